Context: an optimization exercise on an open-source flow, tuned for small area, a short achievable clock period and few clock cycles. The choices shown serve that exercise and are no tape-out recipe.
Where RTL was checked, it was by simulation tests only, not by an equivalence proof against the original.
Order is by start time. A run may have started before the one above it ended, and the first run may already hold edits.
Not every run is shown, and edits may drop behaviour that the tests do not exercise.
The RTL of runs 2 to 5, 9 to 14, 16 to 25, 30, 31 and 41 was laid out without a check of its function.
Power is estimated from default activity; no workload was simulated.

==> flow/design.v <==
module C2(d00, d01, d10, d11, a1, b1, a0, b0, out);
	input d00, d01, d10, d11, a1, b1, a0, b0;
	output out;
	wire s1, s0;
	assign s1 = a1 || b1;
	assign s0 = a0 && b0;
	assign out = {s1, s0} == 2'b00 ? d00:
	     	{s1, s0} == 2'b01 ? d01:
	     	{s1, s0} == 2'b10 ? d10: d11;
endmodule
module Not(x, nx);
input x;
output nx;
C2 myc2(1'b1, 1'b1, 1'b1, 1'b0, x, x, x, x, nx);
endmodule
module Xor(a, b, c, out);
input a, b, c;
output out;
wire nc;
Not mynot(c, nc);
C2 myc2(c, nc, nc, c, a, b, a, b, out);
endmodule
module Co(a, b, c, out);
input a, b, c;
output out;
C2 myc2(1'b0, c, c, 1'b1, a, b, a, b, out);
endmodule
module FA(a, b, ci, co, res);
input a, b, ci;
output co, res;
Xor myxor(a, b, ci, res);
Co myco(a, b, ci, co);
endmodule
module And1bit(a, b, res);
input a, b;
output res;
C2 myc2(1'b0, 1'b0, 1'b0, 1'b1, a, b, a, b, res);
endmodule
module And5bit(a, b, res);
input [4:0] a, b;
output [4:0] res;
C2 myc21(1'b0, 1'b0, 1'b0, 1'b1, a[4], b[4], a[4], b[4], res[4]);
C2 myc22(1'b0, 1'b0, 1'b0, 1'b1, a[3], b[3], a[3], b[3], res[3]);
C2 myc23(1'b0, 1'b0, 1'b0, 1'b1, a[2], b[2], a[2], b[2], res[2]);
C2 myc24(1'b0, 1'b0, 1'b0, 1'b1, a[1], b[1], a[1], b[1], res[1]);
C2 myc25(1'b0, 1'b0, 1'b0, 1'b1, a[0], b[0], a[0], b[0], res[0]);
endmodule
module Or1bit(a0, a1, a2, a3, a4, a5, out);
input a0, a1, a2, a3, a4, a5;
output out;
wire w1, w2, w3, w4;
C2 myc21(1'b0, 1'b1, 1'b1, 1'b1, a0, a1, a0, a1, w1);
C2 myc22(1'b0, 1'b1, 1'b1, 1'b1, a2, a3, a2, a3, w2);
C2 myc23(1'b0, 1'b1, 1'b1, 1'b1, a4, a5, a4, a5, w3);
C2 myc24(1'b0, 1'b1, 1'b1, 1'b1, w1, w2, w1, w2, w4);
C2 myc25(1'b0, 1'b1, 1'b1, 1'b1, w4, w3, w4, w3, out);
endmodule
module Adder11(a, b, out);
	input [9:0] a, b;
	output [10:0] out;
	wire [10:0] c;
	FA FA1(a[0], b[0], 1'b0, c[0], out[0]);
	FA FA2(a[1], b[1], c[0], c[1], out[1]);
	FA FA3(a[2], b[2], c[1], c[2], out[2]);
	FA FA4(a[3], b[3], c[2], c[3], out[3]);
	FA FA5(a[4], b[4], c[3], c[4], out[4]);
	FA FA6(a[5], b[5], c[4], c[5], out[5]);
	FA FA7(a[6], b[6], c[5], c[6], out[6]);
	FA FA8(a[7], b[7], c[6], c[7], out[7]);
	FA FA9(a[8], b[8], c[7], c[8], out[8]);
	FA FA10(a[9], b[9], c[8], c[9], out[9]);
	FA FA11(a[9], b[9], c[9], c[10], out[10]);
endmodule	 
module Adder12(a, b, out);
	input [10:0] a, b;
	output [11:0] out;
	wire [11:0] c;
	FA FA1(a[0], b[0], 1'b0, c[0], out[0]);
	FA FA2(a[1], b[1], c[0], c[1], out[1]);
	FA FA3(a[2], b[2], c[1], c[2], out[2]);
	FA FA4(a[3], b[3], c[2], c[3], out[3]);
	FA FA5(a[4], b[4], c[3], c[4], out[4]);
	FA FA6(a[5], b[5], c[4], c[5], out[5]);
	FA FA7(a[6], b[6], c[5], c[6], out[6]);
	FA FA8(a[7], b[7], c[6], c[7], out[7]);
	FA FA9(a[8], b[8], c[7], c[8], out[8]);
	FA FA10(a[9], b[9], c[8], c[9], out[9]);
	FA FA11(a[10], b[10], c[9], c[10], out[10]); 
	FA FA12(a[10], b[10], c[10], c[11], out[11]);
endmodule	 
module Abs #(parameter N = 5) (a, signbit, out);
    input[N-1:0] a;
    input signbit;
    output[N-1:0] out;
    wire [10:0] tmpout;
    wire[N-1:0] not_a;
    wire co;
    genvar i;
    generate
        for (i = 0; i < N; i = i + 1) begin
            Xor xor_ins(a[i], signbit, 1'b0, not_a[i]);
        end
    endgenerate
   Adder11 adder1 ({{(10-N){1'b0}}, not_a}, {{9{1'b0}}, signbit}, tmpout);
   assign out = tmpout[N-1:0];
endmodule
module Cell(input xn, am, Sin, Cin, output Cout, Sout);
  wire t;
  And1bit myand1(xn, am, t);
  wire xortmp;
  Xor myxor(t, Sin, Cin, Sout);
  Xor myxor3(Sin, Cin, 1'b0, t1);
  And1bit myand2(t, t1, t2);
  And1bit myand3(Cin, Sin, t3);
  Or1bit myor1(t2, t3, 1'b0, 1'b0, 1'b0, 1'b0, Cout);
endmodule
module Multiplier(a_2, x_2, out);
  parameter m = 5;
  parameter n = 5;
  output [m+n-1:0] out;
  wire [m+n-1:0] product;
  input [m-1:0] a_2;
  input [n-1:0] x_2;
  wire [m-1:0] a;
  wire [n-1:0] x;
  Abs #(m) a1(a_2, a_2[m - 1], a);
  Abs #(m) a2(x_2, x_2[m - 1], x);
  wire c_partial[m*n:0] ;
  wire s_partial[m*n:0] ;
  genvar i;
  generate
    for(i=0; i<m; i=i+1)
    begin
      Cell mycell(x[0], a[i], 1'b0, 1'b0, c_partial[i], s_partial[i]);
    end
  endgenerate
  genvar j, k;
  generate
    for(k=0; k<n-1; k=k+1)
    begin
      for(j=0; j<m-1; j=j+1)
      begin
  	 Cell mycell2(x[k + 1], a[j], s_partial[m*(k + 1) + j - m + 1], c_partial[m*(k+1)+j-m], c_partial[m*(k+1)+j], s_partial[m*(k+1)+j]);
      end
    end
  endgenerate
  genvar z;
  generate
    for(z=0; z<n-1; z=z+1)
    begin
      Cell c_middle_last_col(x[z+1], a[+(m-1)], 1'b0, c_partial[m*(z+1)+(m-1)-m], c_partial[m*(z+1)+(m-1)], s_partial[m*(z+1)+(m-1)]);
    end
  endgenerate
  wire c_last_partial[m-1:0] ;
  wire s_last_partial[m-2:0] ;
  assign c_last_partial[0] = 1'b0;
  genvar l;
  generate
    for(l=0; l<m-1; l=l+1)
    begin
      FA c_last(c_partial[(n-1)*m+l], s_partial[(n-1)*m+l+1], c_last_partial[l], c_last_partial[l+1], s_last_partial[l]);
    end
  endgenerate
  generate
    for(i=0; i<n; i=i+1)
    begin
      assign product[i] = s_partial[m*i];
    end
  endgenerate
  generate
    for(i=n; i<n+m-1; i=i+1)
    begin
      assign product[i] = s_last_partial[i-n];
    end
  endgenerate
  assign product[m+n-1] = c_last_partial[m-2];
  wire signbit_res;
  Xor xor1(a_2[m-1], x_2[n-1], 1'b0, signbit_res);
  Abs #(m+n) newAbs(product, signbit_res, out);
endmodule
module Mux2to1(a, b, sel, c);
	input [4:0] a, b;
	input sel;
	output [4:0] c;
	C2 myc2(a[0], a[0], b[0], b[0], sel, sel, sel, sel, c[0]); 
	C2 myc21(a[1], a[1], b[1], b[1], sel, sel, sel, sel, c[1]);
	C2 myc22(a[2], a[2], b[2], b[2], sel, sel, sel, sel, c[2]);
	C2 myc23(a[3], a[3], b[3], b[3], sel, sel, sel, sel, c[3]);
	C2 myc24(a[4], a[4], b[4], b[4], sel, sel, sel, sel, c[4]);
endmodule    
module iszer(A, out);
input [4:0] A;
output out;
Or1bit myOr1(A[4], A[3], A[2], A[1], A[0], 1'b0, out);
endmodule
module reg5bit(a, en, clk, rst, out);
input clk, rst, en;
input [4:0] a;
output [4:0] out;
wire b4, b3, b2, b1, b0;
S2 reg4(out[4], a[4], 1'b0, 1'b0, 1'b0, 1'b0, en, en, rst, clk, b4);
S2 reg3(out[3], a[3], 1'b0, 1'b0, 1'b0, 1'b0, en, en, rst, clk, b3);
S2 reg2(out[2], a[2], 1'b0, 1'b0, 1'b0, 1'b0, en, en, rst, clk, b2);
S2 reg1(out[1], a[1], 1'b0, 1'b0, 1'b0, 1'b0, en, en, rst, clk, b1);
S2 reg0(out[0], a[0], 1'b0, 1'b0, 1'b0, 1'b0, en, en, rst, clk, b0);
assign out = {b4, b3, b2, b1, b0};
endmodule
module reg10bit(A, clk, rst, out);
input clk, rst;
input [9:0] A;
output [9:0] out;
wire b9, b8, b7, b6, b5, b4, b3, b2, b1, b0;
S2 reg9(A[9], 1'b0, 1'b0, 1'b0, 1'b0, 1'b0, 1'b0, 1'b0, rst, clk, b9);
S2 reg8(A[8], 1'b0, 1'b0, 1'b0, 1'b0, 1'b0, 1'b0, 1'b0,  rst, clk, b8);
S2 reg7(A[7], 1'b0, 1'b0, 1'b0, 1'b0, 1'b0, 1'b0, 1'b0,  rst, clk, b7);
S2 reg6(A[6], 1'b0, 1'b0, 1'b0, 1'b0, 1'b0, 1'b0, 1'b0,  rst, clk, b6);
S2 reg5(A[5], 1'b0, 1'b0, 1'b0, 1'b0, 1'b0, 1'b0, 1'b0, rst, clk, b5);
S2 reg4(A[4], 1'b0, 1'b0, 1'b0, 1'b0, 1'b0, 1'b0, 1'b0,  rst, clk, b4);
S2 reg3(A[3], 01'b0, 1'b0, 1'b0, 1'b0, 1'b0, 1'b0, 1'b0,  rst, clk, b3);
S2 reg2(A[2], 1'b0, 1'b0, 1'b0, 1'b0, 1'b0, 1'b0, 1'b0,  rst, clk, b2);
S2 reg1(A[1], 01'b0, 1'b0, 1'b0, 1'b0, 1'b0, 1'b0, 1'b0,  rst, clk, b1);
S2 reg0(A[0], 01'b0, 1'b0, 1'b0, 1'b0, 1'b0, 1'b0, 1'b0,  rst, clk, b0);
assign out = {b9, b8, b7, b6, b5, b4, b3, b2, b1, b0};
endmodule
module S2(d00, d01, d10, d11, a1, b1, a0, b0, clr, clk, out);
input d00, d01, d10, d11, a1, b1, a0, b0, clr, clk;
output reg out;
wire s1, s0, d;
assign s1 = a1 || b1;
assign s0 = a0 && b0;
assign d = {s1, s0} == 2'b00 ? d00 :
	   {s1, s0} == 2'b01 ? d01 :
	   {s1, s0} == 2'b10 ? d10 : d11;
always@(posedge clk) begin
	if (clr) out <= 1'b0;
	else out <= d;
end
endmodule
module Actfun(A, out);
input [11:0] A;
output [4:0] out;
wire lb;
wire[11:0] B;
assign lb = A[11];
C2 c0(A[11], 1'b0, 1'b0, 1'b0, lb, lb, lb, lb, B[11]);
C2 c1(A[10], 1'b0, 1'b0, 1'b0, lb, lb, lb, lb, B[10]);
C2 c2(A[9], 1'b0, 1'b0, 1'b0, lb, lb, lb, lb, B[9]);
C2 c3(A[8], 1'b0, 1'b0, 1'b0, lb, lb, lb, lb, B[8]);
C2 c4(A[7], 1'b0, 1'b0, 1'b0, lb, lb, lb, lb, B[7]);
C2 c5(A[6], 1'b0, 1'b0, 1'b0, lb, lb, lb, lb, B[6]);
C2 c6(A[5], 1'b0, 1'b0, 1'b0, lb, lb, lb, lb, B[5]);
C2 c7(A[4], 1'b0, 1'b0, 1'b0, lb, lb, lb, lb, B[4]);
C2 c8(A[3], 1'b0, 1'b0, 1'b0, lb, lb, lb, lb, B[3]);
C2 c9(A[2], 1'b0, 1'b0, 1'b0, lb, lb, lb, lb, B[2]);
C2 c10(A[1], 1'b0, 1'b0, 1'b0, lb, lb, lb, lb, B[1]);
C2 c11(A[0], 1'b0, 1'b0, 1'b0, lb, lb, lb, lb, B[0]);
assign out = {B[11], B[6:3]};
endmodule
module PU(x1, w1, x2, w2, x3, w3, x4, w4, clk, rst, out);
input [4:0] x1, x2, x3, x4, w1, w2, w3, w4;
input clk, rst;
output [4:0] out;
wire [9:0] mres1, mres2, mres3, mres4, mreg1, mreg2, mreg3, mreg4;
wire [10:0] addres1, addres2;
wire [11:0] addres3;
Multiplier mul1(x1, w1, mres1);
Multiplier mul2(x2, w2, mres2);
Multiplier mul3(x3, w3, mres3);
Multiplier mul4(x4, w4, mres4);
reg10bit reg1(mres1, clk, rst, mreg1);
reg10bit reg2(mres2, clk, rst, mreg2);
reg10bit reg3(mres3, clk, rst, mreg3);
reg10bit reg4(mres4, clk, rst, mreg4);
Adder11 add1(mreg1, mreg2, addres1);
Adder11 add2(mreg3, mreg4, addres2);
Adder12 add3(addres1, addres2, addres3);
Actfun myfun(addres3, out);
endmodule
module DataPath(clk, rst, ix1, ix2, ix3, ix4, ieps, wen, wene, sel, zer, out);
input clk, rst, wen, wene, sel;
input [4:0] ix1, ix2, ix3, ix4, ieps;
output zer;
output [4:0] out;
wire [4:0] xp1, xp2, xp3, xp4, w1, w2, w3, w4, x1, x2, x3, x4, eps, initx1, initx2, initx3, initx4;
wire zx1, zx2, zx3, zx4, nsel;
Mux2to1 mux1(ix1, xp1, sel, w1);
Mux2to1 mux2(ix2, xp2, sel, w2);
Mux2to1 mux3(ix3, xp3, sel, w3);
Mux2to1 mux4(ix4, xp4, sel, w4);
Not Not1(sel, nsel);
reg5bit my_x1(w1, wen, clk, rst, x1);
reg5bit my_x2(w2, wen, clk, rst, x2);
reg5bit my_x3(w3, wen, clk, rst, x3);
reg5bit my_x4(w4, wen, clk, rst, x4);
reg5bit my_ix1(ix1, nsel, clk, rst, initx1);
reg5bit my_ix2(ix2, nsel, clk, rst, initx2);
reg5bit my_ix3(ix3, nsel, clk, rst, initx3);
reg5bit my_ix4(ix4, nsel, clk, rst, initx4);
reg5bit my_eps(ieps, wene, clk, rst, eps);
wire [4:0] one2c = 4'b01000;
PU PU1(x1, one2c, x2, eps, x3, eps, x4, eps, clk, rst, xp1);
PU PU2(x1, eps, x2, one2c, x3, eps, x4, eps, clk, rst, xp2);
PU PU3(x1, eps, x2, eps, x3, one2c, x4, eps, clk, rst, xp3);
PU PU4(x1, eps, x2, eps, x3, eps, x4, one2c, clk, rst, xp4);
iszer zerx1(x1, zx1);
iszer zerx2(x2, zx2);
iszer zerx3(x3, zx3);
iszer zerx4(x4, zx4);
wire [4:0] resx1, resx2, resx3, resx4;
And5bit myand1({5{zx1}}, initx1, resx1);
And5bit myand2({5{zx2}}, initx2, resx2);
And5bit myand3({5{zx3}}, initx3, resx3);
And5bit myand4({5{zx4}}, initx4, resx4);
Or1bit myor1(resx1[0], resx2[0], resx3[0], resx4[0], 1'b0, 1'b0, out[0]);
Or1bit myor2(resx1[1], resx2[1], resx3[1], resx4[1], 1'b0, 1'b0, out[1]);
Or1bit myor3(resx1[2], resx2[2], resx3[2], resx4[2], 1'b0, 1'b0, out[2]);
Or1bit myor4(resx1[3], resx2[3], resx3[3], resx4[3], 1'b0, 1'b0, out[3]);
Or1bit myor5(resx1[4], resx2[4], resx3[4], resx4[4], 1'b0, 1'b0, out[4]);
wire rega1, rega2, rega3, rega4, rega5, rega6;
And1bit myand5(zx1, zx2, rega1);
And1bit myand6(zx1, zx3, rega2);
And1bit myand7(zx1, zx4, rega3);
And1bit myand8(zx2, zx3, rega4);
And1bit myand9(zx2, zx4, rega5);
And1bit myand10(zx3, zx4, rega6);
Or1bit mynewor(rega1, rega2, rega3, rega4, rega5, rega6, zer);
endmodule
module controller(clk, rst, start, zer, wen, wenep, sel, done);
	input clk, rst, start, zer;
	output wen, wenep, sel, done;
	wire Q1, Q2, Q3, Q21, Q22, Q23, Q31, Q32, wen2;
	S2 newQ1(1'b0, 1'b1, 1'b0, 1'b0, Q1, zer, Q2, Q3, rst, clk, Q1);
	C2 newQ21(1'b0, 1'b0, 1'b1, 1'b0, Q2, Q2, Q3, Q3, Q21);
	C2 newQ22(1'b0, 1'b0, 1'b0, 1'b1, Q2, Q2, zer, zer, Q22);
	C2 newQ23(1'b0, 1'b1, 1'b0, 1'b0, Q2, start, Q3, Q3, Q23);
	S2 newQ2(Q23, Q23, 1'b1, 1'b1, Q21, Q22, 1'b1, 1'b1, rst, clk, Q2);
	C2 newQ31(1'b0, 1'b0, 1'b1, 1'b0, Q2, Q2, Q3, Q3, Q31);
	C2 newQ32(1'b0, 1'b1, 1'b0, 1'b0, Q1, Q2, start, start, Q32);
	S2 newQ3(1'b0, 1'b0, 1'b1, 1'b1, Q31, Q32, 1'b1, 1'b1, rst, clk, Q3);
	C2 newwen1(1'b0, 1'b1, 1'b0, 1'b0, Q1, Q2, Q3, Q3, wenep);
	C2 newwen2(1'b0, 1'b1, 1'b0, 1'b0, Q1, Q1, Q2, Q3, sel);
	C2 newwen(1'b0, 1'b0, 1'b1, 1'b1, wenep, sel, 1'b1, 1'b1, wen);
	C2 newdone(1'b0, 1'b1, 1'b0, 1'b0, Q2, Q3, Q1, Q1, done);
endmodule
module maxfinder(clk, rst, start, x1, x2, x3, x4, eps, done, result);
input clk, start, rst;
input [4:0] x1, x2, x3, x4, eps;
output done;
output [4:0] result;
wire wen, wenep, sel, zer;
DataPath datapath(clk, rst, x1, x2, x3, x4, eps, wen, wenep, sel, zer, result);
controller con(clk, rst, start, zer, wen, wenep, sel, done);
endmodule
==> flow/run.sh <==
#!/bin/bash
# synth_recipe.tcl (not shown) runs the flow's synth.tcl, then flattens the netlist and writes it again
# the make line also repeats each setting of config.mk as NAME=value (left out here)
make -C /OpenROAD-flow-scripts/flow DESIGN_CONFIG=/design/flow/config.mk WORK_HOME=/design/flow/orfs CLKGATE_MAP_FILE= SYNTH_SCRIPT=/design/flow/synth_recipe.tcl finish
==> flow/config.mk <==
export PLATFORM = sky130hd
export DESIGN_NAME = maxfinder
export DESIGN_NICKNAME = maxfinder
export VERILOG_FILES = /design/flow/design.v
export SDC_FILE = /design/flow/constraint.sdc
export NUM_CORES = 4
export LEC_CHECK = 0
export CAP_MARGIN = 20
export CORE_MARGIN = 2
export CORE_UTILIZATION = 40
export SLEW_MARGIN = 20
==> flow/constraint.sdc <==
create_clock -name core_clock -period 9.0 [get_ports {clk}]
set_input_delay 1.8000 -clock core_clock [delete_from_list [all_inputs] [get_ports {clk}]]
set_output_delay 1.8000 -clock core_clock [all_outputs]
set_load 0.01 [all_outputs]
==> summary.txt, run 1 <==
Detailed routing
  – Via count: between 8000 and 9000
  – Antenna Nets Post-Route: 0
  – First-pass detailed-route iteration total: 5
  – DRT met1 WL: around 14000 µm
  – DRC: 0
  – Post-Route WL: a little under 30000 µm
  – Via density: between 4 and 5
  – Met2 routed WL: 13950 µm
  – DR iter-0 viols: 453
  – Uppermost layer routed: met4
  – Post-detailed-route wirelength per cell: 15.91 µm
  – Met3 wire length: around 990 µm

Min path
  – Hold Crit Depth: 2
  – Worst hold path type: reg -> reg

Global routing
  – Largest net degree at the start of global routing: 62
  – First-pass GRT wire length: around 47000 µm
  – Initial antenna violation count: 1
  – Vias in the first global route: between 9000 and 10000
  – Total global-route track usage: 0.1836
  – Total gr overflow: 0

Finish
  – FF/Latch Area: between 2000 and 2500 µm²
  – Non-filler cells, final: around 1800
  – # fillers: 3003
  – Area of the multi-input gates: 9150 µm²
  – Area grow syn2layout: 10.01%
  – Most frequent cells in the layout: 234 x ha_1, 228 x inv_1, 116 x dfxtp_1
  – Commonest non-fill, non-tap cell in the layout: ha_1
  – Share of cells above drive strength 1: 0.04176
  – Final #Nets: ~1800

Setup path
  – Critical path's slowest cell: fa_1
  – Worst setup SP type: flip-flop
  – Critical path depth: 26
  – CP max stage delay: 0.46 ns
  – CP max FO: 5
  – Worst path top cell family by delay: adder cells
  – Worst R2R Path Depth: 26
  – CP arrival: roughly 6.8 ns
  – Critical path class: reg -> reg
  – Setup crit end kind: flip-flop
  – Buffer and inverter count on the worst path: 5
  – Req. time, crit path: a little over 9 ns
  – Most used cell, CP: fa_1

CTS
  – Post_cts resized: 0
  – TritonCTS clock tree: done
  – Clk Latency, worst-skew pair: around 0.44 ns
  – Hold_buf cts: 0
  – CTS H-Tree Depth: 4
  – CTS buffer count: 17
  – Clock-pin slew of the registers on the worst-case setup and hold paths: ~0.07 ns
  – CTS max path bufs: 2
  – Post-CTS setup buffer count: 0
  – CTS sink cnt: between 100 and 150
  – Root buffer cell: clkbuf_16

Timing
  – Endpoints failing hold: 0
  – Unrepaired setup endpoints after global routing: no
  – Final Critical Period: about 6.5 ns
  – Setup tns final: 0 ns
  – Final Skew: between 0.01 and 0.015 ns
  – Final Max Tran Viols: 0
  – Setup violators final: 0
  – Worst-Margin Slew: 0.9503 ns
  – Max Clk Rate: between 0.15 and 0.2 GHz
  – Crit share post-route: 0.7169
  – Max transition margin: 0.3619

Yosys
  – Top_reg_cell synth: dfxtp_1
  – Seq cells post-synth: approximately 120
  – Ys async rst share: 0
  – Yosys warns: 5
  – Mapped Avg Cell Area: 9.055 µm²
  – Number of synthesized flops with an enable pin: 0
  – Post-synthesis cell count: 1384
  – Yosys cell types: 69
  – Seq/Total Area, Yosys: 0.1853
  – Synthesized area: 12530 µm²

Die
  – FP Rows: 64
  – Die ar.: 32760 µm²
  – Area of the core: ~30000 µm²
  – Die outline height: about 180 µm
  – Die W: about 180 µm
  – Ports: 34
  – Initial Util: 0.4076

Place
  – DP HPWL: 23820 µm
  – Placed insts: 1777
  – Placer's final routability congestion estimate: around 0.84
  – Port buffer count: 33

Power and ir drop
  – Worst vdd ir: about 0.094 mV
  – Cell Pwr Density: 184.8 nW/µm²
  – Static Leak: 6.930 nW

Status
  – Status: timing/DRC/antenna clean

Run
  – Max Cap Viol: 0
## layout make-up
| cell class | instances | share of cell area |
|---|---|---|
| Multi-Input combinational cell | 991 | 0.6637 |
| Sequential cell | 116 | 0.1684 |
| Inverter | 232 | 0.06316 |
| Tap cell | 396 | 0.03594 |
| Clock buffer | 17 | 0.03086 |
| Timing Repair Buffer | 42 | 0.02868 |
| Clock inverter | 15 | 0.009075 |
| Antenna cell | 1 | 0.0001815 |
## through the flow
step                utilization  instance area (µm²)  power [mW]  hold slack, ns  worst slack [ns]
global placement         0.4304                13230       1.888          0.4386             2.661
finish                   0.4484                13790       2.547          0.4509             2.548
detailed placement       0.4304                13230       1.927          0.4426             2.602
CTS                      0.4483                13780       2.572          0.4522             2.528
global route             0.4483                13780       2.765          0.4735             2.006
floorplan                     -                12540       1.541          0.4315             3.088
## worst paths after layout
| path | start | end | slack (ns) |
|---|---|---|---|
| worst max register to register | datapath.PU4.reg3.reg1.out | datapath.my_x1.reg1.out | 2.55 |
| worst min-delay path | datapath.my_ix1.reg0.out | datapath.my_ix1.reg0.out | 0.45 |
| worst min register to register | datapath.my_ix1.reg0.out | datapath.my_ix1.reg0.out | 0.45 |
| worst max-delay path | datapath.PU4.reg3.reg1.out | datapath.my_x1.reg1.out | 2.55 |
## worst register-to-register path, delay by kind of cell, from the launching register on
family / cells / cell delay (ns)
flops: 1 / 0.38
buf+inv: 5 / 0.39
compound gates: 9 / 2.08
fa+ha+maj: 11 / 3.43
simple gates: 1 / 0.07
## power by group
part	internal (mW)	switching, mW	leakage (nW)
logic	0.529	0.755	5.71
clock network	0.358	0.283	0.264
registers	0.569	0.0530	0.952
total	1.46	1.09	6.93
## metal layers
metal	GRT usage	vias to the layer above
li1	-	4438
met5	0	-
met4	0.04033	0
met3	0.02560	32
met1	0.2437	4357
met2	0.3178	125
## cell families (layout without fill, tap and decap cells)
kind of cell    after synthesis  in the layout  share of synthesized area
mux                           8              8                   0.006889
other cells                   2              5                  0.0005993
xor+xnor                     75             75                    0.05242
compound gates              193            193                     0.1043
simple gates                359            359                     0.1464
flops                       116            116                     0.1853
fa+ha+maj                   352            352                     0.4189
buf+inv                     279            306                    0.08516
## Yosys cell counts (3+ instances only)
library cell  count  area, µm²
inv_1           228      855.8
o31ai_1           3      22.52
clkbuf_1         37      138.9
and3_1            4      25.02
a211o_1           5      43.79
a21oi_1          76      380.4
o21bai_1          4      30.03
nand3_1          11      55.05
buf_4             5      37.54
xnor2_1          41      359.1
mux2i_1           6      60.06
nor2_1           55      206.5
a21o_1            9      67.56
ha_1            234       2928
a222oi_1          8      80.08
maj3_1            4      40.04
dfxtp_1         116       2322
xor2_1           34      297.8
o211a_1           3      30.03
inv_2             4      15.01
nor3b_1           4      30.03
or3_1             6      37.54
fa_1            114       2282
a22oi_1          11      82.58
buf_1             4      15.01
o211ai_1          4      30.03
o21ai_0          23      115.1
a21boi_0          4      30.03
a31oi_1           9      56.30
nor3_1           15      75.07
and2_1           71      444.2
nand2b_1          7      43.79
nor2b_1          57      356.6
a211oi_1         12      90.09
nand2_1         114      427.9
Testbench counts, summed over its fixed seeds: cycles 21,968.
==> run 2: changes to the inputs <==
==> flow/design.v (replaced) <==
module maxfinder(clk, rst, start, x1, x2, x3, x4, eps, done, result);
input clk, start, rst;
input [4:0] x1, x2, x3, x4, eps;
output reg done;
output [4:0] result;
reg busy;
reg [3:0] v1, v2, v3, v4;
wire signed [4:0] a1 = start ? x1 : {1'b0, v1};
wire signed [4:0] a2 = start ? x2 : {1'b0, v2};
wire signed [4:0] a3 = start ? x3 : {1'b0, v3};
wire signed [4:0] a4 = start ? x4 : {1'b0, v4};
wire signed [4:0] e = eps;
function [3:0] act(input signed [10:0] s);
    act = s[10] ? 4'd0 : s[6:3];
endfunction
wire signed [10:0] s1 = 8 * a1 + e * (a2 + a3 + a4);
wire signed [10:0] s2 = 8 * a2 + e * (a1 + a3 + a4);
wire signed [10:0] s3 = 8 * a3 + e * (a1 + a2 + a4);
wire signed [10:0] s4 = 8 * a4 + e * (a1 + a2 + a3);
wire [3:0] n1 = act(s1), n2 = act(s2), n3 = act(s3), n4 = act(s4);
function lt2(input f1, f2, f3, f4);
    lt2 = !((f1 & (f2 | f3 | f4)) | (f2 & (f3 | f4)) | (f3 & f4));
endfunction
wire last = lt2(|a1, |a2, |a3, |a4) | lt2(|n1, |n2, |n3, |n4);
wire run = start | busy;
always @(posedge clk) begin
    v1 <= n1; v2 <= n2; v3 <= n3; v4 <= n4;
    if (rst) begin
        busy <= 1'b0;
        done <= 1'b0;
    end else begin
        busy <= run & !last;
        done <= run & last;
    end
end
assign result = ({5{|v1}} & x1) | ({5{|v2}} & x2) | ({5{|v3}} & x3) | ({5{|v4}} & x4);
endmodule
==> summary.txt, run 2 <==
CTS
  – CTS H-Tree Depth: 1 (-3)
  – Clock-pin slew of the registers on the worst-case setup and hold paths: 0.05 ns (-0.02 ns)
  – CTS max path bufs: 2 (unchanged)
  – Hold_buf cts: 0 (unchanged)
  – Clk Latency, worst-skew pair: 0.25 ns (-0.19 ns)
  – CTS sink cnt: 18 (-84%)
  – CTS buffer count: 3 (-14)
  – Root buffer cell: clkbuf_16
  – TritonCTS clock tree: done

Finish
  – Share of cells above drive strength 1: 0.1200 (+0.07820)
  – Most frequent cells in the layout: 149 x inv_1, 114 x fa_1, 91 x ha_1
  – # fillers: 1603 (-47%)
  – Final #Nets: 1079 (-39%)
  – Area grow syn2layout: 18.84%
  – FF/Latch Area: 360.3 µm² (-84%)
  – Area of the multi-input gates: 5742 µm² (-37%)
  – Commonest non-fill, non-tap cell in the layout: inv_1
  – N_diodes: 0 (-1)
  – Final instance area: 7941 µm² (-42%)

Die
  – FP Rows: 47 (-27%)
  – Initial Util: 0.4059 (-0.001701)
  – Die outline height: 133.3 µm (-26%)
  – Ports: 34 (unchanged)
  – Die W: 133.3 µm (-26%)
  – Die ar.: 17760 µm² (-46%)
  – Area of the core: 16470 µm² (-46%)

Timing
  – Worst-Margin Slew: 0.8812 ns (-0.06909 ns)
  – Final Critical Period: 8.660 ns (+2.208 ns)
  – Final Max Tran Viols: 0 (unchanged)
  – Unrepaired setup endpoints after global routing: no
  – Max transition margin: 0.4107 (+0.04877)
  – Setup violators final: 0 (unchanged)
  – Crit share post-route: 0.9622 (+0.2453)
  – Final Skew: 0.004776 ns (-0.009312 ns)
  – Endpoints failing hold: 0 (unchanged)
  – Max Clk Rate: 0.1155 GHz (-25%)
  – Setup WS post-layout: 0.3399 ns (-2.208 ns)
  – Setup tns final: 0 ns (unchanged)

Place
  – Dpl ws: -0.3218 ns (-2.924 ns)
  – Port buffer count: 33 (unchanged)
  – DP HPWL: 13890 µm (-42%)
  – Placer's final routability congestion estimate: 0.9201 (+10%)
  – DP Area: 7825 µm² (-41%)

Status
  – Status: timing/DRC/antenna clean

Yosys
  – Leading area contributor after synthesis: fa_1
  – Mapped Avg Cell Area: 9.018 µm² (-0.40%)
  – Seq/Total Area, Yosys: 0.05392 (-0.1314)
  – Number of synthesized flops with an enable pin: 0 (unchanged)
  – Top post-synthesis cells by area: fa_1 34%, ha_1 17%, inv_1 8.4%
  – Area share of the largest cell type after synthesis: 0.3445 (+0.1109)
  – Yosys warns: 1 (-4)
  – Synthesized area: 6683 µm² (-47%)
  – Commonest cells post-synth: 149 x inv_1, 115 x fa_1, 92 x ha_1, 69 x and2_1, 43 x nand2_1
  – Yosys cell types: 44 (-36%)
  – Top_reg_cell synth: dfxtp_1
  – Seq cells post-synth: 18 (-84%)
  – Top-count cell post-synth: inv_1
  – Ys async rst share: 0 (unchanged)
  – Post-synthesis cell count: 741 (-46%)

Setup path
  – Critical path's slowest cell: fa_1
  – CP max stage delay: 0.49 ns (+0.03 ns)
  – Worst setup SP type: primary input
  – Setup crit end kind: flip-flop
  – CP arrival: 8.81 ns (+2.03 ns)
  – Critical path class: in -> reg
  – Buffer and inverter count on the worst path: 5 (unchanged)
  – Req. time, crit path: 9.15 ns (-0.18 ns)
  – Most used cell, CP: fa_1
  – CP max FO: 2 (-3)
  – Worst path top cell family by delay: adder cells

Detailed routing
  – First-pass detailed-route iteration total: 4 (-1)
  – Antenna Nets Post-Route: 0 (unchanged)
  – Via density: 4.859 (-1.8%)
  – DR iter-0 viols: 261 (-42%)
  – Via count: 5160 (-42%)
  – DRC: 0 (unchanged)
  – Post-detailed-route wirelength per cell: 15.08 µm (-5.2%)
  – Post-Route WL: 16020 µm (-44%)

Run
  – Max Cap Viol: 0 (unchanged)

Global routing
  – Total global-route track usage: 0.1897 (+0.006153)
  – Initial antenna violation count: 0 (-1)
  – Largest net degree at the start of global routing: 30 (-52%)
  – First-pass GRT wire length: 27020 µm (-43%)
  – Total gr overflow: 0 (unchanged)
  – Vias in the first global route: 5443 (-41%)

Min path
  – Worst hold path type: reg -> reg
[run 2: per-stage QoR]
stage / utilization / std cells / hold WS (ns)
after floorplan: - / 741 / 0.4667
after global placement: 0.4752 / 1058 / 0.5426
after detailed placement: 0.4752 / 1058 / 0.5452
after CTS: 0.4799 / 1061 / 0.5643
after global routing: 0.4823 / 1062 / 0.5856
final: 0.4823 / 1062 / 0.5673
[run 2: layer usage]
metal | global-route usage | part of all wire
met1 | 0.2762 | 0.48
met2 | 0.3210 | 0.47
met3 | 0.01674 | 0.046
met4 | 0.01655 | 0.0054
met5 | 0 | 0
[run 2: worst min-delay path: stages, from the launching register on]
cell and delay [ns]:
dfxtp_1 0.32, o21bai_1 0.10, nor2_1 0.10
[run 2: path summary, 6_finish.rpt]
| kind | start | endpoint | slack, ns | cells after the start |
|---|---|---|---|---|
| worst max-delay path | x1[0] | busy | 0.34 | 29 |
| worst min-delay path | busy | done | 0.57 | 2 |
| worst max register to register | v1[0] | busy | 2.04 | 28 |
| worst min register to register | busy | done | 0.57 | 2 |
[run 2: cell families (layout without fill, tap and decap cells)]
family / Yosys count / in the layout / share of synthesized area
xor gates and xnor gates: 49 / 49 / 0.06834
muxes: 21 / 21 / 0.03276
and+or+nand+nor: 212 / 212 / 0.1672
adders and majority gates: 209 / 209 / 0.5199
AOI/OAI and AO/OA: 68 / 68 / 0.06572
buffers and inverters: 164 / 265 / 0.09212
DFF: 18 / 18 / 0.05392
[run 2: area by class of cell]
cell class                      count  share of cell area
Clock buffer                        3            0.009453
Tap cell                          220             0.03466
Sequential cell                    18             0.04538
Multi-Input combinational cell    559              0.7230
Inverter                          149             0.07043
Timing Repair Buffer              113              0.1171
[run 2: repair_timing]
item,in CTS,in global routing
gates resized for setup,2,10
pin swaps,0,8
setup buffers,0,1
endpoints found under the setup margin,2,2
Power of run 2 is not shown: default switching activity piles up to over one toggle a cycle in this logic, so the estimate is an artifact.
==> run 3: changes to the inputs <==
--- a/flow/config.mk
+++ b/flow/config.mk
@@ -5,7 +5,9 @@
 export SDC_FILE = /design/flow/constraint.sdc
 export NUM_CORES = 4
 export LEC_CHECK = 0
+export ABC_CLOCK_PERIOD_IN_PS = 4000
 export CAP_MARGIN = 20
 export CORE_MARGIN = 2
 export CORE_UTILIZATION = 40
+export SETUP_SLACK_MARGIN = 3
 export SLEW_MARGIN = 20
==> summary.txt, run 3 <==
Yosys
  – Top_reg_cell synth: dfxtp_1
  – Mapped Avg Cell Area: 9.018 µm² (unchanged)
  – Area share of the largest cell type after synthesis: 0.3445 (unchanged)
  – Leading area contributor after synthesis: fa_1
  – Number of synthesized flops with an enable pin: 0 (unchanged)
  – Post-synthesis cell count: 741 (unchanged)
  – Ys async rst share: 0 (unchanged)
  – Synthesized area: 6683 µm² (unchanged)
  – Commonest cells post-synth: 149 x inv_1, 115 x fa_1, 92 x ha_1, 69 x and2_1, 43 x nand2_1
  – Seq cells post-synth: 18 (unchanged)
  – Seq/Total Area, Yosys: 0.05392 (unchanged)
  – Yosys cell types: 44 (unchanged)
  – Top-count cell post-synth: inv_1
  – Yosys warns: 1 (unchanged)
  – Top post-synthesis cells by area: fa_1 34%, ha_1 17%, inv_1 8.4%

CTS
  – CTS H-Tree Depth: 1 (unchanged)
  – TritonCTS clock tree: done
  – CTS sink cnt: 18 (unchanged)
  – Clk Latency, worst-skew pair: 0.25 ns (about the same)
  – Root buffer cell: clkbuf_16
  – CTS buffer count: 3 (unchanged)
  – CTS max path bufs: 2 (unchanged)
  – Hold_buf cts: 0 (unchanged)
  – Clock-pin slew of the registers on the worst-case setup and hold paths: 0.05 ns (about the same)

Setup path
  – Req. time, crit path: 9.13 ns (-0.02 ns)
  – CP max FO: 5 (+3)
  – CP arrival: 8.27 ns (-0.54 ns)
  – CP max stage delay: 0.51 ns (+0.02 ns)
  – Most used cell, CP: fa_1
  – Critical path class: in -> reg
  – Worst setup SP type: primary input
  – Critical path's slowest cell: fa_1
  – Setup crit end kind: flip-flop

Die
  – Initial Util: 0.4059 (unchanged)
  – Die ar.: 17760 µm² (unchanged)
  – Die outline height: 133.3 µm (unchanged)
  – Die W: 133.3 µm (unchanged)
  – FP Rows: 47 (unchanged)
  – Ports: 34 (unchanged)
  – Area of the core: 16470 µm² (unchanged)

Detailed routing
  – First-pass detailed-route iteration total: 5 (+1)
  – DRC: 0 (unchanged)
  – Antenna Nets Post-Route: 0 (unchanged)
  – Post-Route WL: 17330 µm (+8.2%)
  – Via density: 4.890 (+0.63%)
  – Via count: 5315 (+3.0%)
  – Post-detailed-route wirelength per cell: 15.94 µm (+5.7%)
  – DR iter-0 viols: 276 (+5.7%)

Place
  – Placed insts: 1015 (-4.1%)
  – Placer's final routability congestion estimate: 0.9292 (+0.99%)
  – DP HPWL: 13760 µm (-0.99%)
  – Port buffer count: 33 (unchanged)

Global routing
  – Initial antenna violation count: 0 (unchanged)
  – Vias in the first global route: 5655 (+3.9%)
  – Largest net degree at the start of global routing: 30 (unchanged)
  – Total gr overflow: 0 (unchanged)
  – Total global-route track usage: 0.1990 (+0.009311)
  – First-pass GRT wire length: 28320 µm (+4.8%)

Finish
  – Non-filler cells, final: 1087 (+2.4%)
  – N_diodes: 0 (unchanged)
  – Most frequent cells in the layout: 120 x inv_1, 106 x fa_1, 90 x buf_4
  – Area grow syn2layout: 34.43%
  – Commonest non-fill, non-tap cell in the layout: inv_1
  – Final #Nets: 1103 (+2.2%)
  – Share of cells above drive strength 1: 0.3068 (+0.1869)

Min path
  – Worst hold path type: reg -> reg

Run
  – Max Cap Viol: 0 (unchanged)

Timing
  – Final Critical Period: 8.137 ns (-0.5235 ns)
  – Final Max Tran Viols: 0 (unchanged)
  – Setup violators final: 0 (unchanged)
  – Final Skew: 0.001986 ns (-0.002790 ns)
  – Max transition margin: 0.4584 (+0.04770)
  – Setup tns final: 0 ns (unchanged)
  – Worst-Margin Slew: 0.8098 ns (-0.07132 ns)
  – Crit share post-route: 0.9041 (-0.05817)
  – Unrepaired setup endpoints after global routing: yes
  – Endpoints failing hold: 0 (unchanged)
  – Max Clk Rate: 0.1229 GHz (+6.4%)

Status
  – Status: timing/DRC/antenna clean
[run 3: cell types whose count changed in the layout (fill, tap and decap cells not counted), sizes merged]
cell           before  now
clkdlybuf4s15       0    1
clkbuf              3    4
dlygate4sd2         1    9
clkdlybuf4s50      32   20
dlymetal6s2s        0    2
buf                80  105
[run 3: final cells by class]
class / count / area [µm²]
clock buffers: 4 / 88.84
fillers: 1492 / 7482
inverters: 149 / 559.3
multi-input cells: 559 / 6479
flip-flops and latches: 18 / 360.3
well taps: 220 / 275.3
repair buffers: 137 / 1221
[run 3: worst max-delay path: cells and delay by family]
family	cells	cell delay, ns
buf+inv	6	0.47
mux	1	0.32
fa+ha+maj	10	3.56
compound gates	7	1.15
xor+xnor	2	0.43
simple gates	5	0.53
[run 3: cell families after synthesis]
family,after synthesis,synth area share
buffers and inverters,164,0.09212
AND/OR/NAND/NOR,212,0.1672
AO/OA/AOI/OAI,68,0.06572
flip-flops,18,0.05392
multiplexers,21,0.03276
XOR/XNOR,49,0.06834
adder cells (fa/ha/maj),209,0.5199
[run 3: what timing repair did]
item                                    in CTS  in global routing
resized for setup                          101                 72
endpoints found under the hold margin        0                  0
cloned                                       2                  0
setup buffers                               40                 26
endpoints found under the setup margin      18                 18
pin swaps                                   66                 75
[run 3: per-stage QoR]
| step | area (µm²) | hold slack (ns) | util | setup slack, ns |
|---|---|---|---|---|
| 3_5_place_dp | 7642 | 0.5212 | 0.4641 | -0.05278 |
| 2_1_floorplan | 6837 | 0.4823 | - | 0.9536 |
| 6_report | 8984 | 0.5528 | 0.5456 | 0.8634 |
| 4_1_cts | 8439 | 0.5512 | 0.5125 | 0.8942 |
| 5_1_grt | 8984 | 0.5870 | 0.5456 | 0.6156 |
| 3_3_place_gp | 7642 | 0.5134 | 0.4641 | 0.05202 |
[run 3: metal layers]
metal | global-route usage | wire, µm | up-vias | share of wire
met5 | 0 | 0 | - | 0
met4 | 0.02600 | 255 | 0 | 0.015
met3 | 0.01979 | 778 | 22 | 0.045
met2 | 0.3465 | 8302 | 130 | 0.48
met1 | 0.2767 | 7990 | 2596 | 0.46
li1 | - | - | 2567 | -
[run 3: final timing paths]
kind | startpoint | end | slack, ns | cells past startpoint
setup / recovery | start | done | 0.86 | 31
hold / removal | busy | done | 0.55 | 2
setup reg to reg | v1[0] | done | 2.35 | 29
hold reg to reg | busy | done | 0.55 | 2
Power of run 3 is left out for the same reason.
==> run 4: changes to the inputs <==
==> flow/config.mk (replaced) <==
export PLATFORM = sky130hd
export DESIGN_NAME = maxfinder
export DESIGN_NICKNAME = maxfinder
export VERILOG_FILES = /design/flow/design.v
export SDC_FILE = /design/flow/constraint.sdc
export NUM_CORES = 4
export LEC_CHECK = 0
export CAP_MARGIN = 20
export CORE_MARGIN = 2
export CORE_UTILIZATION = 60
export SETUP_SLACK_MARGIN = 4
export SLEW_MARGIN = 20
==> summary.txt, run 4 <==
Yosys
  – Seq cells post-synth: 18 (unchanged)
  – Yosys cell types: 44 (unchanged)
  – Leading area contributor after synthesis: fa_1
  – Top_reg_cell synth: dfxtp_1
  – Seq/Total Area, Yosys: 0.05392 (unchanged)
  – Top-count cell post-synth: inv_1
  – Area share of the largest cell type after synthesis: 0.3445 (unchanged)
  – Ys async rst share: 0 (unchanged)
  – Top post-synthesis cells by area: fa_1 34%, ha_1 17%, inv_1 8.4%
  – Post-synthesis cell count: 741 (unchanged)
  – Yosys warns: 1 (unchanged)
  – Synthesized area: 6683 µm² (unchanged)
  – Number of synthesized flops with an enable pin: 0 (unchanged)
  – Mapped Avg Cell Area: 9.018 µm² (unchanged)
  – Commonest cells post-synth: 149 x inv_1, 115 x fa_1, 92 x ha_1, 69 x and2_1, 43 x nand2_1

Setup path
  – Critical path's slowest cell: fa_1
  – CP arrival: 8.32 ns (+0.05 ns)
  – CP max FO: 5 (unchanged)
  – RR Startpoint: v1[0]
  – Worst path top cell family by delay: adder cells
  – CP startpoint: start
  – Worst setup SP type: primary input
  – Most used cell, CP: fa_1
  – Setup crit end kind: flip-flop
  – Buffer and inverter count on the worst path: 7 (+1)
  – Req. time, crit path: 9.16 ns (+0.03 ns)
  – Critical path class: in -> reg
  – CP max stage delay: 0.51 ns (about the same)

Global routing
  – Vias in the first global route: 5764 (+1.9%)
  – GR Layer Usage met1: 0.4252 (+0.1484)
  – Total gr overflow: 0 (unchanged)
  – Total global-route track usage: 0.3130 (+0.1140)
  – First-pass GRT wire length: 28480 µm (+0.56%)
  – GRT Max-Usage Layer: met2
  – Initial antenna violation count: 0 (unchanged)
  – Largest net degree at the start of global routing: 18 (-40%)
  – GR Util met3: 0.04209 (+0.02230)
  – M2 GR Usage: 0.5331 (+0.1866)

Timing
  – Final Critical Period: 8.159 ns (+0.02200 ns)
  – Final Max Tran Viols: 0 (unchanged)
  – Max Clk Rate: 0.1226 GHz (-0.27%)
  – Worst-Margin Slew: 0.8407 ns (+0.03082 ns)
  – Max transition margin: 0.4378 (-0.02061)
  – Setup violators final: 0 (unchanged)
  – Setup tns final: 0 ns (unchanged)
  – Crit share post-route: 0.9065 (+0.002444)
  – Endpoints failing hold: 0 (unchanged)
  – Unrepaired setup endpoints after global routing: yes
  – Final Skew: 0.004852 ns (+0.002866 ns)

Status
  – Status: timing/DRC/antenna clean

CTS
  – CTS max path bufs: 2 (unchanged)
  – TritonCTS clock tree: done
  – CTS H-Tree Depth: 1 (unchanged)
  – Hold_buf cts: 0 (unchanged)
  – CTS sink cnt: 18 (unchanged)
  – Clk Latency, worst-skew pair: 0.26 ns (about the same)
  – CTS buffer count: 3 (unchanged)
  – Root buffer cell: clkbuf_8
  – Clock-pin slew of the registers on the worst-case setup and hold paths: 0.07 ns (+0.02 ns)

Detailed routing
  – Post-Route WL: 18210 µm (+5.1%)
  – Via count: 5568 (+4.8%)
  – Antenna Nets Post-Route: 0 (unchanged)
  – First-pass detailed-route iteration total: 5 (unchanged)
  – Post-detailed-route wirelength per cell: 18.24 µm (+14%)
  – DRC: 0 (unchanged)
  – Via density: 5.579 (+14%)
  – DR iter-0 viols: 306 (+11%)

Die
  – Area of the core: 10840 µm² (-34%)
  – Die W: 109.5 µm (-18%)
  – FP Rows: 38 (-19%)
  – Ports: 34 (unchanged)
  – Die outline height: 109.5 µm (-18%)
  – Die ar.: 12000 µm² (-32%)
  – Initial Util: 0.6165 (+0.2106)

Min path
  – Worst hold path type: reg -> reg
  – Worst Hold Launch: busy

Finish
  – Most frequent cells in the layout: 130 x inv_1, 103 x fa_1, 85 x buf_4
  – FF/Latch Area: 360.3 µm² (unchanged)
  – Area grow syn2layout: 28.40%
  – Final #Nets: 1094 (-0.82%)
  – Commonest non-fill, non-tap cell in the layout: inv_1
  – Share of cells above drive strength 1: 0.2716 (-0.03524)
  – Area of the multi-input gates: 6311 µm² (-2.6%)
  – # fillers: 720 (-52%)
  – N_diodes: 0 (unchanged)

Place
  – Placer's final routability congestion estimate: 1.021 (+9.8%)
  – Port buffer count: 33 (unchanged)
  – DP HPWL: 13920 µm (+1.2%)

Run
  – Max Cap Viol: 0 (unchanged)
run 4: cell counts after synthesis:
No cell type changed its count.
run 4: kinds of logic (layout without fill, tap and decap cells):
kind of cell	count (synthesis)	after routing	synth area share
flops	18	18	0.05392
mux	21	21	0.03276
simple gates	212	212	0.1672
xor+xnor	49	49	0.06834
fa+ha+maj	209	209	0.5199
compound gates	68	68	0.06572
buf+inv	164	281	0.09212
run 4: layout make-up:
| type | instances | area share |
|---|---|---|
| flip-flops and latches | 18 | 0.04199 |
| multi-input cells | 559 | 0.7355 |
| clock buffers | 4 | 0.006416 |
| repair buffers | 128 | 0.1305 |
| inverters | 149 | 0.06518 |
| well taps | 140 | 0.02041 |
run 4: repair_timing:
action / CTS / global route
gates resized for setup: 97 / 41
endpoints found under the setup margin: 18 / 18
pin swaps: 65 / 47
hold endpoints to repair: 0 / 0
gates cloned: 2 / 0
setup buffers: 45 / 12
run 4: tightest hold or removal path, stage by stage (launching register included):
cell and delay, ns:
dfxtp_1 0.31, o21bai_1 0.11, nor2_1 0.12
run 4: path summary, 6_finish.rpt:
check | to | slack [ns] | depth (start not counted)
max | busy | 0.84 | 28
min | done | 0.58 | 2
max reg2reg | busy | 2.32 | 26
min reg2reg | done | 0.58 | 2
run 4: routing by layer:
layer  wire, µm  vias up
li1           -     2557
met1       7697     2760
met2       8842      219
met3       1318       32
met4        350        0
met5          0        -
run 4: stage by stage:
stage	hold slack (ns)	setup WS (ns)	cell area, µm²	utilization	std cells
after global placement	0.5071	0.1387	7542	0.6958	935
after CTS	0.5335	0.9109	8337	0.7690	986
after global routing	0.5996	0.6804	8581	0.7916	998
final	0.5782	0.8414	8581	0.7916	998
after floorplan	0.4823	0.9536	6837	-	741
after detailed placement	0.5326	0.01139	7542	0.6958	935
Power of run 4 is left out for the same reason.
==> run 5: changes to the inputs <==
==> flow/design.v (replaced) <==
module maxfinder(clk, rst, start, x1, x2, x3, x4, eps, done, result);
input clk, start, rst;
input [4:0] x1, x2, x3, x4, eps;
output reg done;
output [4:0] result;
reg busy;
reg [3:0] v1, v2, v3, v4;
wire signed [4:0] a1 = start ? x1 : {1'b0, v1};
wire signed [4:0] a2 = start ? x2 : {1'b0, v2};
wire signed [4:0] a3 = start ? x3 : {1'b0, v3};
wire signed [4:0] a4 = start ? x4 : {1'b0, v4};
wire [3:0] n1, n2, n3, n4;
wire signed [6:0] t1 = a2 + a3 + a4;
wire p1_1;
assign p1_1 = eps[0] & t1[0];
wire p1_2;
assign p1_2 = eps[0] & t1[1];
wire p1_3;
assign p1_3 = eps[0] & t1[2];
wire p1_4;
assign p1_4 = eps[0] & t1[3];
wire p1_5;
assign p1_5 = eps[0] & t1[4];
wire p1_6;
assign p1_6 = eps[0] & t1[5];
wire p1_7;
assign p1_7 = eps[0] & t1[6];
wire p1_8;
assign p1_8 = eps[1] & t1[0];
wire p1_9;
assign p1_9 = eps[1] & t1[1];
wire p1_10;
assign p1_10 = eps[1] & t1[2];
wire p1_11;
assign p1_11 = eps[1] & t1[3];
wire p1_12;
assign p1_12 = eps[1] & t1[4];
wire p1_13;
assign p1_13 = eps[1] & t1[5];
wire p1_14;
assign p1_14 = eps[1] & t1[6];
wire p1_15;
assign p1_15 = eps[2] & t1[0];
wire p1_16;
assign p1_16 = eps[2] & t1[1];
wire p1_17;
assign p1_17 = eps[2] & t1[2];
wire p1_18;
assign p1_18 = eps[2] & t1[3];
wire p1_19;
assign p1_19 = eps[2] & t1[4];
wire p1_20;
assign p1_20 = eps[2] & t1[5];
wire p1_21;
assign p1_21 = eps[2] & t1[6];
wire p1_22;
assign p1_22 = eps[3] & t1[0];
wire p1_23;
assign p1_23 = eps[3] & t1[1];
wire p1_24;
assign p1_24 = eps[3] & t1[2];
wire p1_25;
assign p1_25 = eps[3] & t1[3];
wire p1_26;
assign p1_26 = eps[3] & t1[4];
wire p1_27;
assign p1_27 = eps[3] & t1[5];
wire p1_28;
assign p1_28 = eps[3] & t1[6];
wire s1_s29;
wire s1_c30;
assign s1_s29 = a1[1] ^ ~t1[0];
assign s1_c30 = a1[1] & ~t1[0];
wire s1_s31;
wire s1_c32;
assign s1_s31 = a1[2] ^ ~t1[1];
assign s1_c32 = a1[2] & ~t1[1];
wire s1_s33;
wire s1_c34;
assign s1_s33 = a1[3] ^ ~t1[2] ^ ~p1_7;
assign s1_c34 = (a1[3] & ~t1[2]) | (a1[3] & ~p1_7) | (~t1[2] & ~p1_7);
wire s1_s35;
wire s1_c36;
assign s1_s35 = ~a1[4] ^ ~t1[3];
assign s1_c36 = ~a1[4] & ~t1[3];
wire s1_s37;
wire s1_c38;
assign s1_s37 = a1[0] ^ p1_4;
assign s1_c38 = a1[0] & p1_4;
wire s1_s39;
wire s1_c40;
assign s1_s39 = p1_5 ^ p1_11 ^ p1_17;
assign s1_c40 = (p1_5 & p1_11) | (p1_5 & p1_17) | (p1_11 & p1_17);
wire s1_s41;
wire s1_c42;
assign s1_s41 = p1_23 ^ 1'b1;
assign s1_c42 = p1_23 & 1'b1;
wire s1_s43;
wire s1_c44;
assign s1_s43 = p1_6 ^ p1_12 ^ p1_18;
assign s1_c44 = (p1_6 & p1_12) | (p1_6 & p1_18) | (p1_12 & p1_18);
wire s1_s45;
wire s1_c46;
assign s1_s45 = p1_24 ^ s1_c30 ^ s1_s31;
assign s1_c46 = (p1_24 & s1_c30) | (p1_24 & s1_s31) | (s1_c30 & s1_s31);
wire s1_s47;
wire s1_c48;
assign s1_s47 = p1_13 ^ p1_19 ^ p1_25;
assign s1_c48 = (p1_13 & p1_19) | (p1_13 & p1_25) | (p1_19 & p1_25);
wire s1_s49;
wire s1_c50;
assign s1_s49 = 1'b1 ^ s1_c32 ^ s1_s33;
assign s1_c50 = (1'b1 & s1_c32) | (1'b1 & s1_s33) | (s1_c32 & s1_s33);
wire s1_s51;
wire s1_c52;
assign s1_s51 = ~p1_14 ^ p1_20 ^ p1_26;
assign s1_c52 = (~p1_14 & p1_20) | (~p1_14 & p1_26) | (p1_20 & p1_26);
wire s1_s53;
wire s1_c54;
assign s1_s53 = 1'b1 ^ s1_c34 ^ s1_s35;
assign s1_c54 = (1'b1 & s1_c34) | (1'b1 & s1_s35) | (s1_c34 & s1_s35);
wire s1_s55;
wire s1_c56;
assign s1_s55 = ~t1[4] ^ ~p1_21 ^ p1_27;
assign s1_c56 = (~t1[4] & ~p1_21) | (~t1[4] & p1_27) | (~p1_21 & p1_27);
wire s1_s57;
wire s1_c58;
assign s1_s57 = 1'b1 ^ s1_c36;
assign s1_c58 = 1'b1 & s1_c36;
wire s1_s59;
wire s1_c60;
assign s1_s59 = ~t1[5] ^ ~p1_28;
assign s1_c60 = ~t1[5] & ~p1_28;
wire s1_s61;
wire s1_c62;
assign s1_s61 = p1_10 ^ p1_16;
assign s1_c62 = p1_10 & p1_16;
wire s1_s63;
wire s1_c64;
assign s1_s63 = s1_s29 ^ s1_c38 ^ s1_s39;
assign s1_c64 = (s1_s29 & s1_c38) | (s1_s29 & s1_s39) | (s1_c38 & s1_s39);
wire s1_s65;
wire s1_c66;
assign s1_s65 = s1_c40 ^ s1_c42 ^ s1_s43;
assign s1_c66 = (s1_c40 & s1_c42) | (s1_c40 & s1_s43) | (s1_c42 & s1_s43);
wire s1_s67;
wire s1_c68;
assign s1_s67 = s1_c44 ^ s1_c46 ^ s1_s47;
assign s1_c68 = (s1_c44 & s1_c46) | (s1_c44 & s1_s47) | (s1_c46 & s1_s47);
wire s1_s69;
wire s1_c70;
assign s1_s69 = s1_c48 ^ s1_c50 ^ s1_s51;
assign s1_c70 = (s1_c48 & s1_c50) | (s1_c48 & s1_s51) | (s1_c50 & s1_s51);
wire s1_s71;
wire s1_c72;
assign s1_s71 = s1_c52 ^ s1_c54 ^ s1_s55;
assign s1_c72 = (s1_c52 & s1_c54) | (s1_c52 & s1_s55) | (s1_c54 & s1_s55);
wire s1_s73;
wire s1_c74;
assign s1_s73 = 1'b1 ^ s1_c56 ^ s1_c58;
assign s1_c74 = (1'b1 & s1_c56) | (1'b1 & s1_c58) | (s1_c56 & s1_c58);
wire s1_s75;
wire s1_c76;
assign s1_s75 = t1[6] ^ 1'b1;
assign s1_c76 = t1[6] & 1'b1;
wire s1_s77;
wire s1_c78;
assign s1_s77 = p1_3 ^ p1_9;
assign s1_c78 = p1_3 & p1_9;
wire s1_s79;
wire s1_c80;
assign s1_s79 = p1_22 ^ s1_s37 ^ s1_s61;
assign s1_c80 = (p1_22 & s1_s37) | (p1_22 & s1_s61) | (s1_s37 & s1_s61);
wire s1_s81;
wire s1_c82;
assign s1_s81 = s1_s41 ^ s1_c62 ^ s1_s63;
assign s1_c82 = (s1_s41 & s1_c62) | (s1_s41 & s1_s63) | (s1_c62 & s1_s63);
wire s1_s83;
wire s1_c84;
assign s1_s83 = s1_s45 ^ s1_c64 ^ s1_s65;
assign s1_c84 = (s1_s45 & s1_c64) | (s1_s45 & s1_s65) | (s1_c64 & s1_s65);
wire s1_s85;
wire s1_c86;
assign s1_s85 = s1_s49 ^ s1_c66 ^ s1_s67;
assign s1_c86 = (s1_s49 & s1_c66) | (s1_s49 & s1_s67) | (s1_c66 & s1_s67);
wire s1_s87;
wire s1_c88;
assign s1_s87 = s1_s53 ^ s1_c68 ^ s1_s69;
assign s1_c88 = (s1_s53 & s1_c68) | (s1_s53 & s1_s69) | (s1_c68 & s1_s69);
wire s1_s89;
wire s1_c90;
assign s1_s89 = s1_s57 ^ s1_c70 ^ s1_s71;
assign s1_c90 = (s1_s57 & s1_c70) | (s1_s57 & s1_s71) | (s1_c70 & s1_s71);
wire s1_s91;
wire s1_c92;
assign s1_s91 = s1_s59 ^ s1_c72 ^ s1_s73;
assign s1_c92 = (s1_s59 & s1_c72) | (s1_s59 & s1_s73) | (s1_c72 & s1_s73);
wire s1_s93;
wire s1_c94;
assign s1_s93 = s1_c60 ^ s1_c74 ^ s1_s75;
assign s1_c94 = (s1_c60 & s1_c74) | (s1_c60 & s1_s75) | (s1_c74 & s1_s75);
wire [10:0] s1__r0 = {s1_c92, s1_c90, s1_c88, s1_c86, s1_c84, s1_c82, s1_c80, s1_c78, p1_15, p1_2, p1_1};
wire [10:0] s1__r1 = {s1_s93, s1_s91, s1_s89, s1_s87, s1_s85, s1_s83, s1_s81, s1_s79, s1_s77, p1_8, 1'b0};
wire [10:0] s1_ = s1__r0 + s1__r1;
assign n1 = s1_[10] ? 4'd0 : s1_[6:3];
wire signed [6:0] t2 = a1 + a3 + a4;
wire p2_95;
assign p2_95 = eps[0] & t2[0];
wire p2_96;
assign p2_96 = eps[0] & t2[1];
wire p2_97;
assign p2_97 = eps[0] & t2[2];
wire p2_98;
assign p2_98 = eps[0] & t2[3];
wire p2_99;
assign p2_99 = eps[0] & t2[4];
wire p2_100;
assign p2_100 = eps[0] & t2[5];
wire p2_101;
assign p2_101 = eps[0] & t2[6];
wire p2_102;
assign p2_102 = eps[1] & t2[0];
wire p2_103;
assign p2_103 = eps[1] & t2[1];
wire p2_104;
assign p2_104 = eps[1] & t2[2];
wire p2_105;
assign p2_105 = eps[1] & t2[3];
wire p2_106;
assign p2_106 = eps[1] & t2[4];
wire p2_107;
assign p2_107 = eps[1] & t2[5];
wire p2_108;
assign p2_108 = eps[1] & t2[6];
wire p2_109;
assign p2_109 = eps[2] & t2[0];
wire p2_110;
assign p2_110 = eps[2] & t2[1];
wire p2_111;
assign p2_111 = eps[2] & t2[2];
wire p2_112;
assign p2_112 = eps[2] & t2[3];
wire p2_113;
assign p2_113 = eps[2] & t2[4];
wire p2_114;
assign p2_114 = eps[2] & t2[5];
wire p2_115;
assign p2_115 = eps[2] & t2[6];
wire p2_116;
assign p2_116 = eps[3] & t2[0];
wire p2_117;
assign p2_117 = eps[3] & t2[1];
wire p2_118;
assign p2_118 = eps[3] & t2[2];
wire p2_119;
assign p2_119 = eps[3] & t2[3];
wire p2_120;
assign p2_120 = eps[3] & t2[4];
wire p2_121;
assign p2_121 = eps[3] & t2[5];
wire p2_122;
assign p2_122 = eps[3] & t2[6];
wire s2_s123;
wire s2_c124;
assign s2_s123 = a2[1] ^ ~t2[0];
assign s2_c124 = a2[1] & ~t2[0];
wire s2_s125;
wire s2_c126;
assign s2_s125 = a2[2] ^ ~t2[1];
assign s2_c126 = a2[2] & ~t2[1];
wire s2_s127;
wire s2_c128;
assign s2_s127 = a2[3] ^ ~t2[2] ^ ~p2_101;
assign s2_c128 = (a2[3] & ~t2[2]) | (a2[3] & ~p2_101) | (~t2[2] & ~p2_101);
wire s2_s129;
wire s2_c130;
assign s2_s129 = ~a2[4] ^ ~t2[3];
assign s2_c130 = ~a2[4] & ~t2[3];
wire s2_s131;
wire s2_c132;
assign s2_s131 = a2[0] ^ p2_98;
assign s2_c132 = a2[0] & p2_98;
wire s2_s133;
wire s2_c134;
assign s2_s133 = p2_99 ^ p2_105 ^ p2_111;
assign s2_c134 = (p2_99 & p2_105) | (p2_99 & p2_111) | (p2_105 & p2_111);
wire s2_s135;
wire s2_c136;
assign s2_s135 = p2_117 ^ 1'b1;
assign s2_c136 = p2_117 & 1'b1;
wire s2_s137;
wire s2_c138;
assign s2_s137 = p2_100 ^ p2_106 ^ p2_112;
assign s2_c138 = (p2_100 & p2_106) | (p2_100 & p2_112) | (p2_106 & p2_112);
wire s2_s139;
wire s2_c140;
assign s2_s139 = p2_118 ^ s2_c124 ^ s2_s125;
assign s2_c140 = (p2_118 & s2_c124) | (p2_118 & s2_s125) | (s2_c124 & s2_s125);
wire s2_s141;
wire s2_c142;
assign s2_s141 = p2_107 ^ p2_113 ^ p2_119;
assign s2_c142 = (p2_107 & p2_113) | (p2_107 & p2_119) | (p2_113 & p2_119);
wire s2_s143;
wire s2_c144;
assign s2_s143 = 1'b1 ^ s2_c126 ^ s2_s127;
assign s2_c144 = (1'b1 & s2_c126) | (1'b1 & s2_s127) | (s2_c126 & s2_s127);
wire s2_s145;
wire s2_c146;
assign s2_s145 = ~p2_108 ^ p2_114 ^ p2_120;
assign s2_c146 = (~p2_108 & p2_114) | (~p2_108 & p2_120) | (p2_114 & p2_120);
wire s2_s147;
wire s2_c148;
assign s2_s147 = 1'b1 ^ s2_c128 ^ s2_s129;
assign s2_c148 = (1'b1 & s2_c128) | (1'b1 & s2_s129) | (s2_c128 & s2_s129);
wire s2_s149;
wire s2_c150;
assign s2_s149 = ~t2[4] ^ ~p2_115 ^ p2_121;
assign s2_c150 = (~t2[4] & ~p2_115) | (~t2[4] & p2_121) | (~p2_115 & p2_121);
wire s2_s151;
wire s2_c152;
assign s2_s151 = 1'b1 ^ s2_c130;
assign s2_c152 = 1'b1 & s2_c130;
wire s2_s153;
wire s2_c154;
assign s2_s153 = ~t2[5] ^ ~p2_122;
assign s2_c154 = ~t2[5] & ~p2_122;
wire s2_s155;
wire s2_c156;
assign s2_s155 = p2_104 ^ p2_110;
assign s2_c156 = p2_104 & p2_110;
wire s2_s157;
wire s2_c158;
assign s2_s157 = s2_s123 ^ s2_c132 ^ s2_s133;
assign s2_c158 = (s2_s123 & s2_c132) | (s2_s123 & s2_s133) | (s2_c132 & s2_s133);
wire s2_s159;
wire s2_c160;
assign s2_s159 = s2_c134 ^ s2_c136 ^ s2_s137;
assign s2_c160 = (s2_c134 & s2_c136) | (s2_c134 & s2_s137) | (s2_c136 & s2_s137);
wire s2_s161;
wire s2_c162;
assign s2_s161 = s2_c138 ^ s2_c140 ^ s2_s141;
assign s2_c162 = (s2_c138 & s2_c140) | (s2_c138 & s2_s141) | (s2_c140 & s2_s141);
wire s2_s163;
wire s2_c164;
assign s2_s163 = s2_c142 ^ s2_c144 ^ s2_s145;
assign s2_c164 = (s2_c142 & s2_c144) | (s2_c142 & s2_s145) | (s2_c144 & s2_s145);
wire s2_s165;
wire s2_c166;
assign s2_s165 = s2_c146 ^ s2_c148 ^ s2_s149;
assign s2_c166 = (s2_c146 & s2_c148) | (s2_c146 & s2_s149) | (s2_c148 & s2_s149);
wire s2_s167;
wire s2_c168;
assign s2_s167 = 1'b1 ^ s2_c150 ^ s2_c152;
assign s2_c168 = (1'b1 & s2_c150) | (1'b1 & s2_c152) | (s2_c150 & s2_c152);
wire s2_s169;
wire s2_c170;
assign s2_s169 = t2[6] ^ 1'b1;
assign s2_c170 = t2[6] & 1'b1;
wire s2_s171;
wire s2_c172;
assign s2_s171 = p2_97 ^ p2_103;
assign s2_c172 = p2_97 & p2_103;
wire s2_s173;
wire s2_c174;
assign s2_s173 = p2_116 ^ s2_s131 ^ s2_s155;
assign s2_c174 = (p2_116 & s2_s131) | (p2_116 & s2_s155) | (s2_s131 & s2_s155);
wire s2_s175;
wire s2_c176;
assign s2_s175 = s2_s135 ^ s2_c156 ^ s2_s157;
assign s2_c176 = (s2_s135 & s2_c156) | (s2_s135 & s2_s157) | (s2_c156 & s2_s157);
wire s2_s177;
wire s2_c178;
assign s2_s177 = s2_s139 ^ s2_c158 ^ s2_s159;
assign s2_c178 = (s2_s139 & s2_c158) | (s2_s139 & s2_s159) | (s2_c158 & s2_s159);
wire s2_s179;
wire s2_c180;
assign s2_s179 = s2_s143 ^ s2_c160 ^ s2_s161;
assign s2_c180 = (s2_s143 & s2_c160) | (s2_s143 & s2_s161) | (s2_c160 & s2_s161);
wire s2_s181;
wire s2_c182;
assign s2_s181 = s2_s147 ^ s2_c162 ^ s2_s163;
assign s2_c182 = (s2_s147 & s2_c162) | (s2_s147 & s2_s163) | (s2_c162 & s2_s163);
wire s2_s183;
wire s2_c184;
assign s2_s183 = s2_s151 ^ s2_c164 ^ s2_s165;
assign s2_c184 = (s2_s151 & s2_c164) | (s2_s151 & s2_s165) | (s2_c164 & s2_s165);
wire s2_s185;
wire s2_c186;
assign s2_s185 = s2_s153 ^ s2_c166 ^ s2_s167;
assign s2_c186 = (s2_s153 & s2_c166) | (s2_s153 & s2_s167) | (s2_c166 & s2_s167);
wire s2_s187;
wire s2_c188;
assign s2_s187 = s2_c154 ^ s2_c168 ^ s2_s169;
assign s2_c188 = (s2_c154 & s2_c168) | (s2_c154 & s2_s169) | (s2_c168 & s2_s169);
wire [10:0] s2__r0 = {s2_c186, s2_c184, s2_c182, s2_c180, s2_c178, s2_c176, s2_c174, s2_c172, p2_109, p2_96, p2_95};
wire [10:0] s2__r1 = {s2_s187, s2_s185, s2_s183, s2_s181, s2_s179, s2_s177, s2_s175, s2_s173, s2_s171, p2_102, 1'b0};
wire [10:0] s2_ = s2__r0 + s2__r1;
assign n2 = s2_[10] ? 4'd0 : s2_[6:3];
wire signed [6:0] t3 = a1 + a2 + a4;
wire p3_189;
assign p3_189 = eps[0] & t3[0];
wire p3_190;
assign p3_190 = eps[0] & t3[1];
wire p3_191;
assign p3_191 = eps[0] & t3[2];
wire p3_192;
assign p3_192 = eps[0] & t3[3];
wire p3_193;
assign p3_193 = eps[0] & t3[4];
wire p3_194;
assign p3_194 = eps[0] & t3[5];
wire p3_195;
assign p3_195 = eps[0] & t3[6];
wire p3_196;
assign p3_196 = eps[1] & t3[0];
wire p3_197;
assign p3_197 = eps[1] & t3[1];
wire p3_198;
assign p3_198 = eps[1] & t3[2];
wire p3_199;
assign p3_199 = eps[1] & t3[3];
wire p3_200;
assign p3_200 = eps[1] & t3[4];
wire p3_201;
assign p3_201 = eps[1] & t3[5];
wire p3_202;
assign p3_202 = eps[1] & t3[6];
wire p3_203;
assign p3_203 = eps[2] & t3[0];
wire p3_204;
assign p3_204 = eps[2] & t3[1];
wire p3_205;
assign p3_205 = eps[2] & t3[2];
wire p3_206;
assign p3_206 = eps[2] & t3[3];
wire p3_207;
assign p3_207 = eps[2] & t3[4];
wire p3_208;
assign p3_208 = eps[2] & t3[5];
wire p3_209;
assign p3_209 = eps[2] & t3[6];
wire p3_210;
assign p3_210 = eps[3] & t3[0];
wire p3_211;
assign p3_211 = eps[3] & t3[1];
wire p3_212;
assign p3_212 = eps[3] & t3[2];
wire p3_213;
assign p3_213 = eps[3] & t3[3];
wire p3_214;
assign p3_214 = eps[3] & t3[4];
wire p3_215;
assign p3_215 = eps[3] & t3[5];
wire p3_216;
assign p3_216 = eps[3] & t3[6];
wire s3_s217;
wire s3_c218;
assign s3_s217 = a3[1] ^ ~t3[0];
assign s3_c218 = a3[1] & ~t3[0];
wire s3_s219;
wire s3_c220;
assign s3_s219 = a3[2] ^ ~t3[1];
assign s3_c220 = a3[2] & ~t3[1];
wire s3_s221;
wire s3_c222;
assign s3_s221 = a3[3] ^ ~t3[2] ^ ~p3_195;
assign s3_c222 = (a3[3] & ~t3[2]) | (a3[3] & ~p3_195) | (~t3[2] & ~p3_195);
wire s3_s223;
wire s3_c224;
assign s3_s223 = ~a3[4] ^ ~t3[3];
assign s3_c224 = ~a3[4] & ~t3[3];
wire s3_s225;
wire s3_c226;
assign s3_s225 = a3[0] ^ p3_192;
assign s3_c226 = a3[0] & p3_192;
wire s3_s227;
wire s3_c228;
assign s3_s227 = p3_193 ^ p3_199 ^ p3_205;
assign s3_c228 = (p3_193 & p3_199) | (p3_193 & p3_205) | (p3_199 & p3_205);
wire s3_s229;
wire s3_c230;
assign s3_s229 = p3_211 ^ 1'b1;
assign s3_c230 = p3_211 & 1'b1;
wire s3_s231;
wire s3_c232;
assign s3_s231 = p3_194 ^ p3_200 ^ p3_206;
assign s3_c232 = (p3_194 & p3_200) | (p3_194 & p3_206) | (p3_200 & p3_206);
wire s3_s233;
wire s3_c234;
assign s3_s233 = p3_212 ^ s3_c218 ^ s3_s219;
assign s3_c234 = (p3_212 & s3_c218) | (p3_212 & s3_s219) | (s3_c218 & s3_s219);
wire s3_s235;
wire s3_c236;
assign s3_s235 = p3_201 ^ p3_207 ^ p3_213;
assign s3_c236 = (p3_201 & p3_207) | (p3_201 & p3_213) | (p3_207 & p3_213);
wire s3_s237;
wire s3_c238;
assign s3_s237 = 1'b1 ^ s3_c220 ^ s3_s221;
assign s3_c238 = (1'b1 & s3_c220) | (1'b1 & s3_s221) | (s3_c220 & s3_s221);
wire s3_s239;
wire s3_c240;
assign s3_s239 = ~p3_202 ^ p3_208 ^ p3_214;
assign s3_c240 = (~p3_202 & p3_208) | (~p3_202 & p3_214) | (p3_208 & p3_214);
wire s3_s241;
wire s3_c242;
assign s3_s241 = 1'b1 ^ s3_c222 ^ s3_s223;
assign s3_c242 = (1'b1 & s3_c222) | (1'b1 & s3_s223) | (s3_c222 & s3_s223);
wire s3_s243;
wire s3_c244;
assign s3_s243 = ~t3[4] ^ ~p3_209 ^ p3_215;
assign s3_c244 = (~t3[4] & ~p3_209) | (~t3[4] & p3_215) | (~p3_209 & p3_215);
wire s3_s245;
wire s3_c246;
assign s3_s245 = 1'b1 ^ s3_c224;
assign s3_c246 = 1'b1 & s3_c224;
wire s3_s247;
wire s3_c248;
assign s3_s247 = ~t3[5] ^ ~p3_216;
assign s3_c248 = ~t3[5] & ~p3_216;
wire s3_s249;
wire s3_c250;
assign s3_s249 = p3_198 ^ p3_204;
assign s3_c250 = p3_198 & p3_204;
wire s3_s251;
wire s3_c252;
assign s3_s251 = s3_s217 ^ s3_c226 ^ s3_s227;
assign s3_c252 = (s3_s217 & s3_c226) | (s3_s217 & s3_s227) | (s3_c226 & s3_s227);
wire s3_s253;
wire s3_c254;
assign s3_s253 = s3_c228 ^ s3_c230 ^ s3_s231;
assign s3_c254 = (s3_c228 & s3_c230) | (s3_c228 & s3_s231) | (s3_c230 & s3_s231);
wire s3_s255;
wire s3_c256;
assign s3_s255 = s3_c232 ^ s3_c234 ^ s3_s235;
assign s3_c256 = (s3_c232 & s3_c234) | (s3_c232 & s3_s235) | (s3_c234 & s3_s235);
wire s3_s257;
wire s3_c258;
assign s3_s257 = s3_c236 ^ s3_c238 ^ s3_s239;
assign s3_c258 = (s3_c236 & s3_c238) | (s3_c236 & s3_s239) | (s3_c238 & s3_s239);
wire s3_s259;
wire s3_c260;
assign s3_s259 = s3_c240 ^ s3_c242 ^ s3_s243;
assign s3_c260 = (s3_c240 & s3_c242) | (s3_c240 & s3_s243) | (s3_c242 & s3_s243);
wire s3_s261;
wire s3_c262;
assign s3_s261 = 1'b1 ^ s3_c244 ^ s3_c246;
assign s3_c262 = (1'b1 & s3_c244) | (1'b1 & s3_c246) | (s3_c244 & s3_c246);
wire s3_s263;
wire s3_c264;
assign s3_s263 = t3[6] ^ 1'b1;
assign s3_c264 = t3[6] & 1'b1;
wire s3_s265;
wire s3_c266;
assign s3_s265 = p3_191 ^ p3_197;
assign s3_c266 = p3_191 & p3_197;
wire s3_s267;
wire s3_c268;
assign s3_s267 = p3_210 ^ s3_s225 ^ s3_s249;
assign s3_c268 = (p3_210 & s3_s225) | (p3_210 & s3_s249) | (s3_s225 & s3_s249);
wire s3_s269;
wire s3_c270;
assign s3_s269 = s3_s229 ^ s3_c250 ^ s3_s251;
assign s3_c270 = (s3_s229 & s3_c250) | (s3_s229 & s3_s251) | (s3_c250 & s3_s251);
wire s3_s271;
wire s3_c272;
assign s3_s271 = s3_s233 ^ s3_c252 ^ s3_s253;
assign s3_c272 = (s3_s233 & s3_c252) | (s3_s233 & s3_s253) | (s3_c252 & s3_s253);
wire s3_s273;
wire s3_c274;
assign s3_s273 = s3_s237 ^ s3_c254 ^ s3_s255;
assign s3_c274 = (s3_s237 & s3_c254) | (s3_s237 & s3_s255) | (s3_c254 & s3_s255);
wire s3_s275;
wire s3_c276;
assign s3_s275 = s3_s241 ^ s3_c256 ^ s3_s257;
assign s3_c276 = (s3_s241 & s3_c256) | (s3_s241 & s3_s257) | (s3_c256 & s3_s257);
wire s3_s277;
wire s3_c278;
assign s3_s277 = s3_s245 ^ s3_c258 ^ s3_s259;
assign s3_c278 = (s3_s245 & s3_c258) | (s3_s245 & s3_s259) | (s3_c258 & s3_s259);
wire s3_s279;
wire s3_c280;
assign s3_s279 = s3_s247 ^ s3_c260 ^ s3_s261;
assign s3_c280 = (s3_s247 & s3_c260) | (s3_s247 & s3_s261) | (s3_c260 & s3_s261);
wire s3_s281;
wire s3_c282;
assign s3_s281 = s3_c248 ^ s3_c262 ^ s3_s263;
assign s3_c282 = (s3_c248 & s3_c262) | (s3_c248 & s3_s263) | (s3_c262 & s3_s263);
wire [10:0] s3__r0 = {s3_c280, s3_c278, s3_c276, s3_c274, s3_c272, s3_c270, s3_c268, s3_c266, p3_203, p3_190, p3_189};
wire [10:0] s3__r1 = {s3_s281, s3_s279, s3_s277, s3_s275, s3_s273, s3_s271, s3_s269, s3_s267, s3_s265, p3_196, 1'b0};
wire [10:0] s3_ = s3__r0 + s3__r1;
assign n3 = s3_[10] ? 4'd0 : s3_[6:3];
wire signed [6:0] t4 = a1 + a2 + a3;
wire p4_283;
assign p4_283 = eps[0] & t4[0];
wire p4_284;
assign p4_284 = eps[0] & t4[1];
wire p4_285;
assign p4_285 = eps[0] & t4[2];
wire p4_286;
assign p4_286 = eps[0] & t4[3];
wire p4_287;
assign p4_287 = eps[0] & t4[4];
wire p4_288;
assign p4_288 = eps[0] & t4[5];
wire p4_289;
assign p4_289 = eps[0] & t4[6];
wire p4_290;
assign p4_290 = eps[1] & t4[0];
wire p4_291;
assign p4_291 = eps[1] & t4[1];
wire p4_292;
assign p4_292 = eps[1] & t4[2];
wire p4_293;
assign p4_293 = eps[1] & t4[3];
wire p4_294;
assign p4_294 = eps[1] & t4[4];
wire p4_295;
assign p4_295 = eps[1] & t4[5];
wire p4_296;
assign p4_296 = eps[1] & t4[6];
wire p4_297;
assign p4_297 = eps[2] & t4[0];
wire p4_298;
assign p4_298 = eps[2] & t4[1];
wire p4_299;
assign p4_299 = eps[2] & t4[2];
wire p4_300;
assign p4_300 = eps[2] & t4[3];
wire p4_301;
assign p4_301 = eps[2] & t4[4];
wire p4_302;
assign p4_302 = eps[2] & t4[5];
wire p4_303;
assign p4_303 = eps[2] & t4[6];
wire p4_304;
assign p4_304 = eps[3] & t4[0];
wire p4_305;
assign p4_305 = eps[3] & t4[1];
wire p4_306;
assign p4_306 = eps[3] & t4[2];
wire p4_307;
assign p4_307 = eps[3] & t4[3];
wire p4_308;
assign p4_308 = eps[3] & t4[4];
wire p4_309;
assign p4_309 = eps[3] & t4[5];
wire p4_310;
assign p4_310 = eps[3] & t4[6];
wire s4_s311;
wire s4_c312;
assign s4_s311 = a4[1] ^ ~t4[0];
assign s4_c312 = a4[1] & ~t4[0];
wire s4_s313;
wire s4_c314;
assign s4_s313 = a4[2] ^ ~t4[1];
assign s4_c314 = a4[2] & ~t4[1];
wire s4_s315;
wire s4_c316;
assign s4_s315 = a4[3] ^ ~t4[2] ^ ~p4_289;
assign s4_c316 = (a4[3] & ~t4[2]) | (a4[3] & ~p4_289) | (~t4[2] & ~p4_289);
wire s4_s317;
wire s4_c318;
assign s4_s317 = ~a4[4] ^ ~t4[3];
assign s4_c318 = ~a4[4] & ~t4[3];
wire s4_s319;
wire s4_c320;
assign s4_s319 = a4[0] ^ p4_286;
assign s4_c320 = a4[0] & p4_286;
wire s4_s321;
wire s4_c322;
assign s4_s321 = p4_287 ^ p4_293 ^ p4_299;
assign s4_c322 = (p4_287 & p4_293) | (p4_287 & p4_299) | (p4_293 & p4_299);
wire s4_s323;
wire s4_c324;
assign s4_s323 = p4_305 ^ 1'b1;
assign s4_c324 = p4_305 & 1'b1;
wire s4_s325;
wire s4_c326;
assign s4_s325 = p4_288 ^ p4_294 ^ p4_300;
assign s4_c326 = (p4_288 & p4_294) | (p4_288 & p4_300) | (p4_294 & p4_300);
wire s4_s327;
wire s4_c328;
assign s4_s327 = p4_306 ^ s4_c312 ^ s4_s313;
assign s4_c328 = (p4_306 & s4_c312) | (p4_306 & s4_s313) | (s4_c312 & s4_s313);
wire s4_s329;
wire s4_c330;
assign s4_s329 = p4_295 ^ p4_301 ^ p4_307;
assign s4_c330 = (p4_295 & p4_301) | (p4_295 & p4_307) | (p4_301 & p4_307);
wire s4_s331;
wire s4_c332;
assign s4_s331 = 1'b1 ^ s4_c314 ^ s4_s315;
assign s4_c332 = (1'b1 & s4_c314) | (1'b1 & s4_s315) | (s4_c314 & s4_s315);
wire s4_s333;
wire s4_c334;
assign s4_s333 = ~p4_296 ^ p4_302 ^ p4_308;
assign s4_c334 = (~p4_296 & p4_302) | (~p4_296 & p4_308) | (p4_302 & p4_308);
wire s4_s335;
wire s4_c336;
assign s4_s335 = 1'b1 ^ s4_c316 ^ s4_s317;
assign s4_c336 = (1'b1 & s4_c316) | (1'b1 & s4_s317) | (s4_c316 & s4_s317);
wire s4_s337;
wire s4_c338;
assign s4_s337 = ~t4[4] ^ ~p4_303 ^ p4_309;
assign s4_c338 = (~t4[4] & ~p4_303) | (~t4[4] & p4_309) | (~p4_303 & p4_309);
wire s4_s339;
wire s4_c340;
assign s4_s339 = 1'b1 ^ s4_c318;
assign s4_c340 = 1'b1 & s4_c318;
wire s4_s341;
wire s4_c342;
assign s4_s341 = ~t4[5] ^ ~p4_310;
assign s4_c342 = ~t4[5] & ~p4_310;
wire s4_s343;
wire s4_c344;
assign s4_s343 = p4_292 ^ p4_298;
assign s4_c344 = p4_292 & p4_298;
wire s4_s345;
wire s4_c346;
assign s4_s345 = s4_s311 ^ s4_c320 ^ s4_s321;
assign s4_c346 = (s4_s311 & s4_c320) | (s4_s311 & s4_s321) | (s4_c320 & s4_s321);
wire s4_s347;
wire s4_c348;
assign s4_s347 = s4_c322 ^ s4_c324 ^ s4_s325;
assign s4_c348 = (s4_c322 & s4_c324) | (s4_c322 & s4_s325) | (s4_c324 & s4_s325);
wire s4_s349;
wire s4_c350;
assign s4_s349 = s4_c326 ^ s4_c328 ^ s4_s329;
assign s4_c350 = (s4_c326 & s4_c328) | (s4_c326 & s4_s329) | (s4_c328 & s4_s329);
wire s4_s351;
wire s4_c352;
assign s4_s351 = s4_c330 ^ s4_c332 ^ s4_s333;
assign s4_c352 = (s4_c330 & s4_c332) | (s4_c330 & s4_s333) | (s4_c332 & s4_s333);
wire s4_s353;
wire s4_c354;
assign s4_s353 = s4_c334 ^ s4_c336 ^ s4_s337;
assign s4_c354 = (s4_c334 & s4_c336) | (s4_c334 & s4_s337) | (s4_c336 & s4_s337);
wire s4_s355;
wire s4_c356;
assign s4_s355 = 1'b1 ^ s4_c338 ^ s4_c340;
assign s4_c356 = (1'b1 & s4_c338) | (1'b1 & s4_c340) | (s4_c338 & s4_c340);
wire s4_s357;
wire s4_c358;
assign s4_s357 = t4[6] ^ 1'b1;
assign s4_c358 = t4[6] & 1'b1;
wire s4_s359;
wire s4_c360;
assign s4_s359 = p4_285 ^ p4_291;
assign s4_c360 = p4_285 & p4_291;
wire s4_s361;
wire s4_c362;
assign s4_s361 = p4_304 ^ s4_s319 ^ s4_s343;
assign s4_c362 = (p4_304 & s4_s319) | (p4_304 & s4_s343) | (s4_s319 & s4_s343);
wire s4_s363;
wire s4_c364;
assign s4_s363 = s4_s323 ^ s4_c344 ^ s4_s345;
assign s4_c364 = (s4_s323 & s4_c344) | (s4_s323 & s4_s345) | (s4_c344 & s4_s345);
wire s4_s365;
wire s4_c366;
assign s4_s365 = s4_s327 ^ s4_c346 ^ s4_s347;
assign s4_c366 = (s4_s327 & s4_c346) | (s4_s327 & s4_s347) | (s4_c346 & s4_s347);
wire s4_s367;
wire s4_c368;
assign s4_s367 = s4_s331 ^ s4_c348 ^ s4_s349;
assign s4_c368 = (s4_s331 & s4_c348) | (s4_s331 & s4_s349) | (s4_c348 & s4_s349);
wire s4_s369;
wire s4_c370;
assign s4_s369 = s4_s335 ^ s4_c350 ^ s4_s351;
assign s4_c370 = (s4_s335 & s4_c350) | (s4_s335 & s4_s351) | (s4_c350 & s4_s351);
wire s4_s371;
wire s4_c372;
assign s4_s371 = s4_s339 ^ s4_c352 ^ s4_s353;
assign s4_c372 = (s4_s339 & s4_c352) | (s4_s339 & s4_s353) | (s4_c352 & s4_s353);
wire s4_s373;
wire s4_c374;
assign s4_s373 = s4_s341 ^ s4_c354 ^ s4_s355;
assign s4_c374 = (s4_s341 & s4_c354) | (s4_s341 & s4_s355) | (s4_c354 & s4_s355);
wire s4_s375;
wire s4_c376;
assign s4_s375 = s4_c342 ^ s4_c356 ^ s4_s357;
assign s4_c376 = (s4_c342 & s4_c356) | (s4_c342 & s4_s357) | (s4_c356 & s4_s357);
wire [10:0] s4__r0 = {s4_c374, s4_c372, s4_c370, s4_c368, s4_c366, s4_c364, s4_c362, s4_c360, p4_297, p4_284, p4_283};
wire [10:0] s4__r1 = {s4_s375, s4_s373, s4_s371, s4_s369, s4_s367, s4_s365, s4_s363, s4_s361, s4_s359, p4_290, 1'b0};
wire [10:0] s4_ = s4__r0 + s4__r1;
assign n4 = s4_[10] ? 4'd0 : s4_[6:3];
function lt2(input f1, f2, f3, f4);
    lt2 = !((f1 & (f2 | f3 | f4)) | (f2 & (f3 | f4)) | (f3 & f4));
endfunction
wire last = lt2(|a1, |a2, |a3, |a4) | lt2(|n1, |n2, |n3, |n4);
wire run = start | busy;
always @(posedge clk) begin
    v1 <= n1; v2 <= n2; v3 <= n3; v4 <= n4;
    if (rst) begin
        busy <= 1'b0;
        done <= 1'b0;
    end else begin
        busy <= run & !last;
        done <= run & last;
    end
end
assign result = ({5{|v1}} & x1) | ({5{|v2}} & x2) | ({5{|v3}} & x3) | ({5{|v4}} & x4);
endmodule
--- a/flow/config.mk
+++ b/flow/config.mk
@@ -7,6 +7,5 @@
 export LEC_CHECK = 0
 export CAP_MARGIN = 20
 export CORE_MARGIN = 2
-export CORE_UTILIZATION = 60
-export SETUP_SLACK_MARGIN = 4
+export CORE_UTILIZATION = 40
 export SLEW_MARGIN = 20
==> summary.txt, run 5 <==
Finish
  – Most frequent cells in the layout: 162 x inv_1, 100 x ha_1, 90 x fa_1
  – Commonest non-fill, non-tap cell in the layout: inv_1
  – Area grow syn2layout: 10.25%
  – Share of cells above drive strength 1: 0.04266 (-0.2289)
  – N_diodes: 0 (unchanged)
  – Final #Nets: 1016 (-7.1%)

Global routing
  – Total global-route track usage: 0.1763 (-0.1367)
  – First-pass GRT wire length: 25470 µm (-11%)
  – Initial antenna violation count: 0 (unchanged)
  – Vias in the first global route: 5219 (-9.5%)
  – Largest net degree at the start of global routing: 29 (+11)
  – Total gr overflow: 0 (unchanged)

Yosys
  – Ys async rst share: 0 (unchanged)
  – Top-count cell post-synth: inv_1
  – Top_reg_cell synth: dfxtp_1
  – Number of synthesized flops with an enable pin: 0 (unchanged)
  – Leading area contributor after synthesis: fa_1
  – Synthesized area: 6530 µm² (-2.3%)
  – Mapped Avg Cell Area: 8.514 µm² (-5.6%)
  – Top post-synthesis cells by area: fa_1 28%, ha_1 19%, inv_1 9.3%
  – Post-synthesis cell count: 767 (+3.5%)
  – Yosys warns: 1 (unchanged)
  – Area share of the largest cell type after synthesis: 0.2759 (-0.06859)
  – Seq cells post-synth: 18 (unchanged)
  – Yosys cell types: 53 (+20%)
  – Commonest cells post-synth: 162 x inv_1, 100 x ha_1, 90 x fa_1, 70 x nand2_1, 54 x and2_1
  – Seq/Total Area, Yosys: 0.05518 (+0.001260)

CTS
  – CTS buffer count: 3 (unchanged)
  – TritonCTS clock tree: done
  – Clock-pin slew of the registers on the worst-case setup and hold paths: 0.06 ns (about the same)
  – Hold_buf cts: 0 (unchanged)
  – CTS H-Tree Depth: 1 (unchanged)
  – Clk Latency, worst-skew pair: 0.25 ns (about the same)
  – CTS max path bufs: 2 (unchanged)
  – Root buffer cell: clkbuf_16
  – Post-CTS setup buffer count: 0 (-100%)
  – CTS sink cnt: 18 (unchanged)
  – Post_cts resized: 0 (-100%)

Setup path
  – Worst setup SP type: primary input
  – CP arrival: 8.65 ns (+0.33 ns)
  – Reg-to-reg slack, setup: 2.57 ns (+0.25 ns)
  – Critical path class: in -> reg
  – Setup crit end kind: flip-flop
  – CP max FO: 18 (+13)
  – Req. time, crit path: 9.15 ns (about the same)

Detailed routing
  – Antenna Nets Post-Route: 0 (unchanged)
  – First-pass detailed-route iteration total: 4 (-1)
  – DRC: 0 (unchanged)
  – DR iter-0 viols: 210 (-31%)
  – Post-detailed-route wirelength per cell: 14.45 µm (-21%)
  – Via density: 4.965 (-11%)
  – Post-Route WL: 14630 µm (-20%)
  – Via count: 5030 (-9.7%)

Die
  – Die outline height: 131.8 µm (+20%)
  – FP Rows: 46 (+21%)
  – Ports: 34 (unchanged)
  – Die ar.: 17360 µm² (+45%)
  – Die W: 131.8 µm (+20%)
  – Area of the core: 15940 µm² (+47%)
  – Initial Util: 0.4096 (-0.2069)

Timing
  – Setup tns final: 0 ns (unchanged)
  – Final Critical Period: 8.498 ns (+0.3395 ns)
  – Worst-Margin Slew: 0.5729 ns (-0.2678 ns)
  – Final Skew: 0.001781 ns (-0.003071 ns)
  – Crit share post-route: 0.9442 (+0.03773)
  – Endpoints failing hold: 0 (unchanged)
  – Hold_ws: 0.5486 ns (-0.02959 ns)
  – Setup WS post-layout: 0.5019 ns (-0.3395 ns)
  – Setup violators final: 0 (unchanged)
  – Final Max Tran Viols: 0 (unchanged)
  – Unrepaired setup endpoints after global routing: no
  – Max Clk Rate: 0.1177 GHz (-4.0%)
  – Max transition margin: 0.6181 (+0.1803)

Place
  – Placer's final routability congestion estimate: 0.8562 (-16%)
  – DP HPWL: 12640 µm (-9.2%)
  – Port buffer count: 32 (-3.0%)
  – Dpl ws: 0.2956 ns (+0.2843 ns)

Min path
  – Worst hold path type: reg -> reg

Run
  – Max Cap Viol: 0 (unchanged)

Status
  – Status: timing/DRC/antenna clean
run 5: logic make-up after synthesis:
logic type / share of synthesized area
AND/OR/NAND/NOR: 0.1663
adder cells (fa/ha/maj): 0.4691
buffers and inverters: 0.1017
AO/OA/AOI/OAI: 0.1121
XOR/XNOR: 0.06745
flip-flops: 0.05518
multiplexers: 0.02817
run 5: final timing paths:
check              from  endpoint  depth (start not counted)
setup / recovery  start      busy                         23
hold / removal     busy      done                          2
setup reg to reg  v2[0]      busy                         27
hold reg to reg    busy      done                          2
run 5: layer usage:
layer  global-route usage  vias to the layer above  wire length [µm]
met5                    0                        -                 0
met4              0.03200                        0               168
met3              0.01269                       11               415
met2               0.2923                       70              6599
met1               0.2558                     2422              7449
li1                     -                     2527                 -
run 5: stage by stage:
stage | utilization | cell area (µm²) | cells
floorplan | - | 6530 | 767
global placement | 0.4466 | 7121 | 1009
detailed placement | 0.4466 | 7121 | 1009
CTS | 0.4522 | 7209 | 1013
global route | 0.4516 | 7199 | 1013
finish | 0.4516 | 7199 | 1013
run 5: area by class of cell:
cell class	instances	area (µm²)
inverter	163	611.8
sequential	18	360.3
tap	216	270.3
fill	1621	8743
clock buffer	4	88.84
timing repair buffer	39	362.8
multi-input combinational	573	5505
run 5: critical path, cell delays in order:
cell and delay (ns):
clkdlybuf4s50_1 0.59, buf_4 0.30, mux2i_1 0.28, inv_1 0.22, fa_1 0.59, ha_1 0.20
inv_1 0.06, fa_1 0.40, inv_1 0.07, a21o_1 0.10, a21oi_1 0.07, xnor2_1 0.38
nand2_1 0.14, fa_1 0.60, fa_1 0.43, fa_1 0.49, inv_1 0.04, ha_1 0.36
or2_2 0.29, a2111oi_0 0.52, o31a_1 0.33, o211ai_2 0.14, and4b_1 0.23
Power of run 5 is left out for the same reason.
==> run 6: changes to the inputs <==
--- a/flow/design.v
+++ b/flow/design.v
@@ -5,10 +5,10 @@
 output [4:0] result;
 reg busy;
 reg [3:0] v1, v2, v3, v4;
-wire signed [4:0] a1 = start ? x1 : {1'b0, v1};
-wire signed [4:0] a2 = start ? x2 : {1'b0, v2};
-wire signed [4:0] a3 = start ? x3 : {1'b0, v3};
-wire signed [4:0] a4 = start ? x4 : {1'b0, v4};
+wire signed [4:0] a1 = busy ? {1'b0, v1} : x1;
+wire signed [4:0] a2 = busy ? {1'b0, v2} : x2;
+wire signed [4:0] a3 = busy ? {1'b0, v3} : x3;
+wire signed [4:0] a4 = busy ? {1'b0, v4} : x4;
 wire [3:0] n1, n2, n3, n4;
 wire signed [6:0] t1 = a2 + a3 + a4;
 wire p1_1;
==> summary.txt, run 6 <==
Die
  – FP Rows: 46 (unchanged)
  – Die ar.: 17380 µm² (about the same)
  – Die outline height: 131.8 µm (about the same)
  – Ports: 34 (unchanged)
  – Die W: 131.8 µm (about the same)
  – Area of the core: 15940 µm² (unchanged)
  – Initial Util: 0.4100 (about the same)

Setup path
  – Worst setup SP type: primary input
  – Req. time, crit path: 9.15 ns (about the same)
  – Buffer and inverter count on the worst path: 4 (-2)
  – Critical path class: in -> reg
  – CP max stage delay: 0.55 ns (-0.05 ns)
  – CP max FO: 5 (-13)
  – Most used cell, CP: fa_1
  – CP arrival: 8.28 ns (-0.37 ns)
  – Setup crit end kind: flip-flop
  – Critical path's slowest cell: fa_1
  – Worst path top cell family by delay: adder cells

Yosys
  – Yosys warns: 1 (unchanged)
  – Post-synthesis xor/xnor area fraction: 0.06738 (about the same)
  – Post-synthesis mux area share: 0.02776 (-0.0004098)
  – Post-synthesis cell count: 768 (+0.13%)
  – Main combinational cell family by area after synthesis: adder cells
  – Area share of the largest cell type after synthesis: 0.2757 (about the same)
  – Leading area contributor after synthesis: fa_1
  – Yosys cell types: 52 (-1.9%)
  – Number of synthesized flops with an enable pin: 0 (unchanged)
  – Post-synthesis compound-gate area fraction: 0.1120 (about the same)
  – Commonest cells post-synth: 163 x inv_1, 100 x ha_1, 90 x fa_1, 65 x nand2_1, 52 x and2_1
  – Mapped Avg Cell Area: 8.511 µm² (about the same)
  – Seq/Total Area, Yosys: 0.05513 (about the same)
  – Seq cells post-synth: 18 (unchanged)
  – Post-Synth Simple-Gate Area: 0.1669 (+0.0006065)
  – Synth Area in Adders: 0.4686 (about the same)
  – Top post-synthesis cells by area: fa_1 28%, ha_1 19%, inv_1 9.4%
  – Ys async rst share: 0 (unchanged)
  – Synthesized area: 6536 µm² (about the same)
  – Top-count cell post-synth: inv_1
  – Top_reg_cell synth: dfxtp_1

CTS
  – Root buffer cell: clkbuf_16
  – Post_cts resized: 0 (unchanged)
  – Post-CTS setup buffer count: 0 (unchanged)
  – Clock-pin slew of the registers on the worst-case setup and hold paths: 0.06 ns (about the same)
  – CTS buffer count: 3 (unchanged)
  – Clk Latency, worst-skew pair: 0.25 ns (about the same)
  – Hold_buf cts: 0 (unchanged)
  – CTS max path bufs: 2 (unchanged)
  – CTS sink cnt: 18 (unchanged)
  – TritonCTS clock tree: done
  – CTS H-Tree Depth: 1 (unchanged)

Finish
  – N_diodes: 0 (unchanged)
  – Share of cells above drive strength 1: 0.03522 (-0.007440)
  – Commonest non-fill, non-tap cell in the layout: inv_1
  – Area grow syn2layout: 9.897%
  – Final #Nets: 1014 (-0.20%)
  – Most frequent cells in the layout: 163 x inv_1, 100 x ha_1, 90 x fa_1
  – # fillers: 1573 (-3.0%)

Timing
  – Final Critical Period: 8.133 ns (-0.3652 ns)
  – Unrepaired setup endpoints after global routing: no
  – Endpoints failing hold: 0 (unchanged)
  – Max transition margin: 0.6011 (-0.01700)
  – Crit share post-route: 0.9037 (-0.04057)
  – Max Clk Rate: 0.1230 GHz (+4.5%)
  – Setup violators final: 0 (unchanged)
  – Final Skew: 0.001716 ns (-0.00006545 ns)
  – Worst-Margin Slew: 0.5944 ns (+0.02151 ns)
  – Setup tns final: 0 ns (unchanged)
  – Final Max Tran Viols: 0 (unchanged)

Detailed routing
  – Post-detailed-route wirelength per cell: 14.52 µm (+0.53%)
  – DRC: 0 (unchanged)
  – First-pass detailed-route iteration total: 5 (+1)
  – DR iter-0 viols: 185 (-12%)
  – Via count: 5046 (+0.32%)
  – Post-Route WL: 14680 µm (+0.33%)
  – Via density: 4.991 (+0.52%)
  – Antenna Nets Post-Route: 0 (unchanged)

Global routing
  – Largest net degree at the start of global routing: 29 (unchanged)
  – Total global-route track usage: 0.1768 (+0.0005058)
  – Vias in the first global route: 5123 (-1.8%)
  – First-pass GRT wire length: 25420 µm (-0.22%)
  – Total gr overflow: 0 (unchanged)
  – Initial antenna violation count: 0 (unchanged)

Run
  – Max Cap Viol: 0 (unchanged)

Place
  – Placer's final routability congestion estimate: 0.8878 (+3.7%)
  – Port buffer count: 32 (unchanged)
  – DP HPWL: 12400 µm (-1.9%)

Status
  – Status: timing/DRC/antenna clean

Min path
  – Worst hold path type: reg -> reg
## run 6: cell types whose count changed after synthesis
cell     previous run  this run
and2_1             54        52
inv_1             162       163
mux2_1              1         2
mux2_2             10         7
mux2i_1             6         8
nand2_1            70        65
nand3_1             1         3
nor2_1             32        33
nor2b_1            12        16
nor3_1              7         9
nor4_1              2         0
xnor2_1            27        28
xor2_1             16        15
## run 6: cell type report
| class | count | area (µm²) | area share |
|---|---|---|---|
| Clock buffer | 4 | 88.84 | 0.01237 |
| Sequential cell | 18 | 360.3 | 0.05017 |
| Timing Repair Buffer | 36 | 340.3 | 0.04738 |
| Multi-Input combinational cell | 573 | 5508 | 0.7668 |
| Tap cell | 216 | 270.3 | 0.03762 |
| Inverter | 164 | 615.6 | 0.08570 |
## run 6: metrics by stage
stage                     worst slack [ns]  cell area [µm²]  hold slack (ns)  utilization  cells
after detailed placement            0.6013             7104           0.6910       0.4456   1007
final                               0.8670             7183           0.7080       0.4506   1011
after global placement              0.6180             7104           0.6995       0.4456   1007
after global routing                0.3613             7183           0.7322       0.4506   1011
after CTS                           0.8537             7193           0.7004       0.4512   1011
after floorplan                      1.571             6536           0.8112            -    768
## run 6: metal layers
metal | part of all wire | global-route usage
met1 | 0.51 | 0.2575
met2 | 0.45 | 0.2932
met3 | 0.025 | 0.01153
met4 | 0.014 | 0.03080
met5 | 0 | 0
## run 6: cell families (layout without fill, tap and decap cells)
kind of cell             count (synthesis)  count (layout)
multiplexers                            17              17
XOR/XNOR                                46              46
flip-flops                              18              18
adder cells (fa/ha/maj)                191             191
AND/OR/NAND/NOR                        211             211
AO/OA/AOI/OAI                          108             108
buffers and inverters                  177             204
## run 6: worst paths after layout
path	start	cells after the start	slack, ns	end
worst max register to register	busy	26	1.95	busy
worst min-delay path	busy	2	0.71	done
worst min register to register	busy	2	0.71	done
worst max-delay path	x2[0]	27	0.87	busy
## run 6: tightest hold or removal path, cell delays in order (launching register included)
cell,delay (ns)
dfxtp_1,0.39
o21bai_1,0.23
a31oi_1,0.05
Testbench counts for the RTL of run 6, summed over its fixed seeds: cycles 4,587.
Power of run 6 is left out for the same reason.
==> run 7: changes to the inputs <==
==> flow/flow/run.sh (new file) <==
#!/bin/bash
export BUFFER_PORTS_ARGS="-buffer_cell sky130_fd_sc_hd__buf_2"
cp standard.sh standard_copy.sh.txt
bash standard.sh > standard.log 2>&1
==> flow/standard.sh (new file) <==
#!/bin/bash
# synth_recipe.tcl (not shown) runs the flow's synth.tcl, then flattens the netlist and writes it again
# the make line also repeats each setting of config.mk as NAME=value (left out here)
make -C /OpenROAD-flow-scripts/flow DESIGN_CONFIG=/design/flow/config.mk WORK_HOME=/design/flow/orfs CLKGATE_MAP_FILE= SYNTH_SCRIPT=/design/flow/synth_recipe.tcl "${@:-finish}"
removed: flow/run.sh
==> summary.txt, run 7 <==
Finish
  – Final #Nets: 1011 (-0.30%)
  – Commonest non-fill, non-tap cell in the layout: inv_1
  – Share of cells above drive strength 1: 0.06944 (+0.03422)
  – # fillers: 1627 (+3.4%)
  – N_diodes: 0 (unchanged)
  – Area grow syn2layout: 7.255%
  – Most frequent cells in the layout: 163 x inv_1, 100 x ha_1, 90 x fa_1

Yosys
  – Number of synthesized flops with an enable pin: 0 (unchanged)
  – Leading area contributor after synthesis: fa_1
  – Commonest cells post-synth: 163 x inv_1, 100 x ha_1, 90 x fa_1, 65 x nand2_1, 52 x and2_1
  – Post-synthesis cell count: 768 (unchanged)
  – Top-count cell post-synth: inv_1
  – Seq/Total Area, Yosys: 0.05513 (unchanged)
  – Ys async rst share: 0 (unchanged)
  – Top_reg_cell synth: dfxtp_1
  – Seq cells post-synth: 18 (unchanged)
  – Top post-synthesis cells by area: fa_1 28%, ha_1 19%, inv_1 9.4%
  – Synthesized area: 6536 µm² (unchanged)
  – Mapped Avg Cell Area: 8.511 µm² (unchanged)
  – Yosys cell types: 52 (unchanged)
  – Yosys warns: 1 (unchanged)
  – Area share of the largest cell type after synthesis: 0.2757 (unchanged)

Timing
  – Final Skew: 0.001881 ns (+0.0001648 ns)
  – Endpoints failing hold: 0 (unchanged)
  – Crit share post-route: 0.8664 (-0.03729)
  – Setup WS post-layout: 1.203 ns (+0.3356 ns)
  – Worst-Margin Slew: 1.015 ns (+0.4206 ns)
  – Setup violators final: 0 (unchanged)
  – Setup tns final: 0 ns (unchanged)
  – Final Max Tran Viols: 0 (unchanged)
  – Max transition margin: 0.3224 (-0.2787)
  – Unrepaired setup endpoints after global routing: no
  – Final Critical Period: 7.797 ns (-0.3356 ns)
  – Max Clk Rate: 0.1282 GHz (+4.3%)

Setup path
  – Setup crit end kind: flip-flop
  – Worst R2R Path Depth: 26 (unchanged)
  – Critical path class: in -> reg
  – CP max FO: 5 (unchanged)
  – CP arrival: 7.94 ns (-0.34 ns)
  – FF-to-FF End: busy
  – Worst setup SP type: primary input
  – CP startpoint: x2[0]
  – Reg-to-reg slack, setup: 1.72 ns (-0.23 ns)
  – Req. time, crit path: 9.14 ns (about the same)
  – Crit path to: busy
  – RR Startpoint: busy

CTS
  – CTS buffer count: 3 (unchanged)
  – CTS sink cnt: 18 (unchanged)
  – Clk Latency, worst-skew pair: 0.25 ns (about the same)
  – Hold_buf cts: 0 (unchanged)
  – CTS H-Tree Depth: 1 (unchanged)
  – Post_cts resized: 0 (unchanged)
  – TritonCTS clock tree: done
  – CTS max path bufs: 2 (unchanged)
  – Clock-pin slew of the registers on the worst-case setup and hold paths: 0.06 ns (about the same)
  – Post-CTS setup buffer count: 0 (unchanged)
  – Root buffer cell: clkbuf_16

Detailed routing
  – Antenna Nets Post-Route: 0 (unchanged)
  – Via count: 5007 (-0.77%)
  – Post-detailed-route wirelength per cell: 14.43 µm (-0.65%)
  – DRC: 0 (unchanged)
  – First-pass detailed-route iteration total: 5 (unchanged)
  – DR iter-0 viols: 238 (+29%)
  – Post-Route WL: 14540 µm (-0.94%)
  – Via density: 4.967 (-0.48%)

Die
  – Die W: 131.8 µm (unchanged)
  – Ports: 34 (unchanged)
  – FP Rows: 46 (unchanged)
  – Initial Util: 0.4100 (unchanged)
  – Area of the core: 15940 µm² (unchanged)
  – Die outline height: 131.8 µm (unchanged)
  – Die ar.: 17380 µm² (unchanged)

Place
  – DP HPWL: 12380 µm (-0.14%)
  – Placer's final routability congestion estimate: 0.8919 (+0.46%)
  – Dpl ws: 0.9682 ns (+0.3669 ns)
  – Port buffer count: 32 (unchanged)

Status
  – Status: timing/DRC/antenna clean

Global routing
  – Total gr overflow: 0 (unchanged)
  – Initial antenna violation count: 0 (unchanged)
  – First-pass GRT wire length: 25410 µm (about the same)
  – Vias in the first global route: 5109 (-0.27%)
  – Total global-route track usage: 0.1769 (about the same)
  – Largest net degree at the start of global routing: 29 (unchanged)

Min path
  – Worst hold path type: reg -> reg

Run
  – Max Cap Viol: 0 (unchanged)
run 7: critical path, stage by stage:
cell	delay, ns
buf_2	0.11
mux2i_1	0.17
inv_1	0.16
ha_1	0.27
fa_1	0.45
a21o_1	0.19
a21oi_1	0.18
xnor2_1	0.21
ha_1	0.32
o21a_1	0.12
o31a_1	0.13
a21oi_1	0.34
and2_1	0.21
fa_1	0.45
fa_1	0.54
inv_1	0.05
fa_1	0.52
inv_1	0.04
ha_1	0.33
nand2_1	0.09
nand2b_1	0.09
nor2b_1	0.16
a211oi_2	0.05
xnor2_1	0.32
o31a_1	0.29
o211ai_1	0.14
and4b_1	0.21
run 7: kinds of logic (layout without fill, tap and decap cells):
logic type	Yosys count	count (layout)	share of synthesized area
fa+ha+maj	191	191	0.4686
xor+xnor	46	46	0.06738
mux	17	17	0.02776
compound gates	108	108	0.1120
simple gates	211	211	0.1669
buf+inv	177	201	0.1022
flops	18	18	0.05513
run 7: area by class of cell:
cell class | instances | area, µm² | share of cell area
Clock buffer | 4 | 88.84 | 0.01267
Inverter | 164 | 615.6 | 0.08781
Multi-Input combinational cell | 573 | 5508 | 0.7857
Sequential cell | 18 | 360.3 | 0.05140
Tap cell | 216 | 270.3 | 0.03855
Timing Repair Buffer | 33 | 167.7 | 0.02392
run 7: worst min path at each step:
stage,slack (ns),depth (start not counted),startpoint,endpoint
after floorplan,0.81,5,v2[3],done
after global placement,0.95,5,v2[1],done
after detailed placement,0.95,5,v2[1],done
after CTS,0.97,5,v2[1],done
after global routing,1.05,5,v2[1],done
final,0.99,5,v2[3],done
run 7: through the flow:
stage               hold WS, ns  instance area, µm²  std cells    util
finish                   0.9882                7010       1008  0.4397
global route              1.055                7010       1008  0.4397
floorplan                0.8112                6536        768       -
global placement         0.9542                6922       1004  0.4342
CTS                      0.9735                7010       1008  0.4397
detailed placement       0.9528                6922       1004  0.4342
run 7: per-layer routing:
metal | up-vias | wire length (µm) | GRT usage
met4 | 0 | 82 | 0.02053
met2 | 66 | 6609 | 0.2906
met5 | - | 0 | 0
met1 | 2422 | 7438 | 0.2637
li1 | 2515 | - | -
met3 | 4 | 414 | 0.01153
Power of run 7 is left out for the same reason.
==> run 8: changes to the inputs <==
--- a/flow/design.v
+++ b/flow/design.v
@@ -1,14 +1,15 @@
 module maxfinder(clk, rst, start, x1, x2, x3, x4, eps, done, result);
 input clk, start, rst;
 input [4:0] x1, x2, x3, x4, eps;
-output reg done;
+output done;
 output [4:0] result;
-reg busy;
+reg active;    
+reg lx;        
 reg [3:0] v1, v2, v3, v4;
-wire signed [4:0] a1 = busy ? {1'b0, v1} : x1;
-wire signed [4:0] a2 = busy ? {1'b0, v2} : x2;
-wire signed [4:0] a3 = busy ? {1'b0, v3} : x3;
-wire signed [4:0] a4 = busy ? {1'b0, v4} : x4;
+wire signed [4:0] a1 = active ? {1'b0, v1} : x1;
+wire signed [4:0] a2 = active ? {1'b0, v2} : x2;
+wire signed [4:0] a3 = active ? {1'b0, v3} : x3;
+wire signed [4:0] a4 = active ? {1'b0, v4} : x4;
 wire [3:0] n1, n2, n3, n4;
 wire signed [6:0] t1 = a2 + a3 + a4;
 wire p1_1;
@@ -785,17 +786,30 @@
 function lt2(input f1, f2, f3, f4);
     lt2 = !((f1 & (f2 | f3 | f4)) | (f2 & (f3 | f4)) | (f3 & f4));
 endfunction
-wire last = lt2(|a1, |a2, |a3, |a4) | lt2(|n1, |n2, |n3, |n4);
-wire run = start | busy;
+function eq2(input f1, f2, f3, f4);
+    eq2 = (f1 + f2 + f3 + f4) == 3'd2;
+endfunction
+wire z1 = |v1, z2 = |v2, z3 = |v3, z4 = |v4;
+wire g1 = (t1[6:4] == 3'd0) & (t1[3:0] < v1);
+wire g2 = (t2[6:4] == 3'd0) & (t2[3:0] < v2);
+wire g3 = (t3[6:4] == 3'd0) & (t3[3:0] < v3);
+wire g4 = (t4[6:4] == 3'd0) & (t4[3:0] < v4);
+wire q1 = (t1[6:4] == 3'd0) & (t1[3:0] == v1);
+wire q2 = (t2[6:4] == 3'd0) & (t2[3:0] == v2);
+wire q3 = (t3[6:4] == 3'd0) & (t3[3:0] == v3);
+wire q4 = (t4[6:4] == 3'd0) & (t4[3:0] == v4);
+wire tie = eq2(z1, z2, z3, z4) & ((z1 & q1) | (z2 & q2) | (z3 & q3) | (z4 & q4));
+wire short = eps[3] & (g1 | g2 | g3 | g4 | tie);
+wire k1 = lx ? z1 : g1;
+wire k2 = lx ? z2 : g2;
+wire k3 = lx ? z3 : g3;
+wire k4 = lx ? z4 : g4;
+assign done = active & (lx | short | lt2(z1, z2, z3, z4));
+assign result = ({5{k1}} & x1) | ({5{k2}} & x2) | ({5{k3}} & x3) | ({5{k4}} & x4);
 always @(posedge clk) begin
     v1 <= n1; v2 <= n2; v3 <= n3; v4 <= n4;
-    if (rst) begin
-        busy <= 1'b0;
-        done <= 1'b0;
-    end else begin
-        busy <= run & !last;
-        done <= run & last;
-    end
+    lx <= !active & lt2(|a1, |a2, |a3, |a4);
+    if (rst) active <= 1'b0;
+    else active <= active ? !done : start;
 end
-assign result = ({5{|v1}} & x1) | ({5{|v2}} & x2) | ({5{|v3}} & x3) | ({5{|v4}} & x4);
 endmodule
==> summary.txt, run 8 <==
Yosys
  – Post-synthesis cell count: 806 (+4.9%)
  – Commonest cells post-synth: 183 x inv_1, 117 x ha_1, 92 x fa_1, 58 x and2_1, 53 x nand2_1
  – Number of synthesized flops with an enable pin: 0 (unchanged)
  – Top-count cell post-synth: inv_1
  – Leading area contributor after synthesis: fa_1
  – Synthesized area: 6920 µm² (+5.9%)
  – Seq cells post-synth: 18 (unchanged)
  – Ys async rst share: 0 (unchanged)
  – Yosys warns: 1 (unchanged)
  – Area share of the largest cell type after synthesis: 0.2661 (-0.009515)
  – Top post-synthesis cells by area: fa_1 27%, ha_1 21%, inv_1 9.9%
  – Yosys cell types: 56 (+7.7%)
  – Seq/Total Area, Yosys: 0.05207 (-0.003060)
  – Mapped Avg Cell Area: 8.586 µm² (+0.89%)
  – Top_reg_cell synth: dfxtp_1

Setup path
  – CP arrival: 5.88 ns (-2.06 ns)
  – Critical path's slowest cell: a2111oi_0
  – Req. time, crit path: 7.20 ns (-1.94 ns)
  – CP max stage delay: 0.75 ns (+0.21 ns)
  – RR Startpoint: active
  – Worst path top cell family by delay: adder cells
  – Setup crit end kind: primary output
  – Critical path class: in -> out
  – Reg-to-reg slack, setup: 1.91 ns (+0.19 ns)
  – CP Cell Sequence: buf_2 -> mux2i_1 -> inv_1 -> fa_1 -> ha_1 -> fa_1 -> xor2_1 -> ha_1 -> a2111oi_0 -> mux2_2 -> a222oi_1 -> o21ai_0 -> buf_2
  – Worst setup SP type: primary input
  – CP max FO: 6 (+1)
  – CP startpoint: x3[1]
  – Buffer and inverter count on the worst path: 3 (-1)

Global routing
  – Total gr overflow: 0 (unchanged)
  – Initial antenna violation count: 0 (unchanged)
  – Total global-route track usage: 0.1834 (+0.006495)
  – Largest net degree at the start of global routing: 30 (+3.4%)
  – First-pass GRT wire length: 26700 µm (+5.1%)
  – Vias in the first global route: 5344 (+4.6%)

CTS
  – Hold_buf cts: 0 (unchanged)
  – Clk Latency, worst-skew pair: 0.26 ns (about the same)
  – TritonCTS clock tree: done
  – CTS sink cnt: 18 (unchanged)
  – Post-CTS setup buffer count: 0 (unchanged)
  – Clock-pin slew of the registers on the worst-case setup and hold paths: 0.06 ns (about the same)
  – Post_cts resized: 0 (unchanged)
  – CTS max path bufs: 2 (unchanged)
  – Root buffer cell: clkbuf_16
  – CTS buffer count: 3 (unchanged)
  – CTS H-Tree Depth: 1 (unchanged)

Place
  – DP HPWL: 13370 µm (+8.0%)
  – Port buffer count: 32 (unchanged)
  – DP Area: 7320 µm² (+5.7%)
  – Placer's final routability congestion estimate: 0.8762 (-1.8%)

Die
  – Die outline height: 135.5 µm (+2.8%)
  – Initial Util: 0.4043 (-0.005670)
  – Die W: 135.5 µm (+2.8%)
  – Area of the core: 17120 µm² (+7.4%)
  – Ports: 34 (unchanged)
  – Die ar.: 18370 µm² (+5.7%)
  – FP Rows: 48 (+4.3%)

Finish
  – Area grow syn2layout: 7.051%
  – Final #Nets: 1067 (+5.5%)
  – Most frequent cells in the layout: 183 x inv_1, 117 x ha_1, 92 x fa_1
  – # fillers: 1740 (+6.9%)
  – Share of cells above drive strength 1: 0.07238 (+0.002932)
  – Final instance area: 7408 µm² (+5.7%)
  – N_diodes: 0 (unchanged)
  – Commonest non-fill, non-tap cell in the layout: inv_1

Detailed routing
  – Post-Route WL: 16040 µm (+10%)
  – Via count: 5359 (+7.0%)
  – Post-detailed-route wirelength per cell: 15.21 µm (+5.4%)
  – Via density: 5.084 (+2.4%)
  – DR iter-0 viols: 286 (+20%)
  – First-pass detailed-route iteration total: 5 (unchanged)
  – Antenna Nets Post-Route: 0 (unchanged)
  – DRC: 0 (unchanged)

Timing
  – Max Clk Rate: 0.1302 GHz (+1.5%)
  – Endpoints failing hold: 0 (unchanged)
  – Crit share post-route: 0.8534 (-0.01296)
  – Unrepaired setup endpoints after global routing: no
  – Final Max Tran Viols: 0 (unchanged)
  – Hold_ws: 0.8137 ns (-0.1745 ns)
  – Max transition margin: 0.2833 (-0.03913)
  – Setup tns final: 0 ns (unchanged)
  – Worst-Margin Slew: 1.074 ns (+0.05862 ns)
  – Setup violators final: 0 (unchanged)
  – Final Skew: 0.002643 ns (+0.0007625 ns)
  – Final Critical Period: 7.681 ns (-0.1166 ns)

Status
  – Status: timing/DRC/antenna clean

Min path
  – Worst hold path type: reg -> reg
  – Worst Hold Launch: v4[2]

Run
  – Max Cap Viol: 0 (unchanged)
==> run 8: changes by cell type after synthesis, moves of 6 or more <==
cell	delta
ha_1	+17
nand2_1	-12
nor2_1	-11
inv_1	+20
o21ai_1	-10
nand3_1	+6
nor4_1	+10
a22oi_1	-10
o21ai_0	+9
and2_1	+6
==> run 8: logic make-up (layout without fill, tap and decap cells) <==
| group | after synthesis | in the layout | share of synthesized area |
|---|---|---|---|
| simple gates | 214 | 214 | 0.1681 |
| fa+ha+maj | 211 | 211 | 0.4807 |
| buf+inv | 198 | 221 | 0.1076 |
| compound gates | 100 | 100 | 0.1032 |
| xor+xnor | 44 | 44 | 0.05569 |
| mux | 21 | 21 | 0.03254 |
| flops | 18 | 18 | 0.05207 |
==> run 8: layout make-up <==
type                            instances  area (µm²)  share of cell area
Clock buffer                            4       88.84             0.01199
Inverter                              183       686.9             0.09272
Sequential cell                        18       360.3             0.04864
Timing Repair Buffer                   34       175.2             0.02364
Tap cell                              225       281.5             0.03800
Multi-Input combinational cell        590        5816              0.7850
==> run 8: worst register-to-register path, delay by kind of cell (launching register included) <==
| family | cells | cell delay [ns] |
|---|---|---|
| simple gates | 5 | 0.85 |
| flops | 1 | 1.03 |
| compound gates | 7 | 1.40 |
| xor+xnor | 1 | 0.26 |
| mux | 2 | 0.64 |
| fa+ha+maj | 7 | 2.31 |
| buf+inv | 6 | 0.52 |
==> run 8: worst paths after layout <==
check                            endpoint  cells after the start
worst min-delay path                   lx                      5
worst max-delay path            result[4]                     13
worst min register to register         lx                      5
worst max register to register      v4[0]                     28
==> run 8: metrics by stage <==
step / setup slack [ns] / utilization / cells
floorplan: 1.942 / - / 806
detailed placement: 1.199 / 0.4276 / 1050
global placement: 1.255 / 0.4276 / 1050
finish: 1.319 / 0.4328 / 1054
global route: 1.033 / 0.4328 / 1054
CTS: 1.349 / 0.4328 / 1054
==> run 8: routing by layer <==
metal / vias to the layer above / wire, µm / GRT usage / share of wire
met1: 2597 / 7572 / 0.2567 / 0.47
met3: 7 / 715 / 0.01272 / 0.045
met2: 109 / 7628 / 0.3184 / 0.48
met5: - / 0 / 0 / 0
met4: 0 / 119 / 0.02720 / 0.0074
li1: 2646 / - / - / -
Testbench counts for the RTL of run 8, summed over its fixed seeds: cycles 3,431.
Power of run 8 is left out for the same reason.
==> run 9: changes to the inputs <==
--- a/flow/design.v
+++ b/flow/design.v
@@ -790,14 +790,15 @@
     eq2 = (f1 + f2 + f3 + f4) == 3'd2;
 endfunction
 wire z1 = |v1, z2 = |v2, z3 = |v3, z4 = |v4;
-wire g1 = (t1[6:4] == 3'd0) & (t1[3:0] < v1);
-wire g2 = (t2[6:4] == 3'd0) & (t2[3:0] < v2);
-wire g3 = (t3[6:4] == 3'd0) & (t3[3:0] < v3);
-wire g4 = (t4[6:4] == 3'd0) & (t4[3:0] < v4);
-wire q1 = (t1[6:4] == 3'd0) & (t1[3:0] == v1);
-wire q2 = (t2[6:4] == 3'd0) & (t2[3:0] == v2);
-wire q3 = (t3[6:4] == 3'd0) & (t3[3:0] == v3);
-wire q4 = (t4[6:4] == 3'd0) & (t4[3:0] == v4);
+wire [5:0] sv = v1 + v2 + v3 + v4;
+wire g1 = {v1, 1'b0} > sv;
+wire g2 = {v2, 1'b0} > sv;
+wire g3 = {v3, 1'b0} > sv;
+wire g4 = {v4, 1'b0} > sv;
+wire q1 = {v1, 1'b0} == sv;
+wire q2 = {v2, 1'b0} == sv;
+wire q3 = {v3, 1'b0} == sv;
+wire q4 = {v4, 1'b0} == sv;
 wire tie = eq2(z1, z2, z3, z4) & ((z1 & q1) | (z2 & q2) | (z3 & q3) | (z4 & q4));
 wire short = eps[3] & (g1 | g2 | g3 | g4 | tie);
 wire k1 = lx ? z1 : g1;
==> summary.txt, run 9 <==
Die
  – Ports: 34 (unchanged)
  – Initial Util: 0.4087 (+0.004369)
  – Area of the core: 17240 µm² (+0.70%)
  – Die W: 136.7 µm (+0.86%)
  – FP Rows: 48 (unchanged)
  – Die outline height: 136.7 µm (+0.86%)
  – Die ar.: 18690 µm² (+1.7%)

Yosys
  – Yosys warns: 1 (unchanged)
  – Top_reg_cell synth: dfxtp_1
  – Top post-synthesis cells by area: fa_1 28%, ha_1 21%, inv_1 8.9%
  – Seq/Total Area, Yosys: 0.05115 (-0.0009156)
  – Leading area contributor after synthesis: fa_1
  – Seq cells post-synth: 18 (unchanged)
  – Number of synthesized flops with an enable pin: 0 (unchanged)
  – Yosys cell types: 53 (-5.4%)
  – Post-synthesis cell count: 804 (-0.25%)
  – Top-count cell post-synth: inv_1
  – Ys async rst share: 0 (unchanged)
  – Area share of the largest cell type after synthesis: 0.2842 (+0.01806)
  – Commonest cells post-synth: 167 x inv_1, 121 x ha_1, 100 x fa_1, 59 x and2_1, 59 x nand2_1
  – Synthesized area: 7044 µm² (+1.8%)
  – Mapped Avg Cell Area: 8.762 µm² (+2.0%)

Timing
  – Crit share post-route: 0.8061 (-0.04735)
  – Unrepaired setup endpoints after global routing: no
  – Setup WS post-layout: 1.745 ns (+0.4262 ns)
  – Final Max Tran Viols: 0 (unchanged)
  – Final Skew: 0.002884 ns (+0.0002406 ns)
  – Worst-Margin Slew: 0.9940 ns (-0.07962 ns)
  – Setup tns final: 0 ns (unchanged)
  – Max transition margin: 0.3364 (+0.05316)
  – Final Critical Period: 7.255 ns (-0.4261 ns)
  – Endpoints failing hold: 0 (unchanged)
  – Max Clk Rate: 0.1378 GHz (+5.9%)
  – Setup violators final: 0 (unchanged)

Setup path
  – Critical path's slowest cell: fa_1
  – Worst R2R Path Depth: 25 (-11%)
  – Worst path top cell family by delay: adder cells
  – CP max stage delay: 0.50 ns (-0.25 ns)
  – Buffer and inverter count on the worst path: 5 (+2)
  – CP max FO: 5 (-1)
  – FF-to-FF End: v4[1]
  – CP arrival: 7.46 ns (+1.58 ns)
  – Critical path class: in -> reg
  – Setup crit end kind: flip-flop
  – Req. time, crit path: 9.20 ns (+2.00 ns)
  – Reg-to-reg slack, setup: 2.26 ns (+0.35 ns)
  – RR Startpoint: active
  – Worst setup SP type: primary input

Status
  – Status: timing/DRC/antenna clean

Detailed routing
  – Via density: 5.009 (-1.5%)
  – DRC: 0 (unchanged)
  – Via count: 5254 (-2.0%)
  – First-pass detailed-route iteration total: 4 (-1)
  – Post-Route WL: 15450 µm (-3.6%)
  – DR iter-0 viols: 256 (-10%)
  – Post-detailed-route wirelength per cell: 14.73 µm (-3.2%)
  – Antenna Nets Post-Route: 0 (unchanged)

Global routing
  – Total gr overflow: 0 (unchanged)
  – First-pass GRT wire length: 26520 µm (-0.65%)
  – Vias in the first global route: 5376 (+0.60%)
  – Largest net degree at the start of global routing: 30 (unchanged)
  – Total global-route track usage: 0.1774 (-0.005987)
  – Initial antenna violation count: 0 (unchanged)

CTS
  – Hold_buf cts: 0 (unchanged)
  – Root buffer cell: clkbuf_16
  – TritonCTS clock tree: done
  – Clk Latency, worst-skew pair: 0.26 ns (about the same)
  – Post-CTS setup buffer count: 0 (unchanged)
  – Clock-pin slew of the registers on the worst-case setup and hold paths: 0.06 ns (about the same)
  – CTS H-Tree Depth: 1 (unchanged)
  – CTS sink cnt: 18 (unchanged)
  – Post_cts resized: 0 (unchanged)
  – CTS buffer count: 3 (unchanged)
  – CTS max path bufs: 2 (unchanged)

Min path
  – Worst Hold Launch: lx
  – Hold Crit Depth: 3 (-2)
  – Worst hold path type: reg -> reg
  – Hold EP: active

Finish
  – Final core utilization: 0.4348 (+0.001992)
  – Area grow syn2layout: 6.394%
  – Commonest non-fill, non-tap cell in the layout: inv_1
  – # fillers: 1750 (+0.57%)
  – Most frequent cells in the layout: 167 x inv_1, 121 x ha_1, 100 x fa_1
  – Final #Nets: 1075 (+0.75%)
  – Non-filler cells, final: 1049 (-0.47%)
  – Share of cells above drive strength 1: 0.07646 (+0.004080)
  – N_diodes: 0 (unchanged)

Run
  – Max Cap Viol: 0 (unchanged)

Place
  – Placer's final routability congestion estimate: 0.8790 (+0.32%)
  – Port buffer count: 32 (unchanged)
  – DP HPWL: 13160 µm (-1.6%)
  – Dpl ws: 1.504 ns (+0.3055 ns)
  – Placed insts: 1046 (-0.38%)
## run 9: layout make-up
cell class / count / area [µm²] / area share
Multi-Input combinational cell: 604 / 5991 / 0.7993
Inverter: 167 / 626.9 / 0.08364
Sequential cell: 18 / 360.3 / 0.04808
Tap cell: 225 / 281.5 / 0.03756
Timing Repair Buffer: 32 / 160.2 / 0.02137
Clock buffer: 3 / 75.07 / 0.01002
## run 9: logic make-up (layout without fill, tap and decap cells)
family,after synthesis,in the layout,synth area share
fa+ha+maj,222,222,0.5005
compound gates,112,112,0.1115
mux,20,20,0.03055
xor+xnor,46,46,0.05719
buf+inv,182,202,0.09840
simple gates,204,204,0.1506
flops,18,18,0.05116
## run 9: stage by stage
step	instance area (µm²)	hold WS [ns]
global placement	7420	0.7539
detailed placement	7420	0.7474
floorplan	7044	0.6975
finish	7495	0.7543
global route	7495	0.8197
CTS	7495	0.7462
## run 9: worst max-delay path by stage
stage,endpoint,cells past startpoint,slack [ns],start
4_1_cts,v3[1],26,1.77,x1[0]
2_1_floorplan,v4[1],25,2.19,x1[0]
5_1_grt,v4[1],25,1.32,x1[1]
3_5_place_dp,v4[1],26,1.50,x1[1]
6_report,v4[1],26,1.75,x2[0]
3_3_place_gp,v3[1],21,1.54,x1[0]
## run 9: worst reg2reg max path, cell delays in order (launching register included)
cell and delay, ns:
dfxtp_1 0.97, mux2_2 0.51, ha_1 0.24, fa_1 0.41
a21o_1 0.20, a21oi_1 0.18, xnor2_1 0.21, ha_1 0.32
o21a_1 0.11, o31a_1 0.12, o22ai_2 0.26, nand2_1 0.11
fa_1 0.44, inv_1 0.06, ha_1 0.14, inv_1 0.06
fa_1 0.50, inv_1 0.05, fa_1 0.47, inv_1 0.04
ha_1 0.29, a21oi_1 0.15, o21ai_0 0.09, a211oi_1 0.29
xnor2_1 0.25, o211a_1 0.22
## run 9: metal layers
metal	wire (µm)	global-route usage
met1	7719	0.2534
met2	7129	0.3025
met3	494	0.01074
met4	109	0.02373
met5	0	0
Power of run 9 is left out for the same reason.
==> run 10: changes to the inputs <==
--- a/flow/config.mk
+++ b/flow/config.mk
@@ -7,5 +7,5 @@
 export LEC_CHECK = 0
 export CAP_MARGIN = 20
 export CORE_MARGIN = 2
-export CORE_UTILIZATION = 40
+export CORE_UTILIZATION = 60
 export SLEW_MARGIN = 20
==> summary.txt, run 10 <==
Min path
  – Hold EP: active
  – Worst hold path type: reg -> reg
  – Hold Crit Depth: 3 (unchanged)
  – Worst Hold Launch: lx

CTS
  – TritonCTS clock tree: done
  – Hold_buf cts: 0 (unchanged)
  – Clk Latency, worst-skew pair: 0.26 ns (about the same)
  – Root buffer cell: clkbuf_16
  – Clock-pin slew of the registers on the worst-case setup and hold paths: 0.05 ns (about the same)
  – CTS max path bufs: 2 (unchanged)
  – Post-CTS setup buffer count: 0 (unchanged)
  – CTS sink cnt: 18 (unchanged)
  – CTS buffer count: 3 (unchanged)
  – CTS H-Tree Depth: 1 (unchanged)
  – Post_cts resized: 0 (unchanged)

Finish
  – Final #Nets: 1076 (+0.093%)
  – Area of the multi-input gates: 5991 µm² (unchanged)
  – Most frequent cells in the layout: 167 x inv_1, 121 x ha_1, 100 x fa_1
  – FF/Latch Area: 360.3 µm² (unchanged)
  – N_diodes: 0 (unchanged)
  – Final core utilization: 0.6480 (+0.2132)
  – Final instance area: 7400 µm² (-1.3%)
  – # fillers: 1000 (-43%)
  – Area grow syn2layout: 5.044%
  – Commonest non-fill, non-tap cell in the layout: inv_1
  – Share of cells above drive strength 1: 0.07758 (+0.001119)

Die
  – Initial Util: 0.6169 (+0.2082)
  – Die outline height: 112.4 µm (-18%)
  – FP Rows: 39 (-19%)
  – Area of the core: 11420 µm² (-34%)
  – Die W: 112.4 µm (-18%)
  – Die ar.: 12620 µm² (-32%)
  – Ports: 34 (unchanged)

Setup path
  – Reg-to-reg slack, setup: 2.29 ns (+0.03 ns)
  – FF-to-FF End: v4[0]
  – CP arrival: 7.38 ns (-0.08 ns)
  – Critical path class: in -> reg
  – CP max FO: 5 (unchanged)
  – RR Startpoint: active
  – Setup crit end kind: flip-flop
  – Worst setup SP type: primary input
  – Worst R2R Path Depth: 25 (unchanged)
  – Req. time, crit path: 9.19 ns (about the same)

Timing
  – Max transition margin: 0.3087 (-0.02769)
  – Hold_ws: 0.7638 ns (+0.009458 ns)
  – Crit share post-route: 0.7989 (-0.007151)
  – Setup violators final: 0 (unchanged)
  – Max Clk Rate: 0.1391 GHz (+0.90%)
  – Setup tns final: 0 ns (unchanged)
  – Final Skew: 0.002619 ns (-0.0002645 ns)
  – Worst-Margin Slew: 1.035 ns (+0.04147 ns)
  – Final Critical Period: 7.190 ns (-0.06436 ns)
  – Unrepaired setup endpoints after global routing: no
  – Final Max Tran Viols: 0 (unchanged)
  – Endpoints failing hold: 0 (unchanged)

Yosys
  – Top_reg_cell synth: dfxtp_1
  – Seq cells post-synth: 18 (unchanged)
  – Post-synthesis cell count: 804 (unchanged)
  – Area share of the largest cell type after synthesis: 0.2842 (unchanged)
  – Synthesized area: 7044 µm² (unchanged)
  – Number of synthesized flops with an enable pin: 0 (unchanged)
  – Ys async rst share: 0 (unchanged)
  – Yosys cell types: 53 (unchanged)
  – Leading area contributor after synthesis: fa_1
  – Seq/Total Area, Yosys: 0.05115 (unchanged)
  – Top-count cell post-synth: inv_1
  – Commonest cells post-synth: 167 x inv_1, 121 x ha_1, 100 x fa_1, 59 x and2_1, 59 x nand2_1
  – Yosys warns: 1 (unchanged)
  – Mapped Avg Cell Area: 8.762 µm² (unchanged)
  – Top post-synthesis cells by area: fa_1 28%, ha_1 21%, inv_1 8.9%

Place
  – DP HPWL: 13540 µm (+2.8%)
  – DP Area: 7325 µm² (-1.3%)
  – Port buffer count: 32 (unchanged)
  – Placer's final routability congestion estimate: 0.8893 (+1.2%)

Status
  – Status: timing/DRC/antenna clean

Global routing
  – Largest net degree at the start of global routing: 30 (unchanged)
  – Total global-route track usage: 0.2731 (+0.09578)
  – Initial antenna violation count: 0 (unchanged)
  – Vias in the first global route: 5862 (+9.0%)
  – Total gr overflow: 0 (unchanged)
  – First-pass GRT wire length: 27830 µm (+4.9%)

Detailed routing
  – DR iter-0 viols: 402 (+57%)
  – First-pass detailed-route iteration total: 5 (+1)
  – Via density: 5.677 (+13%)
  – Post-Route WL: 16000 µm (+3.5%)
  – Antenna Nets Post-Route: 0 (unchanged)
  – DRC: 0 (unchanged)
  – Via count: 5495 (+4.6%)
  – Post-detailed-route wirelength per cell: 16.53 µm (+12%)

Run
  – Max Cap Viol: 0 (unchanged)
run 10: how the worst max path moves through the flow:
stage | slack (ns) | to | depth (start not counted) | from
floorplan | 2.19 | v4[1] | 25 | x1[0]
global placement | 1.62 | v4[3] | 26 | x1[0]
detailed placement | 1.53 | v4[3] | 26 | x1[0]
CTS | 1.81 | v4[3] | 26 | x1[0]
global route | 1.40 | v4[0] | 24 | x1[1]
finish | 1.81 | v4[0] | 26 | x1[0]
run 10: worst max-delay path, stage by stage:
cell and delay [ns]:
buf_2 0.11, mux2_2 0.33, ha_1 0.25, fa_1 0.41
a21o_1 0.19, a21oi_1 0.18, xnor2_1 0.22, ha_1 0.32
o21a_1 0.11, o31a_1 0.11, o22ai_2 0.26, nand2_1 0.11
fa_1 0.44, inv_1 0.08, ha_1 0.14, inv_1 0.05
fa_1 0.50, inv_1 0.05, fa_1 0.47, inv_1 0.04
ha_1 0.30, a21oi_1 0.14, o21ai_0 0.08, a211oi_1 0.25
xnor2_1 0.21, and2_1 0.21
run 10: kinds of logic (layout without fill, tap and decap cells):
group / after synthesis / in the layout / synth area share
flip-flops: 18 / 18 / 0.05116
XOR/XNOR: 46 / 46 / 0.05719
adder cells (fa/ha/maj): 222 / 222 / 0.5005
AND/OR/NAND/NOR: 204 / 204 / 0.1506
multiplexers: 20 / 20 / 0.03055
buffers and inverters: 182 / 203 / 0.09840
AO/OA/AOI/OAI: 112 / 112 / 0.1115
run 10: layer usage:
| metal | routed length (µm) | track usage | up-vias |
|---|---|---|---|
| li1 | - | - | 2642 |
| met1 | 7260 | 0.3640 | 2681 |
| met2 | 7653 | 0.4719 | 148 |
| met3 | 730 | 0.03132 | 24 |
| met4 | 355 | 0.07967 | 0 |
| met5 | 0 | 0 | - |
run 10: through the flow:
stage | std cells | setup WS (ns)
after floorplan | 804 | 2.194
after global placement | 965 | 1.621
after detailed placement | 965 | 1.530
after CTS | 968 | 1.811
after global routing | 968 | 1.401
final | 968 | 1.810
run 10: area by class of cell:
type                            count  area share
Clock buffer                        3     0.01015
Inverter                          167     0.08471
Multi-Input combinational cell    604      0.8096
Sequential cell                    18     0.04870
Tap cell                          143     0.02418
Timing Repair Buffer               33     0.02266
Power of run 10 is left out for the same reason.
==> run 11: changes to the inputs <==
--- a/flow/config.mk
+++ b/flow/config.mk
@@ -7,5 +7,6 @@
 export LEC_CHECK = 0
 export CAP_MARGIN = 20
 export CORE_MARGIN = 2
-export CORE_UTILIZATION = 60
+export CORE_UTILIZATION = 40
+export SETUP_SLACK_MARGIN = 1
 export SLEW_MARGIN = 20
==> summary.txt, run 11 <==
Status
  – Status: timing/DRC/antenna clean

CTS
  – CTS buffer count: 3 (unchanged)
  – TritonCTS clock tree: done
  – CTS H-Tree Depth: 1 (unchanged)
  – Clock-pin slew of the registers on the worst-case setup and hold paths: 0.06 ns (about the same)
  – Post_cts resized: 0 (unchanged)
  – Clk Latency, worst-skew pair: 0.26 ns (about the same)
  – Hold_buf cts: 0 (unchanged)
  – Post-CTS setup buffer count: 0 (unchanged)
  – CTS max path bufs: 2 (unchanged)
  – CTS sink cnt: 18 (unchanged)
  – Root buffer cell: clkbuf_16

Setup path
  – CP max FO: 5 (unchanged)
  – Buffer and inverter count on the worst path: 5 (unchanged)
  – FF-to-FF End: v4[1]
  – Critical path class: in -> reg
  – CP arrival: 7.46 ns (+0.08 ns)
  – Critical path's slowest cell: fa_1
  – Setup crit end kind: flip-flop
  – Req. time, crit path: 9.20 ns (about the same)
  – Worst R2R Path Depth: 25 (unchanged)
  – Reg-to-reg slack, setup: 2.26 ns (-0.03 ns)
  – Worst path top cell family by delay: adder cells
  – CP max stage delay: 0.50 ns (about the same)
  – RR Startpoint: active
  – Worst setup SP type: primary input

Min path
  – Worst Hold Launch: lx
  – Hold Crit Depth: 3 (unchanged)
  – Worst hold path type: reg -> reg
  – Hold EP: active

Detailed routing
  – Via density: 5.009 (-12%)
  – DR iter-0 viols: 256 (-36%)
  – Via count: 5254 (-4.4%)
  – Antenna Nets Post-Route: 0 (unchanged)
  – Post-detailed-route wirelength per cell: 14.73 µm (-11%)
  – Post-Route WL: 15450 µm (-3.4%)
  – First-pass detailed-route iteration total: 4 (-1)
  – DRC: 0 (unchanged)

Place
  – Placer's final routability congestion estimate: 0.8790 (-1.2%)
  – DP HPWL: 13160 µm (-2.8%)
  – Port buffer count: 32 (unchanged)
  – Placed insts: 1046 (+8.4%)
  – Dpl ws: 1.504 ns (-0.02546 ns)

Global routing
  – Total gr overflow: 0 (unchanged)
  – First-pass GRT wire length: 26520 µm (-4.7%)
  – Total global-route track usage: 0.1774 (-0.09578)
  – Largest net degree at the start of global routing: 30 (unchanged)
  – Initial antenna violation count: 0 (unchanged)
  – Vias in the first global route: 5376 (-8.3%)

Yosys
  – Number of synthesized flops with an enable pin: 0 (unchanged)
  – Yosys cell types: 53 (unchanged)
  – Top-count cell post-synth: inv_1
  – Ys async rst share: 0 (unchanged)
  – Commonest cells post-synth: 167 x inv_1, 121 x ha_1, 100 x fa_1, 59 x and2_1, 59 x nand2_1
  – Top post-synthesis cells by area: fa_1 28%, ha_1 21%, inv_1 8.9%
  – Seq cells post-synth: 18 (unchanged)
  – Yosys warns: 1 (unchanged)
  – Seq/Total Area, Yosys: 0.05115 (unchanged)
  – Post-synthesis cell count: 804 (unchanged)
  – Top_reg_cell synth: dfxtp_1
  – Synthesized area: 7044 µm² (unchanged)
  – Area share of the largest cell type after synthesis: 0.2842 (unchanged)
  – Mapped Avg Cell Area: 8.762 µm² (unchanged)
  – Leading area contributor after synthesis: fa_1

Finish
  – Share of cells above drive strength 1: 0.07646 (-0.001119)
  – Non-filler cells, final: 1049 (+8.4%)
  – Commonest non-fill, non-tap cell in the layout: inv_1
  – Most frequent cells in the layout: 167 x inv_1, 121 x ha_1, 100 x fa_1
  – # fillers: 1750 (+75%)
  – Area grow syn2layout: 6.394%
  – Final #Nets: 1075 (-0.093%)
  – N_diodes: 0 (unchanged)

Die
  – Initial Util: 0.4087 (-0.2082)
  – Die ar.: 18690 µm² (+48%)
  – Die W: 136.7 µm (+22%)
  – Area of the core: 17240 µm² (+51%)
  – Die outline height: 136.7 µm (+22%)
  – FP Rows: 48 (+23%)
  – Ports: 34 (unchanged)

Timing
  – Unrepaired setup endpoints after global routing: no
  – Crit share post-route: 0.8061 (+0.007151)
  – Final Skew: 0.002884 ns (+0.0002645 ns)
  – Worst-Margin Slew: 0.9940 ns (-0.04147 ns)
  – Setup violators final: 0 (unchanged)
  – Max transition margin: 0.3364 (+0.02769)
  – Setup WS post-layout: 1.745 ns (-0.06436 ns)
  – Setup tns final: 0 ns (unchanged)
  – Endpoints failing hold: 0 (unchanged)
  – Final Critical Period: 7.255 ns (+0.06436 ns)
  – Max Clk Rate: 0.1378 GHz (-0.89%)
  – Final Max Tran Viols: 0 (unchanged)

Run
  – Max Cap Viol: 0 (unchanged)
-- run 11: changes by cell type in the layout (fill, tap and decap cells not counted) --
cell   previous run  this run
buf_4             1         0
-- run 11: stage by stage --
| stage | hold WS [ns] | cell area [µm²] | util |
|---|---|---|---|
| 2_1_floorplan | 0.6975 | 7044 | - |
| 3_3_place_gp | 0.7539 | 7420 | 0.4305 |
| 3_5_place_dp | 0.7474 | 7420 | 0.4305 |
| 4_1_cts | 0.7462 | 7495 | 0.4348 |
| 5_1_grt | 0.8197 | 7495 | 0.4348 |
| 6_report | 0.7543 | 7495 | 0.4348 |
-- run 11: cells by family after synthesis --
kind of cell,after synthesis,synth area share
XOR/XNOR,46,0.05719
adder cells (fa/ha/maj),222,0.5005
AO/OA/AOI/OAI,112,0.1115
flip-flops,18,0.05116
multiplexers,20,0.03055
AND/OR/NAND/NOR,204,0.1506
buffers and inverters,182,0.09840
-- run 11: final cells by class --
class | instances | area [µm²] | area share
inverters | 167 | 626.9 | 0.08364
well taps | 225 | 281.5 | 0.03756
repair buffers | 32 | 160.2 | 0.02137
clock buffers | 3 | 75.07 | 0.01002
flip-flops and latches | 18 | 360.3 | 0.04808
multi-input cells | 604 | 5991 | 0.7993
-- run 11: worst max path at each step --
stage,from,end,slack [ns],cells past startpoint
after global routing,x1[1],v4[1],1.32,25
after CTS,x1[0],v3[1],1.77,26
after global placement,x1[0],v3[1],1.54,21
final,x2[0],v4[1],1.75,26
after floorplan,x1[0],v4[1],2.19,25
after detailed placement,x1[1],v4[1],1.50,26
-- run 11: metal layers --
layer / global-route usage / vias up / routed length (µm)
met1: 0.2534 / 2539 / 7719
li1: - / 2632 / -
met2: 0.3025 / 74 / 7129
met3: 0.01074 / 9 / 494
met4: 0.02373 / 0 / 109
met5: 0 / - / 0
-- run 11: worst min-delay path, delay by kind of cell (launching register included) --
kind               cells  cell delay (ns)
DFF                    1             0.45
and+or+nand+nor        1             0.05
AOI/OAI and AO/OA      2             0.22
Power of run 11 is left out for the same reason.
==> run 12: changes to the inputs <==
--- a/flow/design.v
+++ b/flow/design.v
@@ -4,6 +4,7 @@
 output done;
 output [4:0] result;
 reg active;    
+reg ph2;       
 reg lx;        
 reg [3:0] v1, v2, v3, v4;
 wire signed [4:0] a1 = active ? {1'b0, v1} : x1;
@@ -786,31 +787,35 @@
 function lt2(input f1, f2, f3, f4);
     lt2 = !((f1 & (f2 | f3 | f4)) | (f2 & (f3 | f4)) | (f3 & f4));
 endfunction
-function eq2(input f1, f2, f3, f4);
-    eq2 = (f1 + f2 + f3 + f4) == 3'd2;
-endfunction
 wire z1 = |v1, z2 = |v2, z3 = |v3, z4 = |v4;
+wire g12 = v1 > v2, e12 = v1 == v2;
+wire g34 = v3 > v4, e34 = v3 == v4;
+wire [3:0] w12 = g12 ? v1 : v2;
+wire [3:0] w34 = g34 ? v3 : v4;
+wire gf = w12 > w34, ef = w12 == w34;
+wire [3:0] vmax = gf ? w12 : w34;
+wire u1 = gf & g12;
+wire u2 = gf & !g12 & !e12;
+wire u3 = !gf & !ef & g34;
+wire u4 = !gf & !ef & !g34 & !e34;
+wire uniq = u1 | u2 | u3 | u4;
 wire [5:0] sv = v1 + v2 + v3 + v4;
-wire g1 = {v1, 1'b0} > sv;
-wire g2 = {v2, 1'b0} > sv;
-wire g3 = {v3, 1'b0} > sv;
-wire g4 = {v4, 1'b0} > sv;
-wire q1 = {v1, 1'b0} == sv;
-wire q2 = {v2, 1'b0} == sv;
-wire q3 = {v3, 1'b0} == sv;
-wire q4 = {v4, 1'b0} == sv;
-wire tie = eq2(z1, z2, z3, z4) & ((z1 & q1) | (z2 & q2) | (z3 & q3) | (z4 & q4));
-wire short = eps[3] & (g1 | g2 | g3 | g4 | tie);
-wire k1 = lx ? z1 : g1;
-wire k2 = lx ? z2 : g2;
-wire k3 = lx ? z3 : g3;
-wire k4 = lx ? z4 : g4;
-assign done = active & (lx | short | lt2(z1, z2, z3, z4));
+wire known = eps[3] & (!uniq | ({vmax, 1'b0} > sv));
+wire k1 = lx ? z1 : u1;
+wire k2 = lx ? z2 : u2;
+wire k3 = lx ? z3 : u3;
+wire k4 = lx ? z4 : u4;
+assign done = active & (ph2 | lx | known | lt2(z1, z2, z3, z4));
 assign result = ({5{k1}} & x1) | ({5{k2}} & x2) | ({5{k3}} & x3) | ({5{k4}} & x4);
 always @(posedge clk) begin
     v1 <= n1; v2 <= n2; v3 <= n3; v4 <= n4;
     lx <= !active & lt2(|a1, |a2, |a3, |a4);
-    if (rst) active <= 1'b0;
-    else active <= active ? !done : start;
+    if (rst) begin
+        active <= 1'b0;
+        ph2 <= 1'b0;
+    end else begin
+        active <= active ? !done : start;
+        ph2 <= active & !done;
+    end
 end
 endmodule
--- a/flow/config.mk
+++ b/flow/config.mk
@@ -8,5 +8,4 @@
 export CAP_MARGIN = 20
 export CORE_MARGIN = 2
 export CORE_UTILIZATION = 40
-export SETUP_SLACK_MARGIN = 1
 export SLEW_MARGIN = 20
==> summary.txt, run 12 <==
Die
  – Initial Util: 0.4049 (-0.003815)
  – Area of the core: 17840 µm² (+3.5%)
  – Ports: 34 (unchanged)
  – Die outline height: 138.4 µm (+1.2%)
  – Die ar.: 19150 µm² (+2.5%)
  – Die W: 138.4 µm (+1.2%)
  – FP Rows: 49 (+2.1%)

Timing
  – Setup tns final: 0 ns (unchanged)
  – Setup violators final: 0 (unchanged)
  – Max Clk Rate: 0.1317 GHz (-4.5%)
  – Final Critical Period: 7.593 ns (+0.3385 ns)
  – Max transition margin: 0.3177 (-0.01872)
  – Worst-Margin Slew: 1.022 ns (+0.02804 ns)
  – Endpoints failing hold: 0 (unchanged)
  – Final Max Tran Viols: 0 (unchanged)
  – Final Skew: 0.004839 ns (+0.001955 ns)
  – Crit share post-route: 0.8437 (+0.03761)
  – Unrepaired setup endpoints after global routing: no

Detailed routing
  – DR iter-0 viols: 190 (-26%)
  – Via count: 5492 (+4.5%)
  – Via density: 5.052 (+0.88%)
  – First-pass detailed-route iteration total: 5 (+1)
  – Post-detailed-route wirelength per cell: 15.00 µm (+1.8%)
  – Post-Route WL: 16300 µm (+5.5%)
  – Antenna Nets Post-Route: 0 (unchanged)
  – DRC: 0 (unchanged)

Finish
  – N_diodes: 0 (unchanged)
  – Share of cells above drive strength 1: 0.06876 (-0.007692)
  – Area grow syn2layout: 6.357% (about the same)
  – Final core utilization: 0.4306 (-0.004209)
  – # fillers: 1773 (+1.3%)
  – Commonest non-fill, non-tap cell in the layout: inv_1
  – Final #Nets: 1106 (+2.9%)
  – Most frequent cells in the layout: 179 x inv_1, 120 x ha_1, 99 x fa_1

Place
  – DP HPWL: 13820 µm (+5.0%)
  – Port buffer count: 32 (unchanged)
  – Placer's final routability congestion estimate: 0.8546 (-2.8%)

Setup path
  – Buffer and inverter count on the worst path: 6 (+1)
  – Most used cell, CP: inv_1
  – CP max FO: 5 (unchanged)
  – CP max stage delay: 0.50 ns (about the same)
  – Critical path class: in -> reg
  – FF-to-FF End: v3[1]
  – Worst setup SP type: primary input
  – Worst path top cell family by delay: adder cells
  – Req. time, crit path: 9.21 ns (about the same)
  – CP arrival: 7.81 ns (+0.35 ns)
  – RR Startpoint: active
  – Setup crit end kind: flip-flop
  – Reg-to-reg slack, setup: 1.90 ns (-0.36 ns)
  – Worst R2R Path Depth: 26 (+4.0%)
  – Critical path's slowest cell: fa_1

Global routing
  – First-pass GRT wire length: 27590 µm (+4.0%)
  – Initial antenna violation count: 0 (unchanged)
  – Total global-route track usage: 0.1758 (-0.001578)
  – Vias in the first global route: 5537 (+3.0%)
  – Largest net degree at the start of global routing: 30 (unchanged)
  – Total gr overflow: 0 (unchanged)

Yosys
  – Top-count cell post-synth: inv_1
  – Top_reg_cell synth: dfxtp_1
  – Number of synthesized flops with an enable pin: 0 (unchanged)
  – Mapped Avg Cell Area: 8.651 µm² (-1.3%)
  – Yosys warns: 1 (unchanged)
  – Top post-synthesis cells by area: fa_1 27%, ha_1 21%, inv_1 9.3%
  – Seq/Total Area, Yosys: 0.05266 (+0.001504)
  – Ys async rst share: 0 (unchanged)
  – Yosys cell types: 58 (+9.4%)
  – Seq cells post-synth: 19 (+1)
  – Area share of the largest cell type after synthesis: 0.2744 (-0.009811)
  – Post-synthesis cell count: 835 (+3.9%)
  – Commonest cells post-synth: 179 x inv_1, 120 x ha_1, 99 x fa_1, 60 x nand2_1, 53 x and2_1
  – Leading area contributor after synthesis: fa_1
  – Synthesized area: 7223 µm² (+2.5%)

CTS
  – CTS sink cnt: 19 (+1)
  – Clock-pin slew of the registers on the worst-case setup and hold paths: 0.06 ns (about the same)
  – Hold_buf cts: 0 (unchanged)
  – Post-CTS setup buffer count: 0 (unchanged)
  – CTS H-Tree Depth: 1 (unchanged)
  – CTS max path bufs: 2 (unchanged)
  – TritonCTS clock tree: done
  – Clk Latency, worst-skew pair: 0.26 ns (about the same)
  – Post_cts resized: 0 (unchanged)
  – CTS buffer count: 3 (unchanged)
  – Root buffer cell: clkbuf_16

Min path
  – Worst hold path type: reg -> reg
  – Hold Crit Depth: 3 (unchanged)
  – Worst Hold Launch: ph2
  – Hold EP: ph2

Run
  – Max Cap Viol: 0 (unchanged)

Status
  – Status: timing/DRC/antenna clean
==> run 12: cell types whose count changed in the layout (fill, tap and decap cells not counted), sizes merged, moves of 6 or more <==
cell    previous run  this run
a21oi             25        35
inv              167       179
mux2i              8        17
a221o              0         6
nor2b              9        17
nor2              35        42
a22oi             10         0
a211oi            14         6
and2              61        54
==> run 12: per-layer routing <==
layer | part of all wire | vias to the layer above | track usage | wire length [µm]
met5 | 0 | - | 0 | 0
met3 | 0.030 | 15 | 0.01420 | 484
met1 | 0.48 | 2639 | 0.2443 | 7784
met2 | 0.48 | 97 | 0.3059 | 7865
met4 | 0.010 | 0 | 0.02739 | 170
li1 | - | 2741 | - | -
==> run 12: cell families (layout without fill, tap and decap cells) <==
family          after synthesis  count (layout)  share of synthesized area
buf+inv                     193             216                     0.1034
simple gates                216             216                     0.1538
compound gates              119             119                     0.1173
flops                        19              19                    0.05266
fa+ha+maj                   221             221                     0.4852
xor+xnor                     43              43                    0.05318
mux                          24              24                    0.03447
==> run 12: worst max path at each step <==
stage	startpoint	to	slack, ns	cells after the start
5_1_grt	x1[0]	v3[1]	1.05	27
3_5_place_dp	x1[0]	v3[1]	1.08	27
3_3_place_gp	x1[0]	v3[1]	1.17	27
2_1_floorplan	x2[0]	v3[1]	1.94	25
6_report	x1[0]	v3[1]	1.41	27
4_1_cts	x1[0]	v3[1]	1.36	27
==> run 12: layout make-up <==
type                            instances  area (µm²)  area share
Clock buffer                            3       75.07    0.009772
Clock inverter                          1       5.005   0.0006515
Inverter                              179       671.9     0.08746
Multi-Input combinational cell        623        6096      0.7935
Sequential cell                        19       380.4     0.04951
Tap cell                              229       286.5     0.03730
Timing Repair Buffer                   33       167.7     0.02182
==> run 12: per-stage QoR <==
step	setup slack, ns	cell area [µm²]	instances	hold slack (ns)
finish	1.407	7682	1087	0.5343
floorplan	1.943	7223	835	0.4837
global placement	1.170	7602	1083	0.5224
detailed placement	1.080	7602	1083	0.5228
CTS	1.357	7682	1087	0.5318
global route	1.052	7682	1087	0.5773
==> run 12: tightest hold or removal path: cells and delay by family, from the launching register on <==
family	cells	cell delay [ns]
DFF	1	0.31
and+or+nand+nor	3	0.18
Power of run 12 is left out for the same reason.
==> run 13: changes to the inputs <==
--- a/flow/design.v
+++ b/flow/design.v
@@ -4,7 +4,6 @@
 output done;
 output [4:0] result;
 reg active;    
-reg ph2;       
 reg lx;        
 reg [3:0] v1, v2, v3, v4;
 wire signed [4:0] a1 = active ? {1'b0, v1} : x1;
@@ -787,35 +786,31 @@
 function lt2(input f1, f2, f3, f4);
     lt2 = !((f1 & (f2 | f3 | f4)) | (f2 & (f3 | f4)) | (f3 & f4));
 endfunction
+function eq2(input f1, f2, f3, f4);
+    eq2 = (f1 + f2 + f3 + f4) == 3'd2;
+endfunction
 wire z1 = |v1, z2 = |v2, z3 = |v3, z4 = |v4;
-wire g12 = v1 > v2, e12 = v1 == v2;
-wire g34 = v3 > v4, e34 = v3 == v4;
-wire [3:0] w12 = g12 ? v1 : v2;
-wire [3:0] w34 = g34 ? v3 : v4;
-wire gf = w12 > w34, ef = w12 == w34;
-wire [3:0] vmax = gf ? w12 : w34;
-wire u1 = gf & g12;
-wire u2 = gf & !g12 & !e12;
-wire u3 = !gf & !ef & g34;
-wire u4 = !gf & !ef & !g34 & !e34;
-wire uniq = u1 | u2 | u3 | u4;
 wire [5:0] sv = v1 + v2 + v3 + v4;
-wire known = eps[3] & (!uniq | ({vmax, 1'b0} > sv));
-wire k1 = lx ? z1 : u1;
-wire k2 = lx ? z2 : u2;
-wire k3 = lx ? z3 : u3;
-wire k4 = lx ? z4 : u4;
-assign done = active & (ph2 | lx | known | lt2(z1, z2, z3, z4));
+wire g1 = {v1, 1'b0} > sv;
+wire g2 = {v2, 1'b0} > sv;
+wire g3 = {v3, 1'b0} > sv;
+wire g4 = {v4, 1'b0} > sv;
+wire q1 = {v1, 1'b0} == sv;
+wire q2 = {v2, 1'b0} == sv;
+wire q3 = {v3, 1'b0} == sv;
+wire q4 = {v4, 1'b0} == sv;
+wire tie = eq2(z1, z2, z3, z4) & ((z1 & q1) | (z2 & q2) | (z3 & q3) | (z4 & q4));
+wire short = eps[3] & (g1 | g2 | g3 | g4 | tie);
+wire k1 = lx ? z1 : g1;
+wire k2 = lx ? z2 : g2;
+wire k3 = lx ? z3 : g3;
+wire k4 = lx ? z4 : g4;
+assign done = active & (lx | short | lt2(z1, z2, z3, z4));
 assign result = ({5{k1}} & x1) | ({5{k2}} & x2) | ({5{k3}} & x3) | ({5{k4}} & x4);
 always @(posedge clk) begin
     v1 <= n1; v2 <= n2; v3 <= n3; v4 <= n4;
     lx <= !active & lt2(|a1, |a2, |a3, |a4);
-    if (rst) begin
-        active <= 1'b0;
-        ph2 <= 1'b0;
-    end else begin
-        active <= active ? !done : start;
-        ph2 <= active & !done;
-    end
+    if (rst) active <= 1'b0;
+    else active <= active ? !done : start;
 end
 endmodule
--- a/flow/config.mk
+++ b/flow/config.mk
@@ -8,4 +8,5 @@
 export CAP_MARGIN = 20
 export CORE_MARGIN = 2
 export CORE_UTILIZATION = 40
+export SETUP_SLACK_MARGIN = 2.5
 export SLEW_MARGIN = 20
==> summary.txt, run 13 <==
Status
  – Status: timing/DRC/antenna clean

Min path
  – Worst hold path type: reg -> reg
  – Hold Crit Depth: 3 (unchanged)
  – Worst Hold Launch: lx
  – Hold EP: active

Place
  – DP HPWL: 13110 µm (-5.2%)
  – Port buffer count: 32 (unchanged)
  – Placer's final routability congestion estimate: 0.8631 (+0.99%)

Yosys
  – Top_reg_cell synth: dfxtp_1
  – Yosys warns: 1 (unchanged)
  – Leading area contributor after synthesis: fa_1
  – Number of synthesized flops with an enable pin: 0 (unchanged)
  – Area share of the largest cell type after synthesis: 0.2842 (+0.009811)
  – Seq/Total Area, Yosys: 0.05115 (-0.001504)
  – Commonest cells post-synth: 167 x inv_1, 121 x ha_1, 100 x fa_1, 59 x and2_1, 59 x nand2_1
  – Mapped Avg Cell Area: 8.762 µm² (+1.3%)
  – Post-synthesis cell count: 804 (-3.7%)
  – Yosys cell types: 53 (-8.6%)
  – Ys async rst share: 0 (unchanged)
  – Top post-synthesis cells by area: fa_1 28%, ha_1 21%, inv_1 8.9%
  – Synthesized area: 7044 µm² (-2.5%)
  – Top-count cell post-synth: inv_1
  – Seq cells post-synth: 18 (-1)

Detailed routing
  – DR iter-0 viols: 232 (+22%)
  – Via count: 5415 (-1.4%)
  – First-pass detailed-route iteration total: 4 (-1)
  – DRC: 0 (unchanged)
  – Post-detailed-route wirelength per cell: 14.94 µm (-0.36%)
  – Via density: 5.000 (-1.0%)
  – Post-Route WL: 16190 µm (-0.72%)
  – Antenna Nets Post-Route: 0 (unchanged)

Die
  – Ports: 34 (unchanged)
  – Initial Util: 0.4087 (+0.003815)
  – FP Rows: 48 (-2.0%)
  – Die ar.: 18690 µm² (-2.4%)
  – Die outline height: 136.7 µm (-1.2%)
  – Die W: 136.7 µm (-1.2%)
  – Area of the core: 17240 µm² (-3.4%)

Finish
  – Final #Nets: 1109 (+0.27%)
  – Most frequent cells in the layout: 156 x inv_1, 104 x ha_1, 91 x fa_1
  – Share of cells above drive strength 1: 0.2203 (+0.1515)
  – N_diodes: 0 (unchanged)
  – Commonest non-fill, non-tap cell in the layout: inv_1
  – # fillers: 1661 (-6.3%)
  – Area grow syn2layout: 18.76%

Setup path
  – Req. time, crit path: 9.20 ns (about the same)
  – Worst setup SP type: primary input
  – CP arrival: 6.94 ns (-0.87 ns)
  – Critical path class: in -> reg
  – CP max FO: 5 (unchanged)
  – FF-to-FF End: v3[1]
  – RR Startpoint: active
  – Worst R2R Path Depth: 24 (-7.7%)
  – Setup crit end kind: flip-flop
  – Reg-to-reg slack, setup: 2.92 ns (+1.02 ns)

Global routing
  – First-pass GRT wire length: 27040 µm (-2.0%)
  – Initial antenna violation count: 0 (unchanged)
  – Total gr overflow: 0 (unchanged)
  – Total global-route track usage: 0.1804 (+0.004601)
  – Largest net degree at the start of global routing: 30 (unchanged)
  – Vias in the first global route: 5548 (+0.20%)

Timing
  – Final Max Tran Viols: 0 (unchanged)
  – Final Critical Period: 6.743 ns (-0.8497 ns)
  – Unrepaired setup endpoints after global routing: yes
  – Setup tns final: 0 ns (unchanged)
  – Crit share post-route: 0.7493 (-0.09441)
  – Max transition margin: 0.4591 (+0.1414)
  – Setup violators final: 0 (unchanged)
  – Max Clk Rate: 0.1483 GHz (+13%)
  – Endpoints failing hold: 0 (unchanged)
  – Final Skew: 0.006549 ns (+0.001710 ns)
  – Worst-Margin Slew: 0.8114 ns (-0.2107 ns)

CTS
  – Hold_buf cts: 0 (unchanged)
  – TritonCTS clock tree: done
  – Clock-pin slew of the registers on the worst-case setup and hold paths: 0.06 ns (about the same)
  – CTS H-Tree Depth: 1 (unchanged)
  – CTS buffer count: 3 (unchanged)
  – Root buffer cell: clkbuf_16
  – CTS max path bufs: 2 (unchanged)
  – Clk Latency, worst-skew pair: 0.26 ns (about the same)
  – CTS sink cnt: 18 (-1)

Run
  – Max Cap Viol: 0 (unchanged)
[run 13: stage by stage]
stage | cell area [µm²] | hold slack (ns) | cells | setup WS [ns] | utilization
after CTS | 8025 | 0.7501 | 1072 | 2.308 | 0.4656
after global routing | 8366 | 0.7818 | 1083 | 2.073 | 0.4853
after detailed placement | 7495 | 0.7518 | 1047 | 1.651 | 0.4348
final | 8366 | 0.7405 | 1083 | 2.257 | 0.4853
after global placement | 7495 | 0.7513 | 1047 | 1.688 | 0.4348
after floorplan | 7112 | 0.6975 | 804 | 2.475 | -
[run 13: worst max path at each step]
stage | from | to | slack, ns | cells after the start
2_1_floorplan | x1[0] | v3[1] | 2.48 | 25
3_3_place_gp | x1[1] | v3[1] | 1.69 | 21
3_5_place_dp | x1[1] | v3[1] | 1.65 | 21
4_1_cts | x2[0] | v3[1] | 2.31 | 24
5_1_grt | x1[1] | v3[1] | 2.07 | 25
6_report | x2[0] | v4[1] | 2.26 | 23
[run 13: area by class of cell]
cell class	count	area, µm²	area share
Tap cell	225	281.5	0.03365
Sequential cell	18	361.6	0.04322
Inverter	167	626.9	0.07493
Clock buffer	3	75.07	0.008974
Multi-Input combinational cell	604	6585	0.7872
Timing Repair Buffer	66	435.4	0.05205
[run 13: timing repair]
action                     4_1_cts  5_1_grt
resized for setup               60       44
setup endpoints to repair       16       21
hold endpoints to repair         0        0
pin swaps                       35       44
setup buffers                   22       11
[run 13: logic make-up after synthesis]
kind of cell    Yosys count  synth area share
buf+inv                 182           0.09840
flops                    18           0.05116
compound gates          112            0.1115
mux                      20           0.03055
fa+ha+maj               222            0.5005
simple gates            204            0.1506
xor+xnor                 46           0.05719
[run 13: layer usage]
metal	GRT usage	wire length [µm]	vias to the layer above	part of all wire
met5	0	0	-	0
met2	0.3106	7718	99	0.48
met4	0.03704	253	0	0.016
met1	0.2517	7597	2588	0.47
met3	0.008889	615	18	0.038
li1	-	-	2710	-
[run 13: critical path: stages]
cell and delay (ns):
buf_6 0.09, mux2_4 0.29, ha_4 0.18, fa_2 0.38
a21o_1 0.18, a21oi_2 0.17, xnor2_2 0.11, buf_4 0.15
ha_4 0.27, o21a_1 0.11, o31a_1 0.21, buf_4 0.15
a21oi_4 0.04, and2_1 0.19, fa_1 0.56, fa_1 0.44
fa_1 0.44, ha_1 0.33, o21ai_2 0.09, o21ai_1 0.09
a211oi_2 0.29, xnor2_2 0.17, o211a_1 0.18
Power of run 13 is left out for the same reason.
## Run 14: large edit since run 13, in outline
flow/design.v: 816 -> 609 lines; modules unchanged: 0
  maxfinder: edited, 816 -> 601 lines, not shown
  mf_fa: new, 4 lines
  mf_ha: new, 4 lines
==> module mf_fa as of run 14 <==
module mf_fa(input a, b, c, output s, co);
assign s = a ^ b ^ c;
assign co = (a & b) | (a & c) | (b & c);
endmodule
==> module mf_ha as of run 14 <==
module mf_ha(input a, b, output s, co);
assign s = a ^ b;
assign co = a & b;
endmodule
--- a/flow/config.mk
+++ b/flow/config.mk
@@ -8,5 +8,6 @@
 export CAP_MARGIN = 20
 export CORE_MARGIN = 2
 export CORE_UTILIZATION = 40
-export SETUP_SLACK_MARGIN = 2.5
 export SLEW_MARGIN = 20
+export SYNTH_HIERARCHICAL = 1
+export SYNTH_MINIMUM_KEEP_SIZE = 0
==> summary.txt, run 14 <==
Timing
  – Final Max Tran Viols: 0 (unchanged)
  – Setup tns final: 0 ns (unchanged)
  – Unrepaired setup endpoints after global routing: no
  – Max Clk Rate: 0.1349 GHz (-9.0%)
  – Crit share post-route: 0.8238 (+0.07451)
  – Setup WS post-layout: 1.586 ns (-0.6706 ns)
  – Max transition margin: 0.2887 (-0.1704)
  – Final Skew: 0.002213 ns (-0.004336 ns)
  – Setup violators final: 0 (unchanged)
  – Endpoints failing hold: 0 (unchanged)
  – Worst-Margin Slew: 1.066 ns (+0.2541 ns)
  – Final Critical Period: 7.414 ns (+0.6706 ns)

Global routing
  – Largest net degree at the start of global routing: 32 (+6.7%)
  – Total global-route track usage: 0.1871 (+0.006739)
  – Total gr overflow: 0 (unchanged)
  – Initial antenna violation count: 0 (unchanged)
  – First-pass GRT wire length: 27260 µm (+0.79%)
  – Vias in the first global route: 5302 (-4.4%)

Detailed routing
  – Via density: 5.308 (+6.2%)
  – First-pass detailed-route iteration total: 5 (+1)
  – Antenna Nets Post-Route: 0 (unchanged)
  – DR iter-0 viols: 265 (+14%)
  – Post-Route WL: 15990 µm (-1.2%)
  – Via count: 5133 (-5.2%)
  – DRC: 0 (unchanged)
  – Post-detailed-route wirelength per cell: 16.54 µm (+11%)

Run
  – Max Cap Viol: 0 (unchanged)

Die
  – Ports: 34 (unchanged)
  – Die outline height: 134.8 µm (-1.4%)
  – Die ar.: 18180 µm² (-2.7%)
  – Initial Util: 0.4113 (+0.002641)
  – FP Rows: 47 (-2.1%)
  – Die W: 134.8 µm (-1.4%)
  – Area of the core: 16640 µm² (-3.4%)

Yosys
  – Synthesized area: 6845 µm² (-2.8%)
  – Leading area contributor after synthesis: fa_1
  – Top post-synthesis cells by area: fa_1 31%, ha_1 19%, and2_1 8.3%
  – Commonest cells post-synth: 107 x fa_1, 104 x ha_1, 91 x and2_1, 60 x inv_1, 40 x nand2_1
  – Yosys cell types: 51 (-3.8%)
  – Number of synthesized flops with an enable pin: 0 (unchanged)
  – Top-count cell post-synth: fa_1
  – Seq/Total Area, Yosys: 0.05557 (+0.004411)
  – Seq cells post-synth: 19 (+1)
  – Post-synthesis cell count: 726 (-9.7%)
  – Mapped Avg Cell Area: 9.429 µm² (+7.6%)
  – Area share of the largest cell type after synthesis: 0.3129 (+0.02873)
  – Ys async rst share: 0 (unchanged)
  – Yosys warns: 7 (+6)
  – Top_reg_cell synth: dfxtp_1

Finish
  – Commonest non-fill, non-tap cell in the layout: fa_1
  – Share of cells above drive strength 1: 0.07363 (-0.1467)
  – Area grow syn2layout: 6.434%
  – # fillers: 1648 (-0.78%)
  – Final #Nets: 987 (-11%)
  – FF/Latch Area: 380.4 µm² (+5.2%)
  – Area of the multi-input gates: 6151 µm² (-6.6%)
  – Final instance area: 7286 µm² (-13%)
  – Most frequent cells in the layout: 107 x fa_1, 104 x ha_1, 91 x and2_1
  – N_diodes: 0 (unchanged)
  – Final core utilization: 0.4378 (-0.04755)

Place
  – Port buffer count: 32 (unchanged)
  – DP HPWL: 13350 µm (+1.8%)
  – Placer's final routability congestion estimate: 0.8240 (-4.5%)
  – DP Area: 7207 µm² (-3.8%)
  – Dpl ws: 1.345 ns (-0.3061 ns)

CTS
  – CTS H-Tree Depth: 1 (unchanged)
  – CTS max path bufs: 2 (unchanged)
  – Clk Latency, worst-skew pair: 0.25 ns (about the same)
  – CTS sink cnt: 19 (+1)
  – CTS buffer count: 3 (unchanged)
  – Post_cts resized: 0 (-100%)
  – Root buffer cell: clkbuf_16
  – Post-CTS setup buffer count: 0 (-100%)
  – Hold_buf cts: 0 (unchanged)
  – TritonCTS clock tree: done
  – Clock-pin slew of the registers on the worst-case setup and hold paths: 0.05 ns (about the same)

Setup path
  – Critical path class: in -> reg
  – Setup crit end kind: flip-flop
  – Buffer and inverter count on the worst path: 3 (unchanged)
  – Worst path top cell family by delay: adder cells
  – CP Cell Sequence: buf_2 -> mux2i_1 -> inv_1 -> ha_1 -> a21o_1 -> a21oi_1 -> xnor2_1 -> ha_1 -> inv_1 -> o21bai_1 -> a2111oi_0 -> a21o_1 -> nand2_1 -> fa_1 -> fa_1 -> fa_1 -> ha_1 -> a21oi_1 -> nor2_1 -> a211oi_1 -> o21ai_1 -> xnor2_1 -> and2_1
  – CP max stage delay: 0.57 ns (about the same)
  – Critical path's slowest cell: fa_1
  – CP arrival: 7.59 ns (+0.65 ns)
  – CP max FO: 5 (unchanged)
  – Worst setup SP type: primary input
  – Req. time, crit path: 9.18 ns (-0.02 ns)

Min path
  – Worst hold path type: reg -> reg

Status
  – Status: timing/DRC/antenna clean
[run 14: cell types whose count changed in the layout (fill, tap and decap cells not counted), moves of 16 or more]
cell	before	now
fa_1	91	107
and2_1	56	91
a21oi_1	13	38
inv_1	156	60
nand2_1	59	40
buf_4	32	2
[run 14: worst paths after layout]
path                from    end  slack, ns  cells past startpoint
hold reg to reg      ph2    ph2       0.65                      3
setup reg to reg  active  v3[3]       2.06                     22
setup / recovery   x1[1]  v3[3]       1.59                     23
hold / removal       ph2    ph2       0.65                      3
[run 14: area by class of cell]
type                    instances  share of cell area
clock buffers                   4             0.01082
multi-input cells             630              0.8442
flip-flops and latches         19             0.05221
well taps                     220             0.03778
repair buffers                 34             0.02404
inverters                      60             0.03091
[run 14: logic make-up after synthesis]
logic type	synth area share
compound gates	0.09615
xor+xnor	0.06142
fa+ha+maj	0.5045
buf+inv	0.04588
flops	0.05557
mux	0.03857
simple gates	0.1980
[run 14: layer usage]
layer  vias to the layer above  global-route usage  share of wire  wire [µm]
li1                       2504                   -              -          -
met1                      2484              0.2749           0.48       7638
met2                       127              0.3034           0.47       7474
met3                        18             0.01201          0.039        622
met4                         0             0.04211          0.016        255
met5                         -                   0              0          0
[run 14: worst register-to-register path, delay by kind of cell, from the launching register on]
family	cells	cell delay, ns
fa+ha+maj	6	2.37
simple gates	3	0.41
mux	1	0.54
flops	1	1.02
compound gates	8	1.65
buf+inv	2	0.34
xor+xnor	2	0.55
[run 14: per-module statistics from Yosys, one instance, submodules excluded]
| module | cell area, µm² | copies in the design | cells | flip-flops and latches |
|---|---|---|---|---|
| maxfinder | 4913 | 1 | 622 | 19 |
| mf_fa | 20.02 | 84 | 1 | 0 |
| mf_ha | 12.51 | 20 | 1 | 0 |
[run 14: metrics by stage]
stage                     hold WS, ns  std cells
after floorplan                0.5939        726
after global placement         0.6406        963
after detailed placement       0.6299        963
after CTS                      0.6462        967
after global routing           0.6819        967
final                          0.6457        967
Power of run 14 is left out for the same reason.
==> run 15: changes to the inputs <==
==> flow/design.v (replaced) <==
module maxfinder(clk, rst, start, x1, x2, x3, x4, eps, done, result);
input clk, start, rst;
input [4:0] x1, x2, x3, x4, eps;
output done;
output [4:0] result;
reg active;    
reg ph2;       
reg lx;        
reg [3:0] v1, v2, v3, v4;
wire signed [4:0] a1 = active ? {1'b0, v1} : x1;
wire signed [4:0] a2 = active ? {1'b0, v2} : x2;
wire signed [4:0] a3 = active ? {1'b0, v3} : x3;
wire signed [4:0] a4 = active ? {1'b0, v4} : x4;
wire [3:0] n1, n2, n3, n4;
wire signed [6:0] t1 = a2 + a3 + a4;
wire p1_1;
assign p1_1 = eps[0] & t1[0];
wire p1_2;
assign p1_2 = eps[0] & t1[1];
wire p1_3;
assign p1_3 = eps[0] & t1[2];
wire p1_4;
assign p1_4 = eps[0] & t1[3];
wire p1_5;
assign p1_5 = eps[0] & t1[4];
wire p1_6;
assign p1_6 = eps[0] & t1[5];
wire p1_7;
assign p1_7 = ~(eps[0] & t1[6]);
wire p1_8;
assign p1_8 = eps[1] & t1[0];
wire p1_9;
assign p1_9 = eps[1] & t1[1];
wire p1_10;
assign p1_10 = eps[1] & t1[2];
wire p1_11;
assign p1_11 = eps[1] & t1[3];
wire p1_12;
assign p1_12 = eps[1] & t1[4];
wire p1_13;
assign p1_13 = eps[1] & t1[5];
wire p1_14;
assign p1_14 = ~(eps[1] & t1[6]);
wire p1_15;
assign p1_15 = eps[2] & t1[0];
wire p1_16;
assign p1_16 = eps[2] & t1[1];
wire p1_17;
assign p1_17 = eps[2] & t1[2];
wire p1_18;
assign p1_18 = eps[2] & t1[3];
wire p1_19;
assign p1_19 = eps[2] & t1[4];
wire p1_20;
assign p1_20 = eps[2] & t1[5];
wire p1_21;
assign p1_21 = ~(eps[2] & t1[6]);
wire p1_22;
assign p1_22 = eps[3] & t1[0];
wire p1_23;
assign p1_23 = eps[3] & t1[1];
wire p1_24;
assign p1_24 = eps[3] & t1[2];
wire p1_25;
assign p1_25 = eps[3] & t1[3];
wire p1_26;
assign p1_26 = eps[3] & t1[4];
wire p1_27;
assign p1_27 = eps[3] & t1[5];
wire p1_28;
assign p1_28 = ~(eps[3] & t1[6]);
wire [10:0] e1 = {{3{a1[4]}}, a1, 3'b000} + 11'd80;
wire s1_s29;
wire s1_c30;
mf_fa s1_f30 (p1_15, p1_9, p1_3, s1_s29, s1_c30);
wire s1_s31;
wire s1_c32;
mf_fa s1_f32 (e1[3], p1_22, p1_16, s1_s31, s1_c32);
wire s1_s33;
wire s1_c34;
mf_fa s1_f34 (p1_10, p1_4, s1_s31, s1_s33, s1_c34);
wire s1_s35;
wire s1_c36;
mf_fa s1_f36 (e1[4], ~t1[0], p1_23, s1_s35, s1_c36);
wire s1_s37;
wire s1_c38;
mf_fa s1_f38 (p1_17, p1_11, p1_5, s1_s37, s1_c38);
wire s1_s39;
wire s1_c40;
mf_fa s1_f40 (s1_c32, s1_s35, s1_s37, s1_s39, s1_c40);
wire s1_s41;
wire s1_c42;
mf_fa s1_f42 (e1[5], ~t1[1], p1_24, s1_s41, s1_c42);
wire s1_s43;
wire s1_c44;
mf_fa s1_f44 (p1_18, p1_12, s1_c36, s1_s43, s1_c44);
wire s1_s45;
wire s1_c46;
mf_fa s1_f46 (p1_6, s1_s41, s1_c38, s1_s45, s1_c46);
wire s1_s47;
wire s1_c48;
mf_fa s1_f48 (s1_s43, s1_c40, s1_s45, s1_s47, s1_c48);
wire s1_s49;
wire s1_c50;
mf_fa s1_f50 (e1[6], ~t1[2], p1_25, s1_s49, s1_c50);
wire s1_s51;
wire s1_c52;
mf_fa s1_f52 (p1_19, p1_13, s1_c42, s1_s51, s1_c52);
wire s1_s53;
wire s1_c54;
mf_fa s1_f54 (s1_s49, s1_c44, p1_7, s1_s53, s1_c54);
wire s1_s55;
wire s1_c56;
mf_fa s1_f56 (s1_s51, s1_c46, s1_s53, s1_s55, s1_c56);
wire s1_s57;
wire s1_c58;
mf_fa s1_f58 (e1[7], ~t1[3], p1_26, s1_s57, s1_c58);
wire s1_s59;
wire s1_c60;
mf_fa s1_f60 (p1_20, s1_c50, s1_s57, s1_s59, s1_c60);
wire s1_s61;
wire s1_c62;
mf_fa s1_f62 (p1_14, s1_c52, s1_s59, s1_s61, s1_c62);
wire s1_s63;
wire s1_c64;
mf_fa s1_f64 (s1_c54, s1_s61, s1_c56, s1_s63, s1_c64);
wire s1_s65;
wire s1_c66;
mf_fa s1_f66 (e1[8], ~t1[4], p1_27, s1_s65, s1_c66);
wire s1_s67;
wire s1_c68;
mf_fa s1_f68 (s1_c58, p1_21, s1_s65, s1_s67, s1_c68);
wire s1_s69;
wire s1_c70;
mf_fa s1_f70 (s1_c60, s1_s67, s1_c62, s1_s69, s1_c70);
wire s1_s71;
wire s1_c72;
mf_fa s1_f72 (e1[9], ~t1[5], s1_c66, s1_s71, s1_c72);
wire s1_s73;
wire s1_c74;
mf_fa s1_f74 (p1_28, s1_c68, s1_s71, s1_s73, s1_c74);
wire s1_s75;
wire s1_c76;
mf_fa s1_f76 (e1[10], t1[6], s1_c72, s1_s75, s1_c76);
wire [10:0] s1_ = {s1_c74, s1_c70, s1_c64, s1_s63, s1_c48, s1_s47, s1_c34, s1_c30, s1_s29, p1_2, p1_1} + {s1_s75, s1_s73, s1_s69, 1'b0, s1_s55, 1'b0, s1_s39, s1_s33, 1'b0, p1_8, 1'b0};
assign n1 = s1_[10] ? 4'd0 : s1_[6:3];
wire signed [6:0] t2 = a1 + a3 + a4;
wire p2_77;
assign p2_77 = eps[0] & t2[0];
wire p2_78;
assign p2_78 = eps[0] & t2[1];
wire p2_79;
assign p2_79 = eps[0] & t2[2];
wire p2_80;
assign p2_80 = eps[0] & t2[3];
wire p2_81;
assign p2_81 = eps[0] & t2[4];
wire p2_82;
assign p2_82 = eps[0] & t2[5];
wire p2_83;
assign p2_83 = ~(eps[0] & t2[6]);
wire p2_84;
assign p2_84 = eps[1] & t2[0];
wire p2_85;
assign p2_85 = eps[1] & t2[1];
wire p2_86;
assign p2_86 = eps[1] & t2[2];
wire p2_87;
assign p2_87 = eps[1] & t2[3];
wire p2_88;
assign p2_88 = eps[1] & t2[4];
wire p2_89;
assign p2_89 = eps[1] & t2[5];
wire p2_90;
assign p2_90 = ~(eps[1] & t2[6]);
wire p2_91;
assign p2_91 = eps[2] & t2[0];
wire p2_92;
assign p2_92 = eps[2] & t2[1];
wire p2_93;
assign p2_93 = eps[2] & t2[2];
wire p2_94;
assign p2_94 = eps[2] & t2[3];
wire p2_95;
assign p2_95 = eps[2] & t2[4];
wire p2_96;
assign p2_96 = eps[2] & t2[5];
wire p2_97;
assign p2_97 = ~(eps[2] & t2[6]);
wire p2_98;
assign p2_98 = eps[3] & t2[0];
wire p2_99;
assign p2_99 = eps[3] & t2[1];
wire p2_100;
assign p2_100 = eps[3] & t2[2];
wire p2_101;
assign p2_101 = eps[3] & t2[3];
wire p2_102;
assign p2_102 = eps[3] & t2[4];
wire p2_103;
assign p2_103 = eps[3] & t2[5];
wire p2_104;
assign p2_104 = ~(eps[3] & t2[6]);
wire [10:0] e2 = {{3{a2[4]}}, a2, 3'b000} + 11'd80;
wire s2_s105;
wire s2_c106;
mf_fa s2_f106 (p2_91, p2_85, p2_79, s2_s105, s2_c106);
wire s2_s107;
wire s2_c108;
mf_fa s2_f108 (e2[3], p2_98, p2_92, s2_s107, s2_c108);
wire s2_s109;
wire s2_c110;
mf_fa s2_f110 (p2_86, p2_80, s2_s107, s2_s109, s2_c110);
wire s2_s111;
wire s2_c112;
mf_fa s2_f112 (e2[4], ~t2[0], p2_99, s2_s111, s2_c112);
wire s2_s113;
wire s2_c114;
mf_fa s2_f114 (p2_93, p2_87, p2_81, s2_s113, s2_c114);
wire s2_s115;
wire s2_c116;
mf_fa s2_f116 (s2_c108, s2_s111, s2_s113, s2_s115, s2_c116);
wire s2_s117;
wire s2_c118;
mf_fa s2_f118 (e2[5], ~t2[1], p2_100, s2_s117, s2_c118);
wire s2_s119;
wire s2_c120;
mf_fa s2_f120 (p2_94, p2_88, s2_c112, s2_s119, s2_c120);
wire s2_s121;
wire s2_c122;
mf_fa s2_f122 (p2_82, s2_s117, s2_c114, s2_s121, s2_c122);
wire s2_s123;
wire s2_c124;
mf_fa s2_f124 (s2_s119, s2_c116, s2_s121, s2_s123, s2_c124);
wire s2_s125;
wire s2_c126;
mf_fa s2_f126 (e2[6], ~t2[2], p2_101, s2_s125, s2_c126);
wire s2_s127;
wire s2_c128;
mf_fa s2_f128 (p2_95, p2_89, s2_c118, s2_s127, s2_c128);
wire s2_s129;
wire s2_c130;
mf_fa s2_f130 (s2_s125, s2_c120, p2_83, s2_s129, s2_c130);
wire s2_s131;
wire s2_c132;
mf_fa s2_f132 (s2_s127, s2_c122, s2_s129, s2_s131, s2_c132);
wire s2_s133;
wire s2_c134;
mf_fa s2_f134 (e2[7], ~t2[3], p2_102, s2_s133, s2_c134);
wire s2_s135;
wire s2_c136;
mf_fa s2_f136 (p2_96, s2_c126, s2_s133, s2_s135, s2_c136);
wire s2_s137;
wire s2_c138;
mf_fa s2_f138 (p2_90, s2_c128, s2_s135, s2_s137, s2_c138);
wire s2_s139;
wire s2_c140;
mf_fa s2_f140 (s2_c130, s2_s137, s2_c132, s2_s139, s2_c140);
wire s2_s141;
wire s2_c142;
mf_fa s2_f142 (e2[8], ~t2[4], p2_103, s2_s141, s2_c142);
wire s2_s143;
wire s2_c144;
mf_fa s2_f144 (s2_c134, p2_97, s2_s141, s2_s143, s2_c144);
wire s2_s145;
wire s2_c146;
mf_fa s2_f146 (s2_c136, s2_s143, s2_c138, s2_s145, s2_c146);
wire s2_s147;
wire s2_c148;
mf_fa s2_f148 (e2[9], ~t2[5], s2_c142, s2_s147, s2_c148);
wire s2_s149;
wire s2_c150;
mf_fa s2_f150 (p2_104, s2_c144, s2_s147, s2_s149, s2_c150);
wire s2_s151;
wire s2_c152;
mf_fa s2_f152 (e2[10], t2[6], s2_c148, s2_s151, s2_c152);
wire [10:0] s2_ = {s2_c150, s2_c146, s2_c140, s2_s139, s2_c124, s2_s123, s2_c110, s2_c106, s2_s105, p2_78, p2_77} + {s2_s151, s2_s149, s2_s145, 1'b0, s2_s131, 1'b0, s2_s115, s2_s109, 1'b0, p2_84, 1'b0};
assign n2 = s2_[10] ? 4'd0 : s2_[6:3];
wire signed [6:0] t3 = a1 + a2 + a4;
wire p3_153;
assign p3_153 = eps[0] & t3[0];
wire p3_154;
assign p3_154 = eps[0] & t3[1];
wire p3_155;
assign p3_155 = eps[0] & t3[2];
wire p3_156;
assign p3_156 = eps[0] & t3[3];
wire p3_157;
assign p3_157 = eps[0] & t3[4];
wire p3_158;
assign p3_158 = eps[0] & t3[5];
wire p3_159;
assign p3_159 = ~(eps[0] & t3[6]);
wire p3_160;
assign p3_160 = eps[1] & t3[0];
wire p3_161;
assign p3_161 = eps[1] & t3[1];
wire p3_162;
assign p3_162 = eps[1] & t3[2];
wire p3_163;
assign p3_163 = eps[1] & t3[3];
wire p3_164;
assign p3_164 = eps[1] & t3[4];
wire p3_165;
assign p3_165 = eps[1] & t3[5];
wire p3_166;
assign p3_166 = ~(eps[1] & t3[6]);
wire p3_167;
assign p3_167 = eps[2] & t3[0];
wire p3_168;
assign p3_168 = eps[2] & t3[1];
wire p3_169;
assign p3_169 = eps[2] & t3[2];
wire p3_170;
assign p3_170 = eps[2] & t3[3];
wire p3_171;
assign p3_171 = eps[2] & t3[4];
wire p3_172;
assign p3_172 = eps[2] & t3[5];
wire p3_173;
assign p3_173 = ~(eps[2] & t3[6]);
wire p3_174;
assign p3_174 = eps[3] & t3[0];
wire p3_175;
assign p3_175 = eps[3] & t3[1];
wire p3_176;
assign p3_176 = eps[3] & t3[2];
wire p3_177;
assign p3_177 = eps[3] & t3[3];
wire p3_178;
assign p3_178 = eps[3] & t3[4];
wire p3_179;
assign p3_179 = eps[3] & t3[5];
wire p3_180;
assign p3_180 = ~(eps[3] & t3[6]);
wire [10:0] e3 = {{3{a3[4]}}, a3, 3'b000} + 11'd80;
wire s3_s181;
wire s3_c182;
mf_fa s3_f182 (p3_167, p3_161, p3_155, s3_s181, s3_c182);
wire s3_s183;
wire s3_c184;
mf_fa s3_f184 (e3[3], p3_174, p3_168, s3_s183, s3_c184);
wire s3_s185;
wire s3_c186;
mf_fa s3_f186 (p3_162, p3_156, s3_s183, s3_s185, s3_c186);
wire s3_s187;
wire s3_c188;
mf_fa s3_f188 (e3[4], ~t3[0], p3_175, s3_s187, s3_c188);
wire s3_s189;
wire s3_c190;
mf_fa s3_f190 (p3_169, p3_163, p3_157, s3_s189, s3_c190);
wire s3_s191;
wire s3_c192;
mf_fa s3_f192 (s3_c184, s3_s187, s3_s189, s3_s191, s3_c192);
wire s3_s193;
wire s3_c194;
mf_fa s3_f194 (e3[5], ~t3[1], p3_176, s3_s193, s3_c194);
wire s3_s195;
wire s3_c196;
mf_fa s3_f196 (p3_170, p3_164, s3_c188, s3_s195, s3_c196);
wire s3_s197;
wire s3_c198;
mf_fa s3_f198 (p3_158, s3_s193, s3_c190, s3_s197, s3_c198);
wire s3_s199;
wire s3_c200;
mf_fa s3_f200 (s3_s195, s3_c192, s3_s197, s3_s199, s3_c200);
wire s3_s201;
wire s3_c202;
mf_fa s3_f202 (e3[6], ~t3[2], p3_177, s3_s201, s3_c202);
wire s3_s203;
wire s3_c204;
mf_fa s3_f204 (p3_171, p3_165, s3_c194, s3_s203, s3_c204);
wire s3_s205;
wire s3_c206;
mf_fa s3_f206 (s3_s201, s3_c196, p3_159, s3_s205, s3_c206);
wire s3_s207;
wire s3_c208;
mf_fa s3_f208 (s3_s203, s3_c198, s3_s205, s3_s207, s3_c208);
wire s3_s209;
wire s3_c210;
mf_fa s3_f210 (e3[7], ~t3[3], p3_178, s3_s209, s3_c210);
wire s3_s211;
wire s3_c212;
mf_fa s3_f212 (p3_172, s3_c202, s3_s209, s3_s211, s3_c212);
wire s3_s213;
wire s3_c214;
mf_fa s3_f214 (p3_166, s3_c204, s3_s211, s3_s213, s3_c214);
wire s3_s215;
wire s3_c216;
mf_fa s3_f216 (s3_c206, s3_s213, s3_c208, s3_s215, s3_c216);
wire s3_s217;
wire s3_c218;
mf_fa s3_f218 (e3[8], ~t3[4], p3_179, s3_s217, s3_c218);
wire s3_s219;
wire s3_c220;
mf_fa s3_f220 (s3_c210, p3_173, s3_s217, s3_s219, s3_c220);
wire s3_s221;
wire s3_c222;
mf_fa s3_f222 (s3_c212, s3_s219, s3_c214, s3_s221, s3_c222);
wire s3_s223;
wire s3_c224;
mf_fa s3_f224 (e3[9], ~t3[5], s3_c218, s3_s223, s3_c224);
wire s3_s225;
wire s3_c226;
mf_fa s3_f226 (p3_180, s3_c220, s3_s223, s3_s225, s3_c226);
wire s3_s227;
wire s3_c228;
mf_fa s3_f228 (e3[10], t3[6], s3_c224, s3_s227, s3_c228);
wire [10:0] s3_ = {s3_c226, s3_c222, s3_c216, s3_s215, s3_c200, s3_s199, s3_c186, s3_c182, s3_s181, p3_154, p3_153} + {s3_s227, s3_s225, s3_s221, 1'b0, s3_s207, 1'b0, s3_s191, s3_s185, 1'b0, p3_160, 1'b0};
assign n3 = s3_[10] ? 4'd0 : s3_[6:3];
wire signed [6:0] t4 = a1 + a2 + a3;
wire p4_229;
assign p4_229 = eps[0] & t4[0];
wire p4_230;
assign p4_230 = eps[0] & t4[1];
wire p4_231;
assign p4_231 = eps[0] & t4[2];
wire p4_232;
assign p4_232 = eps[0] & t4[3];
wire p4_233;
assign p4_233 = eps[0] & t4[4];
wire p4_234;
assign p4_234 = eps[0] & t4[5];
wire p4_235;
assign p4_235 = ~(eps[0] & t4[6]);
wire p4_236;
assign p4_236 = eps[1] & t4[0];
wire p4_237;
assign p4_237 = eps[1] & t4[1];
wire p4_238;
assign p4_238 = eps[1] & t4[2];
wire p4_239;
assign p4_239 = eps[1] & t4[3];
wire p4_240;
assign p4_240 = eps[1] & t4[4];
wire p4_241;
assign p4_241 = eps[1] & t4[5];
wire p4_242;
assign p4_242 = ~(eps[1] & t4[6]);
wire p4_243;
assign p4_243 = eps[2] & t4[0];
wire p4_244;
assign p4_244 = eps[2] & t4[1];
wire p4_245;
assign p4_245 = eps[2] & t4[2];
wire p4_246;
assign p4_246 = eps[2] & t4[3];
wire p4_247;
assign p4_247 = eps[2] & t4[4];
wire p4_248;
assign p4_248 = eps[2] & t4[5];
wire p4_249;
assign p4_249 = ~(eps[2] & t4[6]);
wire p4_250;
assign p4_250 = eps[3] & t4[0];
wire p4_251;
assign p4_251 = eps[3] & t4[1];
wire p4_252;
assign p4_252 = eps[3] & t4[2];
wire p4_253;
assign p4_253 = eps[3] & t4[3];
wire p4_254;
assign p4_254 = eps[3] & t4[4];
wire p4_255;
assign p4_255 = eps[3] & t4[5];
wire p4_256;
assign p4_256 = ~(eps[3] & t4[6]);
wire [10:0] e4 = {{3{a4[4]}}, a4, 3'b000} + 11'd80;
wire s4_s257;
wire s4_c258;
mf_fa s4_f258 (p4_243, p4_237, p4_231, s4_s257, s4_c258);
wire s4_s259;
wire s4_c260;
mf_fa s4_f260 (e4[3], p4_250, p4_244, s4_s259, s4_c260);
wire s4_s261;
wire s4_c262;
mf_fa s4_f262 (p4_238, p4_232, s4_s259, s4_s261, s4_c262);
wire s4_s263;
wire s4_c264;
mf_fa s4_f264 (e4[4], ~t4[0], p4_251, s4_s263, s4_c264);
wire s4_s265;
wire s4_c266;
mf_fa s4_f266 (p4_245, p4_239, p4_233, s4_s265, s4_c266);
wire s4_s267;
wire s4_c268;
mf_fa s4_f268 (s4_c260, s4_s263, s4_s265, s4_s267, s4_c268);
wire s4_s269;
wire s4_c270;
mf_fa s4_f270 (e4[5], ~t4[1], p4_252, s4_s269, s4_c270);
wire s4_s271;
wire s4_c272;
mf_fa s4_f272 (p4_246, p4_240, s4_c264, s4_s271, s4_c272);
wire s4_s273;
wire s4_c274;
mf_fa s4_f274 (p4_234, s4_s269, s4_c266, s4_s273, s4_c274);
wire s4_s275;
wire s4_c276;
mf_fa s4_f276 (s4_s271, s4_c268, s4_s273, s4_s275, s4_c276);
wire s4_s277;
wire s4_c278;
mf_fa s4_f278 (e4[6], ~t4[2], p4_253, s4_s277, s4_c278);
wire s4_s279;
wire s4_c280;
mf_fa s4_f280 (p4_247, p4_241, s4_c270, s4_s279, s4_c280);
wire s4_s281;
wire s4_c282;
mf_fa s4_f282 (s4_s277, s4_c272, p4_235, s4_s281, s4_c282);
wire s4_s283;
wire s4_c284;
mf_fa s4_f284 (s4_s279, s4_c274, s4_s281, s4_s283, s4_c284);
wire s4_s285;
wire s4_c286;
mf_fa s4_f286 (e4[7], ~t4[3], p4_254, s4_s285, s4_c286);
wire s4_s287;
wire s4_c288;
mf_fa s4_f288 (p4_248, s4_c278, s4_s285, s4_s287, s4_c288);
wire s4_s289;
wire s4_c290;
mf_fa s4_f290 (p4_242, s4_c280, s4_s287, s4_s289, s4_c290);
wire s4_s291;
wire s4_c292;
mf_fa s4_f292 (s4_c282, s4_s289, s4_c284, s4_s291, s4_c292);
wire s4_s293;
wire s4_c294;
mf_fa s4_f294 (e4[8], ~t4[4], p4_255, s4_s293, s4_c294);
wire s4_s295;
wire s4_c296;
mf_fa s4_f296 (s4_c286, p4_249, s4_s293, s4_s295, s4_c296);
wire s4_s297;
wire s4_c298;
mf_fa s4_f298 (s4_c288, s4_s295, s4_c290, s4_s297, s4_c298);
wire s4_s299;
wire s4_c300;
mf_fa s4_f300 (e4[9], ~t4[5], s4_c294, s4_s299, s4_c300);
wire s4_s301;
wire s4_c302;
mf_fa s4_f302 (p4_256, s4_c296, s4_s299, s4_s301, s4_c302);
wire s4_s303;
wire s4_c304;
mf_fa s4_f304 (e4[10], t4[6], s4_c300, s4_s303, s4_c304);
wire [10:0] s4_ = {s4_c302, s4_c298, s4_c292, s4_s291, s4_c276, s4_s275, s4_c262, s4_c258, s4_s257, p4_230, p4_229} + {s4_s303, s4_s301, s4_s297, 1'b0, s4_s283, 1'b0, s4_s267, s4_s261, 1'b0, p4_236, 1'b0};
assign n4 = s4_[10] ? 4'd0 : s4_[6:3];
function lt2(input f1, f2, f3, f4);
    lt2 = !((f1 & (f2 | f3 | f4)) | (f2 & (f3 | f4)) | (f3 & f4));
endfunction
wire z1 = |v1, z2 = |v2, z3 = |v3, z4 = |v4;
wire g12 = v1 > v2, e12 = v1 == v2;
wire g34 = v3 > v4, e34 = v3 == v4;
wire [3:0] w12 = g12 ? v1 : v2;
wire [3:0] w34 = g34 ? v3 : v4;
wire gf = w12 > w34, ef = w12 == w34;
wire [3:0] vmax = gf ? w12 : w34;
wire u1 = gf & g12;
wire u2 = gf & !g12 & !e12;
wire u3 = !gf & !ef & g34;
wire u4 = !gf & !ef & !g34 & !e34;
wire uniq = u1 | u2 | u3 | u4;
wire [5:0] sv = v1 + v2 + v3 + v4;
wire known = eps[3] & (!uniq | ({vmax, 1'b0} > sv));
wire k1 = lx ? z1 : u1;
wire k2 = lx ? z2 : u2;
wire k3 = lx ? z3 : u3;
wire k4 = lx ? z4 : u4;
assign done = active & (ph2 | lx | known | lt2(z1, z2, z3, z4));
assign result = ({5{k1}} & x1) | ({5{k2}} & x2) | ({5{k3}} & x3) | ({5{k4}} & x4);
always @(posedge clk) begin
    v1 <= n1; v2 <= n2; v3 <= n3; v4 <= n4;
    lx <= !active & lt2(|a1, |a2, |a3, |a4);
    if (rst) begin
        active <= 1'b0;
        ph2 <= 1'b0;
    end else begin
        active <= active ? !done : start;
        ph2 <= active & !done;
    end
end
endmodule
module mf_fa(input a, b, c, output s, co);
assign s = a ^ b ^ c;
assign co = (a & b) | (a & c) | (b & c);
endmodule
module mf_ha(input a, b, output s, co);
assign s = a ^ b;
assign co = a & b;
endmodule
==> summary.txt, run 15 <==
Status
  – Status: timing/DRC/antenna clean

Setup path
  – Critical path's slowest cell: fa_1
  – Most used cell, CP: fa_1
  – Buffer and inverter count on the worst path: 3 (unchanged)
  – Worst setup SP type: primary input
  – RR Startpoint: active
  – Worst path top cell family by delay: adder cells
  – CP max FO: 5 (unchanged)
  – CP startpoint: x2[1]
  – Setup crit end kind: flip-flop
  – Critical path class: in -> reg
  – CP Cell Sequence: buf_2 -> mux2i_1 -> inv_1 -> fa_1 -> inv_1 -> fa_1 -> nor2b_1 -> o21ai_0 -> a21boi_0 -> nor2_1 -> and2_1 -> fa_1 -> fa_1 -> fa_1 -> fa_1 -> ha_1 -> or3_1 -> a31o_2 -> a21o_1 -> a21oi_1
  – CP arrival: 7.67 ns (+0.08 ns)
  – Req. time, crit path: 9.18 ns (about the same)
  – CP max stage delay: 0.63 ns (+0.06 ns)

Global routing
  – Largest net degree at the start of global routing: 32 (unchanged)
  – Total global-route track usage: 0.1991 (+0.01201)
  – First-pass GRT wire length: 28360 µm (+4.1%)
  – Total gr overflow: 0 (unchanged)
  – Vias in the first global route: 5496 (+3.7%)
  – Initial antenna violation count: 0 (unchanged)

Die
  – Ports: 34 (unchanged)
  – Initial Util: 0.4071 (-0.004180)
  – Die ar.: 17810 µm² (-2.0%)
  – Die outline height: 133.5 µm (-1.0%)
  – Die W: 133.5 µm (-1.0%)
  – Area of the core: 16470 µm² (-1.1%)
  – FP Rows: 47 (unchanged)

CTS
  – CTS buffer count: 3 (unchanged)
  – Hold_buf cts: 0 (unchanged)
  – Post_cts resized: 0 (unchanged)
  – Clk Latency, worst-skew pair: 0.26 ns (about the same)
  – CTS sink cnt: 19 (unchanged)
  – CTS H-Tree Depth: 1 (unchanged)
  – Root buffer cell: clkbuf_16
  – Clock-pin slew of the registers on the worst-case setup and hold paths: 0.06 ns (about the same)
  – CTS max path bufs: 2 (unchanged)
  – TritonCTS clock tree: done
  – Post-CTS setup buffer count: 0 (unchanged)

Timing
  – Max transition margin: 0.4207 (+0.1320)
  – Setup tns final: 0 ns (unchanged)
  – Final Skew: 0.003472 ns (+0.001259 ns)
  – Endpoints failing hold: 0 (unchanged)
  – Final Critical Period: 7.497 ns (+0.08318 ns)
  – Worst-Margin Slew: 0.8448 ns (-0.2207 ns)
  – Hold_ws: 0.5790 ns (-0.06673 ns)
  – Unrepaired setup endpoints after global routing: no
  – Final Max Tran Viols: 0 (unchanged)
  – Max Clk Rate: 0.1334 GHz (-1.1%)
  – Crit share post-route: 0.8330 (+0.009242)
  – Setup violators final: 0 (unchanged)

Place
  – DP HPWL: 14450 µm (+8.2%)
  – Placer's final routability congestion estimate: 0.8942 (+8.5%)
  – Port buffer count: 32 (unchanged)
  – DP Area: 7071 µm² (-1.9%)
  – Placed insts: 940 (-2.4%)

Detailed routing
  – DRC: 0 (unchanged)
  – Post-Route WL: 16940 µm (+5.9%)
  – Via count: 5224 (+1.8%)
  – First-pass detailed-route iteration total: 5 (unchanged)
  – DR iter-0 viols: 337 (+27%)
  – Post-detailed-route wirelength per cell: 17.95 µm (+8.5%)
  – Via density: 5.534 (+4.3%)
  – Antenna Nets Post-Route: 0 (unchanged)

Yosys
  – Number of synthesized flops with an enable pin: 0 (unchanged)
  – Top post-synthesis cells by area: fa_1 36%, ha_1 13%, and2_1 7.5%
  – Synthesized area: 6704 µm² (-2.1%)
  – Post-synthesis cell count: 703 (-3.2%)
  – Ys async rst share: 0 (unchanged)
  – Yosys cell types: 52 (+2.0%)
  – Seq cells post-synth: 19 (unchanged)
  – Seq/Total Area, Yosys: 0.05674 (+0.001172)
  – Commonest cells post-synth: 119 x fa_1, 80 x and2_1, 72 x ha_1, 61 x inv_1
  – Yosys warns: 7 (unchanged)
  – Top_reg_cell synth: dfxtp_1
  – Top-count cell post-synth: fa_1
  – Area share of the largest cell type after synthesis: 0.3554 (+0.04243)
  – Leading area contributor after synthesis: fa_1
  – Mapped Avg Cell Area: 9.536 µm² (+1.1%)

Finish
  – Area grow syn2layout: 6.663%
  – Commonest non-fill, non-tap cell in the layout: fa_1
  – N_diodes: 0 (unchanged)
  – Final instance area: 7151 µm² (-1.9%)
  – Share of cells above drive strength 1: 0.06768 (-0.005948)
  – Final #Nets: 944 (-4.4%)
  – Most frequent cells in the layout: 119 x fa_1, 80 x and2_1, 72 x ha_1
  – Non-filler cells, final: 944 (-2.4%)

Run
  – Max Cap Viol: 0 (unchanged)

Min path
  – Worst Hold Launch: ph2
  – Worst hold path type: reg -> reg
run 15: cell types whose count changed after synthesis, moves of 11 or more:
cell,change
nor2_1,-11
fa_1,+12
and3_1,+12
ha_1,-32
and2_1,-11
xnor2_1,-12
run 15: routing by layer:
layer | up-vias | track usage | wire length (µm)
met5 | - | 0 | 0
met4 | 0 | 0.04551 | 280
met3 | 20 | 0.006469 | 492
met2 | 122 | 0.3468 | 8485
met1 | 2644 | 0.2774 | 7684
li1 | 2438 | - | -
run 15: layout make-up:
type,instances,area (µm²)
Sequential cell,19,380.4
Fill cell,1617,9315
Tap cell,220,275.3
Multi-Input combinational cell,605,6003
Clock buffer,3,75.07
Timing Repair Buffer,35,182.7
Clock inverter,1,5.005
Inverter,61,229.0
run 15: worst reg2reg max path: stages, from the launching register on:
cell and delay (ns):
dfxtp_1 0.44, buf_4 0.33, mux2i_1 0.72, inv_1 0.34, fa_1 0.55, ha_1 0.24, fa_1 0.40, xor2_1 0.35
inv_1 0.13, fa_1 0.50, fa_1 0.52, fa_1 0.44, fa_1 0.40, ha_1 0.22, or3_1 0.36, a31o_2 0.23
a21o_1 0.22, a21oi_1 0.16
run 15: logic make-up after synthesis:
logic type / synth area share
AND/OR/NAND/NOR: 0.1934
adder cells (fa/ha/maj): 0.4914
AO/OA/AOI/OAI: 0.1103
buffers and inverters: 0.04778
XOR/XNOR: 0.05618
multiplexers: 0.04423
flip-flops: 0.05674
run 15: Yosys stat by module (local to each module, per instance):
module / cells inside / area (µm²) / copies in the design
maxfinder: 607 / 4782 / 1
mf_fa: 1 / 20.02 / 96
run 15: final timing paths:
kind	end	slack, ns	depth (start not counted)
setup / recovery	v3[3]	1.50	20
hold / removal	ph2	0.58	3
setup reg to reg	v2[2]	2.37	17
hold reg to reg	ph2	0.58	3
run 15: through the flow:
stage          utilization  setup slack [ns]
6_report            0.4343             1.503
5_1_grt             0.4343             1.147
4_1_cts             0.4343             1.496
3_5_place_dp        0.4294             1.233
3_3_place_gp        0.4294             1.339
2_1_floorplan            -             2.066
Testbench counts for the RTL of run 15, summed over its fixed seeds: cycles 3,295.
Power of run 15 is left out for the same reason.
==> run 16: changes to the inputs <==
==> flow/design.v (replaced) <==
module maxfinder(clk, rst, start, x1, x2, x3, x4, eps, done, result);
input clk, start, rst;
input [4:0] x1, x2, x3, x4, eps;
output done;
output [4:0] result;
reg active;    
reg ph2;       
reg lx;        
reg [3:0] v1, v2, v3, v4;
wire signed [4:0] a1 = active ? {1'b0, v1} : x1;
wire signed [4:0] a2 = active ? {1'b0, v2} : x2;
wire signed [4:0] a3 = active ? {1'b0, v3} : x3;
wire signed [4:0] a4 = active ? {1'b0, v4} : x4;
wire [3:0] n1, n2, n3, n4;
wire signed [6:0] t1 = a2 + a3 + a4;
wire p1_1;
assign p1_1 = eps[0] & t1[0];
wire p1_2;
assign p1_2 = eps[0] & t1[1];
wire p1_3;
assign p1_3 = eps[0] & t1[2];
wire p1_4;
assign p1_4 = eps[0] & t1[3];
wire p1_5;
assign p1_5 = eps[0] & t1[4];
wire p1_6;
assign p1_6 = eps[0] & t1[5];
wire p1_7;
assign p1_7 = ~(eps[0] & t1[6]);
wire p1_8;
assign p1_8 = eps[1] & t1[0];
wire p1_9;
assign p1_9 = eps[1] & t1[1];
wire p1_10;
assign p1_10 = eps[1] & t1[2];
wire p1_11;
assign p1_11 = eps[1] & t1[3];
wire p1_12;
assign p1_12 = eps[1] & t1[4];
wire p1_13;
assign p1_13 = eps[1] & t1[5];
wire p1_14;
assign p1_14 = ~(eps[1] & t1[6]);
wire p1_15;
assign p1_15 = eps[2] & t1[0];
wire p1_16;
assign p1_16 = eps[2] & t1[1];
wire p1_17;
assign p1_17 = eps[2] & t1[2];
wire p1_18;
assign p1_18 = eps[2] & t1[3];
wire p1_19;
assign p1_19 = eps[2] & t1[4];
wire p1_20;
assign p1_20 = eps[2] & t1[5];
wire p1_21;
assign p1_21 = ~(eps[2] & t1[6]);
wire p1_22;
assign p1_22 = eps[3] & t1[0];
wire p1_23;
assign p1_23 = eps[3] & t1[1];
wire p1_24;
assign p1_24 = eps[3] & t1[2];
wire p1_25;
assign p1_25 = eps[3] & t1[3];
wire p1_26;
assign p1_26 = eps[3] & t1[4];
wire p1_27;
assign p1_27 = eps[3] & t1[5];
wire p1_28;
assign p1_28 = ~(eps[3] & t1[6]);
wire [10:0] e1 = {{3{a1[4]}}, a1, 3'b000} + 11'd80;
wire s1_s29;
wire s1_c30;
mf_ha s1_h30 (e1[3], p1_22, s1_s29, s1_c30);
wire s1_s31;
wire s1_c32;
mf_fa s1_f32 (e1[4], ~t1[0], p1_23, s1_s31, s1_c32);
wire s1_s33;
wire s1_c34;
mf_ha s1_h34 (p1_17, p1_11, s1_s33, s1_c34);
wire s1_s35;
wire s1_c36;
mf_fa s1_f36 (e1[5], ~t1[1], p1_24, s1_s35, s1_c36);
wire s1_s37;
wire s1_c38;
mf_fa s1_f38 (p1_18, p1_12, p1_6, s1_s37, s1_c38);
wire s1_s39;
wire s1_c40;
mf_fa s1_f40 (e1[6], ~t1[2], p1_25, s1_s39, s1_c40);
wire s1_s41;
wire s1_c42;
mf_fa s1_f42 (p1_19, p1_13, p1_7, s1_s41, s1_c42);
wire s1_s43;
wire s1_c44;
mf_fa s1_f44 (e1[7], ~t1[3], p1_26, s1_s43, s1_c44);
wire s1_s45;
wire s1_c46;
mf_ha s1_h46 (p1_20, p1_14, s1_s45, s1_c46);
wire s1_s47;
wire s1_c48;
mf_fa s1_f48 (e1[8], ~t1[4], p1_27, s1_s47, s1_c48);
wire s1_s49;
wire s1_c50;
mf_ha s1_h50 (p1_16, p1_10, s1_s49, s1_c50);
wire s1_s51;
wire s1_c52;
mf_fa s1_f52 (s1_c30, p1_5, s1_s31, s1_s51, s1_c52);
wire s1_s53;
wire s1_c54;
mf_fa s1_f54 (s1_c32, s1_c34, s1_s35, s1_s53, s1_c54);
wire s1_s55;
wire s1_c56;
mf_fa s1_f56 (s1_c36, s1_s39, s1_c38, s1_s55, s1_c56);
wire s1_s57;
wire s1_c58;
mf_fa s1_f58 (s1_c40, s1_s43, s1_s45, s1_s57, s1_c58);
wire s1_s59;
wire s1_c60;
mf_fa s1_f60 (s1_c44, p1_21, s1_s47, s1_s59, s1_c60);
wire s1_s61;
wire s1_c62;
mf_fa s1_f62 (e1[9], ~t1[5], s1_c48, s1_s61, s1_c62);
wire s1_s63;
wire s1_c64;
mf_ha s1_h64 (p1_15, p1_9, s1_s63, s1_c64);
wire s1_s65;
wire s1_c66;
mf_fa s1_f66 (s1_s29, p1_4, s1_s49, s1_s65, s1_c66);
wire s1_s67;
wire s1_c68;
mf_fa s1_f68 (s1_c50, s1_s33, s1_s51, s1_s67, s1_c68);
wire s1_s69;
wire s1_c70;
mf_fa s1_f70 (s1_c52, s1_s37, s1_s53, s1_s69, s1_c70);
wire s1_s71;
wire s1_c72;
mf_fa s1_f72 (s1_c54, s1_s55, s1_s41, s1_s71, s1_c72);
wire s1_s73;
wire s1_c74;
mf_fa s1_f74 (s1_c56, s1_c42, s1_s57, s1_s73, s1_c74);
wire s1_s75;
wire s1_c76;
mf_fa s1_f76 (s1_c46, s1_s59, s1_c58, s1_s75, s1_c76);
wire s1_s77;
wire s1_c78;
mf_fa s1_f78 (p1_28, s1_c60, s1_s61, s1_s77, s1_c78);
wire s1_s79;
wire s1_c80;
mf_fa s1_f80 (e1[10], t1[6], s1_c62, s1_s79, s1_c80);
wire [10:0] s1_ = {s1_c78, s1_c76, s1_c74, s1_c72, s1_c70, s1_c68, s1_c66, s1_c64, s1_s63, p1_8, p1_1} + {s1_s79, s1_s77, s1_s75, s1_s73, s1_s71, s1_s69, s1_s67, s1_s65, p1_3, p1_2, 1'b0};
assign n1 = s1_[10] ? 4'd0 : s1_[6:3];
wire signed [6:0] t2 = a1 + a3 + a4;
wire p2_81;
assign p2_81 = eps[0] & t2[0];
wire p2_82;
assign p2_82 = eps[0] & t2[1];
wire p2_83;
assign p2_83 = eps[0] & t2[2];
wire p2_84;
assign p2_84 = eps[0] & t2[3];
wire p2_85;
assign p2_85 = eps[0] & t2[4];
wire p2_86;
assign p2_86 = eps[0] & t2[5];
wire p2_87;
assign p2_87 = ~(eps[0] & t2[6]);
wire p2_88;
assign p2_88 = eps[1] & t2[0];
wire p2_89;
assign p2_89 = eps[1] & t2[1];
wire p2_90;
assign p2_90 = eps[1] & t2[2];
wire p2_91;
assign p2_91 = eps[1] & t2[3];
wire p2_92;
assign p2_92 = eps[1] & t2[4];
wire p2_93;
assign p2_93 = eps[1] & t2[5];
wire p2_94;
assign p2_94 = ~(eps[1] & t2[6]);
wire p2_95;
assign p2_95 = eps[2] & t2[0];
wire p2_96;
assign p2_96 = eps[2] & t2[1];
wire p2_97;
assign p2_97 = eps[2] & t2[2];
wire p2_98;
assign p2_98 = eps[2] & t2[3];
wire p2_99;
assign p2_99 = eps[2] & t2[4];
wire p2_100;
assign p2_100 = eps[2] & t2[5];
wire p2_101;
assign p2_101 = ~(eps[2] & t2[6]);
wire p2_102;
assign p2_102 = eps[3] & t2[0];
wire p2_103;
assign p2_103 = eps[3] & t2[1];
wire p2_104;
assign p2_104 = eps[3] & t2[2];
wire p2_105;
assign p2_105 = eps[3] & t2[3];
wire p2_106;
assign p2_106 = eps[3] & t2[4];
wire p2_107;
assign p2_107 = eps[3] & t2[5];
wire p2_108;
assign p2_108 = ~(eps[3] & t2[6]);
wire [10:0] e2 = {{3{a2[4]}}, a2, 3'b000} + 11'd80;
wire s2_s109;
wire s2_c110;
mf_ha s2_h110 (e2[3], p2_102, s2_s109, s2_c110);
wire s2_s111;
wire s2_c112;
mf_fa s2_f112 (e2[4], ~t2[0], p2_103, s2_s111, s2_c112);
wire s2_s113;
wire s2_c114;
mf_ha s2_h114 (p2_97, p2_91, s2_s113, s2_c114);
wire s2_s115;
wire s2_c116;
mf_fa s2_f116 (e2[5], ~t2[1], p2_104, s2_s115, s2_c116);
wire s2_s117;
wire s2_c118;
mf_fa s2_f118 (p2_98, p2_92, p2_86, s2_s117, s2_c118);
wire s2_s119;
wire s2_c120;
mf_fa s2_f120 (e2[6], ~t2[2], p2_105, s2_s119, s2_c120);
wire s2_s121;
wire s2_c122;
mf_fa s2_f122 (p2_99, p2_93, p2_87, s2_s121, s2_c122);
wire s2_s123;
wire s2_c124;
mf_fa s2_f124 (e2[7], ~t2[3], p2_106, s2_s123, s2_c124);
wire s2_s125;
wire s2_c126;
mf_ha s2_h126 (p2_100, p2_94, s2_s125, s2_c126);
wire s2_s127;
wire s2_c128;
mf_fa s2_f128 (e2[8], ~t2[4], p2_107, s2_s127, s2_c128);
wire s2_s129;
wire s2_c130;
mf_ha s2_h130 (p2_96, p2_90, s2_s129, s2_c130);
wire s2_s131;
wire s2_c132;
mf_fa s2_f132 (s2_c110, p2_85, s2_s111, s2_s131, s2_c132);
wire s2_s133;
wire s2_c134;
mf_fa s2_f134 (s2_c112, s2_c114, s2_s115, s2_s133, s2_c134);
wire s2_s135;
wire s2_c136;
mf_fa s2_f136 (s2_c116, s2_s119, s2_c118, s2_s135, s2_c136);
wire s2_s137;
wire s2_c138;
mf_fa s2_f138 (s2_c120, s2_s123, s2_s125, s2_s137, s2_c138);
wire s2_s139;
wire s2_c140;
mf_fa s2_f140 (s2_c124, p2_101, s2_s127, s2_s139, s2_c140);
wire s2_s141;
wire s2_c142;
mf_fa s2_f142 (e2[9], ~t2[5], s2_c128, s2_s141, s2_c142);
wire s2_s143;
wire s2_c144;
mf_ha s2_h144 (p2_95, p2_89, s2_s143, s2_c144);
wire s2_s145;
wire s2_c146;
mf_fa s2_f146 (s2_s109, p2_84, s2_s129, s2_s145, s2_c146);
wire s2_s147;
wire s2_c148;
mf_fa s2_f148 (s2_c130, s2_s113, s2_s131, s2_s147, s2_c148);
wire s2_s149;
wire s2_c150;
mf_fa s2_f150 (s2_c132, s2_s117, s2_s133, s2_s149, s2_c150);
wire s2_s151;
wire s2_c152;
mf_fa s2_f152 (s2_c134, s2_s135, s2_s121, s2_s151, s2_c152);
wire s2_s153;
wire s2_c154;
mf_fa s2_f154 (s2_c136, s2_c122, s2_s137, s2_s153, s2_c154);
wire s2_s155;
wire s2_c156;
mf_fa s2_f156 (s2_c126, s2_s139, s2_c138, s2_s155, s2_c156);
wire s2_s157;
wire s2_c158;
mf_fa s2_f158 (p2_108, s2_c140, s2_s141, s2_s157, s2_c158);
wire s2_s159;
wire s2_c160;
mf_fa s2_f160 (e2[10], t2[6], s2_c142, s2_s159, s2_c160);
wire [10:0] s2_ = {s2_c158, s2_c156, s2_c154, s2_c152, s2_c150, s2_c148, s2_c146, s2_c144, s2_s143, p2_88, p2_81} + {s2_s159, s2_s157, s2_s155, s2_s153, s2_s151, s2_s149, s2_s147, s2_s145, p2_83, p2_82, 1'b0};
assign n2 = s2_[10] ? 4'd0 : s2_[6:3];
wire signed [6:0] t3 = a1 + a2 + a4;
wire p3_161;
assign p3_161 = eps[0] & t3[0];
wire p3_162;
assign p3_162 = eps[0] & t3[1];
wire p3_163;
assign p3_163 = eps[0] & t3[2];
wire p3_164;
assign p3_164 = eps[0] & t3[3];
wire p3_165;
assign p3_165 = eps[0] & t3[4];
wire p3_166;
assign p3_166 = eps[0] & t3[5];
wire p3_167;
assign p3_167 = ~(eps[0] & t3[6]);
wire p3_168;
assign p3_168 = eps[1] & t3[0];
wire p3_169;
assign p3_169 = eps[1] & t3[1];
wire p3_170;
assign p3_170 = eps[1] & t3[2];
wire p3_171;
assign p3_171 = eps[1] & t3[3];
wire p3_172;
assign p3_172 = eps[1] & t3[4];
wire p3_173;
assign p3_173 = eps[1] & t3[5];
wire p3_174;
assign p3_174 = ~(eps[1] & t3[6]);
wire p3_175;
assign p3_175 = eps[2] & t3[0];
wire p3_176;
assign p3_176 = eps[2] & t3[1];
wire p3_177;
assign p3_177 = eps[2] & t3[2];
wire p3_178;
assign p3_178 = eps[2] & t3[3];
wire p3_179;
assign p3_179 = eps[2] & t3[4];
wire p3_180;
assign p3_180 = eps[2] & t3[5];
wire p3_181;
assign p3_181 = ~(eps[2] & t3[6]);
wire p3_182;
assign p3_182 = eps[3] & t3[0];
wire p3_183;
assign p3_183 = eps[3] & t3[1];
wire p3_184;
assign p3_184 = eps[3] & t3[2];
wire p3_185;
assign p3_185 = eps[3] & t3[3];
wire p3_186;
assign p3_186 = eps[3] & t3[4];
wire p3_187;
assign p3_187 = eps[3] & t3[5];
wire p3_188;
assign p3_188 = ~(eps[3] & t3[6]);
wire [10:0] e3 = {{3{a3[4]}}, a3, 3'b000} + 11'd80;
wire s3_s189;
wire s3_c190;
mf_ha s3_h190 (e3[3], p3_182, s3_s189, s3_c190);
wire s3_s191;
wire s3_c192;
mf_fa s3_f192 (e3[4], ~t3[0], p3_183, s3_s191, s3_c192);
wire s3_s193;
wire s3_c194;
mf_ha s3_h194 (p3_177, p3_171, s3_s193, s3_c194);
wire s3_s195;
wire s3_c196;
mf_fa s3_f196 (e3[5], ~t3[1], p3_184, s3_s195, s3_c196);
wire s3_s197;
wire s3_c198;
mf_fa s3_f198 (p3_178, p3_172, p3_166, s3_s197, s3_c198);
wire s3_s199;
wire s3_c200;
mf_fa s3_f200 (e3[6], ~t3[2], p3_185, s3_s199, s3_c200);
wire s3_s201;
wire s3_c202;
mf_fa s3_f202 (p3_179, p3_173, p3_167, s3_s201, s3_c202);
wire s3_s203;
wire s3_c204;
mf_fa s3_f204 (e3[7], ~t3[3], p3_186, s3_s203, s3_c204);
wire s3_s205;
wire s3_c206;
mf_ha s3_h206 (p3_180, p3_174, s3_s205, s3_c206);
wire s3_s207;
wire s3_c208;
mf_fa s3_f208 (e3[8], ~t3[4], p3_187, s3_s207, s3_c208);
wire s3_s209;
wire s3_c210;
mf_ha s3_h210 (p3_176, p3_170, s3_s209, s3_c210);
wire s3_s211;
wire s3_c212;
mf_fa s3_f212 (s3_c190, p3_165, s3_s191, s3_s211, s3_c212);
wire s3_s213;
wire s3_c214;
mf_fa s3_f214 (s3_c192, s3_c194, s3_s195, s3_s213, s3_c214);
wire s3_s215;
wire s3_c216;
mf_fa s3_f216 (s3_c196, s3_s199, s3_c198, s3_s215, s3_c216);
wire s3_s217;
wire s3_c218;
mf_fa s3_f218 (s3_c200, s3_s203, s3_s205, s3_s217, s3_c218);
wire s3_s219;
wire s3_c220;
mf_fa s3_f220 (s3_c204, p3_181, s3_s207, s3_s219, s3_c220);
wire s3_s221;
wire s3_c222;
mf_fa s3_f222 (e3[9], ~t3[5], s3_c208, s3_s221, s3_c222);
wire s3_s223;
wire s3_c224;
mf_ha s3_h224 (p3_175, p3_169, s3_s223, s3_c224);
wire s3_s225;
wire s3_c226;
mf_fa s3_f226 (s3_s189, p3_164, s3_s209, s3_s225, s3_c226);
wire s3_s227;
wire s3_c228;
mf_fa s3_f228 (s3_c210, s3_s193, s3_s211, s3_s227, s3_c228);
wire s3_s229;
wire s3_c230;
mf_fa s3_f230 (s3_c212, s3_s197, s3_s213, s3_s229, s3_c230);
wire s3_s231;
wire s3_c232;
mf_fa s3_f232 (s3_c214, s3_s215, s3_s201, s3_s231, s3_c232);
wire s3_s233;
wire s3_c234;
mf_fa s3_f234 (s3_c216, s3_c202, s3_s217, s3_s233, s3_c234);
wire s3_s235;
wire s3_c236;
mf_fa s3_f236 (s3_c206, s3_s219, s3_c218, s3_s235, s3_c236);
wire s3_s237;
wire s3_c238;
mf_fa s3_f238 (p3_188, s3_c220, s3_s221, s3_s237, s3_c238);
wire s3_s239;
wire s3_c240;
mf_fa s3_f240 (e3[10], t3[6], s3_c222, s3_s239, s3_c240);
wire [10:0] s3_ = {s3_c238, s3_c236, s3_c234, s3_c232, s3_c230, s3_c228, s3_c226, s3_c224, s3_s223, p3_168, p3_161} + {s3_s239, s3_s237, s3_s235, s3_s233, s3_s231, s3_s229, s3_s227, s3_s225, p3_163, p3_162, 1'b0};
assign n3 = s3_[10] ? 4'd0 : s3_[6:3];
wire signed [6:0] t4 = a1 + a2 + a3;
wire p4_241;
assign p4_241 = eps[0] & t4[0];
wire p4_242;
assign p4_242 = eps[0] & t4[1];
wire p4_243;
assign p4_243 = eps[0] & t4[2];
wire p4_244;
assign p4_244 = eps[0] & t4[3];
wire p4_245;
assign p4_245 = eps[0] & t4[4];
wire p4_246;
assign p4_246 = eps[0] & t4[5];
wire p4_247;
assign p4_247 = ~(eps[0] & t4[6]);
wire p4_248;
assign p4_248 = eps[1] & t4[0];
wire p4_249;
assign p4_249 = eps[1] & t4[1];
wire p4_250;
assign p4_250 = eps[1] & t4[2];
wire p4_251;
assign p4_251 = eps[1] & t4[3];
wire p4_252;
assign p4_252 = eps[1] & t4[4];
wire p4_253;
assign p4_253 = eps[1] & t4[5];
wire p4_254;
assign p4_254 = ~(eps[1] & t4[6]);
wire p4_255;
assign p4_255 = eps[2] & t4[0];
wire p4_256;
assign p4_256 = eps[2] & t4[1];
wire p4_257;
assign p4_257 = eps[2] & t4[2];
wire p4_258;
assign p4_258 = eps[2] & t4[3];
wire p4_259;
assign p4_259 = eps[2] & t4[4];
wire p4_260;
assign p4_260 = eps[2] & t4[5];
wire p4_261;
assign p4_261 = ~(eps[2] & t4[6]);
wire p4_262;
assign p4_262 = eps[3] & t4[0];
wire p4_263;
assign p4_263 = eps[3] & t4[1];
wire p4_264;
assign p4_264 = eps[3] & t4[2];
wire p4_265;
assign p4_265 = eps[3] & t4[3];
wire p4_266;
assign p4_266 = eps[3] & t4[4];
wire p4_267;
assign p4_267 = eps[3] & t4[5];
wire p4_268;
assign p4_268 = ~(eps[3] & t4[6]);
wire [10:0] e4 = {{3{a4[4]}}, a4, 3'b000} + 11'd80;
wire s4_s269;
wire s4_c270;
mf_ha s4_h270 (e4[3], p4_262, s4_s269, s4_c270);
wire s4_s271;
wire s4_c272;
mf_fa s4_f272 (e4[4], ~t4[0], p4_263, s4_s271, s4_c272);
wire s4_s273;
wire s4_c274;
mf_ha s4_h274 (p4_257, p4_251, s4_s273, s4_c274);
wire s4_s275;
wire s4_c276;
mf_fa s4_f276 (e4[5], ~t4[1], p4_264, s4_s275, s4_c276);
wire s4_s277;
wire s4_c278;
mf_fa s4_f278 (p4_258, p4_252, p4_246, s4_s277, s4_c278);
wire s4_s279;
wire s4_c280;
mf_fa s4_f280 (e4[6], ~t4[2], p4_265, s4_s279, s4_c280);
wire s4_s281;
wire s4_c282;
mf_fa s4_f282 (p4_259, p4_253, p4_247, s4_s281, s4_c282);
wire s4_s283;
wire s4_c284;
mf_fa s4_f284 (e4[7], ~t4[3], p4_266, s4_s283, s4_c284);
wire s4_s285;
wire s4_c286;
mf_ha s4_h286 (p4_260, p4_254, s4_s285, s4_c286);
wire s4_s287;
wire s4_c288;
mf_fa s4_f288 (e4[8], ~t4[4], p4_267, s4_s287, s4_c288);
wire s4_s289;
wire s4_c290;
mf_ha s4_h290 (p4_256, p4_250, s4_s289, s4_c290);
wire s4_s291;
wire s4_c292;
mf_fa s4_f292 (s4_c270, p4_245, s4_s271, s4_s291, s4_c292);
wire s4_s293;
wire s4_c294;
mf_fa s4_f294 (s4_c272, s4_c274, s4_s275, s4_s293, s4_c294);
wire s4_s295;
wire s4_c296;
mf_fa s4_f296 (s4_c276, s4_s279, s4_c278, s4_s295, s4_c296);
wire s4_s297;
wire s4_c298;
mf_fa s4_f298 (s4_c280, s4_s283, s4_s285, s4_s297, s4_c298);
wire s4_s299;
wire s4_c300;
mf_fa s4_f300 (s4_c284, p4_261, s4_s287, s4_s299, s4_c300);
wire s4_s301;
wire s4_c302;
mf_fa s4_f302 (e4[9], ~t4[5], s4_c288, s4_s301, s4_c302);
wire s4_s303;
wire s4_c304;
mf_ha s4_h304 (p4_255, p4_249, s4_s303, s4_c304);
wire s4_s305;
wire s4_c306;
mf_fa s4_f306 (s4_s269, p4_244, s4_s289, s4_s305, s4_c306);
wire s4_s307;
wire s4_c308;
mf_fa s4_f308 (s4_c290, s4_s273, s4_s291, s4_s307, s4_c308);
wire s4_s309;
wire s4_c310;
mf_fa s4_f310 (s4_c292, s4_s277, s4_s293, s4_s309, s4_c310);
wire s4_s311;
wire s4_c312;
mf_fa s4_f312 (s4_c294, s4_s295, s4_s281, s4_s311, s4_c312);
wire s4_s313;
wire s4_c314;
mf_fa s4_f314 (s4_c296, s4_c282, s4_s297, s4_s313, s4_c314);
wire s4_s315;
wire s4_c316;
mf_fa s4_f316 (s4_c286, s4_s299, s4_c298, s4_s315, s4_c316);
wire s4_s317;
wire s4_c318;
mf_fa s4_f318 (p4_268, s4_c300, s4_s301, s4_s317, s4_c318);
wire s4_s319;
wire s4_c320;
mf_fa s4_f320 (e4[10], t4[6], s4_c302, s4_s319, s4_c320);
wire [10:0] s4_ = {s4_c318, s4_c316, s4_c314, s4_c312, s4_c310, s4_c308, s4_c306, s4_c304, s4_s303, p4_248, p4_241} + {s4_s319, s4_s317, s4_s315, s4_s313, s4_s311, s4_s309, s4_s307, s4_s305, p4_243, p4_242, 1'b0};
assign n4 = s4_[10] ? 4'd0 : s4_[6:3];
function lt2(input f1, f2, f3, f4);
    lt2 = !((f1 & (f2 | f3 | f4)) | (f2 & (f3 | f4)) | (f3 & f4));
endfunction
wire z1 = |v1, z2 = |v2, z3 = |v3, z4 = |v4;
wire g12 = v1 > v2, e12 = v1 == v2;
wire g34 = v3 > v4, e34 = v3 == v4;
wire [3:0] w12 = g12 ? v1 : v2;
wire [3:0] w34 = g34 ? v3 : v4;
wire gf = w12 > w34, ef = w12 == w34;
wire [3:0] vmax = gf ? w12 : w34;
wire u1 = gf & g12;
wire u2 = gf & !g12 & !e12;
wire u3 = !gf & !ef & g34;
wire u4 = !gf & !ef & !g34 & !e34;
wire uniq = u1 | u2 | u3 | u4;
wire [5:0] sv = v1 + v2 + v3 + v4;
wire known = eps[3] & (!uniq | ({vmax, 1'b0} > sv));
wire k1 = lx ? z1 : u1;
wire k2 = lx ? z2 : u2;
wire k3 = lx ? z3 : u3;
wire k4 = lx ? z4 : u4;
assign done = active & (ph2 | lx | known | lt2(z1, z2, z3, z4));
assign result = ({5{k1}} & x1) | ({5{k2}} & x2) | ({5{k3}} & x3) | ({5{k4}} & x4);
always @(posedge clk) begin
    v1 <= n1; v2 <= n2; v3 <= n3; v4 <= n4;
    lx <= !active & lt2(|a1, |a2, |a3, |a4);
    if (rst) begin
        active <= 1'b0;
        ph2 <= 1'b0;
    end else begin
        active <= active ? !done : start;
        ph2 <= active & !done;
    end
end
endmodule
module mf_fa(input a, b, c, output s, co);
assign s = a ^ b ^ c;
assign co = (a & b) | (a & c) | (b & c);
endmodule
module mf_ha(input a, b, output s, co);
assign s = a ^ b;
assign co = a & b;
endmodule
==> summary.txt, run 16 <==
Status
  – Status: timing/DRC/antenna clean

Yosys
  – Yosys warns: 7 (unchanged)
  – Top_reg_cell synth: dfxtp_1
  – Commonest cells post-synth: 107 x fa_1, 104 x ha_1, 95 x and2_1, 62 x inv_1, 47 x nand2_1
  – Seq cells post-synth: 19 (unchanged)
  – Top post-synthesis cells by area: fa_1 31%, ha_1 19%, and2_1 8.7%
  – Mapped Avg Cell Area: 9.662 µm² (+1.3%)
  – Number of synthesized flops with an enable pin: 0 (unchanged)
  – Yosys cell types: 57 (+9.6%)
  – Leading area contributor after synthesis: fa_1
  – Top-count cell post-synth: fa_1
  – Ys async rst share: 0 (unchanged)
  – Post-synthesis cell count: 705 (+0.28%)
  – Synthesized area: 6812 µm² (+1.6%)
  – Area share of the largest cell type after synthesis: 0.3145 (-0.04088)
  – Seq/Total Area, Yosys: 0.05584 (-0.0008963)

Finish
  – # fillers: 1598 (-1.2%)
  – FF/Latch Area: 380.4 µm² (unchanged)
  – Area of the multi-input gates: 6125 µm² (+2.0%)
  – Final instance area: 7268 µm² (+1.6%)
  – Area grow syn2layout: 6.705% (about the same)
  – Final #Nets: 969 (+2.6%)
  – Share of cells above drive strength 1: 0.08505 (+0.01737)
  – Commonest non-fill, non-tap cell in the layout: fa_1
  – Most frequent cells in the layout: 107 x fa_1, 104 x ha_1, 95 x and2_1
  – N_diodes: 0 (unchanged)

Detailed routing
  – Via count: 5112 (-2.1%)
  – DR iter-0 viols: 203 (-40%)
  – Via density: 5.387 (-2.7%)
  – Post-detailed-route wirelength per cell: 16.84 µm (-6.2%)
  – Post-Route WL: 15980 µm (-5.7%)
  – DRC: 0 (unchanged)
  – First-pass detailed-route iteration total: 6 (+1)
  – Antenna Nets Post-Route: 0 (unchanged)

Die
  – Die W: 134.5 µm (+0.78%)
  – Die ar.: 18090 µm² (+1.6%)
  – FP Rows: 47 (unchanged)
  – Area of the core: 16640 µm² (+1.1%)
  – Die outline height: 134.5 µm (+0.78%)
  – Ports: 34 (unchanged)
  – Initial Util: 0.4093 (+0.002150)

Min path
  – Worst hold path type: reg -> reg

Global routing
  – Total gr overflow: 0 (unchanged)
  – First-pass GRT wire length: 26930 µm (-5.0%)
  – Total global-route track usage: 0.1844 (-0.01474)
  – Largest net degree at the start of global routing: 32 (unchanged)
  – Vias in the first global route: 5457 (-0.71%)
  – Initial antenna violation count: 0 (unchanged)

CTS
  – CTS sink cnt: 19 (unchanged)
  – Root buffer cell: clkbuf_16
  – Hold_buf cts: 0 (unchanged)
  – Clk Latency, worst-skew pair: 0.26 ns (about the same)
  – CTS max path bufs: 2 (unchanged)
  – CTS buffer count: 3 (unchanged)
  – TritonCTS clock tree: done
  – Post_cts resized: 0 (unchanged)
  – CTS H-Tree Depth: 1 (unchanged)
  – Post-CTS setup buffer count: 0 (unchanged)
  – Clock-pin slew of the registers on the worst-case setup and hold paths: 0.06 ns (about the same)

Run
  – Max Cap Viol: 0 (unchanged)

Timing
  – Max Clk Rate: 0.1395 GHz (+4.6%)
  – Final Critical Period: 7.171 ns (-0.3266 ns)
  – Unrepaired setup endpoints after global routing: no
  – Endpoints failing hold: 0 (unchanged)
  – Crit share post-route: 0.7967 (-0.03629)
  – Final Max Tran Viols: 0 (unchanged)
  – Max transition margin: 0.3519 (-0.06877)
  – Setup violators final: 0 (unchanged)
  – Setup tns final: 0 ns (unchanged)
  – Final Skew: 0.008382 ns (+0.004910 ns)
  – Worst-Margin Slew: 0.9700 ns (+0.1252 ns)

Place
  – Port buffer count: 32 (unchanged)
  – DP HPWL: 13630 µm (-5.7%)
  – Placer's final routability congestion estimate: 0.8956 (+0.16%)
  – DP Area: 7188 µm² (+1.7%)

Setup path
  – Worst setup SP type: primary input
  – CP max FO: 5 (unchanged)
  – Req. time, crit path: 9.20 ns (+0.02 ns)
  – Setup crit end kind: flip-flop
  – CP arrival: 7.37 ns (-0.30 ns)
  – Critical path's slowest cell: fa_1
  – CP max stage delay: 0.66 ns (+0.03 ns)
  – Critical path class: in -> reg
  – Most used cell, CP: fa_1
  – CP Cell Sequence: buf_2 -> mux2i_1 -> inv_1 -> fa_1 -> inv_1 -> fa_1 -> inv_1 -> a21oi_1 -> o21bai_1 -> xor2_1 -> and2_1 -> fa_1 -> fa_1 -> fa_1 -> ha_1 -> a21oi_1 -> nor2_1 -> a211oi_1 -> o21ai_1 -> xnor2_1 -> and2_1
==> run 16: worst paths after layout <==
check                             from  endpoint  slack, ns  depth (start not counted)
worst max register to register  active     v4[2]       2.57                         21
worst min register to register     ph2       ph2       0.57                          3
worst max-delay path             x1[1]     v4[2]       1.83                         21
worst min-delay path               ph2       ph2       0.57                          3
==> run 16: layout make-up <==
type / instances / area share
Timing Repair Buffer: 34 / 0.02410
Inverter: 62 / 0.03202
Sequential cell: 19 / 0.05233
Multi-Input combinational cell: 610 / 0.8427
Clock buffer: 3 / 0.01033
Clock inverter: 1 / 0.0006886
Tap cell: 220 / 0.03787
==> run 16: critical path, delay by kind of cell <==
| kind | cells | cell delay (ns) |
|---|---|---|
| fa+ha+maj | 6 | 2.80 |
| simple gates | 3 | 0.46 |
| mux | 1 | 0.32 |
| xor+xnor | 2 | 0.71 |
| buf+inv | 4 | 0.54 |
| compound gates | 5 | 0.74 |
==> run 16: layer usage <==
| metal | share of wire | global-route usage |
|---|---|---|
| met1 | 0.46 | 0.2514 |
| met2 | 0.49 | 0.3214 |
| met3 | 0.036 | 0.009384 |
| met4 | 0.016 | 0.04854 |
| met5 | 0 | 0 |
==> run 16: cells by family (layout without fill, tap and decap cells) <==
logic type,Yosys count,count (layout),share of synthesized area
and+or+nand+nor,222,222,0.1837
AOI/OAI and AO/OA,103,103,0.1073
adders and majority gates,211,211,0.5055
buffers and inverters,76,100,0.04500
muxes,25,25,0.03968
xor gates and xnor gates,49,49,0.06300
DFF,19,19,0.05584
==> run 16: Yosys stat by module (local to each module, per instance) <==
module     flops+latches  cells inside  cell area (µm²)
mf_fa                  0             1            20.02
mf_ha                  0             1            12.51
maxfinder             19           601             4880
==> run 16: stage by stage <==
| step | hold slack [ns] | setup WS, ns | util | instances |
|---|---|---|---|---|
| 2_1_floorplan | 0.4972 | 2.443 | - | 705 |
| 3_3_place_gp | 0.5604 | 1.707 | 0.4319 | 945 |
| 3_5_place_dp | 0.5534 | 1.631 | 0.4319 | 945 |
| 4_1_cts | 0.5643 | 1.879 | 0.4367 | 949 |
| 5_1_grt | 0.6177 | 1.463 | 0.4367 | 949 |
| 6_report | 0.5742 | 1.829 | 0.4367 | 949 |
Power of run 16 is left out for the same reason.
--- run 17: outline of the changes from run 16 ---
flow/design.v: 609 -> 669 lines; modules unchanged: 2
  maxfinder: edited, 601 -> 661 lines, not shown
==> summary.txt, run 17 <==
Detailed routing
  – Post-Route WL: 16260 µm (+1.7%)
  – Antenna Nets Post-Route: 0 (unchanged)
  – DR iter-0 viols: 240 (+18%)
  – First-pass detailed-route iteration total: 4 (-2)
  – Via density: 5.401 (+0.27%)
  – Post-detailed-route wirelength per cell: 17.17 µm (+1.9%)
  – Via count: 5115 (+0.059%)
  – DRC: 0 (unchanged)

Yosys
  – Seq cells post-synth: 19 (unchanged)
  – Top post-synthesis cells by area: fa_1 34%, ha_1 18%, and2_1 8.9%
  – Top-count cell post-synth: fa_1
  – Seq/Total Area, Yosys: 0.05585 (about the same)
  – Ys async rst share: 0 (unchanged)
  – Yosys warns: 7 (unchanged)
  – Leading area contributor after synthesis: fa_1
  – Number of synthesized flops with an enable pin: 0 (unchanged)
  – Commonest cells post-synth: 116 x fa_1, 97 x and2_1, 97 x ha_1, 50 x inv_1, 39 x nand2_1
  – Mapped Avg Cell Area: 9.633 µm² (-0.30%)
  – Area share of the largest cell type after synthesis: 0.3410 (+0.02651)
  – Post-synthesis cell count: 707 (+0.28%)
  – Yosys cell types: 45 (-21%)
  – Top_reg_cell synth: dfxtp_1
  – Synthesized area: 6810 µm² (about the same)

Die
  – FP Rows: 47 (unchanged)
  – Initial Util: 0.4092 (about the same)
  – Ports: 34 (unchanged)
  – Die outline height: 134.5 µm (about the same)
  – Die ar.: 18080 µm² (about the same)
  – Die W: 134.5 µm (about the same)
  – Area of the core: 16640 µm² (unchanged)

Global routing
  – Initial antenna violation count: 0 (unchanged)
  – Total global-route track usage: 0.1890 (+0.004626)
  – Total gr overflow: 0 (unchanged)
  – First-pass GRT wire length: 27460 µm (+1.9%)
  – Vias in the first global route: 5593 (+2.5%)
  – Largest net degree at the start of global routing: 32 (unchanged)

CTS
  – TritonCTS clock tree: done
  – CTS H-Tree Depth: 1 (unchanged)
  – Clk Latency, worst-skew pair: 0.26 ns (about the same)
  – Root buffer cell: clkbuf_16
  – Post-CTS setup buffer count: 0 (unchanged)
  – Hold_buf cts: 0 (unchanged)
  – CTS sink cnt: 19 (unchanged)
  – CTS buffer count: 3 (unchanged)
  – CTS max path bufs: 2 (unchanged)
  – Clock-pin slew of the registers on the worst-case setup and hold paths: 0.06 ns (about the same)
  – Post_cts resized: 0 (unchanged)

Setup path
  – Req. time, crit path: 9.21 ns (about the same)
  – CP arrival: 7.25 ns (-0.12 ns)
  – Critical path class: in -> reg
  – CP max stage delay: 0.54 ns (-0.12 ns)
  – Worst setup SP type: primary input
  – Critical path's slowest cell: fa_1
  – Most used cell, CP: fa_1
  – CP Cell Sequence: buf_2 -> mux2i_1 -> inv_1 -> fa_1 -> ha_1 -> fa_1 -> a21o_1 -> a21oi_1 -> xnor2_1 -> and2_1 -> fa_1 -> fa_1 -> fa_1 -> ha_1 -> nand2_1 -> nor2_1 -> a211oi_1 -> o21ai_0 -> xnor2_1 -> and3b_1
  – Buffer and inverter count on the worst path: 2 (-2)
  – Worst path top cell family by delay: adder cells
  – CP max FO: 5 (unchanged)
  – Setup crit end kind: flip-flop

Timing
  – Final Skew: 0.007522 ns (-0.0008598 ns)
  – Worst-Margin Slew: 0.9598 ns (-0.01022 ns)
  – Crit share post-route: 0.7830 (-0.01369)
  – Endpoints failing hold: 0 (unchanged)
  – Final Critical Period: 7.047 ns (-0.1232 ns)
  – Max Clk Rate: 0.1419 GHz (+1.7%)
  – Max transition margin: 0.3588 (+0.006893)
  – Setup tns final: 0 ns (unchanged)
  – Unrepaired setup endpoints after global routing: no
  – Setup WS post-layout: 1.953 ns (+0.1232 ns)
  – Final Max Tran Viols: 0 (unchanged)
  – Setup violators final: 0 (unchanged)

Finish
  – Area grow syn2layout: 6.394%
  – Commonest non-fill, non-tap cell in the layout: fa_1
  – Final instance area: 7246 µm² (-0.31%)
  – # fillers: 1590 (-0.50%)
  – N_diodes: 0 (unchanged)
  – Final #Nets: 969 (unchanged)
  – Most frequent cells in the layout: 116 x fa_1, 97 x and2_1, 97 x ha_1
  – Share of cells above drive strength 1: 0.07978 (-0.005268)

Run
  – Max Cap Viol: 0 (unchanged)

Place
  – Dpl ws: 1.659 ns (+0.02856 ns)
  – Port buffer count: 32 (unchanged)
  – DP Area: 7166 µm² (-0.31%)
  – DP HPWL: 13670 µm (+0.28%)
  – Placer's final routability congestion estimate: 0.9270 (+3.5%)

Status
  – Status: timing/DRC/antenna clean

Min path
  – Worst hold path type: reg -> reg
run 17: per-stage QoR:
| stage | hold slack [ns] | util | std cells |
|---|---|---|---|
| floorplan | 0.5939 | - | 707 |
| global placement | 0.6768 | 0.4306 | 943 |
| detailed placement | 0.6622 | 0.4306 | 943 |
| CTS | 0.6697 | 0.4354 | 947 |
| global route | 0.7221 | 0.4354 | 947 |
| finish | 0.6644 | 0.4354 | 947 |
run 17: worst min-delay path: stages (launching register included):
cell	delay (ns)
dfxtp_1	0.31
or4_4	0.14
or3b_1	0.12
a21oi_1	0.04
run 17: worst paths after layout:
check / cells after the start / end / slack, ns / start
min reg2reg: 3 / ph2 / 0.66 / ph2
max reg2reg: 20 / v2[1] / 2.88 / active
max: 20 / v2[1] / 1.95 / x1[1]
min: 3 / ph2 / 0.66 / ph2
run 17: cell families after synthesis:
kind of cell             synth area share
flip-flops                        0.05585
XOR/XNOR                          0.05530
AO/OA/AOI/OAI                     0.08029
multiplexers                      0.04189
buffers and inverters             0.04042
adder cells (fa/ha/maj)            0.5192
AND/OR/NAND/NOR                    0.2071
run 17: metal layers:
layer	share of wire	vias up	GRT usage
li1	-	2427	-
met1	0.44	2521	0.2434
met2	0.49	130	0.3359
met3	0.047	37	0.02102
met4	0.026	0	0.05439
met5	0	-	0
run 17: layout make-up:
| class | count | area (µm²) | area share |
|---|---|---|---|
| Multi-Input combinational cell | 621 | 6155 | 0.8494 |
| Sequential cell | 19 | 380.4 | 0.05250 |
| Tap cell | 220 | 275.3 | 0.03799 |
| Inverter | 50 | 187.7 | 0.02590 |
| Timing Repair Buffer | 33 | 167.7 | 0.02314 |
| Clock buffer | 3 | 75.07 | 0.01036 |
| Clock inverter | 1 | 5.005 | 0.0006907 |
run 17: Yosys stat by module (local to each module, per instance):
module | area (µm²) | flops+latches | cells inside | copies in the design
maxfinder | 4478 | 19 | 583 | 1
mf_fa | 20.02 | 0 | 1 | 104
mf_ha | 12.51 | 0 | 1 | 20
Power of run 17 is left out for the same reason.
==> run 18: changes to the inputs <==
--- a/flow/config.mk
+++ b/flow/config.mk
@@ -7,7 +7,7 @@
 export LEC_CHECK = 0
 export CAP_MARGIN = 20
 export CORE_MARGIN = 2
-export CORE_UTILIZATION = 40
+export CORE_UTILIZATION = 60
 export SLEW_MARGIN = 20
 export SYNTH_HIERARCHICAL = 1
 export SYNTH_MINIMUM_KEEP_SIZE = 0
==> summary.txt, run 18 <==
Yosys
  – Seq/Total Area, Yosys: 0.05585 (unchanged)
  – Mapped Avg Cell Area: 9.633 µm² (unchanged)
  – Number of synthesized flops with an enable pin: 0 (unchanged)
  – Area share of the largest cell type after synthesis: 0.3410 (unchanged)
  – Synthesized area: 6810 µm² (unchanged)
  – Ys async rst share: 0 (unchanged)
  – Post-synthesis cell count: 707 (unchanged)
  – Top_reg_cell synth: dfxtp_1
  – Commonest cells post-synth: 116 x fa_1, 97 x and2_1, 97 x ha_1, 50 x inv_1, 39 x nand2_1
  – Yosys cell types: 45 (unchanged)
  – Yosys warns: 7 (unchanged)
  – Leading area contributor after synthesis: fa_1
  – Top-count cell post-synth: fa_1
  – Top post-synthesis cells by area: fa_1 34%, ha_1 18%, and2_1 8.9%
  – Seq cells post-synth: 19 (unchanged)

CTS
  – CTS buffer count: 3 (unchanged)
  – TritonCTS clock tree: done
  – Root buffer cell: clkbuf_16
  – Post_cts resized: 0 (unchanged)
  – CTS max path bufs: 2 (unchanged)
  – Hold_buf cts: 0 (unchanged)
  – Clk Latency, worst-skew pair: 0.25 ns (about the same)
  – CTS sink cnt: 19 (unchanged)
  – Clock-pin slew of the registers on the worst-case setup and hold paths: 0.06 ns (about the same)
  – Post-CTS setup buffer count: 0 (unchanged)
  – CTS H-Tree Depth: 1 (unchanged)

Timing
  – Crit share post-route: 0.7865 (+0.003508)
  – Unrepaired setup endpoints after global routing: no
  – Setup tns final: 0 ns (unchanged)
  – Setup violators final: 0 (unchanged)
  – Final Max Tran Viols: 0 (unchanged)
  – Hold_ws: 0.6981 ns (+0.03370 ns)
  – Final Skew: 0.0008371 ns (-0.006685 ns)
  – Max transition margin: 0.3897 (+0.03089)
  – Worst-Margin Slew: 0.9135 ns (-0.04633 ns)
  – Final Critical Period: 7.079 ns (+0.03157 ns)
  – Max Clk Rate: 0.1413 GHz (-0.45%)
  – Endpoints failing hold: 0 (unchanged)

Global routing
  – Largest net degree at the start of global routing: 32 (unchanged)
  – Total global-route track usage: 0.2749 (+0.08590)
  – Vias in the first global route: 5480 (-2.0%)
  – First-pass GRT wire length: 27460 µm (unchanged)
  – Total gr overflow: 0 (unchanged)
  – Initial antenna violation count: 0 (unchanged)

Place
  – Placer's final routability congestion estimate: 0.8696 (-6.2%)
  – Port buffer count: 32 (unchanged)
  – DP HPWL: 13390 µm (-2.1%)

Setup path
  – Buffer and inverter count on the worst path: 2 (unchanged)
  – Worst path top cell family by delay: adder cells
  – CP max FO: 5 (unchanged)
  – CP arrival: 7.27 ns (+0.02 ns)
  – CP max stage delay: 0.55 ns (about the same)
  – Critical path class: in -> reg
  – Worst setup SP type: primary input
  – Setup crit end kind: flip-flop
  – CP Cell Sequence: buf_2 -> mux2i_1 -> inv_1 -> fa_1 -> ha_1 -> fa_1 -> a21o_1 -> a21oi_1 -> xnor2_1 -> and2_1 -> fa_1 -> fa_1 -> fa_1 -> ha_1 -> nand2_1 -> nor2_1 -> a211oi_1 -> o21ai_0 -> xnor2_1 -> and3b_1
  – Most used cell, CP: fa_1
  – RR Startpoint: active
  – Req. time, crit path: 9.19 ns (-0.02 ns)
  – CP startpoint: x1[1]
  – Critical path's slowest cell: fa_1

Finish
  – # fillers: 928 (-42%)
  – Area grow syn2layout: 4.924%
  – Commonest non-fill, non-tap cell in the layout: fa_1
  – Share of cells above drive strength 1: 0.07978 (unchanged)
  – N_diodes: 0 (unchanged)
  – Most frequent cells in the layout: 116 x fa_1, 97 x and2_1, 97 x ha_1
  – Final #Nets: 969 (unchanged)

Detailed routing
  – Via density: 5.840 (+8.1%)
  – Antenna Nets Post-Route: 0 (unchanged)
  – DR iter-0 viols: 316 (+32%)
  – Post-Route WL: 15790 µm (-2.9%)
  – First-pass detailed-route iteration total: 4 (unchanged)
  – DRT met1 WL: 7283 µm (+1.9%)
  – Via count: 5063 (-1.0%)
  – Uppermost layer routed: met4
  – DRC: 0 (unchanged)
  – Met2 routed WL: 7604 µm (-4.1%)
  – Met3 wire length: 712 µm (-6.3%)
  – Post-detailed-route wirelength per cell: 18.21 µm (+6.1%)

Die
  – Ports: 34 (unchanged)
  – Initial Util: 0.6228 (+0.2136)
  – Area of the core: 10940 µm² (-34%)
  – Die ar.: 12220 µm² (-32%)
  – Die outline height: 110.5 µm (-18%)
  – FP Rows: 38 (-19%)
  – Die W: 110.5 µm (-18%)

Min path
  – Worst hold path type: reg -> reg
  – Worst Hold Launch: ph2

Status
  – Status: timing/DRC/antenna clean

Run
  – Max Cap Viol: 0 (unchanged)
==> run 18: cell counts after synthesis <==
Identical to the previous run, type by type.
==> run 18: worst register-to-register path, stage by stage, from the launching register on <==
cell and delay [ns]:
dfxtp_1 0.30, buf_4 0.30, mux2i_1 0.47, inv_1 0.26, fa_1 0.55, ha_1 0.24
fa_1 0.40, a21o_1 0.19, a21oi_1 0.18, xnor2_1 0.24, and2_1 0.20, fa_1 0.43
fa_1 0.48, fa_1 0.45, ha_1 0.33, nand2_1 0.10, nor2_1 0.04, a211oi_1 0.26
o21ai_0 0.17, xnor2_1 0.26, and3b_1 0.22
==> run 18: metrics by stage <==
stage,util,cell area [µm²],setup slack [ns],instances
2_1_floorplan,-,6810,2.538,707
5_1_grt,0.6534,7146,1.527,867
6_report,0.6534,7146,1.921,867
3_5_place_dp,0.6461,7066,1.636,863
4_1_cts,0.6534,7146,1.890,867
3_3_place_gp,0.6461,7066,1.776,863
==> run 18: final timing paths <==
| path | slack (ns) | depth (start not counted) | to |
|---|---|---|---|
| worst max-delay path | 1.92 | 20 | v4[1] |
| worst min-delay path | 0.70 | 3 | ph2 |
| worst min register to register | 0.70 | 3 | ph2 |
| worst max register to register | 2.87 | 20 | v4[1] |
==> run 18: per-layer routing <==
layer | up-vias | track usage
li1 | 2439 | -
met1 | 2495 | 0.3878
met2 | 108 | 0.4691
met3 | 21 | 0.02689
met4 | 0 | 0.04667
met5 | - | 0
==> run 18: cell type report <==
class	count	area, µm²	share of cell area
clock buffer	3	75.07	0.01051
timing repair buffer	33	167.7	0.02346
clock inverter	1	5.005	0.0007004
inverter	50	187.7	0.02627
sequential	19	380.4	0.05323
tap	140	175.2	0.02451
multi-input combinational	621	6155	0.8613
==> run 18: Yosys stat by module, one instance, submodules excluded <==
module | cells | copies in the design
mf_fa | 1 | 104
maxfinder | 583 | 1
mf_ha | 1 | 20
==> run 18: cell families (layout without fill, tap and decap cells) <==
kind of cell | count (synthesis) | count (layout) | share of synthesized area
compound gates | 89 | 89 | 0.08029
xor+xnor | 43 | 43 | 0.05530
fa+ha+maj | 213 | 213 | 0.5192
buf+inv | 67 | 87 | 0.04042
flops | 19 | 19 | 0.05585
mux | 27 | 27 | 0.04189
simple gates | 249 | 249 | 0.2071
Power of run 18 is left out for the same reason.
==> run 19: changes to the inputs <==
--- a/flow/config.mk
+++ b/flow/config.mk
@@ -7,7 +7,8 @@
 export LEC_CHECK = 0
 export CAP_MARGIN = 20
 export CORE_MARGIN = 2
-export CORE_UTILIZATION = 60
+export CORE_UTILIZATION = 40
+export SETUP_SLACK_MARGIN = 2.2
 export SLEW_MARGIN = 20
 export SYNTH_HIERARCHICAL = 1
 export SYNTH_MINIMUM_KEEP_SIZE = 0
==> summary.txt, run 19 <==
Yosys
  – Yosys cell types: 45 (unchanged)
  – Leading area contributor after synthesis: fa_1
  – Seq cells post-synth: 19 (unchanged)
  – Yosys warns: 7 (unchanged)
  – Area share of the largest cell type after synthesis: 0.3410 (unchanged)
  – Top_reg_cell synth: dfxtp_1
  – Post-synthesis cell count: 707 (unchanged)
  – Top post-synthesis cells by area: fa_1 34%, ha_1 18%, and2_1 8.9%
  – Number of synthesized flops with an enable pin: 0 (unchanged)
  – Top-count cell post-synth: fa_1
  – Ys async rst share: 0 (unchanged)
  – Seq/Total Area, Yosys: 0.05585 (unchanged)
  – Synthesized area: 6810 µm² (unchanged)
  – Mapped Avg Cell Area: 9.633 µm² (unchanged)
  – Commonest cells post-synth: 116 x fa_1, 97 x and2_1, 97 x ha_1, 50 x inv_1, 39 x nand2_1

Timing
  – Final Skew: 0.01028 ns (+0.009438 ns)
  – Crit share post-route: 0.7371 (-0.04948)
  – Final Critical Period: 6.634 ns (-0.4453 ns)
  – Setup violators final: 0 (unchanged)
  – Endpoints failing hold: 0 (unchanged)
  – Final Max Tran Viols: 0 (unchanged)
  – Setup tns final: 0 ns (unchanged)
  – Worst-Margin Slew: 0.8318 ns (-0.08169 ns)
  – Max Clk Rate: 0.1507 GHz (+6.7%)
  – Unrepaired setup endpoints after global routing: yes
  – Max transition margin: 0.4443 (+0.05458)

Finish
  – Most frequent cells in the layout: 116 x fa_1, 97 x and2_1, 97 x ha_1
  – Commonest non-fill, non-tap cell in the layout: fa_1
  – N_diodes: 0 (unchanged)
  – Final #Nets: 972 (+0.31%)
  – Area grow syn2layout: 9.296%
  – Share of cells above drive strength 1: 0.1329 (+0.05310)

Global routing
  – Vias in the first global route: 5576 (+1.8%)
  – GRT Max-Usage Layer: met2
  – GR Layer Usage met1: 0.2451 (-0.1427)
  – Largest net degree at the start of global routing: 32 (unchanged)
  – Total global-route track usage: 0.1891 (-0.08584)
  – M2 GR Usage: 0.3359 (-0.1332)
  – First-pass GRT wire length: 27440 µm (about the same)
  – GR Util met3: 0.01914 (-0.007749)
  – Total gr overflow: 0 (unchanged)
  – Initial antenna violation count: 0 (unchanged)

Setup path
  – Reg-to-reg slack, setup: 3.22 ns (+0.35 ns)
  – CP max FO: 5 (unchanged)
  – Worst R2R Path Depth: 20 (unchanged)
  – CP arrival: 6.80 ns (-0.47 ns)
  – Setup crit end kind: flip-flop
  – Req. time, crit path: 9.16 ns (-0.03 ns)
  – Critical path class: in -> reg
  – FF-to-FF End: v2[1]
  – RR Startpoint: active
  – Worst setup SP type: primary input

CTS
  – CTS buffer count: 3 (unchanged)
  – CTS sink cnt: 19 (unchanged)
  – CTS max path bufs: 2 (unchanged)
  – TritonCTS clock tree: done
  – Clock-pin slew of the registers on the worst-case setup and hold paths: 0.06 ns (about the same)
  – CTS H-Tree Depth: 1 (unchanged)
  – Root buffer cell: clkbuf_16
  – Clk Latency, worst-skew pair: 0.27 ns (+0.02 ns)

Min path
  – Hold EP: ph2
  – Worst hold path type: reg -> reg
  – Worst Hold Launch: ph2
  – Hold Crit Depth: 3 (unchanged)

Die
  – Die W: 134.5 µm (+22%)
  – Initial Util: 0.4092 (-0.2136)
  – Area of the core: 16640 µm² (+52%)
  – Die outline height: 134.5 µm (+22%)
  – Die ar.: 18080 µm² (+48%)
  – Ports: 34 (unchanged)
  – FP Rows: 47 (+24%)

Run
  – Max Cap Viol: 0 (unchanged)

Detailed routing
  – DR iter-0 viols: 231 (-27%)
  – Antenna Nets Post-Route: 0 (unchanged)
  – Post-Route WL: 16430 µm (+4.0%)
  – Via density: 5.366 (-8.1%)
  – First-pass detailed-route iteration total: 4 (unchanged)
  – Via count: 5098 (+0.69%)
  – DRC: 0 (unchanged)
  – Post-detailed-route wirelength per cell: 17.29 µm (-5.1%)

Place
  – Port buffer count: 32 (unchanged)
  – Placer's final routability congestion estimate: 0.9270 (+6.6%)
  – DP HPWL: 13670 µm (+2.1%)

Status
  – Status: timing/DRC/antenna clean
[run 19: final cells by class]
class                      count  area [µm²]
clock buffer                   3       75.07
clock inverter                 1       5.005
fill                        1572        9199
inverter                      50       187.7
multi-input combinational    621        6330
sequential                    19       380.4
tap                          220       275.3
timing repair buffer          36       190.2
[run 19: layer usage]
layer	vias up	share of wire
met3	25	0.038
li1	2442	-
met4	0	0.018
met2	103	0.50
met1	2528	0.45
met5	-	0
[run 19: kinds of logic (layout without fill, tap and decap cells)]
family / Yosys count / count (layout) / synth area share
multiplexers: 27 / 27 / 0.04189
AND/OR/NAND/NOR: 249 / 249 / 0.2071
flip-flops: 19 / 19 / 0.05585
XOR/XNOR: 43 / 43 / 0.05530
AO/OA/AOI/OAI: 89 / 89 / 0.08029
adder cells (fa/ha/maj): 213 / 213 / 0.5192
buffers and inverters: 67 / 90 / 0.04042
[run 19: per-stage QoR]
| stage | area [µm²] | setup slack [ns] | utilization | hold slack [ns] | instances |
|---|---|---|---|---|---|
| 2_1_floorplan | 6810 | 2.538 | - | 0.5939 | 707 |
| 3_3_place_gp | 7166 | 1.735 | 0.4306 | 0.6768 | 943 |
| 3_5_place_dp | 7166 | 1.659 | 0.4306 | 0.6622 | 943 |
| 4_1_cts | 7288 | 2.203 | 0.4379 | 0.6697 | 948 |
| 5_1_grt | 7443 | 2.149 | 0.4473 | 0.7221 | 950 |
| 6_report | 7443 | 2.366 | 0.4473 | 0.6633 | 950 |
[run 19: repair_timing]
item	4_1_cts	5_1_grt
endpoints found under the setup margin	16	17
gates resized for setup	10	31
setup buffers	1	2
hold buffers	0	0
pin swaps	1	3
[run 19: worst max-delay path, cell delays in order]
cell and delay [ns]:
buf_2 0.12, mux2i_2 0.38, inv_1 0.26, fa_1 0.54, ha_1 0.34, a21o_1 0.20
a21oi_2 0.18, xnor2_2 0.18, and2_1 0.19, fa_1 0.42, fa_1 0.52, fa_1 0.43
ha_1 0.28, nand2_1 0.10, nor2_1 0.05, a211oi_1 0.20, o21ai_0 0.15, xnor2_1 0.14
buf_4 0.15, and3b_1 0.16
[run 19: worst max path at each step]
stage               cells after the start  start  slack, ns  endpoint
finish                                 20  x1[3]       2.37     v2[1]
global route                           20  x1[1]       2.15     v4[1]
CTS                                    20  x3[1]       2.20     v1[0]
detailed placement                     20  x1[1]       1.66     v2[1]
global placement                       20  x1[1]       1.74     v4[1]
floorplan                              19  x1[1]       2.54     v3[0]
[run 19: modules after synthesis, one instance, submodules excluded]
module	flip-flops and latches	cells
mf_fa	0	1
maxfinder	19	583
mf_ha	0	1
Power of run 19 is left out for the same reason.
==> run 20: changes to the inputs <==
--- a/flow/config.mk
+++ b/flow/config.mk
@@ -8,7 +8,7 @@
 export CAP_MARGIN = 20
 export CORE_MARGIN = 2
 export CORE_UTILIZATION = 40
-export SETUP_SLACK_MARGIN = 2.2
+export SETUP_SLACK_MARGIN = 2.6
 export SLEW_MARGIN = 20
 export SYNTH_HIERARCHICAL = 1
 export SYNTH_MINIMUM_KEEP_SIZE = 0
==> summary.txt, run 20 <==
Status
  – Status: timing/DRC/antenna clean

Timing
  – Max Clk Rate: 0.1548 GHz (+2.7%)
  – Final Critical Period: 6.460 ns (-0.1731 ns)
  – Hold_ws: 0.6521 ns (-0.01127 ns)
  – Crit share post-route: 0.7178 (-0.01923)
  – Setup violators final: 0 (unchanged)
  – Unrepaired setup endpoints after global routing: yes
  – Setup tns final: 0 ns (unchanged)
  – Endpoints failing hold: 0 (unchanged)
  – Final Skew: 0.002016 ns (-0.008260 ns)
  – Max transition margin: 0.4278 (-0.01648)
  – Setup WS post-layout: 2.540 ns (+0.1731 ns)
  – Final Max Tran Viols: 0 (unchanged)
  – Worst-Margin Slew: 0.8565 ns (+0.02467 ns)

Detailed routing
  – DRC: 0 (unchanged)
  – DR iter-0 viols: 299 (+29%)
  – Via count: 5261 (+3.2%)
  – Post-detailed-route wirelength per cell: 17.89 µm (+3.4%)
  – Post-Route WL: 17300 µm (+5.3%)
  – Antenna Nets Post-Route: 0 (unchanged)
  – First-pass detailed-route iteration total: 4 (unchanged)
  – Via density: 5.441 (+1.4%)

Yosys
  – Seq cells post-synth: 19 (unchanged)
  – Top post-synthesis cells by area: fa_1 34%, ha_1 18%, and2_1 8.9%
  – Leading area contributor after synthesis: fa_1
  – Top_reg_cell synth: dfxtp_1
  – Yosys cell types: 45 (unchanged)
  – Yosys warns: 7 (unchanged)
  – Seq/Total Area, Yosys: 0.05585 (unchanged)
  – Ys async rst share: 0 (unchanged)
  – Top-count cell post-synth: fa_1
  – Post-synthesis cell count: 707 (unchanged)
  – Synthesized area: 6810 µm² (unchanged)
  – Commonest cells post-synth: 116 x fa_1, 97 x and2_1, 97 x ha_1, 50 x inv_1, 39 x nand2_1
  – Area share of the largest cell type after synthesis: 0.3410 (unchanged)
  – Number of synthesized flops with an enable pin: 0 (unchanged)
  – Mapped Avg Cell Area: 9.633 µm² (unchanged)

CTS
  – CTS max path bufs: 2 (unchanged)
  – Clock-pin slew of the registers on the worst-case setup and hold paths: 0.06 ns (about the same)
  – CTS sink cnt: 19 (unchanged)
  – Clk Latency, worst-skew pair: 0.25 ns (-0.02 ns)
  – Hold_buf cts: 0 (unchanged)
  – TritonCTS clock tree: done
  – CTS buffer count: 3 (unchanged)
  – Root buffer cell: clkbuf_16
  – CTS H-Tree Depth: 1 (unchanged)

Place
  – Port buffer count: 32 (unchanged)
  – Placer's final routability congestion estimate: 0.8919 (-3.8%)
  – DP HPWL: 14090 µm (+3.1%)
  – Dpl ws: 1.774 ns (+0.1143 ns)

Global routing
  – Vias in the first global route: 5740 (+2.9%)
  – Largest net degree at the start of global routing: 32 (unchanged)
  – First-pass GRT wire length: 28480 µm (+3.8%)
  – Initial antenna violation count: 0 (unchanged)
  – Total global-route track usage: 0.1980 (+0.008920)
  – Total gr overflow: 0 (unchanged)

Finish
  – Final #Nets: 989 (+1.7%)
  – Area grow syn2layout: 15.73%
  – N_diodes: 0 (unchanged)
  – Final core utilization: 0.4736 (+0.02631)
  – Share of cells above drive strength 1: 0.2142 (+0.08131)
  – Commonest non-fill, non-tap cell in the layout: fa_1
  – Most frequent cells in the layout: 108 x fa_1, 91 x and2_1, 88 x ha_1

Setup path
  – FF-to-FF End: v2[1]
  – Critical path class: in -> reg
  – Most used cell, CP: fa_1
  – Req. time, crit path: 9.18 ns (+0.02 ns)
  – RR Startpoint: active
  – Buffer and inverter count on the worst path: 2 (-1)
  – Worst path top cell family by delay: adder cells
  – Worst setup SP type: primary input
  – CP arrival: 6.64 ns (-0.16 ns)
  – Reg-to-reg slack, setup: 3.25 ns (+0.03 ns)
  – CP max stage delay: 0.54 ns (about the same)
  – Worst R2R Path Depth: 20 (unchanged)
  – CP max FO: 5 (unchanged)
  – CP Cell Sequence: buf_6 -> mux2i_4 -> inv_4 -> fa_1 -> ha_2 -> fa_2 -> a21o_1 -> a21oi_2 -> xnor2_2 -> and2_4 -> fa_1 -> fa_1 -> fa_1 -> ha_4 -> nand2_4 -> nor2_2 -> a211oi_2 -> o21ai_1 -> xnor2_1 -> and3b_1
  – Critical path's slowest cell: fa_1
  – Setup crit end kind: flip-flop

Die
  – Die ar.: 18080 µm² (unchanged)
  – Die W: 134.5 µm (unchanged)
  – FP Rows: 47 (unchanged)
  – Ports: 34 (unchanged)
  – Area of the core: 16640 µm² (unchanged)
  – Die outline height: 134.5 µm (unchanged)
  – Initial Util: 0.4092 (unchanged)

Run
  – Max Cap Viol: 0 (unchanged)

Min path
  – Worst hold path type: reg -> reg
  – Hold EP: ph2
  – Hold Crit Depth: 3 (unchanged)
  – Worst Hold Launch: ph2
-- run 20: layout make-up --
| cell class | count | area, µm² |
|---|---|---|
| multi-input cells | 621 | 6591 |
| flip-flops and latches | 19 | 385.4 |
| fillers | 1572 | 8761 |
| clock buffers | 4 | 78.83 |
| repair buffers | 53 | 350.3 |
| well taps | 220 | 275.3 |
| inverters | 50 | 200.2 |
-- run 20: Yosys stat by module (local to each module, per instance) --
module	cells inside	flops+latches
mf_ha	1	0
maxfinder	583	19
mf_fa	1	0
-- run 20: worst register-to-register path, stage by stage, from the launching register on --
cell	delay [ns]
dfxtp_1	0.31
buf_4	0.44
mux2i_4	0.40
inv_4	0.09
fa_1	0.49
ha_2	0.22
fa_2	0.37
a21o_1	0.19
a21oi_2	0.16
xnor2_2	0.17
and2_4	0.20
fa_1	0.44
fa_1	0.54
fa_1	0.46
ha_4	0.27
nand2_4	0.06
nor2_2	0.04
a211oi_2	0.22
o21ai_1	0.12
xnor2_1	0.25
and3b_1	0.24
-- run 20: per-layer routing --
layer,share of wire,global-route usage,vias up
met5,0,0,-
met4,0.017,0.03801,0
met3,0.038,0.02215,21
met2,0.50,0.3452,138
met1,0.45,0.2683,2626
li1,-,-,2476
-- run 20: what timing repair did --
action,CTS,global route
gates cloned,0,0
setup buffers,12,8
resized for setup,71,47
pin swaps,21,36
endpoints found under the setup margin,17,17
-- run 20: metrics by stage --
stage          area (µm²)  instances
2_1_floorplan        6818        707
3_3_place_gp         7173        943
3_5_place_dp         7173        943
4_1_cts              7614        959
5_1_grt              7881        967
6_report             7881        967
-- run 20: cell families (layout without fill, tap and decap cells) --
family,after synthesis,after routing,share of synthesized area
muxes,27,27,0.04189
xor gates and xnor gates,43,43,0.05530
DFF,19,19,0.05585
AOI/OAI and AO/OA,89,89,0.08029
and+or+nand+nor,249,249,0.2071
adders and majority gates,213,213,0.5192
buffers and inverters,67,107,0.04042
-- run 20: worst max path at each step --
stage | from | endpoint | slack, ns | cells after the start
4_1_cts | x2[1] | v4[1] | 2.56 | 21
3_5_place_dp | x4[1] | v2[1] | 1.77 | 20
2_1_floorplan | x2[1] | v1[1] | 2.62 | 19
5_1_grt | x4[1] | v2[1] | 2.39 | 20
3_3_place_gp | x3[1] | v2[1] | 1.83 | 20
6_report | x1[1] | v2[1] | 2.54 | 20
Power of run 20 is left out for the same reason.
==> run 21: changes to the inputs <==
--- a/flow/design.v
+++ b/flow/design.v
@@ -6,12 +6,18 @@
 reg active;    
 reg ph2;       
 reg lx;        
-reg [3:0] v1, v2, v3, v4;
+reg [3:0] r1, r2, r3, r4;    
+reg q1, q2, q3, q4;          
+wire [3:0] v1 = q1 ? 4'd0 : r1;
+wire [3:0] v2 = q2 ? 4'd0 : r2;
+wire [3:0] v3 = q3 ? 4'd0 : r3;
+wire [3:0] v4 = q4 ? 4'd0 : r4;
 wire signed [4:0] a1 = active ? {1'b0, v1} : x1;
 wire signed [4:0] a2 = active ? {1'b0, v2} : x2;
 wire signed [4:0] a3 = active ? {1'b0, v3} : x3;
 wire signed [4:0] a4 = active ? {1'b0, v4} : x4;
 wire [3:0] n1, n2, n3, n4;
+wire m1, m2, m3, m4;
 wire t1s1;
 wire t1c2;
 mf_fa t1f0 (a2[0], a3[0], a4[0], t1s1, t1c2);
@@ -164,7 +170,8 @@
 wire s1_c90;
 mf_fa s1_f90 (e1[10], t1[6], s1_c72, s1_s89, s1_c90);
 wire [10:0] s1_ = {s1_c88, s1_c86, s1_c84, s1_c82, s1_c80, s1_c78, s1_c76, s1_c74, s1_s73, p1_18, p1_11} + {s1_s89, s1_s87, s1_s85, s1_s83, s1_s81, s1_s79, s1_s77, s1_s75, p1_13, p1_12, 1'b0};
-assign n1 = s1_[10] ? 4'd0 : s1_[6:3];
+assign n1 = s1_[6:3];
+assign m1 = s1_[10];
 wire t2s91;
 wire t2c92;
 mf_fa t2f0 (a1[0], a3[0], a4[0], t2s91, t2c92);
@@ -317,7 +324,8 @@
 wire s2_c180;
 mf_fa s2_f180 (e2[10], t2[6], s2_c162, s2_s179, s2_c180);
 wire [10:0] s2_ = {s2_c178, s2_c176, s2_c174, s2_c172, s2_c170, s2_c168, s2_c166, s2_c164, s2_s163, p2_108, p2_101} + {s2_s179, s2_s177, s2_s175, s2_s173, s2_s171, s2_s169, s2_s167, s2_s165, p2_103, p2_102, 1'b0};
-assign n2 = s2_[10] ? 4'd0 : s2_[6:3];
+assign n2 = s2_[6:3];
+assign m2 = s2_[10];
 wire t3s181;
 wire t3c182;
 mf_fa t3f0 (a1[0], a2[0], a4[0], t3s181, t3c182);
@@ -470,7 +478,8 @@
 wire s3_c270;
 mf_fa s3_f270 (e3[10], t3[6], s3_c252, s3_s269, s3_c270);
 wire [10:0] s3_ = {s3_c268, s3_c266, s3_c264, s3_c262, s3_c260, s3_c258, s3_c256, s3_c254, s3_s253, p3_198, p3_191} + {s3_s269, s3_s267, s3_s265, s3_s263, s3_s261, s3_s259, s3_s257, s3_s255, p3_193, p3_192, 1'b0};
-assign n3 = s3_[10] ? 4'd0 : s3_[6:3];
+assign n3 = s3_[6:3];
+assign m3 = s3_[10];
 wire t4s271;
 wire t4c272;
 mf_fa t4f0 (a1[0], a2[0], a3[0], t4s271, t4c272);
@@ -623,7 +632,8 @@
 wire s4_c360;
 mf_fa s4_f360 (e4[10], t4[6], s4_c342, s4_s359, s4_c360);
 wire [10:0] s4_ = {s4_c358, s4_c356, s4_c354, s4_c352, s4_c350, s4_c348, s4_c346, s4_c344, s4_s343, p4_288, p4_281} + {s4_s359, s4_s357, s4_s355, s4_s353, s4_s351, s4_s349, s4_s347, s4_s345, p4_283, p4_282, 1'b0};
-assign n4 = s4_[10] ? 4'd0 : s4_[6:3];
+assign n4 = s4_[6:3];
+assign m4 = s4_[10];
 function lt2(input f1, f2, f3, f4);
     lt2 = !((f1 & (f2 | f3 | f4)) | (f2 & (f3 | f4)) | (f3 & f4));
 endfunction
@@ -648,7 +658,8 @@
 assign done = active & (ph2 | lx | known | lt2(z1, z2, z3, z4));
 assign result = ({5{k1}} & x1) | ({5{k2}} & x2) | ({5{k3}} & x3) | ({5{k4}} & x4);
 always @(posedge clk) begin
-    v1 <= n1; v2 <= n2; v3 <= n3; v4 <= n4;
+    r1 <= n1; r2 <= n2; r3 <= n3; r4 <= n4;
+    q1 <= m1; q2 <= m2; q3 <= m3; q4 <= m4;
     lx <= !active & lt2(|a1, |a2, |a3, |a4);
     if (rst) begin
         active <= 1'b0;
--- a/flow/config.mk
+++ b/flow/config.mk
@@ -8,7 +8,6 @@
 export CAP_MARGIN = 20
 export CORE_MARGIN = 2
 export CORE_UTILIZATION = 40
-export SETUP_SLACK_MARGIN = 2.6
 export SLEW_MARGIN = 20
 export SYNTH_HIERARCHICAL = 1
 export SYNTH_MINIMUM_KEEP_SIZE = 0
==> summary.txt, run 21 <==
Global routing
  – Largest net degree at the start of global routing: 31 (-3.1%)
  – First-pass GRT wire length: 28970 µm (+1.7%)
  – Total global-route track usage: 0.1984 (+0.0003818)
  – Vias in the first global route: 5801 (+1.1%)
  – Initial antenna violation count: 0 (unchanged)
  – Total gr overflow: 0 (unchanged)

Min path
  – Hold Crit Depth: 3 (unchanged)
  – Worst hold path type: reg -> reg

Setup path
  – Reg-to-reg slack, setup: 3.24 ns (about the same)
  – Worst path top cell family by delay: simple AND/OR/NAND/NOR gates
  – CP arrival: 5.33 ns (-1.31 ns)
  – CP max FO: 9 (+4)
  – CP max stage delay: 0.49 ns (-0.05 ns)
  – Buffer and inverter count on the worst path: 1 (-1)
  – Critical path's slowest cell: nor2b_1
  – Worst R2R Path Depth: 16 (-20%)
  – Req. time, crit path: 7.20 ns (-1.98 ns)
  – Setup crit end kind: primary output
  – Worst setup SP type: flip-flop
  – Critical path depth: 18 (-10%)
  – Critical path class: reg -> out
  – CP Cell Sequence: nand2b_1 -> ha_1 -> nor2b_1 -> a221o_1 -> nor2b_1 -> mux2_2 -> ha_1 -> nor2b_1 -> o21ai_1 -> a32o_1 -> nor3b_1 -> a21oi_1 -> ha_1 -> nand2_1 -> o311ai_0 -> nand3b_1 -> and2_1 -> buf_2

Finish
  – Share of cells above drive strength 1: 0.08796 (-0.1262)
  – # fillers: 1659 (+5.5%)
  – Area grow syn2layout: 6.471%
  – Most frequent cells in the layout: 114 x fa_1, 99 x ha_1, 88 x and2_1
  – N_diodes: 0 (unchanged)
  – Final instance area: 7493 µm² (-4.9%)
  – Final #Nets: 981 (-0.81%)
  – Commonest non-fill, non-tap cell in the layout: fa_1

Yosys
  – Synth Area in Adders: 0.5033 (-0.01591)
  – Post-synthesis cell count: 718 (+1.6%)
  – Seq cells post-synth: 23 (+4)
  – Top-count cell post-synth: fa_1
  – Leading area contributor after synthesis: fa_1
  – Post-Synth Simple-Gate Area: 0.1865 (-0.02057)
  – Main combinational cell family by area after synthesis: adder cells
  – Area share of the largest cell type after synthesis: 0.3243 (-0.01672)
  – Post-synthesis xor/xnor area fraction: 0.05476 (-0.0005448)
  – Ys async rst share: 0 (unchanged)
  – Synthesized area: 7038 µm² (+3.3%)
  – Post-synthesis compound-gate area fraction: 0.1058 (+0.02549)
  – Post-synthesis mux area share: 0.04284 (+0.0009558)
  – Yosys warns: 7 (unchanged)
  – Number of synthesized flops with an enable pin: 0 (unchanged)
  – Top_reg_cell synth: dfxtp_1
  – Seq/Total Area, Yosys: 0.06542 (+0.009571)
  – Yosys cell types: 60 (+33%)
  – Mapped Avg Cell Area: 9.802 µm² (+1.8%)
  – Commonest cells post-synth: 114 x fa_1, 99 x ha_1, 88 x and2_1, 54 x inv_1, 31 x nand2_1
  – Top post-synthesis cells by area: fa_1 32%, ha_1 18%, and2_1 7.8%

Timing
  – Final Skew: 0.001295 ns (-0.0007211 ns)
  – Setup violators final: 0 (unchanged)
  – Max transition margin: 0.2935 (-0.1343)
  – Unrepaired setup endpoints after global routing: no
  – Endpoints failing hold: 0 (unchanged)
  – Max Clk Rate: 0.1403 GHz (-9.4%)
  – Setup tns final: 0 ns (unchanged)
  – Hold_ws: 0.7639 ns (+0.1118 ns)
  – Crit share post-route: 0.7920 (+0.07419)
  – Final Max Tran Viols: 0 (unchanged)
  – Worst-Margin Slew: 1.030 ns (+0.1738 ns)
  – Final Critical Period: 7.128 ns (+0.6677 ns)

Detailed routing
  – Post-detailed-route wirelength per cell: 17.83 µm (-0.32%)
  – DRC: 0 (unchanged)
  – Post-Route WL: 17190 µm (-0.63%)
  – DR iter-0 viols: 290 (-3.0%)
  – Antenna Nets Post-Route: 0 (unchanged)
  – Via density: 5.476 (+0.65%)
  – Via count: 5279 (+0.34%)
  – First-pass detailed-route iteration total: 4 (unchanged)

CTS
  – Hold_buf cts: 0 (unchanged)
  – Root buffer cell: clkbuf_16
  – Clock-pin slew of the registers on the worst-case setup and hold paths: 0.06 ns (about the same)
  – Post-CTS setup buffer count: 0 (-12)
  – Post_cts resized: 0 (-100%)
  – Clk Latency, worst-skew pair: 0.26 ns (about the same)
  – TritonCTS clock tree: done
  – CTS buffer count: 3 (unchanged)
  – CTS sink cnt: 23 (+4)
  – CTS max path bufs: 2 (unchanged)
  – CTS H-Tree Depth: 1 (unchanged)

Die
  – Area of the core: 17240 µm² (+3.6%)
  – Initial Util: 0.4083 (-0.0008986)
  – Die ar.: 18670 µm² (+3.2%)
  – Ports: 34 (unchanged)
  – FP Rows: 48 (+2.1%)
  – Die outline height: 136.6 µm (+1.6%)
  – Die W: 136.6 µm (+1.6%)

Place
  – DP HPWL: 14430 µm (+2.4%)
  – DP Area: 7415 µm² (+3.4%)
  – Placer's final routability congestion estimate: 0.9086 (+1.9%)
  – Port buffer count: 32 (unchanged)

Run
  – Max Cap Viol: 0 (unchanged)

Status
  – Status: timing/DRC/antenna clean
-- run 21: changes by cell type after synthesis, sizes merged, moves of 7 or more --
cell / delta
nor2b: +11
and2: -9
a21o: +7
nand4: -14
o21a: +10
nand2: -8
nor4: +8
-- run 21: worst paths after layout --
kind | from | end
min | active | ph2
min reg2reg | active | ph2
max reg2reg | active | q4
max | q2 | done
-- run 21: layer usage --
metal	routed length (µm)	up-vias	share of wire	track usage
li1	-	2474	-	-
met1	7702	2646	0.45	0.2705
met2	8404	135	0.49	0.3397
met3	742	24	0.043	0.01852
met4	338	0	0.020	0.04803
met5	0	-	0	0
-- run 21: worst register-to-register path, cell delays in order (launching register included) --
cell     delay, ns
dfxtp_1       0.31
buf_4         0.32
mux2i_1       0.91
fa_1          0.58
ha_1          0.34
a21oi_1       0.10
xnor2_1       0.39
and2_1        0.21
fa_1          0.43
fa_1          0.55
fa_1          0.42
ha_1          0.30
a21o_1        0.18
a21o_1        0.16
a21oi_1       0.17
o21a_1        0.16
xnor2_1       0.13
-- run 21: per-module statistics from Yosys (local to each module, per instance) --
module	cells	times used
maxfinder	594	1
mf_fa	1	104
mf_ha	1	20
-- run 21: layout make-up --
class                   count  area, µm²  share of cell area
clock buffers               4      78.83             0.01052
flip-flops and latches     23      460.4             0.06145
repair buffers             35      180.2             0.02404
well taps                 225      281.5             0.03757
inverters                  55      206.4             0.02755
multi-input cells         622       6286              0.8389
-- run 21: kinds of logic after synthesis --
group	Yosys count
AO/OA/AOI/OAI	110
XOR/XNOR	44
adder cells (fa/ha/maj)	215
buffers and inverters	73
flip-flops	23
multiplexers	28
AND/OR/NAND/NOR	225
-- run 21: stage by stage --
step | cells | utilization | setup WS (ns)
after floorplan | 718 | - | 2.814
after global placement | 959 | 0.4299 | 2.094
after detailed placement | 960 | 0.4302 | 2.079
after CTS | 964 | 0.4347 | 1.906
after global routing | 964 | 0.4347 | 1.515
final | 964 | 0.4347 | 1.872
Power of run 21 is left out for the same reason.
==> run 22: changes to the inputs <==
==> flow/design.v: back to that of run 17 <==
--- a/flow/config.mk
+++ b/flow/config.mk
@@ -8,6 +8,7 @@
 export CAP_MARGIN = 20
 export CORE_MARGIN = 2
 export CORE_UTILIZATION = 40
+export SETUP_SLACK_MARGIN = 2.0
 export SLEW_MARGIN = 20
 export SYNTH_HIERARCHICAL = 1
 export SYNTH_MINIMUM_KEEP_SIZE = 0
==> summary.txt, run 22 <==
Status
  – Status: timing/DRC/antenna clean

Yosys
  – Ys async rst share: 0 (unchanged)
  – Yosys warns: 7 (unchanged)
  – Commonest cells post-synth: 116 x fa_1, 97 x and2_1, 97 x ha_1, 50 x inv_1, 39 x nand2_1
  – Yosys cell types: 45 (-25%)
  – Top post-synthesis cells by area: fa_1 34%, ha_1 18%, and2_1 8.9%
  – Mapped Avg Cell Area: 9.633 µm² (-1.7%)
  – Leading area contributor after synthesis: fa_1
  – Seq/Total Area, Yosys: 0.05585 (-0.009571)
  – Top_reg_cell synth: dfxtp_1
  – Synthesized area: 6810 µm² (-3.2%)
  – Number of synthesized flops with an enable pin: 0 (unchanged)
  – Seq cells post-synth: 19 (-17%)
  – Area share of the largest cell type after synthesis: 0.3410 (+0.01672)
  – Post-synthesis cell count: 707 (-1.5%)
  – Top-count cell post-synth: fa_1

CTS
  – Clock-pin slew of the registers on the worst-case setup and hold paths: 0.06 ns (about the same)
  – Root buffer cell: clkbuf_16
  – CTS max path bufs: 2 (unchanged)
  – Hold_buf cts: 0 (unchanged)
  – CTS buffer count: 3 (unchanged)
  – CTS sink cnt: 19 (-17%)
  – TritonCTS clock tree: done
  – CTS H-Tree Depth: 1 (unchanged)
  – Clk Latency, worst-skew pair: 0.26 ns (about the same)

Setup path
  – Reg-to-reg slack, setup: 3.08 ns (-0.16 ns)
  – CP max FO: 5 (-4)
  – Worst setup SP type: primary input
  – Req. time, crit path: 9.20 ns (+2.00 ns)
  – Critical path class: in -> reg
  – Setup crit end kind: flip-flop
  – CP arrival: 6.95 ns (+1.62 ns)

Timing
  – Final Max Tran Viols: 0 (unchanged)
  – Setup violators final: 0 (unchanged)
  – Worst-Margin Slew: 0.8684 ns (-0.1618 ns)
  – Max transition margin: 0.4199 (+0.1264)
  – Setup tns final: 0 ns (unchanged)
  – Final Critical Period: 6.751 ns (-0.3768 ns)
  – Max Clk Rate: 0.1481 GHz (+5.6%)
  – Final Skew: 0.005157 ns (+0.003863 ns)
  – Crit share post-route: 0.7502 (-0.04187)
  – Unrepaired setup endpoints after global routing: yes
  – Endpoints failing hold: 0 (unchanged)

Place
  – DP HPWL: 13670 µm (-5.3%)
  – Placer's final routability congestion estimate: 0.9270 (+2.0%)
  – Port buffer count: 32 (unchanged)
  – Placed insts: 943 (-1.8%)

Die
  – Initial Util: 0.4092 (+0.0008986)
  – Die W: 134.5 µm (-1.6%)
  – Die outline height: 134.5 µm (-1.6%)
  – Die ar.: 18080 µm² (-3.1%)
  – FP Rows: 47 (-2.1%)
  – Area of the core: 16640 µm² (-3.4%)
  – Ports: 34 (unchanged)

Detailed routing
  – Post-detailed-route wirelength per cell: 17.19 µm (-3.6%)
  – DRC: 0 (unchanged)
  – Post-Route WL: 16290 µm (-5.2%)
  – Antenna Nets Post-Route: 0 (unchanged)
  – Via density: 5.373 (-1.9%)
  – First-pass detailed-route iteration total: 4 (unchanged)
  – DR iter-0 viols: 268 (-7.6%)
  – Via count: 5094 (-3.5%)

Finish
  – Area of the multi-input gates: 6257 µm² (-0.46%)
  – Most frequent cells in the layout: 116 x fa_1, 97 x and2_1, 97 x ha_1
  – Share of cells above drive strength 1: 0.1085 (+0.02056)
  – Area grow syn2layout: 8.010%
  – # fillers: 1582 (-4.6%)
  – Non-filler cells, final: 948 (-1.7%)
  – N_diodes: 0 (unchanged)
  – Final #Nets: 970 (-1.1%)
  – FF/Latch Area: 380.4 µm² (-17%)
  – Commonest non-fill, non-tap cell in the layout: fa_1

Run
  – Max Cap Viol: 0 (unchanged)

Global routing
  – Largest net degree at the start of global routing: 32 (+3.2%)
  – Initial antenna violation count: 0 (unchanged)
  – Total global-route track usage: 0.1892 (-0.009187)
  – Total gr overflow: 0 (unchanged)
  – First-pass GRT wire length: 27480 µm (-5.1%)
  – Vias in the first global route: 5599 (-3.5%)

Min path
  – Worst hold path type: reg -> reg
run 22: repair_timing:
action,in CTS,in global routing
gates resized for setup,1,23
endpoints found under the setup margin,6,17
pin swaps,0,3
gates cloned,0,0
buffers inserted,0,1
run 22: final cells by class:
| type | instances | share of cell area |
|---|---|---|
| Clock buffer | 3 | 0.01021 |
| Clock inverter | 1 | 0.0006804 |
| Inverter | 50 | 0.02551 |
| Multi-Input combinational cell | 621 | 0.8507 |
| Sequential cell | 19 | 0.05171 |
| Tap cell | 220 | 0.03742 |
| Timing Repair Buffer | 34 | 0.02381 |
run 22: path summary, 6_finish.rpt:
kind / depth (start not counted) / end / from
worst max-delay path: 20 / v2[1] / x1[1]
worst min-delay path: 3 / ph2 / ph2
worst max register to register: 20 / v2[1] / active
worst min register to register: 3 / ph2 / ph2
run 22: through the flow:
| stage | area, µm² | hold WS (ns) | util | worst slack, ns |
|---|---|---|---|---|
| after global routing | 7356 | 0.7221 | 0.4420 | 1.954 |
| after floorplan | 6810 | 0.5939 | - | 2.538 |
| after CTS | 7249 | 0.6697 | 0.4356 | 2.023 |
| final | 7356 | 0.6650 | 0.4420 | 2.249 |
| after global placement | 7166 | 0.6768 | 0.4306 | 1.735 |
| after detailed placement | 7166 | 0.6622 | 0.4306 | 1.659 |
run 22: cells by family after synthesis:
logic type,synth area share
muxes,0.04189
and+or+nand+nor,0.2071
DFF,0.05585
AOI/OAI and AO/OA,0.08029
buffers and inverters,0.04042
adders and majority gates,0.5192
xor gates and xnor gates,0.05530
run 22: critical path: stages:
cell      delay, ns
buf_2          0.13
mux2i_4        0.26
inv_2          0.13
fa_1           0.52
ha_1           0.23
fa_1           0.40
a21o_1         0.17
a21oi_1        0.19
xnor2_1        0.25
and2_1         0.21
fa_1           0.42
fa_1           0.52
fa_1           0.43
ha_1           0.28
nand2_1        0.10
nor2_1         0.05
a211oi_1       0.20
o21ai_0        0.15
xnor2_1        0.31
and3b_1        0.22
run 22: routing by layer:
metal  global-route usage  routed length (µm)  up-vias
met5                    0                   0        -
met4              0.05439                 318        0
met3              0.02102                 647       30
met2               0.3362                8118      116
met1               0.2437                7206     2514
li1                     -                   -     2434
run 22: modules after synthesis, one instance, submodules excluded:
module,times used,flip-flops and latches
maxfinder,1,19
mf_fa,104,0
mf_ha,20,0
Power of run 22 is left out for the same reason.
==> run 23: changes to the inputs <==
--- a/flow/config.mk
+++ b/flow/config.mk
@@ -8,7 +8,7 @@
 export CAP_MARGIN = 20
 export CORE_MARGIN = 2
 export CORE_UTILIZATION = 40
-export SETUP_SLACK_MARGIN = 2.0
+export SETUP_SLACK_MARGIN = 2.4
 export SLEW_MARGIN = 20
 export SYNTH_HIERARCHICAL = 1
 export SYNTH_MINIMUM_KEEP_SIZE = 0
==> summary.txt, run 23 <==
Run
  – Max Cap Viol: 0 (unchanged)

Yosys
  – Post-synthesis mux area share: 0.04189 (unchanged)
  – Post-Synth Simple-Gate Area: 0.2071 (unchanged)
  – Top post-synthesis cells by area: fa_1 34%, ha_1 18%, and2_1 8.9%
  – Ys async rst share: 0 (unchanged)
  – Synth Area in Adders: 0.5192 (unchanged)
  – Top-count cell post-synth: fa_1
  – Synthesized area: 6810 µm² (unchanged)
  – Seq cells post-synth: 19 (unchanged)
  – Area share of the largest cell type after synthesis: 0.3410 (unchanged)
  – Top_reg_cell synth: dfxtp_1
  – Post-synthesis cell count: 707 (unchanged)
  – Seq/Total Area, Yosys: 0.05585 (unchanged)
  – Yosys cell types: 45 (unchanged)
  – Commonest cells post-synth: 116 x fa_1, 97 x and2_1, 97 x ha_1, 50 x inv_1, 39 x nand2_1
  – Post-synthesis compound-gate area fraction: 0.08029 (unchanged)
  – Post-synthesis xor/xnor area fraction: 0.05530 (unchanged)
  – Number of synthesized flops with an enable pin: 0 (unchanged)
  – Main combinational cell family by area after synthesis: adder cells
  – Yosys warns: 7 (unchanged)
  – Mapped Avg Cell Area: 9.633 µm² (unchanged)
  – Leading area contributor after synthesis: fa_1

Detailed routing
  – First-pass detailed-route iteration total: 4 (unchanged)
  – DRC: 0 (unchanged)
  – Via density: 5.419 (+0.85%)
  – Post-Route WL: 16590 µm (+1.8%)
  – Antenna Nets Post-Route: 0 (unchanged)
  – DR iter-0 viols: 197 (-26%)
  – Via count: 5175 (+1.6%)
  – Post-detailed-route wirelength per cell: 17.37 µm (+1.1%)

Place
  – Placer's final routability congestion estimate: 0.9270 (unchanged)
  – DP HPWL: 13670 µm (unchanged)
  – Dpl ws: 1.659 ns (unchanged)
  – Port buffer count: 32 (unchanged)

Finish
  – Area grow syn2layout: 11.89%
  – Commonest non-fill, non-tap cell in the layout: fa_1
  – Most frequent cells in the layout: 112 x fa_1, 94 x ha_1, 93 x and2_1
  – Final #Nets: 977 (+0.72%)
  – # fillers: 1551 (-2.0%)
  – N_diodes: 0 (unchanged)
  – Share of cells above drive strength 1: 0.1782 (+0.06971)

Global routing
  – Total gr overflow: 0 (unchanged)
  – Total global-route track usage: 0.1915 (+0.002292)
  – Vias in the first global route: 5656 (+1.0%)
  – Largest net degree at the start of global routing: 32 (unchanged)
  – First-pass GRT wire length: 27790 µm (+1.1%)
  – Initial antenna violation count: 0 (unchanged)

Setup path
  – Setup crit end kind: flip-flop
  – Worst setup SP type: primary input
  – Req. time, crit path: 9.15 ns (-0.05 ns)
  – Critical path class: in -> reg
  – CP arrival: 6.57 ns (-0.38 ns)
  – CP max FO: 5 (unchanged)

Die
  – FP Rows: 47 (unchanged)
  – Die ar.: 18080 µm² (unchanged)
  – Die W: 134.5 µm (unchanged)
  – Ports: 34 (unchanged)
  – Area of the core: 16640 µm² (unchanged)
  – Die outline height: 134.5 µm (unchanged)
  – Initial Util: 0.4092 (unchanged)

Timing
  – Setup tns final: 0 ns (unchanged)
  – Final Skew: 0.005631 ns (+0.0004738 ns)
  – Unrepaired setup endpoints after global routing: no
  – Max transition margin: 0.4472 (+0.02730)
  – Final Critical Period: 6.416 ns (-0.3357 ns)
  – Endpoints failing hold: 0 (unchanged)
  – Setup WS post-layout: 2.584 ns (+0.3357 ns)
  – Max Clk Rate: 0.1559 GHz (+5.2%)
  – Worst-Margin Slew: 0.8274 ns (-0.04096 ns)
  – Crit share post-route: 0.7128 (-0.03730)
  – Setup violators final: 0 (unchanged)
  – Final Max Tran Viols: 0 (unchanged)

CTS
  – CTS buffer count: 3 (unchanged)
  – Clk Latency, worst-skew pair: 0.26 ns (about the same)
  – CTS max path bufs: 2 (unchanged)
  – TritonCTS clock tree: done
  – Hold_buf cts: 0 (unchanged)
  – Clock-pin slew of the registers on the worst-case setup and hold paths: 0.05 ns (about the same)
  – Root buffer cell: clkbuf_16
  – CTS sink cnt: 19 (unchanged)
  – CTS H-Tree Depth: 1 (unchanged)

Min path
  – Worst hold path type: reg -> reg

Status
  – Status: timing/DRC/antenna clean
==> run 23: cells by family (layout without fill, tap and decap cells) <==
family | Yosys count | in the layout
AND/OR/NAND/NOR | 249 | 249
adder cells (fa/ha/maj) | 213 | 213
AO/OA/AOI/OAI | 89 | 89
buffers and inverters | 67 | 95
XOR/XNOR | 43 | 43
multiplexers | 27 | 27
flip-flops | 19 | 19
==> run 23: Yosys stat by module, one instance, submodules excluded <==
module / area [µm²] / flops+latches
mf_fa: 20.02 / 0
maxfinder: 4478 / 19
mf_ha: 12.51 / 0
==> run 23: worst paths after layout <==
check	startpoint	end	slack, ns	cells past startpoint
worst max register to register	active	v4[1]	3.35	19
worst max-delay path	x1[2]	v4[1]	2.58	19
worst min register to register	ph2	ph2	0.67	3
worst min-delay path	ph2	ph2	0.67	3
==> run 23: worst max-delay path, cell delays in order <==
cell and delay (ns):
buf_2 0.13, mux2i_4 0.21, inv_2 0.13, fa_1 0.61
ha_1 0.24, a21o_1 0.20, a21oi_2 0.20, xnor2_2 0.19
and2_1 0.19, fa_1 0.44, fa_1 0.54, fa_1 0.42
ha_1 0.31, a21oi_1 0.15, nor2_1 0.07, a211oi_2 0.28
o21ai_2 0.11, xnor2_2 0.16, and3b_1 0.17
==> run 23: area by class of cell <==
type | instances | area, µm² | share of cell area
Tap cell | 220 | 275.3 | 0.03612
Clock buffer | 3 | 75.07 | 0.009852
Timing Repair Buffer | 41 | 227.7 | 0.02988
Sequential cell | 19 | 386.6 | 0.05074
Clock inverter | 1 | 5.005 | 0.0006568
Multi-Input combinational cell | 621 | 6455 | 0.8471
Inverter | 50 | 195.2 | 0.02562
==> run 23: metal layers <==
metal  part of all wire  vias up  GRT usage
met5                  0        -          0
li1                   -     2456          -
met4              0.029        0    0.06550
met3              0.038       43    0.02628
met1               0.44     2574     0.2428
met2               0.49      102     0.3362
==> run 23: repair_timing <==
item / 4_1_cts / 5_1_grt
pin swaps: 4 / 9
setup endpoints to repair: 17 / 17
gates resized for setup: 34 / 50
hold endpoints to repair: 0 / 0
setup buffers: 2 / 6
==> run 23: stage by stage <==
stage          hold slack (ns)  utilization  cell area [µm²]  std cells
6_report                0.6652       0.4579             7620        955
5_1_grt                 0.7221       0.4579             7620        955
4_1_cts                 0.6697       0.4449             7403        949
3_5_place_dp            0.6622       0.4306             7166        943
3_3_place_gp            0.6768       0.4306             7166        943
2_1_floorplan           0.5939            -             6810        707
Power of run 23 is left out for the same reason.
==> run 24: changes to the inputs <==
--- a/flow/design.v
+++ b/flow/design.v
@@ -7,10 +7,12 @@
 reg ph2;       
 reg lx;        
 reg [3:0] v1, v2, v3, v4;
-wire signed [4:0] a1 = active ? {1'b0, v1} : x1;
-wire signed [4:0] a2 = active ? {1'b0, v2} : x2;
-wire signed [4:0] a3 = active ? {1'b0, v3} : x3;
-wire signed [4:0] a4 = active ? {1'b0, v4} : x4;
+wire signed [4:0] a1, a2, a3, a4;
+wire nactive = !active;
+mf_sel sel1 (x1, {1'b0, v1}, nactive, active, a1);
+mf_sel sel2 (x2, {1'b0, v2}, nactive, active, a2);
+mf_sel sel3 (x3, {1'b0, v3}, nactive, active, a3);
+mf_sel sel4 (x4, {1'b0, v4}, nactive, active, a4);
 wire [3:0] n1, n2, n3, n4;
 wire t1s1;
 wire t1c2;
@@ -663,6 +665,9 @@
 assign s = a ^ b ^ c;
 assign co = (a & b) | (a & c) | (b & c);
 endmodule
+module mf_sel(input [4:0] x, y, input nsx, sy, output [4:0] a);
+assign a = (x & {5{nsx}}) | (y & {5{sy}});
+endmodule
 module mf_ha(input a, b, output s, co);
 assign s = a ^ b;
 assign co = a & b;
==> summary.txt, run 24 <==
Status
  – Status: timing/DRC/antenna clean

Setup path
  – CP arrival: 6.62 ns (+0.05 ns)
  – Worst setup SP type: primary input
  – Req. time, crit path: 9.14 ns (about the same)
  – CP max FO: 5 (unchanged)
  – CP max stage delay: 0.56 ns (-0.05 ns)
  – Critical path's slowest cell: fa_2
  – Critical path class: in -> reg
  – Setup crit end kind: flip-flop
  – Most used cell, CP: fa_1
  – CP Cell Sequence: buf_2 -> a22o_4 -> fa_1 -> ha_1 -> fa_2 -> a21o_1 -> a21oi_2 -> xnor2_2 -> and2_4 -> fa_1 -> fa_2 -> fa_1 -> ha_1 -> nand2_1 -> nor2_1 -> a211oi_2 -> o21ai_1 -> xnor2_1 -> buf_4 -> and3b_1

Timing
  – Setup tns final: 0 ns (unchanged)
  – Crit share post-route: 0.7197 (+0.006812)
  – Final Skew: 0.003674 ns (-0.001958 ns)
  – Max transition margin: 0.4383 (-0.008896)
  – Setup violators final: 0 (unchanged)
  – Hold_ws: 0.6352 ns (-0.02997 ns)
  – Max Clk Rate: 0.1544 GHz (-0.95%)
  – Final Critical Period: 6.477 ns (+0.06131 ns)
  – Worst-Margin Slew: 0.8416 ns (+0.01421 ns)
  – Endpoints failing hold: 0 (unchanged)
  – Final Max Tran Viols: 0 (unchanged)
  – Unrepaired setup endpoints after global routing: yes

Die
  – Die outline height: 133.9 µm (-0.45%)
  – Initial Util: 0.4083 (-0.0009491)
  – Ports: 34 (unchanged)
  – Die ar.: 17920 µm² (-0.91%)
  – FP Rows: 47 (unchanged)
  – Die W: 133.9 µm (-0.45%)
  – Area of the core: 16520 µm² (-0.71%)

CTS
  – CTS H-Tree Depth: 1 (unchanged)
  – Clock-pin slew of the registers on the worst-case setup and hold paths: 0.06 ns (about the same)
  – TritonCTS clock tree: done
  – CTS buffer count: 3 (unchanged)
  – CTS max path bufs: 2 (unchanged)
  – Root buffer cell: clkbuf_16
  – Clk Latency, worst-skew pair: 0.25 ns (about the same)
  – CTS sink cnt: 19 (unchanged)

Yosys
  – Yosys warns: 7 (unchanged)
  – Commonest cells post-synth: 116 x fa_1, 97 x and2_1, 97 x ha_1, 46 x inv_1, 38 x nand2_1
  – Yosys cell types: 45 (unchanged)
  – Post-synthesis mux area share: 0.01743 (-0.02446)
  – Top post-synthesis cells by area: fa_1 34%, ha_1 18%, and2_1 9.0%
  – Synth Area in Adders: 0.5256 (+0.006395)
  – Post-synthesis compound-gate area fraction: 0.1087 (+0.02839)
  – Synthesized area: 6746 µm² (-0.94%)
  – Seq/Total Area, Yosys: 0.05638 (+0.0005283)
  – Top_reg_cell synth: dfxtp_1
  – Leading area contributor after synthesis: fa_1
  – Seq cells post-synth: 19 (unchanged)
  – Top-count cell post-synth: fa_1
  – Post-Synth Simple-Gate Area: 0.2003 (-0.006758)
  – Post-synthesis cell count: 697 (-1.4%)
  – Main combinational cell family by area after synthesis: adder cells
  – Number of synthesized flops with an enable pin: 0 (unchanged)
  – Area share of the largest cell type after synthesis: 0.3442 (+0.003225)
  – Post-synthesis xor/xnor area fraction: 0.05582 (+0.0005231)
  – Mapped Avg Cell Area: 9.679 µm² (+0.48%)
  – Ys async rst share: 0 (unchanged)

Global routing
  – Initial antenna violation count: 0 (unchanged)
  – First-pass GRT wire length: 28030 µm (+0.89%)
  – Total gr overflow: 0 (unchanged)
  – GR Layer Usage met1: 0.2640 (+0.02125)
  – GR Util met3: 0.01361 (-0.01267)
  – M2 GR Usage: 0.3504 (+0.01426)
  – Total global-route track usage: 0.1943 (+0.002813)
  – Largest net degree at the start of global routing: 32 (unchanged)
  – Vias in the first global route: 5582 (-1.3%)
  – GRT Max-Usage Layer: met2

Place
  – Placer's final routability congestion estimate: 0.8831 (-4.7%)
  – DP HPWL: 13560 µm (-0.79%)
  – DP Area: 7128 µm² (-0.52%)
  – Port buffer count: 32 (unchanged)

Detailed routing
  – Antenna Nets Post-Route: 0 (unchanged)
  – First-pass detailed-route iteration total: 4 (unchanged)
  – Via count: 5265 (+1.7%)
  – DR iter-0 viols: 274 (+39%)
  – Post-Route WL: 17160 µm (+3.4%)
  – Post-detailed-route wirelength per cell: 18.04 µm (+3.8%)
  – Via density: 5.536 (+2.2%)
  – DRC: 0 (unchanged)

Finish
  – Commonest non-fill, non-tap cell in the layout: fa_1
  – FF/Latch Area: 381.6 µm² (-1.3%)
  – Share of cells above drive strength 1: 0.1560 (-0.02228)
  – Final instance area: 7536 µm² (-1.1%)
  – Area of the multi-input gates: 6404 µm² (-0.79%)
  – Most frequent cells in the layout: 108 x fa_1, 95 x ha_1, 94 x and2_1
  – Final #Nets: 973 (-0.41%)
  – Final core utilization: 0.4560 (-0.001814)
  – N_diodes: 0 (unchanged)
  – Area grow syn2layout: 11.70%
  – # fillers: 1557 (+0.39%)

Min path
  – Worst hold path type: reg -> reg

Run
  – Max Cap Viol: 0 (unchanged)
==> run 24: cell types whose count changed in the layout (fill, tap and decap cells not counted), sizes merged, moves of 5 or more <==
cell	previous run	this run
mux2	12	6
xor2	19	13
a22o	0	20
xnor2	24	30
mux2i	15	5
nor2b	10	5
==> run 24: modules after synthesis, one instance, submodules excluded <==
module	cells	cell area [µm²]
mf_sel	5	43.79
mf_fa	1	20.02
mf_ha	1	12.51
maxfinder	553	4239
==> run 24: metal layers <==
layer,vias to the layer above,routed length [µm],part of all wire
li1,2461,-,-
met1,2679,7570,0.44
met2,112,8818,0.51
met3,13,635,0.037
met4,0,132,0.0077
met5,-,0,0
==> run 24: kinds of logic (layout without fill, tap and decap cells) <==
logic type / count (synthesis) / count (layout)
mux: 11 / 11
flops: 19 / 19
other cells: 1 / 4
buf+inv: 59 / 90
xor+xnor: 43 / 43
compound gates: 109 / 109
fa+ha+maj: 214 / 214
simple gates: 241 / 241
==> run 24: cell type report <==
class,count,share of cell area
inverter,46,0.02291
sequential,19,0.05064
multi-input combinational,622,0.8497
clock inverter,1,0.0009962
clock buffer,3,0.009962
tap,220,0.03653
timing repair buffer,40,0.02922
==> run 24: worst paths after layout <==
kind         startpoint     to  slack [ns]  cells after the start
min reg2reg         ph2    ph2        0.64                      3
min                 ph2    ph2        0.64                      3
max               x2[1]  v1[1]        2.52                     20
max reg2reg      active  v1[1]        2.82                     20
==> run 24: worst max-delay path: cells and delay by family <==
family	cells	cell delay (ns)
AOI/OAI and AO/OA	5	0.94
xor gates and xnor gates	2	0.32
adders and majority gates	7	2.77
buffers and inverters	2	0.27
and+or+nand+nor	4	0.53
==> run 24: through the flow <==
| stage | std cells | setup WS [ns] |
|---|---|---|
| final | 951 | 2.523 |
| after global routing | 951 | 2.375 |
| after CTS | 947 | 2.396 |
| after detailed placement | 939 | 1.900 |
| after global placement | 939 | 1.925 |
| after floorplan | 700 | 2.677 |
==> run 24: timing repair <==
item,CTS,global route
resized for setup,22,48
hold buffers,0,0
setup endpoints to repair,16,17
pin swaps,4,13
hold endpoints to repair,0,0
setup buffers,4,4
Power of run 24 is left out for the same reason.
==> run 25: changes to the inputs <==
--- a/flow/config.mk
+++ b/flow/config.mk
@@ -8,7 +8,6 @@
 export CAP_MARGIN = 20
 export CORE_MARGIN = 2
 export CORE_UTILIZATION = 40
-export SETUP_SLACK_MARGIN = 2.4
 export SLEW_MARGIN = 20
 export SYNTH_HIERARCHICAL = 1
 export SYNTH_MINIMUM_KEEP_SIZE = 0
==> summary.txt, run 25 <==
Timing
  – Final Skew: 0.003092 ns (-0.0005817 ns)
  – Final Critical Period: 6.858 ns (+0.3806 ns)
  – Endpoints failing hold: 0 (unchanged)
  – Worst-Margin Slew: 0.8025 ns (-0.03908 ns)
  – Unrepaired setup endpoints after global routing: no
  – Final Max Tran Viols: 0 (unchanged)
  – Setup tns final: 0 ns (unchanged)
  – Setup violators final: 0 (unchanged)
  – Crit share post-route: 0.7619 (+0.04229)
  – Max Clk Rate: 0.1458 GHz (-5.6%)
  – Max transition margin: 0.4638 (+0.02552)

CTS
  – Clock-pin slew of the registers on the worst-case setup and hold paths: 0.06 ns (about the same)
  – Hold_buf cts: 0 (unchanged)
  – Post-CTS setup buffer count: 0 (-4)
  – Root buffer cell: clkbuf_16
  – CTS max path bufs: 2 (unchanged)
  – CTS sink cnt: 19 (unchanged)
  – Post_cts resized: 0 (-100%)
  – TritonCTS clock tree: done
  – Clk Latency, worst-skew pair: 0.25 ns (about the same)
  – CTS H-Tree Depth: 1 (unchanged)
  – CTS buffer count: 3 (unchanged)

Die
  – Die outline height: 133.9 µm (unchanged)
  – Die ar.: 17920 µm² (unchanged)
  – Initial Util: 0.4083 (unchanged)
  – Die W: 133.9 µm (unchanged)
  – FP Rows: 47 (unchanged)
  – Area of the core: 16520 µm² (unchanged)
  – Ports: 34 (unchanged)

Detailed routing
  – Via density: 5.558 (+0.39%)
  – DRC: 0 (unchanged)
  – First-pass detailed-route iteration total: 5 (+1)
  – Antenna Nets Post-Route: 0 (unchanged)
  – Via count: 5241 (-0.46%)
  – Post-Route WL: 16790 µm (-2.1%)
  – DR iter-0 viols: 315 (+15%)
  – Post-detailed-route wirelength per cell: 17.81 µm (-1.3%)

Setup path
  – CP max FO: 7 (+2)
  – FF-to-FF End: v1[1]
  – Req. time, crit path: 9.20 ns (+0.06 ns)
  – Most used cell, CP: fa_1
  – CP startpoint: x2[1]
  – Buffer and inverter count on the worst path: 1 (-1)
  – CP Cell Sequence: buf_2 -> a22o_1 -> fa_1 -> ha_1 -> fa_1 -> a21o_1 -> a21oi_1 -> xnor2_1 -> and2_1 -> fa_1 -> fa_1 -> fa_1 -> ha_1 -> nand2_1 -> nor2_1 -> a211oi_1 -> o21ai_0 -> xnor2_1 -> and3b_1
  – Critical path's slowest cell: fa_1
  – Worst R2R Path Depth: 19 (-5.0%)
  – Reg-to-reg slack, setup: 2.30 ns (-0.52 ns)
  – RR Startpoint: active
  – Worst setup SP type: primary input
  – Critical path depth: 19 (-5.0%)
  – Setup crit end kind: flip-flop
  – CP arrival: 7.05 ns (+0.43 ns)
  – CP max stage delay: 0.54 ns (-0.02 ns)
  – Critical path class: in -> reg
  – Worst path top cell family by delay: adder cells
  – Crit path to: v1[1]

Yosys
  – Area share of the largest cell type after synthesis: 0.3442 (unchanged)
  – Top post-synthesis cells by area: fa_1 34%, ha_1 18%, and2_1 9.0%
  – Ys async rst share: 0 (unchanged)
  – Commonest cells post-synth: 116 x fa_1, 97 x and2_1, 97 x ha_1, 46 x inv_1, 38 x nand2_1
  – Post-synthesis mux area share: 0.01743 (unchanged)
  – Synth Area in Adders: 0.5256 (unchanged)
  – Main combinational cell family by area after synthesis: adder cells
  – Seq cells post-synth: 19 (unchanged)
  – Yosys warns: 7 (unchanged)
  – Post-synthesis xor/xnor area fraction: 0.05582 (unchanged)
  – Seq/Total Area, Yosys: 0.05638 (unchanged)
  – Leading area contributor after synthesis: fa_1
  – Yosys cell types: 45 (unchanged)
  – Post-synthesis cell count: 697 (unchanged)
  – Top-count cell post-synth: fa_1
  – Mapped Avg Cell Area: 9.679 µm² (unchanged)
  – Post-synthesis compound-gate area fraction: 0.1087 (unchanged)
  – Top_reg_cell synth: dfxtp_1
  – Post-Synth Simple-Gate Area: 0.2003 (unchanged)
  – Number of synthesized flops with an enable pin: 0 (unchanged)
  – Synthesized area: 6746 µm² (unchanged)

Place
  – Port buffer count: 32 (unchanged)
  – DP HPWL: 13560 µm (unchanged)
  – Placer's final routability congestion estimate: 0.8831 (unchanged)

Finish
  – Commonest non-fill, non-tap cell in the layout: fa_1
  – Area of the multi-input gates: 6140 µm² (-4.1%)
  – Share of cells above drive strength 1: 0.07331 (-0.08265)
  – Final #Nets: 965 (-0.82%)
  – # fillers: 1581 (+1.5%)
  – FF/Latch Area: 380.4 µm² (-0.33%)
  – Area grow syn2layout: 6.881%
  – N_diodes: 0 (unchanged)
  – Most frequent cells in the layout: 116 x fa_1, 97 x and2_1, 97 x ha_1

Global routing
  – Initial antenna violation count: 0 (unchanged)
  – Total global-route track usage: 0.1930 (-0.001325)
  – First-pass GRT wire length: 27840 µm (-0.69%)
  – Vias in the first global route: 5562 (-0.36%)
  – Total gr overflow: 0 (unchanged)
  – Largest net degree at the start of global routing: 32 (unchanged)

Status
  – Status: timing/DRC/antenna clean

Min path
  – Worst hold path type: reg -> reg

Run
  – Max Cap Viol: 0 (unchanged)
## run 25: cell counts after synthesis
No cell type changed its count.
## run 25: per-layer routing
layer | share of wire | wire length, µm | global-route usage | vias up
met5 | 0 | 0 | 0 | -
met4 | 0.0092 | 155 | 0.02719 | 0
met3 | 0.050 | 832 | 0.01663 | 15
met2 | 0.50 | 8416 | 0.3450 | 166
met1 | 0.44 | 7389 | 0.2610 | 2625
li1 | - | - | - | 2435
## run 25: per-stage QoR
| stage | std cells | setup slack [ns] | instance area (µm²) | hold slack [ns] | utilization |
|---|---|---|---|---|---|
| after global placement | 939 | 1.925 | 7128 | 0.6128 | 0.4314 |
| after CTS | 943 | 2.134 | 7211 | 0.6392 | 0.4364 |
| final | 943 | 2.142 | 7211 | 0.6364 | 0.4364 |
| after global routing | 943 | 1.837 | 7211 | 0.6624 | 0.4364 |
| after detailed placement | 939 | 1.900 | 7128 | 0.6278 | 0.4314 |
| after floorplan | 700 | 2.677 | 6758 | 0.5898 | - |
## run 25: worst min path at each step
stage	startpoint	end	slack [ns]	cells after the start
floorplan	ph2	ph2	0.59	3
global placement	ph2	ph2	0.61	3
detailed placement	ph2	ph2	0.63	3
CTS	ph2	ph2	0.64	3
global route	ph2	ph2	0.66	3
finish	ph2	ph2	0.64	3
## run 25: layout make-up
class | count | area share
Clock buffer | 3 | 0.01041
Clock inverter | 1 | 0.001041
Inverter | 46 | 0.02395
Multi-Input combinational cell | 622 | 0.8515
Sequential cell | 19 | 0.05275
Tap cell | 220 | 0.03817
Timing Repair Buffer | 32 | 0.02221
## run 25: logic make-up (layout without fill, tap and decap cells)
| family | Yosys count | after routing |
|---|---|---|
| simple gates | 241 | 241 |
| fa+ha+maj | 214 | 214 |
| flops | 19 | 19 |
| xor+xnor | 43 | 43 |
| mux | 11 | 11 |
| other cells | 1 | 4 |
| compound gates | 109 | 109 |
| buf+inv | 59 | 82 |
## run 25: worst register-to-register path, delay by kind of cell (launching register included)
family	cells	cell delay [ns]
buffers and inverters	1	0.57
XOR/XNOR	2	0.57
adder cells (fa/ha/maj)	7	2.84
AND/OR/NAND/NOR	4	0.60
AO/OA/AOI/OAI	5	1.26
flip-flops	1	0.81
## run 25: per-module statistics from Yosys, one instance, submodules excluded
module | cells inside | cell area [µm²]
mf_fa | 1 | 20.02
mf_ha | 1 | 12.51
mf_sel | 5 | 43.79
maxfinder | 553 | 4239
Power of run 25 is left out for the same reason.
==> run 26: changes to the inputs <==
--- a/flow/design.v
+++ b/flow/design.v
@@ -642,7 +642,7 @@
 wire u4 = !gf & !ef & !g34 & !e34;
 wire uniq = u1 | u2 | u3 | u4;
 wire [5:0] sv = v1 + v2 + v3 + v4;
-wire known = eps[3] & (!uniq | ({vmax, 1'b0} > sv));
+wire known = (eps[3] & eps[2] & eps[1]) | (eps[3] & (!uniq | ({vmax, 1'b0} > sv)));
 wire k1 = lx ? z1 : u1;
 wire k2 = lx ? z2 : u2;
 wire k3 = lx ? z3 : u3;
--- a/flow/config.mk
+++ b/flow/config.mk
@@ -8,6 +8,7 @@
 export CAP_MARGIN = 20
 export CORE_MARGIN = 2
 export CORE_UTILIZATION = 40
+export SETUP_SLACK_MARGIN = 2.8
 export SLEW_MARGIN = 20
 export SYNTH_HIERARCHICAL = 1
 export SYNTH_MINIMUM_KEEP_SIZE = 0
==> summary.txt, run 26 <==
CTS
  – Root buffer cell: clkbuf_16
  – CTS buffer count: 3 (unchanged)
  – CTS max path bufs: 2 (unchanged)
  – CTS H-Tree Depth: 1 (unchanged)
  – TritonCTS clock tree: done
  – CTS sink cnt: 19 (unchanged)
  – Clk Latency, worst-skew pair: 0.26 ns (about the same)
  – Clock-pin slew of the registers on the worst-case setup and hold paths: 0.06 ns (about the same)
  – Hold_buf cts: 0 (unchanged)

Setup path
  – CP Cell Sequence: buf_8 -> a22o_4 -> fa_1 -> ha_2 -> fa_2 -> a21o_1 -> a21oi_2 -> xnor2_2 -> and2_4 -> fa_1 -> fa_1 -> fa_1 -> ha_4 -> nand2_4 -> nor3_4 -> a21oi_2 -> xnor2_2 -> nor4b_4
  – RR Startpoint: active
  – Worst setup SP type: primary input
  – Reg-to-reg slack, setup: 2.88 ns (+0.58 ns)
  – Most used cell, CP: fa_1
  – CP max FO: 4 (-3)
  – Req. time, crit path: 9.16 ns (-0.04 ns)
  – CP max stage delay: 0.57 ns (+0.03 ns)
  – Critical path's slowest cell: fa_1
  – Critical path class: in -> reg
  – Worst R2R Path Depth: 18 (-1)
  – FF-to-FF End: v1[1]
  – Setup crit end kind: flip-flop
  – CP arrival: 6.48 ns (-0.57 ns)

Global routing
  – Total gr overflow: 0 (unchanged)
  – Total global-route track usage: 0.2098 (+0.01686)
  – First-pass GRT wire length: 30520 µm (+9.6%)
  – Initial antenna violation count: 0 (unchanged)
  – Vias in the first global route: 6196 (+11%)
  – Largest net degree at the start of global routing: 32 (unchanged)

Status
  – Status: timing/DRC/antenna clean

Yosys
  – Number of synthesized flops with an enable pin: 0 (unchanged)
  – Commonest cells post-synth: 116 x fa_1, 99 x and2_1, 97 x ha_1, 61 x inv_1, 44 x nand2_1
  – Post-Synth Simple-Gate Area: 0.1835 (-0.01682)
  – Top post-synthesis cells by area: fa_1 34%, ha_1 18%, and2_1 9.0%
  – Main combinational cell family by area after synthesis: adder cells
  – Post-synthesis xor/xnor area fraction: 0.05373 (-0.002095)
  – Seq cells post-synth: 19 (unchanged)
  – Yosys warns: 7 (unchanged)
  – Area share of the largest cell type after synthesis: 0.3392 (-0.005032)
  – Post-synthesis cell count: 716 (+2.7%)
  – Post-synthesis compound-gate area fraction: 0.1316 (+0.02290)
  – Ys async rst share: 0 (unchanged)
  – Post-synthesis mux area share: 0.01754 (+0.0001106)
  – Leading area contributor after synthesis: fa_1
  – Top_reg_cell synth: dfxtp_1
  – Top-count cell post-synth: fa_1
  – Seq/Total Area, Yosys: 0.05556 (-0.0008243)
  – Synth Area in Adders: 0.5179 (-0.007684)
  – Yosys cell types: 48 (+6.7%)
  – Synthesized area: 6847 µm² (+1.5%)
  – Mapped Avg Cell Area: 9.562 µm² (-1.2%)

Detailed routing
  – First-pass detailed-route iteration total: 5 (unchanged)
  – Post-detailed-route wirelength per cell: 18.60 µm (+4.4%)
  – Via count: 5599 (+6.8%)
  – DR iter-0 viols: 355 (+13%)
  – Post-Route WL: 18300 µm (+9.0%)
  – DRC: 0 (unchanged)
  – Antenna Nets Post-Route: 0 (unchanged)
  – Via density: 5.690 (+2.4%)

Timing
  – Max Clk Rate: 0.1582 GHz (+8.5%)
  – Crit share post-route: 0.7022 (-0.05975)
  – Setup tns final: 0 ns (unchanged)
  – Final Critical Period: 6.320 ns (-0.5378 ns)
  – Max transition margin: 0.4370 (-0.02683)
  – Endpoints failing hold: 0 (unchanged)
  – Worst-Margin Slew: 0.8368 ns (+0.03426 ns)
  – Unrepaired setup endpoints after global routing: yes
  – Final Max Tran Viols: 0 (unchanged)
  – Setup violators final: 0 (unchanged)
  – Final Skew: 0.004101 ns (+0.001009 ns)

Min path
  – Hold Crit Depth: 3 (unchanged)
  – Worst Hold Launch: ph2
  – Worst hold path type: reg -> reg
  – Hold EP: ph2

Finish
  – Commonest non-fill, non-tap cell in the layout: fa_1
  – Final core utilization: 0.4832 (+0.04684)
  – Final #Nets: 1006 (+4.2%)
  – Area grow syn2layout: 17.45%
  – N_diodes: 0 (unchanged)
  – Most frequent cells in the layout: 105 x fa_1, 92 x and2_1, 86 x ha_1
  – Share of cells above drive strength 1: 0.2147 (+0.1414)

Run
  – Max Cap Viol: 0 (unchanged)

Die
  – FP Rows: 47 (unchanged)
  – Area of the core: 16640 µm² (+0.71%)
  – Initial Util: 0.4114 (+0.003129)
  – Die outline height: 134.8 µm (+0.72%)
  – Die W: 134.8 µm (+0.72%)
  – Die ar.: 18180 µm² (+1.4%)
  – Ports: 34 (unchanged)

Place
  – Port buffer count: 32 (unchanged)
  – Placer's final routability congestion estimate: 0.8859 (+0.32%)
  – DP HPWL: 14050 µm (+3.6%)
==> run 26: critical path: cells and delay by family <==
family	cells	cell delay (ns)
xor gates and xnor gates	2	0.38
buffers and inverters	1	0.10
AOI/OAI and AO/OA	4	0.72
and+or+nand+nor	4	0.64
adders and majority gates	7	2.84
==> run 26: kinds of logic after synthesis <==
kind of cell / Yosys count
muxes: 12
xor gates and xnor gates: 42
and+or+nand+nor: 227
adders and majority gates: 214
AOI/OAI and AO/OA: 129
DFF: 19
buffers and inverters: 72
other: 1
==> run 26: cell type report <==
cell class / count / area, µm²
flip-flops and latches: 19 / 390.4
inverters: 61 / 229.0
repair buffers: 52 / 340.3
well taps: 220 / 275.3
clock buffers: 3 / 75.07
fillers: 1537 / 8601
clock inverters: 1 / 5.005
multi-input cells: 628 / 6726
==> run 26: repair_timing <==
| item | CTS | global route |
|---|---|---|
| endpoints found under the hold margin | 0 | 0 |
| setup buffers | 15 | 5 |
| pin swaps | 37 | 22 |
| cloned | 0 | 0 |
| gates resized for setup | 72 | 46 |
| endpoints found under the setup margin | 17 | 17 |
==> run 26: how the worst max path moves through the flow <==
stage | from | end | slack [ns] | depth (start not counted)
3_3_place_gp | x4[1] | v2[1] | 2.15 | 18
6_report | x3[1] | v1[1] | 2.68 | 18
2_1_floorplan | x3[1] | v2[1] | 2.75 | 17
4_1_cts | x3[1] | v1[1] | 2.67 | 18
5_1_grt | v2[1] | done | 2.49 | 19
3_5_place_dp | x4[1] | v2[1] | 2.10 | 18
==> run 26: per-stage QoR <==
stage	instance area [µm²]	hold WS, ns	worst slack [ns]	instances
3_5_place_dp	7295	0.5821	2.102	960
6_report	8041	0.5999	2.680	984
4_1_cts	7789	0.5903	2.669	979
5_1_grt	8041	0.6512	2.494	984
2_1_floorplan	6902	0.5239	2.754	719
3_3_place_gp	7295	0.5644	2.154	960
==> run 26: per-module statistics from Yosys, one instance, submodules excluded <==
| module | flops+latches | times used | cell area, µm² |
|---|---|---|---|
| maxfinder | 19 | 1 | 4339 |
| mf_fa | 0 | 104 | 20.02 |
| mf_ha | 0 | 20 | 12.51 |
| mf_sel | 0 | 4 | 43.79 |
==> run 26: layer usage <==
metal | global-route usage | wire [µm]
met1 | 0.2716 | 8052
met2 | 0.3723 | 9238
met3 | 0.02177 | 674
met4 | 0.05965 | 335
met5 | 0 | 0
Testbench counts for the RTL of run 26, summed over its fixed seeds: cycles 3,201.
Power of run 26 is left out for the same reason.
==> run 27: changes to the inputs <==
--- a/flow/config.mk
+++ b/flow/config.mk
@@ -8,7 +8,7 @@
 export CAP_MARGIN = 20
 export CORE_MARGIN = 2
 export CORE_UTILIZATION = 40
-export SETUP_SLACK_MARGIN = 2.8
+export SETUP_SLACK_MARGIN = 2.4
 export SLEW_MARGIN = 20
 export SYNTH_HIERARCHICAL = 1
 export SYNTH_MINIMUM_KEEP_SIZE = 0
==> summary.txt, run 27 <==
Yosys
  – Ys async rst share: 0 (unchanged)
  – Yosys cell types: 48 (unchanged)
  – Yosys warns: 7 (unchanged)
  – Commonest cells post-synth: 116 x fa_1, 99 x and2_1, 97 x ha_1, 61 x inv_1, 44 x nand2_1
  – Mapped Avg Cell Area: 9.562 µm² (unchanged)
  – Top post-synthesis cells by area: fa_1 34%, ha_1 18%, and2_1 9.0%
  – Post-synthesis cell count: 716 (unchanged)
  – Area share of the largest cell type after synthesis: 0.3392 (unchanged)
  – Top-count cell post-synth: fa_1
  – Synthesized area: 6847 µm² (unchanged)
  – Seq cells post-synth: 19 (unchanged)
  – Seq/Total Area, Yosys: 0.05556 (unchanged)
  – Number of synthesized flops with an enable pin: 0 (unchanged)
  – Top_reg_cell synth: dfxtp_1
  – Leading area contributor after synthesis: fa_1

Die
  – Ports: 34 (unchanged)
  – Die ar.: 18180 µm² (unchanged)
  – FP Rows: 47 (unchanged)
  – Initial Util: 0.4114 (unchanged)
  – Die W: 134.8 µm (unchanged)
  – Area of the core: 16640 µm² (unchanged)
  – Die outline height: 134.8 µm (unchanged)

Setup path
  – CP max stage delay: 0.54 ns (-0.03 ns)
  – Worst R2R Path Depth: 18 (unchanged)
  – Worst setup SP type: primary input
  – Req. time, crit path: 9.19 ns (+0.03 ns)
  – Critical path's slowest cell: fa_1
  – FF-to-FF End: v3[2]
  – CP max FO: 7 (+3)
  – Buffer and inverter count on the worst path: 1 (unchanged)
  – Setup crit end kind: flip-flop
  – CP arrival: 6.59 ns (+0.11 ns)
  – Reg-to-reg slack, setup: 3.00 ns (+0.12 ns)
  – Worst path top cell family by delay: adder cells
  – Critical path class: in -> reg
  – RR Startpoint: active
  – CP Cell Sequence: buf_2 -> a22o_2 -> fa_1 -> ha_1 -> fa_1 -> a21o_1 -> a21oi_2 -> xnor2_2 -> and2_1 -> fa_1 -> fa_1 -> fa_1 -> ha_1 -> nand2_1 -> nor3_1 -> a21oi_1 -> xnor2_2 -> and2_1
  – Most used cell, CP: fa_1

Global routing
  – Total gr overflow: 0 (unchanged)
  – GRT Max-Usage Layer: met2
  – M2 GR Usage: 0.3567 (-0.01551)
  – Largest net degree at the start of global routing: 32 (unchanged)
  – GR Layer Usage met1: 0.2928 (+0.02122)
  – First-pass GRT wire length: 30430 µm (-0.29%)
  – Initial antenna violation count: 0 (unchanged)
  – Total global-route track usage: 0.2114 (+0.001521)
  – Vias in the first global route: 5988 (-3.4%)
  – GR Util met3: 0.02027 (-0.001502)

Timing
  – Worst-Margin Slew: 0.9325 ns (+0.09565 ns)
  – Setup violators final: 0 (unchanged)
  – Final Skew: 0.004656 ns (+0.0005556 ns)
  – Setup tns final: 0 ns (unchanged)
  – Final Max Tran Viols: 0 (unchanged)
  – Unrepaired setup endpoints after global routing: yes
  – Final Critical Period: 6.400 ns (+0.08061 ns)
  – Max Clk Rate: 0.1562 GHz (-1.3%)
  – Endpoints failing hold: 0 (unchanged)
  – Crit share post-route: 0.7112 (+0.008957)
  – Max transition margin: 0.3726 (-0.06436)

Place
  – Port buffer count: 32 (unchanged)
  – DP HPWL: 14860 µm (+5.7%)
  – Placer's final routability congestion estimate: 0.8852 (about the same)

Run
  – Max Cap Viol: 0 (unchanged)

Detailed routing
  – First-pass detailed-route iteration total: 4 (-1)
  – DR iter-0 viols: 370 (+4.2%)
  – Post-Route WL: 18240 µm (-0.32%)
  – Via density: 5.604 (-1.5%)
  – Via count: 5447 (-2.7%)
  – Post-detailed-route wirelength per cell: 18.77 µm (+0.91%)
  – Antenna Nets Post-Route: 0 (unchanged)
  – DRC: 0 (unchanged)

Status
  – Status: timing/DRC/antenna clean

Min path
  – Hold Crit Depth: 3 (unchanged)
  – Worst Hold Launch: ph2
  – Hold EP: ph2
  – Worst hold path type: reg -> reg

Finish
  – Commonest non-fill, non-tap cell in the layout: fa_1
  – # fillers: 1610 (+4.7%)
  – N_diodes: 0 (unchanged)
  – Share of cells above drive strength 1: 0.1436 (-0.07104)
  – Final #Nets: 994 (-1.2%)
  – Area grow syn2layout: 12.23%
  – Final core utilization: 0.4617 (-0.02150)
  – Most frequent cells in the layout: 114 x fa_1, 98 x and2_1, 97 x ha_1

CTS
  – CTS sink cnt: 19 (unchanged)
  – TritonCTS clock tree: done
  – CTS max path bufs: 2 (unchanged)
  – CTS buffer count: 3 (unchanged)
  – Hold_buf cts: 0 (unchanged)
  – CTS H-Tree Depth: 1 (unchanged)
  – Clock-pin slew of the registers on the worst-case setup and hold paths: 0.06 ns (about the same)
  – Clk Latency, worst-skew pair: 0.26 ns (about the same)
  – Root buffer cell: clkbuf_16
run 27: cell counts after synthesis:
No cell type changed its count.
run 27: tightest hold or removal path, delay by kind of cell, from the launching register on:
| kind | cells | cell delay [ns] |
|---|---|---|
| AOI/OAI and AO/OA | 1 | 0.05 |
| and+or+nand+nor | 2 | 0.18 |
| DFF | 1 | 0.31 |
run 27: Yosys stat by module, one instance, submodules excluded:
module / flip-flops and latches / area, µm²
maxfinder: 19 / 4339
mf_sel: 0 / 43.79
mf_fa: 0 / 20.02
mf_ha: 0 / 12.51
run 27: what timing repair did:
item	4_1_cts	5_1_grt
setup endpoints to repair	14	17
pin swaps	3	12
gates cloned	0	0
resized for setup	16	51
buffers inserted	0	8
run 27: final cells by class:
type                    count  area, µm²  share of cell area
clock buffers               3      75.07            0.009770
inverters                  61      229.0             0.02980
multi-input cells         628       6487              0.8443
repair buffers             40      220.2             0.02866
well taps                 220      275.3             0.03582
flip-flops and latches     19      391.6             0.05097
clock inverters             1      5.005           0.0006514
run 27: worst max-delay path by stage:
stage                  to  start  slack [ns]  depth (start not counted)
floorplan           v2[1]  x1[1]        2.69                         17
CTS                  done  v2[1]        2.37                         19
detailed placement  v4[1]  x1[1]        1.98                         18
global route        v4[1]  x2[1]        2.40                         18
global placement    v2[1]  x1[1]        2.07                         18
finish              v3[2]  x4[1]        2.60                         18
run 27: per-stage QoR:
step | setup slack (ns) | cells | instance area, µm² | hold slack (ns)
floorplan | 2.690 | 719 | 6858 | 0.5239
global placement | 2.070 | 960 | 7251 | 0.5700
detailed placement | 1.981 | 960 | 7251 | 0.5723
CTS | 2.374 | 964 | 7401 | 0.5830
global route | 2.396 | 972 | 7684 | 0.6109
finish | 2.600 | 972 | 7684 | 0.5914
run 27: cell families (layout without fill, tap and decap cells):
group                    count (synthesis)  after routing  share of synthesized area
adder cells (fa/ha/maj)                214            214                     0.5179
XOR/XNOR                                42             42                    0.05373
AO/OA/AOI/OAI                          129            129                     0.1316
flip-flops                              19             19                    0.05555
buffers and inverters                   72            105                    0.03966
other                                    1              4                  0.0005477
multiplexers                            12             12                    0.01754
AND/OR/NAND/NOR                        227            227                     0.1835
run 27: metal layers:
metal  vias to the layer above  wire length [µm]
li1                       2557                 -
met1                      2720              8075
met2                       144              8913
met3                        26               889
met4                         0               364
met5                         -                 0
Power of run 27 is left out for the same reason.
==> run 28: changes to the inputs <==
--- a/flow/config.mk
+++ b/flow/config.mk
@@ -8,7 +8,6 @@
 export CAP_MARGIN = 20
 export CORE_MARGIN = 2
 export CORE_UTILIZATION = 40
-export SETUP_SLACK_MARGIN = 2.4
 export SLEW_MARGIN = 20
 export SYNTH_HIERARCHICAL = 1
 export SYNTH_MINIMUM_KEEP_SIZE = 0
==> summary.txt, run 28 <==
Min path
  – Worst hold path type: reg -> reg
  – Worst Hold Launch: ph2

Global routing
  – M2 GR Usage: 0.3573 (+0.0005640)
  – GR Layer Usage met1: 0.2913 (-0.001506)
  – Total gr overflow: 0 (unchanged)
  – GRT Max-Usage Layer: met2
  – GR Util met3: 0.02027 (unchanged)
  – First-pass GRT wire length: 30380 µm (-0.16%)
  – Vias in the first global route: 5976 (-0.20%)
  – Initial antenna violation count: 0 (unchanged)
  – Total global-route track usage: 0.2107 (-0.0006591)
  – Largest net degree at the start of global routing: 32 (unchanged)

CTS
  – Root buffer cell: clkbuf_16
  – Clk Latency, worst-skew pair: 0.26 ns (about the same)
  – CTS max path bufs: 2 (unchanged)
  – CTS H-Tree Depth: 1 (unchanged)
  – Clock-pin slew of the registers on the worst-case setup and hold paths: 0.06 ns (about the same)
  – Hold_buf cts: 0 (unchanged)
  – CTS buffer count: 3 (unchanged)
  – CTS sink cnt: 19 (unchanged)
  – Post-CTS setup buffer count: 0 (unchanged)
  – TritonCTS clock tree: done
  – Post_cts resized: 0 (-16)

Detailed routing
  – Antenna Nets Post-Route: 0 (unchanged)
  – DRC: 0 (unchanged)
  – First-pass detailed-route iteration total: 5 (+1)
  – Via density: 5.612 (+0.14%)
  – DR iter-0 viols: 362 (-2.2%)
  – Via count: 5410 (-0.68%)
  – Post-detailed-route wirelength per cell: 18.71 µm (-0.33%)
  – Post-Route WL: 18030 µm (-1.1%)

Timing
  – Crit share post-route: 0.7767 (+0.06559)
  – Setup WS post-layout: 2.009 ns (-0.5903 ns)
  – Worst-Margin Slew: 0.9619 ns (+0.02940 ns)
  – Endpoints failing hold: 0 (unchanged)
  – Setup tns final: 0 ns (unchanged)
  – Final Max Tran Viols: 0 (unchanged)
  – Max Clk Rate: 0.1430 GHz (-8.4%)
  – Final Critical Period: 6.991 ns (+0.5903 ns)
  – Final Skew: 0.004765 ns (+0.0001089 ns)
  – Hold_ws: 0.5906 ns (-0.0008230 ns)
  – Unrepaired setup endpoints after global routing: no
  – Max transition margin: 0.3528 (-0.01978)
  – Setup violators final: 0 (unchanged)

Setup path
  – CP startpoint: v2[1]
  – Most used cell, CP: ha_1
  – CP max FO: 5 (-2)
  – CP Cell Sequence: inv_1 -> ha_1 -> nor2b_1 -> o211ai_2 -> a21boi_1 -> mux2i_1 -> inv_1 -> ha_1 -> nor2b_1 -> o31a_1 -> o21ai_1 -> mux2i_1 -> ha_1 -> nand2_1 -> or3_1 -> a32oi_1 -> o21ai_1 -> a31o_1 -> buf_2
  – Buffer and inverter count on the worst path: 3 (+2)
  – Setup crit end kind: primary output
  – RR Startpoint: active
  – Worst path top cell family by delay: compound AO/OA/AOI/OAI gates
  – CP arrival: 5.19 ns (-1.40 ns)
  – Req. time, crit path: 7.20 ns (-1.99 ns)
  – Critical path's slowest cell: dfxtp_1
  – Worst setup SP type: flip-flop
  – CP max stage delay: 0.54 ns (about the same)
  – Critical path class: reg -> out

Finish
  – FF/Latch Area: 380.4 µm² (-2.9%)
  – Area grow syn2layout: 7.072%
  – N_diodes: 0 (unchanged)
  – # fillers: 1638 (+1.7%)
  – Most frequent cells in the layout: 116 x fa_1, 99 x and2_1, 97 x ha_1
  – Commonest non-fill, non-tap cell in the layout: fa_1
  – Final #Nets: 986 (-0.80%)
  – Area of the multi-input gates: 6206 µm² (-4.3%)
  – Share of cells above drive strength 1: 0.05645 (-0.08717)

Yosys
  – Seq/Total Area, Yosys: 0.05556 (unchanged)
  – Seq cells post-synth: 19 (unchanged)
  – Top-count cell post-synth: fa_1
  – Top post-synthesis cells by area: fa_1 34%, ha_1 18%, and2_1 9.0%
  – Ys async rst share: 0 (unchanged)
  – Commonest cells post-synth: 116 x fa_1, 99 x and2_1, 97 x ha_1, 61 x inv_1, 44 x nand2_1
  – Top_reg_cell synth: dfxtp_1
  – Yosys warns: 7 (unchanged)
  – Post-synthesis cell count: 716 (unchanged)
  – Yosys cell types: 48 (unchanged)
  – Synthesized area: 6847 µm² (unchanged)
  – Leading area contributor after synthesis: fa_1
  – Mapped Avg Cell Area: 9.562 µm² (unchanged)
  – Area share of the largest cell type after synthesis: 0.3392 (unchanged)
  – Number of synthesized flops with an enable pin: 0 (unchanged)

Die
  – Initial Util: 0.4114 (unchanged)
  – Die outline height: 134.8 µm (unchanged)
  – Die W: 134.8 µm (unchanged)
  – FP Rows: 47 (unchanged)
  – Ports: 34 (unchanged)
  – Area of the core: 16640 µm² (unchanged)
  – Die ar.: 18180 µm² (unchanged)

Status
  – Status: timing/DRC/antenna clean

Run
  – Max Cap Viol: 0 (unchanged)

Place
  – DP HPWL: 14860 µm (unchanged)
  – Dpl ws: 1.981 ns (unchanged)
  – Port buffer count: 32 (unchanged)
  – Placer's final routability congestion estimate: 0.8852 (unchanged)
## run 28: cell counts after synthesis
No cell type changed its count.
## run 28: area by class of cell
cell class                      instances  area share
Clock buffer                            3     0.01024
Clock inverter                          1   0.0006827
Inverter                               61     0.03123
Multi-Input combinational cell        628      0.8466
Sequential cell                        19     0.05189
Tap cell                              220     0.03755
Timing Repair Buffer                   32     0.02185
## run 28: worst min-delay path, cell delays in order (launching register included)
cell,delay (ns)
dfxtp_1,0.31
nor4_1,0.07
nand3b_1,0.11
a21oi_1,0.05
## run 28: layer usage
metal,vias up,part of all wire
li1,2533,-
met1,2714,0.45
met2,135,0.49
met3,28,0.042
met4,0,0.020
met5,-,0
## run 28: logic make-up (layout without fill, tap and decap cells)
| group | count (synthesis) | count (layout) | share of synthesized area |
|---|---|---|---|
| other | 1 | 4 | 0.0005477 |
| xor gates and xnor gates | 42 | 42 | 0.05373 |
| adders and majority gates | 214 | 214 | 0.5179 |
| DFF | 19 | 19 | 0.05555 |
| buffers and inverters | 72 | 97 | 0.03966 |
| AOI/OAI and AO/OA | 129 | 129 | 0.1316 |
| and+or+nand+nor | 227 | 227 | 0.1835 |
| muxes | 12 | 12 | 0.01754 |
## run 28: metrics by stage
stage,cell area [µm²],cells,util
3_3_place_gp,7251,960,0.4357
3_5_place_dp,7251,960,0.4357
2_1_floorplan,6858,719,-
4_1_cts,7331,964,0.4405
5_1_grt,7331,964,0.4405
6_report,7331,964,0.4405
## run 28: modules after synthesis (local to each module, per instance)
module | area (µm²) | cells inside | flops+latches
maxfinder | 4339 | 572 | 19
mf_fa | 20.02 | 1 | 0
mf_ha | 12.51 | 1 | 0
mf_sel | 43.79 | 5 | 0
## run 28: path summary, 6_finish.rpt
check                             end  slack, ns  cells after the start
worst min register to register    ph2       0.59                      3
worst max-delay path             done       2.01                     19
worst min-delay path              ph2       0.59                      3
worst max register to register  v4[1]       2.31                     18
Power of run 28 is left out for the same reason.
==> run 29: changes to the inputs <==
--- a/flow/config.mk
+++ b/flow/config.mk
@@ -6,8 +6,12 @@
 export NUM_CORES = 4
 export LEC_CHECK = 0
 export CAP_MARGIN = 20
+export CELL_PAD_IN_SITES_DETAIL_PLACEMENT = 0
+export CELL_PAD_IN_SITES_GLOBAL_PLACEMENT = 0
 export CORE_MARGIN = 2
 export CORE_UTILIZATION = 40
+export PLACE_DENSITY = 0.8
+export SETUP_SLACK_MARGIN = 2.4
 export SLEW_MARGIN = 20
 export SYNTH_HIERARCHICAL = 1
 export SYNTH_MINIMUM_KEEP_SIZE = 0
==> summary.txt, run 29 <==
Status
  – Status: timing/DRC/antenna clean

Setup path
  – CP Cell Sequence: buf_2 -> a22o_4 -> fa_1 -> ha_1 -> fa_2 -> a21o_1 -> a21oi_2 -> xnor2_2 -> and2_4 -> fa_1 -> fa_1 -> fa_1 -> ha_1 -> nand2_1 -> nor3_1 -> a21oi_1 -> xnor2_2 -> nor4b_2
  – Req. time, crit path: 9.17 ns (+1.97 ns)
  – FF-to-FF End: v4[1]
  – Worst R2R Path Depth: 18 (unchanged)
  – Most used cell, CP: fa_1
  – Reg-to-reg slack, setup: 2.84 ns (+0.53 ns)
  – CP startpoint: x1[1]
  – Worst path top cell family by delay: adder cells
  – Crit path to: v4[1]
  – CP max stage delay: 0.52 ns (-0.02 ns)
  – CP max FO: 6 (+1)
  – Critical path's slowest cell: fa_1
  – Critical path class: in -> reg
  – Critical path depth: 18 (-1)
  – RR Startpoint: active
  – Worst setup SP type: primary input
  – CP arrival: 6.60 ns (+1.41 ns)
  – Setup crit end kind: flip-flop
  – Buffer and inverter count on the worst path: 1 (-2)

Detailed routing
  – Via count: 5531 (+2.2%)
  – Antenna Nets Post-Route: 0 (unchanged)
  – DR iter-0 viols: 333 (-8.0%)
  – Via density: 5.714 (+1.8%)
  – Post-detailed-route wirelength per cell: 17.78 µm (-5.0%)
  – Post-Route WL: 17210 µm (-4.6%)
  – DRC: 0 (unchanged)
  – First-pass detailed-route iteration total: 6 (+1)

Yosys
  – Commonest cells post-synth: 116 x fa_1, 99 x and2_1, 97 x ha_1, 61 x inv_1, 44 x nand2_1
  – Yosys cell types: 48 (unchanged)
  – Top-count cell post-synth: fa_1
  – Yosys warns: 7 (unchanged)
  – Seq cells post-synth: 19 (unchanged)
  – Top post-synthesis cells by area: fa_1 34%, ha_1 18%, and2_1 9.0%
  – Seq/Total Area, Yosys: 0.05556 (unchanged)
  – Ys async rst share: 0 (unchanged)
  – Post-synthesis cell count: 716 (unchanged)
  – Area share of the largest cell type after synthesis: 0.3392 (unchanged)
  – Top_reg_cell synth: dfxtp_1
  – Number of synthesized flops with an enable pin: 0 (unchanged)
  – Synthesized area: 6847 µm² (unchanged)
  – Leading area contributor after synthesis: fa_1
  – Mapped Avg Cell Area: 9.562 µm² (unchanged)

Die
  – Area of the core: 16640 µm² (unchanged)
  – Die outline height: 134.8 µm (unchanged)
  – Die W: 134.8 µm (unchanged)
  – FP Rows: 47 (unchanged)
  – Ports: 34 (unchanged)
  – Die ar.: 18180 µm² (unchanged)
  – Initial Util: 0.4114 (unchanged)

Timing
  – Max Clk Rate: 0.1556 GHz (+8.8%)
  – Crit share post-route: 0.7141 (-0.06264)
  – Setup WS post-layout: 2.573 ns (+0.5637 ns)
  – Max transition margin: 0.4463 (+0.09342)
  – Final Skew: 0.002229 ns (-0.002536 ns)
  – Unrepaired setup endpoints after global routing: no
  – Setup violators final: 0 (unchanged)
  – Final Critical Period: 6.427 ns (-0.5637 ns)
  – Final Max Tran Viols: 0 (unchanged)
  – Setup tns final: 0 ns (unchanged)
  – Endpoints failing hold: 0 (unchanged)
  – Worst-Margin Slew: 0.8297 ns (-0.1322 ns)

Finish
  – Share of cells above drive strength 1: 0.1297 (+0.07323)
  – Final #Nets: 990 (+0.41%)
  – Area grow syn2layout: 11.40%
  – Area of the multi-input gates: 6467 µm² (+4.2%)
  – Most frequent cells in the layout: 112 x fa_1, 97 x and2_1, 97 x ha_1
  – Commonest non-fill, non-tap cell in the layout: fa_1
  – # fillers: 1543 (-5.8%)
  – Non-filler cells, final: 968 (+0.41%)
  – N_diodes: 0 (unchanged)
  – FF/Latch Area: 386.6 µm² (+1.6%)
  – Final core utilization: 0.4583 (+0.01782)

Global routing
  – Largest net degree at the start of global routing: 32 (unchanged)
  – Total global-route track usage: 0.1928 (-0.01795)
  – Total gr overflow: 0 (unchanged)
  – Initial antenna violation count: 0 (unchanged)
  – First-pass GRT wire length: 28280 µm (-6.9%)
  – Vias in the first global route: 5818 (-2.6%)

CTS
  – Clock-pin slew of the registers on the worst-case setup and hold paths: 0.06 ns (about the same)
  – Clk Latency, worst-skew pair: 0.26 ns (about the same)
  – Hold_buf cts: 0 (unchanged)
  – CTS max path bufs: 2 (unchanged)
  – CTS H-Tree Depth: 1 (unchanged)
  – CTS buffer count: 3 (unchanged)
  – TritonCTS clock tree: done
  – CTS sink cnt: 19 (unchanged)
  – Root buffer cell: clkbuf_16

Place
  – DP HPWL: 13340 µm (-10%)
  – Port buffer count: 32 (unchanged)
  – Dpl ws: 2.018 ns (+0.03701 ns)
  – Placer's final routability congestion estimate: 0.9060 (+2.3%)
  – Placed insts: 960 (unchanged)

Min path
  – Worst hold path type: reg -> reg

Run
  – Max Cap Viol: 0 (unchanged)
[run 29: cell count changes in the layout (fill, tap and decap cells not counted), moves of 5 or more]
cell | previous run | this run
a22o_1 | 20 | 9
dfxtp_1 | 19 | 14
dfxtp_2 | 0 | 5
a21oi_2 | 0 | 8
xnor2_1 | 30 | 19
a22o_4 | 0 | 7
a21oi_1 | 39 | 31
xnor2_2 | 0 | 11
[run 29: area by class of cell]
class                   instances  share of cell area
clock buffers                   4             0.01033
multi-input cells             628              0.8479
well taps                     220             0.03609
repair buffers                 36             0.02493
flip-flops and latches         19             0.05069
inverters                      61             0.03002
[run 29: worst min path at each step]
stage	start	endpoint	slack [ns]	cells after the start
floorplan	ph2	ph2	0.52	3
global placement	ph2	ph2	0.61	3
detailed placement	ph2	ph2	0.59	3
CTS	ph2	ph2	0.58	3
global route	ph2	ph2	0.64	3
finish	ph2	ph2	0.59	3
[run 29: worst min-delay path: cells and delay by family, from the launching register on]
| family | cells | cell delay [ns] |
|---|---|---|
| DFF | 1 | 0.31 |
| AOI/OAI and AO/OA | 1 | 0.04 |
| and+or+nand+nor | 2 | 0.19 |
[run 29: timing repair]
item / 4_1_cts / 5_1_grt
buffers inserted: 2 / 2
pin swaps: 2 / 5
resized for setup: 14 / 47
endpoints found under the setup margin: 11 / 17
[run 29: cells by family (layout without fill, tap and decap cells)]
kind of cell / Yosys count / count (layout) / share of synthesized area
buffers and inverters: 72 / 101 / 0.03966
DFF: 19 / 19 / 0.05555
muxes: 12 / 12 / 0.01754
other: 1 / 4 / 0.0005477
AOI/OAI and AO/OA: 129 / 129 / 0.1316
xor gates and xnor gates: 42 / 42 / 0.05373
and+or+nand+nor: 227 / 227 / 0.1835
adders and majority gates: 214 / 214 / 0.5179
[run 29: layer usage]
layer	track usage	routed length, µm	vias up
li1	-	-	2549
met1	0.2508	7057	2724
met2	0.3395	8571	213
met3	0.01989	1146	45
met4	0.05673	433	0
met5	0	0	-
[run 29: Yosys stat by module, one instance, submodules excluded]
module | flops+latches | cells inside
mf_ha | 0 | 1
mf_fa | 0 | 1
maxfinder | 19 | 572
mf_sel | 0 | 5
[run 29: metrics by stage]
step                      cell area, µm²  hold slack [ns]
after detailed placement            7251           0.5942
after global placement              7251           0.6055
after floorplan                     6858           0.5239
final                               7627           0.5927
after global routing                7627           0.6429
after CTS                           7400           0.5830
Power of run 29 is left out for the same reason.
--- run 30: outline of the changes from run 29 ---
flow/design.v: 674 -> 722 lines; modules unchanged: 3
  maxfinder: edited, 663 -> 707 lines, not shown
  mf_fa1: new, 4 lines
==> module mf_fa1 as of run 30 <==
module mf_fa1(input a, b, output s, co);
assign s = ~(a ^ b);
assign co = a | b;
endmodule
--- a/flow/config.mk
+++ b/flow/config.mk
@@ -6,11 +6,8 @@
 export NUM_CORES = 4
 export LEC_CHECK = 0
 export CAP_MARGIN = 20
-export CELL_PAD_IN_SITES_DETAIL_PLACEMENT = 0
-export CELL_PAD_IN_SITES_GLOBAL_PLACEMENT = 0
 export CORE_MARGIN = 2
 export CORE_UTILIZATION = 40
-export PLACE_DENSITY = 0.8
 export SETUP_SLACK_MARGIN = 2.4
 export SLEW_MARGIN = 20
 export SYNTH_HIERARCHICAL = 1
==> summary.txt, run 30 <==
Die
  – Die W: 130.9 µm (-2.9%)
  – Die outline height: 130.9 µm (-2.9%)
  – Ports: 34 (unchanged)
  – FP Rows: 46 (-2.1%)
  – Area of the core: 15830 µm² (-4.9%)
  – Die ar.: 17140 µm² (-5.7%)
  – Initial Util: 0.4072 (-0.004204)

Timing
  – Worst-Margin Slew: 0.8632 ns (+0.03347 ns)
  – Unrepaired setup endpoints after global routing: no
  – Endpoints failing hold: 0 (unchanged)
  – Max Clk Rate: 0.1553 GHz (-0.17%)
  – Crit share post-route: 0.7153 (+0.001231)
  – Setup violators final: 0 (unchanged)
  – Max transition margin: 0.4239 (-0.02234)
  – Final Skew: 0.005339 ns (+0.003110 ns)
  – Setup tns final: 0 ns (unchanged)
  – Final Max Tran Viols: 0 (unchanged)
  – Final Critical Period: 6.438 ns (+0.01108 ns)

Yosys
  – Number of synthesized flops with an enable pin: 0 (unchanged)
  – Top_reg_cell synth: dfxtp_1
  – Seq/Total Area, Yosys: 0.05902 (+0.003462)
  – Synthesized area: 6445 µm² (-5.9%)
  – Seq cells post-synth: 19 (unchanged)
  – Post-synthesis cell count: 667 (-6.8%)
  – Ys async rst share: 0 (unchanged)
  – Leading area contributor after synthesis: fa_1
  – Area share of the largest cell type after synthesis: 0.3510 (+0.01182)
  – Yosys cell types: 53 (+10%)
  – Top-count cell post-synth: fa_1
  – Top post-synthesis cells by area: fa_1 35%, ha_1 17%, and2_1 9.4%
  – Yosys warns: 7 (unchanged)
  – Mapped Avg Cell Area: 9.663 µm² (+1.0%)
  – Commonest cells post-synth: 113 x fa_1, 97 x and2_1, 90 x ha_1, 58 x inv_1, 37 x nand2_1

Min path
  – Hold Crit Depth: 3 (unchanged)
  – Worst hold path type: reg -> reg
  – Hold EP: ph2
  – Worst Hold Launch: ph2

Finish
  – # fillers: 1452 (-5.9%)
  – Area grow syn2layout: 12.79%
  – N_diodes: 0 (unchanged)
  – Final #Nets: 928 (-6.3%)
  – Commonest non-fill, non-tap cell in the layout: fa_1
  – Final core utilization: 0.4593 (+0.0009780)
  – Share of cells above drive strength 1: 0.1552 (+0.02549)
  – Most frequent cells in the layout: 109 x fa_1, 94 x and2_1, 86 x ha_1

CTS
  – CTS max path bufs: 2 (unchanged)
  – Clock-pin slew of the registers on the worst-case setup and hold paths: 0.05 ns (about the same)
  – TritonCTS clock tree: done
  – Root buffer cell: clkbuf_16
  – CTS H-Tree Depth: 1 (unchanged)
  – Hold_buf cts: 0 (unchanged)
  – CTS sink cnt: 19 (unchanged)
  – Clk Latency, worst-skew pair: 0.25 ns (about the same)
  – CTS buffer count: 3 (unchanged)

Setup path
  – Worst R2R Path Depth: 17 (-1)
  – Worst setup SP type: primary input
  – Critical path class: in -> reg
  – Req. time, crit path: 9.13 ns (-0.04 ns)
  – Setup crit end kind: flip-flop
  – RR Startpoint: active
  – CP max FO: 5 (-1)
  – Reg-to-reg slack, setup: 2.92 ns (+0.08 ns)
  – FF-to-FF End: v4[1]
  – CP arrival: 6.56 ns (-0.04 ns)

Detailed routing
  – Post-detailed-route wirelength per cell: 17.61 µm (-0.96%)
  – Via count: 5038 (-8.9%)
  – DRC: 0 (unchanged)
  – First-pass detailed-route iteration total: 4 (-2)
  – DR iter-0 viols: 316 (-5.1%)
  – Post-Route WL: 16060 µm (-6.7%)
  – Via density: 5.524 (-3.3%)
  – Antenna Nets Post-Route: 0 (unchanged)

Status
  – Status: timing/DRC/antenna clean

Global routing
  – First-pass GRT wire length: 26850 µm (-5.1%)
  – Largest net degree at the start of global routing: 31 (-3.1%)
  – Total gr overflow: 0 (unchanged)
  – Initial antenna violation count: 0 (unchanged)
  – Vias in the first global route: 5394 (-7.3%)
  – Total global-route track usage: 0.1983 (+0.005512)

Place
  – DP HPWL: 12980 µm (-2.7%)
  – Placer's final routability congestion estimate: 0.8379 (-7.5%)
  – Port buffer count: 32 (unchanged)

Run
  – Max Cap Viol: 0 (unchanged)
-- run 30: per-layer routing --
layer  wire, µm  share of wire  GRT usage
met5          0              0          0
met4        273          0.017    0.05820
met3        663          0.041    0.01384
met2       8045           0.50     0.3395
met1       7075           0.44     0.2712
-- run 30: metrics by stage --
| stage | setup WS, ns | cell area, µm² | hold WS, ns | cells |
|---|---|---|---|---|
| floorplan | 2.571 | 6456 | 0.4943 | 670 |
| global placement | 1.986 | 6825 | 0.5258 | 902 |
| detailed placement | 1.921 | 6825 | 0.5316 | 902 |
| CTS | 2.405 | 6979 | 0.5499 | 906 |
| global route | 2.368 | 7269 | 0.5717 | 912 |
| finish | 2.562 | 7269 | 0.5486 | 912 |
-- run 30: what timing repair did --
item / in CTS / in global routing
endpoints found under the setup margin: 13 / 16
buffers inserted: 0 / 6
resized for setup: 17 / 48
pin swaps: 1 / 23
-- run 30: cell type report --
class                           instances  area (µm²)  share of cell area
Clock buffer                            4       78.83             0.01084
Inverter                               58       217.7             0.02995
Multi-Input combinational cell        576        6110              0.8404
Sequential cell                        19       380.4             0.05232
Tap cell                              216       270.3             0.03718
Timing Repair Buffer                   39       212.7             0.02926
-- run 30: kinds of logic after synthesis --
group | synth area share
flops | 0.05902
buf+inv | 0.04446
compound gates | 0.1281
simple gates | 0.1893
other cells | 0.0005819
xor+xnor | 0.03805
fa+ha+maj | 0.5290
mux | 0.01145
-- run 30: worst max-delay path by stage --
stage	from	to	slack, ns	cells after the start
2_1_floorplan	x1[1]	v4[1]	2.57	16
6_report	x1[1]	v4[1]	2.56	18
3_5_place_dp	x1[1]	v4[1]	1.92	17
4_1_cts	x1[1]	v4[1]	2.40	17
3_3_place_gp	x3[1]	v4[1]	1.99	17
5_1_grt	x1[4]	v4[1]	2.37	16
-- run 30: per-module statistics from Yosys (local to each module, per instance) --
module | copies in the design | area [µm²]
mf_fa | 108 | 20.02
mf_sel | 4 | 43.79
mf_ha | 20 | 12.51
maxfinder | 1 | 3857
-- run 30: worst max-delay path, stage by stage --
cell and delay [ns]:
buf_2 0.12, a22o_4 0.30, fa_1 0.49, ha_2 0.20
fa_2 0.36, a21o_1 0.20, a21oi_2 0.17, xnor2_2 0.17
and2_4 0.19, fa_1 0.43, fa_1 0.51, fa_1 0.46
ha_4 0.31, nand3_1 0.07, o211ai_1 0.25, a211oi_1 0.08
and4bb_4 0.39, nor3_2 0.05
Power of run 30 is left out for the same reason.
==> run 31: changes to the inputs <==
--- a/flow/config.mk
+++ b/flow/config.mk
@@ -8,7 +8,7 @@
 export CAP_MARGIN = 20
 export CORE_MARGIN = 2
 export CORE_UTILIZATION = 40
-export SETUP_SLACK_MARGIN = 2.4
+export SETUP_SLACK_MARGIN = 2.0
 export SLEW_MARGIN = 20
 export SYNTH_HIERARCHICAL = 1
 export SYNTH_MINIMUM_KEEP_SIZE = 0
==> summary.txt, run 31 <==
Yosys
  – Mapped Avg Cell Area: 9.663 µm² (unchanged)
  – Post-synthesis cell count: 667 (unchanged)
  – Number of synthesized flops with an enable pin: 0 (unchanged)
  – Top post-synthesis cells by area: fa_1 35%, ha_1 17%, and2_1 9.4%
  – Yosys cell types: 53 (unchanged)
  – Ys async rst share: 0 (unchanged)
  – Seq cells post-synth: 19 (unchanged)
  – Leading area contributor after synthesis: fa_1
  – Yosys warns: 7 (unchanged)
  – Commonest cells post-synth: 113 x fa_1, 97 x and2_1, 90 x ha_1, 58 x inv_1, 37 x nand2_1
  – Area share of the largest cell type after synthesis: 0.3510 (unchanged)
  – Top_reg_cell synth: dfxtp_1
  – Synthesized area: 6445 µm² (unchanged)
  – Seq/Total Area, Yosys: 0.05902 (unchanged)
  – Top-count cell post-synth: fa_1

CTS
  – CTS H-Tree Depth: 1 (unchanged)
  – Post-CTS setup buffer count: 0 (unchanged)
  – Clk Latency, worst-skew pair: 0.25 ns (about the same)
  – CTS max path bufs: 2 (unchanged)
  – Root buffer cell: clkbuf_16
  – CTS sink cnt: 19 (unchanged)
  – TritonCTS clock tree: done
  – Clock-pin slew of the registers on the worst-case setup and hold paths: 0.05 ns (about the same)
  – CTS buffer count: 3 (unchanged)
  – Hold_buf cts: 0 (unchanged)

Detailed routing
  – Post-detailed-route wirelength per cell: 17.50 µm (-0.61%)
  – Via density: 5.528 (about the same)
  – First-pass detailed-route iteration total: 5 (+1)
  – Met3 wire length: 534 µm (-19%)
  – DR iter-0 viols: 287 (-9.2%)
  – DRC: 0 (unchanged)
  – Post-Route WL: 15850 µm (-1.3%)
  – Uppermost layer routed: met4
  – Via count: 5008 (-0.60%)
  – DRT met1 WL: 7260 µm (+2.6%)
  – Met2 routed WL: 7791 µm (-3.2%)
  – Antenna Nets Post-Route: 0 (unchanged)

Global routing
  – Total global-route track usage: 0.1971 (-0.001126)
  – Largest net degree at the start of global routing: 31 (unchanged)
  – Total gr overflow: 0 (unchanged)
  – Initial antenna violation count: 0 (unchanged)
  – Vias in the first global route: 5348 (-0.85%)
  – First-pass GRT wire length: 26640 µm (-0.77%)

Finish
  – N_diodes: 0 (unchanged)
  – # fillers: 1480 (+1.9%)
  – Final #Nets: 922 (-0.65%)
  – Area grow syn2layout: 7.435%
  – Share of cells above drive strength 1: 0.08116 (-0.07401)
  – Commonest non-fill, non-tap cell in the layout: fa_1
  – Most frequent cells in the layout: 113 x fa_1, 97 x and2_1, 90 x ha_1

Setup path
  – Req. time, crit path: 9.16 ns (+0.03 ns)
  – Worst setup SP type: primary input
  – CP max FO: 6 (+1)
  – Critical path class: in -> reg
  – Setup crit end kind: flip-flop
  – CP arrival: 6.86 ns (+0.30 ns)

Place
  – Port buffer count: 32 (unchanged)
  – DP HPWL: 12980 µm (unchanged)
  – Placer's final routability congestion estimate: 0.8379 (unchanged)

Timing
  – Final Skew: 0.007102 ns (+0.001763 ns)
  – Endpoints failing hold: 0 (unchanged)
  – Setup tns final: 0 ns (unchanged)
  – Unrepaired setup endpoints after global routing: yes
  – Setup violators final: 0 (unchanged)
  – Max Clk Rate: 0.1491 GHz (-4.0%)
  – Max transition margin: 0.5195 (+0.09559)
  – Final Critical Period: 6.705 ns (+0.2669 ns)
  – Final Max Tran Viols: 0 (unchanged)
  – Crit share post-route: 0.7450 (+0.02965)
  – Worst-Margin Slew: 0.7199 ns (-0.1432 ns)

Die
  – Die ar.: 17140 µm² (unchanged)
  – Initial Util: 0.4072 (unchanged)
  – Area of the core: 15830 µm² (unchanged)
  – Die outline height: 130.9 µm (unchanged)
  – FP Rows: 46 (unchanged)
  – Ports: 34 (unchanged)
  – Die W: 130.9 µm (unchanged)

Min path
  – Worst hold path type: reg -> reg

Run
  – Max Cap Viol: 0 (unchanged)

Status
  – Status: timing/DRC/antenna clean
run 31: cell counts after synthesis:
No cell type changed its count.
run 31: logic make-up after synthesis:
| family | after synthesis | share of synthesized area |
|---|---|---|
| mux | 7 | 0.01145 |
| fa+ha+maj | 205 | 0.5290 |
| flops | 19 | 0.05902 |
| xor+xnor | 28 | 0.03805 |
| buf+inv | 75 | 0.04446 |
| other cells | 1 | 0.0005819 |
| compound gates | 115 | 0.1281 |
| simple gates | 217 | 0.1893 |
run 31: modules after synthesis, one instance, submodules excluded:
module     flops+latches  times used  cells inside  cell area (µm²)
maxfinder             19           1           519             3857
mf_fa                  0         108             1            20.02
mf_ha                  0          20             1            12.51
mf_sel                 0           4             5            43.79
run 31: path summary, 6_finish.rpt:
path / startpoint / endpoint / slack, ns / cells after the start
worst max-delay path: x1[1] / v4[1] / 2.30 / 17
worst min-delay path: ph2 / ph2 / 0.55 / 3
worst min register to register: ph2 / ph2 / 0.55 / 3
worst max register to register: active / v4[1] / 2.85 / 18
run 31: critical path: stages:
cell and delay, ns:
buf_2 0.12, a22o_2 0.37, fa_1 0.51, ha_1 0.23
fa_1 0.40, a21o_1 0.19, a21oi_1 0.24, xnor2_2 0.19
and2_1 0.19, fa_1 0.43, fa_1 0.52, fa_1 0.42
ha_1 0.33, and4_1 0.22, a211oi_1 0.22, and4bb_1 0.25
nor3_1 0.22
run 31: per-stage QoR:
step           setup slack [ns]  utilization  cells  hold WS [ns]  area [µm²]
2_1_floorplan             2.571            -    670        0.4943        6456
3_3_place_gp              1.986       0.4312    902        0.5258        6825
3_5_place_dp              1.921       0.4312    902        0.5316        6825
4_1_cts                   2.167       0.4362    906        0.5499        6904
5_1_grt                   2.019       0.4375    906        0.5717        6924
6_report                  2.295       0.4375    906        0.5461        6924
run 31: what timing repair did:
| item | in CTS | in global routing |
|---|---|---|
| gates resized for setup | 0 | 7 |
| endpoints found under the hold margin | 0 | 0 |
| setup endpoints to repair | 0 | 11 |
run 31: cell type report:
cell class | count | area, µm² | area share
sequential | 19 | 380.4 | 0.05493
multi-input combinational | 576 | 5809 | 0.8390
tap | 216 | 270.3 | 0.03903
clock buffer | 4 | 78.83 | 0.01138
inverter | 58 | 217.7 | 0.03144
timing repair buffer | 33 | 167.7 | 0.02421
run 31: layer usage:
layer | vias up | global-route usage
met5 | - | 0
met4 | 0 | 0.05632
met3 | 13 | 0.01303
met2 | 123 | 0.3398
met1 | 2517 | 0.2688
li1 | 2355 | -
Power of run 31 is left out for the same reason.
==> run 32: changes to the inputs <==
--- a/flow/design.v
+++ b/flow/design.v
@@ -687,10 +687,7 @@
     eq2 = (f1 + f2 + f3 + f4) == 3'd2;
 endfunction
 wire known = (eps[3] & eps[2] & eps[1]) | (eps[3] & eq2(z1, z2, z3, z4));
-wire k1 = lx ? z1 : u1;
-wire k2 = lx ? z2 : u2;
-wire k3 = lx ? z3 : u3;
-wire k4 = lx ? z4 : u4;
+wire k1 = u1, k2 = u2, k3 = u3, k4 = u4;
 assign done = active & (ph2 | lx | known | lt2(z1, z2, z3, z4));
 assign result = ({5{k1}} & x1) | ({5{k2}} & x2) | ({5{k3}} & x3) | ({5{k4}} & x4);
 always @(posedge clk) begin
==> summary.txt, run 32 <==
Timing
  – Setup violators final: 0 (unchanged)
  – Setup tns final: 0 ns (unchanged)
  – Final Max Tran Viols: 0 (unchanged)
  – Unrepaired setup endpoints after global routing: no
  – Max transition margin: 0.4805 (-0.03905)
  – Final Critical Period: 6.780 ns (+0.07535 ns)
  – Max Clk Rate: 0.1475 GHz (-1.1%)
  – Final Skew: 0.003142 ns (-0.003960 ns)
  – Endpoints failing hold: 0 (unchanged)
  – Crit share post-route: 0.7534 (+0.008372)
  – Worst-Margin Slew: 0.7782 ns (+0.05831 ns)

Finish
  – Final core utilization: 0.4361 (-0.001413)
  – Commonest non-fill, non-tap cell in the layout: fa_1
  – Area of the multi-input gates: 5725 µm² (-1.4%)
  – FF/Latch Area: 380.4 µm² (unchanged)
  – # fillers: 1540 (+4.1%)
  – Final #Nets: 915 (-0.76%)
  – Most frequent cells in the layout: 113 x fa_1, 92 x and2_1, 90 x ha_1
  – Share of cells above drive strength 1: 0.08053 (-0.0006323)
  – N_diodes: 0 (unchanged)
  – Area grow syn2layout: 7.520% (about the same)
  – Non-filler cells, final: 899 (-0.77%)

Die
  – Initial Util: 0.4056 (-0.001635)
  – Area of the core: 15710 µm² (-0.73%)
  – Ports: 34 (unchanged)
  – Die ar.: 16960 µm² (-1.1%)
  – FP Rows: 46 (unchanged)
  – Die W: 130.2 µm (-0.55%)
  – Die outline height: 130.2 µm (-0.55%)

Setup path
  – Req. time, crit path: 9.20 ns (+0.04 ns)
  – CP startpoint: x2[1]
  – Setup crit end kind: flip-flop
  – Worst setup SP type: primary input
  – Reg-to-reg slack, setup: 2.35 ns (-0.50 ns)
  – CP max FO: 6 (unchanged)
  – Critical path class: in -> reg
  – Crit path to: v1[1]
  – CP Cell Sequence: buf_2 -> a22o_2 -> fa_1 -> ha_1 -> fa_1 -> a21o_1 -> a21oi_1 -> xnor2_1 -> and2_1 -> fa_1 -> fa_1 -> fa_1 -> ha_1 -> a21oi_1 -> a21boi_0 -> a2111oi_2 -> xnor2_1 -> and3b_1
  – RR Startpoint: active
  – CP max stage delay: 0.52 ns (about the same)
  – Critical path depth: 18 (+1)
  – FF-to-FF End: v1[1]
  – Most used cell, CP: fa_1
  – CP arrival: 6.98 ns (+0.12 ns)
  – Buffer and inverter count on the worst path: 1 (unchanged)
  – Worst R2R Path Depth: 18 (unchanged)
  – Critical path's slowest cell: fa_1
  – Worst path top cell family by delay: adder cells

Status
  – Status: timing/DRC/antenna clean

Yosys
  – Yosys warns: 7 (unchanged)
  – Synthesized area: 6372 µm² (-1.1%)
  – Top post-synthesis cells by area: fa_1 35%, ha_1 18%, and2_1 9.0%
  – Leading area contributor after synthesis: fa_1
  – Post-synthesis cell count: 657 (-1.5%)
  – Mapped Avg Cell Area: 9.699 µm² (+0.38%)
  – Number of synthesized flops with an enable pin: 0 (unchanged)
  – Seq/Total Area, Yosys: 0.05969 (+0.0006721)
  – Area share of the largest cell type after synthesis: 0.3550 (+0.003997)
  – Commonest cells post-synth: 113 x fa_1, 92 x and2_1, 90 x ha_1, 62 x inv_1, 34 x nand2_1
  – Top_reg_cell synth: dfxtp_1
  – Seq cells post-synth: 19 (unchanged)
  – Top-count cell post-synth: fa_1
  – Ys async rst share: 0 (unchanged)
  – Yosys cell types: 45 (-15%)

CTS
  – CTS buffer count: 3 (unchanged)
  – CTS H-Tree Depth: 1 (unchanged)
  – Root buffer cell: clkbuf_16
  – Hold_buf cts: 0 (unchanged)
  – Clk Latency, worst-skew pair: 0.26 ns (about the same)
  – CTS sink cnt: 19 (unchanged)
  – TritonCTS clock tree: done
  – Clock-pin slew of the registers on the worst-case setup and hold paths: 0.06 ns (about the same)
  – CTS max path bufs: 2 (unchanged)

Place
  – Placed insts: 895 (-0.78%)
  – Port buffer count: 32 (unchanged)
  – DP HPWL: 13510 µm (+4.1%)
  – Placer's final routability congestion estimate: 0.8945 (+6.8%)

Detailed routing
  – Post-Route WL: 16690 µm (+5.3%)
  – First-pass detailed-route iteration total: 4 (-1)
  – Via count: 4932 (-1.5%)
  – Antenna Nets Post-Route: 0 (unchanged)
  – Post-detailed-route wirelength per cell: 18.57 µm (+6.1%)
  – Via density: 5.486 (-0.75%)
  – DR iter-0 viols: 363 (+26%)
  – DRC: 0 (unchanged)

Global routing
  – Total gr overflow: 0 (unchanged)
  – First-pass GRT wire length: 27490 µm (+3.2%)
  – Initial antenna violation count: 0 (unchanged)
  – Vias in the first global route: 5515 (+3.1%)
  – Largest net degree at the start of global routing: 31 (unchanged)
  – Total global-route track usage: 0.2065 (+0.009385)

Run
  – Max Cap Viol: 0 (unchanged)

Min path
  – Worst hold path type: reg -> reg
[run 32: worst min path at each step]
stage          slack, ns  start  cells past startpoint  end
2_1_floorplan       0.51     lx                      3  ph2
3_3_place_gp        0.54     lx                      3  ph2
3_5_place_dp        0.56     lx                      3  ph2
4_1_cts             0.57     lx                      3  ph2
5_1_grt             0.64     lx                      3  ph2
6_report            0.57     lx                      3  ph2
[run 32: Yosys stat by module (local to each module, per instance)]
module     flops+latches  times used  cells  area (µm²)
mf_ha                  0          20      1       12.51
maxfinder             19           1    509        3785
mf_fa                  0         108      1       20.02
mf_sel                 0           4      5       43.79
[run 32: logic make-up after synthesis]
logic type / count (synthesis) / share of synthesized area
simple gates: 219 / 0.1950
fa+ha+maj: 204 / 0.5333
other cells: 1 / 0.0005885
compound gates: 104 / 0.1166
buf+inv: 75 / 0.04555
mux: 5 / 0.008050
flops: 19 / 0.05969
xor+xnor: 30 / 0.04123
[run 32: what timing repair did]
action | in CTS | in global routing
resized for setup | 0 | 6
buffers inserted | 0 | 0
endpoints found under the setup margin | 0 | 12
[run 32: metal layers]
metal / wire, µm / track usage / part of all wire
met5: 0 / 0 / 0
met3: 769 / 0.01640 / 0.046
met4: 494 / 0.07717 / 0.030
met2: 8294 / 0.3603 / 0.50
met1: 7134 / 0.2686 / 0.43
[run 32: per-stage QoR]
step | hold slack, ns | cell area (µm²) | setup WS, ns
2_1_floorplan | 0.5070 | 6384 | 2.523
3_3_place_gp | 0.5405 | 6756 | 1.997
3_5_place_dp | 0.5593 | 6756 | 1.919
4_1_cts | 0.5721 | 6839 | 2.165
5_1_grt | 0.6381 | 6852 | 2.011
6_report | 0.5709 | 6852 | 2.220
[run 32: area by class of cell]
type / count / area share
multi-input cells: 566 / 0.8356
repair buffers: 32 / 0.02337
clock buffers: 3 / 0.01096
inverters: 62 / 0.03397
clock inverters: 1 / 0.001096
flip-flops and latches: 19 / 0.05552
well taps: 216 / 0.03944
[run 32: worst reg2reg max path, stage by stage, from the launching register on]
cell       delay [ns]
dfxtp_1          0.82
inv_1            0.58
a22o_2           0.50
fa_1             0.51
ha_1             0.23
fa_1             0.42
a21o_1           0.18
a21oi_1          0.17
xnor2_1          0.24
and2_1           0.20
fa_1             0.45
fa_1             0.52
fa_1             0.44
ha_1             0.33
a21oi_1          0.13
a21boi_0         0.12
a2111oi_2        0.32
xnor2_1          0.23
and3b_1          0.21
Testbench counts for the RTL of run 32, summed over its fixed seeds: cycles 3,201.
Power of run 32 is left out for the same reason.
==> run 33: changes to the inputs <==
--- a/flow/config.mk
+++ b/flow/config.mk
@@ -8,7 +8,7 @@
 export CAP_MARGIN = 20
 export CORE_MARGIN = 2
 export CORE_UTILIZATION = 40
-export SETUP_SLACK_MARGIN = 2.0
+export SETUP_SLACK_MARGIN = 2.2
 export SLEW_MARGIN = 20
 export SYNTH_HIERARCHICAL = 1
 export SYNTH_MINIMUM_KEEP_SIZE = 0
==> summary.txt, run 33 <==
Yosys
  – Yosys warns: 7 (unchanged)
  – Area share of the largest cell type after synthesis: 0.3550 (unchanged)
  – Commonest cells post-synth: 113 x fa_1, 92 x and2_1, 90 x ha_1, 62 x inv_1, 34 x nand2_1
  – Top-count cell post-synth: fa_1
  – Top_reg_cell synth: dfxtp_1
  – Yosys cell types: 45 (unchanged)
  – Post-synthesis cell count: 657 (unchanged)
  – Ys async rst share: 0 (unchanged)
  – Seq cells post-synth: 19 (unchanged)
  – Post-synthesis compound-gate area fraction: 0.1166 (unchanged)
  – Mapped Avg Cell Area: 9.699 µm² (unchanged)
  – Main combinational cell family by area after synthesis: adder cells
  – Top post-synthesis cells by area: fa_1 35%, ha_1 18%, and2_1 9.0%
  – Synth Area in Adders: 0.5333 (unchanged)
  – Synthesized area: 6372 µm² (unchanged)
  – Post-synthesis mux area share: 0.008050 (unchanged)
  – Number of synthesized flops with an enable pin: 0 (unchanged)
  – Post-Synth Simple-Gate Area: 0.1950 (unchanged)
  – Seq/Total Area, Yosys: 0.05969 (unchanged)
  – Post-synthesis xor/xnor area fraction: 0.04123 (unchanged)
  – Leading area contributor after synthesis: fa_1

CTS
  – Clock-pin slew of the registers on the worst-case setup and hold paths: 0.06 ns (about the same)
  – Post-CTS setup buffer count: 0 (unchanged)
  – Clk Latency, worst-skew pair: 0.26 ns (about the same)
  – CTS max path bufs: 2 (unchanged)
  – CTS buffer count: 3 (unchanged)
  – CTS H-Tree Depth: 1 (unchanged)
  – CTS sink cnt: 19 (unchanged)
  – Root buffer cell: clkbuf_16
  – TritonCTS clock tree: done

Global routing
  – Total global-route track usage: 0.2064 (about the same)
  – First-pass GRT wire length: 27470 µm (about the same)
  – Total gr overflow: 0 (unchanged)
  – Largest net degree at the start of global routing: 31 (unchanged)
  – Initial antenna violation count: 0 (unchanged)
  – Vias in the first global route: 5530 (+0.27%)

Timing
  – Max Clk Rate: 0.1519 GHz (+3.0%)
  – Unrepaired setup endpoints after global routing: no
  – Worst-Margin Slew: 0.8121 ns (+0.03389 ns)
  – Setup tns final: 0 ns (unchanged)
  – Max transition margin: 0.4580 (-0.02248)
  – Final Max Tran Viols: 0 (unchanged)
  – Setup violators final: 0 (unchanged)
  – Hold_ws: 0.5748 ns (+0.003928 ns)
  – Final Critical Period: 6.581 ns (-0.1988 ns)
  – Final Skew: 0.002397 ns (-0.0007456 ns)
  – Endpoints failing hold: 0 (unchanged)
  – Crit share post-route: 0.7313 (-0.02209)

Min path
  – Worst Hold Launch: lx
  – Worst hold path type: reg -> reg

Setup path
  – RR Startpoint: active
  – Reg-to-reg slack, setup: 2.77 ns (+0.42 ns)
  – Worst R2R Path Depth: 18 (unchanged)
  – Critical path class: in -> reg
  – Crit path to: v1[1]
  – Req. time, crit path: 9.20 ns (about the same)
  – FF-to-FF End: v1[1]
  – CP arrival: 6.78 ns (-0.20 ns)
  – CP max FO: 6 (unchanged)
  – Setup crit end kind: flip-flop
  – CP startpoint: x2[1]
  – Worst setup SP type: primary input

Die
  – FP Rows: 46 (unchanged)
  – Die W: 130.2 µm (unchanged)
  – Ports: 34 (unchanged)
  – Die ar.: 16960 µm² (unchanged)
  – Initial Util: 0.4056 (unchanged)
  – Area of the core: 15710 µm² (unchanged)
  – Die outline height: 130.2 µm (unchanged)

Finish
  – Area grow syn2layout: 9.209%
  – Final core utilization: 0.4429 (+0.006848)
  – Most frequent cells in the layout: 112 x fa_1, 92 x and2_1, 90 x ha_1
  – N_diodes: 0 (unchanged)
  – Commonest non-fill, non-tap cell in the layout: fa_1
  – Share of cells above drive strength 1: 0.1098 (+0.02928)
  – Final #Nets: 915 (unchanged)

Status
  – Status: timing/DRC/antenna clean

Detailed routing
  – Via count: 5026 (+1.9%)
  – DRC: 0 (unchanged)
  – Via density: 5.591 (+1.9%)
  – Post-Route WL: 16780 µm (+0.51%)
  – Antenna Nets Post-Route: 0 (unchanged)
  – Post-detailed-route wirelength per cell: 18.66 µm (+0.51%)
  – DR iter-0 viols: 274 (-25%)
  – First-pass detailed-route iteration total: 5 (+1)

Place
  – DP HPWL: 13510 µm (unchanged)
  – Placer's final routability congestion estimate: 0.8945 (unchanged)
  – Port buffer count: 32 (unchanged)

Run
  – Max Cap Viol: 0 (unchanged)
## run 33: through the flow
| step | cells | cell area (µm²) | worst slack, ns |
|---|---|---|---|
| 3_5_place_dp | 895 | 6756 | 1.919 |
| 5_1_grt | 899 | 6959 | 2.207 |
| 6_report | 899 | 6959 | 2.419 |
| 3_3_place_gp | 895 | 6756 | 1.997 |
| 2_1_floorplan | 660 | 6384 | 2.523 |
| 4_1_cts | 899 | 6844 | 2.244 |
## run 33: kinds of logic after synthesis
family | after synthesis
AND/OR/NAND/NOR | 219
adder cells (fa/ha/maj) | 204
AO/OA/AOI/OAI | 104
buffers and inverters | 75
XOR/XNOR | 30
flip-flops | 19
multiplexers | 5
other | 1
## run 33: layer usage
metal  share of wire  up-vias  GRT usage  wire [µm]
met2            0.48      172     0.3594       8127
met5               0        -          0          0
li1                -     2309          -          -
met1            0.43     2488     0.2678       7224
met4           0.044        0    0.07970        742
met3           0.041       57    0.01640        683
## run 33: timing repair
| action | 4_1_cts | 5_1_grt |
|---|---|---|
| endpoints found under the setup margin | 2 | 13 |
| pin swaps | 0 | 4 |
| gates cloned | 0 | 0 |
| hold buffers | 0 | 0 |
| gates resized for setup | 4 | 28 |
## run 33: how the worst min path moves through the flow
stage          end  slack [ns]  cells past startpoint
4_1_cts        ph2        0.57                      3
3_3_place_gp   ph2        0.54                      3
6_report       ph2        0.57                      3
5_1_grt        ph2        0.64                      3
2_1_floorplan  ph2        0.51                      3
3_5_place_dp   ph2        0.56                      3
## run 33: layout make-up
| cell class | instances | area [µm²] |
|---|---|---|
| Sequential cell | 19 | 381.6 |
| Timing Repair Buffer | 32 | 160.2 |
| Fill cell | 1526 | 8753 |
| Inverter | 62 | 232.7 |
| Clock inverter | 1 | 7.507 |
| Tap cell | 216 | 270.3 |
| Multi-Input combinational cell | 566 | 5832 |
| Clock buffer | 3 | 75.07 |
## run 33: worst max-delay path: stages
cell and delay (ns):
buf_2 0.12, a22o_4 0.32, fa_1 0.49, ha_1 0.23, fa_2 0.36, a21o_1 0.19, a21oi_2 0.18, xnor2_2 0.17
and2_1 0.18, fa_1 0.44, fa_1 0.52, fa_1 0.44, ha_1 0.33, nand4_1 0.12, nor2_1 0.06, a2111oi_2 0.38
xnor2_1 0.23, and3b_1 0.21
## run 33: modules after synthesis (local to each module, per instance)
module / flip-flops and latches / area, µm²
maxfinder: 19 / 3785
mf_sel: 0 / 43.79
mf_fa: 0 / 20.02
mf_ha: 0 / 12.51
Power of run 33 is left out for the same reason.
==> run 34: changes to the inputs <==
--- a/flow/design.v
+++ b/flow/design.v
@@ -5,7 +5,6 @@
 output [4:0] result;
 reg active;    
 reg ph2;       
-reg lx;        
 reg [3:0] v1, v2, v3, v4;
 wire signed [4:0] a1, a2, a3, a4;
 wire nactive = !active;
@@ -688,11 +687,11 @@
 endfunction
 wire known = (eps[3] & eps[2] & eps[1]) | (eps[3] & eq2(z1, z2, z3, z4));
 wire k1 = u1, k2 = u2, k3 = u3, k4 = u4;
+wire lx = lt2(|x1, |x2, |x3, |x4);
 assign done = active & (ph2 | lx | known | lt2(z1, z2, z3, z4));
 assign result = ({5{k1}} & x1) | ({5{k2}} & x2) | ({5{k3}} & x3) | ({5{k4}} & x4);
 always @(posedge clk) begin
     v1 <= n1; v2 <= n2; v3 <= n3; v4 <= n4;
-    lx <= !active & lt2(|a1, |a2, |a3, |a4);
     if (rst) begin
         active <= 1'b0;
         ph2 <= 1'b0;
==> summary.txt, run 34 <==
Yosys
  – Number of synthesized flops with an enable pin: 0 (unchanged)
  – Area share of the largest cell type after synthesis: 0.3558 (+0.0008384)
  – Yosys warns: 7 (unchanged)
  – Commonest cells post-synth: 113 x fa_1, 97 x and2_1, 90 x ha_1, 65 x inv_1, 37 x nand2_1
  – Top-count cell post-synth: fa_1
  – Post-synthesis cell count: 661 (+0.61%)
  – Leading area contributor after synthesis: fa_1
  – Yosys cell types: 49 (+8.9%)
  – Seq cells post-synth: 18 (-1)
  – Mapped Avg Cell Area: 9.618 µm² (-0.84%)
  – Ys async rst share: 0 (unchanged)
  – Synthesized area: 6357 µm² (-0.24%)
  – Top post-synthesis cells by area: fa_1 36%, ha_1 18%, and2_1 9.5%
  – Seq/Total Area, Yosys: 0.05668 (-0.003008)
  – Top_reg_cell synth: dfxtp_1

CTS
  – CTS sink cnt: 18 (-1)
  – CTS buffer count: 3 (unchanged)
  – CTS max path bufs: 2 (unchanged)
  – Clk Latency, worst-skew pair: 0.26 ns (about the same)
  – Clock-pin slew of the registers on the worst-case setup and hold paths: 0.05 ns (about the same)
  – Post-CTS setup buffer count: 0 (unchanged)
  – TritonCTS clock tree: done
  – Root buffer cell: clkbuf_16
  – CTS H-Tree Depth: 1 (unchanged)

Die
  – Die ar.: 16920 µm² (-0.22%)
  – Area of the core: 15710 µm² (unchanged)
  – Die W: 130.1 µm (-0.11%)
  – Ports: 34 (unchanged)
  – Initial Util: 0.4046 (-0.0009556)
  – Die outline height: 130.1 µm (-0.11%)
  – FP Rows: 46 (unchanged)

Detailed routing
  – Via count: 4898 (-2.5%)
  – First-pass detailed-route iteration total: 4 (-1)
  – Post-detailed-route wirelength per cell: 17.45 µm (-6.5%)
  – Via density: 5.418 (-3.1%)
  – DR iter-0 viols: 324 (+18%)
  – Antenna Nets Post-Route: 0 (unchanged)
  – Post-Route WL: 15770 µm (-6.0%)
  – DRC: 0 (unchanged)

Setup path
  – Most used cell, CP: fa_1
  – Setup crit end kind: flip-flop
  – CP max stage delay: 0.50 ns (-0.02 ns)
  – Critical path's slowest cell: fa_1
  – Req. time, crit path: 9.19 ns (about the same)
  – CP startpoint: x2[0]
  – CP Cell Sequence: buf_2 -> a22o_1 -> fa_1 -> ha_1 -> fa_1 -> a21o_1 -> a21oi_1 -> xnor2_2 -> and2_1 -> fa_1 -> fa_1 -> fa_1 -> ha_1 -> a21oi_1 -> o21ai_0 -> a31oi_1 -> xnor2_1 -> and3_1
  – Worst setup SP type: primary input
  – Critical path class: in -> reg
  – CP max FO: 5 (-1)
  – RR Startpoint: active
  – CP arrival: 6.72 ns (-0.06 ns)

Min path
  – Worst hold path type: reg -> reg
  – Worst Hold Launch: ph2

Finish
  – Final instance area: 6909 µm² (-0.72%)
  – # fillers: 1552 (+1.7%)
  – N_diodes: 0 (unchanged)
  – Area grow syn2layout: 8.679%
  – Final #Nets: 920 (+0.55%)
  – Commonest non-fill, non-tap cell in the layout: fa_1
  – Most frequent cells in the layout: 113 x fa_1, 97 x and2_1, 90 x ha_1
  – Share of cells above drive strength 1: 0.09593 (-0.01388)

Place
  – Placer's final routability congestion estimate: 0.9447 (+5.6%)
  – DP HPWL: 12960 µm (-4.1%)
  – DP Area: 6753 µm² (about the same)
  – Port buffer count: 32 (unchanged)

Timing
  – Setup tns final: 0 ns (unchanged)
  – Worst-Margin Slew: 0.6612 ns (-0.1510 ns)
  – Final Skew: 0.006846 ns (+0.004449 ns)
  – Max Clk Rate: 0.1532 GHz (+0.82%)
  – Unrepaired setup endpoints after global routing: no
  – Setup violators final: 0 (unchanged)
  – Max transition margin: 0.5592 (+0.1013)
  – Final Critical Period: 6.528 ns (-0.05327 ns)
  – Endpoints failing hold: 0 (unchanged)
  – Crit share post-route: 0.7253 (-0.005919)
  – Final Max Tran Viols: 0 (unchanged)

Global routing
  – Vias in the first global route: 5263 (-4.8%)
  – Total global-route track usage: 0.1965 (-0.009827)
  – First-pass GRT wire length: 26070 µm (-5.1%)
  – Initial antenna violation count: 0 (unchanged)
  – Largest net degree at the start of global routing: 31 (unchanged)
  – Total gr overflow: 0 (unchanged)

Status
  – Status: timing/DRC/antenna clean

Run
  – Max Cap Viol: 0 (unchanged)
==> run 34: final timing paths <==
check | to | slack [ns] | cells past startpoint
max | v4[2] | 2.47 | 18
max reg2reg | v3[1] | 3.01 | 16
min reg2reg | ph2 | 0.63 | 3
min | ph2 | 0.63 | 3
==> run 34: critical path, delay by kind of cell <==
family,cells,cell delay (ns)
fa+ha+maj,7,2.79
compound gates,6,1.25
simple gates,2,0.39
xor+xnor,2,0.38
buf+inv,1,0.12
==> run 34: modules after synthesis (local to each module, per instance) <==
| module | area, µm² | cells | times used |
|---|---|---|---|
| mf_ha | 12.51 | 1 | 20 |
| mf_sel | 43.79 | 5 | 4 |
| maxfinder | 3770 | 513 | 1 |
| mf_fa | 20.02 | 1 | 108 |
==> run 34: kinds of logic after synthesis <==
kind of cell	count (synthesis)	share of synthesized area
flip-flops	18	0.05668
buffers and inverters	78	0.04684
XOR/XNOR	30	0.04133
AND/OR/NAND/NOR	218	0.1978
other	1	0.0005899
adder cells (fa/ha/maj)	204	0.5345
multiplexers	2	0.003346
AO/OA/AOI/OAI	110	0.1189
==> run 34: per-stage QoR <==
stage,utilization,std cells,setup slack (ns),hold WS [ns]
CTS,0.4354,904,2.216,0.6234
global route,0.4397,904,2.208,0.6358
global placement,0.4298,900,2.045,0.5850
floorplan,-,664,2.722,0.5243
detailed placement,0.4298,900,2.002,0.5952
finish,0.4397,904,2.472,0.6257
==> run 34: final cells by class <==
type	count	area [µm²]	area share
multi-input combinational	568	5778	0.8363
inverter	65	244.0	0.03531
tap	216	270.3	0.03912
sequential	18	360.3	0.05216
timing repair buffer	33	167.7	0.02427
clock buffer	4	88.84	0.01286
==> run 34: timing repair <==
action,in CTS,in global routing
gates resized for setup,0,14
setup endpoints to repair,0,14
endpoints found under the hold margin,0,0
hold buffers,0,0
==> run 34: layer usage <==
layer / global-route usage / part of all wire / up-vias
met5: 0 / 0 / -
met4: 0.05250 / 0.015 / 0
met3: 0.007790 / 0.031 / 22
met2: 0.3440 / 0.49 / 101
met1: 0.2683 / 0.46 / 2467
li1: - / - / 2308
Testbench counts for the RTL of run 34, summed over its fixed seeds: cycles 3,201.
Power of run 34 is left out for the same reason.
==> run 35: changes to the inputs <==
--- a/flow/config.mk
+++ b/flow/config.mk
@@ -8,7 +8,7 @@
 export CAP_MARGIN = 20
 export CORE_MARGIN = 2
 export CORE_UTILIZATION = 40
-export SETUP_SLACK_MARGIN = 2.2
+export SETUP_SLACK_MARGIN = 2.4
 export SLEW_MARGIN = 20
 export SYNTH_HIERARCHICAL = 1
 export SYNTH_MINIMUM_KEEP_SIZE = 0
==> summary.txt, run 35 <==
Status
  – Status: timing/DRC/antenna clean

Yosys
  – Commonest cells post-synth: 113 x fa_1, 97 x and2_1, 90 x ha_1, 65 x inv_1, 37 x nand2_1
  – Synthesized area: 6357 µm² (unchanged)
  – Post-synthesis xor/xnor area fraction: 0.04133 (unchanged)
  – Leading area contributor after synthesis: fa_1
  – Post-synthesis cell count: 661 (unchanged)
  – Ys async rst share: 0 (unchanged)
  – Post-synthesis mux area share: 0.003346 (unchanged)
  – Top_reg_cell synth: dfxtp_1
  – Top-count cell post-synth: fa_1
  – Mapped Avg Cell Area: 9.618 µm² (unchanged)
  – Main combinational cell family by area after synthesis: adder cells
  – Yosys warns: 7 (unchanged)
  – Seq/Total Area, Yosys: 0.05668 (unchanged)
  – Yosys cell types: 49 (unchanged)
  – Seq cells post-synth: 18 (unchanged)
  – Area share of the largest cell type after synthesis: 0.3558 (unchanged)
  – Post-Synth Simple-Gate Area: 0.1978 (unchanged)
  – Synth Area in Adders: 0.5345 (unchanged)
  – Post-synthesis compound-gate area fraction: 0.1189 (unchanged)
  – Top post-synthesis cells by area: fa_1 36%, ha_1 18%, and2_1 9.5%
  – Number of synthesized flops with an enable pin: 0 (unchanged)

Finish
  – Most frequent cells in the layout: 111 x fa_1, 94 x and2_1, 87 x ha_1
  – N_diodes: 0 (unchanged)
  – Share of cells above drive strength 1: 0.1435 (+0.04754)
  – Final #Nets: 929 (+0.98%)
  – Area of the multi-input gates: 5912 µm² (+2.3%)
  – Commonest non-fill, non-tap cell in the layout: fa_1
  – Non-filler cells, final: 913 (+1.0%)
  – # fillers: 1533 (-1.2%)
  – FF/Latch Area: 360.3 µm² (unchanged)
  – Final core utilization: 0.4536 (+0.01386)
  – Area grow syn2layout: 12.10%

Global routing
  – GR Layer Usage met1: 0.2681 (about the same)
  – First-pass GRT wire length: 26070 µm (unchanged)
  – Total gr overflow: 0 (unchanged)
  – Largest net degree at the start of global routing: 31 (unchanged)
  – GRT Max-Usage Layer: met2
  – GR Util met3: 0.007790 (unchanged)
  – Vias in the first global route: 5271 (+0.15%)
  – M2 GR Usage: 0.3440 (unchanged)
  – Total global-route track usage: 0.1965 (about the same)
  – Initial antenna violation count: 0 (unchanged)

Timing
  – Setup tns final: 0 ns (unchanged)
  – Crit share post-route: 0.7179 (-0.007489)
  – Worst-Margin Slew: 0.7280 ns (+0.06680 ns)
  – Final Max Tran Viols: 0 (unchanged)
  – Max Clk Rate: 0.1548 GHz (+1.0%)
  – Endpoints failing hold: 0 (unchanged)
  – Max transition margin: 0.5142 (-0.04507)
  – Setup violators final: 0 (unchanged)
  – Final Skew: 0.006657 ns (-0.0001886 ns)
  – Final Critical Period: 6.461 ns (-0.06740 ns)
  – Unrepaired setup endpoints after global routing: yes

CTS
  – Clock-pin slew of the registers on the worst-case setup and hold paths: 0.06 ns (about the same)
  – TritonCTS clock tree: done
  – CTS H-Tree Depth: 1 (unchanged)
  – CTS buffer count: 3 (unchanged)
  – Clk Latency, worst-skew pair: 0.25 ns (about the same)
  – Hold_buf cts: 0 (unchanged)
  – CTS max path bufs: 2 (unchanged)
  – CTS sink cnt: 18 (unchanged)
  – Root buffer cell: clkbuf_16

Place
  – Port buffer count: 32 (unchanged)
  – Placer's final routability congestion estimate: 0.9447 (unchanged)
  – Placed insts: 900 (unchanged)
  – DP HPWL: 12960 µm (unchanged)

Setup path
  – Critical path class: in -> reg
  – CP max FO: 4 (-1)
  – CP arrival: 6.62 ns (-0.10 ns)
  – Req. time, crit path: 9.16 ns (-0.03 ns)
  – Setup crit end kind: flip-flop
  – Worst setup SP type: primary input

Min path
  – Worst hold path type: reg -> reg

Die
  – Die ar.: 16920 µm² (unchanged)
  – Die W: 130.1 µm (unchanged)
  – Die outline height: 130.1 µm (unchanged)
  – FP Rows: 46 (unchanged)
  – Ports: 34 (unchanged)
  – Initial Util: 0.4046 (unchanged)
  – Area of the core: 15710 µm² (unchanged)

Detailed routing
  – DRC: 0 (unchanged)
  – Antenna Nets Post-Route: 0 (unchanged)
  – Post-detailed-route wirelength per cell: 17.50 µm (+0.29%)
  – First-pass detailed-route iteration total: 4 (unchanged)
  – Post-Route WL: 15970 µm (+1.3%)
  – Via count: 4953 (+1.1%)
  – Via density: 5.425 (+0.13%)
  – DR iter-0 viols: 308 (-4.9%)

Run
  – Max Cap Viol: 0 (unchanged)
run 35: logic make-up after synthesis:
group           Yosys count
xor+xnor                 30
simple gates            218
mux                       2
flops                    18
fa+ha+maj               204
compound gates          110
buf+inv                  78
other cells               1
run 35: layer usage:
layer | share of wire | vias up
li1 | - | 2327
met1 | 0.45 | 2482
met2 | 0.49 | 120
met3 | 0.039 | 24
met4 | 0.020 | 0
met5 | 0 | -
run 35: repair_timing:
action | in CTS | in global routing
gates cloned | 0 | 0
setup buffers | 0 | 9
endpoints found under the setup margin | 12 | 16
pin swaps | 0 | 16
gates resized for setup | 8 | 41
run 35: worst paths after layout:
check              start     to  slack [ns]  cells after the start
setup reg to reg  active  v3[1]        3.04                     19
hold reg to reg      ph2    ph2        0.62                      3
setup / recovery   x1[1]  v3[1]        2.54                     18
hold / removal       ph2    ph2        0.62                      3
run 35: critical path: stages:
cell	delay, ns
buf_8	0.10
a22o_4	0.29
fa_1	0.47
ha_2	0.22
fa_2	0.38
a21o_1	0.20
a21oi_2	0.17
xnor2_2	0.19
and2_4	0.20
fa_1	0.45
fa_1	0.57
fa_1	0.46
ha_4	0.29
nand4_1	0.08
nor2_1	0.09
a21oi_1	0.08
xnor2_1	0.31
nor4b_4	0.26
run 35: area by class of cell:
cell class / count / share of cell area
Multi-Input combinational cell: 568 / 0.8295
Sequential cell: 18 / 0.05056
Tap cell: 216 / 0.03792
Timing Repair Buffer: 42 / 0.03529
Inverter: 65 / 0.03423
Clock buffer: 4 / 0.01246
run 35: modules after synthesis, one instance, submodules excluded:
| module | flip-flops and latches | cell area, µm² | cells | times used |
|---|---|---|---|---|
| maxfinder | 18 | 3770 | 513 | 1 |
| mf_sel | 0 | 43.79 | 5 | 4 |
| mf_fa | 0 | 20.02 | 1 | 108 |
| mf_ha | 0 | 12.51 | 1 | 20 |
run 35: through the flow:
step / worst slack, ns / hold slack, ns / area (µm²)
2_1_floorplan: 2.722 / 0.5243 / 6369
3_3_place_gp: 2.045 / 0.5850 / 6753
3_5_place_dp: 2.002 / 0.5952 / 6753
4_1_cts: 2.348 / 0.6234 / 6870
5_1_grt: 2.343 / 0.6358 / 7127
6_report: 2.539 / 0.6239 / 7127
Power of run 35 is left out for the same reason.
==> run 36: changes to the inputs <==
==> flow/flow/run.sh (replaced) <==
#!/bin/bash
export BUFFER_PORTS_ARGS="-buffer_cell sky130_fd_sc_hd__buf_1"
bash standard.sh > standard.log 2>&1
--- a/flow/config.mk
+++ b/flow/config.mk
@@ -8,7 +8,7 @@
 export CAP_MARGIN = 20
 export CORE_MARGIN = 2
 export CORE_UTILIZATION = 40
-export SETUP_SLACK_MARGIN = 2.4
+export SETUP_SLACK_MARGIN = 2.2
 export SLEW_MARGIN = 20
 export SYNTH_HIERARCHICAL = 1
 export SYNTH_MINIMUM_KEEP_SIZE = 0
==> summary.txt, run 36 <==
Status
  – Status: timing/DRC/antenna clean

Finish
  – Most frequent cells in the layout: 113 x fa_1, 97 x and2_1, 90 x ha_1
  – Area grow syn2layout: 8.109%
  – Final #Nets: 924 (-0.54%)
  – # fillers: 1517 (-1.0%)
  – Commonest non-fill, non-tap cell in the layout: fa_1
  – Final instance area: 6873 µm² (-3.6%)
  – N_diodes: 0 (unchanged)
  – FF/Latch Area: 360.3 µm² (unchanged)
  – Area of the multi-input gates: 5752 µm² (-2.7%)
  – Share of cells above drive strength 1: 0.05202 (-0.09145)

Global routing
  – Total gr overflow: 0 (unchanged)
  – Vias in the first global route: 5308 (+0.70%)
  – Initial antenna violation count: 0 (unchanged)
  – First-pass GRT wire length: 26100 µm (+0.13%)
  – Largest net degree at the start of global routing: 31 (unchanged)
  – Total global-route track usage: 0.1955 (-0.0009946)

CTS
  – Clk Latency, worst-skew pair: 0.25 ns (about the same)
  – Root buffer cell: clkbuf_16
  – CTS H-Tree Depth: 1 (unchanged)
  – TritonCTS clock tree: done
  – Post_cts resized: 0 (-8)
  – CTS max path bufs: 2 (unchanged)
  – CTS buffer count: 3 (unchanged)
  – Hold_buf cts: 0 (unchanged)
  – Clock-pin slew of the registers on the worst-case setup and hold paths: 0.06 ns (about the same)
  – Post-CTS setup buffer count: 0 (unchanged)
  – CTS sink cnt: 18 (unchanged)

Yosys
  – Commonest cells post-synth: 113 x fa_1, 97 x and2_1, 90 x ha_1, 65 x inv_1, 37 x nand2_1
  – Yosys cell types: 49 (unchanged)
  – Top post-synthesis cells by area: fa_1 36%, ha_1 18%, and2_1 9.5%
  – Top-count cell post-synth: fa_1
  – Leading area contributor after synthesis: fa_1
  – Seq/Total Area, Yosys: 0.05668 (unchanged)
  – Post-synthesis cell count: 661 (unchanged)
  – Mapped Avg Cell Area: 9.618 µm² (unchanged)
  – Synthesized area: 6357 µm² (unchanged)
  – Area share of the largest cell type after synthesis: 0.3558 (unchanged)
  – Seq cells post-synth: 18 (unchanged)
  – Yosys warns: 7 (unchanged)
  – Top_reg_cell synth: dfxtp_1
  – Number of synthesized flops with an enable pin: 0 (unchanged)
  – Ys async rst share: 0 (unchanged)

Timing
  – Final Skew: 0.001333 ns (-0.005324 ns)
  – Endpoints failing hold: 0 (unchanged)
  – Setup WS post-layout: 2.425 ns (-0.1139 ns)
  – Worst-Margin Slew: 0.6473 ns (-0.08063 ns)
  – Final Max Tran Viols: 0 (unchanged)
  – Max Clk Rate: 0.1521 GHz (-1.7%)
  – Final Critical Period: 6.575 ns (+0.1139 ns)
  – Crit share post-route: 0.7305 (+0.01265)
  – Setup violators final: 0 (unchanged)
  – Setup tns final: 0 ns (unchanged)
  – Unrepaired setup endpoints after global routing: no
  – Max transition margin: 0.5684 (+0.05429)

Setup path
  – CP max stage delay: 0.50 ns (-0.07 ns)
  – Req. time, crit path: 9.17 ns (about the same)
  – Critical path's slowest cell: fa_1
  – CP Cell Sequence: buf_1 -> a22o_2 -> fa_1 -> ha_1 -> fa_1 -> a21o_1 -> a21oi_1 -> xnor2_2 -> and2_1 -> fa_1 -> fa_1 -> fa_1 -> ha_1 -> a21oi_1 -> o21ai_0 -> a21oi_1 -> xnor2_2 -> nor4b_2
  – Most used cell, CP: fa_1
  – Setup crit end kind: flip-flop
  – CP arrival: 6.75 ns (+0.13 ns)
  – Critical path class: in -> reg
  – CP max FO: 5 (+1)
  – Worst path top cell family by delay: adder cells
  – Buffer and inverter count on the worst path: 1 (unchanged)
  – Worst setup SP type: primary input

Die
  – Initial Util: 0.4046 (unchanged)
  – Die outline height: 130.1 µm (unchanged)
  – Die W: 130.1 µm (unchanged)
  – Die ar.: 16920 µm² (unchanged)
  – Area of the core: 15710 µm² (unchanged)
  – FP Rows: 46 (unchanged)
  – Ports: 34 (unchanged)

Detailed routing
  – Post-Route WL: 15730 µm (-1.5%)
  – Via density: 5.464 (+0.71%)
  – Post-detailed-route wirelength per cell: 17.33 µm (-0.96%)
  – First-pass detailed-route iteration total: 5 (+1)
  – DR iter-0 viols: 184 (-40%)
  – Via count: 4961 (+0.16%)
  – DRC: 0 (unchanged)
  – Antenna Nets Post-Route: 0 (unchanged)

Run
  – Max Cap Viol: 0 (unchanged)

Place
  – DP Area: 6743 µm² (-0.15%)
  – DP HPWL: 13050 µm (+0.65%)
  – Port buffer count: 32 (unchanged)
  – Dpl ws: 1.989 ns (-0.01317 ns)
  – Placer's final routability congestion estimate: 0.9296 (-1.6%)

Min path
  – Worst hold path type: reg -> reg
## run 36: cell counts after synthesis
No cell type changed its count.
## run 36: layer usage
metal,track usage,vias to the layer above,share of wire
met4,0.05946,0,0.033
met2,0.3499,137,0.50
met3,0.01025,32,0.035
li1,-,2304,-
met1,0.2557,2488,0.44
met5,0,-,0
## run 36: path summary, 6_finish.rpt
path / startpoint / end / slack, ns / cells after the start
setup / recovery: x1[1] / v3[1] / 2.43 / 18
hold / removal: ph2 / ph2 / 0.61 / 3
setup reg to reg: active / v4[0] / 3.07 / 19
hold reg to reg: ph2 / ph2 / 0.61 / 3
## run 36: cells by family after synthesis
kind of cell / synth area share
AOI/OAI and AO/OA: 0.1189
xor gates and xnor gates: 0.04133
adders and majority gates: 0.5345
buffers and inverters: 0.04684
DFF: 0.05668
muxes: 0.003346
other: 0.0005899
and+or+nand+nor: 0.1978
## run 36: through the flow
stage	utilization	std cells	hold WS [ns]
detailed placement	0.4291	904	0.5968
global placement	0.4291	904	0.5885
global route	0.4374	908	0.6503
finish	0.4374	908	0.6127
floorplan	-	664	0.5243
CTS	0.4348	908	0.6080
## run 36: cell type report
cell class | instances | area share
flip-flops and latches | 18 | 0.05243
inverters | 65 | 0.03550
repair buffers | 37 | 0.02294
well taps | 216 | 0.03932
clock buffers | 4 | 0.01293
multi-input cells | 568 | 0.8369
## run 36: per-module statistics from Yosys, one instance, submodules excluded
module     times used  area, µm²  cells inside  flops+latches
mf_fa             108      20.02             1              0
maxfinder           1       3770           513             18
mf_sel              4      43.79             5              0
mf_ha              20      12.51             1              0
## run 36: worst register-to-register path, cell delays in order, from the launching register on
cell	delay, ns
dfxtp_1	0.30
buf_4	0.20
inv_1	0.49
a22o_2	0.44
fa_1	0.48
ha_1	0.22
fa_1	0.40
a21o_1	0.19
a21oi_1	0.18
xnor2_1	0.26
and2_1	0.21
fa_1	0.43
fa_1	0.48
fa_1	0.41
ha_1	0.34
a21oi_1	0.17
o21ai_0	0.11
a31oi_1	0.18
xnor2_1	0.19
and3_1	0.20
Power of run 36 is left out for the same reason.
==> run 37: changes to the inputs <==
--- a/flow/config.mk
+++ b/flow/config.mk
@@ -7,7 +7,7 @@
 export LEC_CHECK = 0
 export CAP_MARGIN = 20
 export CORE_MARGIN = 2
-export CORE_UTILIZATION = 40
+export CORE_UTILIZATION = 60
 export SETUP_SLACK_MARGIN = 2.2
 export SLEW_MARGIN = 20
 export SYNTH_HIERARCHICAL = 1
==> summary.txt, run 37 <==
Finish
  – Final #Nets: 923 (-0.11%)
  – Share of cells above drive strength 1: 0.05499 (+0.002970)
  – Most frequent cells in the layout: 113 x fa_1, 97 x and2_1, 90 x ha_1
  – N_diodes: 0 (unchanged)
  – Final instance area: 6743 µm² (-1.9%)
  – # fillers: 873 (-42%)
  – Area grow syn2layout: 6.062%
  – Commonest non-fill, non-tap cell in the layout: fa_1
  – Final core utilization: 0.6531 (+0.2157)

Setup path
  – Worst R2R Path Depth: 18 (-1)
  – Critical path class: in -> reg
  – Worst setup SP type: primary input
  – RR Startpoint: active
  – Setup crit end kind: flip-flop
  – Req. time, crit path: 9.17 ns (about the same)
  – FF-to-FF End: v2[1]
  – CP arrival: 6.75 ns (about the same)
  – CP max FO: 5 (unchanged)
  – Reg-to-reg slack, setup: 2.97 ns (-0.10 ns)

Min path
  – Worst hold path type: reg -> reg
  – Worst Hold Launch: ph2
  – Hold Crit Depth: 3 (unchanged)
  – Hold EP: ph2

Place
  – Port buffer count: 32 (unchanged)
  – DP HPWL: 12680 µm (-2.8%)
  – Placer's final routability congestion estimate: 0.8959 (-3.6%)
  – DP Area: 6635 µm² (-1.6%)

CTS
  – Clk Latency, worst-skew pair: 0.26 ns (about the same)
  – CTS max path bufs: 2 (unchanged)
  – CTS H-Tree Depth: 1 (unchanged)
  – Clock-pin slew of the registers on the worst-case setup and hold paths: 0.07 ns (about the same)
  – Post-CTS setup buffer count: 0 (unchanged)
  – CTS sink cnt: 18 (unchanged)
  – CTS buffer count: 3 (unchanged)
  – Root buffer cell: clkbuf_8
  – TritonCTS clock tree: done

Yosys
  – Yosys cell types: 49 (unchanged)
  – Synthesized area: 6357 µm² (unchanged)
  – Post-synthesis cell count: 661 (unchanged)
  – Leading area contributor after synthesis: fa_1
  – Seq cells post-synth: 18 (unchanged)
  – Yosys warns: 7 (unchanged)
  – Top post-synthesis cells by area: fa_1 36%, ha_1 18%, and2_1 9.5%
  – Seq/Total Area, Yosys: 0.05668 (unchanged)
  – Mapped Avg Cell Area: 9.618 µm² (unchanged)
  – Commonest cells post-synth: 113 x fa_1, 97 x and2_1, 90 x ha_1, 65 x inv_1, 37 x nand2_1
  – Ys async rst share: 0 (unchanged)
  – Top_reg_cell synth: dfxtp_1
  – Top-count cell post-synth: fa_1
  – Area share of the largest cell type after synthesis: 0.3558 (unchanged)
  – Number of synthesized flops with an enable pin: 0 (unchanged)

Timing
  – Crit share post-route: 0.7302 (about the same)
  – Max Clk Rate: 0.1522 GHz (about the same)
  – Worst-Margin Slew: 0.7277 ns (+0.08035 ns)
  – Final Skew: 0.004061 ns (+0.002728 ns)
  – Unrepaired setup endpoints after global routing: yes
  – Final Max Tran Viols: 0 (unchanged)
  – Max transition margin: 0.5149 (-0.05356)
  – Setup violators final: 0 (unchanged)
  – Endpoints failing hold: 0 (unchanged)
  – Final Critical Period: 6.572 ns (-0.002600 ns)
  – Setup tns final: 0 ns (unchanged)
  – Hold_ws: 0.6065 ns (-0.006138 ns)

Detailed routing
  – DR iter-0 viols: 298 (+62%)
  – First-pass detailed-route iteration total: 5 (unchanged)
  – DRC: 0 (unchanged)
  – Via count: 4934 (-0.54%)
  – Antenna Nets Post-Route: 0 (unchanged)
  – Post-detailed-route wirelength per cell: 18.80 µm (+8.5%)
  – Via density: 5.966 (+9.2%)
  – Post-Route WL: 15550 µm (-1.2%)

Die
  – Area of the core: 10320 µm² (-34%)
  – Die ar.: 11440 µm² (-32%)
  – Ports: 34 (unchanged)
  – Die outline height: 106.9 µm (-18%)
  – Die W: 106.9 µm (-18%)
  – Initial Util: 0.6158 (+0.2112)
  – FP Rows: 37 (-20%)

Global routing
  – Largest net degree at the start of global routing: 31 (unchanged)
  – Vias in the first global route: 5433 (+2.4%)
  – Total global-route track usage: 0.2937 (+0.09821)
  – Total gr overflow: 0 (unchanged)
  – First-pass GRT wire length: 26120 µm (about the same)
  – Initial antenna violation count: 0 (unchanged)

Status
  – Status: timing/DRC/antenna clean

Run
  – Max Cap Viol: 0 (unchanged)
==> run 37: cell counts after synthesis <==
No cell type changed its count.
==> run 37: logic make-up after synthesis <==
group	count (synthesis)	share of synthesized area
AND/OR/NAND/NOR	218	0.1978
adder cells (fa/ha/maj)	204	0.5345
AO/OA/AOI/OAI	110	0.1189
buffers and inverters	78	0.04684
XOR/XNOR	30	0.04133
flip-flops	18	0.05668
multiplexers	2	0.003346
other	1	0.0005899
==> run 37: stage by stage <==
stage	cells	setup slack (ns)
2_1_floorplan	664	2.722
3_3_place_gp	823	2.095
3_5_place_dp	823	1.997
4_1_cts	827	2.247
5_1_grt	827	2.117
6_report	827	2.428
==> run 37: critical path, stage by stage <==
cell and delay, ns:
buf_1 0.11, a22o_2 0.38, fa_1 0.48, ha_1 0.23
fa_1 0.43, a21o_1 0.18, a21oi_1 0.23, xnor2_2 0.18
and2_1 0.18, fa_1 0.43, fa_1 0.47, fa_1 0.42
ha_1 0.33, a21oi_1 0.19, o21ai_0 0.11, a21oi_1 0.22
xnor2_2 0.17, nor4b_2 0.21
==> run 37: per-module statistics from Yosys (local to each module, per instance) <==
module,cell area [µm²],flip-flops and latches
maxfinder,3770,18
mf_sel,43.79,0
mf_fa,20.02,0
mf_ha,12.51,0
==> run 37: metal layers <==
metal,routed length (µm),vias up,GRT usage
li1,-,2317,-
met1,6574,2457,0.3782
met2,7765,128,0.5296
met3,755,32,0.02736
met4,452,0,0.07885
met5,0,-,0
==> run 37: worst max path at each step <==
stage,startpoint,slack (ns),endpoint,cells after the start
after floorplan,x1[1],2.72,v2[1],17
after global placement,x1[1],2.10,v2[1],18
after CTS,x1[1],2.25,v2[1],18
after global routing,x3[1],2.12,v2[1],18
after detailed placement,x1[1],2.00,v2[1],18
final,x3[1],2.43,v2[1],18
==> run 37: final cells by class <==
type / count / area, µm² / share of cell area
Multi-Input combinational cell: 568 / 5762 / 0.8545
Sequential cell: 18 / 361.6 / 0.05363
Inverter: 65 / 244.0 / 0.03618
Tap cell: 136 / 170.2 / 0.02524
Timing Repair Buffer: 36 / 150.1 / 0.02227
Clock buffer: 4 / 55.05 / 0.008165
==> run 37: timing repair <==
| item | in CTS | in global routing |
|---|---|---|
| hold buffers | 0 | 0 |
| gates resized for setup | 0 | 13 |
| endpoints found under the setup margin | 0 | 16 |
Power of run 37 is left out for the same reason.
==> run 38: changes to the inputs <==
--- a/flow/config.mk
+++ b/flow/config.mk
@@ -7,8 +7,9 @@
 export LEC_CHECK = 0
 export CAP_MARGIN = 20
 export CORE_MARGIN = 2
-export CORE_UTILIZATION = 60
+export CORE_UTILIZATION = 40
 export SETUP_SLACK_MARGIN = 2.2
 export SLEW_MARGIN = 20
 export SYNTH_HIERARCHICAL = 1
 export SYNTH_MINIMUM_KEEP_SIZE = 0
+export TNS_END_PERCENT = 0
==> summary.txt, run 38 <==
CTS
  – CTS buffer count: 3 (unchanged)
  – CTS sink cnt: 18 (unchanged)
  – Root buffer cell: clkbuf_16
  – Clk Latency, worst-skew pair: 0.25 ns (about the same)
  – TritonCTS clock tree: done
  – Clock-pin slew of the registers on the worst-case setup and hold paths: 0.06 ns (about the same)
  – CTS H-Tree Depth: 1 (unchanged)
  – Post-CTS setup buffer count: 0 (unchanged)
  – CTS max path bufs: 2 (unchanged)

Timing
  – Setup violators final: 0 (unchanged)
  – Final Critical Period: 6.575 ns (+0.002770 ns)
  – Final Max Tran Viols: 0 (unchanged)
  – Max transition margin: 0.5697 (+0.05477)
  – Endpoints failing hold: 0 (unchanged)
  – Worst-Margin Slew: 0.6455 ns (-0.08215 ns)
  – Unrepaired setup endpoints after global routing: yes
  – Max Clk Rate: 0.1521 GHz (about the same)
  – Final Skew: 0.001470 ns (-0.002591 ns)
  – Crit share post-route: 0.7305 (about the same)
  – Setup tns final: 0 ns (unchanged)

Yosys
  – Synthesized area: 6357 µm² (unchanged)
  – Post-Synth Simple-Gate Area: 0.1978 (unchanged)
  – Post-synthesis xor/xnor area fraction: 0.04133 (unchanged)
  – Post-synthesis compound-gate area fraction: 0.1189 (unchanged)
  – Top post-synthesis cells by area: fa_1 36%, ha_1 18%, and2_1 9.5%
  – Mapped Avg Cell Area: 9.618 µm² (unchanged)
  – Top-count cell post-synth: fa_1
  – Post-synthesis cell count: 661 (unchanged)
  – Area share of the largest cell type after synthesis: 0.3558 (unchanged)
  – Number of synthesized flops with an enable pin: 0 (unchanged)
  – Commonest cells post-synth: 113 x fa_1, 97 x and2_1, 90 x ha_1, 65 x inv_1, 37 x nand2_1
  – Seq/Total Area, Yosys: 0.05668 (unchanged)
  – Leading area contributor after synthesis: fa_1
  – Seq cells post-synth: 18 (unchanged)
  – Main combinational cell family by area after synthesis: adder cells
  – Top_reg_cell synth: dfxtp_1
  – Yosys cell types: 49 (unchanged)
  – Post-synthesis mux area share: 0.003346 (unchanged)
  – Synth Area in Adders: 0.5345 (unchanged)
  – Yosys warns: 7 (unchanged)
  – Ys async rst share: 0 (unchanged)

Detailed routing
  – DRC: 0 (unchanged)
  – Post-detailed-route wirelength per cell: 17.32 µm (-7.9%)
  – First-pass detailed-route iteration total: 5 (unchanged)
  – Via count: 4957 (+0.47%)
  – Via density: 5.459 (-8.5%)
  – Antenna Nets Post-Route: 0 (unchanged)
  – Post-Route WL: 15730 µm (+1.1%)
  – DR iter-0 viols: 185 (-38%)

Global routing
  – Largest net degree at the start of global routing: 31 (unchanged)
  – Total gr overflow: 0 (unchanged)
  – First-pass GRT wire length: 26100 µm (about the same)
  – Initial antenna violation count: 0 (unchanged)
  – Total global-route track usage: 0.1955 (-0.09821)
  – Vias in the first global route: 5308 (-2.3%)

Setup path
  – Critical path class: in -> reg
  – Worst path top cell family by delay: adder cells
  – CP arrival: 6.77 ns (+0.02 ns)
  – CP Cell Sequence: buf_1 -> a22o_2 -> fa_1 -> ha_1 -> fa_1 -> a21o_1 -> a21oi_1 -> xnor2_1 -> and2_1 -> fa_1 -> fa_1 -> fa_1 -> ha_1 -> a21oi_1 -> o21ai_0 -> a31oi_1 -> xnor2_1 -> and3_1
  – Req. time, crit path: 9.20 ns (+0.03 ns)
  – Setup crit end kind: flip-flop
  – Buffer and inverter count on the worst path: 1 (unchanged)
  – Worst setup SP type: primary input
  – Critical path's slowest cell: fa_1
  – CP max stage delay: 0.51 ns (+0.03 ns)
  – Most used cell, CP: fa_1
  – CP max FO: 5 (unchanged)

Place
  – Placer's final routability congestion estimate: 0.9296 (+3.8%)
  – Port buffer count: 32 (unchanged)
  – DP Area: 6743 µm² (+1.6%)
  – DP HPWL: 13050 µm (+2.9%)

Die
  – Die outline height: 130.1 µm (+22%)
  – FP Rows: 46 (+24%)
  – Die W: 130.1 µm (+22%)
  – Initial Util: 0.4046 (-0.2112)
  – Ports: 34 (unchanged)
  – Area of the core: 15710 µm² (+52%)
  – Die ar.: 16920 µm² (+48%)

Finish
  – FF/Latch Area: 360.3 µm² (-0.35%)
  – Area grow syn2layout: 7.892%
  – Commonest non-fill, non-tap cell in the layout: fa_1
  – Area of the multi-input gates: 5738 µm² (-0.41%)
  – Most frequent cells in the layout: 113 x fa_1, 97 x and2_1, 90 x ha_1
  – Final instance area: 6859 µm² (+1.7%)
  – N_diodes: 0 (unchanged)
  – Share of cells above drive strength 1: 0.04913 (-0.005860)
  – Final #Nets: 924 (+0.11%)
  – # fillers: 1519 (+74%)

Run
  – Max Cap Viol: 0 (unchanged)

Min path
  – Worst hold path type: reg -> reg

Status
  – Status: timing/DRC/antenna clean
[run 38: final timing paths]
path              cells after the start  startpoint  endpoint  slack [ns]
hold / removal                        3         ph2       ph2        0.61
setup reg to reg                     19      active     v4[2]        3.07
hold reg to reg                       3         ph2       ph2        0.61
setup / recovery                     18       x1[1]     v4[2]        2.43
[run 38: stage by stage]
stage	setup slack [ns]	utilization	hold slack, ns	std cells
floorplan	2.722	-	0.5243	664
global placement	2.071	0.4291	0.5885	904
detailed placement	1.989	0.4291	0.5968	904
CTS	2.250	0.4348	0.6080	908
global route	2.180	0.4365	0.6503	908
finish	2.425	0.4365	0.6129	908
[run 38: cells by family after synthesis]
logic type	count (synthesis)
AO/OA/AOI/OAI	110
XOR/XNOR	30
adder cells (fa/ha/maj)	204
buffers and inverters	78
flip-flops	18
multiplexers	2
other	1
AND/OR/NAND/NOR	218
[run 38: timing repair]
action | in CTS | in global routing
gates resized for setup | 0 | 7
endpoints found under the setup margin | 0 | 16
hold buffers | 0 | 0
[run 38: modules after synthesis (local to each module, per instance)]
module     flops+latches  area, µm²
mf_sel                 0      43.79
mf_fa                  0      20.02
mf_ha                  0      12.51
maxfinder             18       3770
[run 38: area by class of cell]
cell class                 count  area share
inverter                      65     0.03557
sequential                    18     0.05254
multi-input combinational    568      0.8366
tap                          216     0.03940
timing repair buffer          37     0.02298
clock buffer                   4     0.01295
[run 38: layer usage]
| metal | vias up | wire, µm | global-route usage |
|---|---|---|---|
| met1 | 2473 | 6821 | 0.2557 |
| met3 | 32 | 598 | 0.01025 |
| met5 | - | 0 | 0 |
| met4 | 0 | 509 | 0.05946 |
| li1 | 2306 | - | - |
| met2 | 146 | 7796 | 0.3499 |
[run 38: worst min-delay path: stages (launching register included)]
cell and delay, ns:
dfxtp_1 0.33, a21oi_1 0.04, nand4_1 0.14, nor2_1 0.06
Power of run 38 is left out for the same reason.
==> run 39: changes to the inputs <==
--- a/flow/config.mk
+++ b/flow/config.mk
@@ -8,8 +8,7 @@
 export CAP_MARGIN = 20
 export CORE_MARGIN = 2
 export CORE_UTILIZATION = 40
-export SETUP_SLACK_MARGIN = 2.2
+export SETUP_SLACK_MARGIN = 2.1
 export SLEW_MARGIN = 20
 export SYNTH_HIERARCHICAL = 1
 export SYNTH_MINIMUM_KEEP_SIZE = 0
-export TNS_END_PERCENT = 0
==> summary.txt, run 39 <==
Timing
  – Final Max Tran Viols: 0 (unchanged)
  – Final Skew: 0.001328 ns (-0.0001419 ns)
  – Final Critical Period: 6.647 ns (+0.07251 ns)
  – Crit share post-route: 0.7386 (+0.008057)
  – Endpoints failing hold: 0 (unchanged)
  – Unrepaired setup endpoints after global routing: no
  – Worst-Margin Slew: 0.6423 ns (-0.003203 ns)
  – Max transition margin: 0.5718 (+0.002135)
  – Max Clk Rate: 0.1504 GHz (-1.1%)
  – Setup tns final: 0 ns (unchanged)
  – Setup violators final: 0 (unchanged)

CTS
  – Clk Latency, worst-skew pair: 0.25 ns (about the same)
  – CTS buffer count: 3 (unchanged)
  – CTS max path bufs: 2 (unchanged)
  – Post-CTS setup buffer count: 0 (unchanged)
  – TritonCTS clock tree: done
  – CTS sink cnt: 18 (unchanged)
  – Root buffer cell: clkbuf_16
  – Clock-pin slew of the registers on the worst-case setup and hold paths: 0.06 ns (about the same)
  – CTS H-Tree Depth: 1 (unchanged)

Setup path
  – Worst R2R Path Depth: 19 (unchanged)
  – FF-to-FF End: v2[1]
  – Req. time, crit path: 9.17 ns (-0.03 ns)
  – Reg-to-reg slack, setup: 3.00 ns (-0.07 ns)
  – CP arrival: 6.82 ns (+0.05 ns)
  – Setup crit end kind: flip-flop
  – Critical path class: in -> reg
  – CP max FO: 5 (unchanged)
  – Worst setup SP type: primary input
  – RR Startpoint: active

Die
  – FP Rows: 46 (unchanged)
  – Die W: 130.1 µm (unchanged)
  – Ports: 34 (unchanged)
  – Die outline height: 130.1 µm (unchanged)
  – Die ar.: 16920 µm² (unchanged)
  – Area of the core: 15710 µm² (unchanged)
  – Initial Util: 0.4046 (unchanged)

Detailed routing
  – Post-detailed-route wirelength per cell: 17.25 µm (-0.38%)
  – Via count: 4939 (-0.36%)
  – Post-Route WL: 15670 µm (-0.38%)
  – DR iter-0 viols: 183 (-1.1%)
  – Antenna Nets Post-Route: 0 (unchanged)
  – Via density: 5.439 (-0.36%)
  – DRC: 0 (unchanged)
  – First-pass detailed-route iteration total: 4 (-1)

Yosys
  – Top post-synthesis cells by area: fa_1 36%, ha_1 18%, and2_1 9.5%
  – Number of synthesized flops with an enable pin: 0 (unchanged)
  – Area share of the largest cell type after synthesis: 0.3558 (unchanged)
  – Mapped Avg Cell Area: 9.618 µm² (unchanged)
  – Yosys warns: 7 (unchanged)
  – Seq cells post-synth: 18 (unchanged)
  – Top_reg_cell synth: dfxtp_1
  – Post-synthesis cell count: 661 (unchanged)
  – Top-count cell post-synth: fa_1
  – Leading area contributor after synthesis: fa_1
  – Yosys cell types: 49 (unchanged)
  – Synthesized area: 6357 µm² (unchanged)
  – Ys async rst share: 0 (unchanged)
  – Seq/Total Area, Yosys: 0.05668 (unchanged)
  – Commonest cells post-synth: 113 x fa_1, 97 x and2_1, 90 x ha_1, 65 x inv_1, 37 x nand2_1

Place
  – Placer's final routability congestion estimate: 0.9296 (unchanged)
  – DP HPWL: 13050 µm (unchanged)
  – Port buffer count: 32 (unchanged)

Finish
  – Share of cells above drive strength 1: 0.04624 (-0.002890)
  – Area grow syn2layout: 7.656%
  – Final #Nets: 924 (unchanged)
  – Commonest non-fill, non-tap cell in the layout: fa_1
  – Most frequent cells in the layout: 113 x fa_1, 97 x and2_1, 90 x ha_1
  – N_diodes: 0 (unchanged)

Min path
  – Worst Hold Launch: ph2
  – Hold Crit Depth: 3 (unchanged)
  – Worst hold path type: reg -> reg
  – Hold EP: ph2

Run
  – Max Cap Viol: 0 (unchanged)

Global routing
  – First-pass GRT wire length: 26100 µm (unchanged)
  – Total global-route track usage: 0.1955 (unchanged)
  – Initial antenna violation count: 0 (unchanged)
  – Vias in the first global route: 5308 (unchanged)
  – Largest net degree at the start of global routing: 31 (unchanged)
  – Total gr overflow: 0 (unchanged)

Status
  – Status: timing/DRC/antenna clean
[run 39: area by class of cell]
class	instances	area, µm²
inverter	65	244.0
sequential	18	360.3
clock buffer	4	88.84
multi-input combinational	568	5723
tap	216	270.3
fill	1521	8869
timing repair buffer	37	157.7
[run 39: logic make-up (layout without fill, tap and decap cells)]
kind of cell | Yosys count | in the layout | share of synthesized area
AOI/OAI and AO/OA | 110 | 110 | 0.1189
xor gates and xnor gates | 30 | 30 | 0.04133
adders and majority gates | 204 | 204 | 0.5345
buffers and inverters | 78 | 106 | 0.04684
DFF | 18 | 18 | 0.05668
muxes | 2 | 2 | 0.003346
other | 1 | 4 | 0.0005899
and+or+nand+nor | 218 | 218 | 0.1978
[run 39: stage by stage]
stage	util	setup WS (ns)	hold slack (ns)	instance area (µm²)	cells
floorplan	-	2.722	0.5243	6369	664
global placement	0.4291	2.071	0.5885	6743	904
detailed placement	0.4291	1.989	0.5968	6743	904
CTS	0.4348	2.250	0.6080	6832	908
global route	0.4356	2.106	0.6503	6844	908
finish	0.4356	2.353	0.6123	6844	908
[run 39: how the worst max path moves through the flow]
| stage | startpoint | end | slack (ns) | depth (start not counted) |
|---|---|---|---|---|
| 2_1_floorplan | x1[1] | v2[1] | 2.72 | 17 |
| 3_3_place_gp | x1[1] | v2[1] | 2.07 | 18 |
| 3_5_place_dp | x2[1] | v3[1] | 1.99 | 18 |
| 4_1_cts | x2[1] | v3[1] | 2.25 | 18 |
| 5_1_grt | x1[1] | v2[1] | 2.11 | 18 |
| 6_report | x1[1] | v2[1] | 2.35 | 18 |
[run 39: worst max-delay path: stages]
cell and delay [ns]:
buf_1 0.11, a22o_2 0.38, fa_1 0.50, ha_1 0.22, fa_1 0.40, a21o_1 0.17
a21oi_1 0.18, xnor2_1 0.24, and2_1 0.20, fa_1 0.43, fa_1 0.53, fa_1 0.42
ha_1 0.28, nand2_1 0.06, nor3_1 0.18, a21oi_1 0.10, xnor2_1 0.33, nor4b_2 0.26
[run 39: metal layers]
layer,part of all wire,up-vias,GRT usage
met5,0,-,0
met2,0.50,138,0.3499
met1,0.44,2466,0.2557
met4,0.030,0,0.05946
met3,0.036,30,0.01025
li1,-,2305,-
[run 39: modules after synthesis (local to each module, per instance)]
module / cells / times used / area (µm²)
mf_sel: 5 / 4 / 43.79
mf_fa: 1 / 108 / 20.02
maxfinder: 513 / 1 / 3770
mf_ha: 1 / 20 / 12.51
[run 39: timing repair]
item / CTS / global route
hold buffers: 0 / 0
endpoints found under the setup margin: 0 / 13
gates resized for setup: 0 / 5
endpoints found under the hold margin: 0 / 0
Power of run 39 is left out for the same reason.
==> run 40: changes to the inputs <==
--- a/flow/config.mk
+++ b/flow/config.mk
@@ -8,7 +8,7 @@
 export CAP_MARGIN = 20
 export CORE_MARGIN = 2
 export CORE_UTILIZATION = 40
-export SETUP_SLACK_MARGIN = 2.1
+export SETUP_SLACK_MARGIN = 2.3
 export SLEW_MARGIN = 20
 export SYNTH_HIERARCHICAL = 1
 export SYNTH_MINIMUM_KEEP_SIZE = 0
==> summary.txt, run 40 <==
Detailed routing
  – Antenna Nets Post-Route: 0 (unchanged)
  – Via count: 4952 (+0.26%)
  – Via density: 5.454 (+0.26%)
  – Post-Route WL: 15760 µm (+0.62%)
  – DRC: 0 (unchanged)
  – First-pass detailed-route iteration total: 4 (unchanged)
  – DR iter-0 viols: 197 (+7.7%)
  – Post-detailed-route wirelength per cell: 17.36 µm (+0.62%)

Yosys
  – Ys async rst share: 0 (unchanged)
  – Post-synthesis xor/xnor area fraction: 0.04133 (unchanged)
  – Number of synthesized flops with an enable pin: 0 (unchanged)
  – Yosys warns: 7 (unchanged)
  – Main combinational cell family by area after synthesis: adder cells
  – Synthesized area: 6357 µm² (unchanged)
  – Leading area contributor after synthesis: fa_1
  – Seq/Total Area, Yosys: 0.05668 (unchanged)
  – Mapped Avg Cell Area: 9.618 µm² (unchanged)
  – Post-synthesis mux area share: 0.003346 (unchanged)
  – Top_reg_cell synth: dfxtp_1
  – Top post-synthesis cells by area: fa_1 36%, ha_1 18%, and2_1 9.5%
  – Commonest cells post-synth: 113 x fa_1, 97 x and2_1, 90 x ha_1, 65 x inv_1, 37 x nand2_1
  – Top-count cell post-synth: fa_1
  – Synth Area in Adders: 0.5345 (unchanged)
  – Yosys cell types: 49 (unchanged)
  – Post-synthesis compound-gate area fraction: 0.1189 (unchanged)
  – Seq cells post-synth: 18 (unchanged)
  – Area share of the largest cell type after synthesis: 0.3558 (unchanged)
  – Post-synthesis cell count: 661 (unchanged)
  – Post-Synth Simple-Gate Area: 0.1978 (unchanged)

Timing
  – Final Skew: 0.001497 ns (+0.0001691 ns)
  – Unrepaired setup endpoints after global routing: yes
  – Crit share post-route: 0.7251 (-0.01349)
  – Worst-Margin Slew: 0.6604 ns (+0.01807 ns)
  – Max transition margin: 0.5593 (-0.01253)
  – Max Clk Rate: 0.1532 GHz (+1.9%)
  – Setup violators final: 0 (unchanged)
  – Setup WS post-layout: 2.474 ns (+0.1214 ns)
  – Final Critical Period: 6.526 ns (-0.1214 ns)
  – Final Max Tran Viols: 0 (unchanged)
  – Setup tns final: 0 ns (unchanged)
  – Endpoints failing hold: 0 (unchanged)

Die
  – FP Rows: 46 (unchanged)
  – Initial Util: 0.4046 (unchanged)
  – Area of the core: 15710 µm² (unchanged)
  – Die ar.: 16920 µm² (unchanged)
  – Die outline height: 130.1 µm (unchanged)
  – Ports: 34 (unchanged)
  – Die W: 130.1 µm (unchanged)

CTS
  – TritonCTS clock tree: done
  – CTS H-Tree Depth: 1 (unchanged)
  – CTS buffer count: 3 (unchanged)
  – Clk Latency, worst-skew pair: 0.25 ns (about the same)
  – CTS max path bufs: 2 (unchanged)
  – Clock-pin slew of the registers on the worst-case setup and hold paths: 0.06 ns (about the same)
  – Root buffer cell: clkbuf_16
  – CTS sink cnt: 18 (unchanged)

Setup path
  – Setup crit end kind: flip-flop
  – CP max FO: 5 (unchanged)
  – CP max stage delay: 0.49 ns (-0.04 ns)
  – Critical path's slowest cell: fa_1
  – Critical path class: in -> reg
  – Worst setup SP type: primary input
  – CP Cell Sequence: buf_1 -> a22o_4 -> fa_1 -> ha_1 -> fa_1 -> a21o_1 -> a21oi_1 -> xnor2_2 -> and2_1 -> fa_1 -> fa_1 -> fa_1 -> ha_1 -> a21oi_1 -> o21ai_0 -> a21oi_1 -> xnor2_2 -> nor4b_2
  – Most used cell, CP: fa_1
  – CP arrival: 6.70 ns (-0.12 ns)
  – Req. time, crit path: 9.17 ns (about the same)

Finish
  – N_diodes: 0 (unchanged)
  – Share of cells above drive strength 1: 0.06792 (+0.02168)
  – # fillers: 1513 (-0.53%)
  – Non-filler cells, final: 908 (unchanged)
  – Final #Nets: 924 (unchanged)
  – Final core utilization: 0.4410 (+0.005415)
  – Commonest non-fill, non-tap cell in the layout: fa_1
  – Area grow syn2layout: 8.994%
  – Most frequent cells in the layout: 113 x fa_1, 97 x and2_1, 90 x ha_1

Place
  – DP HPWL: 13050 µm (unchanged)
  – Placed insts: 904 (unchanged)
  – Port buffer count: 32 (unchanged)
  – Dpl ws: 1.989 ns (unchanged)
  – Placer's final routability congestion estimate: 0.9296 (unchanged)

Global routing
  – First-pass GRT wire length: 26100 µm (unchanged)
  – Total global-route track usage: 0.1955 (unchanged)
  – Initial antenna violation count: 0 (unchanged)
  – Largest net degree at the start of global routing: 31 (unchanged)
  – Vias in the first global route: 5308 (unchanged)
  – Total gr overflow: 0 (unchanged)

Run
  – Max Cap Viol: 0 (unchanged)

Status
  – Status: timing/DRC/antenna clean

Min path
  – Worst hold path type: reg -> reg
==> run 40: final timing paths <==
kind	cells past startpoint	slack, ns	startpoint	to
hold / removal	3	0.61	ph2	ph2
setup / recovery	18	2.47	x1[1]	v3[1]
hold reg to reg	3	0.61	ph2	ph2
setup reg to reg	19	3.07	active	v4[2]
==> run 40: area by class of cell <==
type	instances	area (µm²)	share of cell area
multi-input combinational	568	5808	0.8382
sequential	18	360.3	0.05200
tap	216	270.3	0.03900
inverter	65	244.0	0.03521
timing repair buffer	37	157.7	0.02275
clock buffer	4	88.84	0.01282
==> run 40: stage by stage <==
stage,cell area [µm²],hold slack (ns)
final,6929,0.6137
after floorplan,6369,0.5243
after CTS,6837,0.6080
after detailed placement,6743,0.5968
after global placement,6743,0.5885
after global routing,6929,0.6503
==> run 40: layer usage <==
metal / global-route usage / part of all wire
met1: 0.2557 / 0.43
met2: 0.3499 / 0.50
met3: 0.01025 / 0.038
met4: 0.05946 / 0.032
met5: 0 / 0
==> run 40: critical path: cells and delay by family <==
| kind | cells | cell delay, ns |
|---|---|---|
| and+or+nand+nor | 2 | 0.40 |
| adders and majority gates | 7 | 2.79 |
| xor gates and xnor gates | 2 | 0.37 |
| buffers and inverters | 1 | 0.12 |
| AOI/OAI and AO/OA | 6 | 1.21 |
==> run 40: logic make-up (layout without fill, tap and decap cells) <==
group / after synthesis / after routing
buf+inv: 78 / 106
fa+ha+maj: 204 / 204
other cells: 1 / 4
compound gates: 110 / 110
simple gates: 218 / 218
xor+xnor: 30 / 30
flops: 18 / 18
mux: 2 / 2
==> run 40: Yosys stat by module, one instance, submodules excluded <==
module | cell area (µm²) | flip-flops and latches | cells inside
mf_fa | 20.02 | 0 | 1
maxfinder | 3770 | 18 | 513
mf_ha | 12.51 | 0 | 1
mf_sel | 43.79 | 0 | 5
==> run 40: repair_timing <==
action                     CTS  global route
cloned                       0             0
hold buffers                 0             0
gates resized for setup      4            19
buffers inserted             0             0
setup endpoints to repair    2            16
Power of run 40 is left out for the same reason.
==> run 41: changes to the inputs <==
--- a/flow/design.v
+++ b/flow/design.v
@@ -5,7 +5,12 @@
 output [4:0] result;
 reg active;    
 reg ph2;       
-reg [3:0] v1, v2, v3, v4;
+reg [3:0] r1, r2, r3, r4;    
+reg q1, q2, q3, q4;          
+wire [3:0] v1 = q1 ? 4'd0 : r1;
+wire [3:0] v2 = q2 ? 4'd0 : r2;
+wire [3:0] v3 = q3 ? 4'd0 : r3;
+wire [3:0] v4 = q4 ? 4'd0 : r4;
 wire signed [4:0] a1, a2, a3, a4;
 wire nactive = !active;
 mf_sel sel1 (x1, {1'b0, v1}, nactive, active, a1);
@@ -13,6 +18,7 @@
 mf_sel sel3 (x3, {1'b0, v3}, nactive, active, a3);
 mf_sel sel4 (x4, {1'b0, v4}, nactive, active, a4);
 wire [3:0] n1, n2, n3, n4;
+wire m1, m2, m3, m4;
 wire t1s1;
 wire t1c2;
 mf_fa t1f0 (a2[0], a3[0], a4[0], t1s1, t1c2);
@@ -176,7 +182,8 @@
 wire s1_c96;
 mf_fa s1_f96 (e1[10], t1[6], s1_c78, s1_s95, s1_c96);
 wire [10:0] s1_ = {s1_c94, s1_c92, s1_c90, s1_c88, s1_c86, s1_c84, s1_c82, s1_c80, s1_s79, p1_18, p1_11} + {s1_s95, s1_s93, s1_s91, s1_s89, s1_s87, s1_s85, s1_s83, s1_s81, p1_13, p1_12, 1'b0};
-assign n1 = s1_[10] ? 4'd0 : s1_[6:3];
+assign n1 = s1_[6:3];
+assign m1 = s1_[10];
 wire t2s97;
 wire t2c98;
 mf_fa t2f0 (a1[0], a3[0], a4[0], t2s97, t2c98);
@@ -340,7 +347,8 @@
 wire s2_c192;
 mf_fa s2_f192 (e2[10], t2[6], s2_c174, s2_s191, s2_c192);
 wire [10:0] s2_ = {s2_c190, s2_c188, s2_c186, s2_c184, s2_c182, s2_c180, s2_c178, s2_c176, s2_s175, p2_114, p2_107} + {s2_s191, s2_s189, s2_s187, s2_s185, s2_s183, s2_s181, s2_s179, s2_s177, p2_109, p2_108, 1'b0};
-assign n2 = s2_[10] ? 4'd0 : s2_[6:3];
+assign n2 = s2_[6:3];
+assign m2 = s2_[10];
 wire t3s193;
 wire t3c194;
 mf_fa t3f0 (a1[0], a2[0], a4[0], t3s193, t3c194);
@@ -504,7 +512,8 @@
 wire s3_c288;
 mf_fa s3_f288 (e3[10], t3[6], s3_c270, s3_s287, s3_c288);
 wire [10:0] s3_ = {s3_c286, s3_c284, s3_c282, s3_c280, s3_c278, s3_c276, s3_c274, s3_c272, s3_s271, p3_210, p3_203} + {s3_s287, s3_s285, s3_s283, s3_s281, s3_s279, s3_s277, s3_s275, s3_s273, p3_205, p3_204, 1'b0};
-assign n3 = s3_[10] ? 4'd0 : s3_[6:3];
+assign n3 = s3_[6:3];
+assign m3 = s3_[10];
 wire t4s289;
 wire t4c290;
 mf_fa t4f0 (a1[0], a2[0], a3[0], t4s289, t4c290);
@@ -668,7 +677,8 @@
 wire s4_c384;
 mf_fa s4_f384 (e4[10], t4[6], s4_c366, s4_s383, s4_c384);
 wire [10:0] s4_ = {s4_c382, s4_c380, s4_c378, s4_c376, s4_c374, s4_c372, s4_c370, s4_c368, s4_s367, p4_306, p4_299} + {s4_s383, s4_s381, s4_s379, s4_s377, s4_s375, s4_s373, s4_s371, s4_s369, p4_301, p4_300, 1'b0};
-assign n4 = s4_[10] ? 4'd0 : s4_[6:3];
+assign n4 = s4_[6:3];
+assign m4 = s4_[10];
 function lt2(input f1, f2, f3, f4);
     lt2 = !((f1 & (f2 | f3 | f4)) | (f2 & (f3 | f4)) | (f3 & f4));
 endfunction
@@ -691,7 +701,8 @@
 assign done = active & (ph2 | lx | known | lt2(z1, z2, z3, z4));
 assign result = ({5{k1}} & x1) | ({5{k2}} & x2) | ({5{k3}} & x3) | ({5{k4}} & x4);
 always @(posedge clk) begin
-    v1 <= n1; v2 <= n2; v3 <= n3; v4 <= n4;
+    r1 <= n1; r2 <= n2; r3 <= n3; r4 <= n4;
+    q1 <= m1; q2 <= m2; q3 <= m3; q4 <= m4;
     if (rst) begin
         active <= 1'b0;
         ph2 <= 1'b0;
--- a/flow/config.mk
+++ b/flow/config.mk
@@ -8,7 +8,7 @@
 export CAP_MARGIN = 20
 export CORE_MARGIN = 2
 export CORE_UTILIZATION = 40
-export SETUP_SLACK_MARGIN = 2.3
+export SETUP_SLACK_MARGIN = 2.2
 export SLEW_MARGIN = 20
 export SYNTH_HIERARCHICAL = 1
 export SYNTH_MINIMUM_KEEP_SIZE = 0
==> summary.txt, run 41 <==
Die
  – Die ar.: 17330 µm² (+2.4%)
  – Die W: 131.6 µm (+1.2%)
  – Die outline height: 131.6 µm (+1.2%)
  – FP Rows: 46 (unchanged)
  – Initial Util: 0.4102 (+0.005605)
  – Ports: 34 (unchanged)
  – Area of the core: 15890 µm² (+1.1%)

CTS
  – CTS buffer count: 3 (unchanged)
  – CTS H-Tree Depth: 1 (unchanged)
  – Clk Latency, worst-skew pair: 0.26 ns (about the same)
  – Root buffer cell: clkbuf_16
  – CTS max path bufs: 2 (unchanged)
  – Clock-pin slew of the registers on the worst-case setup and hold paths: 0.06 ns (about the same)
  – Hold_buf cts: 0 (unchanged)
  – TritonCTS clock tree: done
  – CTS sink cnt: 22 (+4)

Yosys
  – Post-synthesis mux area share: 0.02074 (+0.01739)
  – Post-synthesis xor/xnor area fraction: 0.05242 (+0.01109)
  – Yosys cell types: 45 (-8.2%)
  – Post-Synth Simple-Gate Area: 0.1720 (-0.02575)
  – Post-synthesis cell count: 674 (+2.0%)
  – Area share of the largest cell type after synthesis: 0.3472 (-0.008677)
  – Commonest cells post-synth: 113 x fa_1, 87 x ha_1, 84 x and2_1, 62 x inv_1, 39 x nand2_1
  – Seq cells post-synth: 22 (+4)
  – Mapped Avg Cell Area: 9.668 µm² (+0.52%)
  – Top-count cell post-synth: fa_1
  – Ys async rst share: 0 (unchanged)
  – Top_reg_cell synth: dfxtp_1
  – Leading area contributor after synthesis: fa_1
  – Synthesized area: 6516 µm² (+2.5%)
  – Main combinational cell family by area after synthesis: adder cells
  – Yosys warns: 7 (unchanged)
  – Synth Area in Adders: 0.5192 (-0.01534)
  – Number of synthesized flops with an enable pin: 0 (unchanged)
  – Top post-synthesis cells by area: fa_1 35%, ha_1 17%, and2_1 8.1%
  – Post-synthesis compound-gate area fraction: 0.1181 (-0.0007867)
  – Seq/Total Area, Yosys: 0.06759 (+0.01091)

Finish
  – Commonest non-fill, non-tap cell in the layout: fa_1
  – Most frequent cells in the layout: 113 x fa_1, 87 x ha_1, 84 x and2_1
  – N_diodes: 0 (unchanged)
  – # fillers: 1573 (+4.0%)
  – Final #Nets: 928 (+0.43%)
  – Area grow syn2layout: 6.951%
  – Share of cells above drive strength 1: 0.02861 (-0.03931)

Global routing
  – First-pass GRT wire length: 27500 µm (+5.4%)
  – Initial antenna violation count: 0 (unchanged)
  – Largest net degree at the start of global routing: 31 (unchanged)
  – Total gr overflow: 0 (unchanged)
  – Total global-route track usage: 0.1963 (+0.0008104)
  – Vias in the first global route: 5600 (+5.5%)

Min path
  – Hold Crit Depth: 3 (unchanged)
  – Worst Hold Launch: ph2
  – Worst hold path type: reg -> reg
  – Hold EP: ph2

Timing
  – Final Max Tran Viols: 0 (unchanged)
  – Final Critical Period: 6.526 ns (+0.0005300 ns)
  – Max Clk Rate: 0.1532 GHz (about the same)
  – Max transition margin: 0.5089 (-0.05037)
  – Unrepaired setup endpoints after global routing: no
  – Setup tns final: 0 ns (unchanged)
  – Setup violators final: 0 (unchanged)
  – Endpoints failing hold: 0 (unchanged)
  – Final Skew: 0.002578 ns (+0.001082 ns)
  – Worst-Margin Slew: 0.7357 ns (+0.07527 ns)
  – Crit share post-route: 0.7252 (about the same)

Setup path
  – Worst R2R Path Depth: 18 (-1)
  – CP max stage delay: 0.51 ns (+0.02 ns)
  – CP arrival: 6.69 ns (about the same)
  – Req. time, crit path: 9.17 ns (about the same)
  – Setup crit end kind: flip-flop
  – CP Cell Sequence: buf_1 -> a22o_1 -> fa_1 -> ha_1 -> fa_1 -> a21o_1 -> a21oi_1 -> xnor2_1 -> and2_1 -> fa_1 -> fa_1 -> fa_1 -> ha_1 -> a21o_1 -> a21o_1 -> a21oi_1 -> nand2_1 -> xnor2_1
  – Reg-to-reg slack, setup: 2.80 ns (-0.27 ns)
  – FF-to-FF End: q4
  – Critical path's slowest cell: fa_1
  – Most used cell, CP: fa_1
  – CP max FO: 5 (unchanged)
  – Worst setup SP type: primary input
  – RR Startpoint: active
  – Critical path class: in -> reg

Place
  – DP HPWL: 12980 µm (-0.51%)
  – Placer's final routability congestion estimate: 0.9641 (+3.7%)
  – Port buffer count: 32 (unchanged)

Detailed routing
  – Via density: 5.414 (-0.72%)
  – DRC: 0 (unchanged)
  – Post-Route WL: 15900 µm (+0.89%)
  – Antenna Nets Post-Route: 0 (unchanged)
  – Post-detailed-route wirelength per cell: 17.38 µm (+0.12%)
  – Via count: 4954 (+0.040%)
  – DR iter-0 viols: 267 (+36%)
  – First-pass detailed-route iteration total: 4 (unchanged)

Status
  – Status: timing/DRC/antenna clean

Run
  – Max Cap Viol: 0 (unchanged)
## run 41: worst max path at each step
stage               startpoint  end
CTS                      x2[1]   q4
global route             x4[1]   q2
detailed placement       x2[1]   q4
global placement         x2[1]   q4
finish                   x4[1]   q2
floorplan                x1[1]   q3
## run 41: stage by stage
step	setup slack (ns)	instances	hold slack (ns)	instance area (µm²)	utilization
finish	2.474	915	0.5523	6969	0.4387
global route	2.213	915	0.6186	6969	0.4387
floorplan	2.793	677	0.5067	6528	-
global placement	2.158	911	0.5305	6870	0.4325
detailed placement	2.130	911	0.5370	6870	0.4325
CTS	2.391	915	0.5564	6959	0.4381
## run 41: cell type report
cell class	count	area, µm²	area share
clock buffers	4	88.84	0.01275
multi-input cells	572	5776	0.8287
inverters	65	244.0	0.03501
repair buffers	36	150.1	0.02154
flip-flops and latches	22	440.4	0.06320
well taps	216	270.3	0.03878
## run 41: cell families (layout without fill, tap and decap cells)
group / count (synthesis) / after routing
compound gates: 106 / 106
flops: 22 / 22
other cells: 1 / 4
xor+xnor: 39 / 39
buf+inv: 83 / 105
mux: 13 / 13
fa+ha+maj: 203 / 203
simple gates: 207 / 207
## run 41: worst max-delay path, delay by kind of cell
family                   cells  cell delay [ns]
adder cells (fa/ha/maj)      7             2.78
AO/OA/AOI/OAI                6             1.25
XOR/XNOR                     2             0.39
AND/OR/NAND/NOR              2             0.29
buffers and inverters        1             0.17
## run 41: Yosys stat by module, one instance, submodules excluded
| module | flip-flops and latches | cells inside | cell area (µm²) | times used |
|---|---|---|---|---|
| mf_ha | 0 | 1 | 12.51 | 20 |
| mf_sel | 0 | 5 | 43.79 | 4 |
| maxfinder | 22 | 526 | 3929 | 1 |
| mf_fa | 0 | 1 | 20.02 | 108 |
## run 41: routing by layer
layer  GRT usage  part of all wire  wire, µm
met5           0                 0         0
met4     0.07548             0.040       630
met3     0.02855             0.053       838
met2      0.3525              0.50      7971
met1      0.2365              0.41      6464
## run 41: timing repair
action,4_1_cts,5_1_grt
endpoints found under the setup margin,0,4
buffers inserted,0,0
resized for setup,0,4
Power of run 41 is left out for the same reason.
==> run 42: changes to the inputs <==
==> flow/design.v: back to that of run 34 <==
--- a/flow/config.mk
+++ b/flow/config.mk
@@ -8,6 +8,7 @@
 export CAP_MARGIN = 20
 export CORE_MARGIN = 2
 export CORE_UTILIZATION = 40
+export PLACE_DENSITY = 0.9
 export SETUP_SLACK_MARGIN = 2.2
 export SLEW_MARGIN = 20
 export SYNTH_HIERARCHICAL = 1
==> summary.txt, run 42 <==
Setup path
  – Setup crit end kind: flip-flop
  – Critical path's slowest cell: fa_1
  – Buffer and inverter count on the worst path: 1 (unchanged)
  – CP max stage delay: 0.47 ns (-0.04 ns)
  – Worst path top cell family by delay: adder cells
  – Worst setup SP type: primary input
  – CP arrival: 6.74 ns (+0.05 ns)
  – CP Cell Sequence: buf_1 -> a22o_1 -> fa_1 -> ha_1 -> fa_1 -> a21o_1 -> a21oi_2 -> xnor2_2 -> and2_1 -> fa_1 -> fa_1 -> fa_1 -> ha_1 -> a21oi_1 -> o21ai_0 -> a21oi_1 -> xnor2_2 -> nor4b_4
  – Reg-to-reg slack, setup: 3.10 ns (+0.30 ns)
  – CP max FO: 5 (unchanged)
  – Req. time, crit path: 9.17 ns (about the same)
  – Critical path class: in -> reg
  – Most used cell, CP: fa_1

Status
  – Status: timing/DRC/antenna clean

CTS
  – Hold_buf cts: 0 (unchanged)
  – Root buffer cell: clkbuf_16
  – TritonCTS clock tree: done
  – CTS H-Tree Depth: 1 (unchanged)
  – CTS sink cnt: 18 (-18%)
  – CTS buffer count: 3 (unchanged)
  – CTS max path bufs: 2 (unchanged)
  – Clock-pin slew of the registers on the worst-case setup and hold paths: 0.06 ns (about the same)
  – Clk Latency, worst-skew pair: 0.25 ns (about the same)

Timing
  – Worst-Margin Slew: 0.6341 ns (-0.1016 ns)
  – Setup tns final: 0 ns (unchanged)
  – Setup WS post-layout: 2.430 ns (-0.04360 ns)
  – Unrepaired setup endpoints after global routing: no
  – Setup violators final: 0 (unchanged)
  – Endpoints failing hold: 0 (unchanged)
  – Final Critical Period: 6.570 ns (+0.04360 ns)
  – Max Clk Rate: 0.1522 GHz (-0.66%)
  – Crit share post-route: 0.7300 (+0.004844)
  – Max transition margin: 0.5773 (+0.06838)
  – Final Max Tran Viols: 0 (unchanged)
  – Final Skew: 0.001532 ns (-0.001046 ns)

Detailed routing
  – Post-detailed-route wirelength per cell: 16.23 µm (-6.6%)
  – Antenna Nets Post-Route: 0 (unchanged)
  – First-pass detailed-route iteration total: 5 (+1)
  – Via count: 5077 (+2.5%)
  – DRC: 0 (unchanged)
  – Via density: 5.591 (+3.3%)
  – Post-Route WL: 14740 µm (-7.3%)
  – DR iter-0 viols: 443 (+66%)

Die
  – Initial Util: 0.4046 (-0.005605)
  – Die ar.: 16920 µm² (-2.4%)
  – Area of the core: 15710 µm² (-1.1%)
  – FP Rows: 46 (unchanged)
  – Ports: 34 (unchanged)
  – Die outline height: 130.1 µm (-1.2%)
  – Die W: 130.1 µm (-1.2%)

Finish
  – Area grow syn2layout: 8.916%
  – Commonest non-fill, non-tap cell in the layout: fa_1
  – Share of cells above drive strength 1: 0.06214 (+0.03353)
  – Non-filler cells, final: 908 (-0.77%)
  – N_diodes: 0 (unchanged)
  – # fillers: 1434 (-8.8%)
  – Final core utilization: 0.4407 (+0.001954)
  – Most frequent cells in the layout: 113 x fa_1, 97 x and2_1, 90 x ha_1
  – Final #Nets: 924 (-0.43%)

Global routing
  – Total global-route track usage: 0.1845 (-0.01182)
  – Total gr overflow: 0 (unchanged)
  – Vias in the first global route: 5360 (-4.3%)
  – First-pass GRT wire length: 25130 µm (-8.6%)
  – Largest net degree at the start of global routing: 31 (unchanged)
  – Initial antenna violation count: 0 (unchanged)

Place
  – DP HPWL: 12090 µm (-6.9%)
  – Dpl ws: 1.969 ns (-0.1611 ns)
  – Placed insts: 904 (-0.77%)
  – Port buffer count: 32 (unchanged)
  – Placer's final routability congestion estimate: 0.9365 (-2.9%)

Yosys
  – Ys async rst share: 0 (unchanged)
  – Number of synthesized flops with an enable pin: 0 (unchanged)
  – Mapped Avg Cell Area: 9.618 µm² (-0.52%)
  – Yosys cell types: 49 (+8.9%)
  – Commonest cells post-synth: 113 x fa_1, 97 x and2_1, 90 x ha_1, 65 x inv_1, 37 x nand2_1
  – Area share of the largest cell type after synthesis: 0.3558 (+0.008677)
  – Leading area contributor after synthesis: fa_1
  – Seq/Total Area, Yosys: 0.05668 (-0.01091)
  – Top_reg_cell synth: dfxtp_1
  – Yosys warns: 7 (unchanged)
  – Top-count cell post-synth: fa_1
  – Post-synthesis cell count: 661 (-1.9%)
  – Seq cells post-synth: 18 (-18%)
  – Top post-synthesis cells by area: fa_1 36%, ha_1 18%, and2_1 9.5%
  – Synthesized area: 6357 µm² (-2.4%)

Run
  – Max Cap Viol: 0 (unchanged)

Min path
  – Worst hold path type: reg -> reg
## run 42: cell count changes after synthesis, sizes merged, moves of 8 or more
cell,before,now
a21oi,21,35
and2,84,97
mux2i,9,1
nand3,8,28
nor2b,10,2
o211ai,15,4
## run 42: area by class of cell
| class | instances | area, µm² | area share |
|---|---|---|---|
| flip-flops and latches | 18 | 360.3 | 0.05204 |
| well taps | 216 | 270.3 | 0.03903 |
| clock buffers | 4 | 88.84 | 0.01283 |
| multi-input cells | 568 | 5803 | 0.8381 |
| inverters | 65 | 244.0 | 0.03524 |
| repair buffers | 37 | 157.7 | 0.02277 |
## run 42: worst paths after layout
kind	start	to	cells past startpoint
worst max-delay path	x1[0]	v3[1]	18
worst min-delay path	ph2	ph2	3
worst max register to register	active	v3[1]	19
worst min register to register	ph2	ph2	3
## run 42: stage by stage
stage                     cell area, µm²  hold slack, ns
after floorplan                     6369          0.5243
after global placement              6743          0.5721
after detailed placement            6743          0.5703
after CTS                           6832          0.5919
after global routing                6924          0.6527
final                               6924          0.6013
## run 42: metal layers
metal  part of all wire  vias up  GRT usage
li1                   -     2313          -
met2               0.50      216     0.3148
met3              0.055       46    0.02788
met4              0.037        0    0.07843
met1               0.41     2502     0.2337
met5                  0        -          0
## run 42: logic make-up after synthesis
| kind of cell | Yosys count | synth area share |
|---|---|---|
| adder cells (fa/ha/maj) | 204 | 0.5345 |
| AND/OR/NAND/NOR | 218 | 0.1978 |
| flip-flops | 18 | 0.05668 |
| multiplexers | 2 | 0.003346 |
| AO/OA/AOI/OAI | 110 | 0.1189 |
| other | 1 | 0.0005899 |
| buffers and inverters | 78 | 0.04684 |
| XOR/XNOR | 30 | 0.04133 |
## run 42: Yosys stat by module, one instance, submodules excluded
module	flip-flops and latches	times used	area (µm²)	cells inside
mf_ha	0	20	12.51	1
mf_sel	0	4	43.79	5
maxfinder	18	1	3770	513
mf_fa	0	108	20.02	1
## run 42: worst reg2reg max path, stage by stage (launching register included)
cell     delay (ns)
dfxtp_1        0.29
buf_4          0.20
inv_1          0.49
a22o_2         0.42
fa_1           0.45
ha_1           0.22
fa_1           0.42
a21o_1         0.19
a21oi_2        0.17
xnor2_2        0.19
and2_1         0.20
fa_1           0.44
fa_1           0.47
fa_1           0.40
ha_1           0.34
a21oi_1        0.18
o21ai_0        0.11
a21oi_1        0.23
xnor2_2        0.18
nor4b_4        0.23
## run 42: repair_timing
item,in CTS,in global routing
gates resized for setup,0,18
setup endpoints to repair,0,16
buffers inserted,0,0
Testbench counts for the RTL of run 42, summed over its fixed seeds: cycles 3,201.
Power of run 42 is left out for the same reason.
==> run 43: changes to the inputs <==
--- a/flow/config.mk
+++ b/flow/config.mk
@@ -8,7 +8,7 @@
 export CAP_MARGIN = 20
 export CORE_MARGIN = 2
 export CORE_UTILIZATION = 40
-export PLACE_DENSITY = 0.9
+export GPL_ROUTABILITY_DRIVEN = 0
 export SETUP_SLACK_MARGIN = 2.2
 export SLEW_MARGIN = 20
 export SYNTH_HIERARCHICAL = 1
==> summary.txt, run 43 <==
Finish
  – Share of cells above drive strength 1: 0.05202 (-0.01012)
  – N_diodes: 0 (unchanged)
  – Final core utilization: 0.4374 (-0.003265)
  – Commonest non-fill, non-tap cell in the layout: fa_1
  – Final #Nets: 924 (unchanged)
  – Most frequent cells in the layout: 113 x fa_1, 97 x and2_1, 90 x ha_1
  – Area grow syn2layout: 8.109%
  – # fillers: 1517 (+5.8%)
  – Final instance area: 6873 µm² (-0.74%)

Place
  – DP Area: 6743 µm² (unchanged)
  – Port buffer count: 32 (unchanged)
  – DP HPWL: 13050 µm (+7.9%)
  – Dpl ws: 1.989 ns (+0.01950 ns)

CTS
  – Clock-pin slew of the registers on the worst-case setup and hold paths: 0.06 ns (about the same)
  – CTS buffer count: 3 (unchanged)
  – CTS H-Tree Depth: 1 (unchanged)
  – CTS max path bufs: 2 (unchanged)
  – Post_cts resized: 0 (unchanged)
  – Hold_buf cts: 0 (unchanged)
  – Clk Latency, worst-skew pair: 0.25 ns (about the same)
  – TritonCTS clock tree: done
  – Root buffer cell: clkbuf_16
  – CTS sink cnt: 18 (unchanged)
  – Post-CTS setup buffer count: 0 (unchanged)

Timing
  – Unrepaired setup endpoints after global routing: no
  – Final Skew: 0.001333 ns (-0.0001990 ns)
  – Max transition margin: 0.5684 (-0.008815)
  – Crit share post-route: 0.7305 (about the same)
  – Final Max Tran Viols: 0 (unchanged)
  – Setup tns final: 0 ns (unchanged)
  – Worst-Margin Slew: 0.6473 ns (+0.01322 ns)
  – Max Clk Rate: 0.1521 GHz (about the same)
  – Setup WS post-layout: 2.425 ns (-0.004630 ns)
  – Final Critical Period: 6.575 ns (+0.004630 ns)
  – Endpoints failing hold: 0 (unchanged)
  – Setup violators final: 0 (unchanged)

Yosys
  – Yosys cell types: 49 (unchanged)
  – Main combinational cell family by area after synthesis: adder cells
  – Leading area contributor after synthesis: fa_1
  – Number of synthesized flops with an enable pin: 0 (unchanged)
  – Synthesized area: 6357 µm² (unchanged)
  – Post-synthesis cell count: 661 (unchanged)
  – Post-synthesis compound-gate area fraction: 0.1189 (unchanged)
  – Seq/Total Area, Yosys: 0.05668 (unchanged)
  – Synth Area in Adders: 0.5345 (unchanged)
  – Top-count cell post-synth: fa_1
  – Ys async rst share: 0 (unchanged)
  – Mapped Avg Cell Area: 9.618 µm² (unchanged)
  – Commonest cells post-synth: 113 x fa_1, 97 x and2_1, 90 x ha_1, 65 x inv_1, 37 x nand2_1
  – Yosys warns: 7 (unchanged)
  – Post-synthesis xor/xnor area fraction: 0.04133 (unchanged)
  – Post-synthesis mux area share: 0.003346 (unchanged)
  – Seq cells post-synth: 18 (unchanged)
  – Area share of the largest cell type after synthesis: 0.3558 (unchanged)
  – Post-Synth Simple-Gate Area: 0.1978 (unchanged)
  – Top_reg_cell synth: dfxtp_1
  – Top post-synthesis cells by area: fa_1 36%, ha_1 18%, and2_1 9.5%

Die
  – Initial Util: 0.4046 (unchanged)
  – Die ar.: 16920 µm² (unchanged)
  – Die W: 130.1 µm (unchanged)
  – Area of the core: 15710 µm² (unchanged)
  – Die outline height: 130.1 µm (unchanged)
  – FP Rows: 46 (unchanged)
  – Ports: 34 (unchanged)

Status
  – Status: timing/DRC/antenna clean

Setup path
  – CP Cell Sequence: buf_1 -> a22o_2 -> fa_1 -> ha_1 -> fa_1 -> a21o_1 -> a21oi_1 -> xnor2_2 -> and2_1 -> fa_1 -> fa_1 -> fa_1 -> ha_1 -> a21oi_1 -> o21ai_0 -> a21oi_1 -> xnor2_2 -> nor4b_2
  – CP startpoint: x1[1]
  – RR Startpoint: active
  – CP arrival: 6.75 ns (about the same)
  – Buffer and inverter count on the worst path: 1 (unchanged)
  – CP max stage delay: 0.50 ns (+0.03 ns)
  – Setup crit end kind: flip-flop
  – CP max FO: 5 (unchanged)
  – Critical path's slowest cell: fa_1
  – Most used cell, CP: fa_1
  – Req. time, crit path: 9.17 ns (about the same)
  – Critical path class: in -> reg
  – Worst path top cell family by delay: adder cells
  – Worst setup SP type: primary input

Global routing
  – GRT Max-Usage Layer: met2
  – Total global-route track usage: 0.1955 (+0.01101)
  – Initial antenna violation count: 0 (unchanged)
  – Total gr overflow: 0 (unchanged)
  – Largest net degree at the start of global routing: 31 (unchanged)
  – GR Util met3: 0.01025 (-0.01763)
  – GR Layer Usage met1: 0.2557 (+0.02205)
  – First-pass GRT wire length: 26100 µm (+3.9%)
  – M2 GR Usage: 0.3499 (+0.03511)
  – Vias in the first global route: 5308 (-0.97%)

Run
  – Max Cap Viol: 0 (unchanged)

Detailed routing
  – Via count: 4961 (-2.3%)
  – Via density: 5.464 (-2.3%)
  – DRC: 0 (unchanged)
  – Antenna Nets Post-Route: 0 (unchanged)
  – Post-detailed-route wirelength per cell: 17.33 µm (+6.8%)
  – First-pass detailed-route iteration total: 5 (unchanged)
  – DR iter-0 viols: 184 (-58%)
  – Post-Route WL: 15730 µm (+6.8%)

Min path
  – Worst hold path type: reg -> reg
  – Worst Hold Launch: ph2
-- run 43: cell counts after synthesis --
No cell type changed its count.
-- run 43: logic make-up (layout without fill, tap and decap cells) --
group,Yosys count,after routing
other,1,4
AND/OR/NAND/NOR,218,218
AO/OA/AOI/OAI,110,110
multiplexers,2,2
flip-flops,18,18
adder cells (fa/ha/maj),204,204
XOR/XNOR,30,30
buffers and inverters,78,106
-- run 43: final timing paths --
check                           endpoint  slack, ns  cells past startpoint
worst min register to register       ph2       0.61                      3
worst max register to register     v4[0]       3.07                     19
worst min-delay path                 ph2       0.61                      3
worst max-delay path               v3[1]       2.43                     18
-- run 43: final cells by class --
class / instances / area, µm² / area share
timing repair buffer: 37 / 157.7 / 0.02294
multi-input combinational: 568 / 5752 / 0.8369
tap: 216 / 270.3 / 0.03932
sequential: 18 / 360.3 / 0.05243
clock buffer: 4 / 88.84 / 0.01293
inverter: 65 / 244.0 / 0.03550
-- run 43: worst min-delay path, stage by stage, from the launching register on --
cell	delay, ns
dfxtp_1	0.33
a21oi_1	0.04
nand4_1	0.14
nor2_1	0.06
-- run 43: Yosys stat by module, one instance, submodules excluded --
| module | flip-flops and latches | cells inside | area, µm² |
|---|---|---|---|
| maxfinder | 18 | 513 | 3770 |
| mf_ha | 0 | 1 | 12.51 |
| mf_fa | 0 | 1 | 20.02 |
| mf_sel | 0 | 5 | 43.79 |
-- run 43: routing by layer --
layer  up-vias  routed length [µm]
li1       2304                   -
met1      2488                6848
met2       137                7811
met3        32                 549
met4         0                 525
met5         -                   0
-- run 43: through the flow --
| step | hold slack, ns | cells |
|---|---|---|
| floorplan | 0.5243 | 664 |
| global placement | 0.5885 | 904 |
| detailed placement | 0.5968 | 904 |
| CTS | 0.6080 | 908 |
| global route | 0.6503 | 908 |
| finish | 0.6127 | 908 |
Power of run 43 is left out for the same reason.

[what the ideal ports hide]
The flow's constraints put no driver on any port. The routed layouts listed below were extracted and timed again, unchanged, in two steps.
Step 1, drivers: a clkbuf_16 drives clk and a buf_2 each remaining input, both assumed.
Step 2, shift: input delay + t, output delay - t, t = (earliest + latest rising clock arrival at the registers) / 2. This alone moves slack from input paths to output paths.
Three values: ideal, step 1, step 2; two values: the first two.
run	t, ns	slack for setup (ns)	worst data-port slew with drivers (ns)	pins driven straight from the clock port
run 1	0.479	2.548 / 2.548 / 2.548	0.07	1
run 2	0.281	0.340 / 0.340 / 0.059	0.04	1
run 3	0.284	0.863 / 0.850 / 0.566	0.06	1
run 4	0.287	0.841 / 0.826 / 0.538	0.05	1
run 5	0.289	0.502 / 0.505 / 0.216	0.05	1
run 6	0.286	0.867 / 0.876 / 0.590	0.05	1
run 7	0.284	1.203 / 1.212 / 0.928	0.04	1
run 8	0.299	1.319 / 1.292 / 1.158	0.04	1
run 9	0.289	1.745 / 1.759 / 1.470	0.04	1
run 10	0.296	1.810 / 1.827 / 1.531	0.03	1
run 11	0.289	1.745 / 1.759 / 1.470	0.04	1
run 12	0.299	1.407 / 1.424 / 1.125	0.04	1
run 13	0.286	2.257 / 2.253 / 1.966	0.04	1
run 14	0.288	1.586 / 1.596 / 1.308	0.04	1
run 15	0.294	1.503 / 1.517 / 1.223	0.04	1
run 16	0.288	1.829 / 1.836 / 1.548	0.04	1
run 17	0.295	1.953 / 1.966 / 1.671	0.04	1
run 18	0.287	1.921 / 1.935 / 1.647	0.04	1
run 19	0.297	2.366 / 2.376 / 2.079	0.04	1
run 20	0.288	2.540 / 2.543 / 2.255	0.06	1
run 21	0.297	1.872 / 1.833 / 2.014	0.05	1
run 22	0.291	2.249 / 2.260 / 1.969	0.04	1
run 23	0.293	2.584 / 2.598 / 2.305	0.04	1
run 24	0.286	2.523 / 2.531 / 2.245	0.03	1
run 25	0.286	2.142 / 2.149 / 1.863	0.04	1
run 26	0.290	2.680 / 2.660 / 2.387	0.06	1
run 27	0.295	2.600 / 2.612 / 2.317	0.04	1
run 28	0.295	2.009 / 1.973 / 1.915	0.04	1
run 29	0.287	2.573 / 2.549 / 2.295	0.03	1
run 30	0.284	2.562 / 2.571 / 2.286	0.04	1
run 31	0.284	2.295 / 2.305 / 2.020	0.04	1
run 32	0.287	2.220 / 2.218 / 1.930	0.05	1
run 33	0.288	2.419 / 2.416 / 2.128	0.05	1
run 34	0.286	2.472 / 2.482 / 2.195	0.04	1
run 35	0.284	2.539 / 2.525 / 2.241	0.06	1
run 36	0.284	2.425 / 2.431 / 2.146	0.03	1
run 37	0.284	2.428 / 2.433 / 2.149	0.04	1
run 38	0.287	2.425 / 2.434 / 2.146	0.03	1
run 39	0.284	2.353 / 2.358 / 2.074	0.03	1
run 40	0.284	2.474 / 2.480 / 2.195	0.03	1
run 41	0.290	2.474 / 2.478 / 2.188	0.04	1
run 42	0.286	2.430 / 2.440 / 2.154	0.04	1
run 43	0.284	2.425 / 2.431 / 2.146	0.03	1
After both steps setup and hold are still met in every run listed. For run 4, which loses most, drivers alone change the setup slack by -0.015 ns; drivers and shift together by -0.303 ns.
